From an optimization exercise on the open Yosys and OpenROAD flow, aimed at small area, a short achievable clock period and few clock cycles; shortcuts taken in it are not production practice.
Where RTL was checked, it was by simulation tests only, not by an equivalence proof against the original.
The runs stand in the order in which they began. Some may have run side by side, so a run need not build on the results above it, and the first need not be the original design.
Not every run is shown, and edits may drop behaviour that the tests do not exercise.
For runs 5, 6, 12 to 24, 32 and 34 to 36, only the layout was checked, not whether the RTL still works.

$ cat constraint.sdc
create_clock -name core_clock -period 5.0 [get_ports {clk}]
set_input_delay 1.0000 -clock core_clock [delete_from_list [all_inputs] [get_ports {clk}]]
set_output_delay 1.0000 -clock core_clock [all_outputs]
set_load 0.01 [all_outputs]
$ cat config.mk
export PLATFORM = sky130hd
export DESIGN_NAME = ATCONV
export DESIGN_NICKNAME = ATCONV
export VERILOG_FILES = /design/flow/design.v
export SDC_FILE = /design/flow/constraint.sdc
export NUM_CORES = 4
export LEC_CHECK = 0
export CAP_MARGIN = 20
export CORE_MARGIN = 2
export CORE_UTILIZATION = 40
export PLACE_DENSITY = 0.6
export SLEW_MARGIN = 20
$ cat run.sh
#!/bin/bash
# synth_recipe.tcl (not shown) runs the flow's synth.tcl, then flattens the netlist and writes it again
# the make line also repeats each setting of config.mk as NAME=value (left out here)
make -C /OpenROAD-flow-scripts/flow DESIGN_CONFIG=/design/flow/config.mk WORK_HOME=/design/flow/orfs CLKGATE_MAP_FILE= SYNTH_SCRIPT=/design/flow/synth_recipe.tcl finish
$ cat design.v
`timescale 1ns/10ps
module  ATCONV(
	input		clk,
	input		reset,
	output	reg	busy,	
	input		ready,	
	output reg	[11:0]	iaddr,
	input signed [12:0]	idata,
	output	reg 	cwr,
	output  reg	[11:0]	caddr_wr,
	output reg 	[12:0] 	cdata_wr,
	output	 	crd,
	output 	[11:0] 	caddr_rd,
	input 	[12:0] 	cdata_rd,
	output reg 	csel
	);
reg [2:0] Currentstate, Nextstate;
localparam CHECK_IMG_RD = 3'd0;
localparam GET_DATA_FROM_MEM = 3'd1;
localparam CONVOLUTION = 3'd2;
localparam WRITE_RELU_LAYER0= 3'd3;
localparam WRITE_LAYER1 = 3'd4;
localparam RESULT = 3'd5;
reg [12:0] sum_conv;				 
reg [11:0] image_mem_idx;    
reg [10:0] layer1_mem_idx;   
reg [11:0] current_pixel; 
reg [3:0] counter_for_8;   
reg [1:0] counter_for_4;   
wire [2:0] filter_shift[8:0];
wire [11:0] next_mem_offset[3:0];
wire [12:0] bias;
reg [12:0] max_data;
assign filter_shift[0] = 3'd0;  
assign filter_shift[1] = 3'd4;  
assign filter_shift[2] = 3'd4;
assign filter_shift[3] = 3'd4;
assign filter_shift[4] = 3'd4;
assign filter_shift[5] = 3'd2;
assign filter_shift[6] = 3'd2;  
assign filter_shift[7] = 3'd3;  
assign filter_shift[8] = 3'd3;
assign bias = 13'h1FF4;         
assign next_mem_offset[0] =  12'd1;
assign next_mem_offset[1] =  12'd63;
assign next_mem_offset[2] =  12'd1;
assign next_mem_offset[3] =  12'hFC1;  
assign crd = 1'b0;
assign caddr_rd = 12'd0;
always @(counter_for_8 or current_pixel) begin
	case (counter_for_8)
		0 : begin
			image_mem_idx <= current_pixel;
		end
		1 : begin
			image_mem_idx <= {current_pixel[11:6] - {current_pixel[11:6] > 6'd1, current_pixel[11:6] == 6'd1}, current_pixel[5:0] - {current_pixel[5:0] > 6'd1, current_pixel[5:0] == 6'd1}};
		end
		2 : begin
			image_mem_idx <= {current_pixel[11:6] - {current_pixel[11:6] > 6'd1, current_pixel[11:6] == 6'd1}, current_pixel[5:0] + {current_pixel[5:0] < 6'd62, current_pixel[5:0] == 6'd62}};
		end
		3 : begin
			image_mem_idx <= {current_pixel[11:6] + {current_pixel[11:6] < 6'd62, current_pixel[11:6] == 6'd62}, current_pixel[5:0] - {current_pixel[5:0] > 6'd1, current_pixel[5:0] == 6'd1}};
		end
		4 : begin
			image_mem_idx <= {current_pixel[11:6] + {current_pixel[11:6] < 6'd62, current_pixel[11:6] == 6'd62}, current_pixel[5:0] + {current_pixel[5:0] < 6'd62, current_pixel[5:0] == 6'd62}};
		end
		5 : begin
			image_mem_idx <= {current_pixel[11:6], current_pixel[5:0] + {current_pixel[5:0] < 6'd62, current_pixel[5:0] == 6'd62}};
		end
		6 : begin
			image_mem_idx <= {current_pixel[11:6], current_pixel[5:0] - {current_pixel[5:0] > 6'd1, current_pixel[5:0] == 6'd1}};
		end
		7 : begin
			image_mem_idx <= {current_pixel[11:6] - {current_pixel[11:6] > 6'd1, current_pixel[11:6] == 6'd1}, current_pixel[5:0]};
		end
		8 : begin
			image_mem_idx <= {current_pixel[11:6] + {current_pixel[11:6] < 6'd62, current_pixel[11:6] == 6'd62}, current_pixel[5:0]};
		end
		default: begin image_mem_idx <= current_pixel; end  
	endcase
end
always @(posedge clk) begin
	if (reset) begin
		Currentstate <= CHECK_IMG_RD;
	end
	else begin
		Currentstate <= Nextstate;
	end 
end
always @(*) begin
	case (Currentstate)
		CHECK_IMG_RD : begin
			if (ready) begin
				Nextstate <= GET_DATA_FROM_MEM;
			end
			else begin
				Nextstate <= CHECK_IMG_RD;
			end
		end 
		GET_DATA_FROM_MEM : begin
			if (layer1_mem_idx < 11'd1024) begin
				Nextstate <= CONVOLUTION;
			end
			else begin
				Nextstate <= RESULT;
			end
		end
		CONVOLUTION : begin
			if (counter_for_8 < 4'd9) begin
				Nextstate <= CONVOLUTION;
			end
			else begin
				Nextstate <= WRITE_RELU_LAYER0;
			end
		end
		WRITE_RELU_LAYER0 : begin
			if (counter_for_4 < 2'd3) begin
				Nextstate <= GET_DATA_FROM_MEM;
			end
			else begin
				Nextstate <= WRITE_LAYER1;
			end
		end
		WRITE_LAYER1 : begin
			Nextstate <= GET_DATA_FROM_MEM;
		end
		RESULT : begin
			Nextstate <= CHECK_IMG_RD;	
		end
		default: begin Nextstate <= CHECK_IMG_RD; end 
	endcase
end
always @(posedge clk) begin
	if (reset) begin
		sum_conv <= bias;  	 
		busy <= 1'd0;  			 
		csel <= 1'd0;
		cwr <= 1'd0;
		iaddr <= 12'd0;
		counter_for_8 <= 4'd0;
		counter_for_4 <= 2'd0;
		current_pixel <= 12'd0;
		layer1_mem_idx <= 11'd0;
		max_data <= 13'd0;
	end
	else begin
		case (Currentstate) 
			CHECK_IMG_RD : begin
				busy <= ready;
			end 
			GET_DATA_FROM_MEM : begin
				iaddr <= image_mem_idx;
				counter_for_8 <= 4'd1;
			end
			CONVOLUTION : begin
				iaddr <= image_mem_idx;
				if (filter_shift[counter_for_8 - 4'd1]) begin
					sum_conv <= sum_conv + (~(idata >> filter_shift[counter_for_8 - 4'd1]) + 13'd1);
				end 
				else begin
					sum_conv <= sum_conv + idata;
				end
				if (counter_for_8 == 4'd9) begin
					counter_for_8 <= 4'd0;
				end
				else begin
					counter_for_8 <= counter_for_8 + 4'd1;
				end
			end
			WRITE_RELU_LAYER0 : begin
				cwr <= 1'd1;   
				csel <= 1'd0;  
				caddr_wr <= current_pixel;  
				current_pixel <= current_pixel + next_mem_offset[counter_for_4];
				if (sum_conv & 13'b1_0000_0000_0000) begin
					cdata_wr <= 13'd0;
				end else begin
					cdata_wr <= sum_conv;
					if (max_data < sum_conv) begin
						max_data <= sum_conv;
					end 
				end
				sum_conv <= bias;
				counter_for_4 <= counter_for_4 + 2'd1;
			end
			WRITE_LAYER1 : begin
				csel <= 1'd1;  
				caddr_wr <= layer1_mem_idx;  
				cdata_wr <= ((max_data >> 4) + (max_data[3:0] != 4'd0)) << 4;
				max_data <= 13'd0;
				layer1_mem_idx <= layer1_mem_idx + 11'd1; 
				current_pixel <= current_pixel + ((layer1_mem_idx[4:0] == 5'd31) << 6);
			end
			RESULT : begin
				busy <= 1'd0;
			end
			default: begin
			end 
		endcase
	end
end
endmodule
==> results_dict.tcl, run 1 <==
set metrics [dict create \
    run_status "complete, no violations" \
    yosys.area.top_type_share_pct 19.00 \
    routed-via-count 7000 \
    initial_core_util_pct 40.69 \
    ys_warn_count 1 \
    cp_num_cells 12 \
    synth_area_per_cell_um2 7.919 \
    ys_ff_latch 97 \
    finalWorstPathRequiredPeriod_ps 3890 \
    startpoint_type "flop" \
    areaGrowthSynthToFinish_pct 12.07 \
    yosys_most_used_dff "sky130_fd_sc_hd__dfxtp_1" \
    grt_first_pass_wirelength_um 32200 \
    grt_util_all_layers_pct 19.81 \
    cts.sink_count 97 \
    yosys.cell_count.top_type "sky130_fd_sc_hd__nand2_1" \
    critical_path_required_ps 5220 \
    r2r-start "counter_for_8[3]" \
    layout-drive-gt1-share_pct 4.597 \
    synth_cell_types 73 \
    wl_met3_um 880 \
    grt_start_max_net_pins 35 \
    reg2reg_to "sum_conv[6]" \
    cts_tree "yes" \
    post_synth_inst_count 958 \
    netlist.top_cell.by_area "sky130_fd_sc_hd__dfxtp_1" \
    wl_met1_um 10200 \
    cts-buffers-inserted 9 \
    port_buffers 55 \
    clk_latency_ps 350 \
    slew-limit-headroom_pct 28.47 \
    drt_iter0_markers 497 \
    top_cell_family_by_delay_on_the_critical_path "compound AO/OA/AOI/OAI gates" \
    grt_overflow 0 \
    drv_slew 0 \
    routed_wirelength_um 19910 \
    min_delay_worst_endpoint "cwr" \
    cp_max_fo 13 \
    path_cells "clkinv_2 -> mux2i_1 -> o22ai_1 -> a21oi_1 -> o21ai_0 -> ha_1 -> nor2b_1 -> o31ai_1 -> a21boi_0 -> or4_1 -> nand3_1 -> a32oi_1" \
    cts_hold_repair.buffers 0 \
    number_of_remaining_drc_errors 0 \
    tcrit_tclk_final_pct 77.80 \
    synthesis.area_mm2 0.007586 \
    worstHoldPathType "flop to flop" \
    via_per_inst 5.771 \
    initial_antenna_violation_count 0 \
    gpl.final_weighted_congestion 0.9239 \
    slew_of_the_pin_with_the_lowest_slew_margin_ps 1061 \
    fin_nets 1069 \
    die_area_mm2 0.02008 \
    timing.reg2reg.worst_path_depth 12 \
    worst-endpoint-arrival_ps 4110 \
    clk_transition_reported_paths_ps 70 \
    maxUsedRoutingLayer "met4" \
    fill_cells 1909 \
    critPathBufInv 1 \
    die_y_um 141.7 \
    fin_tns_setup_ps 0 \
    rsz0062_at_grt "false" \
    detailroute.wirelength.met2_um 8374 \
    fin_skew_ps 10.19 \
    die_width_um 141.7 \
    ioPinCount 82 \
    timing.hold.worst.start "cwr" \
    detail-route-antenna-nets 0 \
    first_global_vias 6272 \
    async_flop_share_pct 0 \
    type_of_element_capturing_the_critical_path "flop" \
    synth_enable_flop_cells 25 \
    synthTopCellsByArea "sky130_fd_sc_hd__dfxtp_1 19%, sky130_fd_sc_hd__ha_1 10%, sky130_fd_sc_hd__edfxtp_1 9.9%" \
    cts_max_path_buffers 2 \
    insertedDiodeCount 0 \
    cts.repair_timing.setup_buffer_count 0 \
    cts_repair_resize_count 0 \
    setup_violations 0 \
    rrSetupSlack_ps 1110 \
    cts-root-buf "sky130_fd_sc_hd__clkbuf_16" \
    fmax_ghz 0.2571 \
    detailedPlacementHpwl_um 14800 \
    max_cap_viols 0 \
    core.rowCount 50 \
    min_path_cells 2 \
    synth_commonest_cells "102 x sky130_fd_sc_hd__nand2_1, 81 x sky130_fd_sc_hd__a21oi_1, 81 x sky130_fd_sc_hd__nor2_1" \
    crit_type "flop to flop" \
    timing_hold_violations_final 0 \
    ctsHtreeMaxLevel 3 \
    cpMaxStageDelayCell "sky130_fd_sc_hd__dfxtp_1" \
    wire_per_inst_um 16.41 \
    crit_path_max_incr_delay_ps 610 \
    drt_pre_antenna_iters 5 \
    core_mm2 0.01864 \
    synth_seq_area_share_pct 28.90 \
]
-- metal layers --
layer  global-route usage (%)  up-vias
li1                         -     3535
met1                    30.10     3223
met2                    28.90      212
met3                    1.856       30
met4                    7.368        0
met5                        0        -
-- state kept, by name, summed over array words and instances, names as in the netlist --
| name | count |
|---|---|
| cdata_wr | 13 |
| sum_conv | 13 |
| caddr_wr | 12 |
| current_pixel | 12 |
| iaddr | 12 |
| max_data | 12 |
| layer1_mem_idx | 11 |
| counter_for_8 | 4 |
| Currentstate | 3 |
| counter_for_4 | 2 |
| busy | 1 |
| csel | 1 |
| cwr | 1 |
-- cell type report --
cell class | instances | area, um2 | area share [%]
Tap cell | 234 | 292.8 | 3.444
Clock inverter | 7 | 68.82 | 0.8094
Clock buffer | 9 | 225.2 | 2.649
Timing Repair Buffer | 66 | 628.1 | 7.388
Inverter | 33 | 125.1 | 1.472
Multi-Input combinational cell | 767 | 4970 | 58.45
Sequential cell | 97 | 2192 | 25.78
-- cells in the final DEF (no fill, tap or decap), drive strengths merged, types with 9 or more instances in the layout --
cell / instances
a21o: 15
nand4: 20
buf: 12
o31ai: 11
nor2: 82
nand2b: 11
edfxtp: 25
or3: 17
xor2: 16
clkdlybuf4s50: 54
o21a: 11
a21oi: 81
mux2i: 13
ha: 61
o21ai: 82
clkbuf: 9
xnor2: 22
a31oi: 15
conb: 13
nand3: 16
dfxtp: 72
o22ai: 9
o211ai: 10
nor3: 29
a211oi: 17
inv: 33
nand2: 102
-- worst register-to-register path, cell delays in order (launching register included) --
cell and delay [ps]:
sky130_fd_sc_hd__dfxtp_1 610, sky130_fd_sc_hd__clkinv_2 300, sky130_fd_sc_hd__mux2i_1 570, sky130_fd_sc_hd__o22ai_1 180
sky130_fd_sc_hd__a21oi_1 250, sky130_fd_sc_hd__o21ai_0 140, sky130_fd_sc_hd__ha_1 350, sky130_fd_sc_hd__nor2b_1 160
sky130_fd_sc_hd__o31ai_1 430, sky130_fd_sc_hd__a21boi_0 200, sky130_fd_sc_hd__or4_1 420, sky130_fd_sc_hd__nand3_1 90
sky130_fd_sc_hd__a32oi_1 50
-- stage by stage --
stage          utilization [%]  cells  setup WS (ps)  cell area (um2)  hold slack [ps]
2_1_floorplan                -    970           1635             7631            457.6
3_3_place_gp             44.03   1197          820.1             8208            457.3
3_5_place_dp             44.03   1197          829.9             8208            478.4
4_1_cts                  45.60   1213           1189             8502            495.0
5_1_grt                  45.60   1213          788.2             8502            524.8
6_report                 45.60   1213           1110             8502            487.3
-- cells by family after synthesis --
kind of cell               share of synthesized area, %
other                                           0.04943
and+or+nand+nor                                   21.05
AOI/OAI and AO/OA                                 25.28
xor gates and xnor gates                          4.387
muxes                                             2.655
DFF                                               28.90
adders and majority gates                         11.38
buffers and inverters                             6.300
-- worst max path at each step --
stage	startpoint	endpoint
3_5_place_dp	idata[6]	sum_conv[12]
3_3_place_gp	idata[6]	sum_conv[12]
2_1_floorplan	idata[6]	sum_conv[12]
4_1_cts	idata[6]	sum_conv[12]
5_1_grt	counter_for_8[3]	sum_conv[12]
6_report	counter_for_8[3]	sum_conv[6]
Testbench counts, summed over its fixed seeds: cycles 737,328.
Power of run 1 is not shown: the default activity estimate is doubtful for this run.
==> run 2, diff against run 1 <==
==> design.v (replaced) <==
`timescale 1ns/10ps
module  ATCONV(
	input		clk,
	input		reset,
	output	reg	busy,
	input		ready,
	output reg	[11:0]	iaddr,
	input signed [12:0]	idata,
	output	reg 	cwr,
	output  reg	[11:0]	caddr_wr,
	output reg 	[12:0] 	cdata_wr,
	output	 	crd,
	output 	[11:0] 	caddr_rd,
	input 	[12:0] 	cdata_rd,
	output reg 	csel
	);
assign crd = 1'b0;
assign caddr_rd = 12'd0;
localparam [12:0] BIAS = 13'h1FF4;    
localparam [12:0] NBIAS = 13'h000C;   
reg        done;       
reg        ending;     
reg  [5:0] bi;         
reg        g;          
reg  [1:0] ph;         
wire [5:0] x = iaddr[5:0];
wire active = busy & ~ending | ~busy & ~done & ready;
reg  [5:0] bi_n;
reg        g_n;
reg  [1:0] ph_n;
reg  [5:0] x_n;
always @(*) begin
	bi_n = bi; g_n = g; ph_n = ph + 2'd1; x_n = x;
	if (ph == 2'd2) begin
		ph_n = 2'd0;
		g_n = ~g;
		if (g) begin
			x_n = x + 6'd1;
			if (x == 6'd63) bi_n = bi + 6'd1;
		end
	end
end
wire [4:0] bim = bi_n[4:0];
reg  [5:0] row_n;
always @(*) begin
	case (ph_n)
		2'd0:    row_n = (bim == 5'd0)  ? 6'd0  : {bim - 5'd1, g_n};
		2'd1:    row_n = {bim, g_n};
		default: row_n = (bim == 5'd31) ? 6'd63 : {bim + 5'd1, g_n};
	endcase
end
reg fx0, fx1, fodd, fvalid, flast;
wire finish = busy & ~ending & (ph == 2'd1);
always @(posedge clk) begin
	if (reset) begin
		busy <= 1'b0;
		done <= 1'b0;
		ending <= 1'b0;
		bi <= 6'd0;
		g <= 1'b0;
		ph <= 2'd0;
		iaddr <= 12'd0;
		fx0 <= 1'b0; fx1 <= 1'b0; fodd <= 1'b0; fvalid <= 1'b0; flast <= 1'b0;
	end else begin
		if (~busy & ~done & ready) busy <= 1'b1;
		if (active) begin
			bi <= bi_n; g <= g_n; ph <= ph_n;
			iaddr <= {row_n, x_n};
			if (ph == 2'd2) begin
				fx0 <= (x == 6'd0);
				fx1 <= (x == 6'd1);
				fodd <= x[0] & g;
				fvalid <= (bi != 6'd0) | (x[5:1] != 5'd0);
				flast <= bi[5] & (x == 6'd1) & g;
			end
		end
		if (finish & flast) ending <= 1'b1;
		if (l1c & ending) begin
			busy <= 1'b0;
			done <= 1'b1;
		end
	end
end
reg  [12:0] dreg;
always @(posedge clk) dreg <= idata;
wire d_top = (ph == 2'd1);
wire d_mid = (ph == 2'd2);
reg  [12:0] acc_s, acc_c;
wire [12:0] s_base = d_top ? BIAS  : acc_s;
wire [12:0] c_base = d_top ? NBIAS : acc_c;
wire [12:0] s_term = d_mid ? {2'b0, dreg[12:2]} : {4'b0, dreg[12:4]};
wire [12:0] c_term = {3'b0, dreg[12:3]};
wire [12:0] s_next = s_base - s_term;
wire [12:0] c_next = d_mid ? c_base + dreg : c_base - c_term;
always @(posedge clk) begin
	acc_s <= s_next;
	acc_c <= c_next;
end
reg  [12:0] sf0, sf1, sf2, sf3;
reg  [12:0] pf0, pf1, pf2, pf3;
wire [12:0] left  = fx0 ? acc_s : (fx1 ? sf2 : sf0);
wire [12:0] right = fx0 ? sf2   : (fx1 ? sf0 : acc_s);
wire [12:0] p_new = acc_c + left;
wire [12:0] l0    = pf0 + right;
always @(posedge clk) begin
	if (finish) begin
		sf0 <= sf1; sf1 <= sf2; sf2 <= sf3; sf3 <= acc_s;
		pf0 <= pf1; pf1 <= pf2; pf2 <= pf3; pf3 <= p_new;
	end
end
reg [11:0] mx;
reg l1a, l1b, l1c;
wire wr0 = finish & fvalid;
always @(posedge clk) begin
	if (reset) begin
		cwr <= 1'b0;
		csel <= 1'b1;
		caddr_wr <= 12'h3FF;
		l1a <= 1'b0; l1b <= 1'b0; l1c <= 1'b0;
	end else begin
		l1a <= wr0 & fodd;
		l1b <= l1a;
		l1c <= l1b;
		cwr <= wr0 | l1b;
		if (wr0) begin
			cdata_wr <= l0[12] ? 13'd0 : l0;
			csel <= 1'b0;
			if (csel)
				caddr_wr <= {caddr_wr[9:5] + {4'd0, &caddr_wr[4:0]}, 1'b0, caddr_wr[4:0] + 5'd1, 1'b0};
			else if (~caddr_wr[6])
				caddr_wr[6] <= 1'b1;
			else begin
				caddr_wr[6] <= 1'b0;
				caddr_wr[0] <= 1'b1;
			end
		end else if (l1b) begin
			cdata_wr <= {{1'b0, mx[11:4]} + {8'd0, mx[3:0] != 4'd0}, 4'd0};
			csel <= 1'b1;
			caddr_wr <= {2'b00, caddr_wr[11:7], caddr_wr[5:1]};
		end
	end
end
always @(posedge clk) begin
	if (cwr & ~csel) begin
		if (~caddr_wr[6] & ~caddr_wr[0])
			mx <= cdata_wr[11:0];
		else if (cdata_wr[11:0] > mx)
			mx <= cdata_wr[11:0];
	end
end
endmodule
==> run 2 against run 1 <==
Compared with the run above:
- cell count up 18%
- synthesized area grew 44%
- die area increased by 43%
- synthesized cell count grew 6.8%
- critical path type unchanged
==> results_dict.tcl, run 2 <==
set metrics [dict create \
    run_status "complete, no violations" \
    initial_core_util_pct 40.73 \
    rsz0062_at_grt "false" \
    worst-endpoint-arrival_ps 4360 \
    die_area_mm2 0.02871 \
    cts_tree "yes" \
    type_of_element_capturing_the_critical_path "flop" \
    grt_first_pass_wirelength_um 34230 \
    core_mm2 0.02688 \
    crit_path_start "ph[1]" \
    slew-limit-headroom_pct 41.53 \
    timing_hold_violations_final 0 \
    routed_wirelength_um 20600 \
    detailedPlacementHpwl_um 14660 \
    die_y_um 169.4 \
    setup_violations 0 \
    initial_antenna_violation_count 0 \
    r2r-start "ph[1]" \
    port_buffers 55 \
    synth_commonest_cells "129 x sky130_fd_sc_hd__edfxtp_1, 87 x sky130_fd_sc_hd__nand2_1, 85 x sky130_fd_sc_hd__dfxtp_1" \
    cts-root-buf "sky130_fd_sc_hd__clkbuf_16" \
    grt_overflow 0 \
    drv_slew 0 \
    slew_of_the_pin_with_the_lowest_slew_margin_ps 877.0 \
    synth_seq_area_share_pct 50.93 \
    startpoint_type "flop" \
    via_per_inst 5.089 \
    areaGrowthSynthToFinish_pct 14.93 \
    insertedDiodeCount 0 \
    wire_per_inst_um 14.36 \
    max_cap_viols 0 \
    synth_cell_types 77 \
    fin_tns_setup_ps 0 \
    cts_hold_repair.buffers 0 \
    detailedPlace.worstSlack_ps 987.0 \
    clk_latency_ps 510 \
    ctsHtreeMaxLevel 1 \
    yosys.area.top_type_share_pct 35.39 \
    min_path_cells 0 \
    cts_max_path_buffers 3 \
    cp_max_fo 21 \
    yosys_most_used_dff "sky130_fd_sc_hd__edfxtp_1" \
    timing.reg2reg.worst_path_depth 15 \
    critical_path_required_ps 5360 \
    finalWorstPathRequiredPeriod_ps 4001 \
    detail-route-antenna-nets 0 \
    synthTopCellsByArea "sky130_fd_sc_hd__edfxtp_1 35%, sky130_fd_sc_hd__dfxtp_1 16%, sky130_fd_sc_hd__ha_1 8.3%" \
    routed-via-count 7298 \
    holdWs_ps 409.9 \
    drt_iter0_markers 484 \
    synthesis.area_mm2 0.01095 \
    fin_skew_ps 10.76 \
    ys_ff_latch 214 \
    timing.hold.worst.start "sf3[12]" \
    tcrit_tclk_final_pct 80.01 \
    first_global_vias 6962 \
    finalWorstSetupSlack_ps 999.3 \
    synth_area_per_cell_um2 10.70 \
    number_of_remaining_drc_errors 0 \
    cts_repair_resize_count 0 \
    layout-drive-gt1-share_pct 6.862 \
    crit_type "flop to flop" \
    netlist.top_cell.by_area "sky130_fd_sc_hd__edfxtp_1" \
    async_flop_share_pct 0 \
    most-common-layout-cells "129 x sky130_fd_sc_hd__edfxtp_1, 87 x sky130_fd_sc_hd__nand2_1, 85 x sky130_fd_sc_hd__dfxtp_1" \
    cts.repair_timing.setup_buffer_count 0 \
    post_synth_inst_count 1023 \
    fmax_ghz 0.2500 \
    die_width_um 169.4 \
    worstHoldPathType "flop to flop" \
    synth_enable_flop_cells 129 \
    dp.cells 1390 \
    core.rowCount 60 \
    gpl.final_weighted_congestion 0.8466 \
    ioPinCount 82 \
    clk_transition_reported_paths_ps 60 \
    fin_nets 1181 \
    grt_start_max_net_pins 72 \
    final_cell_count_no_fill 1434 \
    layout_commonest_cell "sky130_fd_sc_hd__edfxtp_1" \
    fill_cells 2508 \
    cts.sink_count 214 \
    yosys.cell_count.top_type "sky130_fd_sc_hd__edfxtp_1" \
    cts-buffers-inserted 24 \
    grt_util_all_layers_pct 14.50 \
    drt_pre_antenna_iters 5 \
    rrSetupSlack_ps 1000 \
    ys_warn_count 1 \
]
==> run 2: changes by cell type after synthesis, sizes merged, moves of 15 or more <==
cell and delta:
mux2i +21, edfxtp +104, a21oi -21, nand2 -15
clkbuf -20, o21ai -25, xnor2 +27
==> run 2: through the flow <==
stage               instance area, um2  util (%)
floorplan                        11000         -
global placement                 11800     43.90
detailed placement               11800     43.90
CTS                              12580     46.81
global route                     12580     46.81
finish                           12580     46.81
==> run 2: layout make-up <==
type	count	area, um2	area share (%)
sequential	214	5575	44.32
multi-input combinational	732	5016	39.87
clock buffer	28	646.9	5.142
inverter	35	131.4	1.044
clock inverter	16	136.4	1.084
tap	341	426.7	3.391
timing repair buffer	68	648.1	5.152
==> run 2: per-layer routing <==
layer  up-vias  share of wire (%)  wire (um)  global-route usage (%)
li1       3767                  -          -                       -
met1      3393                 50      10360                   20.99
met2       107                 45       9201                   23.02
met3        31                3.2        666                   2.146
met4         0                1.8        364                   3.344
met5         -                  0          0                       0
==> run 2: worst paths after layout <==
path,endpoint
max reg2reg,acc_s[12]
max,acc_s[12]
min,sf2[12]
min reg2reg,sf2[12]
==> run 2: cells by family after synthesis <==
kind of cell	after synthesis	synth area share (%)
simple gates	326	14.84
flops	214	50.93
compound gates	206	12.13
buf+inv	89	3.783
fa+ha+maj	77	9.075
xor+xnor	75	6.001
mux	35	3.212
other cells	1	0.03426
==> run 2: worst max-delay path, stage by stage, from the launching register on <==
cell and delay, ps:
sky130_fd_sc_hd__dfxtp_1 720, sky130_fd_sc_hd__inv_1 160, sky130_fd_sc_hd__nor2_1 170, sky130_fd_sc_hd__buf_4 270, sky130_fd_sc_hd__nand2_1 90, sky130_fd_sc_hd__o21ai_0 120
sky130_fd_sc_hd__ha_1 220, sky130_fd_sc_hd__inv_1 50, sky130_fd_sc_hd__fa_1 400, sky130_fd_sc_hd__a21o_1 180, sky130_fd_sc_hd__a21oi_1 270, sky130_fd_sc_hd__o21ai_0 160
sky130_fd_sc_hd__a31oi_1 240, sky130_fd_sc_hd__o21ai_0 190, sky130_fd_sc_hd__mux2i_1 150, sky130_fd_sc_hd__a2111oi_0 440
Testbench counts for the RTL of run 2, summed over its fixed seeds: cycles 196,880.
Power of run 2 is not shown: the default activity estimate is doubtful for this run.
==> run 3, diff against run 2 <==
--- a/config.mk
+++ b/config.mk
@@ -5,8 +5,10 @@
 export SDC_FILE = /design/flow/constraint.sdc
 export NUM_CORES = 4
 export LEC_CHECK = 0
+export ABC_CLOCK_PERIOD_IN_PS = 3000
 export CAP_MARGIN = 20
 export CORE_MARGIN = 2
 export CORE_UTILIZATION = 40
 export PLACE_DENSITY = 0.6
+export SETUP_SLACK_MARGIN = 2.0
 export SLEW_MARGIN = 20
==> run 3 against run 2 <==
Compared with the run above:
- global-route usage up 0.16 points
- count of clock-buffer cells in the layout up 1
- setup slack better by 950 ps
- design area up 4.0%
- critical path type unchanged
- critical endpoint is now acc_c[12]
- largest cell class unchanged
- highest routed layer unchanged
==> results_dict.tcl, run 3 <==
set metrics [dict create \
    tcrit_tclk_final_pct 61.04 \
    reg2reg_to "acc_c[12]" \
    rrSetupSlack_ps 1950 \
    cp_max_fo 3 \
    fin_skew_ps 15.27 \
    finalWorstPathRequiredPeriod_ps 3052 \
    netlist.top_cell.by_area "sky130_fd_sc_hd__edfxtp_1" \
    timing.reg2reg.worst_path_depth 10 \
    synth_seq_area_share_pct 50.93 \
    routed_wirelength_um 21370 \
    startpoint_type "flop" \
    post_synth_inst_count 1023 \
    r2r-start "dreg[7]" \
    first_global_vias 6862 \
    ctsHtreeMaxLevel 1 \
    max_cap_viols 0 \
    yosys-mux-area-fraction_pct 3.212 \
    worst-endpoint-arrival_ps 3500 \
    crit_path_start "dreg[7]" \
    initial_antenna_violation_count 0 \
    fmax_ghz 0.3276 \
    cts_max_path_buffers 3 \
    initial_core_util_pct 40.73 \
    routed-via-count 7507 \
    finalWorstSetupSlack_ps 1948 \
    timing.hold.worst.start "pf1[5]" \
    adder_cell_area_share_of_the_yosys_netlist_pct 9.075 \
    fin_tns_setup_ps 0 \
    detailedPlace.worstSlack_ps 1403 \
    synthesis.area_mm2 0.01095 \
    drt_iter0_markers 475 \
    cts.sink_count 214 \
    synth_area_per_cell_um2 10.70 \
    synth_xor_area_share_pct 6.001 \
    core.rowCount 60 \
    worstHoldPathType "flop to flop" \
    rsz0062_at_grt "true" \
    synth_enable_flop_cells 129 \
    slew_of_the_pin_with_the_lowest_slew_margin_ps 904.7 \
    clk_transition_reported_paths_ps 60 \
    via_per_inst 5.142 \
    yosys_most_used_dff "sky130_fd_sc_hd__edfxtp_1" \
    insertedDiodeCount 0 \
    yosys.cell_count.top_type "sky130_fd_sc_hd__edfxtp_1" \
    run_status "complete, no violations" \
    synth_cell_types 77 \
    final_util_pct 48.68 \
    final-seq-area_mm2 0.005597 \
    layout_commonest_cell "sky130_fd_sc_hd__edfxtp_1" \
    fin_nets 1207 \
    die_y_um 169.4 \
    layout-drive-gt1-share_pct 13.32 \
    type_of_element_capturing_the_critical_path "flop" \
    critical_path_required_ps 5440 \
    timing_hold_violations_final 0 \
    number_of_remaining_drc_errors 0 \
    synth_commonest_cells "129 x sky130_fd_sc_hd__edfxtp_1, 87 x sky130_fd_sc_hd__nand2_1, 85 x sky130_fd_sc_hd__dfxtp_1" \
    drt_pre_antenna_iters 5 \
    slew-limit-headroom_pct 39.69 \
    gpl.final_weighted_congestion 0.8200 \
    wire_per_inst_um 14.64 \
    core_mm2 0.02688 \
    setup_violations 0 \
    grt_overflow 0 \
    yosys.area.top_type_share_pct 35.39 \
    port_buffers 55 \
    ys_ff_latch 214 \
    detailedPlacementHpwl_um 14620 \
    most-common-layout-cells "129 x sky130_fd_sc_hd__edfxtp_1, 85 x sky130_fd_sc_hd__nand2_1, 78 x sky130_fd_sc_hd__dfxtp_1" \
    die_width_um 169.4 \
    main_combinational_cell_family_by_area_after_synthesis "simple AND/OR/NAND/NOR gates" \
    synth-compound-area-share_pct 12.13 \
    multi_input_area_mm2 0.005223 \
    grt_util_all_layers_pct 14.66 \
    worstSetupEndpoint "acc_c[12]" \
    grt_start_max_net_pins 61 \
    areaGrowthSynthToFinish_pct 19.51 \
    clk_latency_ps 510 \
    detail-route-antenna-nets 0 \
    fill_cells 2458 \
    cts_tree "yes" \
    synth_simple_gate_area_share_pct 14.84 \
    cts-buffers-inserted 24 \
    crit_type "flop to flop" \
    drv_slew 0 \
    ys_warn_count 1 \
    synthTopCellsByArea "sky130_fd_sc_hd__edfxtp_1 35%, sky130_fd_sc_hd__dfxtp_1 16%, sky130_fd_sc_hd__ha_1 8.3%" \
    async_flop_share_pct 0 \
    grt_first_pass_wirelength_um 34400 \
    die_area_mm2 0.02871 \
    cts-root-buf "sky130_fd_sc_hd__clkbuf_16" \
    ioPinCount 82 \
]
[run 3: cell counts after synthesis]
No cell type changed its count.
[run 3: how the worst min path moves through the flow]
stage,to,slack (ps),cells past startpoint
4_1_cts,pf2[7],420,0
3_3_place_gp,pf2[7],400,0
6_report,pf0[5],410,0
2_1_floorplan,pf0[0],400,0
5_1_grt,sf0[2],420,0
3_5_place_dp,pf0[5],400,0
[run 3: final cells by class]
class	instances	share of cell area (%)
Timing Repair Buffer	93	6.561
Inverter	35	1.004
Clock buffer	29	4.897
Multi-Input combinational cell	733	39.92
Sequential cell	214	42.78
Tap cell	341	3.261
Clock inverter	15	1.578
[run 3: logic make-up after synthesis]
family	count (synthesis)
mux	35
other cells	1
fa+ha+maj	77
flops	214
buf+inv	89
xor+xnor	75
compound gates	206
simple gates	326
[run 3: metrics by stage]
step	cells	hold WS (ps)	instance area (um2)
after detailed placement	1388	404.5	11840
after global placement	1388	400.1	11840
after floorplan	1035	400.3	11110
after CTS	1444	417.0	12820
after global routing	1460	421.3	13080
final	1460	414.1	13080
[run 3: what timing repair did]
action / in CTS / in global routing
endpoints found under the setup margin: 33 / 31
setup buffers: 11 / 15
cloned: 1 / 1
hold buffers: 0 / 0
resized for setup: 19 / 41
pin swaps: 4 / 9
[run 3: critical path: stages (launching register included)]
cell and delay (ps):
sky130_fd_sc_hd__dfxtp_4 340, sky130_fd_sc_hd__or4_4 530, sky130_fd_sc_hd__or3_4 360, sky130_fd_sc_hd__or3_4 330, sky130_fd_sc_hd__o32ai_2 210, sky130_fd_sc_hd__nor2_1 70
sky130_fd_sc_hd__ha_1 320, sky130_fd_sc_hd__nor2b_1 140, sky130_fd_sc_hd__a41o_1 240, sky130_fd_sc_hd__o41ai_4 250, sky130_fd_sc_hd__xor2_1 170
[run 3: layer usage]
| metal | vias to the layer above | wire (um) | GRT usage, % |
|---|---|---|---|
| li1 | 3827 | - | - |
| met1 | 3538 | 10640 | 21.39 |
| met2 | 113 | 9527 | 22.84 |
| met3 | 29 | 716 | 2.052 |
| met4 | 0 | 493 | 4.051 |
| met5 | - | 0 | 0 |
Power of run 3 is not shown: the default activity estimate is doubtful for this run.
==> run 4, diff against run 3 <==
--- a/config.mk
+++ b/config.mk
@@ -5,10 +5,10 @@
 export SDC_FILE = /design/flow/constraint.sdc
 export NUM_CORES = 4
 export LEC_CHECK = 0
-export ABC_CLOCK_PERIOD_IN_PS = 3000
+export ABC_CLOCK_PERIOD_IN_PS = 2300
 export CAP_MARGIN = 20
 export CORE_MARGIN = 2
 export CORE_UTILIZATION = 40
 export PLACE_DENSITY = 0.6
-export SETUP_SLACK_MARGIN = 2.0
+export SETUP_SLACK_MARGIN = 2.7
 export SLEW_MARGIN = 20
==> run 4 against run 3 <==
Compared with the run above:
- critical path depth increased by 2
- largest cell class is now multi-input gates
- count of clock-buffer cells in the layout increased by 2
- critical path type unchanged
- flip-flop and latch count unchanged
- maximum frequency increased by 1.8%
- critical endpoint is now cdata_wr[6]
- global-route usage increased by 1.2 points
==> results_dict.tcl, run 4 <==
set metrics [dict create \
    fin_skew_ps 9.565 \
    finalWorstSetupSlack_ps 2002 \
    core_mm2 0.02688 \
    startpoint_type "flop" \
    detailedPlace.worstSlack_ps 1426 \
    slew_of_the_pin_with_the_lowest_slew_margin_ps 694.9 \
    synth_enable_flop_cells 129 \
    yosys.cell_count.top_type "sky130_fd_sc_hd__edfxtp_1" \
    worstSetupEndpoint "cdata_wr[6]" \
    synth_seq_area_share_pct 50.93 \
    ys_ff_latch 214 \
    netlist.top_cell.by_area "sky130_fd_sc_hd__edfxtp_1" \
    rrSetupSlack_ps 2000 \
    cp_max_fo 8 \
    max_cap_viols 0 \
    detailroute.wirelength.met2_um 11070 \
    synthesis.area_mm2 0.01095 \
    timing.reg2reg.worst_path_depth 12 \
    run_status "complete, no violations" \
    grt_start_max_net_pins 66 \
    critical_path_required_ps 5240 \
    worst-endpoint-arrival_ps 3240 \
    wl_met3_um 946 \
    grt_util_all_layers_pct 15.87 \
    fin_tns_setup_ps 0 \
    synth_area_per_cell_um2 10.70 \
    async_flop_share_pct 0 \
    clk_transition_reported_paths_ps 60 \
    number_of_remaining_drc_errors 0 \
    synthTopCellsByArea "sky130_fd_sc_hd__edfxtp_1 35%, sky130_fd_sc_hd__dfxtp_1 16%, sky130_fd_sc_hd__ha_1 8.3%" \
    yosys_most_used_dff "sky130_fd_sc_hd__edfxtp_1" \
    cts_hold_repair.buffers 0 \
    cts-root-buf "sky130_fd_sc_hd__clkbuf_16" \
    via_per_inst 5.135 \
    fin_nets 1278 \
    holdWs_ps 415.1 \
    layout-drive-gt1-share_pct 26.89 \
    gpl.final_weighted_congestion 0.7970 \
    wl_met1_um 10800 \
    slew-limit-headroom_pct 53.25 \
    reg2reg_to "cdata_wr[6]" \
    maxUsedRoutingLayer "met4" \
    most-common-layout-cells "129 x sky130_fd_sc_hd__edfxtp_1, 82 x sky130_fd_sc_hd__buf_4, 75 x sky130_fd_sc_hd__nand2_1" \
    areaGrowthSynthToFinish_pct 29.72 \
    port_buffers 55 \
    die_area_mm2 0.02871 \
    tcrit_tclk_final_pct 59.96 \
    ioPinCount 82 \
    worstHoldPathType "flop to flop" \
    routed_wirelength_um 23270 \
    detail-route-antenna-nets 0 \
    fmax_ghz 0.3335 \
    timing_hold_violations_final 0 \
    type_of_element_capturing_the_critical_path "flop" \
    grt_overflow 0 \
    layout_commonest_cell "sky130_fd_sc_hd__edfxtp_1" \
    initial_antenna_violation_count 0 \
    crit_path_start "fx1" \
    final_cell_count_no_fill 1531 \
    drt_pre_antenna_iters 5 \
    drv_slew 0 \
    initial_core_util_pct 40.73 \
    routed-via-count 7862 \
    cts_tree "yes" \
    post_synth_inst_count 1023 \
    cts.sink_count 214 \
    synth_cell_types 77 \
    cts_max_path_buffers 3 \
    yosys.area.top_type_share_pct 35.39 \
    crit_type "flop to flop" \
    grt_first_pass_wirelength_um 37070 \
    cts-buffers-inserted 24 \
    setup_violations 0 \
    r2r-start "fx1" \
    timing.hold.worst.start "pf3[11]" \
    drt_iter0_markers 537 \
    first_global_vias 7404 \
    ys_warn_count 1 \
    detailedPlacementHpwl_um 14790 \
    ctsHtreeMaxLevel 1 \
    finalWorstPathRequiredPeriod_ps 2998 \
    core.rowCount 60 \
    synth_commonest_cells "129 x sky130_fd_sc_hd__edfxtp_1, 87 x sky130_fd_sc_hd__nand2_1, 85 x sky130_fd_sc_hd__dfxtp_1" \
    dp.cells 1385 \
    insertedDiodeCount 0 \
    clk_latency_ps 510 \
    rsz0062_at_grt "true" \
    die_width_um 169.4 \
    wire_per_inst_um 15.20 \
    die_y_um 169.4 \
]
run 4: cell types whose count changed in the layout (fill, tap and decap cells not counted), sizes merged, moves of 2 or more:
cell | previous run | this run
clkbuf | 30 | 33
bufinv | 5 | 3
clkdlybuf4s50 | 55 | 15
buf | 37 | 105
dlygate4sd2 | 0 | 40
run 4: critical path, cell delays in order, from the launching register on:
cell and delay [ps]:
sky130_fd_sc_hd__dfxtp_4 420, sky130_fd_sc_hd__buf_12 140, sky130_fd_sc_hd__mux2i_2 220, sky130_fd_sc_hd__o21ai_2 100
sky130_fd_sc_hd__ha_1 340, sky130_fd_sc_hd__o21a_1 200, sky130_fd_sc_hd__o31a_1 120, sky130_fd_sc_hd__o221ai_2 180
sky130_fd_sc_hd__a21oi_2 110, sky130_fd_sc_hd__o41ai_4 280, sky130_fd_sc_hd__mux2i_2 340, sky130_fd_sc_hd__buf_4 210
sky130_fd_sc_hd__o22ai_1 80
run 4: timing repair:
action / in CTS / in global routing
cloned: 4 / 3
pin swaps: 33 / 56
gates resized for setup: 139 / 104
endpoints found under the setup margin: 198 / 133
hold endpoints to repair: 0 / 0
buffers inserted: 61 / 34
run 4: area by class of cell:
| type | instances | area [um2] |
|---|---|---|
| Clock inverter | 13 | 142.6 |
| Sequential cell | 214 | 5625 |
| Clock buffer | 31 | 648.1 |
| Multi-Input combinational cell | 734 | 5728 |
| Fill cell | 2320 | 12680 |
| Timing Repair Buffer | 163 | 1494 |
| Tap cell | 341 | 426.7 |
| Inverter | 35 | 135.1 |
run 4: logic make-up after synthesis:
group / count (synthesis) / synth area share [%]
other: 1 / 0.03426
AO/OA/AOI/OAI: 206 / 12.13
adder cells (fa/ha/maj): 77 / 9.075
XOR/XNOR: 75 / 6.001
buffers and inverters: 89 / 3.783
flip-flops: 214 / 50.93
multiplexers: 35 / 3.212
AND/OR/NAND/NOR: 326 / 14.84
run 4: worst min path at each step:
stage | endpoint | depth (start not counted) | slack, ps
floorplan | pf0[0] | 0 | 400
global placement | pf2[8] | 0 | 400
detailed placement | pf0[2] | 0 | 400
CTS | sf2[10] | 0 | 420
global route | pf1[10] | 0 | 420
finish | pf2[11] | 0 | 420
run 4: per-layer routing:
| metal | vias up | track usage (%) |
|---|---|---|
| li1 | 3981 | - |
| met4 | 0 | 4.236 |
| met3 | 33 | 2.099 |
| met1 | 3702 | 22.58 |
| met2 | 146 | 25.55 |
| met5 | - | 0 |
run 4: per-stage QoR:
stage          area [um2]  util (%)
2_1_floorplan       11220         -
3_3_place_gp        11900     44.26
3_5_place_dp        11900     44.26
4_1_cts             13480     50.16
5_1_grt             14200     52.84
6_report            14200     52.84
Power of run 4 is not shown: the default activity estimate is doubtful for this run.
==> run 5, diff against run 4 <==
==> design.v (replaced) <==
`timescale 1ns/10ps
module  ATCONV(
	input		clk,
	input		reset,
	output	reg	busy,
	input		ready,
	output reg	[11:0]	iaddr,
	input signed [12:0]	idata,
	output	reg 	cwr,
	output  reg	[11:0]	caddr_wr,
	output reg 	[12:0] 	cdata_wr,
	output	 	crd,
	output 	[11:0] 	caddr_rd,
	input 	[12:0] 	cdata_rd,
	output reg 	csel
	);
assign crd = 1'b0;
assign caddr_rd = 12'd0;
localparam [12:0] BIAS = 13'h1FF4;    
localparam [12:0] NBIAS = 13'h000C;   
reg        done;       
reg        ending;     
reg  [5:0] bi;         
reg        g;          
reg  [1:0] ph;         
reg        vm1;        
wire [5:0] x = iaddr[5:0];
wire active = busy & ~ending | ~busy & ~done & ready;
reg  [5:0] bi_n;
reg        g_n, vm1_n;
reg  [1:0] ph_n;
reg  [5:0] x_n;
always @(*) begin
	bi_n = bi; g_n = g; ph_n = ph + 2'd1; x_n = x; vm1_n = vm1;
	if (ph == 2'd2) begin
		ph_n = 2'd0;
		g_n = ~g;
		if (g) begin
			if (vm1)
				vm1_n = 1'b0;
			else if (x == 6'd63) begin
				x_n = 6'd0;
				vm1_n = 1'b1;
				bi_n = bi + 6'd1;
			end else
				x_n = x + 6'd1;
		end
	end
end
wire [4:0] bim = bi_n[4:0];
reg  [5:0] row_n;
always @(*) begin
	case (ph_n)
		2'd0:    row_n = (bim == 5'd0)  ? 6'd0  : {bim - 5'd1, g_n};
		2'd1:    row_n = {bim, g_n};
		default: row_n = (bim == 5'd31) ? 6'd63 : {bim + 5'd1, g_n};
	endcase
end
reg d_top, d_mid, d_bot;   
reg d_fl;                  
reg d_vm1;                 
reg d_v1;                  
reg d_bi0;                 
reg f_valid;               
always @(posedge clk) begin
	if (reset) begin
		busy <= 1'b0;
		done <= 1'b0;
		bi <= 6'd0;
		g <= 1'b0;
		ph <= 2'd0;
		vm1 <= 1'b1;
		iaddr <= 12'd0;
		d_top <= 1'b0; d_mid <= 1'b0; d_bot <= 1'b0;
		d_fl <= 1'b0; d_vm1 <= 1'b0; d_v1 <= 1'b0; d_bi0 <= 1'b0;
		f_valid <= 1'b0;
	end else begin
		if (~busy & ~done & ready) busy <= 1'b1;
		if (active) begin
			bi <= bi_n; g <= g_n; ph <= ph_n; vm1 <= vm1_n;
			iaddr <= {row_n, x_n};
		end
		d_top <= active & (ph == 2'd0);
		d_mid <= active & (ph == 2'd1);
		d_bot <= active & (ph == 2'd2);
		d_fl  <= vm1 | (x == 6'd0);
		d_vm1 <= vm1;
		d_v1  <= ~vm1 & (x == 6'd1);
		d_bi0 <= (bi == 6'd0);
		if (d_bot)
			f_valid <= d_fl ? ~d_bi0 : ~d_v1;
		if (ending) begin
			busy <= 1'b0;
			done <= 1'b1;
		end
	end
end
reg  [12:0] dreg;
always @(posedge clk) dreg <= idata;
wire [12:0] d2 = {2'b0, dreg[12:2]};
wire [12:0] d3 = {3'b0, dreg[12:3]};
wire [12:0] d4 = {4'b0, dreg[12:4]};
wire [12:0] sterm = d_mid ? d2 : d4;
reg  [12:0] sf0, sf1, sf2, sf3;
reg  [12:0] pf0, pf1, pf2, pf3;
reg  [12:0] acc_s, acc_c, acc_o;
wire [12:0] left = d_fl ? sf3 : sf1;
wire [12:0] o_add = ~d_fl ? ~sterm :
                    d_top ? (d_vm1 ? sf3 : sf1) :
                    d_mid ? NBIAS : 13'd0;
always @(posedge clk) begin
	acc_s <= (d_top ? BIAS : acc_s) - sterm;
	acc_c <= (d_top ? left : acc_c) + (d_mid ? dreg : ~d3) + {12'd0, ~d_mid};
	acc_o <= (d_top ? pf1  : acc_o) + o_add + {12'd0, ~d_fl};
end
wire finish = busy & d_top;
always @(posedge clk) begin
	if (finish) begin
		sf0 <= sf1; sf1 <= sf2; sf2 <= sf3; sf3 <= acc_s;
		pf0 <= pf1; pf1 <= pf2; pf2 <= pf3; pf3 <= acc_c;
	end
end
reg [11:0] mx;
reg l1a, l1b;
wire wr0 = finish & f_valid & ~ending;
always @(posedge clk) begin
	if (reset) begin
		cwr <= 1'b0;
		csel <= 1'b1;
		caddr_wr <= 12'h3FF;
		l1a <= 1'b0; l1b <= 1'b0;
		ending <= 1'b0;
	end else begin
		l1a <= wr0 & ~csel & ~caddr_wr[6] & caddr_wr[0];
		l1b <= l1a;
		cwr <= wr0 | l1b;
		if (wr0) begin
			cdata_wr <= acc_o[12] ? 13'd0 : acc_o;
			csel <= 1'b0;
			if (csel)
				caddr_wr <= {caddr_wr[9:5] + {4'd0, &caddr_wr[4:0]}, 1'b0, caddr_wr[4:0] + 5'd1, 1'b0};
			else if (~caddr_wr[6])
				caddr_wr[6] <= 1'b1;
			else begin
				caddr_wr[6] <= 1'b0;
				caddr_wr[0] <= 1'b1;
			end
		end else if (l1b) begin
			cdata_wr <= {{1'b0, mx[11:4]} + {8'd0, mx[3:0] != 4'd0}, 4'd0};
			csel <= 1'b1;
			caddr_wr <= {2'b00, caddr_wr[11:7], caddr_wr[5:1]};
			if ((&caddr_wr[11:7]) & (&caddr_wr[5:1])) ending <= 1'b1;
		end
	end
end
always @(posedge clk) begin
	if (cwr & ~csel) begin
		if ((~caddr_wr[6] & ~caddr_wr[0]) | (cdata_wr[11:0] > mx))
			mx <= cdata_wr[11:0];
	end
end
endmodule
--- a/config.mk
+++ b/config.mk
@@ -5,10 +5,10 @@
 export SDC_FILE = /design/flow/constraint.sdc
 export NUM_CORES = 4
 export LEC_CHECK = 0
-export ABC_CLOCK_PERIOD_IN_PS = 2300
+export ABC_CLOCK_PERIOD_IN_PS = 2400
 export CAP_MARGIN = 20
 export CORE_MARGIN = 2
 export CORE_UTILIZATION = 40
 export PLACE_DENSITY = 0.6
-export SETUP_SLACK_MARGIN = 2.7
+export SETUP_SLACK_MARGIN = 2.6
 export SLEW_MARGIN = 20
==> run 5 against run 4 <==
Compared with the run above:
- synthesized area is 11% lower
- flip-flop and latch count is 10 lower
- register-to-register slack better by 140 ps
- critical endpoint is now acc_c[12]
==> results_dict.tcl, run 5 <==
set metrics [dict create \
    layout-drive-gt1-share_pct 21.87 \
    drt_pre_antenna_iters 5 \
    initial_antenna_violation_count 0 \
    port_buffers 55 \
    tcrit_tclk_final_pct 57.20 \
    most-common-layout-cells "103 x sky130_fd_sc_hd__edfxtp_1, 85 x sky130_fd_sc_hd__nor2_1, 77 x sky130_fd_sc_hd__dfxtp_1" \
    ctsHtreeMaxLevel 1 \
    fin_nets 1103 \
    initial_core_util_pct 40.49 \
    synth_commonest_cells "103 x sky130_fd_sc_hd__edfxtp_1, 101 x sky130_fd_sc_hd__dfxtp_1, 91 x sky130_fd_sc_hd__nor2_1" \
    final-seq-area_mm2 0.005172 \
    yosys.cell_count.top_type "sky130_fd_sc_hd__edfxtp_1" \
    setup_violations 0 \
    cts-root-buf "sky130_fd_sc_hd__clkbuf_16" \
    synth_area_per_cell_um2 10.82 \
    insertedDiodeCount 0 \
    die_area_mm2 0.02574 \
    run_status "complete, no violations" \
    die_width_um 160.4 \
    timing_hold_violations_final 0 \
    slew-limit-headroom_pct 55.95 \
    worst-endpoint-arrival_ps 3250 \
    grt_start_max_net_pins 80 \
    clk_latency_ps 500 \
    gpl.final_weighted_congestion 0.8113 \
    ioPinCount 82 \
    ys_ff_latch 204 \
    grt_overflow 0 \
    synth_enable_flop_cells 103 \
    crit_type "flop to flop" \
    async_flop_share_pct 0 \
    cts.sink_count 204 \
    post_synth_inst_count 905 \
    yosys.area.top_type_share_pct 31.60 \
    synth_cell_types 66 \
    drv_slew 0 \
    detailedPlacementHpwl_um 13000 \
    fin_tns_setup_ps 0 \
    first_global_vias 6337 \
    synthesis.area_mm2 0.009788 \
    grt_util_all_layers_pct 15.46 \
    areaGrowthSynthToFinish_pct 26.60 \
    slew_of_the_pin_with_the_lowest_slew_margin_ps 660.8 \
    via_per_inst 4.996 \
    cts_hold_repair.buffers 0 \
    finalWorstPathRequiredPeriod_ps 2860 \
    fin_skew_ps 9.314 \
    cts_tree "yes" \
    synthTopCellsByArea "sky130_fd_sc_hd__edfxtp_1 32%, sky130_fd_sc_hd__dfxtp_1 21%, sky130_fd_sc_hd__ha_1 7.4%" \
    fill_cells 2151 \
    core_mm2 0.02418 \
    clk_transition_reported_paths_ps 60 \
    max_cap_viols 0 \
    type_of_element_capturing_the_critical_path "flop" \
    worstHoldPathType "flop to flop" \
    number_of_remaining_drc_errors 0 \
    cp_max_fo 5 \
    synth_seq_area_share_pct 52.26 \
    rsz0062_at_grt "true" \
    startpoint_type "flop" \
    core.rowCount 57 \
    yosys_most_used_dff "sky130_fd_sc_hd__edfxtp_1" \
    multi_input_area_mm2 0.004817 \
    layout_commonest_cell "sky130_fd_sc_hd__edfxtp_1" \
    critical_path_required_ps 5390 \
    detail-route-antenna-nets 0 \
    cts_max_path_buffers 3 \
    cts-buffers-inserted 24 \
    wire_per_inst_um 14.95 \
    die_y_um 160.4 \
    drt_iter0_markers 364 \
    netlist.top_cell.by_area "sky130_fd_sc_hd__edfxtp_1" \
    fmax_ghz 0.3496 \
    grt_first_pass_wirelength_um 32780 \
    routed_wirelength_um 20230 \
    ys_warn_count 1 \
    routed-via-count 6759 \
]
==> run 5: what timing repair did <==
item / in CTS / in global routing
pin swaps: 26 / 37
gates resized for setup: 109 / 57
gates cloned: 2 / 0
setup buffers: 34 / 19
setup endpoints to repair: 121 / 58
==> run 5: logic make-up (layout without fill, tap and decap cells) <==
group	count (synthesis)	after routing	share of synthesized area, %
buf+inv	86	198	4.001
other cells	1	13	0.03831
xor+xnor	53	53	4.742
fa+ha+maj	63	63	8.437
mux	51	51	5.382
flops	204	204	52.26
compound gates	170	170	11.02
simple gates	277	277	14.13
==> run 5: layout make-up <==
| type | count | area share (%) |
|---|---|---|
| Multi-Input combinational cell | 627 | 38.87 |
| Clock buffer | 30 | 5.200 |
| Inverter | 39 | 1.242 |
| Timing Repair Buffer | 115 | 8.905 |
| Clock inverter | 14 | 0.7674 |
| Tap cell | 324 | 3.271 |
| Sequential cell | 204 | 41.74 |
==> run 5: worst paths after layout <==
path	to	from	slack (ps)	cells past startpoint
worst max-delay path	acc_c[12]	d_fl	2140	14
worst min-delay path	pf2[3]	pf3[3]	410	0
worst max register to register	acc_c[12]	d_fl	2140	14
worst min register to register	pf2[3]	pf3[3]	410	0
==> run 5: through the flow <==
stage	utilization, %	worst slack (ps)	hold WS, ps	instances	cell area (um2)
5_1_grt	51.25	2026	414.6	1353	12390
6_report	51.25	2140	413.6	1353	12390
3_3_place_gp	44.19	1641	400.2	1254	10680
2_1_floorplan	-	2233	400.0	917	10020
3_5_place_dp	44.19	1604	404.5	1254	10680
4_1_cts	49.57	2106	412.5	1334	11990
==> run 5: layer usage <==
layer	up-vias	global-route usage [%]	part of all wire (%)
met3	26	2.014	3.6
met5	-	0	0
met1	3161	23.52	51
li1	3444	-	-
met4	0	3.358	1.4
met2	128	23.55	44
==> run 5: worst max-delay path: stages, from the launching register on <==
cell and delay, ps:
sky130_fd_sc_hd__dfxtp_4 350, sky130_fd_sc_hd__buf_12 110, sky130_fd_sc_hd__mux2i_2 260, sky130_fd_sc_hd__nor2_2 60, sky130_fd_sc_hd__a21oi_2 170, sky130_fd_sc_hd__fa_2 250
sky130_fd_sc_hd__inv_2 40, sky130_fd_sc_hd__fa_2 330, sky130_fd_sc_hd__a21o_1 180, sky130_fd_sc_hd__a21oi_2 140, sky130_fd_sc_hd__nor2_1 70, sky130_fd_sc_hd__o31a_1 270
sky130_fd_sc_hd__o211ai_1 230, sky130_fd_sc_hd__a31oi_1 130, sky130_fd_sc_hd__xnor2_1 140
Power of run 5 is not shown: the default activity estimate is doubtful for this run.
==> run 6, diff against run 5 <==
--- a/config.mk
+++ b/config.mk
@@ -5,10 +5,10 @@
 export SDC_FILE = /design/flow/constraint.sdc
 export NUM_CORES = 4
 export LEC_CHECK = 0
-export ABC_CLOCK_PERIOD_IN_PS = 2400
+export ABC_CLOCK_PERIOD_IN_PS = 2100
 export CAP_MARGIN = 20
 export CORE_MARGIN = 2
 export CORE_UTILIZATION = 40
 export PLACE_DENSITY = 0.6
-export SETUP_SLACK_MARGIN = 2.6
+export SETUP_SLACK_MARGIN = 2.9
 export SLEW_MARGIN = 20
==> run 6 against run 5 <==
Compared with the run above:
- setup slack got worse by 3.1 ps
- synthesized cell count unchanged
- maximum frequency decreased by 0.11%
- wire length increased by 12%
- via count increased by 8.5%
- flip-flop and latch count unchanged
- sequential share of layout area decreased by 3.2 points
- non-clock buffer count increased by 80
- first-iteration DRC count increased by 15%
- worst hold slack improved by 4.3 ps
- synthesized area unchanged
- critical path type unchanged
==> results_dict.tcl, run 6 <==
set metrics [dict create \
    dp.cells 1254 \
    die_width_um 160.4 \
    die_area_mm2 0.02574 \
    grt_first_pass_wirelength_um 35550 \
    grt_start_max_net_pins 79 \
    netlist.top_cell.by_area "sky130_fd_sc_hd__edfxtp_1" \
    core.rowCount 57 \
    fin_nets 1186 \
    startpoint_type "flop" \
    synthTopCellsByArea "sky130_fd_sc_hd__edfxtp_1 32%, sky130_fd_sc_hd__dfxtp_1 21%, sky130_fd_sc_hd__ha_1 7.4%" \
    core_mm2 0.02418 \
    synthesis.area_mm2 0.009788 \
    via_per_inst 5.108 \
    layout-drive-gt1-share_pct 37.68 \
    die_y_um 160.4 \
    cts.sink_count 204 \
    final_cell_count_no_fill 1436 \
    cp_max_fo 5 \
    drv_slew 0 \
    synth_cell_types 66 \
    ioPinCount 82 \
    cts_max_path_buffers 3 \
    synth_enable_flop_cells 103 \
    rrSetupSlack_ps 2140 \
    initial_core_util_pct 40.49 \
    fin_skew_ps 11.10 \
    cts_tree "yes" \
    async_flop_share_pct 0 \
    initial_antenna_violation_count 0 \
    fin_tns_setup_ps 0 \
    areaGrowthSynthToFinish_pct 38.35 \
    tcrit_tclk_final_pct 57.27 \
    layout_commonest_cell "sky130_fd_sc_hd__edfxtp_1" \
    wire_per_inst_um 15.76 \
    grt_util_all_layers_pct 16.75 \
    setup_violations 0 \
    cts-root-buf "sky130_fd_sc_hd__clkbuf_16" \
    cts-buffers-inserted 24 \
    yosys.area.top_type_share_pct 31.60 \
    cts_hold_repair.buffers 0 \
    grt_overflow 0 \
    worstHoldPathType "flop to flop" \
    max_cap_viols 0 \
    ctsHtreeMaxLevel 1 \
    clk_latency_ps 510 \
    slew_of_the_pin_with_the_lowest_slew_margin_ps 713.1 \
    gpl.final_weighted_congestion 0.8272 \
    rsz0062_at_grt "true" \
    critical_path_required_ps 5400 \
    dpl-instance-area_mm2 0.01077 \
    timing_hold_violations_final 0 \
    run_status "complete, no violations" \
    synth_area_per_cell_um2 10.82 \
    fmax_ghz 0.3493 \
    yosys.cell_count.top_type "sky130_fd_sc_hd__edfxtp_1" \
    type_of_element_capturing_the_critical_path "flop" \
    final_design_area_no_fill_mm2 0.01354 \
    routed-via-count 7335 \
    detail-route-antenna-nets 0 \
    most-common-layout-cells "103 x sky130_fd_sc_hd__edfxtp_1, 100 x sky130_fd_sc_hd__buf_4, 80 x sky130_fd_sc_hd__nor2_1" \
    fill_cells 1992 \
    crit_type "flop to flop" \
    synth_seq_area_share_pct 52.26 \
    slew-limit-headroom_pct 52.46 \
    finalWorstPathRequiredPeriod_ps 2863 \
    number_of_remaining_drc_errors 0 \
    yosys_most_used_dff "sky130_fd_sc_hd__edfxtp_1" \
    drt_pre_antenna_iters 5 \
    drt_iter0_markers 419 \
    ys_ff_latch 204 \
    ys_warn_count 1 \
    final_util_pct 56.01 \
    post_synth_inst_count 905 \
    insertedDiodeCount 0 \
    worst-endpoint-arrival_ps 3260 \
    clk_transition_reported_paths_ps 60 \
    synth_commonest_cells "103 x sky130_fd_sc_hd__edfxtp_1, 101 x sky130_fd_sc_hd__dfxtp_1, 91 x sky130_fd_sc_hd__nor2_1" \
    first_global_vias 7041 \
    routed_wirelength_um 22630 \
    detailedPlacementHpwl_um 13140 \
    port_buffers 55 \
]
[run 6: cell counts after synthesis]
No cell type changed its count.
[run 6: timing repair]
item | 4_1_cts | 5_1_grt
setup buffers | 97 | 35
cloned | 3 | 3
gates resized for setup | 281 | 105
pin swaps | 63 | 60
setup endpoints to repair | 209 | 86
[run 6: kinds of logic after synthesis]
group                    synth area share, %
AND/OR/NAND/NOR                        14.13
flip-flops                             52.26
AO/OA/AOI/OAI                          11.02
buffers and inverters                  4.001
adder cells (fa/ha/maj)                8.437
XOR/XNOR                               4.742
multiplexers                           5.382
other                                0.03831
[run 6: per-layer routing]
metal  track usage (%)  part of all wire [%]  vias up
met2             27.35                    47      159
met5                 0                     0        -
met4             3.890                   2.0        0
met3             2.454                   4.1       35
li1                  -                     -     3628
met1             23.63                    47     3513
[run 6: area by class of cell]
type	instances	area, um2	area share [%]
sequential	204	5220	38.55
tap	324	405.4	2.994
timing repair buffer	195	1740	12.85
clock buffer	27	633.1	4.675
inverter	39	153.9	1.136
clock inverter	17	116.4	0.8593
multi-input combinational	630	5273	38.94
[run 6: final timing paths]
| check | start | to | cells after the start |
|---|---|---|---|
| worst max-delay path | d_fl | acc_c[12] | 14 |
| worst min-delay path | pf3[11] | pf2[11] | 0 |
| worst max register to register | d_fl | acc_c[12] | 14 |
| worst min register to register | pf3[11] | pf2[11] | 0 |
[run 6: worst max-delay path, cell delays in order, from the launching register on]
cell                       delay (ps)
sky130_fd_sc_hd__dfxtp_4          350
sky130_fd_sc_hd__buf_12           120
sky130_fd_sc_hd__mux2i_1          200
sky130_fd_sc_hd__nor2_1            70
sky130_fd_sc_hd__a21oi_2          180
sky130_fd_sc_hd__fa_2             250
sky130_fd_sc_hd__inv_2             40
sky130_fd_sc_hd__fa_2             330
sky130_fd_sc_hd__a21o_1           170
sky130_fd_sc_hd__a21oi_2          170
sky130_fd_sc_hd__nor2_2            60
sky130_fd_sc_hd__o31a_1           280
sky130_fd_sc_hd__o211ai_1         250
sky130_fd_sc_hd__a31oi_1          130
sky130_fd_sc_hd__xnor2_1          140
[run 6: per-stage QoR]
step,setup WS (ps),hold slack [ps]
floorplan,2233,400.0
global placement,1631,400.2
detailed placement,1597,404.5
CTS,2117,417.0
global route,1980,425.4
finish,2137,417.9
Power of run 6 is not shown: the default activity estimate is doubtful for this run.
==> run 7, diff against run 6 <==
--- a/design.v
+++ b/design.v
@@ -108,10 +108,30 @@
 wire [12:0] o_add = ~d_fl ? ~sterm :
                     d_top ? (d_vm1 ? sf3 : sf1) :
                     d_mid ? NBIAS : 13'd0;
+function [12:0] add13;
+	input [12:0] a, b;
+	input        ci;
+	reg   [12:0] p, gg, pp;
+	integer      k, i, j;
+	begin
+		p  = a ^ b;
+		gg = a & b;
+		gg[0] = gg[0] | (p[0] & ci);
+		pp = p;
+		for (k = 0; k < 4; k = k + 1)
+			for (i = 0; i < 13; i = i + 1)
+				if (i[k]) begin
+					j = ((i >> k) << k) - 1;
+					gg[i] = gg[i] | (pp[i] & gg[j]);
+					pp[i] = pp[i] & pp[j];
+				end
+		add13 = p ^ {gg[11:0], ci};
+	end
+endfunction
 always @(posedge clk) begin
-	acc_s <= (d_top ? BIAS : acc_s) - sterm;
-	acc_c <= (d_top ? left : acc_c) + (d_mid ? dreg : ~d3) + {12'd0, ~d_mid};
-	acc_o <= (d_top ? pf1  : acc_o) + o_add + {12'd0, ~d_fl};
+	acc_s <= add13(d_top ? BIAS : acc_s, ~sterm, 1'b1);
+	acc_c <= add13(d_top ? left : acc_c, d_mid ? dreg : ~d3, ~d_mid);
+	acc_o <= add13(d_top ? pf1  : acc_o, o_add, ~d_fl);
 end
 wire finish = busy & d_top;
 always @(posedge clk) begin
--- a/config.mk
+++ b/config.mk
@@ -5,10 +5,9 @@
 export SDC_FILE = /design/flow/constraint.sdc
 export NUM_CORES = 4
 export LEC_CHECK = 0
-export ABC_CLOCK_PERIOD_IN_PS = 2100
 export CAP_MARGIN = 20
 export CORE_MARGIN = 2
 export CORE_UTILIZATION = 40
 export PLACE_DENSITY = 0.6
-export SETUP_SLACK_MARGIN = 2.9
+export SETUP_SLACK_MARGIN = 2.8
 export SLEW_MARGIN = 20
==> run 7 against run 6 <==
Compared with the run above:
- via count fell by 7.7%
- still clean
- count of clock-buffer cells in the layout rose by 8
- non-clock buffer count fell by 50
- critical path type unchanged
- die area rose by 1.8%
- register-to-register slack improved by 60 ps
==> results_dict.tcl, run 7 <==
set metrics [dict create \
    cts_max_path_buffers 3 \
    ys_warn_count 1 \
    synth_commonest_cells "103 x sky130_fd_sc_hd__edfxtp_1, 101 x sky130_fd_sc_hd__dfxtp_1, 81 x sky130_fd_sc_hd__nor2_1" \
    detail-route-antenna-nets 0 \
    rrSetupSlack_ps 2200 \
    grt_start_max_net_pins 79 \
    clk_transition_reported_paths_ps 60 \
    die_y_um 161.9 \
    drt_pre_antenna_iters 5 \
    slew_of_the_pin_with_the_lowest_slew_margin_ps 723.6 \
    fmax_ghz 0.3565 \
    ys_ff_latch 204 \
    initial_antenna_violation_count 0 \
    routed_wirelength_um 20970 \
    final_cell_count_no_fill 1368 \
    ctsHtreeMaxLevel 1 \
    number_of_remaining_drc_errors 0 \
    yosys.area.top_type_share_pct 31.03 \
    core.rowCount 57 \
    rsz0062_at_grt "true" \
    netlist.top_cell.by_area "sky130_fd_sc_hd__edfxtp_1" \
    drt_iter0_markers 324 \
    layout_commonest_cell "sky130_fd_sc_hd__edfxtp_1" \
    yosys.cell_count.top_type "sky130_fd_sc_hd__edfxtp_1" \
    die_area_mm2 0.02620 \
    setup_violations 0 \
    type_of_element_capturing_the_critical_path "flop" \
    grt_util_all_layers_pct 15.66 \
    timing_hold_violations_final 0 \
    routed-via-count 6772 \
    cts_tree "yes" \
    insertedDiodeCount 0 \
    cp_max_fo 7 \
    max_cap_viols 0 \
    dp.cells 1241 \
    drv_slew 0 \
    synth_area_per_cell_um2 11.20 \
    worstHoldPathType "flop to flop" \
    synth_enable_flop_cells 103 \
    dpl-instance-area_mm2 0.01093 \
    die_width_um 161.9 \
    cts.sink_count 204 \
    final_design_area_no_fill_mm2 0.01287 \
    layout-drive-gt1-share_pct 27.20 \
    worst-endpoint-arrival_ps 3200 \
    fin_skew_ps 19.07 \
    async_flop_share_pct 0 \
    synth_cell_types 71 \
    finalWorstPathRequiredPeriod_ps 2805 \
    slew-limit-headroom_pct 51.76 \
    synthesis.area_mm2 0.009967 \
    gpl.final_weighted_congestion 0.8353 \
    run_status "complete, no violations" \
    cts-buffers-inserted 24 \
    initial_core_util_pct 40.86 \
    grt_first_pass_wirelength_um 33380 \
    clk_latency_ps 510 \
    detailedPlacementHpwl_um 12900 \
    areaGrowthSynthToFinish_pct 29.16 \
    cts-root-buf "sky130_fd_sc_hd__clkbuf_16" \
    post_synth_inst_count 890 \
    via_per_inst 4.950 \
    startpoint_type "flop" \
    tcrit_tclk_final_pct 56.10 \
    core_mm2 0.02439 \
    wire_per_inst_um 15.33 \
    crit_type "flop to flop" \
    fin_nets 1125 \
    fin_tns_setup_ps 0 \
    critical_path_required_ps 5390 \
    grt_overflow 0 \
    most-common-layout-cells "103 x sky130_fd_sc_hd__edfxtp_1, 75 x sky130_fd_sc_hd__nor2_1, 69 x sky130_fd_sc_hd__dfxtp_1" \
    yosys_most_used_dff "sky130_fd_sc_hd__edfxtp_1" \
    synthTopCellsByArea "sky130_fd_sc_hd__edfxtp_1 31%, sky130_fd_sc_hd__dfxtp_1 20%, sky130_fd_sc_hd__ha_1 6.9%" \
    ioPinCount 82 \
    synth_seq_area_share_pct 51.32 \
    first_global_vias 6509 \
    port_buffers 55 \
]
run 7: metrics by stage:
stage	worst slack, ps	utilization, %	hold slack, ps
2_1_floorplan	2202	-	400.0
3_3_place_gp	1422	44.79	400.7
3_5_place_dp	1411	44.79	404.5
4_1_cts	2186	50.88	410.2
5_1_grt	2074	52.78	423.1
6_report	2195	52.78	411.8
run 7: what timing repair did:
item                       CTS  global route
hold buffers                 0             0
gates cloned                 3             0
setup endpoints to repair  201            89
pin swaps                   28            52
buffers inserted            54            27
resized for setup          138            80
run 7: routing by layer:
metal	up-vias	share of wire [%]	track usage, %
met1	3219	49	22.89
met5	-	0	0
met3	30	3.6	1.890
li1	3394	-	-
met2	129	45	24.47
met4	0	1.9	4.666
run 7: path summary, 6_finish.rpt:
kind | cells past startpoint | from | to
hold reg to reg | 0 | pf3[4] | pf2[4]
hold / removal | 0 | pf3[4] | pf2[4]
setup reg to reg | 11 | d_mid | acc_s[9]
setup / recovery | 11 | d_mid | acc_s[9]
run 7: critical path: stages, from the launching register on:
cell	delay (ps)
sky130_fd_sc_hd__dfxtp_4	390
sky130_fd_sc_hd__o21ai_4	190
sky130_fd_sc_hd__buf_6	120
sky130_fd_sc_hd__ha_4	110
sky130_fd_sc_hd__inv_2	30
sky130_fd_sc_hd__fa_2	370
sky130_fd_sc_hd__a21o_1	190
sky130_fd_sc_hd__a21o_1	200
sky130_fd_sc_hd__a2111oi_4	430
sky130_fd_sc_hd__o21bai_4	150
sky130_fd_sc_hd__fa_2	350
sky130_fd_sc_hd__xor2_1	160
run 7: logic make-up (layout without fill, tap and decap cells):
logic type | Yosys count | after routing | share of synthesized area [%]
and+or+nand+nor | 236 | 236 | 12.55
DFF | 204 | 204 | 51.32
AOI/OAI and AO/OA | 153 | 155 | 10.06
buffers and inverters | 118 | 258 | 5.636
adders and majority gates | 69 | 69 | 9.716
muxes | 56 | 56 | 5.762
xor gates and xnor gates | 53 | 53 | 4.921
other | 1 | 13 | 0.03762
run 7: layout make-up:
class                   instances  area (um2)
clock buffers                  35       673.1
clock inverters                 8       118.9
fillers                      2154       11520
inverters                      70       265.3
multi-input cells             582        4897
flip-flops and latches        204        5192
well taps                     324       405.4
repair buffers                145        1321
Testbench counts for the RTL of run 7, summed over its fixed seeds: cycles 199,952.
Power of run 7 is not shown: the default activity estimate is doubtful for this run.
==> run 8, diff against run 7 <==
--- a/config.mk
+++ b/config.mk
@@ -9,5 +9,5 @@
 export CORE_MARGIN = 2
 export CORE_UTILIZATION = 40
 export PLACE_DENSITY = 0.6
-export SETUP_SLACK_MARGIN = 2.8
+export SETUP_SLACK_MARGIN = 2.6
 export SLEW_MARGIN = 20
==> run 8 against run 7 <==
Compared with the run above:
- flip-flop and latch count unchanged
- core utilization down 2.1 points
- synthesized cell count unchanged
- sequential share of layout area up 1.5 points
- maximum frequency down 2.1%
- synthesized area unchanged
- register-to-register slack worse by 60 ps
- setup slack worse by 60 ps
- worst hold slack better by 4.8 ps
- critical path depth up 2
- global-route usage down 0.12 points
- count of clock-buffer cells in the layout down 4
- critical endpoint is now acc_o[8]
==> results_dict.tcl, run 8 <==
set metrics [dict create \
    synth_area_per_cell_um2 11.20 \
    multi_input_area_mm2 0.004747 \
    gpl.final_weighted_congestion 0.8601 \
    fin_skew_ps 8.653 \
    timing_hold_violations_final 0 \
    fin_tns_setup_ps 0 \
    async_flop_share_pct 0 \
    die_width_um 161.9 \
    crit_path_start "sf3[0]" \
    synth_xor_area_share_pct 4.921 \
    fill_cells 2156 \
    cts_hold_repair.buffers 0 \
    rsz0062_at_grt "true" \
    yosys-mux-area-fraction_pct 5.762 \
    wire_per_inst_um 15.02 \
    insertedDiodeCount 0 \
    first_global_vias 6451 \
    final-seq-area_mm2 0.005170 \
    core_mm2 0.02439 \
    initial_antenna_violation_count 0 \
    ys_warn_count 1 \
    routed-via-count 6547 \
    via_per_inst 4.926 \
    yosys.area.top_type_share_pct 31.03 \
    drv_slew 0 \
    critical_path_required_ps 5450 \
    die_area_mm2 0.02620 \
    clk_transition_reported_paths_ps 60 \
    synth_cell_types 71 \
    main_combinational_cell_family_by_area_after_synthesis "simple AND/OR/NAND/NOR gates" \
    worstHoldPathType "flop to flop" \
    ioPinCount 82 \
    synthesis.area_mm2 0.009967 \
    min_path_cells 0 \
    slew_of_the_pin_with_the_lowest_slew_margin_ps 976.8 \
    clk_latency_ps 510 \
    cts-buffers-inserted 23 \
    type_of_element_capturing_the_critical_path "flop" \
    core.rowCount 57 \
    fin_nets 1086 \
    yosys_most_used_dff "sky130_fd_sc_hd__edfxtp_1" \
    max_cap_viols 0 \
    detailedPlacementHpwl_um 13070 \
    setup_violations 0 \
    grt_util_all_layers_pct 15.54 \
    cts_max_path_buffers 3 \
    r2r-start "sf3[0]" \
    areaGrowthSynthToFinish_pct 24.11 \
    run_status "complete, no violations" \
    startpoint_type "flop" \
    timing.reg2reg.worst_path_depth 13 \
    drt_pre_antenna_iters 5 \
    synth_seq_area_share_pct 51.32 \
    cts-root-buf "sky130_fd_sc_hd__clkbuf_16" \
    most-common-layout-cells "103 x sky130_fd_sc_hd__edfxtp_1, 75 x sky130_fd_sc_hd__dfxtp_1, 73 x sky130_fd_sc_hd__nor2_1" \
    post_synth_inst_count 890 \
    layout_commonest_cell "sky130_fd_sc_hd__edfxtp_1" \
    adder_cell_area_share_of_the_yosys_netlist_pct 9.716 \
    synth_simple_gate_area_share_pct 12.55 \
    yosys.cell_count.top_type "sky130_fd_sc_hd__edfxtp_1" \
    number_of_remaining_drc_errors 0 \
    ctsHtreeMaxLevel 1 \
    synth_commonest_cells "103 x sky130_fd_sc_hd__edfxtp_1, 101 x sky130_fd_sc_hd__dfxtp_1, 81 x sky130_fd_sc_hd__nor2_1" \
    die_y_um 161.9 \
    fmax_ghz 0.3490 \
    netlist.top_cell.by_area "sky130_fd_sc_hd__edfxtp_1" \
    finalWorstPathRequiredPeriod_ps 2865 \
    ys_ff_latch 204 \
    timing.hold.worst.start "pf3[5]" \
    synthTopCellsByArea "sky130_fd_sc_hd__edfxtp_1 31%, sky130_fd_sc_hd__dfxtp_1 20%, sky130_fd_sc_hd__ha_1 6.9%" \
    crit_type "flop to flop" \
    grt_first_pass_wirelength_um 33090 \
    port_buffers 55 \
    tcrit_tclk_final_pct 57.31 \
    layout-drive-gt1-share_pct 21.59 \
    synth-compound-area-share_pct 10.06 \
    drt_iter0_markers 315 \
    cp_max_fo 3 \
    worst-endpoint-arrival_ps 3310 \
    slew-limit-headroom_pct 34.88 \
    detail-route-antenna-nets 0 \
    cts_tree "yes" \
    cts.sink_count 204 \
    grt_overflow 0 \
    grt_start_max_net_pins 79 \
    routed_wirelength_um 19970 \
    initial_core_util_pct 40.86 \
    synth_enable_flop_cells 103 \
]
-- run 8: cell counts after synthesis --
No cell type changed its count.
-- run 8: per-stage QoR --
step                cell area, um2  worst slack, ps  cells  hold WS, ps  utilization (%)
detailed placement           10850             1531   1242        404.5            44.49
global placement             10850             1561   1242        400.5            44.49
global route                 12370             2031   1329        420.2            50.72
floorplan                    10240             2172    902        400.0                -
CTS                          12050             2224   1319        418.3            49.42
finish                       12370             2135   1329        416.7            50.72
-- run 8: critical path, stage by stage (launching register included) --
cell and delay, ps:
sky130_fd_sc_hd__edfxtp_1 410, sky130_fd_sc_hd__mux2i_1 160, sky130_fd_sc_hd__o22a_1 240, sky130_fd_sc_hd__fa_2 240
sky130_fd_sc_hd__inv_2 40, sky130_fd_sc_hd__fa_2 330, sky130_fd_sc_hd__a21o_1 170, sky130_fd_sc_hd__a21oi_2 160
sky130_fd_sc_hd__o21bai_1 110, sky130_fd_sc_hd__a21oi_2 180, sky130_fd_sc_hd__o21bai_2 100, sky130_fd_sc_hd__a21oi_2 180
sky130_fd_sc_hd__fa_1 430, sky130_fd_sc_hd__inv_1 50
-- run 8: final timing paths --
check,slack [ps],end
worst max-delay path,2130,acc_o[8]
worst min-delay path,420,pf2[5]
worst max register to register,2130,acc_o[8]
worst min register to register,420,pf2[5]
-- run 8: layer usage --
layer / track usage, % / up-vias / wire length [um]
li1: - / 3305 / -
met1: 22.93 / 3084 / 9850
met2: 24.04 / 131 / 8877
met3: 2.349 / 27 / 848
met4: 3.821 / 0 / 389
met5: 0 / - / 0
-- run 8: what timing repair did --
action	4_1_cts	5_1_grt
pin swaps	27	30
setup endpoints to repair	182	54
gates resized for setup	111	59
buffers inserted	34	10
cloned	1	0
-- run 8: cell families after synthesis --
kind of cell / Yosys count
compound gates: 153
buf+inv: 118
other cells: 1
flops: 204
xor+xnor: 53
simple gates: 236
fa+ha+maj: 69
mux: 56
-- run 8: area by class of cell --
type / instances / area share [%]
Tap cell: 324 / 3.277
Sequential cell: 204 / 41.79
Timing Repair Buffer: 109 / 8.476
Clock buffer: 31 / 5.219
Inverter: 70 / 2.164
Multi-Input combinational cell: 580 / 38.37
Clock inverter: 11 / 0.6979
Power of run 8 is not shown: the default activity estimate is doubtful for this run.
==> run 9, diff against run 8 <==
--- a/config.mk
+++ b/config.mk
@@ -7,7 +7,8 @@
 export LEC_CHECK = 0
 export CAP_MARGIN = 20
 export CORE_MARGIN = 2
-export CORE_UTILIZATION = 40
-export PLACE_DENSITY = 0.6
+export CORE_UTILIZATION = 60
+export CTS_BUF_LIST = sky130_fd_sc_hd__clkbuf_4 sky130_fd_sc_hd__clkbuf_8
+export PLACE_DENSITY = 0.75
 export SETUP_SLACK_MARGIN = 2.6
 export SLEW_MARGIN = 20
==> run 9 against run 8 <==
Compared with the run above:
- global-route usage grew 8.0 points
- sequential share of layout area rose by 0.083 points
- register-to-register slack about the same
==> results_dict.tcl, run 9 <==
set metrics [dict create \
    fin_tns_setup_ps 0 \
    slew-limit-headroom_pct 33.82 \
    cts_max_path_buffers 3 \
    detailroute.wirelength.met2_um 10610 \
    via_per_inst 5.531 \
    timing.reg2reg.worst_path_depth 14 \
    fin_skew_ps 24.33 \
    number_of_remaining_drc_errors 0 \
    core.rowCount 47 \
    max_cap_viols 0 \
    r2r-start "d_mid" \
    startpoint_type "flop" \
    rrSetupSlack_ps 2130 \
    yosys.area.top_type_share_pct 31.03 \
    timing.hold.worst.start "pf3[5]" \
    yosys_most_used_dff "sky130_fd_sc_hd__edfxtp_1" \
    rsz0062_at_grt "true" \
    cts-root-buf "sky130_fd_sc_hd__clkbuf_8" \
    first_global_vias 6745 \
    clk_transition_reported_paths_ps 60 \
    layout-drive-gt1-share_pct 24.93 \
    slew_of_the_pin_with_the_lowest_slew_margin_ps 992.7 \
    min_delay_worst_endpoint "pf2[5]" \
    cts-buffers-inserted 36 \
    core_mm2 0.01641 \
    drt_pre_antenna_iters 5 \
    synth_area_per_cell_um2 11.20 \
    ys_ff_latch 204 \
    critical_path_required_ps 5470 \
    drv_slew 0 \
    wl_met1_um 9617 \
    gpl.final_weighted_congestion 0.8916 \
    ioPinCount 82 \
    tcrit_tclk_final_pct 57.37 \
    cpMaxStageDelayCell "sky130_fd_sc_hd__fa_2" \
    die_width_um 132.9 \
    grt_first_pass_wirelength_um 33400 \
    async_flop_share_pct 0 \
    wire_per_inst_um 17.25 \
    cts_hold_repair.buffers 0 \
    critPathBufInv 2 \
    routed-via-count 6942 \
    grt_start_max_net_pins 79 \
    path_cells "nand2_4 -> o21ai_4 -> o22a_1 -> fa_2 -> inv_2 -> fa_2 -> a21o_1 -> a21oi_4 -> o21bai_1 -> a21oi_2 -> o21bai_2 -> a21oi_2 -> fa_2 -> inv_1" \
    grt_util_all_layers_pct 23.51 \
    cp_max_fo 8 \
    crit_top_cell "sky130_fd_sc_hd__fa_2" \
    setup_violations 0 \
    grt_overflow 0 \
    timing_hold_violations_final 0 \
    detail-route-antenna-nets 0 \
    crit_type "flop to flop" \
    type_of_element_capturing_the_critical_path "flop" \
    port_buffers 55 \
    drt_iter0_markers 518 \
    initial_antenna_violation_count 0 \
    layout_commonest_cell "sky130_fd_sc_hd__edfxtp_1" \
    top_cell_family_by_delay_on_the_critical_path "compound AO/OA/AOI/OAI gates" \
    synth_seq_area_share_pct 51.32 \
    areaGrowthSynthToFinish_pct 23.69 \
    synthesis.area_mm2 0.009967 \
    synth_enable_flop_cells 103 \
    die_area_mm2 0.01766 \
    fin_nets 1106 \
    min_path_cells 0 \
    detailedPlacementHpwl_um 13080 \
    synth_cell_types 71 \
    reg2reg_to "acc_o[8]" \
    worst-endpoint-arrival_ps 3340 \
    clk_latency_ps 540 \
    ys_warn_count 1 \
    ctsHtreeMaxLevel 2 \
    fmax_ghz 0.3486 \
    yosys.cell_count.top_type "sky130_fd_sc_hd__edfxtp_1" \
    insertedDiodeCount 0 \
    netlist.top_cell.by_area "sky130_fd_sc_hd__edfxtp_1" \
    run_status "complete, no violations" \
    cts.sink_count 204 \
    cts_tree "yes" \
    most-common-layout-cells "103 x sky130_fd_sc_hd__edfxtp_1, 77 x sky130_fd_sc_hd__nor2_1, 77 x sky130_fd_sc_hd__dfxtp_1" \
    crit_path_max_incr_delay_ps 450 \
    synth_commonest_cells "103 x sky130_fd_sc_hd__edfxtp_1, 101 x sky130_fd_sc_hd__dfxtp_1, 81 x sky130_fd_sc_hd__nor2_1" \
    post_synth_inst_count 890 \
    synthTopCellsByArea "sky130_fd_sc_hd__edfxtp_1 31%, sky130_fd_sc_hd__dfxtp_1 20%, sky130_fd_sc_hd__ha_1 6.9%" \
    wl_met3_um 1021 \
    die_y_um 132.9 \
    finalWorstPathRequiredPeriod_ps 2869 \
    initial_core_util_pct 60.75 \
    routed_wirelength_um 21650 \
    worstHoldPathType "flop to flop" \
    maxUsedRoutingLayer "met4" \
]
## run 9: cell types whose count changed in the layout (fill, tap and decap cells not counted), moves of 5 or more
cell                            before  now
sky130_fd_sc_hd__clkbuf_8            4   40
sky130_fd_sc_hd__clkbuf_4            0   17
sky130_fd_sc_hd__clkbuf_16          23    1
sky130_fd_sc_hd__dlygate4sd2_1      33   39
sky130_fd_sc_hd__nor2_2              5    0
sky130_fd_sc_hd__buf_4              36   43
## run 9: repair_timing
action / in CTS / in global routing
buffers inserted: 23 / 28
setup endpoints to repair: 141 / 52
resized for setup: 97 / 70
gates cloned: 2 / 1
pin swaps: 16 / 42
## run 9: cell type report
| class | count | area [um2] |
|---|---|---|
| fillers | 1083 | 4079 |
| inverters | 70 | 265.3 |
| well taps | 220 | 275.3 |
| clock inverters | 8 | 65.06 |
| flip-flops and latches | 204 | 5162 |
| multi-input cells | 581 | 4805 |
| repair buffers | 115 | 1077 |
| clock buffers | 57 | 678.2 |
## run 9: stage by stage
step	utilization (%)	hold slack (ps)	area, um2	setup WS (ps)	std cells
floorplan	-	400.0	10240	2172	902
global placement	65.25	400.2	10710	1586	1136
detailed placement	65.25	404.5	10710	1441	1136
CTS	71.97	409.3	11810	2163	1226
global route	75.14	414.0	12330	1994	1255
finish	75.14	406.2	12330	2131	1255
## run 9: worst max path at each step
stage	startpoint	to	slack, ps	cells past startpoint
finish	d_mid	acc_o[8]	2130	14
CTS	d_fl	acc_o[9]	2160	13
detailed placement	d_vm1	acc_o[8]	1440	13
floorplan	d_mid	acc_o[9]	2170	16
global route	d_mid	acc_o[8]	1990	14
global placement	d_vm1	acc_o[8]	1590	13
## run 9: cell families after synthesis
group | after synthesis | share of synthesized area (%)
adder cells (fa/ha/maj) | 69 | 9.716
XOR/XNOR | 53 | 4.921
multiplexers | 56 | 5.762
other | 1 | 0.03762
buffers and inverters | 118 | 5.636
AND/OR/NAND/NOR | 236 | 12.55
AO/OA/AOI/OAI | 153 | 10.06
flip-flops | 204 | 51.32
## run 9: metal layers
layer | GRT usage, % | vias to the layer above
li1 | - | 3357
met1 | 32.20 | 3361
met2 | 38.23 | 190
met3 | 5.134 | 34
met4 | 6.272 | 0
met5 | 0 | -
Power of run 9 is not shown: the default activity estimate is doubtful for this run.
==> run 10, diff against run 9 <==
--- a/design.v
+++ b/design.v
@@ -96,66 +96,83 @@
 	end
 end
 reg  [12:0] dreg;
-always @(posedge clk) dreg <= idata;
-wire [12:0] d2 = {2'b0, dreg[12:2]};
-wire [12:0] d3 = {3'b0, dreg[12:3]};
-wire [12:0] d4 = {4'b0, dreg[12:4]};
-wire [12:0] sterm = d_mid ? d2 : d4;
+reg  [12:7] dreg_h;        
+always @(posedge clk) begin
+	dreg <= idata;
+	dreg_h <= dreg[12:7];
+end
+reg d_top_h, d_mid_h, d_fl_h, d_vm1_h;
+always @(posedge clk) begin
+	d_top_h <= d_top;
+	d_mid_h <= d_mid;
+	d_fl_h  <= d_fl;
+	d_vm1_h <= d_vm1;
+end
 reg  [12:0] sf0, sf1, sf2, sf3;
 reg  [12:0] pf0, pf1, pf2, pf3;
 reg  [12:0] acc_s, acc_c, acc_o;
-wire [12:0] left = d_fl ? sf3 : sf1;
-wire [12:0] o_add = ~d_fl ? ~sterm :
+reg         cy_s, cy_c, cy_o;   
+wire [12:0] sterm = d_mid ? {2'b0, dreg[12:2]} : {4'b0, dreg[12:4]};
+wire [12:0] nsterm = ~sterm;
+wire [12:0] cterm = d_mid ? dreg : ~{3'b0, dreg[12:3]};
+wire [12:0] left  = d_fl ? sf3 : sf1;
+wire [12:0] o_add = ~d_fl ? nsterm :
                     d_top ? (d_vm1 ? sf3 : sf1) :
                     d_mid ? NBIAS : 13'd0;
-function [12:0] add13;
-	input [12:0] a, b;
-	input        ci;
-	reg   [12:0] p, gg, pp;
-	integer      k, i, j;
-	begin
-		p  = a ^ b;
-		gg = a & b;
-		gg[0] = gg[0] | (p[0] & ci);
-		pp = p;
-		for (k = 0; k < 4; k = k + 1)
-			for (i = 0; i < 13; i = i + 1)
-				if (i[k]) begin
-					j = ((i >> k) << k) - 1;
-					gg[i] = gg[i] | (pp[i] & gg[j]);
-					pp[i] = pp[i] & pp[j];
-				end
-		add13 = p ^ {gg[11:0], ci};
-	end
-endfunction
+wire [12:0] dh      = {dreg_h, 7'd0};
+wire [12:0] sterm_h = d_mid_h ? {2'b0, dh[12:2]} : {4'b0, dh[12:4]};
+wire [12:0] nsterm_h = ~sterm_h;
+wire [12:0] cterm_h = d_mid_h ? dh : ~{3'b0, dh[12:3]};
+wire [12:0] left_h  = d_fl_h ? sf3 : sf1;
+wire [12:0] o_add_h = ~d_fl_h ? nsterm_h :
+                      d_top_h ? (d_vm1_h ? sf3 : sf1) : 13'd0;
+wire [7:0] s_lo = (d_top ? BIAS[6:0] : acc_s[6:0]) + nsterm[6:0] + 8'd1;
+wire [7:0] c_lo = (d_top ? left[6:0] : acc_c[6:0]) + cterm[6:0] + {6'd0, ~d_mid};
+wire [7:0] o_lo = (d_top ? pf1[6:0]  : acc_o[6:0]) + o_add[6:0] + {6'd0, ~d_fl};
+wire [5:0] s_hi = (d_top_h ? BIAS[12:7]  : acc_s[12:7]) + nsterm_h[12:7] + {5'd0, cy_s};
+wire [5:0] c_hi = (d_top_h ? left_h[12:7] : acc_c[12:7]) + cterm_h[12:7] + {5'd0, cy_c};
+wire [5:0] o_hi = (d_top_h ? pf1[12:7]   : acc_o[12:7]) + o_add_h[12:7] + {5'd0, cy_o};
 always @(posedge clk) begin
-	acc_s <= add13(d_top ? BIAS : acc_s, ~sterm, 1'b1);
-	acc_c <= add13(d_top ? left : acc_c, d_mid ? dreg : ~d3, ~d_mid);
-	acc_o <= add13(d_top ? pf1  : acc_o, o_add, ~d_fl);
+	{cy_s, acc_s[6:0]} <= s_lo;
+	{cy_c, acc_c[6:0]} <= c_lo;
+	{cy_o, acc_o[6:0]} <= o_lo;
+	acc_s[12:7] <= s_hi;
+	acc_c[12:7] <= c_hi;
+	acc_o[12:7] <= o_hi;
 end
 wire finish = busy & d_top;
+reg  finish_h;
+always @(posedge clk) finish_h <= finish;
 always @(posedge clk) begin
 	if (finish) begin
-		sf0 <= sf1; sf1 <= sf2; sf2 <= sf3; sf3 <= acc_s;
-		pf0 <= pf1; pf1 <= pf2; pf2 <= pf3; pf3 <= acc_c;
+		sf0[6:0] <= sf1[6:0]; sf1[6:0] <= sf2[6:0]; sf2[6:0] <= sf3[6:0]; sf3[6:0] <= acc_s[6:0];
+		pf0[6:0] <= pf1[6:0]; pf1[6:0] <= pf2[6:0]; pf2[6:0] <= pf3[6:0]; pf3[6:0] <= acc_c[6:0];
+	end
+	if (finish_h) begin
+		sf0[12:7] <= sf1[12:7]; sf1[12:7] <= sf2[12:7]; sf2[12:7] <= sf3[12:7]; sf3[12:7] <= acc_s[12:7];
+		pf0[12:7] <= pf1[12:7]; pf1[12:7] <= pf2[12:7]; pf2[12:7] <= pf3[12:7]; pf3[12:7] <= acc_c[12:7];
 	end
 end
-reg [11:0] mx;
-reg l1a, l1b;
-wire wr0 = finish & f_valid & ~ending;
+reg  [11:0] mx;
+reg         wr0_h, l1;
+wire        wr0 = finish & f_valid & ~ending;
+wire [11:0] l0v = acc_o[12] ? 12'd0 : {acc_o[11:7], cdata_wr[6:0]};
 always @(posedge clk) begin
 	if (reset) begin
 		cwr <= 1'b0;
 		csel <= 1'b1;
 		caddr_wr <= 12'h3FF;
-		l1a <= 1'b0; l1b <= 1'b0;
+		wr0_h <= 1'b0;
+		l1 <= 1'b0;
 		ending <= 1'b0;
 	end else begin
-		l1a <= wr0 & ~csel & ~caddr_wr[6] & caddr_wr[0];
-		l1b <= l1a;
-		cwr <= wr0 | l1b;
-		if (wr0) begin
-			cdata_wr <= acc_o[12] ? 13'd0 : acc_o;
+		wr0_h <= wr0;
+		l1 <= wr0_h & ~csel & ~caddr_wr[6] & caddr_wr[0];
+		cwr <= wr0_h | l1;
+		if (wr0)
+			cdata_wr[6:0] <= acc_o[6:0];
+		if (wr0_h) begin
+			cdata_wr <= {1'b0, l0v};
 			csel <= 1'b0;
 			if (csel)
 				caddr_wr <= {caddr_wr[9:5] + {4'd0, &caddr_wr[4:0]}, 1'b0, caddr_wr[4:0] + 5'd1, 1'b0};
@@ -165,7 +182,7 @@
 				caddr_wr[6] <= 1'b0;
 				caddr_wr[0] <= 1'b1;
 			end
-		end else if (l1b) begin
+		end else if (l1) begin
 			cdata_wr <= {{1'b0, mx[11:4]} + {8'd0, mx[3:0] != 4'd0}, 4'd0};
 			csel <= 1'b1;
 			caddr_wr <= {2'b00, caddr_wr[11:7], caddr_wr[5:1]};
@@ -174,9 +191,7 @@
 	end
 end
 always @(posedge clk) begin
-	if (cwr & ~csel) begin
-		if ((~caddr_wr[6] & ~caddr_wr[0]) | (cdata_wr[11:0] > mx))
-			mx <= cdata_wr[11:0];
-	end
+	if (wr0_h & (csel | (l0v > mx)))
+		mx <= l0v;
 end
 endmodule
==> config.mk (replaced) <==
export PLATFORM = sky130hd
export DESIGN_NAME = ATCONV
export DESIGN_NICKNAME = ATCONV
export VERILOG_FILES = /design/flow/design.v
export SDC_FILE = /design/flow/constraint.sdc
export NUM_CORES = 4
export LEC_CHECK = 0
export CAP_MARGIN = 20
export CORE_MARGIN = 2
export CORE_UTILIZATION = 40
export PLACE_DENSITY = 0.6
export SETUP_SLACK_MARGIN = 3.0
export SLEW_MARGIN = 20
==> run 10 against run 9 <==
Compared with the run above:
- first-iteration DRC count is 39% lower
- worst hold slack worse by 80 ps
- maximum frequency is 26% higher
- core utilization is 20 points lower
- wire length is 4.7% lower
- flip-flop and latch count is 14 higher
- critical path depth is 3 lower
- critical path type unchanged
- largest cell class unchanged
==> results_dict.tcl, run 10 <==
set metrics [dict create \
    cts_max_path_buffers 3 \
    gpl.final_weighted_congestion 0.7993 \
    detail-route-antenna-nets 0 \
    grt_overflow 0 \
    cts.sink_count 218 \
    final-seq-area_mm2 0.005529 \
    yosys.area.top_type_share_pct 30.91 \
    finalWorstSetupSlack_ps 2723 \
    synth_enable_flop_cells 103 \
    areaGrowthSynthToFinish_pct 34.46 \
    synth_area_per_cell_um2 11.27 \
    critical_path_required_ps 5400 \
    drt_iter0_markers 315 \
    insertedDiodeCount 0 \
    drt_pre_antenna_iters 5 \
    drv_slew 0 \
    routed_wirelength_um 20630 \
    die_y_um 162.2 \
    number_of_remaining_drc_errors 0 \
    most-common-layout-cells "103 x sky130_fd_sc_hd__edfxtp_1, 97 x sky130_fd_sc_hd__buf_4, 70 x sky130_fd_sc_hd__nor2_1, 70 x sky130_fd_sc_hd__dfxtp_1, 45 x sky130_fd_sc_hd__inv_1" \
    cts-root-buf "sky130_fd_sc_hd__clkbuf_16" \
    ioPinCount 82 \
    fin_nets 1153 \
    detailedPlace.worstSlack_ps 2000 \
    fin_skew_ps 13.34 \
    setup_violations 0 \
    core.rowCount 57 \
    slew-limit-headroom_pct 62.58 \
    fmax_ghz 0.4392 \
    rsz0062_at_grt "true" \
    port_buffers 55 \
    grt_start_max_net_pins 45 \
    wire_per_inst_um 14.71 \
    yosys.cell_count.top_type "sky130_fd_sc_hd__dfxtp_1" \
    core_mm2 0.02446 \
    ys_ff_latch 218 \
    synth_commonest_cells "115 x sky130_fd_sc_hd__dfxtp_1, 103 x sky130_fd_sc_hd__edfxtp_1, 78 x sky130_fd_sc_hd__nor2_1" \
    type_of_element_capturing_the_critical_path "flop" \
    grt_first_pass_wirelength_um 32920 \
    final_util_pct 55.00 \
    cts_tree "yes" \
    synthTopCellsByArea "sky130_fd_sc_hd__edfxtp_1 31%, sky130_fd_sc_hd__dfxtp_1 23%, sky130_fd_sc_hd__ha_1 6.8%" \
    cts-buffers-inserted 25 \
    cp_max_fo 7 \
    layout_commonest_cell "sky130_fd_sc_hd__edfxtp_1" \
    grt_util_all_layers_pct 15.28 \
    die_area_mm2 0.02630 \
    run_status "complete, no violations" \
    fill_cells 2052 \
    worst-endpoint-arrival_ps 2680 \
    crit_type "flop to flop" \
    max_cap_viols 0 \
    layout-drive-gt1-share_pct 36.83 \
    multi_input_area_mm2 0.005012 \
    synth_seq_area_share_pct 53.92 \
    ctsHtreeMaxLevel 1 \
    die_width_um 162.2 \
    holdWs_ps 326.4 \
    first_global_vias 6588 \
    slew_of_the_pin_with_the_lowest_slew_margin_ps 560.1 \
    post_synth_inst_count 888 \
    synth_cell_types 55 \
    yosys_most_used_dff "sky130_fd_sc_hd__dfxtp_1" \
    initial_core_util_pct 40.90 \
    timing_hold_violations_final 0 \
    worstHoldPathType "flop to flop" \
    initial_antenna_violation_count 0 \
    startpoint_type "flop" \
    finalWorstPathRequiredPeriod_ps 2277 \
    via_per_inst 4.820 \
    fin_tns_setup_ps 0 \
    netlist.top_cell.by_area "sky130_fd_sc_hd__edfxtp_1" \
    routed-via-count 6757 \
    async_flop_share_pct 0 \
    detailedPlacementHpwl_um 12530 \
    tcrit_tclk_final_pct 45.53 \
    clk_transition_reported_paths_ps 60 \
    ys_warn_count 1 \
    synthesis.area_mm2 0.01001 \
    clk_latency_ps 520 \
]
[run 10: cell types whose count changed in the layout (fill, tap and decap cells not counted), moves of 13 or more]
cell                            previous run  this run
sky130_fd_sc_hd__inv_1                    61        45
sky130_fd_sc_hd__buf_6                    12        42
sky130_fd_sc_hd__clkbuf_16                 1        25
sky130_fd_sc_hd__a21oi_1                  23        36
sky130_fd_sc_hd__clkbuf_4                 17         0
sky130_fd_sc_hd__buf_4                    43        97
sky130_fd_sc_hd__buf_2                     0        17
sky130_fd_sc_hd__ha_4                      2        15
sky130_fd_sc_hd__dfxtp_4                   7        31
sky130_fd_sc_hd__clkbuf_8                 40         1
sky130_fd_sc_hd__dlygate4sd2_1            39         1
[run 10: final cells by class]
| type | count | share of cell area (%) |
|---|---|---|
| clock buffer | 29 | 4.836 |
| inverter | 51 | 1.451 |
| clock inverter | 17 | 1.414 |
| tap | 324 | 3.013 |
| timing repair buffer | 173 | 10.94 |
| sequential | 218 | 41.10 |
| multi-input combinational | 590 | 37.25 |
[run 10: metal layers]
metal  vias up  GRT usage, %  routed length [um]
met3        35         2.349                 778
met1      3158         21.54               10010
met5         -             0                   0
li1       3442             -                   -
met4         0         4.023                 450
met2       122         24.66                9392
[run 10: logic make-up after synthesis]
| family | count (synthesis) | share of synthesized area, % |
|---|---|---|
| other | 1 | 0.03748 |
| buffers and inverters | 95 | 4.189 |
| adders and majority gates | 65 | 8.953 |
| AOI/OAI and AO/OA | 156 | 9.579 |
| and+or+nand+nor | 240 | 12.39 |
| muxes | 59 | 6.127 |
| xor gates and xnor gates | 54 | 4.802 |
| DFF | 218 | 53.92 |
[run 10: worst max-delay path, cell delays in order (launching register included)]
cell and delay [ps]:
sky130_fd_sc_hd__dfxtp_4 430, sky130_fd_sc_hd__buf_4 160, sky130_fd_sc_hd__buf_4 120, sky130_fd_sc_hd__nor2b_2 40, sky130_fd_sc_hd__a21oi_1 250, sky130_fd_sc_hd__a21o_1 200
sky130_fd_sc_hd__ha_1 260, sky130_fd_sc_hd__a21boi_1 150, sky130_fd_sc_hd__o21a_1 180, sky130_fd_sc_hd__nor2_2 110, sky130_fd_sc_hd__o21bai_1 80, sky130_fd_sc_hd__a21o_1 180
[run 10: final timing paths]
check             startpoint    endpoint  slack [ps]  cells past startpoint
hold reg to reg     dreg[11]  dreg_h[11]         330                      0
hold / removal      dreg[11]  dreg_h[11]         330                      0
setup / recovery       d_mid        cy_o        2720                     11
setup reg to reg       d_mid        cy_o        2720                     11
[run 10: what timing repair did]
item	in CTS	in global routing
setup endpoints to repair	167	88
buffers inserted	84	28
pin swaps	50	65
gates cloned	2	1
hold buffers	0	0
resized for setup	320	96
[run 10: stage by stage]
| step | std cells | instance area (um2) |
|---|---|---|
| finish | 1402 | 13450 |
| global route | 1402 | 13450 |
| CTS | 1373 | 12770 |
| detailed placement | 1241 | 10950 |
| global placement | 1241 | 10950 |
| floorplan | 900 | 10270 |
Testbench counts for the RTL of run 10, summed over its fixed seeds: cycles 199,952.
Power of run 10 is not shown: the default activity estimate is doubtful for this run.
==> run 11, diff against run 10 <==
--- a/config.mk
+++ b/config.mk
@@ -9,5 +9,5 @@
 export CORE_MARGIN = 2
 export CORE_UTILIZATION = 40
 export PLACE_DENSITY = 0.6
-export SETUP_SLACK_MARGIN = 3.0
+export SETUP_SLACK_MARGIN = 2.7
 export SLEW_MARGIN = 20
==> run 11 against run 10 <==
Compared with the run above:
- synthesized area is the same
- clock skew shrank 3.7 ps
- setup slack lost 8.2 ps
- cell count shrank 5.6%
- non-clock buffer count shrank 74
- design area shrank 8.9%
- via count shrank 5.2%
- global-route usage shrank 1.1 points
- worst hold slack gained 1.4 ps
- synthesized cell count is the same
==> results_dict.tcl, run 11 <==
set metrics [dict create \
    slew_of_the_pin_with_the_lowest_slew_margin_ps 585.8 \
    routed_wirelength_um 19030 \
    clk_latency_ps 510 \
    ys_warn_count 1 \
    top_cell_family_by_delay_on_the_critical_path "compound AO/OA/AOI/OAI gates" \
    crit_type "flop to flop" \
    core_mm2 0.02446 \
    grt.met1_usage_pct 20.48 \
    synth_simple_gate_area_share_pct 12.39 \
    cts_hold_repair.buffers 0 \
    synth_seq_area_share_pct 53.92 \
    global_route.peak_usage_layer "met2" \
    yosys_most_used_dff "sky130_fd_sc_hd__dfxtp_1" \
    synth_enable_flop_cells 103 \
    cts.sink_count 218 \
    layout_commonest_cell "sky130_fd_sc_hd__edfxtp_1" \
    yosys.cell_count.top_type "sky130_fd_sc_hd__dfxtp_1" \
    post_synth_inst_count 888 \
    initial_core_util_pct 40.90 \
    die_width_um 162.2 \
    groute.layer.met3.usage_pct 2.171 \
    type_of_element_capturing_the_critical_path "flop" \
    cp_max_fo 7 \
    main_combinational_cell_family_by_area_after_synthesis "simple AND/OR/NAND/NOR gates" \
    crit_top_cell "sky130_fd_sc_hd__a21o_1" \
    cts-root-buf "sky130_fd_sc_hd__clkbuf_16" \
    rsz0062_at_grt "true" \
    routed-via-count 6403 \
    holdWs_ps 327.7 \
    fin_skew_ps 9.664 \
    port_buffers 55 \
    insertedDiodeCount 0 \
    drt_pre_antenna_iters 5 \
    drv_slew 0 \
    areaGrowthSynthToFinish_pct 22.52 \
    cts_max_path_buffers 3 \
    ctsHtreeMaxLevel 1 \
    timing_hold_violations_final 0 \
    grt_overflow 0 \
    most-common-layout-cells "103 x sky130_fd_sc_hd__edfxtp_1, 82 x sky130_fd_sc_hd__dfxtp_1, 71 x sky130_fd_sc_hd__nor2_1" \
    synth_area_per_cell_um2 11.27 \
    finalWorstPathRequiredPeriod_ps 2285 \
    startpoint_type "flop" \
    initial_antenna_violation_count 0 \
    die_area_mm2 0.02630 \
    async_flop_share_pct 0 \
    grt_first_pass_wirelength_um 30660 \
    grt_start_max_net_pins 45 \
    wire_per_inst_um 14.38 \
    synth-compound-area-share_pct 9.579 \
    die_y_um 162.2 \
    number_of_remaining_drc_errors 0 \
    ys_ff_latch 218 \
    synth_xor_area_share_pct 4.802 \
    core.rowCount 57 \
    gpl.final_weighted_congestion 0.8079 \
    setup_violations 0 \
    fmax_ghz 0.4376 \
    via_per_inst 4.836 \
    cpMaxStageDelayCell "sky130_fd_sc_hd__dfxtp_4" \
    grt_util_all_layers_pct 14.16 \
    synthesis.area_mm2 0.01001 \
    path_cells "buf_4 -> nor2b_1 -> a21oi_1 -> a21o_1 -> ha_1 -> a21boi_1 -> o21a_1 -> nor2_2 -> o21bai_1 -> a21o_1" \
    yosys.area.top_type_share_pct 30.91 \
    fin_tns_setup_ps 0 \
    grtUsageMet2_pct 22.38 \
    cts-buffers-inserted 24 \
    adder_cell_area_share_of_the_yosys_netlist_pct 8.953 \
    critPathBufInv 1 \
    crit_path_max_incr_delay_ps 430 \
    synth_commonest_cells "115 x sky130_fd_sc_hd__dfxtp_1, 103 x sky130_fd_sc_hd__edfxtp_1, 78 x sky130_fd_sc_hd__nor2_1" \
    clk_transition_reported_paths_ps 60 \
    drt_iter0_markers 437 \
    slew-limit-headroom_pct 60.95 \
    detailedPlacementHpwl_um 12510 \
    worst-endpoint-arrival_ps 2680 \
    tcrit_tclk_final_pct 45.70 \
    netlist.top_cell.by_area "sky130_fd_sc_hd__edfxtp_1" \
    run_status "complete, no violations" \
    fin_nets 1076 \
    cts_tree "yes" \
    yosys-mux-area-fraction_pct 6.127 \
    first_global_vias 6106 \
    worstHoldPathType "flop to flop" \
    ioPinCount 82 \
    detail-route-antenna-nets 0 \
    layout-drive-gt1-share_pct 20.40 \
    max_cap_viols 0 \
    synthTopCellsByArea "sky130_fd_sc_hd__edfxtp_1 31%, sky130_fd_sc_hd__dfxtp_1 23%, sky130_fd_sc_hd__ha_1 6.8%" \
    critical_path_required_ps 5390 \
    synth_cell_types 55 \
]
## run 11: cell count changes in the layout (fill, tap and decap cells not counted), sizes merged
| cell | change |
|---|---|
| buf | -115 |
| dlygate4sd2 | +39 |
| clkinvlp | -4 |
| clkdlybuf4s15 | -1 |
| and2 | -1 |
| clkinv | -2 |
| bufinv | -3 |
| xnor2 | -1 |
| clkbuf | +9 |
| clkdlybuf4s50 | +1 |
## run 11: layout make-up
class / instances / area [um2]
clock buffer: 36 / 749.5
timing repair buffer: 99 / 862.1
sequential: 218 / 5466
tap: 324 / 405.4
clock inverter: 8 / 67.56
inverter: 51 / 191.4
multi-input combinational: 588 / 4517
fill: 2184 / 12200
## run 11: layer usage
layer / vias up / share of wire, % / routed length (um)
met1: 2973 / 50 / 9592
met4: 0 / 1.6 / 299
met3: 31 / 4.0 / 758
li1: 3295 / - / -
met2: 104 / 44 / 8382
met5: - / 0 / 0
## run 11: kinds of logic after synthesis
| group | Yosys count |
|---|---|
| AND/OR/NAND/NOR | 240 |
| flip-flops | 218 |
| AO/OA/AOI/OAI | 156 |
| buffers and inverters | 95 |
| adder cells (fa/ha/maj) | 65 |
| multiplexers | 59 |
| XOR/XNOR | 54 |
| other | 1 |
## run 11: through the flow
step | std cells | cell area, um2 | setup slack (ps) | utilization, %
6_report | 1324 | 12260 | 2715 | 50.12
5_1_grt | 1324 | 12260 | 2558 | 50.12
3_3_place_gp | 1240 | 10850 | 1862 | 44.37
2_1_floorplan | 900 | 10140 | 2693 | -
3_5_place_dp | 1240 | 10850 | 1888 | 44.37
4_1_cts | 1308 | 11920 | 2703 | 48.73
## run 11: path summary, 6_finish.rpt
check | from | endpoint | slack (ps) | depth (start not counted)
worst min register to register | dreg[12] | dreg_h[12] | 330 | 0
worst max-delay path | d_mid | cy_o | 2720 | 10
worst max register to register | d_mid | cy_o | 2720 | 10
worst min-delay path | dreg[12] | dreg_h[12] | 330 | 0
## run 11: timing repair
| action | in CTS | in global routing |
|---|---|---|
| buffers inserted | 24 | 15 |
| pin swaps | 9 | 22 |
| hold endpoints to repair | 0 | 0 |
| cloned | 0 | 1 |
| gates resized for setup | 96 | 61 |
| endpoints found under the setup margin | 102 | 37 |
Power of run 11 is not shown: the default activity estimate is doubtful for this run.
==> run 12, diff against run 11 <==
==> design.v (replaced) <==
`timescale 1ns/10ps
module  ATCONV(
	input		clk,
	input		reset,
	output	reg	busy,
	input		ready,
	output reg	[11:0]	iaddr,
	input signed [12:0]	idata,
	output	reg 	cwr,
	output  reg	[11:0]	caddr_wr,
	output reg 	[12:0] 	cdata_wr,
	output	 	crd,
	output 	[11:0] 	caddr_rd,
	input 	[12:0] 	cdata_rd,
	output reg 	csel
	);
assign crd = 1'b0;
assign caddr_rd = 12'd0;
localparam [12:0] BIAS = 13'h1FF4;    
localparam [12:0] NBIAS = 13'h000C;   
reg        done;        
reg        ending;      
reg  [5:0] bi;          
reg        g;           
reg        p0, p1, p2;  
reg        vm1;         
reg        c_fl;        
wire [5:0] x = iaddr[5:0];
wire [12:0] din = idata;
wire hold = reset | ~busy & ~ready;
wire       col_end = p2 & g;                       
wire       row_end = col_end & ~vm1 & (x == 6'd63);
wire [4:0] bip = bi[4:0] + 5'd1;
wire [4:0] bim = bi[4:0] - 5'd1;
wire       vm1_n = row_end | vm1 & ~col_end;
wire [5:0] x_n = (col_end & ~vm1) ? x + 6'd1 : x;   
wire [5:0] row_n = p0 ? {bi[4:0], g} :
                   p1 ? ((bi[4:0] == 5'd31) ? 6'd63 : {bip, g}) :
                   row_end ? {bi[4:0], 1'b0} :
                   (bi[4:0] == 5'd0) ? 6'd0 : {bim, ~g};
always @(posedge clk) begin
	if (hold) begin
		bi <= 6'd0;
		g <= 1'b0;
		p0 <= 1'b1; p1 <= 1'b0; p2 <= 1'b0;
		vm1 <= 1'b1;
		c_fl <= 1'b1;
		iaddr <= 12'd0;
	end else begin
		if (row_end) bi <= bi + 6'd1;
		if (p2) g <= ~g;
		p0 <= p2; p1 <= p0; p2 <= p1;
		vm1 <= vm1_n;
		c_fl <= vm1_n | (x_n == 6'd0);
		iaddr <= {row_n, x_n};
	end
end
always @(posedge clk) begin
	if (reset) begin
		busy <= 1'b0;
		done <= 1'b0;
	end else begin
		if (~busy & ~done & ready) busy <= 1'b1;
		if (ending) begin
			busy <= 1'b0;
			done <= 1'b1;
		end
	end
end
reg f_valid;
always @(posedge clk)
	f_valid <= c_fl ? (bi != 6'd0) : ~(~vm1 & (x == 6'd1));
reg [12:7] din_h;
reg        p0_h, p1_h, fl_h, vm1_h;
always @(posedge clk) begin
	din_h <= din[12:7];
	p0_h  <= p0;
	p1_h  <= p1;
	fl_h  <= c_fl;
	vm1_h <= vm1;
end
reg  [12:0] sf0, sf1, sf2, sf3;
reg  [12:0] pf0, pf1, pf2, pf3;
reg  [12:0] acc_s, acc_c, acc_o;
reg         cy_s, cy_c, cy_o;   
wire [12:0] sterm = p1 ? {2'b0, din[12:2]} : {4'b0, din[12:4]};
wire [12:0] nsterm = ~sterm;
wire [12:0] cterm = p1 ? din : ~{3'b0, din[12:3]};
wire [12:0] left  = c_fl ? sf3 : sf1;
wire [12:0] o_add = ~c_fl ? nsterm :
                    p0 ? (vm1 ? sf3 : sf1) :
                    p1 ? NBIAS : 13'd0;
wire [12:0] dh      = {din_h, 7'd0};
wire [12:0] sterm_h = p1_h ? {2'b0, dh[12:2]} : {4'b0, dh[12:4]};
wire [12:0] nsterm_h = ~sterm_h;
wire [12:0] cterm_h = p1_h ? dh : ~{3'b0, dh[12:3]};
wire [12:0] left_h  = fl_h ? sf3 : sf1;
wire [12:0] o_add_h = ~fl_h ? nsterm_h :
                      p0_h ? (vm1_h ? sf3 : sf1) : 13'd0;
wire [7:0] s_lo = (p0 ? BIAS[6:0] : acc_s[6:0]) + nsterm[6:0] + 8'd1;
wire [7:0] c_lo = (p0 ? left[6:0] : acc_c[6:0]) + cterm[6:0] + {6'd0, ~p1};
wire [7:0] o_lo = (p0 ? pf1[6:0]  : acc_o[6:0]) + o_add[6:0] + {6'd0, ~c_fl};
wire [5:0] s_hi = (p0_h ? BIAS[12:7]  : acc_s[12:7]) + nsterm_h[12:7] + {5'd0, cy_s};
wire [5:0] c_hi = (p0_h ? left_h[12:7] : acc_c[12:7]) + cterm_h[12:7] + {5'd0, cy_c};
wire [5:0] o_hi = (p0_h ? pf1[12:7]   : acc_o[12:7]) + o_add_h[12:7] + {5'd0, cy_o};
always @(posedge clk) begin
	{cy_s, acc_s[6:0]} <= s_lo;
	{cy_c, acc_c[6:0]} <= c_lo;
	{cy_o, acc_o[6:0]} <= o_lo;
	acc_s[12:7] <= s_hi;
	acc_c[12:7] <= c_hi;
	acc_o[12:7] <= o_hi;
end
wire finish = busy & p0;
reg  finish_h;
always @(posedge clk) finish_h <= finish;
always @(posedge clk) begin
	if (finish) begin
		sf0[6:0] <= sf1[6:0]; sf1[6:0] <= sf2[6:0]; sf2[6:0] <= sf3[6:0]; sf3[6:0] <= acc_s[6:0];
		pf0[6:0] <= pf1[6:0]; pf1[6:0] <= pf2[6:0]; pf2[6:0] <= pf3[6:0]; pf3[6:0] <= acc_c[6:0];
	end
	if (finish_h) begin
		sf0[12:7] <= sf1[12:7]; sf1[12:7] <= sf2[12:7]; sf2[12:7] <= sf3[12:7]; sf3[12:7] <= acc_s[12:7];
		pf0[12:7] <= pf1[12:7]; pf1[12:7] <= pf2[12:7]; pf2[12:7] <= pf3[12:7]; pf3[12:7] <= acc_c[12:7];
	end
end
reg  [11:0] mx;
reg         wr0_h, l1;
wire        wr0 = finish & f_valid & ~ending;
wire [11:0] l0v = acc_o[12] ? 12'd0 : {acc_o[11:7], cdata_wr[6:0]};
always @(posedge clk) begin
	if (reset) begin
		cwr <= 1'b0;
		csel <= 1'b1;
		caddr_wr <= 12'h3FF;
		wr0_h <= 1'b0;
		l1 <= 1'b0;
		ending <= 1'b0;
	end else begin
		wr0_h <= wr0;
		l1 <= wr0_h & ~csel & ~caddr_wr[6] & caddr_wr[0];
		cwr <= wr0_h | l1;
		if (wr0)
			cdata_wr[6:0] <= acc_o[6:0];
		if (wr0_h) begin
			cdata_wr <= {1'b0, l0v};
			csel <= 1'b0;
			if (csel)
				caddr_wr <= {caddr_wr[9:5] + {4'd0, &caddr_wr[4:0]}, 1'b0, caddr_wr[4:0] + 5'd1, 1'b0};
			else if (~caddr_wr[6])
				caddr_wr[6] <= 1'b1;
			else begin
				caddr_wr[6] <= 1'b0;
				caddr_wr[0] <= 1'b1;
			end
		end else if (l1) begin
			cdata_wr <= {{1'b0, mx[11:4]} + {8'd0, mx[3:0] != 4'd0}, 4'd0};
			csel <= 1'b1;
			caddr_wr <= {2'b00, caddr_wr[11:7], caddr_wr[5:1]};
			if ((&caddr_wr[11:7]) & (&caddr_wr[5:1])) ending <= 1'b1;
		end
	end
end
always @(posedge clk) begin
	if (wr0_h & (csel | (l0v > mx)))
		mx <= l0v;
end
endmodule
==> run 12 against run 11 <==
Compared with the run above:
- sequential share of layout area is 0.23 points higher
- count of clock-buffer cells in the layout fell by 19
- core utilization shrank 1.4 points
- register-to-register slack worse by 140 ps
- first-iteration DRC count is 32% lower
- cell count decreased by 5.1%
- synthesized cell count shrank 4.3%
==> results_dict.tcl, run 12 <==
set metrics [dict create \
    tcrit_tclk_final_pct 50.78 \
    yosys_most_used_dff "sky130_fd_sc_hd__edfxtp_1" \
    finalWorstPathRequiredPeriod_ps 2539 \
    run_status "complete, no violations" \
    critical_path_required_ps 5310 \
    adder_cell_area_share_of_the_yosys_netlist_pct 9.499 \
    most-common-layout-cells "103 x sky130_fd_sc_hd__edfxtp_1, 75 x sky130_fd_sc_hd__nor2_1, 72 x sky130_fd_sc_hd__dfxtp_1" \
    post_synth_inst_count 850 \
    yosys.area.top_type_share_pct 32.79 \
    synth-compound-area-share_pct 9.963 \
    final-seq-area_mm2 0.005096 \
    synth_cell_types 61 \
    cts-buffers-inserted 17 \
    slew_of_the_pin_with_the_lowest_slew_margin_ps 757.5 \
    detailedPlacementHpwl_um 12160 \
    synth_commonest_cells "103 x sky130_fd_sc_hd__edfxtp_1, 97 x sky130_fd_sc_hd__dfxtp_1, 79 x sky130_fd_sc_hd__nor2_1" \
    synth_enable_flop_cells 103 \
    fin_nets 1019 \
    via_per_inst 4.838 \
    initial_antenna_violation_count 0 \
    drv_slew 0 \
    worst-endpoint-arrival_ps 2850 \
    worstHoldPathType "flop to flop" \
    synth_area_per_cell_um2 11.10 \
    layout-drive-gt1-share_pct 20.79 \
    ys_warn_count 1 \
    setup_violations 0 \
    routed-via-count 6081 \
    crit_type "input port to flop" \
    cpMaxStageDelayCell "sky130_fd_sc_hd__fa_2" \
    synth_simple_gate_area_share_pct 12.36 \
    clk_transition_reported_paths_ps 80 \
    drt_iter0_markers 299 \
    ioPinCount 82 \
    slew-limit-headroom_pct 49.11 \
    die_width_um 157.6 \
    synthTopCellsByArea "sky130_fd_sc_hd__edfxtp_1 33%, sky130_fd_sc_hd__dfxtp_1 21%, sky130_fd_sc_hd__ha_1 7.2%" \
    ctsHtreeMaxLevel 4 \
    grt_start_max_net_pins 45 \
    port_buffers 55 \
    clk_latency_ps 430 \
    grt_first_pass_wirelength_um 29000 \
    synth_xor_area_share_pct 4.086 \
    cp_max_fo 3 \
    yosys-mux-area-fraction_pct 5.943 \
    drt_pre_antenna_iters 4 \
    grt_util_all_layers_pct 14.78 \
    startpoint_type "input port" \
    async_flop_share_pct 0 \
    insertedDiodeCount 0 \
    rsz0062_at_grt "true" \
    core_mm2 0.02333 \
    max_cap_viols 0 \
    ys_ff_latch 200 \
    core.rowCount 56 \
    fin_tns_setup_ps 0 \
    timing_hold_violations_final 0 \
    gpl.final_weighted_congestion 0.7647 \
    cts_hold_repair.buffers 0 \
    grt_overflow 0 \
    type_of_element_capturing_the_critical_path "flop" \
    first_global_vias 5870 \
    cts_max_path_buffers 2 \
    fin_skew_ps 12.46 \
    routed_wirelength_um 17520 \
    netlist.top_cell.by_area "sky130_fd_sc_hd__edfxtp_1" \
    synthesis.area_mm2 0.009432 \
    crit_path_max_incr_delay_ps 340 \
    wire_per_inst_um 13.94 \
    fmax_ghz 0.3939 \
    die_area_mm2 0.02482 \
    detail-route-antenna-nets 0 \
    number_of_remaining_drc_errors 0 \
    path_cells "buf_2 -> nand2_4 -> o21ai_4 -> o22ai_4 -> fa_2 -> inv_2 -> fa_2 -> nor2b_2 -> o21ai_2 -> a21boi_2 -> nor4_1 -> a311o_1" \
    fill_cells 2054 \
    detailedPlace.worstSlack_ps 1224 \
    initial_core_util_pct 40.42 \
    cts.sink_count 200 \
    multi_input_area_mm2 0.004282 \
    cts_tree "yes" \
    die_y_um 157.6 \
    finalWorstSetupSlack_ps 2461 \
    yosys.cell_count.top_type "sky130_fd_sc_hd__edfxtp_1" \
    synth_seq_area_share_pct 53.38 \
    areaGrowthSynthToFinish_pct 20.55 \
    layout_commonest_cell "sky130_fd_sc_hd__edfxtp_1" \
    main_combinational_cell_family_by_area_after_synthesis "simple AND/OR/NAND/NOR gates" \
    cts-root-buf "sky130_fd_sc_hd__clkbuf_16" \
    crit_top_cell "sky130_fd_sc_hd__fa_2" \
]
-- run 12: cell type report --
| class | count | share of cell area [%] |
|---|---|---|
| sequential | 200 | 44.82 |
| tap | 319 | 3.510 |
| inverter | 52 | 1.805 |
| timing repair buffer | 87 | 7.109 |
| clock buffer | 17 | 3.742 |
| multi-input combinational | 567 | 37.66 |
| clock inverter | 15 | 1.354 |
-- run 12: path summary, 6_finish.rpt --
| kind | depth (start not counted) | start | endpoint | slack [ps] |
|---|---|---|---|---|
| worst max-delay path | 12 | idata[2] | acc_o[6] | 2460 |
| worst min-delay path | 0 | pf2[9] | pf1[9] | 420 |
| worst max register to register | 10 | p0 | acc_o[6] | 2580 |
| worst min register to register | 0 | pf2[9] | pf1[9] | 420 |
-- run 12: per-stage QoR --
step / cells / area (um2) / hold WS, ps / util [%]
after CTS: 1241 / 11080 / 417.7 / 47.49
after floorplan: 862 / 9538 / 359.3 / -
final: 1257 / 11370 / 417.9 / 48.73
after global placement: 1199 / 10280 / 400.5 / 44.07
after detailed placement: 1199 / 10280 / 404.5 / 44.07
after global routing: 1257 / 11370 / 425.7 / 48.73
-- run 12: kinds of logic (layout without fill, tap and decap cells) --
kind of cell             after synthesis  in the layout
other                                  1             13
XOR/XNOR                              44             44
AND/OR/NAND/NOR                      239            239
flip-flops                           200            200
buffers and inverters                 95            171
adder cells (fa/ha/maj)               65             65
multiplexers                          54             54
AO/OA/AOI/OAI                        152            152
-- run 12: per-layer routing --
layer,GRT usage [%],up-vias,wire length (um)
li1,-,3129,-
met1,20.30,2859,8811
met2,23.62,76,7983
met3,3.359,17,516
met4,3.853,0,209
met5,0,-,0
-- run 12: worst max-delay path: cells and delay by family --
family / cells / cell delay [ps]
simple gates: 3 / 290
buf+inv: 2 / 160
fa+ha+maj: 2 / 590
compound gates: 5 / 810
-- run 12: timing repair --
| item | in CTS | in global routing |
|---|---|---|
| gates resized for setup | 127 | 46 |
| buffers inserted | 10 | 16 |
| setup endpoints to repair | 85 | 47 |
| pin swaps | 23 | 26 |
Power of run 12 is not shown: the default activity estimate is doubtful for this run.
==> run 13, diff against run 12 <==
--- a/design.v
+++ b/design.v
@@ -26,7 +26,7 @@
 reg        vm1;         
 reg        c_fl;        
 wire [5:0] x = iaddr[5:0];
-wire [12:0] din = idata;
+reg  [12:0] din;         
 wire hold = reset | ~busy & ~ready;
 wire       col_end = p2 & g;                       
 wire       row_end = col_end & ~vm1 & (x == 6'd63);
@@ -67,42 +67,48 @@
 		end
 	end
 end
-reg f_valid;
-always @(posedge clk)
-	f_valid <= c_fl ? (bi != 6'd0) : ~(~vm1 & (x == 6'd1));
+reg f_valid, f_valid2;
+always @(posedge clk) begin
+	if (reset) begin
+		f_valid <= 1'b0;
+		f_valid2 <= 1'b0;
+	end else begin
+		f_valid <= c_fl ? (bi != 6'd0) : ~(~vm1 & (x == 6'd1));
+		f_valid2 <= f_valid;
+	end
+end
 reg [12:7] din_h;
-reg        p0_h, p1_h, fl_h, vm1_h;
+reg        fl_lo, fl_hi;
 always @(posedge clk) begin
+	din <= idata;
 	din_h <= din[12:7];
-	p0_h  <= p0;
-	p1_h  <= p1;
-	fl_h  <= c_fl;
-	vm1_h <= vm1;
+	fl_lo <= c_fl;
+	fl_hi <= fl_lo;
 end
 reg  [12:0] sf0, sf1, sf2, sf3;
 reg  [12:0] pf0, pf1, pf2, pf3;
 reg  [12:0] acc_s, acc_c, acc_o;
 reg         cy_s, cy_c, cy_o;   
-wire [12:0] sterm = p1 ? {2'b0, din[12:2]} : {4'b0, din[12:4]};
+wire [12:0] sterm = p2 ? {2'b0, din[12:2]} : {4'b0, din[12:4]};
 wire [12:0] nsterm = ~sterm;
-wire [12:0] cterm = p1 ? din : ~{3'b0, din[12:3]};
-wire [12:0] left  = c_fl ? sf3 : sf1;
-wire [12:0] o_add = ~c_fl ? nsterm :
-                    p0 ? (vm1 ? sf3 : sf1) :
-                    p1 ? NBIAS : 13'd0;
+wire [12:0] cterm = p2 ? din : ~{3'b0, din[12:3]};
+wire [12:0] left  = fl_lo ? sf3 : sf1;
+wire [12:0] o_add = ~fl_lo ? nsterm :
+                    p1 ? (vm1 ? sf3 : sf1) :
+                    p2 ? NBIAS : 13'd0;
 wire [12:0] dh      = {din_h, 7'd0};
-wire [12:0] sterm_h = p1_h ? {2'b0, dh[12:2]} : {4'b0, dh[12:4]};
+wire [12:0] sterm_h = p0 ? {2'b0, dh[12:2]} : {4'b0, dh[12:4]};
 wire [12:0] nsterm_h = ~sterm_h;
-wire [12:0] cterm_h = p1_h ? dh : ~{3'b0, dh[12:3]};
-wire [12:0] left_h  = fl_h ? sf3 : sf1;
-wire [12:0] o_add_h = ~fl_h ? nsterm_h :
-                      p0_h ? (vm1_h ? sf3 : sf1) : 13'd0;
-wire [7:0] s_lo = (p0 ? BIAS[6:0] : acc_s[6:0]) + nsterm[6:0] + 8'd1;
-wire [7:0] c_lo = (p0 ? left[6:0] : acc_c[6:0]) + cterm[6:0] + {6'd0, ~p1};
-wire [7:0] o_lo = (p0 ? pf1[6:0]  : acc_o[6:0]) + o_add[6:0] + {6'd0, ~c_fl};
-wire [5:0] s_hi = (p0_h ? BIAS[12:7]  : acc_s[12:7]) + nsterm_h[12:7] + {5'd0, cy_s};
-wire [5:0] c_hi = (p0_h ? left_h[12:7] : acc_c[12:7]) + cterm_h[12:7] + {5'd0, cy_c};
-wire [5:0] o_hi = (p0_h ? pf1[12:7]   : acc_o[12:7]) + o_add_h[12:7] + {5'd0, cy_o};
+wire [12:0] cterm_h = p0 ? dh : ~{3'b0, dh[12:3]};
+wire [12:0] left_h  = fl_hi ? sf3 : sf1;
+wire [12:0] o_add_h = ~fl_hi ? nsterm_h :
+                      p2 ? (vm1 ? sf3 : sf1) : 13'd0;
+wire [7:0] s_lo = (p1 ? BIAS[6:0] : acc_s[6:0]) + nsterm[6:0] + 8'd1;
+wire [7:0] c_lo = (p1 ? left[6:0] : acc_c[6:0]) + cterm[6:0] + {6'd0, ~p2};
+wire [7:0] o_lo = (p1 ? pf1[6:0]  : acc_o[6:0]) + o_add[6:0] + {6'd0, ~fl_lo};
+wire [5:0] s_hi = (p2 ? BIAS[12:7]  : acc_s[12:7]) + nsterm_h[12:7] + {5'd0, cy_s};
+wire [5:0] c_hi = (p2 ? left_h[12:7] : acc_c[12:7]) + cterm_h[12:7] + {5'd0, cy_c};
+wire [5:0] o_hi = (p2 ? pf1[12:7]   : acc_o[12:7]) + o_add_h[12:7] + {5'd0, cy_o};
 always @(posedge clk) begin
 	{cy_s, acc_s[6:0]} <= s_lo;
 	{cy_c, acc_c[6:0]} <= c_lo;
@@ -111,9 +117,8 @@
 	acc_c[12:7] <= c_hi;
 	acc_o[12:7] <= o_hi;
 end
-wire finish = busy & p0;
-reg  finish_h;
-always @(posedge clk) finish_h <= finish;
+wire finish = busy & p1;
+wire finish_h = busy & p2;
 always @(posedge clk) begin
 	if (finish) begin
 		sf0[6:0] <= sf1[6:0]; sf1[6:0] <= sf2[6:0]; sf2[6:0] <= sf3[6:0]; sf3[6:0] <= acc_s[6:0];
@@ -126,7 +131,7 @@
 end
 reg  [11:0] mx;
 reg         wr0_h, l1;
-wire        wr0 = finish & f_valid & ~ending;
+wire        wr0 = finish & f_valid2 & ~ending;
 wire [11:0] l0v = acc_o[12] ? 12'd0 : {acc_o[11:7], cdata_wr[6:0]};
 always @(posedge clk) begin
 	if (reset) begin
--- a/config.mk
+++ b/config.mk
@@ -9,5 +9,5 @@
 export CORE_MARGIN = 2
 export CORE_UTILIZATION = 40
 export PLACE_DENSITY = 0.6
-export SETUP_SLACK_MARGIN = 2.7
+export SETUP_SLACK_MARGIN = 2.8
 export SLEW_MARGIN = 20
==> run 13 against run 12 <==
Compared with the run above:
- synthesized area rose by 3.1%
- count of clock-buffer cells in the layout rose by 11
- via count grew 7.7%
- non-clock buffer count up 27
- design area up 8.1%
- maximum frequency up 9.1%
- synthesized cell count rose by 2.5%
- register-to-register slack better by 90 ps
- critical path depth did not move
- worst hold slack lost 91 ps
- first-iteration DRC count increased by 44%
- wire length increased by 17%
- highest routed layer unchanged
==> results_dict.tcl, run 13 <==
set metrics [dict create \
    run_status "complete, no violations" \
    crit_type "flop to flop" \
    async_flop_share_pct 0 \
    cts-root-buf "sky130_fd_sc_hd__clkbuf_16" \
    rsz0062_at_grt "true" \
    gpl.final_weighted_congestion 0.8134 \
    type_of_element_capturing_the_critical_path "flop" \
    setup_violations 0 \
    cts.sink_count 211 \
    r2r-start "p2" \
    cpMaxStageDelayCell "sky130_fd_sc_hd__or4b_1" \
    worstHoldPathType "flop to flop" \
    grt_first_pass_wirelength_um 33360 \
    netlist.top_cell.by_area "sky130_fd_sc_hd__edfxtp_1" \
    fin_nets 1072 \
    insertedDiodeCount 0 \
    layout_commonest_cell "sky130_fd_sc_hd__edfxtp_1" \
    areaGrowthSynthToFinish_pct 26.43 \
    crit_path_start "p2" \
    number_of_remaining_drc_errors 0 \
    synth_cell_types 61 \
    grt_util_all_layers_pct 16.00 \
    port_buffers 55 \
    most-common-layout-cells "103 x sky130_fd_sc_hd__edfxtp_1, 82 x sky130_fd_sc_hd__dfxtp_1, 76 x sky130_fd_sc_hd__nor2_1" \
    cp_max_fo 5 \
    drt_pre_antenna_iters 5 \
    initial_antenna_violation_count 0 \
    final_cell_count_no_fill 1319 \
    cts_max_path_buffers 3 \
    yosys_most_used_dff "sky130_fd_sc_hd__dfxtp_1" \
    detail-route-antenna-nets 0 \
    core.rowCount 57 \
    clk_latency_ps 520 \
    cts_tree "yes" \
    crit_path_max_incr_delay_ps 480 \
    die_y_um 159.9 \
    ys_ff_latch 211 \
    initial_core_util_pct 40.32 \
    fin_tns_setup_ps 0 \
    dp.cells 1222 \
    die_area_mm2 0.02556 \
    ys_warn_count 1 \
    drt_iter0_markers 430 \
    synthTopCellsByArea "sky130_fd_sc_hd__edfxtp_1 32%, sky130_fd_sc_hd__dfxtp_1 22%, sky130_fd_sc_hd__ha_1 7.0%" \
    detailedPlacementHpwl_um 13250 \
    startpoint_type "flop" \
    yosys.cell_count.top_type "sky130_fd_sc_hd__dfxtp_1" \
    finalWorstPathRequiredPeriod_ps 2328 \
    core_mm2 0.02411 \
    drv_slew 0 \
    first_global_vias 6393 \
    die_width_um 159.9 \
    clk_transition_reported_paths_ps 60 \
    cts_hold_repair.buffers 0 \
    wire_per_inst_um 15.48 \
    synth_commonest_cells "108 x sky130_fd_sc_hd__dfxtp_1, 103 x sky130_fd_sc_hd__edfxtp_1, 80 x sky130_fd_sc_hd__nor2_1" \
    post_synth_inst_count 871 \
    ioPinCount 82 \
    routed_wirelength_um 20420 \
    worst-endpoint-arrival_ps 2760 \
    timing.hold.worst.start "din[11]" \
    synth_enable_flop_cells 103 \
    synth_area_per_cell_um2 11.16 \
    cts-buffers-inserted 23 \
    max_cap_viols 0 \
    fin_skew_ps 16.23 \
    slew_of_the_pin_with_the_lowest_slew_margin_ps 695.2 \
    final_util_pct 50.98 \
    synthesis.area_mm2 0.009721 \
    ctsHtreeMaxLevel 1 \
    tcrit_tclk_final_pct 46.55 \
    via_per_inst 4.967 \
    fmax_ghz 0.4296 \
    grt_start_max_net_pins 44 \
    grt_overflow 0 \
    timing_hold_violations_final 0 \
    layout-drive-gt1-share_pct 25.03 \
    synth_seq_area_share_pct 54.06 \
    routed-via-count 6552 \
    path_cells "buf_8 -> buf_4 -> nand2_1 -> o21ai_2 -> fa_2 -> inv_2 -> fa_2 -> nor2b_1 -> o21ai_2 -> a21boi_2 -> or4b_1 -> o2111ai_2" \
    yosys.area.top_type_share_pct 31.82 \
    slew-limit-headroom_pct 53.53 \
    critical_path_required_ps 5430 \
]
==> run 13: cell types whose count changed in the layout (fill, tap and decap cells not counted), sizes merged, moves of 11 or more <==
cell,previous run,this run
clkbuf,18,34
dfxtp,97,108
buf,37,59
dlygate4sd2,33,19
clkdlybuf4s15,0,15
dlymetal6s2s,11,0
==> run 13: worst paths after layout <==
kind	to	slack [ps]	depth (start not counted)
min	din_h[11]	330	0
max reg2reg	acc_c[6]	2670	12
min reg2reg	din_h[11]	330	0
max	acc_c[6]	2670	12
==> run 13: routing by layer <==
metal  vias to the layer above  global-route usage, %  part of all wire, %
li1                       3265                      -                    -
met1                      3113                  23.30                   50
met2                       140                  24.95                   44
met3                        34                  2.468                  4.3
met4                         0                  4.300                  2.1
met5                         -                      0                    0
==> run 13: final cells by class <==
cell class | count | area, um2
inverters | 52 | 202.7
well taps | 324 | 405.4
clock inverters | 14 | 122.6
flip-flops and latches | 211 | 5335
clock buffers | 28 | 615.6
repair buffers | 114 | 1084
multi-input cells | 576 | 4524
fillers | 2187 | 11820
==> run 13: cells by family after synthesis <==
group | synth area share (%)
other | 0.03858
adders and majority gates | 9.216
AOI/OAI and AO/OA | 9.396
xor gates and xnor gates | 4.325
muxes | 5.869
DFF | 54.06
buffers and inverters | 4.531
and+or+nand+nor | 12.56
==> run 13: stage by stage <==
step | worst slack, ps | hold slack, ps | instance area, um2
finish | 2672 | 326.7 | 12290
global route | 2571 | 344.1 | 12290
global placement | 1877 | 312.3 | 10560
floorplan | 2746 | 309.6 | 9908
detailed placement | 1816 | 316.1 | 10560
CTS | 2565 | 329.3 | 11930
==> run 13: repair_timing <==
item | 4_1_cts | 5_1_grt
endpoints found under the setup margin | 165 | 55
pin swaps | 23 | 43
buffers inserted | 34 | 19
gates cloned | 2 | 0
resized for setup | 175 | 62
endpoints found under the hold margin | 0 | 0
==> run 13: critical path: cells and delay by family (launching register included) <==
family / cells / cell delay, ps
simple gates: 3 / 590
fa+ha+maj: 2 / 570
compound gates: 4 / 380
buf+inv: 3 / 350
flops: 1 / 350
Power of run 13 is not shown: the default activity estimate is doubtful for this run.
==> run 14, diff against run 13 <==
--- a/config.mk
+++ b/config.mk
@@ -9,5 +9,5 @@
 export CORE_MARGIN = 2
 export CORE_UTILIZATION = 40
 export PLACE_DENSITY = 0.6
-export SETUP_SLACK_MARGIN = 2.8
+export SETUP_SLACK_MARGIN = 2.7
 export SLEW_MARGIN = 20
==> run 14 against run 13 <==
Compared with the run above:
- still clean
- synthesized cell count unchanged
- synthesized area unchanged
- core utilization fell by 1.3 points
==> results_dict.tcl, run 14 <==
set metrics [dict create \
    run_status "complete, no violations" \
    grt_overflow 0 \
    cts.sink_count 211 \
    core_mm2 0.02411 \
    first_global_vias 6184 \
    grtUsageMet2_pct 24.50 \
    crit_type "flop to flop" \
    areaGrowthSynthToFinish_pct 23.27 \
    port_buffers 55 \
    cp_max_fo 9 \
    global_route.peak_usage_layer "met2" \
    async_flop_share_pct 0 \
    ys_ff_latch 211 \
    synth_commonest_cells "108 x sky130_fd_sc_hd__dfxtp_1, 103 x sky130_fd_sc_hd__edfxtp_1, 80 x sky130_fd_sc_hd__nor2_1" \
    startpoint_type "flop" \
    synthTopCellsByArea "sky130_fd_sc_hd__edfxtp_1 32%, sky130_fd_sc_hd__dfxtp_1 22%, sky130_fd_sc_hd__ha_1 7.0%" \
    synth_cell_types 61 \
    grt_start_max_net_pins 44 \
    main_combinational_cell_family_by_area_after_synthesis "simple AND/OR/NAND/NOR gates" \
    most-common-layout-cells "103 x sky130_fd_sc_hd__edfxtp_1, 85 x sky130_fd_sc_hd__dfxtp_1, 78 x sky130_fd_sc_hd__nor2_1" \
    fin_skew_ps 14.97 \
    cts-buffers-inserted 23 \
    grt_util_all_layers_pct 15.38 \
    cts-root-buf "sky130_fd_sc_hd__clkbuf_16" \
    synth-compound-area-share_pct 9.396 \
    layout-drive-gt1-share_pct 20.96 \
    via_per_inst 4.951 \
    drv_slew 0 \
    worstHoldPathType "flop to flop" \
    drt_iter0_markers 441 \
    detail-route-antenna-nets 0 \
    initial_core_util_pct 40.32 \
    clk_transition_reported_paths_ps 60 \
    core.rowCount 57 \
    yosys.cell_count.top_type "sky130_fd_sc_hd__dfxtp_1" \
    worst-endpoint-arrival_ps 2780 \
    type_of_element_capturing_the_critical_path "flop" \
    rrSetupSlack_ps 2640 \
    synth_seq_area_share_pct 54.06 \
    detailedPlacementHpwl_um 13430 \
    wire_per_inst_um 15.66 \
    cts_tree "yes" \
    grt.met1_usage_pct 21.60 \
    synth_area_per_cell_um2 11.16 \
    rsz0062_at_grt "true" \
    clk_latency_ps 510 \
    yosys.area.top_type_share_pct 31.82 \
    fin_tns_setup_ps 0 \
    groute.layer.met3.usage_pct 2.234 \
    yosys-mux-area-fraction_pct 5.869 \
    routed_wirelength_um 20390 \
    insertedDiodeCount 0 \
    die_area_mm2 0.02556 \
    post_synth_inst_count 871 \
    drt_pre_antenna_iters 5 \
    synth_simple_gate_area_share_pct 12.56 \
    ctsHtreeMaxLevel 1 \
    max_cap_viols 0 \
    synthesis.area_mm2 0.009721 \
    critical_path_required_ps 5410 \
    adder_cell_area_share_of_the_yosys_netlist_pct 9.216 \
    synth_xor_area_share_pct 4.325 \
    routed-via-count 6446 \
    die_y_um 159.9 \
    ioPinCount 82 \
    ys_warn_count 1 \
    die_width_um 159.9 \
    layout_commonest_cell "sky130_fd_sc_hd__edfxtp_1" \
    slew-limit-headroom_pct 44.53 \
    setup_violations 0 \
    finalWorstPathRequiredPeriod_ps 2363 \
    yosys_most_used_dff "sky130_fd_sc_hd__dfxtp_1" \
    netlist.top_cell.by_area "sky130_fd_sc_hd__edfxtp_1" \
    fmax_ghz 0.4232 \
    grt_first_pass_wirelength_um 32070 \
    timing_hold_violations_final 0 \
    fin_nets 1057 \
    number_of_remaining_drc_errors 0 \
    gpl.final_weighted_congestion 0.8102 \
    cts_max_path_buffers 3 \
    synth_enable_flop_cells 103 \
    initial_antenna_violation_count 0 \
    slew_of_the_pin_with_the_lowest_slew_margin_ps 832.1 \
    tcrit_tclk_final_pct 47.26 \
]
run 14: cell counts after synthesis:
Identical to the previous run, type by type.
run 14: cells by family (layout without fill, tap and decap cells):
kind of cell,after synthesis,count (layout)
buffers and inverters,96,191
XOR/XNOR,48,48
AO/OA/AOI/OAI,148,148
adder cells (fa/ha/maj),65,65
multiplexers,55,55
AND/OR/NAND/NOR,247,247
flip-flops,211,211
other,1,13
run 14: layout make-up:
class	instances	area [um2]
clock buffers	32	639.4
repair buffers	99	924.6
inverters	52	206.4
well taps	324	405.4
flip-flops and latches	211	5306
clock inverters	8	68.82
fillers	2200	12120
multi-input cells	576	4432
run 14: metrics by stage:
| step | hold slack (ps) | cells | utilization, % | cell area [um2] | setup slack [ps] |
|---|---|---|---|---|---|
| 6_report | 326.3 | 1302 | 49.71 | 11980 | 2637 |
| 5_1_grt | 334.4 | 1302 | 49.71 | 11980 | 2535 |
| 4_1_cts | 325.8 | 1280 | 47.78 | 11520 | 2456 |
| 3_5_place_dp | 312.8 | 1224 | 43.78 | 10550 | 1781 |
| 3_3_place_gp | 312.4 | 1224 | 43.78 | 10550 | 1803 |
| 2_1_floorplan | 309.6 | 883 | - | 9871 | 2692 |
run 14: worst max-delay path, cell delays in order (launching register included):
cell and delay, ps:
sky130_fd_sc_hd__dfxtp_4 400, sky130_fd_sc_hd__buf_4 160, sky130_fd_sc_hd__nor2_2 110, sky130_fd_sc_hd__a21oi_2 50, sky130_fd_sc_hd__fa_2 430, sky130_fd_sc_hd__inv_2 70
sky130_fd_sc_hd__fa_2 190, sky130_fd_sc_hd__nor2b_1 50, sky130_fd_sc_hd__o21ai_2 150, sky130_fd_sc_hd__a21boi_2 90, sky130_fd_sc_hd__or4b_1 470, sky130_fd_sc_hd__o2111ai_1 100
run 14: timing repair:
action,4_1_cts,5_1_grt
cloned,0,1
hold buffers,0,0
endpoints found under the setup margin,107,34
pin swaps,9,15
resized for setup,107,65
buffers inserted,16,21
run 14: layer usage:
| layer | up-vias | routed length (um) | share of wire, % |
|---|---|---|---|
| met5 | - | 0 | 0 |
| met2 | 135 | 9185 | 45 |
| met4 | 0 | 490 | 2.4 |
| met1 | 3054 | 9812 | 48 |
| li1 | 3222 | - | - |
| met3 | 35 | 901 | 4.4 |
run 14: worst paths after layout:
kind / end / startpoint / cells after the start
worst min register to register: din_h[12] / din[12] / 0
worst min-delay path: din_h[12] / din[12] / 0
worst max register to register: acc_c[6] / p1 / 11
worst max-delay path: acc_c[6] / p1 / 11
Power of run 14 is not shown: the default activity estimate is doubtful for this run.
==> run 15, diff against run 14 <==
--- a/config.mk
+++ b/config.mk
@@ -9,5 +9,5 @@
 export CORE_MARGIN = 2
 export CORE_UTILIZATION = 40
 export PLACE_DENSITY = 0.6
-export SETUP_SLACK_MARGIN = 2.7
+export SETUP_SLACK_MARGIN = 2.5
 export SLEW_MARGIN = 20
==> run 15 against run 14 <==
Compared with the run above:
- first-iteration DRC count down 6.1%
- wire length down 3.1%
- cell count down 1.7%
- synthesized cell count unchanged
- synthesized area unchanged
- setup slack worse by 110 ps
- non-clock buffer count down 26
- via count down 2.4%
==> results_dict.tcl, run 15 <==
set metrics [dict create \
    fill_cells 2235 \
    path_cells "mux2i_1 -> o22ai_2 -> fa_1 -> inv_1 -> fa_1 -> nor2b_1 -> o21ai_1 -> a21boi_2 -> a311o_1" \
    ioPinCount 82 \
    timing_hold_violations_final 0 \
    cts_max_path_buffers 3 \
    gpl.final_weighted_congestion 0.8249 \
    crit_top_cell "sky130_fd_sc_hd__fa_1" \
    die_y_um 159.9 \
    yosys.cell_count.top_type "sky130_fd_sc_hd__dfxtp_1" \
    synth_commonest_cells "108 x sky130_fd_sc_hd__dfxtp_1, 103 x sky130_fd_sc_hd__edfxtp_1, 80 x sky130_fd_sc_hd__nor2_1" \
    detail-route-antenna-nets 0 \
    multi_input_area_mm2 0.004131 \
    final-seq-area_mm2 0.005313 \
    die_area_mm2 0.02556 \
    finalWorstPathRequiredPeriod_ps 2475 \
    clk_transition_reported_paths_ps 60 \
    setup_violations 0 \
    min_path_cells 0 \
    synth_enable_flop_cells 103 \
    grt_first_pass_wirelength_um 32030 \
    grt_util_all_layers_pct 15.54 \
    most-common-layout-cells "103 x sky130_fd_sc_hd__edfxtp_1, 82 x sky130_fd_sc_hd__dfxtp_1, 79 x sky130_fd_sc_hd__nor2_1" \
    synth_cell_types 61 \
    final_util_pct 47.85 \
    insertedDiodeCount 0 \
    areaGrowthSynthToFinish_pct 18.66 \
    fin_tns_setup_ps 0 \
    cp_max_fo 16 \
    first_global_vias 6185 \
    port_buffers 55 \
    synthesis.area_mm2 0.009721 \
    critical_path_required_ps 5390 \
    ctsHtreeMaxLevel 1 \
    slew-limit-headroom_pct 32.23 \
    core.rowCount 57 \
    drv_slew 0 \
    fin_nets 1032 \
    ys_warn_count 1 \
    clk_latency_ps 510 \
    routed-via-count 6291 \
    yosys.area.top_type_share_pct 31.82 \
    drt_iter0_markers 414 \
    initial_antenna_violation_count 0 \
    synth_seq_area_share_pct 54.06 \
    layout-drive-gt1-share_pct 13.28 \
    die_width_um 159.9 \
    via_per_inst 4.915 \
    synth_area_per_cell_um2 11.16 \
    crit_type "flop to flop" \
    worst-endpoint-arrival_ps 2860 \
    run_status "complete, no violations" \
    post_synth_inst_count 871 \
    tcrit_tclk_final_pct 49.50 \
    netlist.top_cell.by_area "sky130_fd_sc_hd__edfxtp_1" \
    detailedPlacementHpwl_um 13400 \
    routed_wirelength_um 19750 \
    layout_commonest_cell "sky130_fd_sc_hd__edfxtp_1" \
    slew_of_the_pin_with_the_lowest_slew_margin_ps 1017 \
    ys_ff_latch 211 \
    cts-root-buf "sky130_fd_sc_hd__clkbuf_16" \
    yosys_most_used_dff "sky130_fd_sc_hd__dfxtp_1" \
    fmax_ghz 0.4041 \
    cts_tree "yes" \
    wire_per_inst_um 15.43 \
    worstHoldPathType "flop to flop" \
    startpoint_type "flop" \
    cts-buffers-inserted 24 \
    rsz0062_at_grt "true" \
    grt_overflow 0 \
    cpMaxStageDelayCell "sky130_fd_sc_hd__dfxtp_4" \
    number_of_remaining_drc_errors 0 \
    timing.reg2reg.worst_path_depth 9 \
    crit_path_max_incr_delay_ps 530 \
    async_flop_share_pct 0 \
    rrSetupSlack_ps 2530 \
    type_of_element_capturing_the_critical_path "flop" \
    initial_core_util_pct 40.32 \
    max_cap_viols 0 \
    cts_hold_repair.buffers 0 \
    grt_start_max_net_pins 44 \
    drt_pre_antenna_iters 6 \
    synthTopCellsByArea "sky130_fd_sc_hd__edfxtp_1 32%, sky130_fd_sc_hd__dfxtp_1 22%, sky130_fd_sc_hd__ha_1 7.0%" \
    core_mm2 0.02411 \
    fin_skew_ps 17.06 \
    cts.sink_count 211 \
]
run 15: layer usage:
| layer | wire [um] | vias to the layer above | global-route usage (%) |
|---|---|---|---|
| met5 | 0 | - | 0 |
| met4 | 509 | 0 | 4.914 |
| met3 | 869 | 38 | 2.545 |
| met2 | 8725 | 125 | 24.60 |
| met1 | 9645 | 2948 | 21.91 |
| li1 | - | 3180 | - |
run 15: area by class of cell:
cell class / count / area share (%)
clock inverters: 6 / 0.2712
inverters: 52 / 1.725
clock buffers: 38 / 6.194
well taps: 324 / 3.514
flip-flops and latches: 211 / 46.06
repair buffers: 73 / 6.422
multi-input cells: 576 / 35.82
run 15: per-stage QoR:
| stage | area [um2] | worst slack, ps | hold WS [ps] | instances |
|---|---|---|---|---|
| 6_report | 11530 | 2525 | 331.2 | 1280 |
| 3_3_place_gp | 10530 | 1868 | 313.2 | 1223 |
| 2_1_floorplan | 9777 | 2512 | 309.6 | 883 |
| 4_1_cts | 11430 | 2403 | 327.9 | 1276 |
| 5_1_grt | 11530 | 2376 | 331.5 | 1280 |
| 3_5_place_dp | 10530 | 1891 | 315.1 | 1223 |
run 15: path summary, 6_finish.rpt:
kind	from	to
worst min-delay path	din[11]	din_h[11]
worst max-delay path	vm1	acc_o[6]
worst max register to register	vm1	acc_o[6]
worst min register to register	din[11]	din_h[11]
run 15: timing repair:
action	4_1_cts	5_1_grt
setup endpoints to repair	56	39
resized for setup	39	28
setup buffers	8	4
gates cloned	1	0
pin swaps	1	2
run 15: logic make-up after synthesis:
kind of cell,count (synthesis),synth area share (%)
multiplexers,55,5.869
adder cells (fa/ha/maj),65,9.216
flip-flops,211,54.06
buffers and inverters,96,4.531
AO/OA/AOI/OAI,148,9.396
AND/OR/NAND/NOR,247,12.56
other,1,0.03858
XOR/XNOR,48,4.325
run 15: worst max-delay path, delay by kind of cell (launching register included):
kind	cells	cell delay, ps
AO/OA/AOI/OAI	4	810
adder cells (fa/ha/maj)	2	620
flip-flops	1	530
multiplexers	1	260
buffers and inverters	1	80
AND/OR/NAND/NOR	1	50
Power of run 15 is not shown: the default activity estimate is doubtful for this run.
==> run 16, diff against run 15 <==
--- a/config.mk
+++ b/config.mk
@@ -8,6 +8,7 @@
 export CAP_MARGIN = 20
 export CORE_MARGIN = 2
 export CORE_UTILIZATION = 40
+export CTS_BUF_LIST = sky130_fd_sc_hd__clkbuf_8
 export PLACE_DENSITY = 0.6
-export SETUP_SLACK_MARGIN = 2.5
+export SETUP_SLACK_MARGIN = 2.7
 export SLEW_MARGIN = 20
==> run 16 against run 15 <==
Compared with the run above:
- still clean on timing, DRC and antenna
- non-clock buffer count up 27
- maximum frequency grew 2.2%
- wire length grew 4.6%
- critical path depth is 1 higher
- cell count rose by 4.0%
- synthesized area did not move
- count of clock-buffer cells in the layout grew 8
- worst hold slack worse by 6.6 ps
==> results_dict.tcl, run 16 <==
set metrics [dict create \
    cp_max_fo 7 \
    yosys_most_used_dff "sky130_fd_sc_hd__dfxtp_1" \
    cts_hold_repair.buffers 0 \
    reg2reg_to "acc_c[6]" \
    type_of_element_capturing_the_critical_path "flop" \
    dpl-instance-area_mm2 0.01055 \
    die_area_mm2 0.02556 \
    yosys.cell_count.top_type "sky130_fd_sc_hd__dfxtp_1" \
    timing_hold_violations_final 0 \
    ys_warn_count 1 \
    synth_commonest_cells "108 x sky130_fd_sc_hd__dfxtp_1, 103 x sky130_fd_sc_hd__edfxtp_1, 80 x sky130_fd_sc_hd__nor2_1" \
    cts_max_path_buffers 3 \
    drv_slew 0 \
    rsz0062_at_grt "true" \
    routed_wirelength_um 20650 \
    grt_util_all_layers_pct 15.78 \
    number_of_remaining_drc_errors 0 \
    most-common-layout-cells "103 x sky130_fd_sc_hd__edfxtp_1, 86 x sky130_fd_sc_hd__dfxtp_1, 78 x sky130_fd_sc_hd__nor2_1" \
    synthesis.area_mm2 0.009721 \
    initial_antenna_violation_count 0 \
    r2r-start "p2" \
    wire_per_inst_um 15.52 \
    via_per_inst 4.928 \
    finalWorstPathRequiredPeriod_ps 2421 \
    ys_ff_latch 211 \
    crit_path_start "p2" \
    port_buffers 55 \
    run_status "complete, no violations" \
    worst-endpoint-arrival_ps 2850 \
    fin_tns_setup_ps 0 \
    worstSetupEndpoint "acc_c[6]" \
    clk_latency_ps 520 \
    initial_core_util_pct 40.32 \
    cts-root-buf "sky130_fd_sc_hd__clkbuf_8" \
    drt_iter0_markers 462 \
    timing.reg2reg.worst_path_depth 10 \
    synth_area_per_cell_um2 11.16 \
    routed-via-count 6559 \
    worstHoldPathType "flop to flop" \
    cts_tree "yes" \
    post_synth_inst_count 871 \
    setup_violations 0 \
    grt_overflow 0 \
    timing.hold.worst.start "din[12]" \
    core_mm2 0.02411 \
    detail-route-antenna-nets 0 \
    layout-drive-gt1-share_pct 20.75 \
    synth_enable_flop_cells 103 \
    drt_pre_antenna_iters 4 \
    fin_nets 1073 \
    first_global_vias 6402 \
    insertedDiodeCount 0 \
    die_width_um 159.9 \
    fmax_ghz 0.4131 \
    layout_commonest_cell "sky130_fd_sc_hd__edfxtp_1" \
    clk_transition_reported_paths_ps 60 \
    fin_skew_ps 17.02 \
    synth_seq_area_share_pct 54.06 \
    slew-limit-headroom_pct 43.15 \
    async_flop_share_pct 0 \
    ioPinCount 82 \
    cts-buffers-inserted 38 \
    netlist.top_cell.by_area "sky130_fd_sc_hd__edfxtp_1" \
    cts.sink_count 211 \
    yosys.area.top_type_share_pct 31.82 \
    dp.cells 1224 \
    die_y_um 159.9 \
    ctsHtreeMaxLevel 2 \
    gpl.final_weighted_congestion 0.8102 \
    detailedPlacementHpwl_um 13430 \
    critical_path_required_ps 5430 \
    final_design_area_no_fill_mm2 0.01193 \
    tcrit_tclk_final_pct 48.42 \
    final_cell_count_no_fill 1331 \
    grt_first_pass_wirelength_um 32690 \
    startpoint_type "flop" \
    rrSetupSlack_ps 2580 \
    core.rowCount 57 \
    areaGrowthSynthToFinish_pct 22.74 \
    max_cap_viols 0 \
    slew_of_the_pin_with_the_lowest_slew_margin_ps 852.8 \
    crit_type "flop to flop" \
    synth_cell_types 61 \
    grt_start_max_net_pins 44 \
    synthTopCellsByArea "sky130_fd_sc_hd__edfxtp_1 32%, sky130_fd_sc_hd__dfxtp_1 22%, sky130_fd_sc_hd__ha_1 7.0%" \
]
[run 16: how the worst min path moves through the flow]
stage          slack (ps)  cells past startpoint        end
3_3_place_gp          310                      0  din_h[11]
6_report              320                      0  din_h[12]
2_1_floorplan         310                      0  din_h[11]
3_5_place_dp          310                      0  din_h[12]
4_1_cts               320                      0  din_h[12]
5_1_grt               330                      0  din_h[12]
[run 16: per-layer routing]
metal / wire length, um / global-route usage, %
met4: 552 / 6.265
met1: 9661 / 21.27
met2: 9516 / 25.13
met3: 920 / 3.091
met5: 0 / 0
[run 16: worst max-delay path, cell delays in order, from the launching register on]
cell	delay, ps
sky130_fd_sc_hd__dfxtp_4	420
sky130_fd_sc_hd__buf_6	130
sky130_fd_sc_hd__clkinvlp_4	200
sky130_fd_sc_hd__fa_2	460
sky130_fd_sc_hd__inv_2	70
sky130_fd_sc_hd__fa_2	190
sky130_fd_sc_hd__nor2b_1	50
sky130_fd_sc_hd__o21ai_2	140
sky130_fd_sc_hd__a21boi_2	90
sky130_fd_sc_hd__or4b_1	460
sky130_fd_sc_hd__o2111ai_1	100
[run 16: layout make-up]
type,instances,area [um2]
Clock buffer,46,633.1
Timing Repair Buffer,100,935.9
Multi-Input combinational cell,576,4352
Fill cell,2227,12170
Inverter,52,206.4
Clock inverter,22,91.34
Tap cell,324,405.4
Sequential cell,211,5308
[run 16: cell families after synthesis]
family | share of synthesized area (%)
buffers and inverters | 4.531
adders and majority gates | 9.216
xor gates and xnor gates | 4.325
AOI/OAI and AO/OA | 9.396
muxes | 5.869
and+or+nand+nor | 12.56
other | 0.03858
DFF | 54.06
[run 16: what timing repair did]
item / in CTS / in global routing
hold endpoints to repair: 0 / 0
cloned: 0 / 1
endpoints found under the setup margin: 107 / 35
resized for setup: 107 / 48
pin swaps: 8 / 7
buffers inserted: 20 / 18
[run 16: stage by stage]
step	util [%]	setup WS, ps	hold slack [ps]
after floorplan	-	2692	309.6
after CTS	47.94	2464	325.0
final	49.50	2579	324.6
after detailed placement	43.78	1781	312.8
after global placement	43.78	1803	312.4
after global routing	49.50	2450	333.4
Power of run 16 is not shown: the default activity estimate is doubtful for this run.
==> run 17, diff against run 16 <==
--- a/config.mk
+++ b/config.mk
@@ -8,7 +8,9 @@
 export CAP_MARGIN = 20
 export CORE_MARGIN = 2
 export CORE_UTILIZATION = 40
-export CTS_BUF_LIST = sky130_fd_sc_hd__clkbuf_8
+export CTS_BUF_LIST = sky130_fd_sc_hd__clkbuf_8 sky130_fd_sc_hd__clkbuf_16
+export CTS_CLUSTER_DIAMETER = 60
+export CTS_CLUSTER_SIZE = 25
 export PLACE_DENSITY = 0.6
 export SETUP_SLACK_MARGIN = 2.7
 export SLEW_MARGIN = 20
==> run 17 against run 16 <==
Compared with the run above:
- global-route usage is 0.25 points lower
- still clean
- maximum frequency is 1.6% higher
- synthesized cell count stayed put
- non-clock buffer count is 4 higher
==> results_dict.tcl, run 17 <==
set metrics [dict create \
    detailedPlacementHpwl_um 13430 \
    number_of_remaining_drc_errors 0 \
    cts.sink_count 211 \
    worstSetupEndpoint "acc_o[6]" \
    initial_antenna_violation_count 0 \
    core_mm2 0.02411 \
    die_area_mm2 0.02556 \
    drv_slew 0 \
    drt_iter0_markers 410 \
    type_of_element_capturing_the_critical_path "flop" \
    post_synth_inst_count 871 \
    detail-route-antenna-nets 0 \
    routed_wirelength_um 20480 \
    ys_ff_latch 211 \
    synth_cell_types 61 \
    run_status "complete, no violations" \
    clk_transition_reported_paths_ps 70 \
    areaGrowthSynthToFinish_pct 23.03 \
    fin_nets 1058 \
    path_cells "buf_6 -> buf_12 -> nor2_1 -> a211oi_1 -> a21o_1 -> ha_1 -> nor2b_2 -> o21ai_2 -> a21boi_2 -> nor4_1 -> a311o_1" \
    cp_max_fo 10 \
    cts-buffers-inserted 19 \
    tcrit_tclk_final_pct 47.67 \
    grt_first_pass_wirelength_um 32370 \
    final-seq-area_mm2 0.005319 \
    layout-drive-gt1-share_pct 22.03 \
    fill_cells 2185 \
    async_flop_share_pct 0 \
    initial_core_util_pct 40.32 \
    slew-limit-headroom_pct 57.74 \
    fin_skew_ps 22.38 \
    grt_start_max_net_pins 44 \
    synthesis.area_mm2 0.009721 \
    ys_warn_count 1 \
    grt_overflow 0 \
    yosys.cell_count.top_type "sky130_fd_sc_hd__dfxtp_1" \
    port_buffers 55 \
    cts_max_path_buffers 3 \
    cts-root-buf "sky130_fd_sc_hd__clkbuf_16" \
    r2r-start "p2" \
    critical_path_required_ps 5380 \
    layout_commonest_cell "sky130_fd_sc_hd__edfxtp_1" \
    yosys_most_used_dff "sky130_fd_sc_hd__dfxtp_1" \
    core.rowCount 57 \
    yosys.area.top_type_share_pct 31.82 \
    gpl.final_weighted_congestion 0.8102 \
    insertedDiodeCount 0 \
    ctsHtreeMaxLevel 1 \
    rsz0062_at_grt "true" \
    slew_of_the_pin_with_the_lowest_slew_margin_ps 632.3 \
    crit_path_max_incr_delay_ps 410 \
    synth_seq_area_share_pct 54.06 \
    synthTopCellsByArea "sky130_fd_sc_hd__edfxtp_1 32%, sky130_fd_sc_hd__dfxtp_1 22%, sky130_fd_sc_hd__ha_1 7.0%" \
    die_width_um 159.9 \
    worstHoldPathType "flop to flop" \
    startpoint_type "flop" \
    finalWorstPathRequiredPeriod_ps 2384 \
    setup_violations 0 \
    worst-endpoint-arrival_ps 2760 \
    reg2reg_to "acc_o[6]" \
    grt_util_all_layers_pct 15.53 \
    routed-via-count 6394 \
    via_per_inst 4.918 \
    fin_tns_setup_ps 0 \
    synth_area_per_cell_um2 11.16 \
    first_global_vias 6197 \
    synth_commonest_cells "108 x sky130_fd_sc_hd__dfxtp_1, 103 x sky130_fd_sc_hd__edfxtp_1, 80 x sky130_fd_sc_hd__nor2_1" \
    rrSetupSlack_ps 2620 \
    most-common-layout-cells "103 x sky130_fd_sc_hd__edfxtp_1, 83 x sky130_fd_sc_hd__dfxtp_1, 78 x sky130_fd_sc_hd__nor2_1" \
    multi_input_area_mm2 0.004438 \
    timing_hold_violations_final 0 \
    die_y_um 159.9 \
    max_cap_viols 0 \
    cts_tree "yes" \
    wire_per_inst_um 15.75 \
    fmax_ghz 0.4195 \
    cpMaxStageDelayCell "sky130_fd_sc_hd__dfxtp_4" \
    ioPinCount 82 \
    drt_pre_antenna_iters 4 \
    crit_path_start "p2" \
    netlist.top_cell.by_area "sky130_fd_sc_hd__edfxtp_1" \
    synth_enable_flop_cells 103 \
    min_path_cells 0 \
    timing.reg2reg.worst_path_depth 11 \
    crit_type "flop to flop" \
    clk_latency_ps 510 \
]
## run 17: cell counts after synthesis
Identical to the previous run, type by type.
## run 17: layer usage
metal | global-route usage [%] | part of all wire, %
met1 | 21.78 | 48
met2 | 25.19 | 46
met3 | 2.234 | 4.2
met4 | 4.423 | 1.9
met5 | 0 | 0
## run 17: metrics by stage
step	hold slack [ps]	instance area, um2	std cells	utilization, %	worst slack, ps
3_3_place_gp	312.4	10550	1224	43.78	1803
3_5_place_dp	312.8	10550	1224	43.78	1781
6_report	330.5	11960	1300	49.61	2616
5_1_grt	339.0	11960	1300	49.61	2525
4_1_cts	330.3	11500	1275	47.72	2510
2_1_floorplan	309.6	9871	883	-	2692
## run 17: worst min path at each step
stage | from | endpoint | slack, ps
final | din[12] | din_h[12] | 330
after global routing | din[12] | din_h[12] | 340
after CTS | din[12] | din_h[12] | 330
after detailed placement | din[12] | din_h[12] | 310
after global placement | din[11] | din_h[11] | 310
after floorplan | din[11] | din_h[11] | 310
## run 17: layout make-up
class	instances	share of cell area, %
Inverter	52	1.695
Tap cell	324	3.390
Clock inverter	14	1.412
Clock buffer	19	3.976
Timing Repair Buffer	104	7.941
Sequential cell	211	44.48
Multi-Input combinational cell	576	37.11
## run 17: cell families (layout without fill, tap and decap cells)
family	Yosys count	count (layout)	synth area share [%]
other	1	13	0.03858
adder cells (fa/ha/maj)	65	65	9.216
multiplexers	55	55	5.869
buffers and inverters	96	189	4.531
AO/OA/AOI/OAI	148	148	9.396
XOR/XNOR	48	48	4.325
flip-flops	211	211	54.06
AND/OR/NAND/NOR	247	247	12.56
## run 17: timing repair
action	in CTS	in global routing
pin swaps	9	24
setup buffers	18	24
endpoints found under the setup margin	109	36
cloned	0	1
hold buffers	0	0
resized for setup	119	67
## run 17: worst max-delay path: cells and delay by family (launching register included)
| kind | cells | cell delay, ps |
|---|---|---|
| AOI/OAI and AO/OA | 5 | 810 |
| and+or+nand+nor | 3 | 390 |
| adders and majority gates | 1 | 340 |
| buffers and inverters | 2 | 310 |
| DFF | 1 | 410 |
Power of run 17 is not shown: the default activity estimate is doubtful for this run.
==> run 18, diff against run 17 <==
==> flow/run.sh (new file) <==
#!/bin/bash
# The standard layout (standard.sh, unchanged synthesis and steps),
# except that the input and output port buffers are plain buf_2 cells
# instead of the delay cells buffer_ports picks by default.
export BUFFER_PORTS_ARGS="-buffer_cell sky130_fd_sc_hd__buf_2"
bash standard.sh > standard.log 2>&1
==> standard.sh (new file) <==
#!/bin/bash
# synth_recipe.tcl (not shown) runs the flow's synth.tcl, then flattens the netlist and writes it again
# the make line also repeats each setting of config.mk as NAME=value (left out here)
make -C /OpenROAD-flow-scripts/flow DESIGN_CONFIG=/design/flow/config.mk WORK_HOME=/design/flow/orfs CLKGATE_MAP_FILE= SYNTH_SCRIPT=/design/flow/synth_recipe.tcl "${@:-finish}"
--- a/config.mk
+++ b/config.mk
@@ -8,9 +8,6 @@
 export CAP_MARGIN = 20
 export CORE_MARGIN = 2
 export CORE_UTILIZATION = 40
-export CTS_BUF_LIST = sky130_fd_sc_hd__clkbuf_8 sky130_fd_sc_hd__clkbuf_16
-export CTS_CLUSTER_DIAMETER = 60
-export CTS_CLUSTER_SIZE = 25
 export PLACE_DENSITY = 0.6
 export SETUP_SLACK_MARGIN = 2.7
 export SLEW_MARGIN = 20
removed: run.sh
==> run 18 against run 17 <==
Compared with the run above:
- sequential share of layout area is 0.27 points higher
- first-iteration DRC count is 14% higher
- wire length is 2.4% lower
- largest cell class unchanged
==> results_dict.tcl, run 18 <==
set metrics [dict create \
    r2r-start "p1" \
    initial_core_util_pct 40.32 \
    ctsHtreeMaxLevel 1 \
    drv_slew 0 \
    yosys-mux-area-fraction_pct 5.869 \
    fin_tns_setup_ps 0 \
    setup_violations 0 \
    dpl-instance-area_mm2 0.01025 \
    synth_enable_flop_cells 103 \
    post_synth_inst_count 871 \
    synthesis.area_mm2 0.009721 \
    ys_ff_latch 211 \
    yosys.cell_count.top_type "sky130_fd_sc_hd__dfxtp_1" \
    number_of_remaining_drc_errors 0 \
    fill_cells 2186 \
    final-seq-area_mm2 0.005283 \
    synth_area_per_cell_um2 11.16 \
    layout-drive-gt1-share_pct 25.31 \
    timing.hold.worst.start "din[11]" \
    die_y_um 159.9 \
    cts_tree "yes" \
    grt_first_pass_wirelength_um 32390 \
    adder_cell_area_share_of_the_yosys_netlist_pct 9.216 \
    routed-via-count 6379 \
    core.rowCount 57 \
    main_combinational_cell_family_by_area_after_synthesis "simple AND/OR/NAND/NOR gates" \
    grt_util_all_layers_pct 15.44 \
    cp_max_fo 12 \
    initial_antenna_violation_count 0 \
    ioPinCount 82 \
    tcrit_tclk_final_pct 47.35 \
    crit_type "flop to flop" \
    cts-root-buf "sky130_fd_sc_hd__clkbuf_16" \
    slew-limit-headroom_pct 27.81 \
    async_flop_share_pct 0 \
    cts_max_path_buffers 3 \
    rsz0062_at_grt "true" \
    final_design_area_no_fill_mm2 0.01181 \
    insertedDiodeCount 0 \
    startpoint_type "flop" \
    grt_overflow 0 \
    cts-buffers-inserted 25 \
    type_of_element_capturing_the_critical_path "flop" \
    max_cap_viols 0 \
    worstHoldPathType "flop to flop" \
    drt_pre_antenna_iters 5 \
    cts.sink_count 211 \
    via_per_inst 4.907 \
    synth_simple_gate_area_share_pct 12.56 \
    rrSetupSlack_ps 2630 \
    layout_commonest_cell "sky130_fd_sc_hd__edfxtp_1" \
    fin_nets 1052 \
    finalWorstPathRequiredPeriod_ps 2367 \
    grt_start_max_net_pins 44 \
    synth_cell_types 61 \
    routed_wirelength_um 19990 \
    slew_of_the_pin_with_the_lowest_slew_margin_ps 1082 \
    fmax_ghz 0.4224 \
    die_area_mm2 0.02556 \
    clk_latency_ps 510 \
    detailedPlacementHpwl_um 13180 \
    timing_hold_violations_final 0 \
    synth-compound-area-share_pct 9.396 \
    critical_path_required_ps 5400 \
    timing.reg2reg.worst_path_depth 10 \
    die_width_um 159.9 \
    areaGrowthSynthToFinish_pct 21.46 \
    netlist.top_cell.by_area "sky130_fd_sc_hd__edfxtp_1" \
    yosys_most_used_dff "sky130_fd_sc_hd__dfxtp_1" \
    min_delay_worst_endpoint "din_h[11]" \
    wire_per_inst_um 15.37 \
    reg2reg_to "acc_o[6]" \
    detail-route-antenna-nets 0 \
    synth_xor_area_share_pct 4.325 \
    synth_commonest_cells "108 x sky130_fd_sc_hd__dfxtp_1, 103 x sky130_fd_sc_hd__edfxtp_1, 80 x sky130_fd_sc_hd__nor2_1" \
    synth_seq_area_share_pct 54.06 \
    min_path_cells 0 \
    first_global_vias 6168 \
    multi_input_area_mm2 0.004446 \
    worst-endpoint-arrival_ps 2760 \
    fin_skew_ps 12.50 \
    ys_warn_count 1 \
    most-common-layout-cells "103 x sky130_fd_sc_hd__edfxtp_1, 100 x sky130_fd_sc_hd__dfxtp_1, 79 x sky130_fd_sc_hd__nor2_1" \
    gpl.final_weighted_congestion 0.8259 \
    port_buffers 55 \
    core_mm2 0.02411 \
    synthTopCellsByArea "sky130_fd_sc_hd__edfxtp_1 32%, sky130_fd_sc_hd__dfxtp_1 22%, sky130_fd_sc_hd__ha_1 7.0%" \
    clk_transition_reported_paths_ps 60 \
    yosys.area.top_type_share_pct 31.82 \
    drt_iter0_markers 468 \
    run_status "complete, no violations" \
]
run 18: cell counts after synthesis:
No cell type changed its count.
run 18: final cells by class:
| class | instances | area share (%) |
|---|---|---|
| inverters | 52 | 1.780 |
| clock buffers | 35 | 5.871 |
| clock inverters | 10 | 1.325 |
| well taps | 324 | 3.434 |
| repair buffers | 92 | 5.193 |
| multi-input cells | 576 | 37.65 |
| flip-flops and latches | 211 | 44.74 |
run 18: logic make-up (layout without fill, tap and decap cells):
group,count (synthesis),count (layout)
buffers and inverters,96,189
and+or+nand+nor,247,247
DFF,211,211
AOI/OAI and AO/OA,148,148
other,1,13
xor gates and xnor gates,48,48
adders and majority gates,65,65
muxes,55,55
run 18: worst max path at each step:
stage	cells past startpoint	endpoint	startpoint
2_1_floorplan	11	acc_c[6]	fl_lo
3_3_place_gp	10	acc_o[6]	p1
3_5_place_dp	10	acc_o[6]	p1
4_1_cts	9	acc_c[6]	p2
5_1_grt	9	acc_c[6]	p2
6_report	10	acc_o[6]	p1
run 18: what timing repair did:
item	4_1_cts	5_1_grt
pin swaps	7	32
setup endpoints to repair	59	36
gates resized for setup	38	81
hold buffers	0	0
setup buffers	19	15
run 18: worst max-delay path: stages, from the launching register on:
cell and delay [ps]:
sky130_fd_sc_hd__dfxtp_4 490, sky130_fd_sc_hd__nand2_2 140, sky130_fd_sc_hd__o22ai_2 180, sky130_fd_sc_hd__fa_2 230
sky130_fd_sc_hd__inv_1 50, sky130_fd_sc_hd__fa_2 340, sky130_fd_sc_hd__nor2b_1 160, sky130_fd_sc_hd__o21ai_2 90
sky130_fd_sc_hd__a21boi_2 190, sky130_fd_sc_hd__nor4_1 60, sky130_fd_sc_hd__a311o_1 320
run 18: metrics by stage:
| stage | cells | setup slack [ps] | hold slack, ps | utilization [%] |
|---|---|---|---|---|
| finish | 1300 | 2633 | 326.6 | 48.98 |
| global route | 1300 | 2502 | 331.2 | 48.98 |
| CTS | 1285 | 2559 | 326.2 | 47.13 |
| detailed placement | 1221 | 1924 | 312.8 | 42.54 |
| global placement | 1221 | 1966 | 313.1 | 42.54 |
| floorplan | 883 | 2692 | 309.6 | - |
run 18: per-layer routing:
metal / part of all wire (%) / global-route usage [%] / vias to the layer above
met5: 0 / 0 / -
met4: 1.8 / 3.931 / 0
met3: 3.7 / 2.494 / 28
met2: 45 / 24.36 / 118
met1: 49 / 22.24 / 3023
li1: - / - / 3210
Power of run 18 is not shown: the default activity estimate is doubtful for this run.
==> run 19, diff against run 18 <==
==> flow/run.sh (replaced) <==
#!/bin/bash
# The standard layout (standard.sh and its synthesis script), with two
# changes: adders are left to ABC as plain logic instead of being mapped to
# full-adder cells first (ADDER_MAP_FILE empty), and the port buffers are
# plain buf_2 cells.
export ADDER_MAP_FILE=
export BUFFER_PORTS_ARGS="-buffer_cell sky130_fd_sc_hd__buf_2"
bash standard.sh > standard.log 2>&1
--- a/config.mk
+++ b/config.mk
@@ -9,5 +9,5 @@
 export CORE_MARGIN = 2
 export CORE_UTILIZATION = 40
 export PLACE_DENSITY = 0.6
-export SETUP_SLACK_MARGIN = 2.7
+export SETUP_SLACK_MARGIN = 2.85
 export SLEW_MARGIN = 20
==> run 19 against run 18 <==
Compared with the run above:
- flip-flop and latch count unchanged
- count of clock-buffer cells in the layout up 3
- sequential share of layout area down 1.3 points
- core utilization up 3.3 points
- global-route usage up 0.56 points
- setup slack worse by 530 ps
- register-to-register slack worse by 530 ps
- critical endpoint unchanged
- die area down 2.4%
- design area up 3.2%
- non-clock buffer count up 54
- synthesized cell count up 0.46%
==> results_dict.tcl, run 19 <==
set metrics [dict create \
    initial_core_util_pct 40.62 \
    cp_max_fo 6 \
    slew_of_the_pin_with_the_lowest_slew_margin_ps 642.7 \
    setup_violations 0 \
    fin_nets 1034 \
    r2r-start "p2" \
    die_width_um 157.9 \
    critical_path_required_ps 5400 \
    ys_ff_latch 211 \
    routed-via-count 6642 \
    core.rowCount 56 \
    cpMaxStageDelayCell "sky130_fd_sc_hd__dfxtp_4" \
    clk_transition_reported_paths_ps 60 \
    number_of_remaining_drc_errors 0 \
    fill_cells 2058 \
    post_synth_inst_count 875 \
    crit_path_start "p2" \
    synth_area_per_cell_um2 10.83 \
    worstHoldPathType "flop to flop" \
    die_y_um 157.9 \
    cts_tree "yes" \
    port_buffers 55 \
    drv_slew 0 \
    tcrit_tclk_final_pct 57.95 \
    slew-limit-headroom_pct 56.99 \
    timing.hold.worst.start "din[11]" \
    ctsHtreeMaxLevel 1 \
    layout-drive-gt1-share_pct 30.11 \
    yosys_most_used_dff "sky130_fd_sc_hd__dfxtp_1" \
    startpoint_type "flop" \
    run_status "complete, no violations" \
    timing_hold_violations_final 0 \
    max_cap_viols 0 \
    cts.sink_count 211 \
    crit_type "flop to flop" \
    crit_path_max_incr_delay_ps 440 \
    die_area_mm2 0.02494 \
    fin_tns_setup_ps 0 \
    synthTopCellsByArea "sky130_fd_sc_hd__edfxtp_1 33%, sky130_fd_sc_hd__dfxtp_1 23%, sky130_fd_sc_hd__xnor2_1 6.2%" \
    grt_util_all_layers_pct 16.00 \
    synth_enable_flop_cells 103 \
    cts-root-buf "sky130_fd_sc_hd__clkbuf_16" \
    worst-endpoint-arrival_ps 3290 \
    async_flop_share_pct 0 \
    fin_skew_ps 12.43 \
    finalWorstPathRequiredPeriod_ps 2897 \
    initial_antenna_violation_count 0 \
    cts-buffers-inserted 24 \
    drt_pre_antenna_iters 5 \
    detailedPlacementHpwl_um 12200 \
    grt_overflow 0 \
    wire_per_inst_um 15.19 \
    synth_cell_types 65 \
    grt_start_max_net_pins 44 \
    core_mm2 0.02333 \
    layout_commonest_cell "sky130_fd_sc_hd__edfxtp_1" \
    ys_warn_count 1 \
    synth_commonest_cells "108 x sky130_fd_sc_hd__dfxtp_1, 103 x sky130_fd_sc_hd__edfxtp_1, 90 x sky130_fd_sc_hd__nor2_1" \
    gpl.final_weighted_congestion 0.7992 \
    yosys.cell_count.top_type "sky130_fd_sc_hd__dfxtp_1" \
    routed_wirelength_um 20390 \
    detail-route-antenna-nets 0 \
    via_per_inst 4.949 \
    clk_latency_ps 510 \
    synthesis.area_mm2 0.009477 \
    type_of_element_capturing_the_critical_path "flop" \
    insertedDiodeCount 0 \
    rrSetupSlack_ps 2100 \
    ioPinCount 82 \
    areaGrowthSynthToFinish_pct 28.60 \
    crit_top_cell "sky130_fd_sc_hd__maj3_2" \
    first_global_vias 6306 \
    synth_seq_area_share_pct 55.45 \
    most-common-layout-cells "103 x sky130_fd_sc_hd__edfxtp_1, 89 x sky130_fd_sc_hd__dfxtp_1, 84 x sky130_fd_sc_hd__nor2_1" \
    yosys.area.top_type_share_pct 32.64 \
    path_cells "mux2_4 -> o22a_1 -> maj3_2 -> maj3_2 -> maj3_2 -> maj3_2 -> maj3_2 -> xnor2_1" \
    netlist.top_cell.by_area "sky130_fd_sc_hd__edfxtp_1" \
    rsz0062_at_grt "true" \
    fmax_ghz 0.3451 \
    drt_iter0_markers 459 \
    cts_max_path_buffers 3 \
    grt_first_pass_wirelength_um 31930 \
]
run 19: cell count changes in the layout (fill, tap and decap cells not counted), moves of 7 or more:
cell                      delta
sky130_fd_sc_hd__ha_1       -49
sky130_fd_sc_hd__xor2_1     +16
sky130_fd_sc_hd__maj3_2     +21
sky130_fd_sc_hd__a21o_1      -9
sky130_fd_sc_hd__buf_6      +11
sky130_fd_sc_hd__nor2b_2     -7
sky130_fd_sc_hd__fa_2        -7
sky130_fd_sc_hd__inv_1      -18
sky130_fd_sc_hd__dfxtp_2    +13
sky130_fd_sc_hd__xnor2_1    +34
sky130_fd_sc_hd__nor3_1      -7
sky130_fd_sc_hd__dfxtp_1    -11
sky130_fd_sc_hd__buf_4      +38
run 19: through the flow:
step           instances  hold slack, ps  setup WS (ps)  area, um2  utilization (%)
4_1_cts             1320           330.6           2100      11810            50.60
3_3_place_gp        1213           316.7           1619      10100            43.27
2_1_floorplan        887           309.6           2194       9669                -
6_report            1342           331.8           2103      12190            52.23
5_1_grt             1342           340.0           2035      12190            52.23
3_5_place_dp        1213           316.4           1605      10100            43.27
run 19: cells by family after synthesis:
family / synth area share (%)
AND/OR/NAND/NOR: 11.76
flip-flops: 55.45
XOR/XNOR: 9.546
multiplexers: 5.796
other: 0.03957
adder cells (fa/ha/maj): 2.363
buffers and inverters: 4.093
AO/OA/AOI/OAI: 10.95
run 19: final timing paths:
path,end,cells after the start
worst max register to register,acc_o[6],8
worst max-delay path,acc_o[6],8
worst min register to register,din_h[11],0
worst min-delay path,din_h[11],0
run 19: worst max-delay path, delay by kind of cell (launching register included):
kind	cells	cell delay, ps
adders and majority gates	5	1640
muxes	1	330
AOI/OAI and AO/OA	1	240
xor gates and xnor gates	1	130
DFF	1	440
run 19: repair_timing:
| action | 4_1_cts | 5_1_grt |
|---|---|---|
| gates cloned | 2 | 1 |
| buffers inserted | 61 | 21 |
| endpoints found under the setup margin | 67 | 62 |
| hold buffers | 0 | 0 |
| resized for setup | 86 | 48 |
| pin swaps | 36 | 38 |
run 19: area by class of cell:
class                   instances  area [um2]  area share, %
flip-flops and latches        211        5291          43.42
multi-input cells             591        4384          35.98
repair buffers                146        1152          9.456
clock buffers                  38       755.7          6.201
well taps                     319       399.1          3.275
inverters                      31       123.9          1.016
clock inverters                 6       80.08         0.6571
run 19: routing by layer:
layer | wire length, um | GRT usage, % | up-vias
met3 | 1014 | 3.093 | 28
met1 | 9608 | 21.74 | 3139
met4 | 379 | 4.632 | 0
met2 | 9387 | 25.98 | 141
li1 | - | - | 3334
met5 | 0 | 0 | -
Power of run 19 is not shown: the default activity estimate is doubtful for this run.
==> run 20, diff against run 19 <==
--- a/config.mk
+++ b/config.mk
@@ -9,5 +9,5 @@
 export CORE_MARGIN = 2
 export CORE_UTILIZATION = 40
 export PLACE_DENSITY = 0.6
-export SETUP_SLACK_MARGIN = 2.85
+export SETUP_SLACK_MARGIN = 2.7
 export SLEW_MARGIN = 20
==> run 20 against run 19 <==
Compared with the run above:
- flip-flop and latch count is the same
- design area is 1.7% lower
- clock skew is 5.0 ps lower
- sequential share of layout area grew 0.66 points
- first-iteration DRC count shrank 7.6%
- synthesized cell count unchanged
- core utilization decreased by 0.90 points
- wire length down 1.5%
- highest routed layer unchanged
==> results_dict.tcl, run 20 <==
set metrics [dict create \
    run_status "complete, no violations" \
    post_synth_inst_count 875 \
    setup_violations 0 \
    yosys_most_used_dff "sky130_fd_sc_hd__dfxtp_1" \
    cts-root-buf "sky130_fd_sc_hd__clkbuf_16" \
    fmax_ghz 0.3566 \
    crit_type "flop to flop" \
    detail-route-antenna-nets 0 \
    r2r-start "p2" \
    final-seq-area_mm2 0.005279 \
    most-common-layout-cells "103 x sky130_fd_sc_hd__edfxtp_1, 101 x sky130_fd_sc_hd__dfxtp_1, 83 x sky130_fd_sc_hd__nor2_1" \
    synth_enable_flop_cells 103 \
    fin_skew_ps 7.447 \
    yosys.cell_count.top_type "sky130_fd_sc_hd__dfxtp_1" \
    synth_cell_types 65 \
    critPathBufInv 0 \
    crit_path_max_incr_delay_ps 410 \
    finalWorstPathRequiredPeriod_ps 2804 \
    timing.hold.worst.start "din[12]" \
    ys_ff_latch 211 \
    die_area_mm2 0.02494 \
    cts-buffers-inserted 24 \
    routed-via-count 6654 \
    top_cell_family_by_delay_on_the_critical_path "adder cells" \
    multi_input_area_mm2 0.004304 \
    drt_pre_antenna_iters 4 \
    first_global_vias 6378 \
    gpl.final_weighted_congestion 0.8131 \
    ctsHtreeMaxLevel 1 \
    critical_path_required_ps 5400 \
    fin_nets 1025 \
    areaGrowthSynthToFinish_pct 26.38 \
    initial_antenna_violation_count 0 \
    async_flop_share_pct 0 \
    worst-endpoint-arrival_ps 3210 \
    core.rowCount 56 \
    layout-drive-gt1-share_pct 27.61 \
    grt_util_all_layers_pct 15.91 \
    insertedDiodeCount 0 \
    clk_latency_ps 510 \
    die_width_um 157.9 \
    grt_overflow 0 \
    slew_of_the_pin_with_the_lowest_slew_margin_ps 602.4 \
    path_cells "mux2_4 -> o22a_1 -> maj3_2 -> maj3_2 -> maj3_2 -> maj3_2 -> maj3_2 -> xnor2_1" \
    fill_cells 2075 \
    detailedPlacementHpwl_um 12260 \
    layout_commonest_cell "sky130_fd_sc_hd__edfxtp_1" \
    cts_max_path_buffers 3 \
    max_cap_viols 0 \
    via_per_inst 4.992 \
    drv_slew 0 \
    yosys.area.top_type_share_pct 32.64 \
    synthTopCellsByArea "sky130_fd_sc_hd__edfxtp_1 33%, sky130_fd_sc_hd__dfxtp_1 23%, sky130_fd_sc_hd__xnor2_1 6.2%" \
    slew-limit-headroom_pct 59.69 \
    cts_tree "yes" \
    routed_wirelength_um 20080 \
    cp_max_fo 6 \
    cts_hold_repair.buffers 0 \
    worstHoldPathType "flop to flop" \
    number_of_remaining_drc_errors 0 \
    tcrit_tclk_final_pct 56.09 \
    synthesis.area_mm2 0.009477 \
    port_buffers 55 \
    ys_warn_count 1 \
    wire_per_inst_um 15.06 \
    drt_iter0_markers 424 \
    clk_transition_reported_paths_ps 60 \
    rsz0062_at_grt "true" \
    timing_hold_violations_final 0 \
    crit_path_start "p2" \
    ioPinCount 82 \
    synth_area_per_cell_um2 10.83 \
    synth_seq_area_share_pct 55.45 \
    type_of_element_capturing_the_critical_path "flop" \
    initial_core_util_pct 40.62 \
    netlist.top_cell.by_area "sky130_fd_sc_hd__edfxtp_1" \
    grt_start_max_net_pins 44 \
    cpMaxStageDelayCell "sky130_fd_sc_hd__dfxtp_4" \
    cts.sink_count 211 \
    core_mm2 0.02333 \
    synth_commonest_cells "108 x sky130_fd_sc_hd__dfxtp_1, 103 x sky130_fd_sc_hd__edfxtp_1, 90 x sky130_fd_sc_hd__nor2_1" \
    crit_top_cell "sky130_fd_sc_hd__maj3_2" \
    die_y_um 157.9 \
    grt_first_pass_wirelength_um 31660 \
    startpoint_type "flop" \
    fin_tns_setup_ps 0 \
]
==> run 20: cell counts after synthesis <==
Identical to the previous run, type by type.
==> run 20: cell families (layout without fill, tap and decap cells) <==
group           after synthesis  in the layout  share of synthesized area (%)
simple gates                241            241                          11.76
flops                       211            211                          55.45
compound gates              163            163                          10.95
xor+xnor                    100            100                          9.546
buf+inv                      86            213                          4.093
mux                          52             52                          5.796
fa+ha+maj                    21             21                          2.363
other cells                   1             13                        0.03957
==> run 20: worst paths after layout <==
kind	to	depth (start not counted)	slack [ps]
worst max-delay path	acc_o[6]	8	2200
worst min-delay path	din_h[12]	0	340
worst max register to register	acc_o[6]	8	2200
worst min register to register	din_h[12]	0	340
==> run 20: repair_timing <==
item / CTS / global route
gates cloned: 3 / 0
pin swaps: 23 / 35
buffers inserted: 56 / 18
resized for setup: 69 / 47
endpoints found under the setup margin: 51 / 35
==> run 20: per-stage QoR <==
step,setup WS (ps),instances,cell area [um2],util [%],hold slack [ps]
global route,2112,1333,11980,51.33,349.8
finish,2196,1333,11980,51.33,341.7
detailed placement,1706,1212,10060,43.12,326.2
floorplan,2194,887,9634,-,309.6
CTS,2117,1315,11650,49.95,340.6
global placement,1747,1212,10060,43.12,314.0
==> run 20: layer usage <==
metal,GRT usage [%],vias up,share of wire [%],wire length [um]
met5,0,-,0,0
met4,4.719,0,2.1,413
met3,2.929,35,5.4,1084
met2,26.52,150,46,9152
met1,21.11,3156,47,9426
li1,-,3313,-,-
==> run 20: final cells by class <==
| type | count | area share, % |
|---|---|---|
| flip-flops and latches | 211 | 44.08 |
| well taps | 319 | 3.333 |
| inverters | 31 | 1.024 |
| clock buffers | 35 | 5.871 |
| repair buffers | 138 | 8.974 |
| clock inverters | 9 | 0.7835 |
| multi-input cells | 590 | 35.94 |
Power of run 20 is not shown: the default activity estimate is doubtful for this run.
==> run 21, diff against run 20 <==
--- a/design.v
+++ b/design.v
@@ -103,12 +103,52 @@
 wire [12:0] left_h  = fl_hi ? sf3 : sf1;
 wire [12:0] o_add_h = ~fl_hi ? nsterm_h :
                       p2 ? (vm1 ? sf3 : sf1) : 13'd0;
-wire [7:0] s_lo = (p1 ? BIAS[6:0] : acc_s[6:0]) + nsterm[6:0] + 8'd1;
-wire [7:0] c_lo = (p1 ? left[6:0] : acc_c[6:0]) + cterm[6:0] + {6'd0, ~p2};
-wire [7:0] o_lo = (p1 ? pf1[6:0]  : acc_o[6:0]) + o_add[6:0] + {6'd0, ~fl_lo};
-wire [5:0] s_hi = (p2 ? BIAS[12:7]  : acc_s[12:7]) + nsterm_h[12:7] + {5'd0, cy_s};
-wire [5:0] c_hi = (p2 ? left_h[12:7] : acc_c[12:7]) + cterm_h[12:7] + {5'd0, cy_c};
-wire [5:0] o_hi = (p2 ? pf1[12:7]   : acc_o[12:7]) + o_add_h[12:7] + {5'd0, cy_o};
+function [7:0] add7;
+	input [6:0] a, b;
+	input       ci;
+	reg   [6:0] p, gg, pp;
+	integer     k, i, j;
+	begin
+		p  = a ^ b;
+		gg = a & b;
+		gg[0] = gg[0] | (p[0] & ci);
+		pp = p;
+		for (k = 0; k < 3; k = k + 1)
+			for (i = 0; i < 7; i = i + 1)
+				if (i[k]) begin
+					j = ((i >> k) << k) - 1;
+					gg[i] = gg[i] | (pp[i] & gg[j]);
+					pp[i] = pp[i] & pp[j];
+				end
+		add7 = {gg[6], p ^ {gg[5:0], ci}};
+	end
+endfunction
+function [5:0] add6;
+	input [5:0] a, b;
+	input       ci;
+	reg   [5:0] p, gg, pp;
+	integer     k, i, j;
+	begin
+		p  = a ^ b;
+		gg = a & b;
+		gg[0] = gg[0] | (p[0] & ci);
+		pp = p;
+		for (k = 0; k < 3; k = k + 1)
+			for (i = 0; i < 6; i = i + 1)
+				if (i[k]) begin
+					j = ((i >> k) << k) - 1;
+					gg[i] = gg[i] | (pp[i] & gg[j]);
+					pp[i] = pp[i] & pp[j];
+				end
+		add6 = p ^ {gg[4:0], ci};
+	end
+endfunction
+wire [7:0] s_lo = add7(p1 ? BIAS[6:0] : acc_s[6:0], nsterm[6:0], 1'b1);
+wire [7:0] c_lo = add7(p1 ? left[6:0] : acc_c[6:0], cterm[6:0], ~p2);
+wire [7:0] o_lo = add7(p1 ? pf1[6:0] : acc_o[6:0], o_add[6:0], ~fl_lo);
+wire [5:0] s_hi = add6(p2 ? BIAS[12:7] : acc_s[12:7], nsterm_h[12:7], cy_s);
+wire [5:0] c_hi = add6(p2 ? left_h[12:7] : acc_c[12:7], cterm_h[12:7], cy_c);
+wire [5:0] o_hi = add6(p2 ? pf1[12:7] : acc_o[12:7], o_add_h[12:7], cy_o);
 always @(posedge clk) begin
 	{cy_s, acc_s[6:0]} <= s_lo;
 	{cy_c, acc_c[6:0]} <= c_lo;
==> run.sh (new file) <==
#!/bin/bash
# synth_recipe.tcl (not shown) runs the flow's synth.tcl, then flattens the netlist and writes it again
# the make line also repeats each setting of config.mk as NAME=value (left out here)
make -C /OpenROAD-flow-scripts/flow DESIGN_CONFIG=/design/flow/config.mk WORK_HOME=/design/flow/orfs CLKGATE_MAP_FILE= SYNTH_SCRIPT=/design/flow/synth_recipe.tcl finish
removed: flow/run.sh
removed: standard.sh
==> run 21 against run 20 <==
Compared with the run above:
- highest routed layer unchanged
- non-clock buffer count down 36
- flip-flop and latch count unchanged
- design area fell by 2.4%
==> results_dict.tcl, run 21 <==
set metrics [dict create \
    first_global_vias 5812 \
    routed-via-count 5991 \
    grt_first_pass_wirelength_um 29900 \
    yosys_most_used_dff "sky130_fd_sc_hd__dfxtp_1" \
    yosys.cell_count.top_type "sky130_fd_sc_hd__dfxtp_1" \
    cts.sink_count 211 \
    worstHoldPathType "flop to flop" \
    most-common-layout-cells "103 x sky130_fd_sc_hd__edfxtp_1, 84 x sky130_fd_sc_hd__dfxtp_1, 63 x sky130_fd_sc_hd__nor2_1" \
    fin_skew_ps 8.224 \
    fill_cells 2104 \
    cts-buffers-inserted 23 \
    drt_pre_antenna_iters 4 \
    ys_warn_count 1 \
    detailedPlacementHpwl_um 11980 \
    clk_transition_reported_paths_ps 60 \
    synth_simple_gate_area_share_pct 11.00 \
    crit_path_max_incr_delay_ps 350 \
    ctsHtreeMaxLevel 1 \
    finalWorstPathRequiredPeriod_ps 2422 \
    drv_slew 0 \
    routed_wirelength_um 18380 \
    via_per_inst 4.816 \
    number_of_remaining_drc_errors 0 \
    synth_seq_area_share_pct 54.98 \
    main_combinational_cell_family_by_area_after_synthesis "simple AND/OR/NAND/NOR gates" \
    final_util_pct 49.81 \
    cpMaxStageDelayCell "sky130_fd_sc_hd__dfxtp_4" \
    clk_latency_ps 500 \
    cts_max_path_buffers 3 \
    async_flop_share_pct 0 \
    synth_xor_area_share_pct 3.299 \
    cp_max_fo 2 \
    startpoint_type "flop" \
    tcrit_tclk_final_pct 48.45 \
    synth_area_per_cell_um2 11.70 \
    initial_antenna_violation_count 0 \
    type_of_element_capturing_the_critical_path "flop" \
    port_buffers 55 \
    initial_core_util_pct 40.72 \
    synthTopCellsByArea "sky130_fd_sc_hd__edfxtp_1 32%, sky130_fd_sc_hd__dfxtp_1 23%, sky130_fd_sc_hd__ha_1 6.2%" \
    grt_overflow 0 \
    grt_util_all_layers_pct 15.00 \
    rsz0062_at_grt "true" \
    ioPinCount 82 \
    die_y_um 158.6 \
    cts_hold_repair.buffers 0 \
    layout_commonest_cell "sky130_fd_sc_hd__edfxtp_1" \
    synth-compound-area-share_pct 9.164 \
    max_cap_viols 0 \
    slew_of_the_pin_with_the_lowest_slew_margin_ps 704.4 \
    post_synth_inst_count 817 \
    synth_cell_types 56 \
    wire_per_inst_um 14.78 \
    synth_enable_flop_cells 103 \
    netlist.top_cell.by_area "sky130_fd_sc_hd__edfxtp_1" \
    die_width_um 158.6 \
    run_status "complete, no violations" \
    path_cells "buf_12 -> mux2i_4 -> nor2_2 -> a21oi_2 -> fa_2 -> inv_2 -> fa_2 -> a21o_1 -> a21o_1 -> fa_2 -> xor2_1" \
    areaGrowthSynthToFinish_pct 22.33 \
    yosys.area.top_type_share_pct 32.36 \
    drt_iter0_markers 280 \
    synth_commonest_cells "108 x sky130_fd_sc_hd__dfxtp_1, 103 x sky130_fd_sc_hd__edfxtp_1, 66 x sky130_fd_sc_hd__nor2_1" \
    die_area_mm2 0.02515 \
    ys_ff_latch 211 \
    worst-endpoint-arrival_ps 2810 \
    grt_start_max_net_pins 44 \
    timing_hold_violations_final 0 \
    fmax_ghz 0.4128 \
    cts-root-buf "sky130_fd_sc_hd__clkbuf_16" \
    adder_cell_area_share_of_the_yosys_netlist_pct 10.76 \
    finalWorstSetupSlack_ps 2578 \
    crit_type "flop to flop" \
    setup_violations 0 \
    synthesis.area_mm2 0.009558 \
    core_mm2 0.02347 \
    crit_top_cell "sky130_fd_sc_hd__fa_2" \
    slew-limit-headroom_pct 52.87 \
    yosys-mux-area-fraction_pct 5.904 \
    layout-drive-gt1-share_pct 19.89 \
    detail-route-antenna-nets 0 \
    fin_nets 1007 \
    critical_path_required_ps 5390 \
    gpl.final_weighted_congestion 0.8201 \
    fin_tns_setup_ps 0 \
    cts_tree "yes" \
    insertedDiodeCount 0 \
    core.rowCount 56 \
    detailedPlace.worstSlack_ps 1870 \
]
## run 21: changes by cell type after synthesis, sizes merged, moves of 14 or more
cell,change
a21o,+14
a21oi,-18
fa,+22
ha,+47
inv,+30
maj3,-21
nand2,-21
nor2,-24
xnor2,-40
xor2,-22
## run 21: layer usage
layer / routed length (um) / share of wire, % / vias to the layer above / track usage [%]
met5: 0 / 0 / - / 0
met4: 398 / 2.2 / 0 / 4.247
met3: 745 / 4.1 / 26 / 2.422
met2: 8024 / 44 / 119 / 23.23
met1: 9215 / 50 / 2825 / 21.76
li1: - / - / 3021 / -
## run 21: cell type report
class / count / area (um2) / area share, %
Sequential cell: 211 / 5308 / 45.39
Tap cell: 319 / 399.1 / 3.414
Clock inverter: 18 / 131.4 / 1.124
Inverter: 59 / 225.2 / 1.926
Multi-Input combinational cell: 512 / 4084 / 34.93
Timing Repair Buffer: 102 / 969.7 / 8.293
Clock buffer: 23 / 575.6 / 4.922
## run 21: repair_timing
item | CTS | global route
endpoints found under the setup margin | 142 | 29
setup buffers | 33 | 5
gates cloned | 2 | 0
gates resized for setup | 114 | 15
pin swaps | 10 | 11
## run 21: cells by family (layout without fill, tap and decap cells)
logic type / Yosys count / count (layout)
adders and majority gates: 69 / 69
AOI/OAI and AO/OA: 133 / 133
DFF: 211 / 211
muxes: 55 / 55
other: 1 / 13
xor gates and xnor gates: 36 / 36
buffers and inverters: 106 / 202
and+or+nand+nor: 206 / 206
## run 21: worst max-delay path: cells and delay by family, from the launching register on
family                     cells  cell delay (ps)
and+or+nand+nor                1               50
adders and majority gates      3              890
muxes                          1              230
DFF                            1              350
AOI/OAI and AO/OA              3              470
xor gates and xnor gates       1              160
buffers and inverters          2              160
## run 21: metrics by stage
step / instance area (um2) / std cells / hold slack, ps
2_1_floorplan: 9713 / 829 / 309.6
4_1_cts: 11600 / 1239 / 326.5
6_report: 11690 / 1244 / 326.1
3_3_place_gp: 10420 / 1163 / 312.7
5_1_grt: 11690 / 1244 / 340.1
3_5_place_dp: 10420 / 1163 / 312.1
## run 21: final timing paths
check / endpoint / cells after the start / slack [ps] / start
worst min register to register: din_h[11] / 0 / 330 / din[11]
worst max register to register: acc_c[5] / 11 / 2580 / fl_lo
worst max-delay path: acc_c[5] / 11 / 2580 / fl_lo
worst min-delay path: din_h[11] / 0 / 330 / din[11]
Power of run 21 is not shown: the default activity estimate is doubtful for this run.
==> run 22, diff against run 21 <==
==> flow/run.sh (new file) <==
#!/bin/bash
# The standard layout (standard.sh and its synthesis script), with two
# changes: adders are left to ABC as plain logic instead of being mapped to
# full-adder cells first (ADDER_MAP_FILE empty), and the port buffers are
# plain buf_2 cells.
export ADDER_MAP_FILE=
export BUFFER_PORTS_ARGS="-buffer_cell sky130_fd_sc_hd__buf_2"
bash standard.sh > standard.log 2>&1
==> standard.sh (new file) <==
#!/bin/bash
# synth_recipe.tcl (not shown) runs the flow's synth.tcl, then flattens the netlist and writes it again
# the make line also repeats each setting of config.mk as NAME=value (left out here)
make -C /OpenROAD-flow-scripts/flow DESIGN_CONFIG=/design/flow/config.mk WORK_HOME=/design/flow/orfs CLKGATE_MAP_FILE= SYNTH_SCRIPT=/design/flow/synth_recipe.tcl "${@:-finish}"
removed: run.sh
==> run 22 against run 21 <==
Compared with the run above:
- maximum frequency shrank 5.6%
- critical endpoint is now acc_c[12]
- via count up 14%
- global-route usage increased by 1.0 points
- still clean on timing, DRC and antenna
- clock skew barely moved
- setup slack got worse by 140 ps
- design area up 3.4%
==> results_dict.tcl, run 22 <==
set metrics [dict create \
    crit_path_start "sf3[7]" \
    startpoint_type "flop" \
    grt_overflow 0 \
    post_synth_inst_count 895 \
    ys_ff_latch 211 \
    core.rowCount 56 \
    most-common-layout-cells "103 x sky130_fd_sc_hd__edfxtp_1, 98 x sky130_fd_sc_hd__dfxtp_1, 82 x sky130_fd_sc_hd__nor2_1" \
    gpl.final_weighted_congestion 0.7796 \
    setup_violations 0 \
    slew_of_the_pin_with_the_lowest_slew_margin_ps 734.6 \
    insertedDiodeCount 0 \
    holdWs_ps 326.6 \
    fin_tns_setup_ps 0 \
    die_area_mm2 0.02522 \
    ys_warn_count 1 \
    routed_wirelength_um 21100 \
    fin_nets 1042 \
    initial_core_util_pct 40.84 \
    yosys.cell_count.top_type "sky130_fd_sc_hd__dfxtp_1" \
    worstHoldPathType "flop to flop" \
    layout_commonest_cell "sky130_fd_sc_hd__edfxtp_1" \
    initial_antenna_violation_count 0 \
    ioPinCount 82 \
    port_buffers 55 \
    finalWorstPathRequiredPeriod_ps 2567 \
    synth_seq_area_share_pct 54.82 \
    crit_type "flop to flop" \
    tcrit_tclk_final_pct 51.34 \
    fmax_ghz 0.3896 \
    rrSetupSlack_ps 2430 \
    min_delay_worst_endpoint "din_h[11]" \
    grt_first_pass_wirelength_um 33010 \
    synthesis.area_mm2 0.009587 \
    timing.reg2reg.worst_path_depth 9 \
    cts-root-buf "sky130_fd_sc_hd__clkbuf_16" \
    clk_latency_ps 510 \
    cp_max_fo 7 \
    cts_max_path_buffers 3 \
    netlist.top_cell.by_area "sky130_fd_sc_hd__edfxtp_1" \
    die_y_um 158.8 \
    async_flop_share_pct 0 \
    critical_path_required_ps 5400 \
    synth_commonest_cells "108 x sky130_fd_sc_hd__dfxtp_1, 103 x sky130_fd_sc_hd__edfxtp_1, 88 x sky130_fd_sc_hd__nor2_1" \
    run_status "complete, no violations" \
    worst-endpoint-arrival_ps 2960 \
    ctsHtreeMaxLevel 1 \
    routed-via-count 6849 \
    min_path_cells 0 \
    cts_tree "yes" \
    cts-buffers-inserted 24 \
    max_cap_viols 0 \
    grt_util_all_layers_pct 16.02 \
    yosys.area.top_type_share_pct 32.26 \
    first_global_vias 6306 \
    detail-route-antenna-nets 0 \
    wire_per_inst_um 15.63 \
    yosys_most_used_dff "sky130_fd_sc_hd__dfxtp_1" \
    reg2reg_to "acc_c[12]" \
    slew-limit-headroom_pct 51.03 \
    drv_slew 0 \
    detailedPlacementHpwl_um 12800 \
    core_mm2 0.02347 \
    synth_cell_types 70 \
    drt_pre_antenna_iters 5 \
    synth_enable_flop_cells 103 \
    cts.sink_count 211 \
    synthTopCellsByArea "sky130_fd_sc_hd__edfxtp_1 32%, sky130_fd_sc_hd__dfxtp_1 23%, sky130_fd_sc_hd__xnor2_1 5.8%" \
    clk_transition_reported_paths_ps 60 \
    fin_skew_ps 8.000 \
    grt_start_max_net_pins 44 \
    drt_iter0_markers 428 \
    areaGrowthSynthToFinish_pct 26.08 \
    timing_hold_violations_final 0 \
    via_per_inst 5.073 \
    layout-drive-gt1-share_pct 28.03 \
    type_of_element_capturing_the_critical_path "flop" \
    number_of_remaining_drc_errors 0 \
    timing.hold.worst.start "din[11]" \
    die_width_um 158.8 \
    synth_area_per_cell_um2 10.71 \
    rsz0062_at_grt "true" \
    cts_hold_repair.buffers 0 \
    r2r-start "sf3[7]" \
]
## run 22: changes by cell type after synthesis, sizes merged, moves of 20 or more
cell / change
a21oi: +20
fa: -22
ha: -47
inv: -29
nand2: +25
nor2: +22
xnor2: +36
xor2: +22
## run 22: routing by layer
layer	part of all wire [%]	up-vias	global-route usage (%)
li1	-	3411	-
met1	48	3246	22.60
met2	45	162	25.49
met3	5.0	30	2.900
met4	1.9	0	4.003
met5	0	-	0
## run 22: area by class of cell
class | instances | area [um2]
fill | 2084 | 11390
sequential | 211 | 5288
multi-input combinational | 610 | 4472
timing repair buffer | 136 | 1026
clock buffer | 38 | 748.2
tap | 319 | 399.1
inverter | 30 | 120.1
clock inverter | 6 | 33.78
## run 22: worst max-delay path, cell delays in order (launching register included)
cell	delay (ps)
sky130_fd_sc_hd__edfxtp_1	390
sky130_fd_sc_hd__mux2i_1	180
sky130_fd_sc_hd__a21oi_2	100
sky130_fd_sc_hd__maj3_2	340
sky130_fd_sc_hd__maj3_2	310
sky130_fd_sc_hd__maj3_2	390
sky130_fd_sc_hd__o21a_1	190
sky130_fd_sc_hd__nor3_1	240
sky130_fd_sc_hd__a31oi_2	160
sky130_fd_sc_hd__xnor2_1	150
## run 22: kinds of logic after synthesis
logic type / Yosys count / synth area share [%]
and+or+nand+nor: 249 / 12.12
DFF: 211 / 54.82
AOI/OAI and AO/OA: 186 / 12.76
xor gates and xnor gates: 95 / 8.823
buffers and inverters: 87 / 4.281
muxes: 51 / 5.508
adders and majority gates: 15 / 1.644
other: 1 / 0.03912
## run 22: repair_timing
| action | in CTS | in global routing |
|---|---|---|
| cloned | 3 | 0 |
| buffers inserted | 50 | 24 |
| gates resized for setup | 62 | 64 |
| setup endpoints to repair | 65 | 34 |
| pin swaps | 38 | 42 |
## run 22: how the worst max path moves through the flow
stage | endpoint | slack [ps] | depth (start not counted)
detailed placement | acc_s[6] | 1680 | 9
CTS | acc_c[12] | 2430 | 9
global route | acc_c[12] | 2310 | 9
global placement | acc_s[6] | 1740 | 9
floorplan | acc_o[12] | 2500 | 10
finish | acc_c[12] | 2430 | 9
## run 22: stage by stage
| stage | cells | instance area (um2) | setup slack [ps] | util [%] |
|---|---|---|---|---|
| final | 1350 | 12090 | 2433 | 51.49 |
| after global routing | 1350 | 12090 | 2310 | 51.49 |
| after CTS | 1326 | 11610 | 2428 | 49.47 |
| after detailed placement | 1229 | 10150 | 1684 | 43.25 |
| after global placement | 1229 | 10150 | 1737 | 43.25 |
| after floorplan | 907 | 9744 | 2500 | - |
Power of run 22 is not shown: the default activity estimate is doubtful for this run.
==> run 23, diff against run 22 <==
==> run.sh (new file) <==
#!/bin/bash
# synth_recipe.tcl (not shown) runs the flow's synth.tcl, then flattens the netlist and writes it again
# the make line also repeats each setting of config.mk as NAME=value (left out here)
make -C /OpenROAD-flow-scripts/flow DESIGN_CONFIG=/design/flow/config.mk WORK_HOME=/design/flow/orfs CLKGATE_MAP_FILE= SYNTH_SCRIPT=/design/flow/synth_recipe.tcl finish
--- a/config.mk
+++ b/config.mk
@@ -9,5 +9,5 @@
 export CORE_MARGIN = 2
 export CORE_UTILIZATION = 40
 export PLACE_DENSITY = 0.6
-export SETUP_SLACK_MARGIN = 2.7
+export SETUP_SLACK_MARGIN = 2.8
 export SLEW_MARGIN = 20
removed: flow/run.sh
removed: standard.sh
==> run 23 against run 22 <==
Compared with the run above:
- synthesized area fell by 0.30%
- register-to-register slack improved by 110 ps
- wire length fell by 9.9%
- highest routed layer unchanged
==> results_dict.tcl, run 23 <==
set metrics [dict create \
    run_status "complete, no violations" \
    grt_util_all_layers_pct 15.24 \
    ys_warn_count 1 \
    cpMaxStageDelayCell "sky130_fd_sc_hd__fa_2" \
    fin_tns_setup_ps 0 \
    clk_transition_reported_paths_ps 60 \
    critical_path_required_ps 5440 \
    ys_ff_latch 211 \
    routed_wirelength_um 19010 \
    cp_max_fo 7 \
    synth_area_per_cell_um2 11.70 \
    drt_iter0_markers 353 \
    synth_enable_flop_cells 103 \
    layout-drive-gt1-share_pct 23.18 \
    wire_per_inst_um 15.15 \
    die_area_mm2 0.02515 \
    yosys.area.top_type_share_pct 32.36 \
    cts.sink_count 211 \
    rrSetupSlack_ps 2540 \
    fill_cells 2110 \
    insertedDiodeCount 0 \
    worstHoldPathType "flop to flop" \
    cts_max_path_buffers 3 \
    grt_overflow 0 \
    max_cap_viols 0 \
    most-common-layout-cells "103 x sky130_fd_sc_hd__edfxtp_1, 82 x sky130_fd_sc_hd__dfxtp_1, 65 x sky130_fd_sc_hd__nor2_1" \
    type_of_element_capturing_the_critical_path "flop" \
    crit_path_max_incr_delay_ps 450 \
    slew-limit-headroom_pct 56.14 \
    netlist.top_cell.by_area "sky130_fd_sc_hd__edfxtp_1" \
    cts_hold_repair.buffers 0 \
    async_flop_share_pct 0 \
    die_width_um 158.6 \
    slew_of_the_pin_with_the_lowest_slew_margin_ps 656.2 \
    drv_slew 0 \
    initial_core_util_pct 40.72 \
    rsz0062_at_grt "true" \
    finalWorstPathRequiredPeriod_ps 2458 \
    die_y_um 158.6 \
    layout_commonest_cell "sky130_fd_sc_hd__edfxtp_1" \
    cts-buffers-inserted 23 \
    drt_pre_antenna_iters 4 \
    core.rowCount 56 \
    grt_first_pass_wirelength_um 30100 \
    synthTopCellsByArea "sky130_fd_sc_hd__edfxtp_1 32%, sky130_fd_sc_hd__dfxtp_1 23%, sky130_fd_sc_hd__ha_1 6.2%" \
    fin_nets 1018 \
    fmax_ghz 0.4068 \
    setup_violations 0 \
    yosys_most_used_dff "sky130_fd_sc_hd__dfxtp_1" \
    worst-endpoint-arrival_ps 2900 \
    startpoint_type "flop" \
    detail-route-antenna-nets 0 \
    timing_hold_violations_final 0 \
    path_cells "buf_6 -> buf_6 -> o21ai_4 -> o22a_4 -> fa_2 -> inv_2 -> fa_2 -> a21o_1 -> a21oi_2 -> fa_2 -> inv_1" \
    first_global_vias 5756 \
    clk_latency_ps 500 \
    crit_type "flop to flop" \
    grt_start_max_net_pins 44 \
    crit_top_cell "sky130_fd_sc_hd__fa_2" \
    areaGrowthSynthToFinish_pct 26.31 \
    via_per_inst 4.819 \
    detailedPlacementHpwl_um 12200 \
    post_synth_inst_count 817 \
    synth_cell_types 56 \
    fin_skew_ps 11.65 \
    initial_antenna_violation_count 0 \
    cts-root-buf "sky130_fd_sc_hd__clkbuf_16" \
    core_mm2 0.02347 \
    tcrit_tclk_final_pct 49.16 \
    cts_tree "yes" \
    gpl.final_weighted_congestion 0.7895 \
    port_buffers 55 \
    ctsHtreeMaxLevel 1 \
    yosys.cell_count.top_type "sky130_fd_sc_hd__dfxtp_1" \
    number_of_remaining_drc_errors 0 \
    ioPinCount 82 \
    synth_seq_area_share_pct 54.98 \
    final_util_pct 51.43 \
    synth_commonest_cells "108 x sky130_fd_sc_hd__dfxtp_1, 103 x sky130_fd_sc_hd__edfxtp_1, 66 x sky130_fd_sc_hd__nor2_1" \
    synthesis.area_mm2 0.009558 \
    routed-via-count 6048 \
]
[run 23: changes by cell type after synthesis, moves of 14 or more]
cell / before / now
sky130_fd_sc_hd__a21o_1: 2 / 16
sky130_fd_sc_hd__a21oi_1: 48 / 28
sky130_fd_sc_hd__fa_1: 0 / 22
sky130_fd_sc_hd__ha_1: 0 / 47
sky130_fd_sc_hd__inv_1: 30 / 59
sky130_fd_sc_hd__nand2_1: 64 / 39
sky130_fd_sc_hd__nor2_1: 88 / 66
sky130_fd_sc_hd__xnor2_1: 63 / 27
sky130_fd_sc_hd__xor2_1: 31 / 9
[run 23: timing repair]
item,in CTS,in global routing
gates cloned,4,1
buffers inserted,25,19
endpoints found under the setup margin,97,58
pin swaps,15,22
gates resized for setup,133,58
[run 23: worst max-delay path, delay by kind of cell (launching register included)]
family,cells,cell delay [ps]
fa+ha+maj,3,990
buf+inv,4,320
flops,1,380
compound gates,4,710
[run 23: cells by family (layout without fill, tap and decap cells)]
logic type	count (synthesis)	after routing	share of synthesized area, %
compound gates	133	133	9.163
xor+xnor	36	36	3.299
fa+ha+maj	69	69	10.76
buf+inv	106	213	4.857
flops	211	211	54.98
mux	55	55	5.904
other cells	1	13	0.03923
simple gates	206	206	11.00
[run 23: area by class of cell]
class	instances	area [um2]	area share (%)
Multi-Input combinational cell	512	4232	35.05
Sequential cell	211	5318	44.05
Inverter	59	221.5	1.834
Clock inverter	10	68.82	0.5700
Clock buffer	31	656.9	5.441
Timing Repair Buffer	113	1177	9.752
Tap cell	319	399.1	3.306
[run 23: worst paths after layout]
kind	from	cells past startpoint	to
worst max-delay path	p2	11	acc_o[4]
worst min-delay path	din[12]	0	din_h[12]
worst max register to register	p2	11	acc_o[4]
worst min register to register	din[12]	0	din_h[12]
[run 23: stage by stage]
step	worst slack, ps	std cells	hold WS, ps	instance area (um2)
final	2542	1255	329.8	12070
after global routing	2483	1255	345.1	12070
after CTS	2548	1235	331.0	11670
after detailed placement	1938	1165	316.8	10440
after global placement	1951	1165	313.7	10440
after floorplan	2566	829	309.6	9717
[run 23: routing by layer]
layer | share of wire (%) | GRT usage, %
met1 | 49 | 22.30
met2 | 44 | 23.27
met3 | 4.0 | 2.559
met4 | 3.1 | 4.376
met5 | 0 | 0
Power of run 23 is not shown: the default activity estimate is doubtful for this run.
==> run 24, diff against run 23 <==
--- a/config.mk
+++ b/config.mk
@@ -9,5 +9,5 @@
 export CORE_MARGIN = 2
 export CORE_UTILIZATION = 40
 export PLACE_DENSITY = 0.6
-export SETUP_SLACK_MARGIN = 2.8
+export SETUP_SLACK_MARGIN = 2.6
 export SLEW_MARGIN = 20
==> run 24 against run 23 <==
Compared with the run above:
- die area is the same
- first-iteration DRC count fell by 0.85%
- flip-flop and latch count unchanged
- core utilization shrank 1.0 points
- clock skew is 0.50 ps lower
- wire length shrank 3.0%
- cell count decreased by 0.96%
- setup slack lost 56 ps
- worst hold slack improved by 4.7 ps
- critical path type unchanged
- critical endpoint is now acc_o[11]
- highest routed layer unchanged
==> results_dict.tcl, run 24 <==
set metrics [dict create \
    critical_path_required_ps 5450 \
    cts_hold_repair.buffers 0 \
    number_of_remaining_drc_errors 0 \
    routed-via-count 5979 \
    startpoint_type "flop" \
    timing_hold_violations_final 0 \
    die_area_mm2 0.02515 \
    grt_start_max_net_pins 44 \
    async_flop_share_pct 0 \
    port_buffers 55 \
    final_cell_count_no_fill 1243 \
    slew-limit-headroom_pct 58.29 \
    wire_per_inst_um 14.84 \
    detailroute.wirelength.met2_um 8271 \
    yosys.area.top_type_share_pct 32.36 \
    cp_max_fo 5 \
    fin_tns_setup_ps 0 \
    cts-root-buf "sky130_fd_sc_hd__clkbuf_16" \
    max_cap_viols 0 \
    clk_transition_reported_paths_ps 60 \
    grt_first_pass_wirelength_um 29920 \
    drt_pre_antenna_iters 4 \
    synth_area_per_cell_um2 11.70 \
    clk_latency_ps 510 \
    fin_skew_ps 11.14 \
    ys_ff_latch 211 \
    synthTopCellsByArea "sky130_fd_sc_hd__edfxtp_1 32%, sky130_fd_sc_hd__dfxtp_1 23%, sky130_fd_sc_hd__ha_1 6.2%" \
    grt_overflow 0 \
    layout_commonest_cell "sky130_fd_sc_hd__edfxtp_1" \
    ys_warn_count 1 \
    synth_cell_types 56 \
    areaGrowthSynthToFinish_pct 23.83 \
    dp.cells 1165 \
    first_global_vias 5806 \
    slew_of_the_pin_with_the_lowest_slew_margin_ps 624.0 \
    die_width_um 158.6 \
    setup_violations 0 \
    detailedPlacementHpwl_um 12150 \
    core.rowCount 56 \
    crit_type "flop to flop" \
    crit_path_max_incr_delay_ps 410 \
    critPathBufInv 2 \
    ioPinCount 82 \
    via_per_inst 4.810 \
    run_status "complete, no violations" \
    top_cell_family_by_delay_on_the_critical_path "adder cells" \
    crit_top_cell "sky130_fd_sc_hd__fa_2" \
    cts.sink_count 211 \
    initial_antenna_violation_count 0 \
    initial_core_util_pct 40.72 \
    holdWs_ps 334.5 \
    synthesis.area_mm2 0.009558 \
    insertedDiodeCount 0 \
    synth_enable_flop_cells 103 \
    fmax_ghz 0.3978 \
    synth_seq_area_share_pct 54.98 \
    most-common-layout-cells "103 x sky130_fd_sc_hd__edfxtp_1, 84 x sky130_fd_sc_hd__dfxtp_1, 64 x sky130_fd_sc_hd__nor2_1" \
    worst-endpoint-arrival_ps 2970 \
    drt_iter0_markers 350 \
    drv_slew 0 \
    cts_tree "yes" \
    type_of_element_capturing_the_critical_path "flop" \
    maxUsedRoutingLayer "met4" \
    path_cells "buf_12 -> mux2_4 -> fa_2 -> fa_2 -> a21o_1 -> a21oi_2 -> fa_1 -> inv_1" \
    cts_max_path_buffers 3 \
    yosys_most_used_dff "sky130_fd_sc_hd__dfxtp_1" \
    post_synth_inst_count 817 \
    routed_wirelength_um 18450 \
    wl_met3_um 648 \
    worstHoldPathType "flop to flop" \
    die_y_um 158.6 \
    gpl.final_weighted_congestion 0.7897 \
    grt_util_all_layers_pct 15.09 \
    synth_commonest_cells "108 x sky130_fd_sc_hd__dfxtp_1, 103 x sky130_fd_sc_hd__edfxtp_1, 66 x sky130_fd_sc_hd__nor2_1" \
    fin_nets 1004 \
    cpMaxStageDelayCell "sky130_fd_sc_hd__dfxtp_4" \
    rsz0062_at_grt "true" \
    detail-route-antenna-nets 0 \
    cts-buffers-inserted 24 \
    yosys.cell_count.top_type "sky130_fd_sc_hd__dfxtp_1" \
    ctsHtreeMaxLevel 1 \
    core_mm2 0.02347 \
    wl_met1_um 9249 \
    netlist.top_cell.by_area "sky130_fd_sc_hd__edfxtp_1" \
    finalWorstPathRequiredPeriod_ps 2514 \
    layout-drive-gt1-share_pct 19.26 \
    tcrit_tclk_final_pct 50.28 \
]
-- run 24: cell count changes in the layout (fill, tap and decap cells not counted), moves of 4 or more --
cell,before,now
sky130_fd_sc_hd__dlygate4sd2_1,28,23
sky130_fd_sc_hd__buf_4,36,29
sky130_fd_sc_hd__ha_1,41,46
sky130_fd_sc_hd__dfxtp_4,12,8
sky130_fd_sc_hd__nor2b_1,11,18
sky130_fd_sc_hd__ha_4,6,0
sky130_fd_sc_hd__bufinv_16,1,5
sky130_fd_sc_hd__clkdlybuf4s15_1,10,0
sky130_fd_sc_hd__nor2b_4,4,0
sky130_fd_sc_hd__dlymetal6s2s_1,0,8
sky130_fd_sc_hd__clkdlybuf4s50_1,14,24
-- run 24: path summary, 6_finish.rpt --
| path | startpoint | end | slack [ps] | depth (start not counted) |
|---|---|---|---|---|
| min reg2reg | din[12] | din_h[12] | 330 | 0 |
| min | din[12] | din_h[12] | 330 | 0 |
| max | p2 | acc_o[11] | 2490 | 8 |
| max reg2reg | p2 | acc_o[11] | 2490 | 8 |
-- run 24: cell type report --
cell class / instances / area [um2]
clock buffers: 30 / 654.4
fillers: 2079 / 11640
multi-input cells: 512 / 4056
flip-flops and latches: 211 / 5305
inverters: 59 / 225.2
well taps: 319 / 399.1
repair buffers: 98 / 1001
clock inverters: 14 / 193.9
-- run 24: cell families after synthesis --
group | after synthesis | synth area share, %
mux | 55 | 5.904
flops | 211 | 54.98
other cells | 1 | 0.03923
xor+xnor | 36 | 3.299
buf+inv | 106 | 4.857
compound gates | 133 | 9.163
simple gates | 206 | 11.00
fa+ha+maj | 69 | 10.76
-- run 24: per-stage QoR --
stage	setup WS, ps	utilization, %	area, um2
6_report	2486	50.42	11840
5_1_grt	2428	50.42	11840
2_1_floorplan	2487	-	9717
4_1_cts	2458	49.46	11610
3_3_place_gp	1761	44.46	10440
3_5_place_dp	1723	44.46	10440
-- run 24: timing repair --
action                     CTS  global route
buffers inserted            17            15
setup endpoints to repair  119            42
pin swaps                    9            13
resized for setup           86            27
gates cloned                 2             0
-- run 24: per-layer routing --
layer,vias to the layer above,GRT usage (%)
met1,2818,21.85
met4,0,4.419
met5,-,0
li1,3026,-
met2,113,23.56
met3,22,2.150
Power of run 24 is not shown: the default activity estimate is doubtful for this run.
==> run 25, diff against run 24 <==
--- a/design.v
+++ b/design.v
@@ -85,24 +85,27 @@
 	fl_lo <= c_fl;
 	fl_hi <= fl_lo;
 end
-reg  [12:0] sf0, sf1, sf2, sf3;
+reg  [11:0] sf0, sf1, sf2, sf3;
+wire [12:0] sx1 = {1'b1, sf1};
+wire [12:0] sx3 = {1'b1, sf3};
 reg  [12:0] pf0, pf1, pf2, pf3;
-reg  [12:0] acc_s, acc_c, acc_o;
+reg  [11:0] acc_s;
+reg  [12:0] acc_c, acc_o;
 reg         cy_s, cy_c, cy_o;   
 wire [12:0] sterm = p2 ? {2'b0, din[12:2]} : {4'b0, din[12:4]};
 wire [12:0] nsterm = ~sterm;
 wire [12:0] cterm = p2 ? din : ~{3'b0, din[12:3]};
-wire [12:0] left  = fl_lo ? sf3 : sf1;
+wire [12:0] left  = fl_lo ? sx3 : sx1;
 wire [12:0] o_add = ~fl_lo ? nsterm :
-                    p1 ? (vm1 ? sf3 : sf1) :
+                    p1 ? (vm1 ? sx3 : sx1) :
                     p2 ? NBIAS : 13'd0;
 wire [12:0] dh      = {din_h, 7'd0};
 wire [12:0] sterm_h = p0 ? {2'b0, dh[12:2]} : {4'b0, dh[12:4]};
 wire [12:0] nsterm_h = ~sterm_h;
 wire [12:0] cterm_h = p0 ? dh : ~{3'b0, dh[12:3]};
-wire [12:0] left_h  = fl_hi ? sf3 : sf1;
+wire [12:0] left_h  = fl_hi ? sx3 : sx1;
 wire [12:0] o_add_h = ~fl_hi ? nsterm_h :
-                      p2 ? (vm1 ? sf3 : sf1) : 13'd0;
+                      p2 ? (vm1 ? sx3 : sx1) : 13'd0;
 function [7:0] add7;
 	input [6:0] a, b;
 	input       ci;
@@ -146,14 +149,14 @@
 wire [7:0] s_lo = add7(p1 ? BIAS[6:0] : acc_s[6:0], nsterm[6:0], 1'b1);
 wire [7:0] c_lo = add7(p1 ? left[6:0] : acc_c[6:0], cterm[6:0], ~p2);
 wire [7:0] o_lo = add7(p1 ? pf1[6:0] : acc_o[6:0], o_add[6:0], ~fl_lo);
-wire [5:0] s_hi = add6(p2 ? BIAS[12:7] : acc_s[12:7], nsterm_h[12:7], cy_s);
+wire [4:0] s_hi = (p2 ? BIAS[11:7] : acc_s[11:7]) + nsterm_h[11:7] + {4'd0, cy_s};
 wire [5:0] c_hi = add6(p2 ? left_h[12:7] : acc_c[12:7], cterm_h[12:7], cy_c);
 wire [5:0] o_hi = add6(p2 ? pf1[12:7] : acc_o[12:7], o_add_h[12:7], cy_o);
 always @(posedge clk) begin
 	{cy_s, acc_s[6:0]} <= s_lo;
 	{cy_c, acc_c[6:0]} <= c_lo;
 	{cy_o, acc_o[6:0]} <= o_lo;
-	acc_s[12:7] <= s_hi;
+	acc_s[11:7] <= s_hi;
 	acc_c[12:7] <= c_hi;
 	acc_o[12:7] <= o_hi;
 end
@@ -165,7 +168,7 @@
 		pf0[6:0] <= pf1[6:0]; pf1[6:0] <= pf2[6:0]; pf2[6:0] <= pf3[6:0]; pf3[6:0] <= acc_c[6:0];
 	end
 	if (finish_h) begin
-		sf0[12:7] <= sf1[12:7]; sf1[12:7] <= sf2[12:7]; sf2[12:7] <= sf3[12:7]; sf3[12:7] <= acc_s[12:7];
+		sf0[11:7] <= sf1[11:7]; sf1[11:7] <= sf2[11:7]; sf2[11:7] <= sf3[11:7]; sf3[11:7] <= acc_s[11:7];
 		pf0[12:7] <= pf1[12:7]; pf1[12:7] <= pf2[12:7]; pf2[12:7] <= pf3[12:7]; pf3[12:7] <= acc_c[12:7];
 	end
 end
--- a/config.mk
+++ b/config.mk
@@ -9,5 +9,5 @@
 export CORE_MARGIN = 2
 export CORE_UTILIZATION = 40
 export PLACE_DENSITY = 0.6
-export SETUP_SLACK_MARGIN = 2.6
+export SETUP_SLACK_MARGIN = 2.7
 export SLEW_MARGIN = 20
==> run 25 against run 24 <==
Compared with the run above:
- still clean
- die area down 1.5%
- via count up 0.23%
- critical path depth rose by 1
- critical endpoint unchanged
==> results_dict.tcl, run 25 <==
set metrics [dict create \
    startpoint_type "flop" \
    most-common-layout-cells "100 x sky130_fd_sc_hd__edfxtp_1, 81 x sky130_fd_sc_hd__dfxtp_1, 63 x sky130_fd_sc_hd__nor2_1" \
    ctsHtreeMaxLevel 1 \
    dpl-instance-area_mm2 0.01028 \
    initial_core_util_pct 40.47 \
    fin_skew_ps 20.51 \
    top_cell_family_by_delay_on_the_critical_path "adder cells" \
    layout_commonest_cell "sky130_fd_sc_hd__edfxtp_1" \
    rsz0062_at_grt "true" \
    port_buffers 55 \
    critPathBufInv 2 \
    detailedPlacementHpwl_um 11970 \
    run_status "complete, no violations" \
    core.rowCount 56 \
    final_cell_count_no_fill 1245 \
    die_width_um 157.4 \
    cpMaxStageDelayCell "sky130_fd_sc_hd__fa_2" \
    via_per_inst 4.814 \
    worstHoldPathType "flop to flop" \
    detail-route-antenna-nets 0 \
    finalWorstPathRequiredPeriod_ps 2408 \
    cts.sink_count 207 \
    final_design_area_no_fill_mm2 0.01163 \
    fill_cells 2124 \
    slew-limit-headroom_pct 55.45 \
    crit_type "flop to flop" \
    finalWorstSetupSlack_ps 2592 \
    grt_start_max_net_pins 44 \
    type_of_element_capturing_the_critical_path "flop" \
    fmax_ghz 0.4153 \
    post_synth_inst_count 812 \
    insertedDiodeCount 0 \
    setup_violations 0 \
    cts_max_path_buffers 3 \
    yosys_most_used_dff "sky130_fd_sc_hd__dfxtp_1" \
    die_area_mm2 0.02478 \
    clk_transition_reported_paths_ps 60 \
    ys_warn_count 1 \
    grt_first_pass_wirelength_um 29560 \
    cts_hold_repair.buffers 0 \
    gpl.final_weighted_congestion 0.7701 \
    first_global_vias 5765 \
    number_of_remaining_drc_errors 0 \
    cts-root-buf "sky130_fd_sc_hd__clkbuf_16" \
    synth_enable_flop_cells 100 \
    initial_antenna_violation_count 0 \
    worst-endpoint-arrival_ps 2850 \
    critical_path_required_ps 5440 \
    drv_slew 0 \
    crit_top_cell "sky130_fd_sc_hd__fa_2" \
    drt_iter0_markers 252 \
    synth_area_per_cell_um2 11.60 \
    synthesis.area_mm2 0.009415 \
    synth_commonest_cells "107 x sky130_fd_sc_hd__dfxtp_1, 100 x sky130_fd_sc_hd__edfxtp_1, 64 x sky130_fd_sc_hd__nor2_1" \
    crit_path_max_incr_delay_ps 440 \
    tcrit_tclk_final_pct 48.15 \
    die_y_um 157.4 \
    fin_nets 1006 \
    drt_pre_antenna_iters 4 \
    core_mm2 0.02326 \
    yosys.cell_count.top_type "sky130_fd_sc_hd__dfxtp_1" \
    synth_cell_types 55 \
    dp.cells 1159 \
    ioPinCount 82 \
    netlist.top_cell.by_area "sky130_fd_sc_hd__edfxtp_1" \
    grt_overflow 0 \
    fin_tns_setup_ps 0 \
    path_cells "buf_8 -> mux2i_2 -> o21ai_2 -> fa_2 -> fa_2 -> a21o_1 -> a21oi_2 -> fa_2 -> inv_1" \
    cts-buffers-inserted 23 \
    routed-via-count 5993 \
    slew_of_the_pin_with_the_lowest_slew_margin_ps 666.5 \
    detailedPlace.worstSlack_ps 1839 \
    async_flop_share_pct 0 \
    yosys.area.top_type_share_pct 31.89 \
    ys_ff_latch 207 \
    clk_latency_ps 510 \
    cts_tree "yes" \
    synthTopCellsByArea "sky130_fd_sc_hd__edfxtp_1 32%, sky130_fd_sc_hd__dfxtp_1 23%, sky130_fd_sc_hd__ha_1 6.2%" \
    areaGrowthSynthToFinish_pct 23.55 \
    routed_wirelength_um 18660 \
    timing_hold_violations_final 0 \
    wire_per_inst_um 14.99 \
    max_cap_viols 0 \
    layout-drive-gt1-share_pct 19.98 \
    cp_max_fo 5 \
    grt_util_all_layers_pct 14.99 \
    synth_seq_area_share_pct 54.64 \
]
-- run 25: cell types whose count changed after synthesis, moves of 3 or more --
| cell | change |
|---|---|
| sky130_fd_sc_hd__o21ai_0 | +3 |
| sky130_fd_sc_hd__edfxtp_1 | -3 |
| sky130_fd_sc_hd__a21oi_1 | +3 |
| sky130_fd_sc_hd__nand2_1 | +3 |
| sky130_fd_sc_hd__nor3_1 | -3 |
| sky130_fd_sc_hd__a21o_1 | -4 |
-- run 25: cell families after synthesis --
kind of cell	after synthesis	share of synthesized area (%)
compound gates	136	9.409
xor+xnor	38	3.535
fa+ha+maj	68	10.71
buf+inv	106	4.957
flops	207	54.64
mux	53	5.781
other cells	1	0.03983
simple gates	203	10.92
-- run 25: layer usage --
metal  GRT usage [%]  vias to the layer above  routed length [um]
met3           2.450                       29                 720
met2           24.02                      112                8314
met4           3.593                        0                 347
met1           21.26                     2828                9279
met5               0                        -                   0
li1                -                     3024                   -
-- run 25: final timing paths --
path	start	slack [ps]	cells past startpoint	to
hold reg to reg	din[12]	330	0	din_h[12]
setup reg to reg	vm1	2590	9	acc_o[11]
hold / removal	din[12]	330	0	din_h[12]
setup / recovery	vm1	2590	9	acc_o[11]
-- run 25: worst reg2reg max path: stages (launching register included) --
cell	delay (ps)
sky130_fd_sc_hd__dfxtp_4	400
sky130_fd_sc_hd__buf_8	120
sky130_fd_sc_hd__mux2i_2	200
sky130_fd_sc_hd__o21ai_2	90
sky130_fd_sc_hd__fa_2	350
sky130_fd_sc_hd__fa_2	350
sky130_fd_sc_hd__a21o_1	190
sky130_fd_sc_hd__a21oi_2	150
sky130_fd_sc_hd__fa_2	440
sky130_fd_sc_hd__inv_1	50
-- run 25: metrics by stage --
| step | util, % | hold WS [ps] |
|---|---|---|
| finish | 50.01 | 326.0 |
| global route | 50.01 | 343.1 |
| CTS | 48.50 | 333.8 |
| detailed placement | 44.20 | 315.0 |
| global placement | 44.20 | 313.0 |
| floorplan | - | 309.6 |
-- run 25: repair_timing --
| item | in CTS | in global routing |
|---|---|---|
| setup endpoints to repair | 147 | 38 |
| cloned | 1 | 4 |
| buffers inserted | 19 | 20 |
| pin swaps | 2 | 24 |
| resized for setup | 106 | 26 |
-- run 25: cell type report --
cell class	instances	area [um2]	share of cell area (%)
multi-input combinational	512	4065	34.95
inverter	60	232.7	2.001
clock inverter	8	71.32	0.6131
clock buffer	34	626.9	5.389
sequential	207	5197	44.68
timing repair buffer	105	1040	8.938
tap	319	399.1	3.431
Testbench counts for the RTL of run 25, summed over its fixed seeds: cycles 199,952.
Power of run 25 is not shown: the default activity estimate is doubtful for this run.
==> run 26, diff against run 25 <==
--- a/config.mk
+++ b/config.mk
@@ -9,5 +9,5 @@
 export CORE_MARGIN = 2
 export CORE_UTILIZATION = 40
 export PLACE_DENSITY = 0.6
-export SETUP_SLACK_MARGIN = 2.7
+export SETUP_SLACK_MARGIN = 2.65
 export SLEW_MARGIN = 20
==> run 26 against run 25 <==
Compared with the run above:
- synthesized area did not move
- sequential share of layout area rose by 0.51 points
- global-route usage rose by 0.082 points
- flip-flop and latch count did not move
- worst hold slack got worse by 1.6 ps
- die area did not move
- first-iteration DRC count fell by 25%
- core utilization fell by 0.58 points
- highest routed layer unchanged
==> results_dict.tcl, run 26 <==
set metrics [dict create \
    run_status "complete, no violations" \
    detailedPlacementHpwl_um 11820 \
    timing_hold_violations_final 0 \
    critical_path_required_ps 5440 \
    cts_max_path_buffers 3 \
    cts_tree "yes" \
    type_of_element_capturing_the_critical_path "flop" \
    drt_iter0_markers 190 \
    cts-root-buf "sky130_fd_sc_hd__clkbuf_16" \
    areaGrowthSynthToFinish_pct 22.13 \
    max_cap_viols 0 \
    cts-buffers-inserted 23 \
    ys_warn_count 1 \
    first_global_vias 5813 \
    synth_area_per_cell_um2 11.60 \
    min_path_cells 0 \
    gpl.final_weighted_congestion 0.7773 \
    grt_start_max_net_pins 44 \
    drv_slew 0 \
    timing.reg2reg.worst_path_depth 11 \
    clk_latency_ps 510 \
    cts.sink_count 207 \
    grt_first_pass_wirelength_um 29760 \
    most-common-layout-cells "100 x sky130_fd_sc_hd__edfxtp_1, 82 x sky130_fd_sc_hd__dfxtp_1, 63 x sky130_fd_sc_hd__nor2_1" \
    cp_max_fo 5 \
    fin_tns_setup_ps 0 \
    grt_overflow 0 \
    dpl-instance-area_mm2 0.01028 \
    fin_skew_ps 19.25 \
    r2r-start "fl_lo" \
    initial_core_util_pct 40.47 \
    dp.cells 1159 \
    rsz0062_at_grt "true" \
    startpoint_type "flop" \
    netlist.top_cell.by_area "sky130_fd_sc_hd__edfxtp_1" \
    synth_cell_types 55 \
    core_mm2 0.02326 \
    async_flop_share_pct 0 \
    detail-route-antenna-nets 0 \
    number_of_remaining_drc_errors 0 \
    insertedDiodeCount 0 \
    slew_of_the_pin_with_the_lowest_slew_margin_ps 677.0 \
    synth_seq_area_share_pct 54.64 \
    via_per_inst 4.790 \
    layout-drive-gt1-share_pct 17.78 \
    routed_wirelength_um 18230 \
    wire_per_inst_um 14.82 \
    reg2reg_to "acc_o[4]" \
    clk_transition_reported_paths_ps 60 \
    core.rowCount 56 \
    routed-via-count 5892 \
    initial_antenna_violation_count 0 \
    yosys.cell_count.top_type "sky130_fd_sc_hd__dfxtp_1" \
    final_cell_count_no_fill 1230 \
    synthTopCellsByArea "sky130_fd_sc_hd__edfxtp_1 32%, sky130_fd_sc_hd__dfxtp_1 23%, sky130_fd_sc_hd__ha_1 6.2%" \
    worst-endpoint-arrival_ps 2860 \
    synthesis.area_mm2 0.009415 \
    synth_commonest_cells "107 x sky130_fd_sc_hd__dfxtp_1, 100 x sky130_fd_sc_hd__edfxtp_1, 64 x sky130_fd_sc_hd__nor2_1" \
    yosys.area.top_type_share_pct 31.89 \
    fmax_ghz 0.4141 \
    ys_ff_latch 207 \
    layout_commonest_cell "sky130_fd_sc_hd__edfxtp_1" \
    die_width_um 157.4 \
    finalWorstPathRequiredPeriod_ps 2415 \
    setup_violations 0 \
    port_buffers 55 \
    yosys_most_used_dff "sky130_fd_sc_hd__dfxtp_1" \
    ctsHtreeMaxLevel 1 \
    tcrit_tclk_final_pct 48.30 \
    crit_type "flop to flop" \
    drt_pre_antenna_iters 4 \
    rrSetupSlack_ps 2590 \
    ioPinCount 82 \
    post_synth_inst_count 812 \
    timing.hold.worst.start "din[11]" \
    grt_util_all_layers_pct 15.07 \
    synth_enable_flop_cells 100 \
    worstHoldPathType "flop to flop" \
    die_area_mm2 0.02478 \
    fin_nets 991 \
    slew-limit-headroom_pct 54.87 \
    final_design_area_no_fill_mm2 0.01150 \
    die_y_um 157.4 \
    min_delay_worst_endpoint "din_h[11]" \
]
==> run 26: cell count changes in the layout (fill, tap and decap cells not counted), moves of 2 or more <==
cell / before / now
sky130_fd_sc_hd__buf_12: 6 / 9
sky130_fd_sc_hd__buf_4: 36 / 21
sky130_fd_sc_hd__clkbuf_16: 26 / 24
sky130_fd_sc_hd__mux2i_1: 38 / 40
sky130_fd_sc_hd__nand2_2: 2 / 0
sky130_fd_sc_hd__nand2_4: 0 / 2
sky130_fd_sc_hd__o21ai_2: 4 / 2
==> run 26: worst max-delay path by stage <==
stage | startpoint | end | slack [ps] | depth (start not counted)
global route | vm1 | acc_o[4] | 2480 | 10
detailed placement | reset | c_fl | 1820 | 4
finish | fl_lo | acc_o[4] | 2590 | 11
CTS | fl_lo | acc_o[4] | 2550 | 11
floorplan | p2 | acc_c[11] | 2420 | 12
global placement | reset | c_fl | 1860 | 4
==> run 26: timing repair <==
item,in CTS,in global routing
hold buffers,0,0
gates resized for setup,109,17
endpoints found under the setup margin,89,32
gates cloned,3,0
endpoints found under the hold margin,0,0
pin swaps,15,8
setup buffers,24,2
==> run 26: routing by layer <==
layer	global-route usage [%]	wire, um
met1	21.53	9104
met2	23.87	8029
met3	2.726	759
met4	3.420	333
met5	0	0
==> run 26: stage by stage <==
stage               hold slack, ps  util, %  worst slack, ps
global placement             311.3    44.19             1864
detailed placement           314.7    44.19             1817
CTS                          329.2    49.06             2547
floorplan                    309.6        -             2419
finish                       324.4    49.43             2585
global route                 334.7    49.43             2482
==> run 26: final cells by class <==
cell class	instances	area, um2
Inverter	60	225.2
Clock inverter	7	41.29
Sequential cell	207	5196
Multi-Input combinational cell	511	4024
Fill cell	2124	11760
Clock buffer	35	651.9
Tap cell	319	399.1
Timing Repair Buffer	91	960.9
==> run 26: cells by family after synthesis <==
| logic type | after synthesis | share of synthesized area (%) |
|---|---|---|
| AOI/OAI and AO/OA | 136 | 9.409 |
| xor gates and xnor gates | 38 | 3.535 |
| adders and majority gates | 68 | 10.71 |
| buffers and inverters | 106 | 4.957 |
| DFF | 207 | 54.64 |
| muxes | 53 | 5.781 |
| other | 1 | 0.03983 |
| and+or+nand+nor | 203 | 10.92 |
==> run 26: critical path, cell delays in order (launching register included) <==
cell and delay, ps:
sky130_fd_sc_hd__dfxtp_4 350, sky130_fd_sc_hd__buf_12 120, sky130_fd_sc_hd__buf_12 120, sky130_fd_sc_hd__nand2_4 100, sky130_fd_sc_hd__o22a_1 210, sky130_fd_sc_hd__fa_2 220, sky130_fd_sc_hd__inv_2 40, sky130_fd_sc_hd__fa_2 330
sky130_fd_sc_hd__a21o_1 180, sky130_fd_sc_hd__a21oi_2 180, sky130_fd_sc_hd__fa_2 450, sky130_fd_sc_hd__inv_1 60
Power of run 26 is not shown: the default activity estimate is doubtful for this run.
==> run 27, diff against run 26 <==
--- a/config.mk
+++ b/config.mk
@@ -9,5 +9,5 @@
 export CORE_MARGIN = 2
 export CORE_UTILIZATION = 40
 export PLACE_DENSITY = 0.6
-export SETUP_SLACK_MARGIN = 2.65
+export SETUP_SLACK_MARGIN = 2.6
 export SLEW_MARGIN = 20
==> run 27 against run 26 <==
Compared with the run above:
- register-to-register slack got worse by 30 ps
- synthesized area unchanged
- core utilization rose by 1.2 points
- wire length is 2.7% higher
- sequential share of layout area fell by 1.1 points
- setup slack lost 25 ps
- critical path depth is 3 lower
- maximum frequency fell by 1.0%
- critical path type unchanged
- highest routed layer unchanged
==> results_dict.tcl, run 27 <==
set metrics [dict create \
    type_of_element_capturing_the_critical_path "flop" \
    port_buffers 55 \
    gpl.final_weighted_congestion 0.7897 \
    reg2reg_to "acc_o[11]" \
    ys_ff_latch 207 \
    detailedPlace.worstSlack_ps 1857 \
    initial_antenna_violation_count 0 \
    final_util_pct 50.66 \
    detail-route-antenna-nets 0 \
    grt_overflow 0 \
    synth-compound-area-share_pct 9.409 \
    initial_core_util_pct 40.47 \
    synthTopCellsByArea "sky130_fd_sc_hd__edfxtp_1 32%, sky130_fd_sc_hd__dfxtp_1 23%, sky130_fd_sc_hd__ha_1 6.2%" \
    detailedPlacementHpwl_um 11860 \
    cts-buffers-inserted 24 \
    grt_first_pass_wirelength_um 30360 \
    cts_tree "yes" \
    yosys.area.top_type_share_pct 31.89 \
    adder_cell_area_share_of_the_yosys_netlist_pct 10.71 \
    startpoint_type "flop" \
    cts-root-buf "sky130_fd_sc_hd__clkbuf_16" \
    finalWorstPathRequiredPeriod_ps 2440 \
    cts_hold_repair.buffers 0 \
    synthesis.area_mm2 0.009415 \
    ys_warn_count 1 \
    synth_commonest_cells "107 x sky130_fd_sc_hd__dfxtp_1, 100 x sky130_fd_sc_hd__edfxtp_1, 64 x sky130_fd_sc_hd__nor2_1" \
    drt_pre_antenna_iters 4 \
    rrSetupSlack_ps 2560 \
    yosys_most_used_dff "sky130_fd_sc_hd__dfxtp_1" \
    drt_iter0_markers 232 \
    cts.sink_count 207 \
    slew_of_the_pin_with_the_lowest_slew_margin_ps 767.3 \
    timing.reg2reg.worst_path_depth 8 \
    synth_simple_gate_area_share_pct 10.92 \
    synth_xor_area_share_pct 3.535 \
    via_per_inst 4.794 \
    routed-via-count 5945 \
    finalWorstSetupSlack_ps 2560 \
    first_global_vias 5858 \
    post_synth_inst_count 812 \
    critical_path_required_ps 5450 \
    cp_max_fo 8 \
    die_y_um 157.4 \
    yosys.cell_count.top_type "sky130_fd_sc_hd__dfxtp_1" \
    run_status "complete, no violations" \
    clk_transition_reported_paths_ps 60 \
    worst-endpoint-arrival_ps 2890 \
    fin_nets 1000 \
    synth_cell_types 55 \
    clk_latency_ps 510 \
    yosys-mux-area-fraction_pct 5.781 \
    timing_hold_violations_final 0 \
    layout-drive-gt1-share_pct 19.65 \
    core_mm2 0.02326 \
    synth_area_per_cell_um2 11.60 \
    dpl-instance-area_mm2 0.01028 \
    worstHoldPathType "flop to flop" \
    final_design_area_no_fill_mm2 0.01179 \
    grt_start_max_net_pins 44 \
    die_width_um 157.4 \
    main_combinational_cell_family_by_area_after_synthesis "simple AND/OR/NAND/NOR gates" \
    routed_wirelength_um 18730 \
    ioPinCount 82 \
    grt_util_all_layers_pct 15.34 \
    multi_input_area_mm2 0.004034 \
    fill_cells 2127 \
    slew-limit-headroom_pct 48.78 \
    insertedDiodeCount 0 \
    cts_max_path_buffers 3 \
    ctsHtreeMaxLevel 1 \
    max_cap_viols 0 \
    netlist.top_cell.by_area "sky130_fd_sc_hd__edfxtp_1" \
    areaGrowthSynthToFinish_pct 25.17 \
    r2r-start "p2" \
    synth_seq_area_share_pct 54.64 \
    fin_skew_ps 12.15 \
    most-common-layout-cells "100 x sky130_fd_sc_hd__edfxtp_1, 82 x sky130_fd_sc_hd__dfxtp_1, 62 x sky130_fd_sc_hd__nor2_1" \
    fin_tns_setup_ps 0 \
    setup_violations 0 \
    wire_per_inst_um 15.10 \
    crit_path_start "p2" \
    worstSetupEndpoint "acc_o[11]" \
    layout_commonest_cell "sky130_fd_sc_hd__edfxtp_1" \
    synth_enable_flop_cells 100 \
    fmax_ghz 0.4098 \
    async_flop_share_pct 0 \
    final-seq-area_mm2 0.005191 \
    drv_slew 0 \
    tcrit_tclk_final_pct 48.80 \
    die_area_mm2 0.02478 \
    number_of_remaining_drc_errors 0 \
    core.rowCount 56 \
    rsz0062_at_grt "true" \
    crit_type "flop to flop" \
]
## run 27: timing repair
action / in CTS / in global routing
setup buffers: 24 / 10
resized for setup: 90 / 30
pin swaps: 9 / 13
setup endpoints to repair: 91 / 42
gates cloned: 3 / 0
## run 27: critical path: stages (launching register included)
cell and delay, ps:
sky130_fd_sc_hd__dfxtp_4 430, sky130_fd_sc_hd__buf_12 140, sky130_fd_sc_hd__mux2_4 300, sky130_fd_sc_hd__fa_2 360, sky130_fd_sc_hd__fa_2 360, sky130_fd_sc_hd__a21o_1 180, sky130_fd_sc_hd__a21oi_2 130, sky130_fd_sc_hd__fa_1 420
sky130_fd_sc_hd__inv_1 60
## run 27: cells by family after synthesis
| logic type | Yosys count |
|---|---|
| muxes | 53 |
| adders and majority gates | 68 |
| other | 1 |
| buffers and inverters | 106 |
| AOI/OAI and AO/OA | 136 |
| xor gates and xnor gates | 38 |
| DFF | 207 |
| and+or+nand+nor | 203 |
## run 27: per-stage QoR
step | hold WS (ps) | instances
after floorplan | 309.6 | 824
after global placement | 313.7 | 1159
after detailed placement | 315.7 | 1159
after CTS | 328.9 | 1230
after global routing | 330.5 | 1240
final | 326.4 | 1240
## run 27: worst min path at each step
stage | startpoint | to | slack [ps] | cells past startpoint
after floorplan | din[11] | din_h[11] | 310 | 0
after global placement | din[11] | din_h[11] | 310 | 0
after detailed placement | din[11] | din_h[11] | 320 | 0
after CTS | din[12] | din_h[12] | 330 | 0
after global routing | din[12] | din_h[12] | 330 | 0
final | din[12] | din_h[12] | 330 | 0
## run 27: per-layer routing
metal	wire length, um	part of all wire (%)	track usage (%)	vias to the layer above
met2	8386	45	24.39	106
met3	816	4.4	2.643	32
met4	330	1.8	3.810	0
met1	9193	49	21.82	2796
li1	-	-	-	3011
met5	0	0	0	-
## run 27: area by class of cell
| type | instances | area share, % |
|---|---|---|
| clock buffer | 31 | 6.030 |
| clock inverter | 13 | 1.274 |
| inverter | 60 | 1.975 |
| multi-input combinational | 511 | 34.23 |
| sequential | 207 | 44.05 |
| tap | 319 | 3.387 |
| timing repair buffer | 99 | 9.056 |
Power of run 27 is not shown: the default activity estimate is doubtful for this run.
==> run 28, diff against run 27 <==
--- a/config.mk
+++ b/config.mk
@@ -8,6 +8,8 @@
 export CAP_MARGIN = 20
 export CORE_MARGIN = 2
 export CORE_UTILIZATION = 40
+export CTS_CLUSTER_DIAMETER = 80
+export CTS_CLUSTER_SIZE = 30
 export PLACE_DENSITY = 0.6
-export SETUP_SLACK_MARGIN = 2.6
+export SETUP_SLACK_MARGIN = 2.65
 export SLEW_MARGIN = 20
==> run 28 against run 27 <==
Compared with the run above:
- via count down 0.87%
- design area is 4.2% lower
- still clean on timing, DRC and antenna
- register-to-register slack worse by 20 ps
- flip-flop and latch count unchanged
- synthesized area is the same
==> results_dict.tcl, run 28 <==
set metrics [dict create \
    drt_iter0_markers 232 \
    wire_per_inst_um 14.85 \
    yosys_most_used_dff "sky130_fd_sc_hd__dfxtp_1" \
    worst-endpoint-arrival_ps 2870 \
    setup_violations 0 \
    ioPinCount 82 \
    initial_core_util_pct 40.47 \
    grt_start_max_net_pins 44 \
    synthesis.area_mm2 0.009415 \
    grt_util_all_layers_pct 14.66 \
    areaGrowthSynthToFinish_pct 19.92 \
    rsz0062_at_grt "true" \
    max_cap_viols 0 \
    finalWorstPathRequiredPeriod_ps 2463 \
    top_cell_family_by_delay_on_the_critical_path "adder cells" \
    crit_path_max_incr_delay_ps 450 \
    worstHoldPathType "flop to flop" \
    gpl.final_weighted_congestion 0.7773 \
    fmax_ghz 0.4060 \
    initial_antenna_violation_count 0 \
    number_of_remaining_drc_errors 0 \
    grt_first_pass_wirelength_um 28760 \
    fin_tns_setup_ps 0 \
    yosys.area.top_type_share_pct 31.89 \
    port_buffers 55 \
    cts-root-buf "sky130_fd_sc_hd__clkbuf_16" \
    cts-buffers-inserted 13 \
    synth_seq_area_share_pct 54.64 \
    core.rowCount 56 \
    synth_enable_flop_cells 100 \
    cts_tree "yes" \
    die_width_um 157.4 \
    cts_max_path_buffers 3 \
    grt_overflow 0 \
    timing_hold_violations_final 0 \
    netlist.top_cell.by_area "sky130_fd_sc_hd__edfxtp_1" \
    run_status "complete, no violations" \
    cts_hold_repair.buffers 0 \
    fill_cells 2144 \
    synth_area_per_cell_um2 11.60 \
    layout_commonest_cell "sky130_fd_sc_hd__edfxtp_1" \
    cp_max_fo 7 \
    detail-route-antenna-nets 0 \
    fin_nets 985 \
    slew-limit-headroom_pct 53.32 \
    first_global_vias 5626 \
    drv_slew 0 \
    synthTopCellsByArea "sky130_fd_sc_hd__edfxtp_1 32%, sky130_fd_sc_hd__dfxtp_1 23%, sky130_fd_sc_hd__ha_1 6.2%" \
    synth_commonest_cells "107 x sky130_fd_sc_hd__dfxtp_1, 100 x sky130_fd_sc_hd__edfxtp_1, 64 x sky130_fd_sc_hd__nor2_1" \
    slew_of_the_pin_with_the_lowest_slew_margin_ps 700.3 \
    yosys.cell_count.top_type "sky130_fd_sc_hd__dfxtp_1" \
    ys_ff_latch 207 \
    crit_type "flop to flop" \
    die_area_mm2 0.02478 \
    startpoint_type "flop" \
    ctsHtreeMaxLevel 1 \
    insertedDiodeCount 0 \
    routed_wirelength_um 18020 \
    ys_warn_count 1 \
    fin_skew_ps 48.73 \
    die_y_um 157.4 \
    clk_latency_ps 500 \
    routed-via-count 5893 \
    core_mm2 0.02326 \
    type_of_element_capturing_the_critical_path "flop" \
    layout-drive-gt1-share_pct 17.65 \
    crit_top_cell "sky130_fd_sc_hd__fa_2" \
    tcrit_tclk_final_pct 49.26 \
    clk_transition_reported_paths_ps 100 \
    path_cells "buf_12 -> o21ai_4 -> o22a_1 -> fa_2 -> inv_2 -> fa_2 -> a21o_1 -> a21oi_2 -> fa_2 -> inv_1" \
    drt_pre_antenna_iters 4 \
    most-common-layout-cells "100 x sky130_fd_sc_hd__edfxtp_1, 81 x sky130_fd_sc_hd__dfxtp_1, 62 x sky130_fd_sc_hd__nor2_1" \
    async_flop_share_pct 0 \
    synth_cell_types 55 \
    cpMaxStageDelayCell "sky130_fd_sc_hd__fa_2" \
    critPathBufInv 3 \
    post_synth_inst_count 812 \
    via_per_inst 4.854 \
    cts.sink_count 207 \
    detailedPlacementHpwl_um 11820 \
    critical_path_required_ps 5410 \
]
==> run 28: layout make-up <==
class,instances,area (um2),area share (%)
clock buffer,13,325.3,2.881
inverter,60,225.2,1.995
tap,319,399.1,3.535
timing repair buffer,95,975.9,8.644
sequential,207,5215,46.19
multi-input combinational,511,4040,35.78
clock inverter,9,110.1,0.9752
==> run 28: cell families after synthesis <==
kind of cell,share of synthesized area (%)
DFF,54.64
AOI/OAI and AO/OA,9.409
other,0.03983
muxes,5.781
and+or+nand+nor,10.92
adders and majority gates,10.71
xor gates and xnor gates,3.535
buffers and inverters,4.957
==> run 28: worst paths after layout <==
path,from,to,slack [ps],cells after the start
worst max-delay path,p2,acc_o[4],2540,10
worst min-delay path,din[12],din_h[12],340,0
worst max register to register,p2,acc_o[4],2540,10
worst min register to register,din[12],din_h[12],340,0
==> run 28: per-stage QoR <==
stage / utilization (%) / instances / hold slack (ps) / instance area, um2 / setup slack (ps)
detailed placement: 44.19 / 1159 / 314.7 / 10280 / 1817
global placement: 44.19 / 1159 / 311.3 / 10280 / 1864
global route: 48.54 / 1214 / 346.9 / 11290 / 2450
floorplan: - / 824 / 309.6 / 9563 / 2419
CTS: 47.73 / 1203 / 340.4 / 11100 / 2471
finish: 48.54 / 1214 / 336.2 / 11290 / 2537
==> run 28: routing by layer <==
layer / up-vias / GRT usage (%) / part of all wire, %
li1: 2969 / - / -
met1: 2796 / 20.89 / 50
met5: - / 0 / 0
met4: 0 / 4.026 / 2.3
met3: 26 / 2.148 / 3.1
met2: 102 / 23.35 / 45
==> run 28: timing repair <==
item                       in CTS  in global routing
gates resized for setup       107                 25
cloned                          3                  0
pin swaps                      14                 12
setup endpoints to repair      83                 42
setup buffers                  19                 11
==> run 28: worst register-to-register path, cell delays in order (launching register included) <==
cell and delay (ps):
sky130_fd_sc_hd__dfxtp_4 380, sky130_fd_sc_hd__buf_12 140, sky130_fd_sc_hd__o21ai_4 160, sky130_fd_sc_hd__o22a_1 240
sky130_fd_sc_hd__fa_2 220, sky130_fd_sc_hd__inv_2 40, sky130_fd_sc_hd__fa_2 330, sky130_fd_sc_hd__a21o_1 180
sky130_fd_sc_hd__a21oi_2 170, sky130_fd_sc_hd__fa_2 450, sky130_fd_sc_hd__inv_1 60
Power of run 28 is not shown: the default activity estimate is doubtful for this run.
==> run 29, diff against run 28 <==
==> config.mk (replaced) <==
export PLATFORM = sky130hd
export DESIGN_NAME = ATCONV
export DESIGN_NICKNAME = ATCONV
export VERILOG_FILES = /design/flow/design.v
export SDC_FILE = /design/flow/constraint.sdc
export NUM_CORES = 4
export LEC_CHECK = 0
export CAP_MARGIN = 5
export CORE_MARGIN = 2
export CORE_UTILIZATION = 40
export PLACE_DENSITY = 0.6
export SETUP_SLACK_MARGIN = 2.65
export SLEW_MARGIN = 5
==> run 29 against run 28 <==
Compared with the run above:
- still clean on timing, DRC and antenna
- wire length grew 1.1%
- maximum frequency grew 2.0%
- die area is the same
- sequential share of layout area shrank 1.0 points
- via count is essentially flat
- critical path type unchanged
==> results_dict.tcl, run 29 <==
set metrics [dict create \
    run_status "complete, no violations" \
    detailedPlacementHpwl_um 11820 \
    crit_path_max_incr_delay_ps 450 \
    crit_type "flop to flop" \
    cts_tree "yes" \
    grt_first_pass_wirelength_um 29760 \
    ys_warn_count 1 \
    grt_util_all_layers_pct 15.07 \
    routed-via-count 5892 \
    timing_hold_violations_final 0 \
    drt_pre_antenna_iters 4 \
    clk_latency_ps 510 \
    path_cells "buf_12 -> buf_12 -> nand2_4 -> o22a_1 -> fa_2 -> inv_2 -> fa_2 -> a21o_1 -> a21oi_2 -> fa_2 -> inv_1" \
    insertedDiodeCount 0 \
    cts_hold_repair.buffers 0 \
    holdWs_ps 324.4 \
    fin_skew_ps 19.25 \
    synth_commonest_cells "107 x sky130_fd_sc_hd__dfxtp_1, 100 x sky130_fd_sc_hd__edfxtp_1, 64 x sky130_fd_sc_hd__nor2_1" \
    grt.met1_usage_pct 21.53 \
    initial_antenna_violation_count 0 \
    yosys.area.top_type_share_pct 31.89 \
    fin_nets 991 \
    ys_ff_latch 207 \
    cts_max_path_buffers 3 \
    slew_of_the_pin_with_the_lowest_slew_margin_ps 677.0 \
    finalWorstPathRequiredPeriod_ps 2415 \
    initial_core_util_pct 40.47 \
    fmax_ghz 0.4141 \
    synthesis.area_mm2 0.009415 \
    rsz0062_at_grt "true" \
    port_buffers 55 \
    tcrit_tclk_final_pct 48.30 \
    synth_cell_types 55 \
    via_per_inst 4.790 \
    core_mm2 0.02326 \
    global_route.peak_usage_layer "met2" \
    drv_slew 0 \
    type_of_element_capturing_the_critical_path "flop" \
    routed_wirelength_um 18230 \
    grt_start_max_net_pins 44 \
    gpl.final_weighted_congestion 0.7773 \
    die_area_mm2 0.02478 \
    wire_per_inst_um 14.82 \
    cpMaxStageDelayCell "sky130_fd_sc_hd__fa_2" \
    layout_commonest_cell "sky130_fd_sc_hd__edfxtp_1" \
    yosys.cell_count.top_type "sky130_fd_sc_hd__dfxtp_1" \
    critical_path_required_ps 5440 \
    yosys_most_used_dff "sky130_fd_sc_hd__dfxtp_1" \
    most-common-layout-cells "100 x sky130_fd_sc_hd__edfxtp_1, 82 x sky130_fd_sc_hd__dfxtp_1, 63 x sky130_fd_sc_hd__nor2_1" \
    grt_overflow 0 \
    groute.layer.met3.usage_pct 2.726 \
    slew-limit-headroom_pct 54.87 \
    core.rowCount 56 \
    setup_violations 0 \
    synth_seq_area_share_pct 54.64 \
    die_width_um 157.4 \
    cts-buffers-inserted 23 \
    netlist.top_cell.by_area "sky130_fd_sc_hd__edfxtp_1" \
    ioPinCount 82 \
    first_global_vias 5813 \
    crit_top_cell "sky130_fd_sc_hd__fa_2" \
    areaGrowthSynthToFinish_pct 22.13 \
    worst-endpoint-arrival_ps 2860 \
    worstHoldPathType "flop to flop" \
    grtUsageMet2_pct 23.87 \
    synthTopCellsByArea "sky130_fd_sc_hd__edfxtp_1 32%, sky130_fd_sc_hd__dfxtp_1 23%, sky130_fd_sc_hd__ha_1 6.2%" \
    cts.sink_count 207 \
    clk_transition_reported_paths_ps 60 \
    die_y_um 157.4 \
    synth_area_per_cell_um2 11.60 \
    drt_iter0_markers 190 \
    synth_enable_flop_cells 100 \
    fin_tns_setup_ps 0 \
    max_cap_viols 0 \
    number_of_remaining_drc_errors 0 \
    detail-route-antenna-nets 0 \
    post_synth_inst_count 812 \
    async_flop_share_pct 0 \
    startpoint_type "flop" \
    cp_max_fo 5 \
    cts-root-buf "sky130_fd_sc_hd__clkbuf_16" \
    ctsHtreeMaxLevel 1 \
    layout-drive-gt1-share_pct 17.78 \
]
## run 29: cells by family after synthesis
group / after synthesis / share of synthesized area (%)
AO/OA/AOI/OAI: 136 / 9.409
XOR/XNOR: 38 / 3.535
adder cells (fa/ha/maj): 68 / 10.71
buffers and inverters: 106 / 4.957
flip-flops: 207 / 54.64
multiplexers: 53 / 5.781
other: 1 / 0.03983
AND/OR/NAND/NOR: 203 / 10.92
## run 29: what timing repair did
item,in CTS,in global routing
resized for setup,109,18
endpoints found under the setup margin,89,36
cloned,3,0
pin swaps,15,8
setup buffers,24,2
## run 29: layout make-up
class                           count  area [um2]
Fill cell                        2124       11760
Sequential cell                   207        5196
Multi-Input combinational cell    511        4024
Timing Repair Buffer               91       960.9
Clock buffer                       35       651.9
Tap cell                          319       399.1
Inverter                           60       225.2
Clock inverter                      7       41.29
## run 29: per-stage QoR
step / utilization, % / instance area, um2 / setup WS [ps] / std cells
floorplan: - / 9563 / 2419 / 824
global placement: 44.19 / 10280 / 1864 / 1159
detailed placement: 44.19 / 10280 / 1817 / 1159
CTS: 49.06 / 11410 / 2547 / 1228
global route: 49.43 / 11500 / 2482 / 1230
finish: 49.43 / 11500 / 2585 / 1230
## run 29: worst max-delay path, delay by kind of cell, from the launching register on
kind                     cells  cell delay, ps
AO/OA/AOI/OAI                3             570
adder cells (fa/ha/maj)      3            1000
buffers and inverters        4             340
flip-flops                   1             350
AND/OR/NAND/NOR              1             100
## run 29: path summary, 6_finish.rpt
kind	startpoint	end	slack (ps)	cells past startpoint
max	fl_lo	acc_o[4]	2590	11
min	din[11]	din_h[11]	320	0
max reg2reg	fl_lo	acc_o[4]	2590	11
min reg2reg	din[11]	din_h[11]	320	0
## run 29: layer usage
metal  vias up  part of all wire, %  wire length (um)
met4         0                  1.8               333
met5         -                    0                 0
met1      2763                   50              9104
met2       117                   44              8029
met3        24                  4.2               759
li1       2988                    -                 -
Power of run 29 is not shown: the default activity estimate is doubtful for this run.
==> run 30, diff against run 29 <==
==> flow/run.sh (new file) <==
#!/bin/bash
# The standard layout (standard.sh: its synthesis, floorplan, power
# grid, placement, clock tree and routing, unchanged), except that the input
# and output port buffers are plain buf_2 cells instead of the delay cells that
# buffer_ports picks by default. The whole flow's output goes to standard.log.
export BUFFER_PORTS_ARGS="-buffer_cell sky130_fd_sc_hd__buf_2"
bash standard.sh > standard.log 2>&1
==> standard.sh (new file) <==
#!/bin/bash
# synth_recipe.tcl (not shown) runs the flow's synth.tcl, then flattens the netlist and writes it again
# the make line also repeats each setting of config.mk as NAME=value (left out here)
make -C /OpenROAD-flow-scripts/flow DESIGN_CONFIG=/design/flow/config.mk WORK_HOME=/design/flow/orfs CLKGATE_MAP_FILE= SYNTH_SCRIPT=/design/flow/synth_recipe.tcl "${@:-finish}"
--- a/config.mk
+++ b/config.mk
@@ -5,9 +5,9 @@
 export SDC_FILE = /design/flow/constraint.sdc
 export NUM_CORES = 4
 export LEC_CHECK = 0
-export CAP_MARGIN = 5
+export CAP_MARGIN = 20
 export CORE_MARGIN = 2
 export CORE_UTILIZATION = 40
 export PLACE_DENSITY = 0.6
 export SETUP_SLACK_MARGIN = 2.65
-export SLEW_MARGIN = 5
+export SLEW_MARGIN = 20
removed: run.sh
==> run 30 against run 29 <==
Compared with the run above:
- still clean
- design area decreased by 1.6%
- wire length grew 2.1%
- synthesized area unchanged
- cell count up 0.65%
- first-iteration DRC count increased by 58%
- global-route usage increased by 0.17 points
- setup slack worse by 27 ps
- register-to-register slack worse by 30 ps
- count of clock-buffer cells in the layout down 7
- critical path type unchanged
- critical endpoint unchanged
- largest cell class unchanged
==> results_dict.tcl, run 30 <==
set metrics [dict create \
    yosys.cell_count.top_type "sky130_fd_sc_hd__dfxtp_1" \
    synth_enable_flop_cells 100 \
    synth_area_per_cell_um2 11.60 \
    gpl.final_weighted_congestion 0.7736 \
    die_width_um 157.4 \
    setup_violations 0 \
    drt_iter0_markers 301 \
    clk_latency_ps 510 \
    grtUsageMet2_pct 25.43 \
    cts.sink_count 207 \
    cpMaxStageDelayCell "sky130_fd_sc_hd__fa_2" \
    cts_tree "yes" \
    cts-buffers-inserted 23 \
    port_buffers 55 \
    cp_max_fo 5 \
    crit_type "flop to flop" \
    slew-limit-headroom_pct 58.98 \
    drv_slew 0 \
    max_cap_viols 0 \
    rsz0062_at_grt "true" \
    drt_pre_antenna_iters 4 \
    core.rowCount 56 \
    initial_antenna_violation_count 0 \
    slew_of_the_pin_with_the_lowest_slew_margin_ps 608.8 \
    timing_hold_violations_final 0 \
    ioPinCount 82 \
    fin_tns_setup_ps 0 \
    run_status "complete, no violations" \
    final-seq-area_mm2 0.005166 \
    die_area_mm2 0.02478 \
    async_flop_share_pct 0 \
    netlist.top_cell.by_area "sky130_fd_sc_hd__edfxtp_1" \
    number_of_remaining_drc_errors 0 \
    grt_overflow 0 \
    via_per_inst 4.813 \
    cts-root-buf "sky130_fd_sc_hd__clkbuf_16" \
    first_global_vias 5900 \
    finalWorstPathRequiredPeriod_ps 2442 \
    synth_cell_types 55 \
    worstHoldPathType "flop to flop" \
    core_mm2 0.02326 \
    areaGrowthSynthToFinish_pct 20.15 \
    grt_start_max_net_pins 44 \
    routed-via-count 5958 \
    crit_path_max_incr_delay_ps 450 \
    groute.layer.met3.usage_pct 2.643 \
    grt_first_pass_wirelength_um 30130 \
    synthesis.area_mm2 0.009415 \
    fin_nets 999 \
    die_y_um 157.4 \
    post_synth_inst_count 812 \
    multi_input_area_mm2 0.004024 \
    layout-drive-gt1-share_pct 23.61 \
    yosys.area.top_type_share_pct 31.89 \
    critPathBufInv 4 \
    fin_skew_ps 18.29 \
    startpoint_type "flop" \
    tcrit_tclk_final_pct 48.83 \
    detailedPlacementHpwl_um 11910 \
    ys_warn_count 1 \
    yosys_most_used_dff "sky130_fd_sc_hd__dfxtp_1" \
    detail-route-antenna-nets 0 \
    type_of_element_capturing_the_critical_path "flop" \
    crit_top_cell "sky130_fd_sc_hd__fa_2" \
    top_cell_family_by_delay_on_the_critical_path "adder cells" \
    fmax_ghz 0.4096 \
    insertedDiodeCount 0 \
    synth_seq_area_share_pct 54.64 \
    grt.met1_usage_pct 20.88 \
    wire_per_inst_um 15.04 \
    holdWs_ps 320.4 \
    initial_core_util_pct 40.47 \
    ys_ff_latch 207 \
    cts_max_path_buffers 3 \
    clk_transition_reported_paths_ps 60 \
    ctsHtreeMaxLevel 1 \
    fill_cells 2167 \
    grt_util_all_layers_pct 15.24 \
    critical_path_required_ps 5450 \
    routed_wirelength_um 18610 \
    synth_commonest_cells "107 x sky130_fd_sc_hd__dfxtp_1, 100 x sky130_fd_sc_hd__edfxtp_1, 64 x sky130_fd_sc_hd__nor2_1" \
    global_route.peak_usage_layer "met2" \
    worst-endpoint-arrival_ps 2890 \
    path_cells "buf_12 -> buf_4 -> nand2_4 -> o22a_1 -> fa_2 -> inv_2 -> fa_2 -> a21o_1 -> a21oi_2 -> fa_2 -> inv_1" \
    most-common-layout-cells "100 x sky130_fd_sc_hd__dfxtp_1, 100 x sky130_fd_sc_hd__edfxtp_1, 63 x sky130_fd_sc_hd__nor2_1" \
    cts_hold_repair.buffers 0 \
    synthTopCellsByArea "sky130_fd_sc_hd__edfxtp_1 32%, sky130_fd_sc_hd__dfxtp_1 23%, sky130_fd_sc_hd__ha_1 6.2%" \
]
-- run 30: final cells by class --
type                    count  share of cell area [%]
flip-flops and latches    207                   45.67
inverters                  60                   2.057
well taps                 319                   3.528
repair buffers             99                   6.305
clock inverters            14                   1.349
multi-input cells         511                   35.57
clock buffers              28                   5.519
-- run 30: final timing paths --
path	startpoint	end	slack, ps	depth (start not counted)
max	fl_lo	acc_o[4]	2560	11
min	din[11]	din_h[11]	320	0
max reg2reg	fl_lo	acc_o[4]	2560	11
min reg2reg	din[11]	din_h[11]	320	0
-- run 30: routing by layer --
layer | vias up | routed length [um]
li1 | 3005 | -
met1 | 2804 | 8825
met2 | 123 | 8564
met3 | 26 | 924
met4 | 0 | 300
met5 | - | 0
-- run 30: logic make-up after synthesis --
group	after synthesis	synth area share, %
AO/OA/AOI/OAI	136	9.409
XOR/XNOR	38	3.535
AND/OR/NAND/NOR	203	10.92
adder cells (fa/ha/maj)	68	10.71
flip-flops	207	54.64
multiplexers	53	5.781
other	1	0.03983
buffers and inverters	106	4.957
-- run 30: what timing repair did --
item                       4_1_cts  5_1_grt
buffers inserted                23       13
gates resized for setup         46       17
gates cloned                     1        0
setup endpoints to repair       97       28
pin swaps                        9       11
-- run 30: metrics by stage --
stage	cells	area, um2	setup WS (ps)	util (%)
after CTS	1225	11140	2517	47.88
after global placement	1159	10000	1758	43.01
after floorplan	824	9563	2419	-
after detailed placement	1159	10000	1763	43.01
after global routing	1238	11310	2475	48.63
final	1238	11310	2558	48.63
Power of run 30 is not shown: the default activity estimate is doubtful for this run.
==> run 31, diff against run 30 <==
==> flow/run.sh (replaced) <==
#!/bin/bash
# The standard layout (standard.sh: its synthesis, floorplan, power
# grid, placement, clock tree and routing, unchanged), except that the input
# and output port buffers are plain buf_1 cells instead of the delay cells that
# buffer_ports picks by default. The whole flow's output goes to standard.log.
export BUFFER_PORTS_ARGS="-buffer_cell sky130_fd_sc_hd__buf_1"
bash standard.sh > standard.log 2>&1
==> run 31 against run 30 <==
Compared with the run above:
- setup slack improved by 20 ps
- clock skew down 4.1 ps
- non-clock buffer count shrank 1
- still clean on timing, DRC and antenna
- wire length is 2.6% lower
- flip-flop and latch count unchanged
- register-to-register slack better by 20 ps
- cell count about the same
- maximum frequency is 0.83% higher
- count of clock-buffer cells in the layout grew 1
- critical path depth down 3
- synthesized cell count stayed put
- first-iteration DRC count down 8.0%
- critical endpoint is now acc_o[11]
==> results_dict.tcl, run 31 <==
set metrics [dict create \
    run_status "complete, no violations" \
    yosys-mux-area-fraction_pct 5.781 \
    crit_path_max_incr_delay_ps 430 \
    worstSetupEndpoint "acc_o[11]" \
    cts.sink_count 207 \
    crit_type "flop to flop" \
    die_area_mm2 0.02478 \
    fin_tns_setup_ps 0 \
    max_cap_viols 0 \
    yosys_most_used_dff "sky130_fd_sc_hd__dfxtp_1" \
    yosys.area.top_type_share_pct 31.89 \
    reg2reg_to "acc_o[11]" \
    clk_transition_reported_paths_ps 60 \
    fin_skew_ps 14.17 \
    synth_xor_area_share_pct 3.535 \
    ioPinCount 82 \
    timing_hold_violations_final 0 \
    worst-endpoint-arrival_ps 2870 \
    critical_path_required_ps 5450 \
    synth_simple_gate_area_share_pct 10.92 \
    tcrit_tclk_final_pct 48.43 \
    grt_overflow 0 \
    layout-drive-gt1-share_pct 16.78 \
    via_per_inst 4.801 \
    initial_core_util_pct 40.47 \
    slew_of_the_pin_with_the_lowest_slew_margin_ps 1064 \
    setup_violations 0 \
    layout_commonest_cell "sky130_fd_sc_hd__edfxtp_1" \
    cp_num_cells 8 \
    initial_antenna_violation_count 0 \
    drt_iter0_markers 277 \
    yosys.cell_count.top_type "sky130_fd_sc_hd__dfxtp_1" \
    fmax_ghz 0.4130 \
    drt_pre_antenna_iters 4 \
    synthTopCellsByArea "sky130_fd_sc_hd__edfxtp_1 32%, sky130_fd_sc_hd__dfxtp_1 23%, sky130_fd_sc_hd__ha_1 6.2%" \
    main_combinational_cell_family_by_area_after_synthesis "simple AND/OR/NAND/NOR gates" \
    ctsHtreeMaxLevel 1 \
    startpoint_type "flop" \
    areaGrowthSynthToFinish_pct 18.56 \
    routed_wirelength_um 18120 \
    async_flop_share_pct 0 \
    rsz0062_at_grt "true" \
    detail-route-antenna-nets 0 \
    synth-compound-area-share_pct 9.409 \
    die_y_um 157.4 \
    synth_commonest_cells "107 x sky130_fd_sc_hd__dfxtp_1, 100 x sky130_fd_sc_hd__edfxtp_1, 64 x sky130_fd_sc_hd__nor2_1" \
    cts-buffers-inserted 23 \
    detailedPlacementHpwl_um 11830 \
    ys_ff_latch 207 \
    port_buffers 55 \
    grt_first_pass_wirelength_um 29330 \
    core.rowCount 56 \
    drv_slew 0 \
    cts_tree "yes" \
    first_global_vias 5685 \
    clk_latency_ps 510 \
    worstHoldPathType "flop to flop" \
    rrSetupSlack_ps 2580 \
    die_width_um 157.4 \
    synth_enable_flop_cells 100 \
    fin_nets 998 \
    number_of_remaining_drc_errors 0 \
    synth_area_per_cell_um2 11.60 \
    core_mm2 0.02326 \
    finalWorstPathRequiredPeriod_ps 2421 \
    insertedDiodeCount 0 \
    cpMaxStageDelayCell "sky130_fd_sc_hd__fa_2" \
    r2r-start "p2" \
    most-common-layout-cells "100 x sky130_fd_sc_hd__edfxtp_1, 99 x sky130_fd_sc_hd__dfxtp_1, 63 x sky130_fd_sc_hd__nor2_1" \
    type_of_element_capturing_the_critical_path "flop" \
    adder_cell_area_share_of_the_yosys_netlist_pct 10.71 \
    fill_cells 2154 \
    cts-root-buf "sky130_fd_sc_hd__clkbuf_16" \
    post_synth_inst_count 812 \
    timing.reg2reg.worst_path_depth 8 \
    synth_seq_area_share_pct 54.64 \
    synthesis.area_mm2 0.009415 \
    cts_hold_repair.buffers 0 \
    grt_start_max_net_pins 44 \
    netlist.top_cell.by_area "sky130_fd_sc_hd__edfxtp_1" \
    gpl.final_weighted_congestion 0.7760 \
    crit_path_start "p2" \
    top_cell_family_by_delay_on_the_critical_path "adder cells" \
    wire_per_inst_um 14.65 \
    path_cells "buf_12 -> mux2_4 -> fa_2 -> fa_2 -> a21o_1 -> a21oi_2 -> fa_2 -> inv_1" \
    synth_cell_types 55 \
    routed-via-count 5939 \
    cp_max_fo 7 \
    cts_max_path_buffers 3 \
    slew-limit-headroom_pct 28.08 \
    crit_top_cell "sky130_fd_sc_hd__fa_2" \
    critPathBufInv 2 \
    grt_util_all_layers_pct 14.83 \
    ys_warn_count 1 \
]
[run 31: cell counts after synthesis]
No cell type changed its count.
[run 31: metrics by stage]
step / instance area, um2 / setup slack [ps] / util (%) / hold slack [ps] / instances
floorplan: 9563 / 2419 / - / 309.6 / 824
global placement: 9943 / 1754 / 42.74 / 311.4 / 1160
detailed placement: 9943 / 1777 / 42.74 / 312.1 / 1160
CTS: 10980 / 2513 / 47.19 / 325.2 / 1222
global route: 11160 / 2500 / 47.99 / 337.1 / 1237
finish: 11160 / 2579 / 47.99 / 324.6 / 1237
[run 31: timing repair]
item                                    CTS  global route
resized for setup                        43            15
pin swaps                                10            15
setup buffers                            19            14
gates cloned                              1             1
endpoints found under the setup margin  117            26
[run 31: how the worst min path moves through the flow]
stage	depth (start not counted)	startpoint	endpoint	slack, ps
2_1_floorplan	0	din[11]	din_h[11]	310
3_3_place_gp	0	din[11]	din_h[11]	310
3_5_place_dp	0	din[11]	din_h[11]	310
4_1_cts	0	din[11]	din_h[11]	330
5_1_grt	0	din[11]	din_h[11]	340
6_report	0	din[11]	din_h[11]	320
[run 31: routing by layer]
| metal | vias up | part of all wire [%] | GRT usage [%] |
|---|---|---|---|
| li1 | 3001 | - | - |
| met1 | 2782 | 50 | 21.28 |
| met2 | 122 | 44 | 23.39 |
| met3 | 34 | 4.0 | 2.423 |
| met4 | 0 | 2.5 | 3.766 |
| met5 | - | 0 | 0 |
[run 31: final cells by class]
type / instances / area [um2] / share of cell area [%]
Timing Repair Buffer: 98 / 651.9 / 5.839
Sequential cell: 207 / 5167 / 46.29
Tap cell: 319 / 399.1 / 3.575
Multi-Input combinational cell: 511 / 3991 / 35.75
Inverter: 60 / 232.7 / 2.085
Clock buffer: 29 / 618.1 / 5.537
Clock inverter: 13 / 102.6 / 0.9191
[run 31: kinds of logic (layout without fill, tap and decap cells)]
| logic type | after synthesis | in the layout |
|---|---|---|
| DFF | 207 | 207 |
| and+or+nand+nor | 203 | 203 |
| AOI/OAI and AO/OA | 136 | 136 |
| buffers and inverters | 106 | 200 |
| adders and majority gates | 68 | 68 |
| muxes | 53 | 53 |
| xor gates and xnor gates | 38 | 38 |
| other | 1 | 13 |
Power of run 31 is not shown: the default activity estimate is doubtful for this run.
==> run 32, diff against run 31 <==
--- a/design.v
+++ b/design.v
@@ -47,7 +47,7 @@
 		c_fl <= 1'b1;
 		iaddr <= 12'd0;
 	end else begin
-		if (row_end) bi <= bi + 6'd1;
+		if (row_end) bi <= {bi[5] | (&bi[4:0]), bip};
 		if (p2) g <= ~g;
 		p0 <= p2; p1 <= p0; p2 <= p1;
 		vm1 <= vm1_n;
@@ -172,7 +172,7 @@
 		pf0[12:7] <= pf1[12:7]; pf1[12:7] <= pf2[12:7]; pf2[12:7] <= pf3[12:7]; pf3[12:7] <= acc_c[12:7];
 	end
 end
-reg  [11:0] mx;
+reg  [8:0]  mr;            
 reg         wr0_h, l1;
 wire        wr0 = finish & f_valid2 & ~ending;
 wire [11:0] l0v = acc_o[12] ? 12'd0 : {acc_o[11:7], cdata_wr[6:0]};
@@ -202,7 +202,7 @@
 				caddr_wr[0] <= 1'b1;
 			end
 		end else if (l1) begin
-			cdata_wr <= {{1'b0, mx[11:4]} + {8'd0, mx[3:0] != 4'd0}, 4'd0};
+			cdata_wr <= {mr, 4'd0};
 			csel <= 1'b1;
 			caddr_wr <= {2'b00, caddr_wr[11:7], caddr_wr[5:1]};
 			if ((&caddr_wr[11:7]) & (&caddr_wr[5:1])) ending <= 1'b1;
@@ -210,7 +210,7 @@
 	end
 end
 always @(posedge clk) begin
-	if (wr0_h & (csel | (l0v > mx)))
-		mx <= l0v;
+	if (wr0_h & (csel | ({1'b0, l0v} > {mr, 4'd0})))
+		mr <= {1'b0, l0v[11:4]} + {8'd0, l0v[3:0] != 4'd0};
 end
 endmodule
==> run 32 against run 31 <==
Compared with the run above:
- global-route usage down 0.18 points
- register-to-register slack worse by 20 ps
- die area is 1.9% lower
- highest routed layer unchanged
==> results_dict.tcl, run 32 <==
set metrics [dict create \
    post_synth_inst_count 801 \
    final_util_pct 49.02 \
    port_buffers 55 \
    synth_commonest_cells "107 x sky130_fd_sc_hd__dfxtp_1, 97 x sky130_fd_sc_hd__edfxtp_1, 68 x sky130_fd_sc_hd__nor2_1" \
    synth_simple_gate_area_share_pct 10.62 \
    gpl.final_weighted_congestion 0.7665 \
    grt_first_pass_wirelength_um 28970 \
    core.rowCount 55 \
    fmax_ghz 0.4090 \
    clk_transition_reported_paths_ps 60 \
    grt.met1_usage_pct 21.01 \
    cts_max_path_buffers 3 \
    yosys_most_used_dff "sky130_fd_sc_hd__dfxtp_1" \
    finalWorstPathRequiredPeriod_ps 2445 \
    grtUsageMet2_pct 22.82 \
    cts.sink_count 204 \
    ctsHtreeMaxLevel 1 \
    yosys-mux-area-fraction_pct 6.096 \
    first_global_vias 5709 \
    ys_warn_count 1 \
    yosys.area.top_type_share_pct 31.54 \
    die_y_um 156.0 \
    initial_antenna_violation_count 0 \
    layout-drive-gt1-share_pct 16.92 \
    wire_per_inst_um 14.68 \
    max_cap_viols 0 \
    synth_seq_area_share_pct 54.73 \
    finalWorstSetupSlack_ps 2555 \
    fin_tns_setup_ps 0 \
    final_cell_count_no_fill 1189 \
    crit_type "flop to flop" \
    tcrit_tclk_final_pct 48.90 \
    min_path_cells 0 \
    grt_start_max_net_pins 44 \
    fin_nets 979 \
    rsz0062_at_grt "true" \
    cp_max_fo 8 \
    netlist.top_cell.by_area "sky130_fd_sc_hd__edfxtp_1" \
    setup_violations 0 \
    detail-route-antenna-nets 0 \
    die_width_um 156.0 \
    worstHoldPathType "flop to flop" \
    routed_wirelength_um 17450 \
    drt_pre_antenna_iters 4 \
    timing_hold_violations_final 0 \
    cts-root-buf "sky130_fd_sc_hd__clkbuf_16" \
    insertedDiodeCount 0 \
    timing.reg2reg.worst_path_depth 8 \
    worst-endpoint-arrival_ps 2900 \
    detailedPlacementHpwl_um 11450 \
    dp.cells 1114 \
    most-common-layout-cells "99 x sky130_fd_sc_hd__dfxtp_1, 97 x sky130_fd_sc_hd__edfxtp_1, 67 x sky130_fd_sc_hd__nor2_1" \
    cts-buffers-inserted 24 \
    cts_tree "yes" \
    drt_iter0_markers 248 \
    synth_enable_flop_cells 97 \
    routed-via-count 5750 \
    die_area_mm2 0.02432 \
    clk_latency_ps 510 \
    groute.layer.met3.usage_pct 2.417 \
    fin_skew_ps 15.61 \
    grt_util_all_layers_pct 14.65 \
    critical_path_required_ps 5450 \
    adder_cell_area_share_of_the_yosys_netlist_pct 10.38 \
    yosys.cell_count.top_type "sky130_fd_sc_hd__dfxtp_1" \
    type_of_element_capturing_the_critical_path "flop" \
    synthTopCellsByArea "sky130_fd_sc_hd__edfxtp_1 32%, sky130_fd_sc_hd__dfxtp_1 23%, sky130_fd_sc_hd__ha_1 5.8%" \
    main_combinational_cell_family_by_area_after_synthesis "simple AND/OR/NAND/NOR gates" \
    synth_area_per_cell_um2 11.53 \
    via_per_inst 4.836 \
    slew_of_the_pin_with_the_lowest_slew_margin_ps 629.6 \
    initial_core_util_pct 40.80 \
    slew-limit-headroom_pct 57.87 \
    async_flop_share_pct 0 \
    global_route.peak_usage_layer "met2" \
    run_status "complete, no violations" \
    core_mm2 0.02264 \
    synthesis.area_mm2 0.009236 \
    areaGrowthSynthToFinish_pct 20.17 \
    detailedPlace.worstSlack_ps 1909 \
    ys_ff_latch 204 \
    synth_cell_types 58 \
    grt_overflow 0 \
    synth-compound-area-share_pct 9.618 \
    number_of_remaining_drc_errors 0 \
    startpoint_type "flop" \
    drv_slew 0 \
    ioPinCount 82 \
    synth_xor_area_share_pct 3.414 \
    layout_commonest_cell "sky130_fd_sc_hd__dfxtp_1" \
]
run 32: cell types whose count changed after synthesis, sizes merged, moves of 4 or more:
cell | before | now
nor2 | 64 | 68
a32o | 0 | 4
ha | 47 | 43
nor2b | 19 | 14
a22o | 4 | 0
o21ai | 33 | 38
a211oi | 7 | 12
a21oi | 31 | 27
xnor2 | 27 | 23
run 32: cell type report:
class / instances / area, um2
multi-input combinational: 501 / 3911
tap: 285 / 356.6
fill: 2008 / 11540
sequential: 204 / 5080
timing repair buffer: 95 / 645.6
clock buffer: 38 / 765.7
clock inverter: 6 / 111.4
inverter: 60 / 229.0
run 32: logic make-up (layout without fill, tap and decap cells):
group | count (synthesis) | in the layout
adders and majority gates | 64 | 64
buffers and inverters | 108 | 199
and+or+nand+nor | 196 | 196
AOI/OAI and AO/OA | 137 | 137
xor gates and xnor gates | 36 | 36
muxes | 55 | 55
other | 1 | 13
DFF | 204 | 204
run 32: final timing paths:
check / from / to / slack, ps
setup reg to reg: p2 / acc_o[11] / 2550
hold reg to reg: din[11] / din_h[11] / 330
hold / removal: din[11] / din_h[11] / 330
setup / recovery: p2 / acc_o[11] / 2550
run 32: timing repair:
item | in CTS | in global routing
gates resized for setup | 43 | 17
setup buffers | 20 | 8
cloned | 3 | 0
setup endpoints to repair | 89 | 23
hold buffers | 0 | 0
pin swaps | 5 | 8
run 32: per-stage QoR:
stage	instance area, um2	hold WS (ps)
6_report	11100	325.8
5_1_grt	11100	328.3
4_1_cts	10960	325.3
3_5_place_dp	9706	312.1
3_3_place_gp	9706	314.3
2_1_floorplan	9380	309.6
run 32: critical path, cell delays in order, from the launching register on:
cell and delay [ps]:
sky130_fd_sc_hd__dfxtp_4 420, sky130_fd_sc_hd__buf_12 130, sky130_fd_sc_hd__mux2_4 300, sky130_fd_sc_hd__fa_2 370, sky130_fd_sc_hd__fa_2 350, sky130_fd_sc_hd__a21o_1 180, sky130_fd_sc_hd__a21oi_2 150, sky130_fd_sc_hd__fa_2 430
sky130_fd_sc_hd__inv_1 50
run 32: layer usage:
layer	vias up	routed length, um
met1	2673	8724
met2	107	7670
met3	27	649
met4	0	410
met5	-	0
li1	2943	-
Power of run 32 is not shown: the default activity estimate is doubtful for this run.
==> run 33, diff against run 32 <==
--- a/design.v
+++ b/design.v
@@ -47,7 +47,7 @@
 		c_fl <= 1'b1;
 		iaddr <= 12'd0;
 	end else begin
-		if (row_end) bi <= {bi[5] | (&bi[4:0]), bip};
+		if (row_end) bi <= bi + 6'd1;
 		if (p2) g <= ~g;
 		p0 <= p2; p1 <= p0; p2 <= p1;
 		vm1 <= vm1_n;
@@ -172,7 +172,7 @@
 		pf0[12:7] <= pf1[12:7]; pf1[12:7] <= pf2[12:7]; pf2[12:7] <= pf3[12:7]; pf3[12:7] <= acc_c[12:7];
 	end
 end
-reg  [8:0]  mr;            
+reg  [11:0] mx;
 reg         wr0_h, l1;
 wire        wr0 = finish & f_valid2 & ~ending;
 wire [11:0] l0v = acc_o[12] ? 12'd0 : {acc_o[11:7], cdata_wr[6:0]};
@@ -202,7 +202,7 @@
 				caddr_wr[0] <= 1'b1;
 			end
 		end else if (l1) begin
-			cdata_wr <= {mr, 4'd0};
+			cdata_wr <= {{1'b0, mx[11:4]} + {8'd0, mx[3:0] != 4'd0}, 4'd0};
 			csel <= 1'b1;
 			caddr_wr <= {2'b00, caddr_wr[11:7], caddr_wr[5:1]};
 			if ((&caddr_wr[11:7]) & (&caddr_wr[5:1])) ending <= 1'b1;
@@ -210,7 +210,7 @@
 	end
 end
 always @(posedge clk) begin
-	if (wr0_h & (csel | ({1'b0, l0v} > {mr, 4'd0})))
-		mr <= {1'b0, l0v[11:4]} + {8'd0, l0v[3:0] != 4'd0};
+	if (wr0_h & (csel | (l0v > mx)))
+		mx <= l0v;
 end
 endmodule
--- a/config.mk
+++ b/config.mk
@@ -9,5 +9,5 @@
 export CORE_MARGIN = 2
 export CORE_UTILIZATION = 40
 export PLACE_DENSITY = 0.6
-export SETUP_SLACK_MARGIN = 2.65
+export SETUP_SLACK_MARGIN = 2.55
 export SLEW_MARGIN = 20
==> run 33 against run 32 <==
Compared with the run above:
- setup slack lost 33 ps
- flip-flop and latch count is 3 higher
- worst hold slack barely moved
- highest routed layer unchanged
- non-clock buffer count down 5
- wire length rose by 4.5%
- clock skew up 7.6 ps
- global-route usage increased by 0.075 points
- first-iteration DRC count up 54%
- die area up 1.9%
- maximum frequency shrank 1.3%
- design area fell by 0.88%
- core utilization down 1.7 points
==> results_dict.tcl, run 33 <==
set metrics [dict create \
    run_status "complete, no violations" \
    most-common-layout-cells "100 x sky130_fd_sc_hd__dfxtp_1, 100 x sky130_fd_sc_hd__edfxtp_1, 63 x sky130_fd_sc_hd__nor2_1" \
    synth_commonest_cells "107 x sky130_fd_sc_hd__dfxtp_1, 100 x sky130_fd_sc_hd__edfxtp_1, 64 x sky130_fd_sc_hd__nor2_1" \
    initial_core_util_pct 40.47 \
    cts-buffers-inserted 23 \
    yosys.cell_count.top_type "sky130_fd_sc_hd__dfxtp_1" \
    top_cell_family_by_delay_on_the_critical_path "adder cells" \
    layout-drive-gt1-share_pct 14.85 \
    fin_tns_setup_ps 0 \
    synth_seq_area_share_pct 54.64 \
    async_flop_share_pct 0 \
    number_of_remaining_drc_errors 0 \
    drt_pre_antenna_iters 6 \
    dpl-instance-area_mm2 0.009941 \
    slew_of_the_pin_with_the_lowest_slew_margin_ps 1104 \
    critPathBufInv 2 \
    grt_overflow 0 \
    clk_latency_ps 510 \
    cp_max_fo 3 \
    crit_top_cell "sky130_fd_sc_hd__fa_2" \
    netlist.top_cell.by_area "sky130_fd_sc_hd__edfxtp_1" \
    synthesis.area_mm2 0.009415 \
    max_cap_viols 0 \
    core.rowCount 56 \
    gpl.final_weighted_congestion 0.7733 \
    post_synth_inst_count 812 \
    final_design_area_no_fill_mm2 0.01100 \
    clk_transition_reported_paths_ps 60 \
    initial_antenna_violation_count 0 \
    drv_slew 0 \
    detailedPlacementHpwl_um 11690 \
    fmax_ghz 0.4035 \
    cts_tree "yes" \
    tcrit_tclk_final_pct 49.57 \
    cts-root-buf "sky130_fd_sc_hd__clkbuf_16" \
    cpMaxStageDelayCell "sky130_fd_sc_hd__fa_2" \
    critical_path_required_ps 5400 \
    die_y_um 157.4 \
    core_mm2 0.02326 \
    ioPinCount 82 \
    first_global_vias 5562 \
    finalWorstPathRequiredPeriod_ps 2478 \
    crit_path_max_incr_delay_ps 400 \
    final_util_pct 47.29 \
    routed-via-count 5869 \
    worst-endpoint-arrival_ps 2880 \
    path_cells "buf_12 -> mux2i_1 -> nor2_1 -> a21oi_2 -> fa_2 -> inv_2 -> fa_2 -> a21o_1 -> a21o_1 -> fa_2 -> xor2_1" \
    ctsHtreeMaxLevel 1 \
    wire_per_inst_um 14.85 \
    insertedDiodeCount 0 \
    rsz0062_at_grt "true" \
    yosys.area.top_type_share_pct 31.89 \
    synth_cell_types 55 \
    die_width_um 157.4 \
    type_of_element_capturing_the_critical_path "flop" \
    detail-route-antenna-nets 0 \
    cts.sink_count 207 \
    ys_warn_count 1 \
    grt_start_max_net_pins 44 \
    synth_area_per_cell_um2 11.60 \
    grt_util_all_layers_pct 14.72 \
    synth_enable_flop_cells 100 \
    crit_type "flop to flop" \
    slew-limit-headroom_pct 25.35 \
    fin_nets 990 \
    grt_first_pass_wirelength_um 28900 \
    ys_ff_latch 207 \
    die_area_mm2 0.02478 \
    startpoint_type "flop" \
    setup_violations 0 \
    port_buffers 55 \
    areaGrowthSynthToFinish_pct 16.85 \
    cts_max_path_buffers 3 \
    routed_wirelength_um 18240 \
    drt_iter0_markers 381 \
    timing_hold_violations_final 0 \
    synthTopCellsByArea "sky130_fd_sc_hd__edfxtp_1 32%, sky130_fd_sc_hd__dfxtp_1 23%, sky130_fd_sc_hd__ha_1 6.2%" \
    via_per_inst 4.779 \
    yosys_most_used_dff "sky130_fd_sc_hd__dfxtp_1" \
    worstHoldPathType "flop to flop" \
    fin_skew_ps 23.24 \
]
## run 33: final cells by class
cell class,count,area (um2)
clock inverters,5,27.53
fillers,2158,12260
inverters,60,229.0
clock buffers,36,665.6
repair buffers,90,553.0
well taps,319,399.1
multi-input cells,511,3961
flip-flops and latches,207,5166
## run 33: final timing paths
path         startpoint   endpoint  slack, ps  cells past startpoint
min             din[12]  din_h[12]        330                      0
min reg2reg     din[12]  din_h[12]        330                      0
max reg2reg       fl_lo   acc_c[5]       2520                     11
max               fl_lo   acc_c[5]       2520                     11
## run 33: cells by family (layout without fill, tap and decap cells)
group | after synthesis | count (layout) | share of synthesized area (%)
adders and majority gates | 68 | 68 | 10.71
xor gates and xnor gates | 38 | 38 | 3.535
DFF | 207 | 207 | 54.64
and+or+nand+nor | 203 | 203 | 10.92
other | 1 | 13 | 0.03983
AOI/OAI and AO/OA | 136 | 136 | 9.409
muxes | 53 | 53 | 5.781
buffers and inverters | 106 | 191 | 4.957
## run 33: what timing repair did
action	in CTS	in global routing
cloned	1	0
endpoints found under the setup margin	47	22
setup buffers	18	8
hold endpoints to repair	0	0
gates resized for setup	29	23
pin swaps	3	17
hold buffers	0	0
## run 33: per-stage QoR
stage	worst slack (ps)	hold WS (ps)	instances
final	2522	325.9	1228
after global routing	2438	335.0	1228
after CTS	2494	328.0	1220
after detailed placement	1809	313.6	1160
after global placement	1821	313.0	1160
after floorplan	2419	309.6	824
## run 33: routing by layer
layer  share of wire [%]  wire (um)  GRT usage [%]  up-vias
li1                    -          -              -     2982
met1                  49       8977          20.76     2724
met2                  44       8040          23.46      137
met3                 4.5        819          2.423       26
met4                 2.2        399          4.113        0
met5                   0          0              0        -
Testbench counts for the RTL of run 33, summed over its fixed seeds: cycles 199,952.
Power of run 33 is not shown: the default activity estimate is doubtful for this run.
==> run 34, diff against run 33 <==
--- a/design.v
+++ b/design.v
@@ -47,7 +47,7 @@
 		c_fl <= 1'b1;
 		iaddr <= 12'd0;
 	end else begin
-		if (row_end) bi <= bi + 6'd1;
+		if (row_end) bi <= {bi[5] | (&bi[4:0]), bip};
 		if (p2) g <= ~g;
 		p0 <= p2; p1 <= p0; p2 <= p1;
 		vm1 <= vm1_n;
@@ -172,7 +172,7 @@
 		pf0[12:7] <= pf1[12:7]; pf1[12:7] <= pf2[12:7]; pf2[12:7] <= pf3[12:7]; pf3[12:7] <= acc_c[12:7];
 	end
 end
-reg  [11:0] mx;
+reg  [8:0]  mr;            
 reg         wr0_h, l1;
 wire        wr0 = finish & f_valid2 & ~ending;
 wire [11:0] l0v = acc_o[12] ? 12'd0 : {acc_o[11:7], cdata_wr[6:0]};
@@ -202,7 +202,7 @@
 				caddr_wr[0] <= 1'b1;
 			end
 		end else if (l1) begin
-			cdata_wr <= {{1'b0, mx[11:4]} + {8'd0, mx[3:0] != 4'd0}, 4'd0};
+			cdata_wr <= {mr, 4'd0};
 			csel <= 1'b1;
 			caddr_wr <= {2'b00, caddr_wr[11:7], caddr_wr[5:1]};
 			if ((&caddr_wr[11:7]) & (&caddr_wr[5:1])) ending <= 1'b1;
@@ -210,7 +210,7 @@
 	end
 end
 always @(posedge clk) begin
-	if (wr0_h & (csel | (l0v > mx)))
-		mx <= l0v;
+	if (wr0_h & (csel | ({1'b0, l0v} > {mr, 4'd0})))
+		mr <= {1'b0, l0v[11:4]} + {8'd0, l0v[3:0] != 4'd0};
 end
 endmodule
--- a/config.mk
+++ b/config.mk
@@ -9,5 +9,5 @@
 export CORE_MARGIN = 2
 export CORE_UTILIZATION = 40
 export PLACE_DENSITY = 0.6
-export SETUP_SLACK_MARGIN = 2.55
+export SETUP_SLACK_MARGIN = 2.75
 export SLEW_MARGIN = 20
==> run 34 against run 33 <==
Compared with the run above:
- still clean on timing, DRC and antenna
- synthesized cell count shrank 1.4%
- register-to-register slack gained 90 ps
- flip-flop and latch count shrank 3
- count of clock-buffer cells in the layout shrank 6
- core utilization grew 1.6 points
- setup slack gained 90 ps
- die area shrank 1.9%
- critical path depth shrank 3
- non-clock buffer count grew 11
==> results_dict.tcl, run 34 <==
set metrics [dict create \
    run_status "complete, no violations" \
    timing_hold_violations_final 0 \
    cts-root-buf "sky130_fd_sc_hd__clkbuf_16" \
    cts_max_path_buffers 3 \
    grt_util_all_layers_pct 15.04 \
    r2r-start "p2" \
    drv_slew 0 \
    fin_skew_ps 14.18 \
    synthTopCellsByArea "sky130_fd_sc_hd__edfxtp_1 32%, sky130_fd_sc_hd__dfxtp_1 23%, sky130_fd_sc_hd__ha_1 5.8%" \
    worst-endpoint-arrival_ps 2840 \
    netlist.top_cell.by_area "sky130_fd_sc_hd__edfxtp_1" \
    core.rowCount 55 \
    grt_start_max_net_pins 44 \
    slew_of_the_pin_with_the_lowest_slew_margin_ps 613.9 \
    yosys.area.top_type_share_pct 31.54 \
    initial_antenna_violation_count 0 \
    drt_iter0_markers 300 \
    async_flop_share_pct 0 \
    detailroute.wirelength.met2_um 8100 \
    areaGrowthSynthToFinish_pct 19.91 \
    detail-route-antenna-nets 0 \
    cts-buffers-inserted 23 \
    cts_tree "yes" \
    synth_commonest_cells "107 x sky130_fd_sc_hd__dfxtp_1, 97 x sky130_fd_sc_hd__edfxtp_1, 68 x sky130_fd_sc_hd__nor2_1" \
    ys_ff_latch 204 \
    timing.hold.worst.start "din[11]" \
    cts.sink_count 204 \
    layout_commonest_cell "sky130_fd_sc_hd__dfxtp_1" \
    type_of_element_capturing_the_critical_path "flop" \
    critical_path_required_ps 5450 \
    drt_pre_antenna_iters 4 \
    wl_met1_um 8661 \
    worstHoldPathType "flop to flop" \
    wire_per_inst_um 14.97 \
    grt_overflow 0 \
    tcrit_tclk_final_pct 47.76 \
    fin_nets 984 \
    path_cells "buf_12 -> mux2_4 -> fa_2 -> fa_2 -> a21o_1 -> a21oi_2 -> fa_1 -> inv_1" \
    ys_warn_count 1 \
    yosys.cell_count.top_type "sky130_fd_sc_hd__dfxtp_1" \
    ioPinCount 82 \
    wl_met3_um 755 \
    clk_transition_reported_paths_ps 60 \
    gpl.final_weighted_congestion 0.7629 \
    synthesis.area_mm2 0.009236 \
    grt_first_pass_wirelength_um 29370 \
    finalWorstPathRequiredPeriod_ps 2388 \
    synth_enable_flop_cells 97 \
    cpMaxStageDelayCell "sky130_fd_sc_hd__fa_2" \
    most-common-layout-cells "99 x sky130_fd_sc_hd__dfxtp_1, 97 x sky130_fd_sc_hd__edfxtp_1, 66 x sky130_fd_sc_hd__nor2_1" \
    crit_type "flop to flop" \
    number_of_remaining_drc_errors 0 \
    slew-limit-headroom_pct 58.92 \
    via_per_inst 4.891 \
    crit_path_max_incr_delay_ps 400 \
    die_area_mm2 0.02432 \
    layout-drive-gt1-share_pct 18.63 \
    synth_area_per_cell_um2 11.53 \
    first_global_vias 5711 \
    ctsHtreeMaxLevel 1 \
    fin_tns_setup_ps 0 \
    startpoint_type "flop" \
    rsz0062_at_grt "true" \
    top_cell_family_by_delay_on_the_critical_path "adder cells" \
    max_cap_viols 0 \
    port_buffers 55 \
    yosys_most_used_dff "sky130_fd_sc_hd__dfxtp_1" \
    post_synth_inst_count 801 \
    die_y_um 156.0 \
    detailedPlacementHpwl_um 11600 \
    cp_max_fo 6 \
    initial_core_util_pct 40.80 \
    synth_cell_types 58 \
    crit_top_cell "sky130_fd_sc_hd__fa_2" \
    maxUsedRoutingLayer "met4" \
    core_mm2 0.02264 \
    routed-via-count 5830 \
    insertedDiodeCount 0 \
    fmax_ghz 0.4187 \
    critPathBufInv 2 \
    synth_seq_area_share_pct 54.73 \
    clk_latency_ps 510 \
    crit_path_start "p2" \
    die_width_um 156.0 \
    routed_wirelength_um 17850 \
    setup_violations 0 \
]
## run 34: metal layers
| layer | track usage, % | vias up |
|---|---|---|
| met2 | 23.83 | 110 |
| li1 | - | 2947 |
| met1 | 21.41 | 2751 |
| met3 | 2.611 | 22 |
| met4 | 3.932 | 0 |
| met5 | 0 | - |
## run 34: final timing paths
| kind | endpoint | slack [ps] | depth (start not counted) |
|---|---|---|---|
| max | acc_o[11] | 2610 | 8 |
| min | din_h[11] | 330 | 0 |
| max reg2reg | acc_o[11] | 2610 | 8 |
| min reg2reg | din_h[11] | 330 | 0 |
## run 34: worst register-to-register path: stages (launching register included)
cell and delay (ps):
sky130_fd_sc_hd__dfxtp_4 390, sky130_fd_sc_hd__buf_12 130, sky130_fd_sc_hd__mux2_4 300, sky130_fd_sc_hd__fa_2 350, sky130_fd_sc_hd__fa_2 400, sky130_fd_sc_hd__a21o_1 170
sky130_fd_sc_hd__a21oi_2 140, sky130_fd_sc_hd__fa_1 400, sky130_fd_sc_hd__inv_1 60
## run 34: through the flow
step | hold slack [ps] | utilization [%] | cells | setup WS (ps) | cell area [um2]
3_5_place_dp | 314.4 | 42.88 | 1113 | 1924 | 9709
3_3_place_gp | 311.0 | 42.88 | 1113 | 1951 | 9709
2_1_floorplan | 309.6 | - | 813 | 2495 | 9395
4_1_cts | 328.0 | 48.11 | 1183 | 2594 | 10890
5_1_grt | 343.4 | 48.92 | 1192 | 2542 | 11080
6_report | 325.6 | 48.92 | 1192 | 2612 | 11080
## run 34: final cells by class
cell class | count | area [um2]
clock buffer | 30 | 633.1
fill | 2045 | 11560
clock inverter | 11 | 138.9
multi-input combinational | 501 | 3980
timing repair buffer | 101 | 655.6
sequential | 204 | 5082
tap | 285 | 356.6
inverter | 60 | 229.0
## run 34: what timing repair did
item	in CTS	in global routing
endpoints found under the setup margin	50	32
hold buffers	0	0
resized for setup	50	26
buffers inserted	27	9
cloned	2	0
pin swaps	12	17
hold endpoints to repair	0	0
## run 34: cells by family (layout without fill, tap and decap cells)
logic type | count (synthesis) | in the layout | synth area share, %
fa+ha+maj | 64 | 64 | 10.38
buf+inv | 108 | 202 | 5.107
other cells | 1 | 13 | 0.04060
compound gates | 137 | 137 | 9.618
mux | 55 | 55 | 6.096
simple gates | 196 | 196 | 10.62
flops | 204 | 204 | 54.73
xor+xnor | 36 | 36 | 3.414
Power of run 34 is not shown: the default activity estimate is doubtful for this run.
==> run 35, diff against run 34 <==
--- a/config.mk
+++ b/config.mk
@@ -9,5 +9,5 @@
 export CORE_MARGIN = 2
 export CORE_UTILIZATION = 40
 export PLACE_DENSITY = 0.6
-export SETUP_SLACK_MARGIN = 2.75
+export SETUP_SLACK_MARGIN = 2.9
 export SLEW_MARGIN = 20
==> run 35 against run 34 <==
Compared with the run above:
- design area rose by 5.2%
- worst hold slack improved by 4.9 ps
- core utilization rose by 2.5 points
- sequential share of layout area fell by 1.9 points
- critical path depth rose by 3
- die area did not move
- clock skew fell by 6.0 ps
- synthesized area did not move
- maximum frequency fell by 0.82%
- register-to-register slack got worse by 20 ps
- cell count rose by 2.7%
- setup slack got worse by 20 ps
- critical path type unchanged
- critical endpoint is now acc_c[5]
==> results_dict.tcl, run 35 <==
set metrics [dict create \
    top_cell_family_by_delay_on_the_critical_path "adder cells" \
    cts-buffers-inserted 23 \
    cts_tree "yes" \
    routed_wirelength_um 19020 \
    path_cells "buf_12 -> mux2i_1 -> nor2_1 -> a21oi_2 -> fa_2 -> inv_2 -> fa_2 -> a21o_1 -> a21o_1 -> fa_2 -> xor2_1" \
    max_cap_viols 0 \
    drv_slew 0 \
    areaGrowthSynthToFinish_pct 26.09 \
    finalWorstPathRequiredPeriod_ps 2408 \
    die_area_mm2 0.02432 \
    crit_top_cell "sky130_fd_sc_hd__fa_2" \
    min_path_cells 0 \
    synthesis.area_mm2 0.009236 \
    tcrit_tclk_final_pct 48.15 \
    async_flop_share_pct 0 \
    core.rowCount 55 \
    adder_cell_area_share_of_the_yosys_netlist_pct 10.38 \
    via_per_inst 4.933 \
    detailedPlacementHpwl_um 11610 \
    slew_of_the_pin_with_the_lowest_slew_margin_ps 656.1 \
    setup_violations 0 \
    fmax_ghz 0.4153 \
    yosys.area.top_type_share_pct 31.54 \
    yosys_most_used_dff "sky130_fd_sc_hd__dfxtp_1" \
    insertedDiodeCount 0 \
    ctsHtreeMaxLevel 1 \
    initial_antenna_violation_count 0 \
    main_combinational_cell_family_by_area_after_synthesis "simple AND/OR/NAND/NOR gates" \
    synth_enable_flop_cells 97 \
    fin_skew_ps 8.177 \
    fin_nets 1015 \
    slew-limit-headroom_pct 56.14 \
    core_mm2 0.02264 \
    cpMaxStageDelayCell "sky130_fd_sc_hd__dfxtp_4" \
    timing_hold_violations_final 0 \
    wire_per_inst_um 15.54 \
    clk_latency_ps 510 \
    grt_util_all_layers_pct 15.55 \
    ys_warn_count 1 \
    fill_cells 1960 \
    synth_commonest_cells "107 x sky130_fd_sc_hd__dfxtp_1, 97 x sky130_fd_sc_hd__edfxtp_1, 68 x sky130_fd_sc_hd__nor2_1" \
    fin_tns_setup_ps 0 \
    port_buffers 55 \
    yosys.cell_count.top_type "sky130_fd_sc_hd__dfxtp_1" \
    cts-root-buf "sky130_fd_sc_hd__clkbuf_16" \
    synthTopCellsByArea "sky130_fd_sc_hd__edfxtp_1 32%, sky130_fd_sc_hd__dfxtp_1 23%, sky130_fd_sc_hd__ha_1 5.8%" \
    crit_path_max_incr_delay_ps 350 \
    run_status "complete, no violations" \
    synth_seq_area_share_pct 54.73 \
    grt_start_max_net_pins 44 \
    type_of_element_capturing_the_critical_path "flop" \
    cp_num_cells 11 \
    netlist.top_cell.by_area "sky130_fd_sc_hd__edfxtp_1" \
    cts_max_path_buffers 3 \
    die_width_um 156.0 \
    yosys-mux-area-fraction_pct 6.096 \
    crit_type "flop to flop" \
    clk_transition_reported_paths_ps 60 \
    most-common-layout-cells "97 x sky130_fd_sc_hd__edfxtp_1, 82 x sky130_fd_sc_hd__dfxtp_1, 64 x sky130_fd_sc_hd__nor2_1" \
    detail-route-antenna-nets 0 \
    critPathBufInv 2 \
    gpl.final_weighted_congestion 0.7868 \
    layout-drive-gt1-share_pct 27.48 \
    worst-endpoint-arrival_ps 2800 \
    routed-via-count 6038 \
    layout_commonest_cell "sky130_fd_sc_hd__edfxtp_1" \
    worstHoldPathType "flop to flop" \
    synth-compound-area-share_pct 9.618 \
    grt_first_pass_wirelength_um 30110 \
    rsz0062_at_grt "true" \
    grt_overflow 0 \
    cp_max_fo 3 \
    critical_path_required_ps 5390 \
    cts.sink_count 204 \
    synth_simple_gate_area_share_pct 10.62 \
    synth_xor_area_share_pct 3.414 \
    first_global_vias 5917 \
    die_y_um 156.0 \
    post_synth_inst_count 801 \
    ioPinCount 82 \
    startpoint_type "flop" \
    cts_hold_repair.buffers 0 \
    synth_cell_types 58 \
    timing.reg2reg.worst_path_depth 11 \
    number_of_remaining_drc_errors 0 \
    initial_core_util_pct 40.80 \
    drt_pre_antenna_iters 4 \
    synth_area_per_cell_um2 11.53 \
    drt_iter0_markers 238 \
    ys_ff_latch 204 \
]
[run 35: per-layer routing]
| metal | share of wire, % | global-route usage (%) | vias to the layer above |
|---|---|---|---|
| met5 | 0 | 0 | - |
| met4 | 1.8 | 3.801 | 0 |
| met3 | 4.3 | 2.583 | 23 |
| met2 | 46 | 25.94 | 113 |
| met1 | 48 | 21.24 | 2874 |
| li1 | - | - | 3028 |
[run 35: logic make-up (layout without fill, tap and decap cells)]
logic type	count (synthesis)	in the layout
DFF	204	204
other	1	13
xor gates and xnor gates	36	36
AOI/OAI and AO/OA	137	137
adders and majority gates	64	64
buffers and inverters	108	233
and+or+nand+nor	196	197
muxes	55	55
[run 35: final cells by class]
type | count | area (um2) | area share, %
well taps | 285 | 356.6 | 3.062
flip-flops and latches | 204 | 5121 | 43.97
inverters | 60 | 239.0 | 2.052
repair buffers | 131 | 1070 | 9.186
multi-input cells | 502 | 4143 | 35.57
clock buffers | 28 | 604.3 | 5.189
clock inverters | 14 | 112.6 | 0.9669
[run 35: worst paths after layout]
kind	start	slack, ps	to
worst max-delay path	fl_lo	2590	acc_c[5]
worst min-delay path	din[12]	330	din_h[12]
worst max register to register	fl_lo	2590	acc_c[5]
worst min register to register	din[12]	330	din_h[12]
[run 35: timing repair]
item                                    4_1_cts  5_1_grt
setup buffers                                44       19
cloned                                        4        2
pin swaps                                    26       31
endpoints found under the setup margin      128       63
resized for setup                            97       60
[run 35: through the flow]
stage	cells	hold slack (ps)	area [um2]	util (%)	setup slack [ps]
global route	1224	345.8	11650	51.44	2500
CTS	1203	336.5	11240	49.63	2535
finish	1224	330.4	11650	51.44	2592
floorplan	813	309.6	9420	-	2501
detailed placement	1113	321.9	9742	43.03	1892
global placement	1113	313.9	9734	43.00	1925
[run 35: worst reg2reg max path, delay by kind of cell (launching register included)]
kind	cells	cell delay, ps
AO/OA/AOI/OAI	3	500
buffers and inverters	2	150
flip-flops	1	350
XOR/XNOR	1	170
multiplexers	1	170
AND/OR/NAND/NOR	1	60
adder cells (fa/ha/maj)	3	900
Power of run 35 is not shown: the default activity estimate is doubtful for this run.
==> run 36, diff against run 35 <==
--- a/config.mk
+++ b/config.mk
@@ -9,5 +9,5 @@
 export CORE_MARGIN = 2
 export CORE_UTILIZATION = 40
 export PLACE_DENSITY = 0.6
-export SETUP_SLACK_MARGIN = 2.9
+export SETUP_SLACK_MARGIN = 2.8
 export SLEW_MARGIN = 20
==> run 36 against run 35 <==
Compared with the run above:
- count of clock-buffer cells in the layout is 1 lower
- largest cell class unchanged
- flip-flop and latch count is the same
- core utilization down 1.8 points
- highest routed layer unchanged
- non-clock buffer count is 23 lower
- global-route usage decreased by 0.46 points
- via count fell by 1.7%
- worst hold slack about the same
- maximum frequency shrank 0.65%
- still clean
==> results_dict.tcl, run 36 <==
set metrics [dict create \
    rrSetupSlack_ps 2580 \
    path_cells "buf_12 -> buf_4 -> nand2_4 -> o22a_1 -> fa_2 -> inv_2 -> fa_2 -> a21o_1 -> a21oi_2 -> fa_2 -> inv_1" \
    drv_slew 0 \
    fin_tns_setup_ps 0 \
    cts-buffers-inserted 23 \
    routed-via-count 5938 \
    via_per_inst 4.952 \
    synthesis.area_mm2 0.009236 \
    initial_antenna_violation_count 0 \
    run_status "complete, no violations" \
    layout-drive-gt1-share_pct 20.68 \
    slew-limit-headroom_pct 57.64 \
    fin_nets 992 \
    fin_skew_ps 9.390 \
    min_delay_worst_endpoint "din_h[12]" \
    crit_top_cell "sky130_fd_sc_hd__fa_2" \
    top_cell_family_by_delay_on_the_critical_path "adder cells" \
    wl_met1_um 8924 \
    synth_cell_types 58 \
    synthTopCellsByArea "sky130_fd_sc_hd__edfxtp_1 32%, sky130_fd_sc_hd__dfxtp_1 23%, sky130_fd_sc_hd__ha_1 5.8%" \
    timing_hold_violations_final 0 \
    cts-root-buf "sky130_fd_sc_hd__clkbuf_16" \
    grt_first_pass_wirelength_um 29330 \
    type_of_element_capturing_the_critical_path "flop" \
    timing.hold.worst.start "din[12]" \
    insertedDiodeCount 0 \
    maxUsedRoutingLayer "met4" \
    die_y_um 156.0 \
    synth_xor_area_share_pct 3.414 \
    synth_commonest_cells "107 x sky130_fd_sc_hd__dfxtp_1, 97 x sky130_fd_sc_hd__edfxtp_1, 68 x sky130_fd_sc_hd__nor2_1" \
    critical_path_required_ps 5450 \
    yosys-mux-area-fraction_pct 6.096 \
    core_mm2 0.02264 \
    die_area_mm2 0.02432 \
    ys_ff_latch 204 \
    gpl.final_weighted_congestion 0.7890 \
    routed_wirelength_um 18520 \
    layout_commonest_cell "sky130_fd_sc_hd__edfxtp_1" \
    startpoint_type "flop" \
    detail-route-antenna-nets 0 \
    synth_seq_area_share_pct 54.73 \
    async_flop_share_pct 0 \
    timing.reg2reg.worst_path_depth 11 \
    number_of_remaining_drc_errors 0 \
    netlist.top_cell.by_area "sky130_fd_sc_hd__edfxtp_1" \
    final_cell_count_no_fill 1199 \
    most-common-layout-cells "97 x sky130_fd_sc_hd__edfxtp_1, 92 x sky130_fd_sc_hd__dfxtp_1, 65 x sky130_fd_sc_hd__nor2_1" \
    final_design_area_no_fill_mm2 0.01123 \
    cp_max_fo 3 \
    areaGrowthSynthToFinish_pct 21.57 \
    finalWorstPathRequiredPeriod_ps 2423 \
    drt_pre_antenna_iters 6 \
    dpl-instance-area_mm2 0.009718 \
    port_buffers 55 \
    detailedPlacementHpwl_um 11680 \
    first_global_vias 5709 \
    cpMaxStageDelayCell "sky130_fd_sc_hd__fa_2" \
    drt_iter0_markers 282 \
    r2r-start "fl_lo" \
    synth_simple_gate_area_share_pct 10.62 \
    crit_type "flop to flop" \
    yosys.area.top_type_share_pct 31.54 \
    cts_hold_repair.buffers 0 \
    grt_overflow 0 \
    clk_latency_ps 510 \
    yosys.cell_count.top_type "sky130_fd_sc_hd__dfxtp_1" \
    worst-endpoint-arrival_ps 2880 \
    reg2reg_to "acc_o[4]" \
    fmax_ghz 0.4126 \
    grt_start_max_net_pins 44 \
    synth_area_per_cell_um2 11.53 \
    wl_met3_um 931 \
    tcrit_tclk_final_pct 48.47 \
    wire_per_inst_um 15.45 \
    crit_path_max_incr_delay_ps 440 \
    ys_warn_count 1 \
    setup_violations 0 \
    synth_enable_flop_cells 97 \
    worstHoldPathType "flop to flop" \
    max_cap_viols 0 \
    dp.cells 1113 \
    clk_transition_reported_paths_ps 60 \
    initial_core_util_pct 40.80 \
    detailroute.wirelength.met2_um 8195 \
    cts_tree "yes" \
    ctsHtreeMaxLevel 1 \
    core.rowCount 55 \
    main_combinational_cell_family_by_area_after_synthesis "simple AND/OR/NAND/NOR gates" \
    grt_util_all_layers_pct 15.09 \
    critPathBufInv 4 \
    post_synth_inst_count 801 \
    die_width_um 156.0 \
    cts.sink_count 204 \
    synth-compound-area-share_pct 9.618 \
    cts_max_path_buffers 3 \
    yosys_most_used_dff "sky130_fd_sc_hd__dfxtp_1" \
    adder_cell_area_share_of_the_yosys_netlist_pct 10.38 \
    ioPinCount 82 \
    holdWs_ps 330.5 \
    slew_of_the_pin_with_the_lowest_slew_margin_ps 633.0 \
    min_path_cells 0 \
    rsz0062_at_grt "true" \
]
-- run 36: cell types whose count changed in the layout (fill, tap and decap cells not counted), moves of 7 or more --
| cell | delta |
|---|---|
| sky130_fd_sc_hd__buf_1 | +13 |
| sky130_fd_sc_hd__clkbuf_2 | -11 |
| sky130_fd_sc_hd__dfxtp_1 | +10 |
| sky130_fd_sc_hd__buf_6 | -9 |
| sky130_fd_sc_hd__buf_4 | -8 |
| sky130_fd_sc_hd__dfxtp_4 | -7 |
-- run 36: cell families (layout without fill, tap and decap cells) --
group | Yosys count | after routing
XOR/XNOR | 36 | 36
AO/OA/AOI/OAI | 137 | 137
other | 1 | 13
adder cells (fa/ha/maj) | 64 | 64
flip-flops | 204 | 204
AND/OR/NAND/NOR | 196 | 197
buffers and inverters | 108 | 208
multiplexers | 55 | 55
-- run 36: timing repair --
| item | 4_1_cts | 5_1_grt |
|---|---|---|
| endpoints found under the setup margin | 100 | 42 |
| pin swaps | 10 | 15 |
| buffers inserted | 28 | 15 |
| gates resized for setup | 62 | 34 |
| gates cloned | 1 | 2 |
-- run 36: per-stage QoR --
stage / setup slack, ps / util [%]
floorplan: 2501 / -
global placement: 1962 / 42.92
detailed placement: 1942 / 42.92
CTS: 2566 / 48.42
global route: 2483 / 49.59
finish: 2577 / 49.59
-- run 36: per-layer routing --
layer	up-vias	track usage [%]
met1	2804	21.82
met5	-	0
met2	124	23.24
met4	0	4.456
li1	2976	-
met3	34	2.694
-- run 36: area by class of cell --
class / instances / area, um2
Multi-Input combinational cell: 502 / 4019
Tap cell: 285 / 356.6
Fill cell: 2033 / 11410
Clock buffer: 27 / 611.8
Timing Repair Buffer: 108 / 729.5
Inverter: 60 / 225.2
Sequential cell: 204 / 5091
Clock inverter: 13 / 195.2
-- run 36: worst reg2reg max path, cell delays in order (launching register included) --
cell                      delay, ps
sky130_fd_sc_hd__dfxtp_4        350
sky130_fd_sc_hd__buf_12         120
sky130_fd_sc_hd__buf_4          130
sky130_fd_sc_hd__nand2_4         80
sky130_fd_sc_hd__o22a_1         200
sky130_fd_sc_hd__fa_2           240
sky130_fd_sc_hd__inv_2           40
sky130_fd_sc_hd__fa_2           330
sky130_fd_sc_hd__a21o_1         210
sky130_fd_sc_hd__a21oi_2        170
sky130_fd_sc_hd__fa_2           440
sky130_fd_sc_hd__inv_1           50
-- run 36: worst max path at each step --
stage / start / end / slack, ps / depth (start not counted)
final: fl_lo / acc_o[4] / 2580 / 11
after global routing: fl_lo / acc_c[5] / 2480 / 11
after CTS: fl_lo / acc_c[5] / 2570 / 11
after detailed placement: p1 / cy_o / 1940 / 9
after global placement: p0 / acc_o[12] / 1960 / 10
after floorplan: p2 / acc_c[5] / 2500 / 12
Power of run 36 is not shown: the default activity estimate is doubtful for this run.
==> run 37, diff against run 36 <==
==> design.v (replaced) <==
`timescale 1ns/10ps
module  ATCONV(
	input		clk,
	input		reset,
	output	reg	busy,
	input		ready,
	output reg	[11:0]	iaddr,
	input signed [12:0]	idata,
	output	reg 	cwr,
	output  reg	[11:0]	caddr_wr,
	output reg 	[12:0] 	cdata_wr,
	output	 	crd,
	output 	[11:0] 	caddr_rd,
	input 	[12:0] 	cdata_rd,
	output reg 	csel
	);
assign crd = 1'b0;
assign caddr_rd = 12'd0;
localparam [12:0] BIAS = 13'h1FF4;    
localparam [12:0] NBIAS = 13'h000C;   
reg        done;        
reg        ending;      
reg  [5:0] bi;          
reg        g;           
reg        p0, p1, p2;  
reg        vm1;         
reg        c_fl;        
wire [5:0] x = iaddr[5:0];
reg  [12:0] din;         
wire hold = reset | ~busy & ~ready;
wire       col_end = p2 & g;                       
wire       row_end = col_end & ~vm1 & (x == 6'd63);
wire [4:0] bip = bi[4:0] + 5'd1;
wire [4:0] bim = bi[4:0] - 5'd1;
wire       vm1_n = row_end | vm1 & ~col_end;
wire [5:0] x_n = (col_end & ~vm1) ? x + 6'd1 : x;   
wire [5:0] row_n = p0 ? {bi[4:0], g} :
                   p1 ? ((bi[4:0] == 5'd31) ? 6'd63 : {bip, g}) :
                   row_end ? {bi[4:0], 1'b0} :
                   (bi[4:0] == 5'd0) ? 6'd0 : {bim, ~g};
always @(posedge clk) begin
	if (hold) begin
		bi <= 6'd0;
		g <= 1'b0;
		p0 <= 1'b1; p1 <= 1'b0; p2 <= 1'b0;
		vm1 <= 1'b1;
		c_fl <= 1'b1;
		iaddr <= 12'd0;
	end else begin
		if (row_end) bi <= {bi[5] | (&bi[4:0]), bip};
		if (p2) g <= ~g;
		p0 <= p2; p1 <= p0; p2 <= p1;
		vm1 <= vm1_n;
		c_fl <= vm1_n | (x_n == 6'd0);
		iaddr <= {row_n, x_n};
	end
end
always @(posedge clk) begin
	if (reset) begin
		busy <= 1'b0;
		done <= 1'b0;
	end else begin
		if (~busy & ~done & ready) busy <= 1'b1;
		if (ending) begin
			busy <= 1'b0;
			done <= 1'b1;
		end
	end
end
reg f_valid, f_valid2;
always @(posedge clk) begin
	if (reset) begin
		f_valid <= 1'b0;
		f_valid2 <= 1'b0;
	end else begin
		f_valid <= c_fl ? (bi != 6'd0) : ~(~vm1 & (x == 6'd1));
		f_valid2 <= f_valid;
	end
end
reg [12:5] din_b;
reg [12:9] din_c;
reg        fl_a, fl_b, fl_c, vm1_c;
always @(posedge clk) begin
	din <= idata;
	din_b <= din[12:5];
	din_c <= din_b[12:9];
	fl_a <= c_fl;
	fl_b <= fl_a;
	fl_c <= fl_b;
	vm1_c <= vm1;
end
reg  [11:0] sf0, sf1, sf2, sf3;
wire [12:0] sx1 = {1'b1, sf1};
wire [12:0] sx3 = {1'b1, sf3};
reg  [12:0] pf0, pf1, pf2, pf3;
reg  [11:0] acc_s;
reg  [12:0] acc_c, acc_o;
reg         ca_s, ca_c, ca_o;   
reg         cb_s, cb_c, cb_o;   
wire [12:0] da = din;
wire [12:0] db = {din_b, 5'd0};
wire [12:0] dc = {din_c, 9'd0};
wire [12:0] nst_a = ~(p2 ? {2'b0, da[12:2]} : {4'b0, da[12:4]});
wire [12:0] nst_b = ~(p0 ? {2'b0, db[12:2]} : {4'b0, db[12:4]});
wire [12:0] nst_c = ~(p1 ? {2'b0, dc[12:2]} : {4'b0, dc[12:4]});
wire [12:0] ct_a = p2 ? da : ~{3'b0, da[12:3]};
wire [12:0] ct_b = p0 ? db : ~{3'b0, db[12:3]};
wire [12:0] ct_c = p1 ? dc : ~{3'b0, dc[12:3]};
wire [12:0] left_a = fl_a ? sx3 : sx1;
wire [12:0] left_b = fl_b ? sx3 : sx1;
wire [12:0] left_c = fl_c ? sx3 : sx1;
wire [12:0] oa_a = ~fl_a ? nst_a : p1 ? (vm1 ? sx3 : sx1) : p2 ? NBIAS : 13'd0;
wire [12:0] oa_b = ~fl_b ? nst_b : p2 ? (vm1 ? sx3 : sx1) : 13'd0;
wire [12:0] oa_c = ~fl_c ? nst_c : p0 ? (vm1_c ? sx3 : sx1) : 13'd0;
wire [5:0] s_a = {1'b0, p1 ? BIAS[4:0] : acc_s[4:0]} + {1'b0, nst_a[4:0]} + 6'd1;
wire [5:0] c_a = {1'b0, p1 ? left_a[4:0] : acc_c[4:0]} + {1'b0, ct_a[4:0]} + {5'd0, ~p2};
wire [5:0] o_a = {1'b0, p1 ? pf1[4:0] : acc_o[4:0]} + {1'b0, oa_a[4:0]} + {5'd0, ~fl_a};
wire [4:0] s_b = {1'b0, p2 ? BIAS[8:5] : acc_s[8:5]} + {1'b0, nst_b[8:5]} + {4'd0, ca_s};
wire [4:0] c_b = {1'b0, p2 ? left_b[8:5] : acc_c[8:5]} + {1'b0, ct_b[8:5]} + {4'd0, ca_c};
wire [4:0] o_b = {1'b0, p2 ? pf1[8:5] : acc_o[8:5]} + {1'b0, oa_b[8:5]} + {4'd0, ca_o};
wire [2:0] s_c = (p0 ? BIAS[11:9] : acc_s[11:9]) + nst_c[11:9] + {2'd0, cb_s};
wire [3:0] c_c = (p0 ? left_c[12:9] : acc_c[12:9]) + ct_c[12:9] + {3'd0, cb_c};
wire [3:0] o_c = (p0 ? pf1[12:9] : acc_o[12:9]) + oa_c[12:9] + {3'd0, cb_o};
always @(posedge clk) begin
	{ca_s, acc_s[4:0]} <= s_a;
	{ca_c, acc_c[4:0]} <= c_a;
	{ca_o, acc_o[4:0]} <= o_a;
	{cb_s, acc_s[8:5]} <= s_b;
	{cb_c, acc_c[8:5]} <= c_b;
	{cb_o, acc_o[8:5]} <= o_b;
	acc_s[11:9] <= s_c;
	acc_c[12:9] <= c_c;
	acc_o[12:9] <= o_c;
end
wire fin_a = busy & p1;
wire fin_b = busy & p2;
wire fin_c = busy & p0;
always @(posedge clk) begin
	if (fin_a) begin
		sf0[4:0] <= sf1[4:0]; sf1[4:0] <= sf2[4:0]; sf2[4:0] <= sf3[4:0]; sf3[4:0] <= acc_s[4:0];
		pf0[4:0] <= pf1[4:0]; pf1[4:0] <= pf2[4:0]; pf2[4:0] <= pf3[4:0]; pf3[4:0] <= acc_c[4:0];
	end
	if (fin_b) begin
		sf0[8:5] <= sf1[8:5]; sf1[8:5] <= sf2[8:5]; sf2[8:5] <= sf3[8:5]; sf3[8:5] <= acc_s[8:5];
		pf0[8:5] <= pf1[8:5]; pf1[8:5] <= pf2[8:5]; pf2[8:5] <= pf3[8:5]; pf3[8:5] <= acc_c[8:5];
	end
	if (fin_c) begin
		sf0[11:9] <= sf1[11:9]; sf1[11:9] <= sf2[11:9]; sf2[11:9] <= sf3[11:9]; sf3[11:9] <= acc_s[11:9];
		pf0[12:9] <= pf1[12:9]; pf1[12:9] <= pf2[12:9]; pf2[12:9] <= pf3[12:9]; pf3[12:9] <= acc_c[12:9];
	end
end
reg  [8:0]  mr;            
reg  [8:0]  o_lo;
reg         wr0_b, wr0_c, l1;
wire        wr0 = fin_a & f_valid2 & ~ending;
wire [11:0] l0v = acc_o[12] ? 12'd0 : {acc_o[11:9], o_lo};
always @(posedge clk) begin
	if (fin_a) o_lo[4:0] <= acc_o[4:0];
	if (fin_b) o_lo[8:5] <= acc_o[8:5];
end
always @(posedge clk) begin
	if (reset) begin
		cwr <= 1'b0;
		csel <= 1'b1;
		caddr_wr <= 12'h3FF;
		wr0_b <= 1'b0;
		wr0_c <= 1'b0;
		l1 <= 1'b0;
		ending <= 1'b0;
	end else begin
		wr0_b <= wr0;
		wr0_c <= wr0_b;
		l1 <= wr0_c & ~csel & ~caddr_wr[6] & caddr_wr[0];
		cwr <= wr0_c | l1;
		if (wr0_c) begin
			cdata_wr <= {1'b0, l0v};
			csel <= 1'b0;
			if (csel)
				caddr_wr <= {caddr_wr[9:5] + {4'd0, &caddr_wr[4:0]}, 1'b0, caddr_wr[4:0] + 5'd1, 1'b0};
			else if (~caddr_wr[6])
				caddr_wr[6] <= 1'b1;
			else begin
				caddr_wr[6] <= 1'b0;
				caddr_wr[0] <= 1'b1;
			end
		end else if (l1) begin
			cdata_wr <= {mr, 4'd0};
			csel <= 1'b1;
			caddr_wr <= {2'b00, caddr_wr[11:7], caddr_wr[5:1]};
			if ((&caddr_wr[11:7]) & (&caddr_wr[5:1])) ending <= 1'b1;
		end
	end
end
always @(posedge clk) begin
	if (wr0_c & (csel | ({1'b0, l0v} > {mr, 4'd0})))
		mr <= {1'b0, l0v[11:4]} + {8'd0, l0v[3:0] != 4'd0};
end
endmodule
--- a/config.mk
+++ b/config.mk
@@ -9,5 +9,5 @@
 export CORE_MARGIN = 2
 export CORE_UTILIZATION = 40
 export PLACE_DENSITY = 0.6
-export SETUP_SLACK_MARGIN = 2.8
+export SETUP_SLACK_MARGIN = 3.0
 export SLEW_MARGIN = 20
==> run 37 against run 36 <==
Compared with the run above:
- sequential share of layout area rose by 0.75 points
- non-clock buffer count rose by 15
- clock skew rose by 7.2 ps
- wire length rose by 3.3%
- synthesized cell count rose by 5.6%
- via count rose by 4.5%
- die area rose by 5.9%
- design area rose by 9.5%
- maximum frequency rose by 17%
==> results_dict.tcl, run 37 <==
set metrics [dict create \
    run_status "complete, no violations" \
    grt_util_all_layers_pct 14.77 \
    main_combinational_cell_family_by_area_after_synthesis "simple AND/OR/NAND/NOR gates" \
    final-seq-area_mm2 0.005665 \
    drv_slew 0 \
    yosys-mux-area-fraction_pct 5.073 \
    layout-drive-gt1-share_pct 28.13 \
    routed-via-count 6208 \
    cts_tree "yes" \
    final_util_pct 50.84 \
    cp_max_fo 6 \
    synth_cell_types 63 \
    yosys_most_used_dff "sky130_fd_sc_hd__dfxtp_1" \
    grt_start_max_net_pins 41 \
    fin_skew_ps 16.60 \
    finalWorstPathRequiredPeriod_ps 2068 \
    slew-limit-headroom_pct 36.30 \
    startpoint_type "flop" \
    fill_cells 2086 \
    areaGrowthSynthToFinish_pct 25.52 \
    post_synth_inst_count 846 \
    synth_xor_area_share_pct 3.578 \
    path_cells "nor2b_4 -> ha_4 -> and4b_1 -> o2111ai_2 -> or4_4 -> o311a_4" \
    cts-root-buf "sky130_fd_sc_hd__clkbuf_16" \
    drt_iter0_markers 343 \
    synth_simple_gate_area_share_pct 10.73 \
    critical_path_required_ps 5260 \
    via_per_inst 4.757 \
    cts-buffers-inserted 25 \
    fmax_ghz 0.4836 \
    netlist.top_cell.by_area "sky130_fd_sc_hd__edfxtp_1" \
    initial_core_util_pct 40.50 \
    die_area_mm2 0.02575 \
    core_mm2 0.02418 \
    synth_enable_flop_cells 106 \
    crit_path_max_incr_delay_ps 530 \
    finalWorstSetupSlack_ps 2932 \
    async_flop_share_pct 0 \
    type_of_element_capturing_the_critical_path "flop" \
    timing_hold_violations_final 0 \
    die_width_um 160.5 \
    die_y_um 160.5 \
    wire_per_inst_um 14.66 \
    most-common-layout-cells "106 x sky130_fd_sc_hd__edfxtp_1, 85 x sky130_fd_sc_hd__dfxtp_1, 72 x sky130_fd_sc_hd__nor2_1" \
    synthTopCellsByArea "sky130_fd_sc_hd__edfxtp_1 33%, sky130_fd_sc_hd__dfxtp_1 24%, sky130_fd_sc_hd__ha_1 5.6%" \
    adder_cell_area_share_of_the_yosys_netlist_pct 9.200 \
    gpl.final_weighted_congestion 0.8362 \
    max_cap_viols 0 \
    ys_ff_latch 225 \
    ioPinCount 82 \
    port_buffers 55 \
    detailedPlacementHpwl_um 12010 \
    number_of_remaining_drc_errors 0 \
    clk_transition_reported_paths_ps 60 \
    grt_first_pass_wirelength_um 30970 \
    insertedDiodeCount 0 \
    slew_of_the_pin_with_the_lowest_slew_margin_ps 955.5 \
    multi_input_area_mm2 0.004228 \
    cpMaxStageDelayCell "sky130_fd_sc_hd__or4_4" \
    ctsHtreeMaxLevel 1 \
    detail-route-antenna-nets 0 \
    synthesis.area_mm2 0.009792 \
    detailedPlace.worstSlack_ps 2035 \
    rsz0062_at_grt "true" \
    yosys.area.top_type_share_pct 32.51 \
    layout_commonest_cell "sky130_fd_sc_hd__edfxtp_1" \
    ys_warn_count 1 \
    first_global_vias 6095 \
    setup_violations 0 \
    grt_overflow 0 \
    routed_wirelength_um 19130 \
    worstHoldPathType "flop to flop" \
    worst-endpoint-arrival_ps 2330 \
    crit_type "flop to flop" \
    initial_antenna_violation_count 0 \
    cts_max_path_buffers 3 \
    cts.sink_count 225 \
    synth-compound-area-share_pct 9.673 \
    fin_tns_setup_ps 0 \
    drt_pre_antenna_iters 5 \
    core.rowCount 57 \
    synth_commonest_cells "119 x sky130_fd_sc_hd__dfxtp_1, 106 x sky130_fd_sc_hd__edfxtp_1, 75 x sky130_fd_sc_hd__nor2_1" \
    synth_area_per_cell_um2 11.57 \
    fin_nets 1052 \
    yosys.cell_count.top_type "sky130_fd_sc_hd__dfxtp_1" \
    tcrit_tclk_final_pct 41.36 \
    clk_latency_ps 530 \
    synth_seq_area_share_pct 56.84 \
]
run 37: cells by family after synthesis:
family                     after synthesis
DFF                                    225
AOI/OAI and AO/OA                      149
muxes                                   48
and+or+nand+nor                        211
adders and majority gates               62
other                                    1
buffers and inverters                  110
xor gates and xnor gates                40
run 37: repair_timing:
action	4_1_cts	5_1_grt
pin swaps	9	12
buffers inserted	50	9
setup endpoints to repair	127	72
cloned	1	0
hold buffers	0	0
gates resized for setup	123	80
run 37: final cells by class:
cell class / count / share of cell area (%)
clock inverter: 7 / 0.5192
clock buffer: 39 / 6.098
tap: 324 / 3.298
inverter: 63 / 1.995
multi-input combinational: 524 / 34.40
sequential: 225 / 46.10
timing repair buffer: 123 / 7.594
run 37: per-layer routing:
| metal | part of all wire [%] | up-vias | global-route usage, % |
|---|---|---|---|
| li1 | - | 3158 | - |
| met1 | 47 | 2907 | 20.74 |
| met2 | 46 | 105 | 23.57 |
| met3 | 3.8 | 38 | 2.221 |
| met4 | 2.7 | 0 | 4.832 |
| met5 | 0 | - | 0 |
run 37: stage by stage:
| step | hold slack (ps) | cells | cell area, um2 |
|---|---|---|---|
| floorplan | 309.6 | 858 | 9963 |
| detailed placement | 312.1 | 1199 | 10330 |
| CTS | 325.3 | 1296 | 11930 |
| finish | 325.5 | 1305 | 12290 |
| global route | 337.9 | 1305 | 12290 |
| global placement | 311.9 | 1199 | 10330 |
run 37: worst paths after layout:
kind | from | endpoint | slack [ps] | depth (start not counted)
min reg2reg | din[9] | din_b[9] | 330 | 0
min | din[9] | din_b[9] | 330 | 0
max reg2reg | acc_o[12] | mr[0] | 2930 | 6
max | acc_o[12] | mr[0] | 2930 | 6
run 37: critical path, delay by kind of cell (launching register included):
family,cells,cell delay [ps]
AND/OR/NAND/NOR,3,820
AO/OA/AOI/OAI,2,310
adder cells (fa/ha/maj),1,270
flip-flops,1,420
Testbench counts for the RTL of run 37, summed over its fixed seeds: cycles 199,968.
Power of run 37 is not shown: the default activity estimate is doubtful for this run.
==> run 38, diff against run 37 <==
--- a/config.mk
+++ b/config.mk
@@ -9,5 +9,5 @@
 export CORE_MARGIN = 2
 export CORE_UTILIZATION = 40
 export PLACE_DENSITY = 0.6
-export SETUP_SLACK_MARGIN = 3.0
+export SETUP_SLACK_MARGIN = 2.85
 export SLEW_MARGIN = 20
==> run 38 against run 37 <==
Compared with the run above:
- clock skew grew 7.3 ps
- synthesized cell count is the same
- non-clock buffer count shrank 42
- critical path type unchanged
- design area shrank 5.7%
- flip-flop and latch count is the same
- count of clock-buffer cells in the layout fell by 1
- wire length shrank 5.3%
- register-to-register slack got worse by 50 ps
==> results_dict.tcl, run 38 <==
set metrics [dict create \
    dpl-instance-area_mm2 0.01030 \
    clk_transition_reported_paths_ps 60 \
    adder_cell_area_share_of_the_yosys_netlist_pct 9.200 \
    setup_violations 0 \
    r2r-start "acc_o[10]" \
    fin_tns_setup_ps 0 \
    final_cell_count_no_fill 1263 \
    grt_util_all_layers_pct 13.91 \
    slew_of_the_pin_with_the_lowest_slew_margin_ps 934.6 \
    ys_warn_count 1 \
    first_global_vias 5806 \
    run_status "complete, no violations" \
    most-common-layout-cells "106 x sky130_fd_sc_hd__edfxtp_1, 91 x sky130_fd_sc_hd__dfxtp_1, 74 x sky130_fd_sc_hd__nor2_1" \
    synth-compound-area-share_pct 9.673 \
    cts-buffers-inserted 25 \
    drt_pre_antenna_iters 5 \
    gpl.final_weighted_congestion 0.8432 \
    initial_antenna_violation_count 0 \
    type_of_element_capturing_the_critical_path "flop" \
    routed_wirelength_um 18110 \
    path_cells "nor2b_4 -> ha_4 -> and4b_1 -> o2111ai_2 -> or4_4 -> o311a_2" \
    cts_max_path_buffers 3 \
    ctsHtreeMaxLevel 1 \
    cp_max_fo 4 \
    die_width_um 160.5 \
    insertedDiodeCount 0 \
    yosys.area.top_type_share_pct 32.51 \
    layout-drive-gt1-share_pct 16.29 \
    grt_first_pass_wirelength_um 29280 \
    startpoint_type "flop" \
    post_synth_inst_count 846 \
    drt_iter0_markers 278 \
    yosys_most_used_dff "sky130_fd_sc_hd__dfxtp_1" \
    slew-limit-headroom_pct 37.70 \
    critPathBufInv 0 \
    yosys.cell_count.top_type "sky130_fd_sc_hd__dfxtp_1" \
    crit_type "flop to flop" \
    drv_slew 0 \
    die_y_um 160.5 \
    synth_seq_area_share_pct 56.84 \
    via_per_inst 4.817 \
    synth_cell_types 63 \
    final_design_area_no_fill_mm2 0.01159 \
    fin_nets 1010 \
    async_flop_share_pct 0 \
    worstHoldPathType "flop to flop" \
    synth_enable_flop_cells 106 \
    timing.hold.worst.start "din[11]" \
    cts_hold_repair.buffers 0 \
    yosys-mux-area-fraction_pct 5.073 \
    main_combinational_cell_family_by_area_after_synthesis "simple AND/OR/NAND/NOR gates" \
    synth_area_per_cell_um2 11.57 \
    grt_overflow 0 \
    cts_tree "yes" \
    routed-via-count 6084 \
    finalWorstPathRequiredPeriod_ps 2116 \
    die_area_mm2 0.02575 \
    critical_path_required_ps 5270 \
    number_of_remaining_drc_errors 0 \
    core.rowCount 57 \
    detailedPlacementHpwl_um 12240 \
    synthesis.area_mm2 0.009792 \
    dp.cells 1200 \
    layout_commonest_cell "sky130_fd_sc_hd__edfxtp_1" \
    detail-route-antenna-nets 0 \
    port_buffers 55 \
    synthTopCellsByArea "sky130_fd_sc_hd__edfxtp_1 33%, sky130_fd_sc_hd__dfxtp_1 24%, sky130_fd_sc_hd__ha_1 5.6%" \
    synth_simple_gate_area_share_pct 10.73 \
    netlist.top_cell.by_area "sky130_fd_sc_hd__edfxtp_1" \
    cpMaxStageDelayCell "sky130_fd_sc_hd__or4_4" \
    ioPinCount 82 \
    areaGrowthSynthToFinish_pct 18.40 \
    worst-endpoint-arrival_ps 2390 \
    synth_xor_area_share_pct 3.578 \
    wire_per_inst_um 14.34 \
    fin_skew_ps 23.87 \
    crit_path_start "acc_o[10]" \
    holdWs_ps 326.0 \
    initial_core_util_pct 40.50 \
    crit_path_max_incr_delay_ps 560 \
    fmax_ghz 0.4726 \
    rsz0062_at_grt "true" \
    top_cell_family_by_delay_on_the_critical_path "simple AND/OR/NAND/NOR gates" \
    clk_latency_ps 540 \
    tcrit_tclk_final_pct 42.32 \
    core_mm2 0.02418 \
    cts.sink_count 225 \
    timing_hold_violations_final 0 \
    cts-root-buf "sky130_fd_sc_hd__clkbuf_16" \
    ys_ff_latch 225 \
    max_cap_viols 0 \
    synth_commonest_cells "119 x sky130_fd_sc_hd__dfxtp_1, 106 x sky130_fd_sc_hd__edfxtp_1, 75 x sky130_fd_sc_hd__nor2_1" \
    grt_start_max_net_pins 40 \
]
run 38: worst register-to-register path: stages (launching register included):
cell                        delay (ps)
sky130_fd_sc_hd__dfxtp_4           350
sky130_fd_sc_hd__nor2b_4           140
sky130_fd_sc_hd__ha_4              260
sky130_fd_sc_hd__and4b_1           240
sky130_fd_sc_hd__o2111ai_2         130
sky130_fd_sc_hd__or4_4             560
sky130_fd_sc_hd__o311a_2           190
run 38: final cells by class:
cell class,instances,area (um2)
Tap cell,324,405.4
Sequential cell,225,5628
Clock buffer,38,804.5
Timing Repair Buffer,81,461.7
Multi-Input combinational cell,524,3971
Fill cell,2229,12580
Inverter,63,237.7
Clock inverter,8,85.08
run 38: kinds of logic after synthesis:
kind of cell | count (synthesis)
AO/OA/AOI/OAI | 149
XOR/XNOR | 40
adder cells (fa/ha/maj) | 62
buffers and inverters | 110
flip-flops | 225
multiplexers | 48
other | 1
AND/OR/NAND/NOR | 211
run 38: per-layer routing:
metal  vias up  track usage, %  wire length (um)  share of wire [%]
met5         -               0                 0                  0
met4         0           4.013               386                2.1
met3        26           2.479               707                3.9
met2       126           22.53              8185                 45
met1      2853           19.21              8835                 49
li1       3079               -                 -                  -
run 38: stage by stage:
step | utilization [%] | worst slack, ps
global route | 47.95 | 2795
finish | 47.95 | 2884
floorplan | - | 2852
CTS | 46.92 | 2778
detailed placement | 42.61 | 2296
global placement | 42.61 | 2321
run 38: what timing repair did:
action | 4_1_cts | 5_1_grt
endpoints found under the setup margin | 66 | 31
pin swaps | 1 | 8
setup buffers | 7 | 8
endpoints found under the hold margin | 0 | 0
cloned | 0 | 2
gates resized for setup | 41 | 40
run 38: final timing paths:
| kind | to | cells past startpoint | slack [ps] |
|---|---|---|---|
| worst max register to register | mr[8] | 6 | 2880 |
| worst max-delay path | mr[8] | 6 | 2880 |
| worst min register to register | din_b[11] | 0 | 330 |
| worst min-delay path | din_b[11] | 0 | 330 |
Power of run 38 is not shown: the default activity estimate is doubtful for this run.
==> run 39, diff against run 38 <==
--- a/config.mk
+++ b/config.mk
@@ -9,5 +9,5 @@
 export CORE_MARGIN = 2
 export CORE_UTILIZATION = 40
 export PLACE_DENSITY = 0.6
-export SETUP_SLACK_MARGIN = 2.85
+export SETUP_SLACK_MARGIN = 2.75
 export SLEW_MARGIN = 20
==> run 39 against run 38 <==
Compared with the run above:
- first-iteration DRC count rose by 31%
- non-clock buffer count fell by 11
- still clean
- critical endpoint is now csel
- core utilization fell by 1.0 points
- synthesized area did not move
- via count fell by 2.4%
- die area did not move
- synthesized cell count did not move
==> results_dict.tcl, run 39 <==
set metrics [dict create \
    drt_iter0_markers 364 \
    die_width_um 160.5 \
    insertedDiodeCount 0 \
    synth_seq_area_share_pct 56.84 \
    grt_first_pass_wirelength_um 28790 \
    first_global_vias 5715 \
    clk_transition_reported_paths_ps 60 \
    cts_tree "yes" \
    ys_ff_latch 225 \
    cts.sink_count 225 \
    run_status "complete, no violations" \
    synth_commonest_cells "119 x sky130_fd_sc_hd__dfxtp_1, 106 x sky130_fd_sc_hd__edfxtp_1, 75 x sky130_fd_sc_hd__nor2_1" \
    crit_path_max_incr_delay_ps 540 \
    async_flop_share_pct 0 \
    crit_type "flop to primary output" \
    worstHoldPathType "flop to flop" \
    die_area_mm2 0.02575 \
    layout_commonest_cell "sky130_fd_sc_hd__edfxtp_1" \
    ctsHtreeMaxLevel 1 \
    cts-root-buf "sky130_fd_sc_hd__clkbuf_16" \
    yosys_most_used_dff "sky130_fd_sc_hd__dfxtp_1" \
    grtUsageMet2_pct 21.53 \
    drv_slew 0 \
    routed-via-count 5939 \
    rsz0062_at_grt "true" \
    synthesis.area_mm2 0.009792 \
    ys_warn_count 1 \
    synth_cell_types 63 \
    yosys.cell_count.top_type "sky130_fd_sc_hd__dfxtp_1" \
    routed_wirelength_um 17570 \
    groute.layer.met3.usage_pct 2.273 \
    number_of_remaining_drc_errors 0 \
    slew-limit-headroom_pct 37.60 \
    fin_tns_setup_ps 0 \
    synthTopCellsByArea "sky130_fd_sc_hd__edfxtp_1 33%, sky130_fd_sc_hd__dfxtp_1 24%, sky130_fd_sc_hd__ha_1 5.6%" \
    grt_overflow 0 \
    wire_per_inst_um 14.03 \
    detail-route-antenna-nets 0 \
    grt_util_all_layers_pct 13.66 \
    grt_start_max_net_pins 40 \
    top_cell_family_by_delay_on_the_critical_path "flip-flops" \
    grt.met1_usage_pct 19.55 \
    via_per_inst 4.744 \
    post_synth_inst_count 846 \
    areaGrowthSynthToFinish_pct 15.92 \
    synth_area_per_cell_um2 11.57 \
    port_buffers 55 \
    ioPinCount 82 \
    global_route.peak_usage_layer "met2" \
    core_mm2 0.02418 \
    gpl.final_weighted_congestion 0.8357 \
    layout-drive-gt1-share_pct 12.72 \
    initial_antenna_violation_count 0 \
    clk_latency_ps 520 \
    tcrit_tclk_final_pct 45.10 \
    initial_core_util_pct 40.50 \
    timing_hold_violations_final 0 \
    cp_max_fo 9 \
    worst-endpoint-arrival_ps 1260 \
    setup_violations 0 \
    fmax_ghz 0.4435 \
    core.rowCount 57 \
    most-common-layout-cells "106 x sky130_fd_sc_hd__edfxtp_1, 105 x sky130_fd_sc_hd__dfxtp_1, 75 x sky130_fd_sc_hd__nor2_1" \
    max_cap_viols 0 \
    cts_max_path_buffers 3 \
    fin_skew_ps 10.04 \
    drt_pre_antenna_iters 4 \
    netlist.top_cell.by_area "sky130_fd_sc_hd__edfxtp_1" \
    fin_nets 999 \
    final_util_pct 46.95 \
    startpoint_type "flop" \
    holdWs_ps 326.4 \
    path_cells "buf_1" \
    slew_of_the_pin_with_the_lowest_slew_margin_ps 936.0 \
    synth_enable_flop_cells 106 \
    critPathBufInv 1 \
    type_of_element_capturing_the_critical_path "primary output" \
    yosys.area.top_type_share_pct 32.51 \
    critical_path_required_ps 4000 \
    die_y_um 160.5 \
    cts-buffers-inserted 25 \
    detailedPlacementHpwl_um 11820 \
    finalWorstPathRequiredPeriod_ps 2255 \
    cpMaxStageDelayCell "sky130_fd_sc_hd__dfxtp_1" \
    fill_cells 2195 \
]
-- run 39: cell count changes in the layout (fill, tap and decap cells not counted), sizes merged --
cell / delta
buf: -10
clkbuf: -5
bufinv: +1
clkinv: +1
clkinvlp: +1
inv: +1
-- run 39: timing repair --
action                                  in CTS  in global routing
gates cloned                                 0                  1
endpoints found under the setup margin      57                 23
setup buffers                                5                  0
pin swaps                                    0                  1
hold buffers                                 0                  0
gates resized for setup                     20                 28
-- run 39: layout make-up --
class,count,area [um2],share of cell area [%]
flip-flops and latches,225,5595,49.29
multi-input cells,524,3894,34.30
repair buffers,70,342.8,3.020
inverters,63,239.0,2.105
clock buffers,34,742.0,6.537
well taps,324,405.4,3.571
clock inverters,12,132.6,1.168
-- run 39: cell families after synthesis --
logic type | Yosys count | share of synthesized area [%]
flip-flops | 225 | 56.84
AND/OR/NAND/NOR | 211 | 10.73
AO/OA/AOI/OAI | 149 | 9.673
buffers and inverters | 110 | 4.868
adder cells (fa/ha/maj) | 62 | 9.200
multiplexers | 48 | 5.073
XOR/XNOR | 40 | 3.578
other | 1 | 0.03830
-- run 39: final timing paths --
check | from | endpoint | slack [ps] | cells past startpoint
worst max-delay path | csel | csel | 2740 | 1
worst min-delay path | din[12] | din_b[12] | 330 | 0
worst max register to register | p1 | acc_o[4] | 2780 | 9
worst min register to register | din[12] | din_b[12] | 330 | 0
-- run 39: layer usage --
layer / vias to the layer above / share of wire, %
li1: 3055 / -
met1: 2757 / 50
met2: 103 / 44
met3: 24 / 3.8
met4: 0 / 2.1
met5: - / 0
-- run 39: metrics by stage --
stage | cells | area [um2] | worst slack [ps]
floorplan | 858 | 9868 | 2735
global placement | 1200 | 10300 | 2206
detailed placement | 1200 | 10300 | 2195
CTS | 1251 | 11260 | 2686
global route | 1252 | 11350 | 2653
finish | 1252 | 11350 | 2745
Power of run 39 is not shown: the default activity estimate is doubtful for this run.
==> run 40, diff against run 39 <==
==> run.sh (new file) <==
#!/bin/bash
# synth_recipe.tcl (not shown) runs the flow's synth.tcl, then flattens the netlist and writes it again
# the make line also repeats each setting of config.mk as NAME=value (left out here)
make -C /OpenROAD-flow-scripts/flow DESIGN_CONFIG=/design/flow/config.mk WORK_HOME=/design/flow/orfs CLKGATE_MAP_FILE= SYNTH_SCRIPT=/design/flow/synth_recipe.tcl finish
--- a/config.mk
+++ b/config.mk
@@ -9,5 +9,5 @@
 export CORE_MARGIN = 2
 export CORE_UTILIZATION = 40
 export PLACE_DENSITY = 0.6
-export SETUP_SLACK_MARGIN = 2.75
+export SETUP_SLACK_MARGIN = 2.85
 export SLEW_MARGIN = 20
removed: flow/run.sh
removed: standard.sh
==> run 40 against run 39 <==
Compared with the run above:
- still clean
- die area is the same
- first-iteration DRC count grew 3.0%
- flip-flop and latch count is the same
- sequential share of layout area is 2.5 points lower
- design area is 6.8% higher
- synthesized area unchanged
- core utilization rose by 3.2 points
- count of clock-buffer cells in the layout is 6 higher
- global-route usage rose by 0.25 points
- wire length grew 3.0%
- via count grew 3.4%
- cell count up 2.6%
- largest cell class unchanged
==> results_dict.tcl, run 40 <==
set metrics [dict create \
    min_delay_worst_endpoint "din_b[12]" \
    cts-root-buf "sky130_fd_sc_hd__clkbuf_16" \
    ctsHtreeMaxLevel 1 \
    run_status "complete, no violations" \
    clk_transition_reported_paths_ps 60 \
    cp_max_fo 5 \
    netlist.top_cell.by_area "sky130_fd_sc_hd__edfxtp_1" \
    drt_pre_antenna_iters 4 \
    detail-route-antenna-nets 0 \
    die_area_mm2 0.02575 \
    path_cells "clkdlybuf4s15_2" \
    cts_tree "yes" \
    min_path_cells 0 \
    drt_iter0_markers 375 \
    synthTopCellsByArea "sky130_fd_sc_hd__edfxtp_1 33%, sky130_fd_sc_hd__dfxtp_1 24%, sky130_fd_sc_hd__ha_1 5.6%" \
    die_y_um 160.5 \
    port_buffers 55 \
    synth_cell_types 63 \
    reg2reg_to "mr[5]" \
    drv_slew 0 \
    slew_of_the_pin_with_the_lowest_slew_margin_ps 978.0 \
    top_cell_family_by_delay_on_the_critical_path "flip-flops" \
    die_width_um 160.5 \
    clk_latency_ps 520 \
    timing.hold.worst.start "din[12]" \
    initial_antenna_violation_count 0 \
    cts.sink_count 225 \
    synth_commonest_cells "119 x sky130_fd_sc_hd__dfxtp_1, 106 x sky130_fd_sc_hd__edfxtp_1, 75 x sky130_fd_sc_hd__nor2_1" \
    cp_num_cells 1 \
    gpl.final_weighted_congestion 0.8227 \
    core_mm2 0.02418 \
    fmax_ghz 0.4745 \
    yosys.cell_count.top_type "sky130_fd_sc_hd__dfxtp_1" \
    critical_path_required_ps 4000 \
    rrSetupSlack_ps 2890 \
    timing_hold_violations_final 0 \
    wire_per_inst_um 14.09 \
    cts_max_path_buffers 3 \
    routed_wirelength_um 18100 \
    routed-via-count 6143 \
    ioPinCount 82 \
    fill_cells 2157 \
    crit_path_max_incr_delay_ps 370 \
    synth_area_per_cell_um2 11.57 \
    slew-limit-headroom_pct 34.80 \
    synthesis.area_mm2 0.009792 \
    crit_type "flop to primary output" \
    initial_core_util_pct 40.50 \
    worst-endpoint-arrival_ps 1110 \
    tcrit_tclk_final_pct 42.15 \
    areaGrowthSynthToFinish_pct 23.77 \
    timing.reg2reg.worst_path_depth 6 \
    grt_start_max_net_pins 41 \
    fin_skew_ps 7.746 \
    number_of_remaining_drc_errors 0 \
    grt_overflow 0 \
    cts-buffers-inserted 25 \
    post_synth_inst_count 846 \
    setup_violations 0 \
    first_global_vias 5786 \
    ys_warn_count 1 \
    via_per_inst 4.781 \
    most-common-layout-cells "106 x sky130_fd_sc_hd__edfxtp_1, 87 x sky130_fd_sc_hd__dfxtp_1, 74 x sky130_fd_sc_hd__nor2_1" \
    rsz0062_at_grt "true" \
    ys_ff_latch 225 \
    critPathBufInv 1 \
    layout-drive-gt1-share_pct 21.54 \
    layout_commonest_cell "sky130_fd_sc_hd__edfxtp_1" \
    yosys_most_used_dff "sky130_fd_sc_hd__dfxtp_1" \
    grt_util_all_layers_pct 13.91 \
    worstHoldPathType "flop to flop" \
    core.rowCount 57 \
    async_flop_share_pct 0 \
    finalWorstPathRequiredPeriod_ps 2108 \
    r2r-start "acc_o[9]" \
    startpoint_type "flop" \
    synth_enable_flop_cells 106 \
    fin_nets 1032 \
    type_of_element_capturing_the_critical_path "primary output" \
    detailedPlacementHpwl_um 11970 \
    synth_seq_area_share_pct 56.84 \
    fin_tns_setup_ps 0 \
    cpMaxStageDelayCell "sky130_fd_sc_hd__dfxtp_4" \
    insertedDiodeCount 0 \
    yosys.area.top_type_share_pct 32.51 \
    max_cap_viols 0 \
    grt_first_pass_wirelength_um 29460 \
]
## run 40: logic make-up (layout without fill, tap and decap cells)
family / Yosys count / in the layout / share of synthesized area, %
buf+inv: 110 / 212 / 4.868
fa+ha+maj: 62 / 62 / 9.200
simple gates: 211 / 211 / 10.73
compound gates: 149 / 150 / 9.673
mux: 48 / 48 / 5.073
other cells: 1 / 13 / 0.03830
flops: 225 / 225 / 56.84
xor+xnor: 40 / 40 / 3.578
## run 40: how the worst max path moves through the flow
| stage | from | to | slack (ps) |
|---|---|---|---|
| final | caddr_wr[2] | caddr_wr[2] | 2890 |
| after global routing | p2 | ca_o | 2780 |
| after CTS | iaddr[1] | iaddr[8] | 2850 |
| after detailed placement | reset | iaddr[10] | 2050 |
| after global placement | reset | iaddr[10] | 2010 |
| after floorplan | p2 | acc_o[4] | 2850 |
## run 40: what timing repair did
action | CTS | global route
cloned | 2 | 0
gates resized for setup | 156 | 51
hold buffers | 0 | 0
endpoints found under the hold margin | 0 | 0
setup buffers | 21 | 17
pin swaps | 0 | 7
endpoints found under the setup margin | 110 | 46
## run 40: routing by layer
metal | wire [um] | up-vias | global-route usage [%]
li1 | - | 3125 | -
met1 | 8921 | 2865 | 20.15
met2 | 8108 | 127 | 21.71
met3 | 762 | 26 | 2.479
met4 | 310 | 0 | 3.481
met5 | 0 | - | 0
## run 40: final cells by class
type | instances | area (um2) | area share [%]
Clock buffer | 40 | 848.3 | 7.000
Clock inverter | 6 | 70.07 | 0.5782
Inverter | 63 | 245.2 | 2.024
Multi-Input combinational cell | 524 | 3983 | 32.86
Sequential cell | 225 | 5668 | 46.77
Tap cell | 324 | 405.4 | 3.345
Timing Repair Buffer | 103 | 899.6 | 7.423
## run 40: metrics by stage
step	cell area, um2	worst slack, ps	hold slack [ps]	utilization, %	cells
after floorplan	9893	2852	309.6	-	858
after global placement	10640	2012	311.8	44.00	1199
after detailed placement	10640	2049	312.8	44.00	1199
after CTS	11910	2848	326.2	49.26	1268
after global routing	12120	2776	330.8	50.13	1285
final	12120	2892	325.6	50.13	1285
Power of run 40 is not shown: the default activity estimate is doubtful for this run.
==> run 41, diff against run 40 <==
==> flow/run.sh (new file) <==
#!/bin/bash
# The standard layout (standard.sh: its synthesis, floorplan, power
# grid, placement, clock tree and routing, unchanged), except that the input
# and output port buffers are plain buf_1 cells instead of the delay cells that
# buffer_ports picks by default. The whole flow's output goes to standard.log.
export BUFFER_PORTS_ARGS="-buffer_cell sky130_fd_sc_hd__buf_1"
bash standard.sh > standard.log 2>&1
==> standard.sh (new file) <==
#!/bin/bash
# synth_recipe.tcl (not shown) runs the flow's synth.tcl, then flattens the netlist and writes it again
# the make line also repeats each setting of config.mk as NAME=value (left out here)
make -C /OpenROAD-flow-scripts/flow DESIGN_CONFIG=/design/flow/config.mk WORK_HOME=/design/flow/orfs CLKGATE_MAP_FILE= SYNTH_SCRIPT=/design/flow/synth_recipe.tcl "${@:-finish}"
--- a/config.mk
+++ b/config.mk
@@ -7,7 +7,7 @@
 export LEC_CHECK = 0
 export CAP_MARGIN = 20
 export CORE_MARGIN = 2
-export CORE_UTILIZATION = 40
-export PLACE_DENSITY = 0.6
+export CORE_UTILIZATION = 55
+export PLACE_DENSITY = 0.7
 export SETUP_SLACK_MARGIN = 2.85
 export SLEW_MARGIN = 20
removed: run.sh
==> run 41 against run 40 <==
Compared with the run above:
- still clean
- synthesized area stayed put
- global-route usage is 6.0 points higher
- first-iteration DRC count is 3.7% lower
- core utilization is 16 points higher
- design area is 5.6% lower
- via count is 2.6% higher
- setup slack worse by 49 ps
- sequential share of layout area is 2.4 points higher
- register-to-register slack worse by 50 ps
- flip-flop and latch count stayed put
- non-clock buffer count is 15 lower
- count of clock-buffer cells in the layout is 9 lower
- highest routed layer unchanged
==> results_dict.tcl, run 41 <==
set metrics [dict create \
    ioPinCount 82 \
    grt_util_all_layers_pct 19.95 \
    worstHoldPathType "flop to flop" \
    first_global_vias 6173 \
    netlist.top_cell.by_area "sky130_fd_sc_hd__edfxtp_1" \
    port_buffers 55 \
    cpMaxStageDelayCell "sky130_fd_sc_hd__fa_1" \
    initial_antenna_violation_count 0 \
    ctsHtreeMaxLevel 1 \
    crit_path_max_incr_delay_ps 400 \
    ys_warn_count 1 \
    fin_skew_ps 17.86 \
    min_delay_worst_endpoint "din_b[11]" \
    synth_area_per_cell_um2 11.57 \
    fmax_ghz 0.4637 \
    timing.hold.worst.start "din[11]" \
    rrSetupSlack_ps 2840 \
    setup_violations 0 \
    async_flop_share_pct 0 \
    post_synth_inst_count 846 \
    synthTopCellsByArea "sky130_fd_sc_hd__edfxtp_1 33%, sky130_fd_sc_hd__dfxtp_1 24%, sky130_fd_sc_hd__ha_1 5.6%" \
    die_area_mm2 0.01889 \
    main_combinational_cell_family_by_area_after_synthesis "simple AND/OR/NAND/NOR gates" \
    cts-buffers-inserted 23 \
    rsz0062_at_grt "true" \
    fin_tns_setup_ps 0 \
    tcrit_tclk_final_pct 43.14 \
    die_y_um 137.4 \
    slew_of_the_pin_with_the_lowest_slew_margin_ps 896.5 \
    synthesis.area_mm2 0.009792 \
    timing.reg2reg.worst_path_depth 6 \
    drt_iter0_markers 361 \
    grt_start_max_net_pins 40 \
    cts_hold_repair.buffers 0 \
    most-common-layout-cells "106 x sky130_fd_sc_hd__edfxtp_1, 92 x sky130_fd_sc_hd__dfxtp_1, 74 x sky130_fd_sc_hd__nor2_1" \
    wire_per_inst_um 16.37 \
    cts.sink_count 225 \
    synth-compound-area-share_pct 9.673 \
    finalWorstPathRequiredPeriod_ps 2157 \
    crit_top_cell "sky130_fd_sc_hd__fa_1" \
    drv_slew 0 \
    cts-root-buf "sky130_fd_sc_hd__clkbuf_16" \
    clk_transition_reported_paths_ps 60 \
    cp_max_fo 12 \
    routed-via-count 6300 \
    reg2reg_to "acc_s[11]" \
    crit_type "flop to flop" \
    ys_ff_latch 225 \
    core.rowCount 48 \
    via_per_inst 5.398 \
    timing_hold_violations_final 0 \
    insertedDiodeCount 0 \
    synth_xor_area_share_pct 3.578 \
    layout_commonest_cell "sky130_fd_sc_hd__edfxtp_1" \
    yosys.cell_count.top_type "sky130_fd_sc_hd__dfxtp_1" \
    detail-route-antenna-nets 0 \
    path_cells "clkbuf_4 -> buf_4 -> or2_2 -> fa_1 -> fa_1 -> xor2_1" \
    clk_latency_ps 510 \
    yosys.area.top_type_share_pct 32.51 \
    synth_commonest_cells "119 x sky130_fd_sc_hd__dfxtp_1, 106 x sky130_fd_sc_hd__edfxtp_1, 75 x sky130_fd_sc_hd__nor2_1" \
    type_of_element_capturing_the_critical_path "flop" \
    routed_wirelength_um 19110 \
    synth_enable_flop_cells 106 \
    grt_first_pass_wirelength_um 29590 \
    run_status "complete, no violations" \
    die_width_um 137.4 \
    areaGrowthSynthToFinish_pct 16.78 \
    grt_overflow 0 \
    layout-drive-gt1-share_pct 17.83 \
    synth_simple_gate_area_share_pct 10.73 \
    slew-limit-headroom_pct 40.23 \
    min_path_cells 0 \
    cts_max_path_buffers 3 \
    initial_core_util_pct 56.42 \
    r2r-start "p0" \
    gpl.final_weighted_congestion 0.8783 \
    synth_cell_types 63 \
    yosys_most_used_dff "sky130_fd_sc_hd__dfxtp_1" \
    fin_nets 1015 \
    drt_pre_antenna_iters 5 \
    fill_cells 1335 \
    worst-endpoint-arrival_ps 2550 \
    cts_tree "yes" \
    yosys-mux-area-fraction_pct 5.073 \
    critical_path_required_ps 5400 \
    max_cap_viols 0 \
    detailedPlacementHpwl_um 12150 \
    adder_cell_area_share_of_the_yosys_netlist_pct 9.200 \
    startpoint_type "flop" \
    synth_seq_area_share_pct 56.84 \
    number_of_remaining_drc_errors 0 \
    core_mm2 0.01736 \
]
[run 41: how the worst max path moves through the flow]
| stage | startpoint | endpoint | slack, ps | depth (start not counted) |
|---|---|---|---|---|
| after floorplan | p2 | acc_o[4] | 2850 | 12 |
| after global placement | p1 | acc_c[4] | 2190 | 9 |
| after detailed placement | p1 | acc_c[4] | 2110 | 9 |
| after CTS | acc_o[9] | mr[0] | 2840 | 6 |
| after global routing | p0 | acc_s[11] | 2800 | 6 |
| final | p0 | acc_s[11] | 2840 | 6 |
[run 41: per-stage QoR]
step / cell area (um2) / cells / utilization [%] / setup WS, ps / hold slack [ps]
after floorplan: 9893 / 858 / - / 2852 / 309.6
after global placement: 10150 / 1097 / 58.47 / 2187 / 313.8
after detailed placement: 10150 / 1097 / 58.47 / 2107 / 313.5
after CTS: 11080 / 1151 / 63.82 / 2845 / 328.7
after global routing: 11430 / 1167 / 65.88 / 2805 / 334.0
final: 11430 / 1167 / 65.88 / 2843 / 326.6
[run 41: logic make-up after synthesis]
kind of cell               Yosys count
DFF                                225
and+or+nand+nor                    211
muxes                               48
xor gates and xnor gates            40
other                                1
AOI/OAI and AO/OA                  149
adders and majority gates           62
buffers and inverters              110
[run 41: layer usage]
| layer | wire [um] | up-vias | GRT usage, % |
|---|---|---|---|
| met3 | 903 | 34 | 3.642 |
| met1 | 8367 | 3009 | 25.49 |
| met2 | 9445 | 170 | 34.55 |
| met4 | 391 | 0 | 6.186 |
| li1 | - | 3087 | - |
| met5 | 0 | - | 0 |
[run 41: timing repair]
| action | CTS | global route |
|---|---|---|
| setup endpoints to repair | 90 | 35 |
| gates resized for setup | 39 | 61 |
| buffers inserted | 12 | 15 |
| cloned | 0 | 1 |
| pin swaps | 0 | 14 |
[run 41: layout make-up]
| type | count | area, um2 | share of cell area, % |
|---|---|---|---|
| Clock buffer | 31 | 656.9 | 5.745 |
| Inverter | 63 | 241.5 | 2.112 |
| Timing Repair Buffer | 88 | 498.0 | 4.355 |
| Clock inverter | 11 | 61.31 | 0.5362 |
| Multi-Input combinational cell | 524 | 4069 | 35.58 |
| Sequential cell | 225 | 5627 | 49.21 |
| Tap cell | 225 | 281.5 | 2.462 |
[run 41: critical path, delay by kind of cell (launching register included)]
kind          cells  cell delay (ps)
buf+inv           2              400
simple gates      1              310
xor+xnor          1              170
flops             1              380
fa+ha+maj         2              790
Power of run 41 is not shown: the default activity estimate is doubtful for this run.
==> run 42, diff against run 41 <==
--- a/config.mk
+++ b/config.mk
@@ -7,7 +7,7 @@
 export LEC_CHECK = 0
 export CAP_MARGIN = 20
 export CORE_MARGIN = 2
-export CORE_UTILIZATION = 55
-export PLACE_DENSITY = 0.7
+export CORE_UTILIZATION = 40
+export PLACE_DENSITY = 0.85
 export SETUP_SLACK_MARGIN = 2.85
 export SLEW_MARGIN = 20
==> run 42 against run 41 <==
Compared with the run above:
- still clean
- non-clock buffer count fell by 3
- synthesized area unchanged
- worst hold slack better by 5.1 ps
- flip-flop and latch count unchanged
- design area rose by 0.72%
- wire length is 0.47% higher
- count of clock-buffer cells in the layout up 3
- largest cell class unchanged
- highest routed layer unchanged
==> results_dict.tcl, run 42 <==
set metrics [dict create \
    run_status "complete, no violations" \
    grt.met1_usage_pct 17.99 \
    ys_warn_count 1 \
    drt_pre_antenna_iters 5 \
    areaGrowthSynthToFinish_pct 17.62 \
    fin_tns_setup_ps 0 \
    cts_tree "yes" \
    die_area_mm2 0.02575 \
    initial_core_util_pct 40.50 \
    number_of_remaining_drc_errors 0 \
    crit_path_max_incr_delay_ps 550 \
    layout_commonest_cell "sky130_fd_sc_hd__edfxtp_1" \
    ctsHtreeMaxLevel 1 \
    synthesis.area_mm2 0.009792 \
    top_cell_family_by_delay_on_the_critical_path "simple AND/OR/NAND/NOR gates" \
    synth_seq_area_share_pct 56.84 \
    clk_latency_ps 500 \
    wire_per_inst_um 15.21 \
    post_synth_inst_count 846 \
    synth_commonest_cells "119 x sky130_fd_sc_hd__dfxtp_1, 106 x sky130_fd_sc_hd__edfxtp_1, 75 x sky130_fd_sc_hd__nor2_1" \
    r2r-start "acc_o[11]" \
    fin_nets 1012 \
    worstHoldPathType "flop to flop" \
    port_buffers 55 \
    slew_of_the_pin_with_the_lowest_slew_margin_ps 896.9 \
    cp_max_fo 4 \
    cts-root-buf "sky130_fd_sc_hd__clkbuf_16" \
    first_global_vias 6166 \
    detail-route-antenna-nets 0 \
    final-seq-area_mm2 0.005625 \
    tcrit_tclk_final_pct 42.92 \
    cts.sink_count 225 \
    setup_violations 0 \
    layout-drive-gt1-share_pct 16.52 \
    worst-endpoint-arrival_ps 2390 \
    yosys.cell_count.top_type "sky130_fd_sc_hd__dfxtp_1" \
    grt_util_all_layers_pct 14.01 \
    insertedDiodeCount 0 \
    grt_overflow 0 \
    yosys.area.top_type_share_pct 32.51 \
    crit_path_start "acc_o[11]" \
    fill_cells 2041 \
    fin_skew_ps 6.770 \
    dpl-instance-area_mm2 0.01026 \
    timing_hold_violations_final 0 \
    slew-limit-headroom_pct 40.21 \
    via_per_inst 5.054 \
    detailedPlacementHpwl_um 12080 \
    core.rowCount 57 \
    rsz0062_at_grt "true" \
    type_of_element_capturing_the_critical_path "flop" \
    critPathBufInv 0 \
    ioPinCount 82 \
    finalWorstPathRequiredPeriod_ps 2146 \
    synth_cell_types 63 \
    most-common-layout-cells "106 x sky130_fd_sc_hd__edfxtp_1, 95 x sky130_fd_sc_hd__dfxtp_1, 74 x sky130_fd_sc_hd__nor2_1" \
    drv_slew 0 \
    die_width_um 160.5 \
    routed_wirelength_um 19200 \
    grtUsageMet2_pct 23.86 \
    timing.hold.worst.start "din[10]" \
    netlist.top_cell.by_area "sky130_fd_sc_hd__edfxtp_1" \
    synth_enable_flop_cells 106 \
    ys_ff_latch 225 \
    cts_max_path_buffers 3 \
    multi_input_area_mm2 0.003999 \
    cpMaxStageDelayCell "sky130_fd_sc_hd__or4_4" \
    die_y_um 160.5 \
    crit_type "flop to flop" \
    synthTopCellsByArea "sky130_fd_sc_hd__edfxtp_1 33%, sky130_fd_sc_hd__dfxtp_1 24%, sky130_fd_sc_hd__ha_1 5.6%" \
    core_mm2 0.02418 \
    cts_hold_repair.buffers 0 \
    yosys_most_used_dff "sky130_fd_sc_hd__dfxtp_1" \
    critical_path_required_ps 5240 \
    routed-via-count 6378 \
    path_cells "nor2b_4 -> ha_1 -> and4b_1 -> o2111ai_2 -> or4_4 -> o311a_2" \
    max_cap_viols 0 \
    gpl.final_weighted_congestion 0.8508 \
    grt_first_pass_wirelength_um 29750 \
    startpoint_type "flop" \
    synth_area_per_cell_um2 11.57 \
    initial_antenna_violation_count 0 \
    holdWs_ps 331.7 \
    clk_transition_reported_paths_ps 60 \
    groute.layer.met3.usage_pct 2.402 \
    global_route.peak_usage_layer "met2" \
    final_design_area_no_fill_mm2 0.01152 \
    fmax_ghz 0.4659 \
    drt_iter0_markers 515 \
    async_flop_share_pct 0 \
    grt_start_max_net_pins 40 \
    cts-buffers-inserted 23 \
]
-- run 42: cell counts after synthesis --
No cell type changed its count.
-- run 42: final timing paths --
kind	end	slack (ps)	cells past startpoint
worst max-delay path	mr[8]	2850	6
worst min-delay path	din_b[10]	330	0
worst max register to register	mr[8]	2850	6
worst min register to register	din_b[10]	330	0
-- run 42: repair_timing --
item / 4_1_cts / 5_1_grt
pin swaps: 1 / 8
cloned: 0 / 1
resized for setup: 34 / 47
buffers inserted: 7 / 18
endpoints found under the setup margin: 106 / 32
-- run 42: cell families (layout without fill, tap and decap cells) --
family	count (synthesis)	after routing	share of synthesized area (%)
xor gates and xnor gates	40	40	3.578
other	1	13	0.03830
AOI/OAI and AO/OA	149	150	9.673
buffers and inverters	110	189	4.868
DFF	225	225	56.84
and+or+nand+nor	211	211	10.73
adders and majority gates	62	62	9.200
muxes	48	48	5.073
-- run 42: layout make-up --
type,instances,area share (%)
clock inverters,7,0.3585
inverters,63,2.108
repair buffers,85,3.922
multi-input cells,524,34.72
flip-flops and latches,225,48.84
clock buffers,34,6.529
well taps,324,3.520
-- run 42: per-stage QoR --
stage	worst slack (ps)	utilization (%)	cells
3_3_place_gp	2314	42.46	1195
3_5_place_dp	2250	42.46	1195
4_1_cts	2825	46.34	1243
2_1_floorplan	2852	-	858
6_report	2854	47.64	1262
5_1_grt	2792	47.64	1262
-- run 42: worst register-to-register path, cell delays in order (launching register included) --
cell and delay, ps:
sky130_fd_sc_hd__dfxtp_4 350, sky130_fd_sc_hd__nor2b_4 130, sky130_fd_sc_hd__ha_1 290, sky130_fd_sc_hd__and4b_1 240, sky130_fd_sc_hd__o2111ai_2 130, sky130_fd_sc_hd__or4_4 550
sky130_fd_sc_hd__o311a_2 190
-- run 42: metal layers --
metal | vias up | routed length (um)
li1 | 3080 | -
met1 | 3013 | 8286
met2 | 226 | 9139
met3 | 59 | 1066
met4 | 0 | 705
met5 | - | 0
Power of run 42 is not shown: the default activity estimate is doubtful for this run.
==> run 43, diff against run 42 <==
--- a/config.mk
+++ b/config.mk
@@ -8,6 +8,6 @@
 export CAP_MARGIN = 20
 export CORE_MARGIN = 2
 export CORE_UTILIZATION = 40
-export PLACE_DENSITY = 0.85
-export SETUP_SLACK_MARGIN = 2.85
+export PLACE_DENSITY = 0.75
+export SETUP_SLACK_MARGIN = 2.9
 export SLEW_MARGIN = 20
==> run 43 against run 42 <==
Compared with the run above:
- clock skew grew 10 ps
- critical path type unchanged
- still clean on timing, DRC and antenna
- setup slack gained 29 ps
- critical path depth is the same
==> results_dict.tcl, run 43 <==
set metrics [dict create \
    run_status "complete, no violations" \
    fin_skew_ps 16.83 \
    ctsHtreeMaxLevel 1 \
    yosys.cell_count.top_type "sky130_fd_sc_hd__dfxtp_1" \
    min_path_cells 0 \
    core_mm2 0.02418 \
    rrSetupSlack_ps 2880 \
    synth_seq_area_share_pct 56.84 \
    detailedPlacementHpwl_um 11780 \
    drt_iter0_markers 443 \
    type_of_element_capturing_the_critical_path "flop" \
    die_width_um 160.5 \
    synth_enable_flop_cells 106 \
    number_of_remaining_drc_errors 0 \
    layout-drive-gt1-share_pct 20.11 \
    most-common-layout-cells "106 x sky130_fd_sc_hd__edfxtp_1, 90 x sky130_fd_sc_hd__dfxtp_1, 74 x sky130_fd_sc_hd__nor2_1" \
    synthTopCellsByArea "sky130_fd_sc_hd__edfxtp_1 33%, sky130_fd_sc_hd__dfxtp_1 24%, sky130_fd_sc_hd__ha_1 5.6%" \
    cts_tree "yes" \
    grtUsageMet2_pct 23.22 \
    cts_hold_repair.buffers 0 \
    path_cells "nor2b_4 -> ha_4 -> and4b_1 -> o2111ai_2 -> or4_4 -> o311a_2" \
    post_synth_inst_count 846 \
    netlist.top_cell.by_area "sky130_fd_sc_hd__edfxtp_1" \
    grt_util_all_layers_pct 14.12 \
    ys_warn_count 1 \
    async_flop_share_pct 0 \
    initial_core_util_pct 40.50 \
    fill_cells 2052 \
    cts_max_path_buffers 3 \
    cp_max_fo 5 \
    routed-via-count 6242 \
    grt_overflow 0 \
    detail-route-antenna-nets 0 \
    timing.hold.worst.start "din[11]" \
    cts-root-buf "sky130_fd_sc_hd__clkbuf_16" \
    yosys_most_used_dff "sky130_fd_sc_hd__dfxtp_1" \
    gpl.final_weighted_congestion 0.8392 \
    crit_path_max_incr_delay_ps 560 \
    routed_wirelength_um 18580 \
    setup_violations 0 \
    grt.met1_usage_pct 19.23 \
    ioPinCount 82 \
    timing_hold_violations_final 0 \
    slew-limit-headroom_pct 39.12 \
    worst-endpoint-arrival_ps 2380 \
    via_per_inst 4.900 \
    slew_of_the_pin_with_the_lowest_slew_margin_ps 913.2 \
    insertedDiodeCount 0 \
    die_y_um 160.5 \
    fmax_ghz 0.4723 \
    crit_type "flop to flop" \
    rsz0062_at_grt "true" \
    drt_pre_antenna_iters 5 \
    synth_area_per_cell_um2 11.57 \
    clk_transition_reported_paths_ps 60 \
    global_route.peak_usage_layer "met2" \
    max_cap_viols 0 \
    groute.layer.met3.usage_pct 2.479 \
    fin_tns_setup_ps 0 \
    grt_start_max_net_pins 40 \
    synthesis.area_mm2 0.009792 \
    layout_commonest_cell "sky130_fd_sc_hd__edfxtp_1" \
    worstHoldPathType "flop to flop" \
    clk_latency_ps 520 \
    reg2reg_to "mr[5]" \
    r2r-start "acc_o[10]" \
    synth_cell_types 63 \
    cts-buffers-inserted 24 \
    startpoint_type "flop" \
    cts.sink_count 225 \
    finalWorstPathRequiredPeriod_ps 2117 \
    drv_slew 0 \
    core.rowCount 57 \
    fin_nets 1022 \
    cpMaxStageDelayCell "sky130_fd_sc_hd__or4_4" \
    wire_per_inst_um 14.58 \
    die_area_mm2 0.02575 \
    tcrit_tclk_final_pct 42.35 \
    ys_ff_latch 225 \
    first_global_vias 6066 \
    port_buffers 55 \
    critical_path_required_ps 5260 \
    timing.reg2reg.worst_path_depth 6 \
    grt_first_pass_wirelength_um 29950 \
    initial_antenna_violation_count 0 \
    yosys.area.top_type_share_pct 32.51 \
    min_delay_worst_endpoint "din_b[11]" \
    synth_commonest_cells "119 x sky130_fd_sc_hd__dfxtp_1, 106 x sky130_fd_sc_hd__edfxtp_1, 75 x sky130_fd_sc_hd__nor2_1" \
    areaGrowthSynthToFinish_pct 20.52 \
]
## run 43: area by class of cell
cell class	instances	area, um2	area share, %
clock inverters	10	88.84	0.7528
inverters	63	242.7	2.057
flip-flops and latches	225	5644	47.83
multi-input cells	524	4018	34.04
well taps	324	405.4	3.435
clock buffers	34	828.3	7.019
repair buffers	94	574.3	4.866
## run 43: worst max path at each step
stage	to	cells after the start	slack, ps	from
floorplan	acc_o[4]	12	2850	p2
global placement	ca_o	8	2270	p2
detailed placement	ca_o	8	2140	p2
CTS	ca_o	8	2860	p1
global route	mr[5]	6	2830	acc_o[10]
finish	mr[5]	6	2880	acc_o[10]
## run 43: through the flow
step / hold slack (ps) / cells / setup WS, ps / utilization [%] / cell area [um2]
floorplan: 309.6 / 858 / 2851 / - / 9923
global placement: 313.7 / 1197 / 2268 / 42.59 / 10300
detailed placement: 317.1 / 1197 / 2142 / 42.59 / 10300
CTS: 331.5 / 1251 / 2857 / 47.31 / 11440
global route: 331.9 / 1274 / 2831 / 48.81 / 11800
finish: 332.0 / 1274 / 2883 / 48.81 / 11800
## run 43: cells by family after synthesis
kind of cell | Yosys count | share of synthesized area [%]
flip-flops | 225 | 56.84
AND/OR/NAND/NOR | 211 | 10.73
AO/OA/AOI/OAI | 149 | 9.673
buffers and inverters | 110 | 4.868
adder cells (fa/ha/maj) | 62 | 9.200
multiplexers | 48 | 5.073
XOR/XNOR | 40 | 3.578
other | 1 | 0.03830
## run 43: routing by layer
metal / wire [um] / share of wire (%)
met5: 0 / 0
met4: 342 / 1.8
met3: 858 / 4.6
met2: 8723 / 47
met1: 8651 / 47
## run 43: repair_timing
action	in CTS	in global routing
setup buffers	10	21
pin swaps	0	8
setup endpoints to repair	80	43
cloned	0	2
resized for setup	54	52
## run 43: worst max-delay path: cells and delay by family (launching register included)
| kind | cells | cell delay [ps] |
|---|---|---|
| AO/OA/AOI/OAI | 2 | 320 |
| flip-flops | 1 | 360 |
| adder cells (fa/ha/maj) | 1 | 260 |
| AND/OR/NAND/NOR | 3 | 940 |
Power of run 43 is not shown: the default activity estimate is doubtful for this run.
==> run 44, diff against run 43 <==
--- a/config.mk
+++ b/config.mk
@@ -9,5 +9,5 @@
 export CORE_MARGIN = 2
 export CORE_UTILIZATION = 40
 export PLACE_DENSITY = 0.75
-export SETUP_SLACK_MARGIN = 2.9
+export SETUP_SLACK_MARGIN = 2.85
 export SLEW_MARGIN = 20
==> run 44 against run 43 <==
Compared with the run above:
- global-route usage is 0.47 points lower
- flip-flop and latch count unchanged
- critical path depth is 5 lower
- die area did not move
- core utilization shrank 1.2 points
- highest routed layer unchanged
- maximum frequency up 0.11%
==> results_dict.tcl, run 44 <==
set metrics [dict create \
    fin_tns_setup_ps 0 \
    drt_pre_antenna_iters 5 \
    fin_nets 1013 \
    fin_skew_ps 17.29 \
    drv_slew 0 \
    yosys_most_used_dff "sky130_fd_sc_hd__dfxtp_1" \
    clk_latency_ps 510 \
    cp_num_cells 1 \
    yosys.cell_count.top_type "sky130_fd_sc_hd__dfxtp_1" \
    synth_area_per_cell_um2 11.57 \
    grtUsageMet2_pct 22.37 \
    port_buffers 55 \
    synth_seq_area_share_pct 56.84 \
    async_flop_share_pct 0 \
    reg2reg_to "iaddr[8]" \
    grt.met1_usage_pct 18.65 \
    grt_util_all_layers_pct 13.64 \
    synth_commonest_cells "119 x sky130_fd_sc_hd__dfxtp_1, 106 x sky130_fd_sc_hd__edfxtp_1, 75 x sky130_fd_sc_hd__nor2_1" \
    detail-route-antenna-nets 0 \
    path_cells "buf_1" \
    top_cell_family_by_delay_on_the_critical_path "flip-flops" \
    groute.layer.met3.usage_pct 2.428 \
    critPathBufInv 1 \
    crit_path_max_incr_delay_ps 440 \
    cp_max_fo 9 \
    synthTopCellsByArea "sky130_fd_sc_hd__edfxtp_1 33%, sky130_fd_sc_hd__dfxtp_1 24%, sky130_fd_sc_hd__ha_1 5.6%" \
    clk_transition_reported_paths_ps 60 \
    yosys-mux-area-fraction_pct 5.073 \
    synth_cell_types 63 \
    critical_path_required_ps 4000 \
    die_y_um 160.5 \
    multi_input_area_mm2 0.004000 \
    synthesis.area_mm2 0.009792 \
    grt_start_max_net_pins 40 \
    main_combinational_cell_family_by_area_after_synthesis "simple AND/OR/NAND/NOR gates" \
    die_width_um 160.5 \
    synth-compound-area-share_pct 9.673 \
    routed_wirelength_um 18070 \
    ys_ff_latch 225 \
    timing.reg2reg.worst_path_depth 6 \
    startpoint_type "flop" \
    layout_commonest_cell "sky130_fd_sc_hd__edfxtp_1" \
    grt_overflow 0 \
    adder_cell_area_share_of_the_yosys_netlist_pct 9.200 \
    cts_tree "yes" \
    drt_iter0_markers 472 \
    initial_antenna_violation_count 0 \
    worstSetupEndpoint "csel" \
    routed-via-count 6153 \
    fill_cells 2108 \
    finalWorstPathRequiredPeriod_ps 2115 \
    worst-endpoint-arrival_ps 1120 \
    wire_per_inst_um 14.30 \
    synth_xor_area_share_pct 3.578 \
    synth_simple_gate_area_share_pct 10.73 \
    run_status "complete, no violations" \
    first_global_vias 5827 \
    netlist.top_cell.by_area "sky130_fd_sc_hd__edfxtp_1" \
    slew-limit-headroom_pct 41.47 \
    max_cap_viols 0 \
    grt_first_pass_wirelength_um 28850 \
    cts-root-buf "sky130_fd_sc_hd__clkbuf_16" \
    slew_of_the_pin_with_the_lowest_slew_margin_ps 878.0 \
    layout-drive-gt1-share_pct 16.91 \
    cts_max_path_buffers 3 \
    areaGrowthSynthToFinish_pct 17.67 \
    worstHoldPathType "flop to flop" \
    synth_enable_flop_cells 106 \
    setup_violations 0 \
    final-seq-area_mm2 0.005622 \
    cts-buffers-inserted 23 \
    die_area_mm2 0.02575 \
    type_of_element_capturing_the_critical_path "primary output" \
    r2r-start "p2" \
    rsz0062_at_grt "true" \
    crit_type "flop to primary output" \
    fmax_ghz 0.4728 \
    post_synth_inst_count 846 \
    ioPinCount 82 \
    number_of_remaining_drc_errors 0 \
    insertedDiodeCount 0 \
    cts.sink_count 225 \
    gpl.final_weighted_congestion 0.8357 \
    core_mm2 0.02418 \
    most-common-layout-cells "106 x sky130_fd_sc_hd__edfxtp_1, 92 x sky130_fd_sc_hd__dfxtp_1, 74 x sky130_fd_sc_hd__nor2_1" \
    crit_path_start "csel" \
    global_route.peak_usage_layer "met2" \
    ctsHtreeMaxLevel 1 \
    rrSetupSlack_ps 2890 \
    yosys.area.top_type_share_pct 32.51 \
    initial_core_util_pct 40.50 \
    cpMaxStageDelayCell "sky130_fd_sc_hd__dfxtp_2" \
    tcrit_tclk_final_pct 42.30 \
    timing_hold_violations_final 0 \
    core.rowCount 57 \
    via_per_inst 4.868 \
    ys_warn_count 1 \
    detailedPlacementHpwl_um 11810 \
]
run 44: metal layers:
layer | part of all wire [%] | wire length [um] | vias to the layer above
met5 | 0 | 0 | -
met4 | 2.7 | 480 | 0
met3 | 4.7 | 853 | 38
li1 | - | - | 3071
met2 | 46 | 8341 | 166
met1 | 46 | 8399 | 2878
run 44: cells by family after synthesis:
group / count (synthesis)
XOR/XNOR: 40
other: 1
multiplexers: 48
AND/OR/NAND/NOR: 211
buffers and inverters: 110
AO/OA/AOI/OAI: 149
flip-flops: 225
adder cells (fa/ha/maj): 62
run 44: worst min-delay path by stage:
stage	to	cells after the start	start
floorplan	din_b[10]	0	din[10]
global placement	din_b[12]	0	din[12]
detailed placement	din_b[11]	0	din[11]
CTS	din_b[11]	0	din[11]
global route	din_b[11]	0	din[11]
finish	din_b[11]	0	din[11]
run 44: per-stage QoR:
stage | hold slack (ps) | util (%) | setup WS, ps | cells | cell area (um2)
after floorplan | 309.6 | - | 2852 | 858 | 9893
after global placement | 314.5 | 42.49 | 2169 | 1196 | 10270
after detailed placement | 315.7 | 42.49 | 2135 | 1196 | 10270
after CTS | 330.5 | 46.46 | 2816 | 1249 | 11230
after global routing | 334.7 | 47.66 | 2817 | 1264 | 11520
final | 329.3 | 47.66 | 2885 | 1264 | 11520
run 44: area by class of cell:
cell class / instances / area share (%)
repair buffers: 86 / 4.170
inverters: 63 / 2.096
multi-input cells: 524 / 34.72
clock buffers: 29 / 5.647
flip-flops and latches: 225 / 48.79
well taps: 324 / 3.518
clock inverters: 13 / 1.064
run 44: what timing repair did:
| item | 4_1_cts | 5_1_grt |
|---|---|---|
| cloned | 0 | 1 |
| hold buffers | 0 | 0 |
| endpoints found under the setup margin | 90 | 30 |
| resized for setup | 36 | 49 |
| setup buffers | 11 | 14 |
| pin swaps | 1 | 6 |
Power of run 44 is not shown: the default activity estimate is doubtful for this run.

[afterwards: timing with drivers on the ports]
How much do the figures lean on ideal ports? The routed layouts below were timed once more, with nothing changed but the port constraints.
Step 1 assumes that a clkbuf_16 drives the clock port and a buf_2 every other input.
Step 2 times the ports against the registers' clock, not the clock port: input delays grow and output delays shrink by t, the midpoint of the rising clock arrivals with the driver on.
Three values: no drivers, after step 1, after step 2; two values: the first two.
run | t (ns) | setup slack, ns | hold slack, ns | pins driven straight from the clock port
run 1 | 0.383 | 1.110 / 1.110 / 0.793 | 0.487 / 0.487 / 0.487 | 1
run 2 | 0.550 | 0.999 / 0.999 / 0.999 | 0.410 / 0.410 / 0.410 | 1
run 3 | 0.554 | 1.948 / 1.948 / 1.926 | 0.414 / 0.414 / 0.414 | 1
run 4 | 0.548 | 2.002 / 2.002 / 2.002 | 0.415 / 0.415 / 0.415 | 1
run 5 | 0.544 | 2.140 / 2.140 / 2.140 | 0.414 / 0.414 / 0.414 | 1
run 6 | 0.547 | 2.137 / 2.137 / 2.137 | 0.418 / 0.418 / 0.418 | 1
run 7 | 0.542 | 2.195 / 2.195 / 2.195 | 0.412 / 0.412 / 0.412 | 1
run 8 | 0.548 | 2.135 / 2.135 / 2.135 | 0.417 / 0.417 / 0.417 | 1
run 9 | 0.564 | 2.131 / 2.131 / 2.131 | 0.406 / 0.406 / 0.406 | 1
run 10 | 0.559 | 2.723 / 2.723 / 2.558 | 0.326 / 0.326 / 0.326 | 1
run 11 | 0.541 | 2.715 / 2.679 / 2.232 | 0.328 / 0.328 / 0.328 | 1
run 12 | 0.473 | 2.461 / 2.488 / 2.016 | 0.418 / 0.418 / 0.418 | 1
run 13 | 0.555 | 2.672 / 2.672 / 2.621 | 0.327 / 0.327 / 0.327 | 1
run 14 | 0.540 | 2.637 / 2.637 / 2.277 | 0.326 / 0.326 / 0.326 | 1
run 15 | 0.550 | 2.525 / 2.490 / 2.377 | 0.331 / 0.331 / 0.331 | 1
run 16 | 0.550 | 2.579 / 2.579 / 2.265 | 0.325 / 0.325 / 0.325 | 1
run 17 | 0.534 | 2.616 / 2.616 / 2.611 | 0.330 / 0.330 / 0.330 | 1
run 18 | 0.550 | 2.633 / 2.633 / 2.511 | 0.327 / 0.327 / 0.327 | 1
run 19 | 0.552 | 2.103 / 2.103 / 2.103 | 0.332 / 0.332 / 0.332 | 1
run 20 | 0.551 | 2.196 / 2.196 / 2.196 | 0.342 / 0.342 / 0.342 | 1
run 21 | 0.540 | 2.578 / 2.578 / 2.310 | 0.326 / 0.326 / 0.326 | 1
run 22 | 0.552 | 2.433 / 2.433 / 2.433 | 0.327 / 0.327 / 0.327 | 1
run 23 | 0.538 | 2.542 / 2.542 / 2.460 | 0.330 / 0.330 / 0.330 | 1
run 24 | 0.550 | 2.486 / 2.486 / 2.162 | 0.334 / 0.334 / 0.334 | 1
run 25 | 0.546 | 2.592 / 2.592 / 2.373 | 0.326 / 0.326 / 0.326 | 1
run 26 | 0.539 | 2.585 / 2.585 / 2.289 | 0.324 / 0.324 / 0.324 | 1
run 27 | 0.551 | 2.560 / 2.560 / 2.443 | 0.326 / 0.326 / 0.326 | 1
run 28 | 0.528 | 2.537 / 2.537 / 2.256 | 0.336 / 0.336 / 0.336 | 1
run 29 | 0.539 | 2.585 / 2.585 / 2.289 | 0.324 / 0.324 / 0.324 | 1
run 30 | 0.545 | 2.558 / 2.558 / 2.558 | 0.320 / 0.320 / 0.320 | 1
run 31 | 0.550 | 2.579 / 2.579 / 2.579 | 0.325 / 0.325 / 0.325 | 1
run 32 | 0.550 | 2.555 / 2.555 / 2.523 | 0.326 / 0.326 / 0.326 | 1
run 33 | 0.549 | 2.522 / 2.522 / 2.522 | 0.326 / 0.326 / 0.326 | 1
run 34 | 0.545 | 2.612 / 2.612 / 2.542 | 0.326 / 0.326 / 0.326 | 1
run 35 | 0.548 | 2.592 / 2.592 / 2.542 | 0.330 / 0.330 / 0.330 | 1
run 36 | 0.546 | 2.577 / 2.577 / 2.515 | 0.331 / 0.331 / 0.331 | 1
run 37 | 0.564 | 2.932 / 2.902 / 2.646 | 0.325 / 0.325 / 0.325 | 1
run 38 | 0.570 | 2.884 / 2.846 / 2.609 | 0.326 / 0.326 / 0.326 | 1
run 39 | 0.566 | 2.745 / 2.698 / 2.580 | 0.326 / 0.326 / 0.326 | 1
run 40 | 0.558 | 2.892 / 2.849 / 2.418 | 0.326 / 0.326 / 0.326 | 1
run 41 | 0.544 | 2.843 / 2.820 / 2.547 | 0.327 / 0.327 / 0.327 | 1
run 42 | 0.546 | 2.854 / 2.836 / 2.503 | 0.332 / 0.332 / 0.332 | 1
run 43 | 0.558 | 2.883 / 2.883 / 2.588 | 0.332 / 0.332 / 0.332 | 1
run 44 | 0.551 | 2.885 / 2.837 / 2.591 | 0.329 / 0.329 / 0.329 | 1
After both steps every run listed still meets setup and hold. For run 11, which loses most, drivers alone change the setup slack by -0.036 ns; drivers and shift together by -0.483 ns.
